What follows belongs to an exercise in optimizing a design on an open flow for small area and a short achievable clock period; a production flow would make more cautious choices. RTL that was checked went through simulation tests only; none was proved equivalent to the original. Order is by start time. A run may have started before the one above it ended, and the first run may already hold edits. Not every run is shown, and edits may drop behaviour that the tests do not exercise. Function not checked in runs 1 to 9, 20, 21, 23 and 26: the RTL went through the layout flow alone.

==> flow/design.v <==
`timescale 1 ns / 1 ns
module filter_mlab
               (
                i_clk,
                i_clk_enable,
                i_reset_n,
                filter_in,
                filter_out
                );
  input   i_clk; 
  input   i_clk_enable; 
  input   i_reset_n; 
  input   signed [17:0] filter_in;  
  output  signed [17:0] filter_out;  
  parameter signed [5:0] coeff1 = 6'b111101;  
  parameter signed [5:0] coeff2 = 6'b111000;  
  parameter signed [5:0] coeff3 = 6'b111000;  
  parameter signed [5:0] coeff4 = 6'b000000;  
  parameter signed [5:0] coeff5 = 6'b001011;  
  parameter signed [5:0] coeff6 = 6'b010000;  
  parameter signed [5:0] coeff7 = 6'b001011;  
  parameter signed [5:0] coeff8 = 6'b000000;  
  parameter signed [5:0] coeff9 = 6'b111000;  
  parameter signed [5:0] coeff10 = 6'b111000;  
  parameter signed [5:0] coeff11 = 6'b111101;  
  reg  [3:0] cur_count;  
  wire phase_8;  
  wire phase_0;  
  reg  signed [17:0] delay_pipeline [0:10] ;  
  wire signed [17:0] inputmux_1;  
  reg  signed [25:0] acc_final;  
  reg  signed [25:0] acc_out_1;  
  wire signed [25:0] product_1;  
  wire signed [5:0] product_1_mux;  
  wire signed [23:0] mul_temp;  
  wire signed [25:0] prod_typeconvert_1;  
  wire signed [25:0] acc_sum_1;  
  wire signed [25:0] acc_in_1;  
  wire signed [25:0] add_signext;  
  wire signed [25:0] add_signext_1;  
  wire signed [26:0] add_temp;  
  wire signed [17:0] output_typeconvert;  
  reg  signed [17:0] output_register;  
  always @ (posedge i_clk or negedge i_reset_n)
    begin: Counter_process
      if (i_reset_n == 1'b0) begin
        cur_count <= 4'b1000;
      end
      else begin
        if (i_clk_enable == 1'b1) begin
          if (cur_count == 4'b1000) begin
            cur_count <= 4'b0000;
          end
          else begin
            cur_count <= cur_count + 1;
          end
        end
      end
    end  
  assign  phase_8 = (cur_count == 4'b1000 && i_clk_enable == 1'b1)? 1 : 0;
  assign  phase_0 = (cur_count == 4'b0000 && i_clk_enable == 1'b1)? 1 : 0;
  always @( posedge i_clk or negedge i_reset_n)
    begin: Delay_Pipeline_process
      if (i_reset_n == 1'b0) begin
        delay_pipeline[0] <= 0;
        delay_pipeline[1] <= 0;
        delay_pipeline[2] <= 0;
        delay_pipeline[3] <= 0;
        delay_pipeline[4] <= 0;
        delay_pipeline[5] <= 0;
        delay_pipeline[6] <= 0;
        delay_pipeline[7] <= 0;
        delay_pipeline[8] <= 0;
        delay_pipeline[9] <= 0;
        delay_pipeline[10] <= 0;
      end
      else begin
        if (phase_8 == 1'b1) begin
          delay_pipeline[0] <= filter_in;
          delay_pipeline[1] <= delay_pipeline[0];
          delay_pipeline[2] <= delay_pipeline[1];
          delay_pipeline[3] <= delay_pipeline[2];
          delay_pipeline[4] <= delay_pipeline[3];
          delay_pipeline[5] <= delay_pipeline[4];
          delay_pipeline[6] <= delay_pipeline[5];
          delay_pipeline[7] <= delay_pipeline[6];
          delay_pipeline[8] <= delay_pipeline[7];
          delay_pipeline[9] <= delay_pipeline[8];
          delay_pipeline[10] <= delay_pipeline[9];
        end
      end
    end  
  assign inputmux_1 = (cur_count == 4'b0000) ? delay_pipeline[0] :
                     (cur_count == 4'b0001) ? delay_pipeline[1] :
                     (cur_count == 4'b0010) ? delay_pipeline[2] :
                     (cur_count == 4'b0011) ? delay_pipeline[4] :
                     (cur_count == 4'b0100) ? delay_pipeline[5] :
                     (cur_count == 4'b0101) ? delay_pipeline[6] :
                     (cur_count == 4'b0110) ? delay_pipeline[8] :
                     (cur_count == 4'b0111) ? delay_pipeline[9] :
                     delay_pipeline[10];
  assign product_1_mux = (cur_count == 4'b0000) ? coeff1 :
                        (cur_count == 4'b0001) ? coeff2 :
                        (cur_count == 4'b0010) ? coeff3 :
                        (cur_count == 4'b0011) ? coeff5 :
                        (cur_count == 4'b0100) ? coeff6 :
                        (cur_count == 4'b0101) ? coeff7 :
                        (cur_count == 4'b0110) ? coeff9 :
                        (cur_count == 4'b0111) ? coeff10 :
                        coeff11;
  assign mul_temp = inputmux_1 * product_1_mux;
  assign product_1 = $signed({mul_temp, 2'b00});
  assign prod_typeconvert_1 = product_1;
  assign add_signext = prod_typeconvert_1;
  assign add_signext_1 = acc_out_1;
  assign add_temp = add_signext + add_signext_1;
  assign acc_sum_1 = ((add_temp[26] == 1'b0 & add_temp[25] != 1'b0) || (add_temp[26] == 1'b0 && add_temp[25:0] == 26'b01111111111111111111111111)  
) ? 26'b01111111111111111111111111 : 
      (add_temp[26] == 1'b1 && add_temp[25] != 1'b1) ? 26'b10000000000000000000000000 : add_temp[25:0];
  assign acc_in_1 = (phase_0 == 1'b1) ? prod_typeconvert_1 :
                   acc_sum_1;
  always @ (posedge i_clk or negedge i_reset_n)
    begin: Acc_reg_1_process
      if (i_reset_n == 1'b0) begin
        acc_out_1 <= 0;
      end
      else begin
        if (i_clk_enable == 1'b1) begin
          acc_out_1 <= acc_in_1;
        end
      end
    end  
  always @ (posedge i_clk or negedge i_reset_n)
    begin: Finalsum_reg_process
      if (i_reset_n == 1'b0) begin
        acc_final <= 0;
      end
      else begin
        if (phase_0 == 1'b1) begin
          acc_final <= acc_out_1;
        end
      end
    end  
  assign output_typeconvert = ((acc_final[25] == 1'b0 & acc_final[24] != 1'b0) || (acc_final[25] == 1'b0 && acc_final[24:7] == 18'b011111111111111111)  
) ? 18'b011111111111111111 : 
      (acc_final[25] == 1'b1 && acc_final[24] != 1'b1) ? 18'b100000000000000000 : (acc_final[24:0] + {acc_final[7], {6{~acc_final[7]}}})>>>7;
  always @ (posedge i_clk or negedge i_reset_n)
    begin: Output_Register_process
      if (i_reset_n == 1'b0) begin
        output_register <= 0;
      end
      else begin
        if (phase_8 == 1'b1) begin
          output_register <= output_typeconvert;
        end
      end
    end  
  assign filter_out = output_register;
endmodule   
==> flow/run.sh <==
#!/bin/bash
# synth_recipe.tcl (not shown) runs the flow's synth.tcl, then flattens the netlist and writes it again
# the make line also repeats each setting of config.mk as NAME=value (left out here)
make -C /OpenROAD-flow-scripts/flow DESIGN_CONFIG=/design/flow/config.mk WORK_HOME=/design/flow/orfs CLKGATE_MAP_FILE= SYNTH_SCRIPT=/design/flow/synth_recipe.tcl finish
==> flow/config.mk <==
export PLATFORM = sky130hd
export DESIGN_NAME = filter_mlab
export DESIGN_NICKNAME = filter_mlab
export VERILOG_FILES = /design/flow/design.v
export SDC_FILE = /design/flow/constraint.sdc
export NUM_CORES = 4
export LEC_CHECK = 0
export CAP_MARGIN = 20
export CORE_MARGIN = 2
export CORE_UTILIZATION = 40
export SLEW_MARGIN = 20
==> flow/constraint.sdc <==
create_clock -name core_clock -period 10.0 [get_ports {i_clk}]
set_input_delay 2.0000 -clock core_clock [delete_from_list [all_inputs] [get_ports {i_clk}]]
set_output_delay 2.0000 -clock core_clock [all_outputs]
set_load 0.01 [all_outputs]
==> notes.md, run 1 <==
- The flow ran to the end and the layout has no timing, DRC or antenna violations.
- The post-synthesis cell count is 1960.
- In this run, CTS created clock tree buffers numbering 30.
- The starting density of the core is 40.5%.
- A synthesized cell averages 8.65 um2.
- Yosys attributes the largest share of cell area to sky130_fd_sc_hd__dfrtp_1 (40%), sky130_fd_sc_hd__nand2_1 (15%), sky130_fd_sc_hd__fa_1 (8.9%).
- The largest net degree at the start of global routing is 106.
- The startpoint class of the critical path is a flip-flop.
- The area growth from synthesis to layout is 12.1%.
- Setup repair after global routing left no endpoint under its margin.
- Input and output buffers added on the ports amount to 38.
- The most critical setup path has its endpoint at acc_out_1[8]$_DFFE_PN0P_.
- The worst pin sits at a relative slew slack of 28.8%.
- The synthesis warning total is 2.
- Of the post-synthesis cell area, the dominant cell type holds 39.7%.
- The worst path needs 9.35 ns of the cycle, external delays included.
- The initial antenna violation count is 0.
- In this run the standard cell core region covers 0.0419 mm2.
- The floorplan step set the die width to 210 um.
- Synthesis inferred 270 register bits.
- The clock input transition at the sequential cells of the worst setup and hold paths is 0.06 ns.
- The multiplexer share of the synthesized area is 1.65%.
- The number of vias per cell is 5.40.
- The maximum level of the CTS H-tree is 1.
- The total overflow reported by the global router is 0.
- In the final timing run, aggregate negative setup slack is 0 ns.
- In the final routed layout, each cell accounts on average for 16.6 um.
- The layout net count is 2148.
- The worst reg-to-reg path cell count is 31.
- 0 antenna diodes ended up in the layout.
- Across every metal layer, demand over resource in global routing totals 19.5%.
- Broken down by cell family, the worst path's largest delay share belongs to adder cells.
- Summing every instance area after synthesis gives 0.0169 mm2.
- After synthesis, the share of flip-flops with an asynchronous set or reset is 100%.
- The leading register cell type out of synthesis is sky130_fd_sc_hd__dfrtp_1.
- The final setup violation count is 0.
- The buffer depth of the longest clock path is 3.
- The aggregate routed wire length is 42100 um.
- The root buffer cell chosen for the clock tree is sky130_fd_sc_hd__clkbuf_16.
- For this design the top-level I/O count stands at 39.
- The path category of the worst min-delay check is reg -> reg.
- Counting both buffers and inverters, the worst setup path holds a total of 4.
- The floorplan step set the die height to 210 um.
- The DRC marker count from the first detailed-route iteration is 933.
- The arrival time at the worst endpoint is 9.83 ns.
- Across the run, the number of max-cap violations was 0.
- TritonCTS built the clock tree.
- In this run the worst setup path begins at cur_count[0]$_DFFE_PN0P_.
- The die covers 0.0440 mm2.
- The endpoint identified for the worst register-to-register timing path is acc_out_1[8]$_DFFE_PN0P_.
- After synthesis, the largest family of logic cells by area is simple AND/OR/NAND/NOR gates.
- The number of endpoints with negative hold slack in the final report is 0.
- For this run, the detailed router's first-pass iteration total came to 5.
- The worst-skew pair later-pin latency is 0.61 ns.
- The via count of the first global-routing pass was 13684.
- The first-pass GRT wire length is 70500 um.
- The via count is 13667.
- Ranked by instance count, the synthesized netlist is headed by sky130_fd_sc_hd__nand2_1 (678), sky130_fd_sc_hd__dfrtp_1 (269), sky130_fd_sc_hd__nor2_1 (136).
- The number of hold buffers added after CTS was 0.
- The weighted congestion reported at the end of routability-driven placement is 0.864.
- The data required time at the worst endpoint is 10.47 ns.
- The slew at the pin closest to its max-slew limit is 1.07 ns.
- The max-slew violation count is 0.
- The detailed-placement wirelength estimate is 29500 um.
- For this run, the top clock speed supported by timing is 0.107 GHz.
- Counting every net in the synthesized netlist gives 2139.
- sky130_fd_sc_hd__dfrtp_1 takes more of the synthesized area than any other cell.
- The maximum net fanout on the critical path is 28.
- After floorplanning, the core was divided into 75 placement rows.
- The period utilization is 93.5%.
- For this design, the slowest cell found on the critical path is sky130_fd_sc_hd__and2_2.
- The tree built by TritonCTS fans out to 270 sinks.
- After detailed routing, the number of remaining DRC violations is 0.
- The reg2reg setup slack is 0.65 ns.
- STA classifies the critical path endpoint as a flip-flop.
- The post-route netlist has 7.79% of its cells at a drive strength greater than 1.
- The sequential cell area fraction in the yosys report is 39.9%.
- The adder-cell share of the synthesized area is 15.0%.
- After synthesis, the netlist uses 72 different library cells.
- The most numerous cell in the Yosys netlist is sky130_fd_sc_hd__nand2_1.
- The cell count along the critical path is 31.
- The number of enable-type register cells in the synthesized netlist is 0.
- The maximum single-stage delay on the critical path is 0.65 ns.
- Summing the areas of all xor and xnor instances in the mapped netlist gives 2.89% of the synthesized area.
- The synthesized netlist devotes 14.0% of its cell area to compound gates.
- The remaining antenna violation count after routing is 0.
- Of the total synthesized cell area, the portion taken by AND, OR, NAND and NOR gates is 22.9%.
- The start-to-end type of the worst setup path is reg -> reg.
- The cell occurring most often along the worst timing path is sky130_fd_sc_hd__ha_1.
- The start of the worst register-to-register path is cur_count[0]$_DFFE_PN0P_.
- For the final database, setup skew stands at 0.0549 ns.
==> cell families (layout without fill, tap and decap cells) <==
family | count (synthesis) | in the layout
compound gates | 347 | 347
xor+xnor | 56 | 56
fa+ha+maj | 158 | 158
buf+inv | 160 | 191
flops | 270 | 270
mux | 25 | 25
simple gates | 944 | 944
==> flip-flops by register name (all words and copies together) (netlist names) <==
| name | cells |
|---|---|
| acc_final | 25 |
| delay_pipeline | 198 |
| output_register | 18 |
| cur_count | 4 |
| acc_out_1 | 25 |
==> what timing repair did <==
| item | 4_1_cts | 5_1_grt |
|---|---|---|
| resized for setup | 0 | 3 |
| setup buffers | 0 | 6 |
| setup endpoints to repair | 0 | 24 |
==> worst register-to-register path, delay by kind of cell (launching register included) <==
kind / cells / cell delay, ns
and+or+nand+nor: 9 / 2.31
xor gates and xnor gates: 1 / 0.15
adders and majority gates: 7 / 3.05
DFF: 1 / 0.44
AOI/OAI and AO/OA: 10 / 2.41
buffers and inverters: 4 / 0.86
==> placed cells by master (no fill, tap or decap), types with 10 or more instances in the layout <==
master	synthesis	routed
sky130_fd_sc_hd__a22oi_1	18	18
sky130_fd_sc_hd__inv_1	56	56
sky130_fd_sc_hd__a21oi_2	12	14
sky130_fd_sc_hd__a31oi_1	28	28
sky130_fd_sc_hd__clkdlybuf4s50_1	0	37
sky130_fd_sc_hd__clkbuf_16	0	30
sky130_fd_sc_hd__mux2_2	23	23
sky130_fd_sc_hd__o21ai_0	38	37
sky130_fd_sc_hd__nor2_1	136	136
sky130_fd_sc_hd__o21bai_1	10	10
sky130_fd_sc_hd__nand2b_1	10	10
sky130_fd_sc_hd__nand2_1	678	678
sky130_fd_sc_hd__dfrtp_1	269	269
sky130_fd_sc_hd__a21o_1	19	19
sky130_fd_sc_hd__ha_1	83	83
sky130_fd_sc_hd__nand3_1	12	12
sky130_fd_sc_hd__o22a_1	17	17
sky130_fd_sc_hd__buf_4	0	40
sky130_fd_sc_hd__a211oi_1	23	22
sky130_fd_sc_hd__o22ai_1	35	35
sky130_fd_sc_hd__nand4_1	10	10
sky130_fd_sc_hd__xor2_1	21	21
sky130_fd_sc_hd__o221ai_1	19	19
sky130_fd_sc_hd__xnor2_1	35	35
sky130_fd_sc_hd__nor3_1	25	25
sky130_fd_sc_hd__a21oi_1	83	81
sky130_fd_sc_hd__fa_1	75	75
sky130_fd_sc_hd__and2_1	22	21
==> area by class of cell <==
| class | count | area [um2] |
|---|---|---|
| Timing Repair Buffer | 81 | 728 |
| Clock inverter | 12 | 166 |
| Fill cell | 4101 | 22900 |
| Sequential cell | 270 | 6760 |
| Clock buffer | 42 | 866 |
| Multi-Input combinational cell | 1530 | 9590 |
| Inverter | 56 | 210 |
| Tap cell | 539 | 674 |
==> stage by stage <==
| step | hold slack, ns | utilization (%) | instance area [um2] | worst slack (ns) | std cells |
|---|---|---|---|---|---|
| 2_1_floorplan | 0.439 | - | 16900 | 1.63 | 1960 |
| 4_1_cts | 0.466 | 45.2 | 18900 | 0.366 | 2524 |
| 3_5_place_dp | 0.449 | 42.7 | 17900 | 0.407 | 2470 |
| 6_report | 0.462 | 45.4 | 19000 | 0.646 | 2530 |
| 5_1_grt | 0.487 | 45.4 | 19000 | 0.0464 | 2530 |
| 3_3_place_gp | 0.444 | 42.7 | 17900 | 0.702 | 2470 |
==> how the worst min path moves through the flow <==
stage	to	start	slack (ns)	cells after the start
global placement	delay_pipeline[8][4]$_DFFE_PN0P_	delay_pipeline[7][4]$_DFFE_PN0P_	0.44	2
global route	delay_pipeline[4][3]$_DFFE_PN0P_	delay_pipeline[3][3]$_DFFE_PN0P_	0.49	2
detailed placement	delay_pipeline[8][3]$_DFFE_PN0P_	delay_pipeline[7][3]$_DFFE_PN0P_	0.45	2
finish	delay_pipeline[8][11]$_DFFE_PN0P_	delay_pipeline[7][11]$_DFFE_PN0P_	0.46	2
CTS	delay_pipeline[8][3]$_DFFE_PN0P_	delay_pipeline[7][3]$_DFFE_PN0P_	0.47	2
floorplan	delay_pipeline[4][0]$_DFFE_PN0P_	delay_pipeline[3][0]$_DFFE_PN0P_	0.44	2
==> layer usage <==
metal  vias to the layer above  share of wire (%)  global-route usage [%]
li1                       6572                  -                       -
met1                      6712                 44                    25.7
met2                       307                 49                    33.4
met3                        76                4.1                    2.51
met4                         0                3.2                    6.63
met5                         -                  0                       0
Power of run 1 is left out: the tool's default activity adds up to more than one toggle a clock period on the data nets, which glitch-free logic cannot reach.
==> run 2: changes to the inputs <==
==> flow/design.v (replaced) <==
`timescale 1 ns / 1 ns
module filter_mlab
               (
                i_clk,
                i_clk_enable,
                i_reset_n,
                filter_in,
                filter_out
                );
  input   i_clk;
  input   i_clk_enable;
  input   i_reset_n;
  input   signed [17:0] filter_in;
  output  signed [17:0] filter_out;
  reg  [3:0] cur_count;
  reg  [3:0] vcnt;                   
  reg  signed [17:0] d [0:10];       
  reg  signed [24:0] acc;
  reg  signed [17:0] output_register;
  wire phase_8 = (cur_count == 4'd8) & i_clk_enable;
  always @(posedge i_clk or negedge i_reset_n)
    if (!i_reset_n)
      cur_count <= 4'd8;
    else if (i_clk_enable)
      cur_count <= (cur_count == 4'd8) ? 4'd0 : cur_count + 4'd1;
  always @(posedge i_clk or negedge i_reset_n)
    if (!i_reset_n)
      vcnt <= 4'd0;
    else if (phase_8 && vcnt != 4'd11)
      vcnt <= vcnt + 4'd1;
  integer i;
  always @(posedge i_clk)
    if (phase_8) begin
      d[0] <= filter_in;
      for (i = 1; i < 11; i = i + 1)
        d[i] <= d[i-1];
    end
  reg  signed [17:0] xsel;
  reg  [3:0] age;
  always @* begin
    case (cur_count)
      4'd0: begin xsel = d[1];  age = 4'd1;  end
      4'd1: begin xsel = d[2];  age = 4'd2;  end
      4'd2: begin xsel = d[3];  age = 4'd3;  end
      4'd3: begin xsel = d[5];  age = 4'd5;  end
      4'd4: begin xsel = d[6];  age = 4'd6;  end
      4'd5: begin xsel = d[7];  age = 4'd7;  end
      4'd6: begin xsel = d[9];  age = 4'd9;  end
      4'd7: begin xsel = d[10]; age = 4'd10; end
      default: begin xsel = d[10]; age = 4'd10; end
    endcase
  end
  wire valid = (age < vcnt);
  wire signed [24:0] x1  = valid ? {{7{xsel[17]}}, xsel} : 25'sd0;
  wire signed [24:0] x3  = x1 + (x1 <<< 1);
  wire signed [24:0] x8  = x1 <<< 3;
  wire signed [24:0] x11 = x8 + x3;
  wire signed [24:0] x16 = x1 <<< 4;
  reg  signed [24:0] term;
  always @* begin
    case (cur_count)
      4'd0, 4'd8:             term = -x3;
      4'd1, 4'd2, 4'd6, 4'd7: term = -x8;
      4'd3, 4'd5:             term = x11;
      default:                term = x16;
    endcase
  end
  wire signed [19:0] q    = acc[24:5];
  wire               up   = acc[4] & ((|acc[3:0]) | acc[5]);
  wire signed [19:0] qr   = q + {19'd0, up};
  wire               pos_ovf = ~qr[19] & (qr[18] | qr[17]);
  wire               neg_ovf =  qr[19] & ~(qr[18] & qr[17]);
  wire signed [17:0] y    = pos_ovf ? 18'sh1ffff : neg_ovf ? 18'sh20000 : qr[17:0];
  always @(posedge i_clk or negedge i_reset_n)
    if (!i_reset_n)
      acc <= 25'sd0;
    else if (i_clk_enable)
      acc <= (cur_count == 4'd8) ? term : acc + term;
  always @(posedge i_clk or negedge i_reset_n)
    if (!i_reset_n)
      output_register <= 18'sd0;
    else if (phase_8)
      output_register <= y;
  assign filter_out = output_register;
endmodule
==> run 2 against run 1 <==
Die area is 18% lower. Hold slack worse by 0.057 ns. Register-to-register slack improved by 0.14 ns. Cell area decreased by 17%. Routed wire length decreased by 24%. Synthesized cell count decreased by 37%. Critical endpoint is now acc[24]$_DFFE_PN0P_. Largest cell class is now registers.
==> notes.md, run 2 <==
- The endpoint of the most critical register-to-register path is acc[24]$_DFFE_PN0P_ (was acc_out_1[8]$_DFFE_PN0P_).
- The number of design rule violations left after detail routing is 0 (unchanged).
- The worst reg-to-reg path cell count is 42 (was 31).
- The most flop-heavy register is d (was delay_pipeline).
- The number of fill cells in the layout is 3207 (was 4101).
- The CTS tree is done (unchanged).
- The timing startpoint of the critical path is cur_count[0]$_DFFE_PN0P_ (unchanged).
- The slew at the pin closest to its max-slew limit is 1.15 ns (was 1.07 ns).
- The die outline area is 0.0362 mm2 (was 0.0440 mm2).
- The setup total negative slack came to 0 ns (unchanged).
- The source of the worst hold timing path is d[8][5]$_DFFE_PP_ (was delay_pipeline[7][11]$_DFFE_PN0P_).
- The count of TritonRoute iterations in the first routing pass is 5 (unchanged).
- The fraction of layout cells with a size suffix above 1 is 8.72% (was 7.79%).
- The largest net degree at the start of global routing came to 93 (was 106).
- The number of diodes added for antenna fixing is 0 (unchanged).
- The met3 usage in global routing is 2.13% (was 2.51%).
- The period utilization came to 92.2% (was 93.5%).
- The number of hold buffers added after CTS was 0 (unchanged).
- The post-synthesis cell type with the largest combined area is sky130_fd_sc_hd__edfxtp_1 (was sky130_fd_sc_hd__dfrtp_1).
- The clock tree root buffer cell is sky130_fd_sc_hd__clkbuf_16 (unchanged).
- The via count of the first global-routing pass came to 9638 (was 13684).
- The total overflow reported by the global router was 0 (unchanged).
- Biggest regs: d x198, acc x25, output_register x18 (was delay_pipeline x198, acc_final x25, acc_out_1 x25).
- The post-synthesis instance area is 0.0139 mm2 (was 0.0169 mm2).
- The busiest metal layer after global routing is met2 (unchanged).
- The height of the chip is 190 um (was 210 um).
- The overall die width came to 190 um (was 210 um).
- The number of clock sinks was 249 (was 270).
- The top cell type's share of synthesized area is 42.9% (was 39.7%).
- The number of maximum-capacitance violations is 0 (unchanged).
- The arrival time at the worst endpoint is 9.68 ns (was 9.83 ns).
- The critical path capture point type is a flip-flop (unchanged).
- The unique cell type count in the Yosys netlist is 84 (was 72).
- The number of flip-flops under the largest register name is 198 (unchanged).
- The initial antenna violation count came to 0 (unchanged).
- The worst clock skew on the final layout is 0.0134 ns (was 0.0549 ns).
- The final cell utilization of the core is 45.6% (was 45.4%).
- The remaining antenna violation count after routing is 0 (unchanged).
- The total number of placement rows is 68 (was 75).
- The maximum single-stage delay on the critical path is 0.41 ns (was 0.65 ns).
- Run status: complete, no violations (unchanged).
- The start-to-end type of the worst setup path is reg -> reg (unchanged).
- The number of buffers created by CTS is 27 (was 30).
- The synthesis-stage register bit count is 249 (was 270).
- The weighted congestion reported at the end of routability-driven placement is 0.917 (was 0.864).
- The first-pass GRT wire length is 51900 um (was 70500 um).
- The path category of the worst min-delay check is reg -> reg (unchanged).
- The final setup violation count is 0 (unchanged).
- The total core area is 0.0344 mm2 (was 0.0419 mm2).
- The average instance area after synthesis is 11.2 um2 (was 8.65 um2).
- The maximum net fanout on the critical path is 17 (was 28).
- The aggregate routed wire length is 32100 um (was 42100 um).
- The most numerous cell in the Yosys netlist is sky130_fd_sc_hd__edfxtp_1 (was sky130_fd_sc_hd__nand2_1).
- The start of the worst register-to-register path is cur_count[0]$_DFFE_PN0P_ (unchanged).
- The number of endpoints with negative hold slack in the final report is 0 (unchanged).
- The detailed-placement wirelength estimate is 22000 um (was 29500 um).
- The starting density of the core is 40.4% (was 40.5%).
- The terminating pin of the worst hold path is d[9][5]$_DFFE_PP_ (was delay_pipeline[8][11]$_DFFE_PN0P_).
- The cell count of the worst hold path is 0 (was 2).
- The startpoint class of the critical path is a flip-flop (unchanged).
- The peak clock frequency supported by timing is 0.108 GHz (was 0.107 GHz).
- The number of vias per cell came to 5.67 (was 5.40).
- Setup repair after global routing missed its margin: no (unchanged).
- The critical path's slowest cell is sky130_fd_sc_hd__dfrtp_1 (was sky130_fd_sc_hd__and2_2).
- The detailed-route wire length per cell is 18.3 um (was 16.6 um).
- Top library cells by usage in the layout, fill and taps aside: sky130_fd_sc_hd__edfxtp_1 (198), sky130_fd_sc_hd__nor2_1 (93), sky130_fd_sc_hd__a21oi_1 (89) (was sky130_fd_sc_hd__nand2_1 (678), sky130_fd_sc_hd__dfrtp_1 (269), sky130_fd_sc_hd__nor2_1 (136)).
- The number of I/O pins is 39 (unchanged).
- The async set or reset register ratio after synthesis is 20.5% (was 100%).
- The DRC marker count from the first detailed-route iteration is 793 (was 933).
- The maximum level of the CTS H-tree is 1 (unchanged).
- The buffer depth of the longest clock path is 3 (unchanged).
- The met2 routing resource usage after global routing is 28.9% (was 33.4%).
- Top cells by count, synth: sky130_fd_sc_hd__edfxtp_1 (198), sky130_fd_sc_hd__nor2_1 (93), sky130_fd_sc_hd__a21oi_1 (90) (was sky130_fd_sc_hd__nand2_1 (678), sky130_fd_sc_hd__dfrtp_1 (269), sky130_fd_sc_hd__nor2_1 (136)).
- The via count is 9925 (was 13667).
- The port buffer count is 38 (unchanged).
- The leading register cell type out of synthesis is sky130_fd_sc_hd__edfxtp_1 (was sky130_fd_sc_hd__dfrtp_1).
- The sequential cell area fraction in the yosys report is 52.1% (was 39.9%).
- The post-synthesis net count is 1340 (was 2139).
- The clock input transition at the sequential cells of the worst setup and hold paths is 0.06 ns (about the same).
- The worst-skew pair later-pin latency is 0.56 ns (was 0.61 ns).
- The post-synthesis cell count came to 1234 (was 1960).
- The most frequent standard cell in the layout excluding fill and tap cells is sky130_fd_sc_hd__edfxtp_1 (was sky130_fd_sc_hd__nand2_1).
- The reg2reg setup slack is 0.78 ns (was 0.65 ns).
- Top post-synthesis cells by area: sky130_fd_sc_hd__edfxtp_1 (43%), sky130_fd_sc_hd__dfrtp_1 (9.0%), sky130_fd_sc_hd__ha_1 (7.5%) (was sky130_fd_sc_hd__dfrtp_1 (40%), sky130_fd_sc_hd__nand2_1 (15%), sky130_fd_sc_hd__fa_1 (8.9%)).
- The synthesis warning total came to 2 (unchanged).
- The headroom to the max-slew limit is 23.0% (was 28.8%).
- The all-layer global routing usage came to 17.9% (was 19.5%).
- The data required time at the worst endpoint is 10.47 ns (about the same).
- The layout net count is 1382 (was 2148).
- The max-slew violation count is 0 (unchanged).
- The shortest clock period the worst path allows after layout is 9.22 ns (was 9.35 ns).
- The area overhead of the layout relative to synthesis is 13.0% (was 12.1%).
- The routing usage on met1 is 25.5% (was 25.7%).
- The number of enable-type register cells in the synthesized netlist is 198 (was 0).
[run 2: layout make-up]
class                   count  area, um2  area share, %
clock inverters            14        126          0.806
repair buffers             68        599           3.82
well taps                 455        569           3.63
multi-input cells         877       6240           39.8
flip-flops and latches    249       7220           46.1
inverters                  53        209           1.33
clock buffers              35        706           4.50
[run 2: worst max-delay path: cells and delay by family (launching register included)]
family	cells	cell delay [ns]
AO/OA/AOI/OAI	25	4.99
adder cells (fa/ha/maj)	5	1.79
AND/OR/NAND/NOR	7	1.13
XOR/XNOR	2	0.41
flip-flops	1	0.41
buffers and inverters	3	0.38
[run 2: worst max path at each step]
stage,slack [ns],endpoint,cells past startpoint
global placement,0.56,acc[24]$_DFFE_PN0P_,38
detailed placement,0.39,acc[24]$_DFFE_PN0P_,39
finish,0.78,acc[24]$_DFFE_PN0P_,42
floorplan,0.60,acc[24]$_DFFE_PN0P_,45
global route,0.07,acc[24]$_DFFE_PN0P_,43
CTS,0.34,acc[24]$_DFFE_PN0P_,39
[run 2: through the flow]
stage	hold WS (ns)	setup WS [ns]	cells	cell area [um2]
finish	0.405	0.782	1751	15700
CTS	0.413	0.337	1748	15600
global placement	0.400	0.563	1699	14800
global route	0.421	0.0657	1751	15700
detailed placement	0.405	0.387	1699	14800
floorplan	0.400	0.603	1234	13900
[run 2: timing repair]
| action | CTS | global route |
|---|---|---|
| endpoints found under the setup margin | 0 | 2 |
| resized for setup | 0 | 6 |
| setup buffers | 0 | 3 |
[run 2: cell families after synthesis]
family          synth area share [%]
compound gates                  19.2
mux                             1.13
buf+inv                         3.16
xor+xnor                        5.80
flops                           52.1
fa+ha+maj                       7.77
simple gates                    10.9
[run 2: layer usage]
metal	wire length, um	vias to the layer above	part of all wire (%)
met5	0	-	0
met4	626	0	2.0
met3	1620	51	5.0
met2	14800	255	46
met1	15100	4834	47
li1	-	4785	-
Power of run 2 is left out for the same reason.
==> run 3: changes to the inputs <==
--- a/flow/design.v
+++ b/flow/design.v
@@ -14,7 +14,7 @@
   output  signed [17:0] filter_out;
   reg  [3:0] cur_count;
   reg  [3:0] vcnt;                   
-  reg  signed [17:0] d [0:10];       
+  reg  signed [17:0] r [0:10];
   reg  signed [24:0] acc;
   reg  signed [17:0] output_register;
   wire phase_8 = (cur_count == 4'd8) & i_clk_enable;
@@ -30,24 +30,25 @@
       vcnt <= vcnt + 4'd1;
   integer i;
   always @(posedge i_clk)
-    if (phase_8) begin
-      d[0] <= filter_in;
+    if (i_clk_enable) begin
+      r[0] <= (cur_count == 4'd8) ? filter_in : r[10];
       for (i = 1; i < 11; i = i + 1)
-        d[i] <= d[i-1];
+        r[i] <= r[i-1];
     end
-  reg  signed [17:0] xsel;
+  wire               use8 = (cur_count == 4'd4) | (cur_count == 4'd6) | (cur_count == 4'd7);
+  wire signed [17:0] xsel = use8 ? r[8] : r[10];
   reg  [3:0] age;
   always @* begin
     case (cur_count)
-      4'd0: begin xsel = d[1];  age = 4'd1;  end
-      4'd1: begin xsel = d[2];  age = 4'd2;  end
-      4'd2: begin xsel = d[3];  age = 4'd3;  end
-      4'd3: begin xsel = d[5];  age = 4'd5;  end
-      4'd4: begin xsel = d[6];  age = 4'd6;  end
-      4'd5: begin xsel = d[7];  age = 4'd7;  end
-      4'd6: begin xsel = d[9];  age = 4'd9;  end
-      4'd7: begin xsel = d[10]; age = 4'd10; end
-      default: begin xsel = d[10]; age = 4'd10; end
+      4'd0: age = 4'd6;
+      4'd1: age = 4'd1;
+      4'd2: age = 4'd7;
+      4'd3: age = 4'd2;
+      4'd4: age = 4'd9;
+      4'd5: age = 4'd3;
+      4'd6: age = 4'd10;
+      4'd7: age = 4'd5;
+      default: age = 4'd10;
     endcase
   end
   wire valid = (age < vcnt);
@@ -59,9 +60,9 @@
   reg  signed [24:0] term;
   always @* begin
     case (cur_count)
-      4'd0, 4'd8:             term = -x3;
-      4'd1, 4'd2, 4'd6, 4'd7: term = -x8;
-      4'd3, 4'd5:             term = x11;
+      4'd1, 4'd8:             term = -x3;
+      4'd3, 4'd4, 4'd5, 4'd6: term = -x8;
+      4'd2, 4'd7:             term = x11;
       default:                term = x16;
     endcase
   end
==> run 3 against run 2 <==
Hold slack gained 0.010 ns. Global-route usage decreased by 2.2 points. Count of clock-buffer cells in the layout rose by 6. Critical path depth shrank 5. Via count decreased by 8.1%. Maximum frequency grew 0.86%. Utilization rose by 0.052 points. Cell area decreased by 2.6%. Critical path type unchanged.
==> notes.md, run 3 <==
- The starting density of the core was 40.6% (was 40.4%).
- The total core area is 0.0334 mm2 (was 0.0344 mm2).
- The DRC marker count from the first detailed-route iteration was 820 (was 793).
- The worst clock skew on the final layout came to 0.0235 ns (was 0.0134 ns).
- The number of flip-flops under the largest register name is 198 (unchanged).
- The first-pass GRT wire length is 45300 um (was 51900 um).
- The average instance area after synthesis came to 11.3 um2 (was 11.2 um2).
- The total overflow reported by the global router is 0 (unchanged).
- The clock tree root buffer cell is sky130_fd_sc_hd__clkbuf_16 (unchanged).
- The aggregate routed wire length is 27900 um (was 32100 um).
- The buffer depth of the longest clock path is 3 (unchanged).
- The unique cell type count in the Yosys netlist is 98 (was 84).
- The number of maximum-capacitance violations is 0 (unchanged).
- The start of the worst register-to-register path is cur_count[0]$_DFFE_PN0P_ (unchanged).
- The slew at the pin closest to its max-slew limit was 0.926 ns (was 1.15 ns).
- The worst reg-to-reg path cell count is 37 (was 42).
- Top library cells by usage in the layout, fill and taps aside: sky130_fd_sc_hd__edfxtp_1 (198), sky130_fd_sc_hd__nand2_1 (136), sky130_fd_sc_hd__a21oi_1 (86) (was sky130_fd_sc_hd__edfxtp_1 (198), sky130_fd_sc_hd__nor2_1 (93), sky130_fd_sc_hd__a21oi_1 (89)).
- The async set or reset register ratio after synthesis came to 20.5% (unchanged).
- The data required time at the worst endpoint is 10.43 ns (was 10.47 ns).
- The number of clock sinks is 249 (unchanged).
- The area overhead of the layout relative to synthesis is 12.5% (was 13.0%).
- Biggest regs: r x198, acc x25, output_register x18 (was d x198, acc x25, output_register x18).
- The critical path capture point type is a flip-flop (unchanged).
- The post-synthesis cell count is 1200 (was 1234).
- The shortest clock period the worst path allows after layout is 9.14 ns (was 9.22 ns).
- The reg2reg setup slack was 0.86 ns (was 0.78 ns).
- The number of buffers created by CTS was 27 (unchanged).
- The most numerous cell type found on the critical path is sky130_fd_sc_hd__ha_1.
- The all-layer global routing usage is 15.7% (was 17.9%).
- The die outline area is 0.0354 mm2 (was 0.0362 mm2).
- The headroom to the max-slew limit was 38.1% (was 23.0%).
- The most frequent standard cell in the layout excluding fill and tap cells is sky130_fd_sc_hd__edfxtp_1 (unchanged).
- The hold slack came to 0.416 ns (was 0.405 ns).
- The number of vias per cell is 5.31 (was 5.67).
- The number of fill cells in the layout is 3104 (was 3207).
- The layout net count is 1355 (was 1382).
- The number of diodes added for antenna fixing is 0 (unchanged).
- The most numerous cell in the Yosys netlist is sky130_fd_sc_hd__edfxtp_1 (unchanged).
- The max-slew violation count is 0 (unchanged).
- The leading register cell type out of synthesis is sky130_fd_sc_hd__edfxtp_1 (unchanged).
- The startpoint class of the critical path is a flip-flop (unchanged).
- The start-to-end type of the worst setup path is reg -> reg (unchanged).
- The CTS tree is done (unchanged).
- The kind of cell adding the most delay to the critical path is compound AO/OA/AOI/OAI gates (unchanged).
- The post-synthesis cell type with the largest combined area is sky130_fd_sc_hd__edfxtp_1 (unchanged).
- Top cells by count, synth: sky130_fd_sc_hd__edfxtp_1 (198), sky130_fd_sc_hd__nand2_1 (136), sky130_fd_sc_hd__a21oi_1 (86) (was sky130_fd_sc_hd__edfxtp_1 (198), sky130_fd_sc_hd__nor2_1 (93), sky130_fd_sc_hd__a21oi_1 (90)).
- The critical path's slowest cell is sky130_fd_sc_hd__a2111oi_1 (was sky130_fd_sc_hd__dfrtp_1).
- The peak clock frequency supported by timing came to 0.109 GHz (was 0.108 GHz).
- The height of the chip came to 188 um (was 190 um).
- The largest net degree at the start of global routing was 101 (was 93).
- The detailed-route wire length per cell is 16.3 um (was 18.3 um).
- The endpoint of the most critical register-to-register path is acc[24]$_DFFE_PN0P_ (unchanged).
- Top post-synthesis cells by area: sky130_fd_sc_hd__edfxtp_1 (44%), sky130_fd_sc_hd__dfrtp_1 (9.2%), sky130_fd_sc_hd__ha_1 (7.7%) (was sky130_fd_sc_hd__edfxtp_1 (43%), sky130_fd_sc_hd__dfrtp_1 (9.0%), sky130_fd_sc_hd__ha_1 (7.5%)).
- The post-synthesis net count is 1307 (was 1340).
- The number of I/O pins is 39 (unchanged).
- The post-synthesis instance area is 0.0136 mm2 (was 0.0139 mm2).
- The via count of the first global-routing pass is 8729 (was 9638).
- The total number of placement rows is 67 (was 68).
- The worst path buffer plus inverter count is 2 (was 3).
- The maximum level of the CTS H-tree is 1 (unchanged).
- Setup repair after global routing missed its margin: no (unchanged).
- The fraction of layout cells with a size suffix above 1 is 8.90% (was 8.72%).
- The via count was 9119 (was 9925).
- Run status: complete, no violations (unchanged).
- The end point of the critical path was acc[24]$_DFFE_PN0P_ (unchanged).
- The maximum single-stage delay on the critical path is 0.49 ns (was 0.41 ns).
- The synthesis-stage register bit count came to 249 (unchanged).
- The synthesis warning total is 2 (unchanged).
- The overall die width is 188 um (was 190 um).
- The remaining antenna violation count after routing is 0 (unchanged).
- The number of design rule violations left after detail routing is 0 (unchanged).
- The count of TritonRoute iterations in the first routing pass is 5 (unchanged).
- The arrival time at the worst endpoint came to 9.57 ns (was 9.68 ns).
- The timing startpoint of the critical path is cur_count[0]$_DFFE_PN0P_ (unchanged).
- The period utilization came to 91.4% (was 92.2%).
- The port buffer count is 38 (unchanged).
- The weighted congestion reported at the end of routability-driven placement came to 0.895 (was 0.917).
- The sequential cell area fraction in the yosys report is 53.2% (was 52.1%).
- The initial antenna violation count is 0 (unchanged).
- The detailed-placement wirelength estimate is 19600 um (was 22000 um).
- The path category of the worst min-delay check is reg -> reg (unchanged).
- The number of enable-type register cells in the synthesized netlist was 198 (unchanged).
- The number of hold buffers added after CTS is 0 (unchanged).
- The cell count along the critical path was 37 (was 42).
- The top cell type's share of synthesized area is 43.8% (was 42.9%).
- The maximum net fanout on the critical path is 17 (unchanged).
- The setup total negative slack is 0 ns (unchanged).
- The final setup violation count is 0 (unchanged).
- The most flop-heavy register is r (was d).
- The number of endpoints with negative hold slack in the final report is 0 (unchanged).
- The worst-skew pair later-pin latency is 0.54 ns (was 0.56 ns).
- The clock input transition at the sequential cells of the worst setup and hold paths is 0.06 ns (about the same).
run 3: cell families after synthesis:
kind of cell	synth area share (%)
adder cells (fa/ha/maj)	8.10
AND/OR/NAND/NOR	13.4
flip-flops	53.2
XOR/XNOR	5.09
multiplexers	2.03
buffers and inverters	3.13
AO/OA/AOI/OAI	15.0
run 3: area by class of cell:
class                           count  area (um2)  area share [%]
Clock buffer                       41         738            4.83
Clock inverter                      9        97.6           0.639
Inverter                           47         178            1.16
Multi-Input combinational cell    864        5930            38.9
Sequential cell                   249        7220            47.3
Tap cell                          448         561            3.67
Timing Repair Buffer               59         538            3.52
run 3: how the worst min path moves through the flow:
stage                                   from            endpoint  slack [ns]  depth (start not counted)
after floorplan            r[9][0]$_DFFE_PP_  r[10][0]$_DFFE_PP_        0.40                          0
final                     r[5][17]$_DFFE_PP_  r[6][17]$_DFFE_PP_        0.42                          0
after detailed placement   r[9][9]$_DFFE_PP_  r[10][9]$_DFFE_PP_        0.40                          0
after global placement     r[9][0]$_DFFE_PP_  r[10][0]$_DFFE_PP_        0.40                          0
after global routing       r[3][9]$_DFFE_PP_   r[4][9]$_DFFE_PP_        0.42                          0
after CTS                 r[5][17]$_DFFE_PP_  r[6][17]$_DFFE_PP_        0.42                          0
run 3: through the flow:
stage	util, %	setup WS (ns)	area [um2]	instances
6_report	45.6	0.860	15300	1717
5_1_grt	45.6	0.0103	15300	1717
4_1_cts	45.6	0.673	15300	1717
3_5_place_dp	43.1	0.733	14400	1667
3_3_place_gp	43.1	0.979	14400	1667
2_1_floorplan	-	1.67	13600	1200
run 3: worst register-to-register path: cells and delay by family (launching register included):
kind | cells | cell delay [ns]
and+or+nand+nor | 8 | 1.75
AOI/OAI and AO/OA | 19 | 4.45
muxes | 2 | 0.43
xor gates and xnor gates | 1 | 0.16
adders and majority gates | 5 | 1.56
DFF | 1 | 0.40
buffers and inverters | 2 | 0.28
run 3: repair_timing:
item,4_1_cts,5_1_grt
buffers inserted,0,0
hold endpoints to repair,0,0
setup endpoints to repair,0,2
gates resized for setup,0,6
run 3: routing by layer:
metal	global-route usage (%)	share of wire [%]	up-vias
li1	-	-	4552
met1	22.5	49	4338
met2	25.0	45	185
met3	2.20	4.3	44
met4	4.33	2.4	0
met5	0	0	-
Power of run 3 is left out for the same reason.
==> run 4: changes to the inputs <==
--- a/flow/design.v
+++ b/flow/design.v
@@ -52,20 +52,25 @@
     endcase
   end
   wire valid = (age < vcnt);
-  wire signed [24:0] x1  = valid ? {{7{xsel[17]}}, xsel} : 25'sd0;
-  wire signed [24:0] x3  = x1 + (x1 <<< 1);
-  wire signed [24:0] x8  = x1 <<< 3;
-  wire signed [24:0] x11 = x8 + x3;
-  wire signed [24:0] x16 = x1 <<< 4;
-  reg  signed [24:0] term;
+  wire signed [17:0] xm = valid ? xsel : 18'sd0;
+  wire signed [24:0] xs = {{7{xm[17]}}, xm};
+  reg p1, n1, m4, m8, p16;
   always @* begin
+    {p1, n1, m4, m8, p16} = 5'b00000;
     case (cur_count)
-      4'd1, 4'd8:             term = -x3;
-      4'd3, 4'd4, 4'd5, 4'd6: term = -x8;
-      4'd2, 4'd7:             term = x11;
-      default:                term = x16;
+      4'd1, 4'd8:             {p1, m4} = 2'b11;         
+      4'd3, 4'd4, 4'd5, 4'd6: m8 = 1'b1;                
+      4'd2, 4'd7:             {n1, m4, p16} = 3'b111;   
+      default:                p16 = 1'b1;               
     endcase
   end
+  wire [24:0] t1 = (p1 | n1) ? (xs ^ {25{n1}}) : 25'd0;
+  wire [24:0] t2 = m4 ? ~(xs << 2) : 25'd0;
+  wire [24:0] t3 = m8 ? ~(xs << 3) : p16 ? (xs << 4) : 25'd0;
+  wire [1:0]  kc = {1'b0, n1} + {1'b0, m4} + {1'b0, m8};
+  wire [24:0] k  = {23'd0, kc};
+  wire [24:0] base = (cur_count == 4'd8) ? 25'd0 : acc;
+  wire [24:0] sum  = base + t1 + t2 + t3 + k;
   wire signed [19:0] q    = acc[24:5];
   wire               up   = acc[4] & ((|acc[3:0]) | acc[5]);
   wire signed [19:0] qr   = q + {19'd0, up};
@@ -76,7 +81,7 @@
     if (!i_reset_n)
       acc <= 25'sd0;
     else if (i_clk_enable)
-      acc <= (cur_count == 4'd8) ? term : acc + term;
+      acc <= sum;
   always @(posedge i_clk or negedge i_reset_n)
     if (!i_reset_n)
       output_register <= 18'sd0;
==> run 4 against run 3 <==
Via count decreased by 21%. Critical endpoint unchanged. Clock skew decreased by 0.0024 ns. Sequential share of layout area increased by 3.1 points. Die area decreased by 6.2%.
==> notes.md, run 4 <==
- Run status: complete, no violations (unchanged).
- The unique cell type count in the Yosys netlist came to 82 (was 98).
- The synthesis warning total is 2 (unchanged).
- The all-layer global routing usage came to 14.2% (was 15.7%).
- The number of cells after detailed placement is 1367 (was 1667).
- The post-synthesis cell type with the largest combined area is sky130_fd_sc_hd__edfxtp_1 (unchanged).
- The clock tree root buffer cell is sky130_fd_sc_hd__clkbuf_16 (unchanged).
- The overall die width is 182 um (was 188 um).
- The number of buffers created by CTS is 27 (unchanged).
- The startpoint class of the critical path is a flip-flop (unchanged).
- The area of all placed cells without fillers came to 0.0143 mm2 (was 0.0153 mm2).
- The data required time at the worst endpoint is 10.41 ns (was 10.43 ns).
- The die outline area is 0.0332 mm2 (was 0.0354 mm2).
- The number of maximum-capacitance violations is 0 (unchanged).
- The most numerous cell in the Yosys netlist is sky130_fd_sc_hd__edfxtp_1 (unchanged).
- The via count came to 7210 (was 9119).
- The setup total negative slack was 0 ns (unchanged).
- The synthesis-stage register bit count is 249 (unchanged).
- The number of setup buffers added after CTS came to 0 (unchanged).
- The critical path capture point type is a flip-flop (unchanged).
- The final setup violation count was 0 (unchanged).
- The number of hold buffers added after CTS is 0 (unchanged).
- The total number of placement rows is 65 (was 67).
- The worst-skew pair later-pin latency is 0.54 ns (about the same).
- The headroom to the max-slew limit is 34.9% (was 38.1%).
- The slew at the pin closest to its max-slew limit came to 0.977 ns (was 0.926 ns).
- The number of fill cells in the layout came to 2877 (was 3104).
- The via count of the first global-routing pass is 7166 (was 8729).
- The maximum net fanout on the critical path is 18 (was 17).
- The post-synthesis net count is 1061 (was 1307).
- The path category of the worst min-delay check was reg -> reg (unchanged).
- The number of enable-type register cells in the synthesized netlist is 198 (unchanged).
- The number of clock sinks came to 249 (unchanged).
- The detailed-route wire length per cell is 16.6 um (was 16.3 um).
- The number of diodes added for antenna fixing is 0 (unchanged).
- The CTS tree was done (unchanged).
- The area overhead of the layout relative to synthesis is 12.9% (was 12.5%).
- The number of resized instances in the post-cts repair step is 0 (unchanged).
- The number of cells in the finished layout apart from fillers was 1416 (was 1717).
- The detailed-placement wirelength estimate is 16300 um (was 19600 um).
- The post-synthesis cell count was 957 (was 1200).
- The max-slew violation count is 0 (unchanged).
- The average instance area after synthesis came to 13.3 um2 (was 11.3 um2).
- The height of the chip came to 182 um (was 188 um).
- The top cell type's share of synthesized area is 46.8% (was 43.8%).
- Top cells by count, synth: sky130_fd_sc_hd__edfxtp_1 (198), sky130_fd_sc_hd__inv_1 (103), sky130_fd_sc_hd__nor2_1 (62) (was sky130_fd_sc_hd__edfxtp_1 (198), sky130_fd_sc_hd__nand2_1 (136), sky130_fd_sc_hd__a21oi_1 (86)).
- The number of flip-flops under the largest register name is 198 (unchanged).
- The number of vias per cell was 5.09 (was 5.31).
- Top library cells by usage in the layout, fill and taps aside: sky130_fd_sc_hd__edfxtp_1 (198), sky130_fd_sc_hd__inv_1 (103), sky130_fd_sc_hd__nor2_1 (62) (was sky130_fd_sc_hd__edfxtp_1 (198), sky130_fd_sc_hd__nand2_1 (136), sky130_fd_sc_hd__a21oi_1 (86)).
- The peak clock frequency supported by timing is 0.159 GHz (was 0.109 GHz).
- The leading register cell type out of synthesis is sky130_fd_sc_hd__edfxtp_1 (unchanged).
- The start-to-end type of the worst setup path was reg -> reg (unchanged).
- The final cell utilization of the core is 45.7% (was 45.6%).
- The remaining antenna violation count after routing is 0 (unchanged).
- Top post-synthesis cells by area: sky130_fd_sc_hd__edfxtp_1 (47%), sky130_fd_sc_hd__dfrtp_1 (9.8%), sky130_fd_sc_hd__fa_1 (7.4%) (was sky130_fd_sc_hd__edfxtp_1 (44%), sky130_fd_sc_hd__dfrtp_1 (9.2%), sky130_fd_sc_hd__ha_1 (7.7%)).
- The fraction of layout cells with a size suffix above 1 came to 13.0% (was 8.90%).
- The most flop-heavy register is r (unchanged).
- The initial antenna violation count is 0 (unchanged).
- The first-pass GRT wire length is 38000 um (was 45300 um).
- The buffer depth of the longest clock path is 3 (unchanged).
- The arrival time at the worst endpoint is 6.70 ns (was 9.57 ns).
- The async set or reset register ratio after synthesis came to 20.5% (unchanged).
- The worst clock skew on the final layout came to 0.0211 ns (was 0.0235 ns).
- The number of I/O pins came to 39 (unchanged).
- The shortest clock period the worst path allows after layout came to 6.29 ns (was 9.14 ns).
- The DRC marker count from the first detailed-route iteration is 319 (was 820).
- The most frequent standard cell in the layout excluding fill and tap cells is sky130_fd_sc_hd__edfxtp_1 (unchanged).
- The sequential cell area fraction in the yosys report was 56.8% (was 53.2%).
- The post-synthesis instance area is 0.0127 mm2 (was 0.0136 mm2).
- The aggregate routed wire length is 23500 um (was 27900 um).
- The layout net count is 1099 (was 1355).
- Setup repair after global routing missed its margin: no (unchanged).
- Biggest regs: r x198, acc x25, output_register x18 (unchanged).
- The clock input transition at the sequential cells of the worst setup and hold paths was 0.06 ns (about the same).
- The total core area is 0.0314 mm2 (was 0.0334 mm2).
- The starting density of the core was 40.5% (was 40.6%).
- The area of placed instances is 0.0135 mm2 (was 0.0144 mm2).
- The maximum level of the CTS H-tree is 1 (unchanged).
- The largest net degree at the start of global routing was 89 (was 101).
- The weighted congestion reported at the end of routability-driven placement is 0.844 (was 0.895).
- The port buffer count was 38 (unchanged).
- The total overflow reported by the global router was 0 (unchanged).
- The period utilization is 62.9% (was 91.4%).
- The count of TritonRoute iterations in the first routing pass was 4 (was 5).
- The number of design rule violations left after detail routing is 0 (unchanged).
- The number of endpoints with negative hold slack in the final report was 0 (unchanged).
## run 4: cell count changes in the layout (fill, tap and decap cells not counted), sizes merged, moves of 17 or more
cell / before / now
ha: 83 / 36
inv: 47 / 105
o21ai: 76 / 20
a21oi: 90 / 29
mux2: 2 / 31
fa: 3 / 47
o22a: 1 / 19
o2bb2ai: 0 / 17
nand2: 137 / 58
xnor2: 52 / 24
## run 4: kinds of logic after synthesis
group / share of synthesized area, %
multiplexers: 5.77
flip-flops: 56.8
AND/OR/NAND/NOR: 9.94
AO/OA/AOI/OAI: 9.28
buffers and inverters: 4.81
adder cells (fa/ha/maj): 11.0
XOR/XNOR: 2.41
## run 4: per-layer routing
metal | global-route usage (%) | wire, um | up-vias
met5 | 0 | 0 | -
met4 | 3.23 | 433 | 0
met3 | 2.18 | 889 | 41
met2 | 22.6 | 10600 | 116
met1 | 20.7 | 11500 | 3548
li1 | - | - | 3505
## run 4: cell type report
| class | count | area, um2 | area share [%] |
|---|---|---|---|
| clock buffer | 34 | 702 | 4.89 |
| sequential | 249 | 7220 | 50.4 |
| timing repair buffer | 48 | 468 | 3.26 |
| clock inverter | 14 | 168 | 1.17 |
| inverter | 105 | 394 | 2.75 |
| tap | 402 | 503 | 3.51 |
| multi-input combinational | 564 | 4880 | 34.0 |
## run 4: stage by stage
stage               hold WS, ns  setup slack, ns
finish                    0.407             3.71
global route              0.421             3.29
CTS                       0.410             3.74
detailed placement        0.405             3.79
global placement          0.400             3.89
floorplan                 0.400             4.42
## run 4: worst max-delay path, stage by stage, from the launching register on
cell and delay, ns:
sky130_fd_sc_hd__dfrtp_1 0.46, sky130_fd_sc_hd__inv_1 0.16, sky130_fd_sc_hd__ha_1 0.36, sky130_fd_sc_hd__mux2i_1 0.14, sky130_fd_sc_hd__nand2_1 0.07, sky130_fd_sc_hd__ha_1 0.26
sky130_fd_sc_hd__a21boi_1 0.12, sky130_fd_sc_hd__o21a_1 0.17, sky130_fd_sc_hd__o21a_1 0.16, sky130_fd_sc_hd__buf_4 0.25, sky130_fd_sc_hd__nor3_2 0.34, sky130_fd_sc_hd__mux2_2 0.39
sky130_fd_sc_hd__fa_1 0.53, sky130_fd_sc_hd__inv_1 0.05, sky130_fd_sc_hd__ha_1 0.37, sky130_fd_sc_hd__a211oi_2 0.32, sky130_fd_sc_hd__a21o_1 0.15, sky130_fd_sc_hd__fa_1 0.21
sky130_fd_sc_hd__a21oi_1 0.11, sky130_fd_sc_hd__nor2_1 0.27, sky130_fd_sc_hd__o21ai_2 0.15, sky130_fd_sc_hd__and3_1 0.22, sky130_fd_sc_hd__o311ai_0 0.57, sky130_fd_sc_hd__a31o_1 0.23
sky130_fd_sc_hd__nand3_1 0.06
## run 4: final timing paths
| kind | start | endpoint | slack, ns | cells past startpoint |
|---|---|---|---|---|
| worst max-delay path | cur_count[0]$_DFFE_PN0P_ | acc[24]$_DFFE_PN0P_ | 3.71 | 24 |
| worst min-delay path | r[2][0]$_DFFE_PP_ | r[3][0]$_DFFE_PP_ | 0.41 | 0 |
| worst max register to register | cur_count[0]$_DFFE_PN0P_ | acc[24]$_DFFE_PN0P_ | 3.71 | 24 |
| worst min register to register | r[2][0]$_DFFE_PP_ | r[3][0]$_DFFE_PP_ | 0.41 | 0 |
| max in group asynchronous | i_reset_n | acc[0]$_DFFE_PN0P_ | 7.93 | 2 |
| min in group asynchronous | i_reset_n | output_register[15]$_DFFE_PN0P_ | 1.59 | 2 |
Power of run 4 is left out for the same reason.
==> run 5: changes to the inputs <==
==> flow/design.v (replaced) <==
`timescale 1 ns / 1 ns
module filter_mlab
               (
                i_clk,
                i_clk_enable,
                i_reset_n,
                filter_in,
                filter_out
                );
  input   i_clk;
  input   i_clk_enable;
  input   i_reset_n;
  input   signed [17:0] filter_in;
  output  signed [17:0] filter_out;
  reg  [3:0] cur_count;             
  reg  [3:0] vcnt;                  
  reg  signed [17:0] r [0:10];
  reg  signed [24:0] acc;
  reg  signed [17:0] output_register;
  reg        is_s;                  
  reg  [3:0] sel1;                  
  reg  [3:0] sel2;                  
  wire [3:0] cnt_n  = is_s ? 4'd0 : cur_count + 4'd1;
  wire [3:0] vcnt_n = (is_s && vcnt != 4'd11) ? vcnt + 4'd1 : vcnt;
  function v;
    input [3:0] vc;
    input [3:0] a;
    v = (a < vc);
  endfunction
  reg [3:0] s1_n, s2_n;
  always @* begin
    s1_n = 4'd0;
    s2_n = 4'd0;
    case (cnt_n)
      4'd0: begin s1_n[0] = v(vcnt_n, 4'd7);  s2_n[0] = v(vcnt_n, 4'd6); end
      4'd1: begin s1_n[1] = v(vcnt_n, 4'd1);  s2_n[1] = v(vcnt_n, 4'd1); end
      4'd2: begin s1_n[1] = v(vcnt_n, 4'd7);  s2_n[0] = v(vcnt_n, 4'd7); end
      4'd3: begin s1_n[2] = v(vcnt_n, 4'd2);                             end
      4'd4: begin s1_n[3] = v(vcnt_n, 4'd9);  s2_n[2] = v(vcnt_n, 4'd5); end
      4'd5: begin s1_n[2] = v(vcnt_n, 4'd3);                             end
      4'd6: begin s1_n[3] = v(vcnt_n, 4'd10);                            end
      4'd7: begin s1_n[0] = v(vcnt_n, 4'd5);  s2_n[3] = v(vcnt_n, 4'd5); end
      default: begin s1_n[1] = v(vcnt_n, 4'd10); s2_n[1] = v(vcnt_n, 4'd10); end
    endcase
  end
  always @(posedge i_clk or negedge i_reset_n)
    if (!i_reset_n) begin
      cur_count <= 4'd8;
      vcnt      <= 4'd0;
      is_s      <= 1'b1;
      sel1      <= 4'd0;
      sel2      <= 4'd0;
    end
    else if (i_clk_enable) begin
      cur_count <= cnt_n;
      vcnt      <= vcnt_n;
      is_s      <= (cnt_n == 4'd8);
      sel1      <= s1_n;
      sel2      <= s2_n;
    end
  integer i;
  always @(posedge i_clk)
    if (i_clk_enable) begin
      r[0] <= is_s ? filter_in : r[10];
      for (i = 1; i < 11; i = i + 1)
        r[i] <= r[i-1];
    end
  wire [24:0] x5  = {{7{r[5][17]}},  r[5]};
  wire [24:0] x8  = {{7{r[8][17]}},  r[8]};
  wire [24:0] x10 = {{7{r[10][17]}}, r[10]};
  wire [24:0] v1 = ({25{sel1[0]}} & x8)
                 | ({25{sel1[1]}} & (x10 << 2))
                 | ({25{sel1[2]}} & (x10 << 3))
                 | ({25{sel1[3]}} & (x8 << 3));
  wire [24:0] v2 = ({25{sel2[0]}} & (x10 << 4))
                 | ({25{sel2[1]}} & x10)
                 | ({25{sel2[2]}} & (x5 << 3))
                 | ({25{sel2[3]}} & (x8 << 2));
  wire [24:0] base = is_s ? 25'd0 : acc;
  wire [24:0] hs   = base ^ ~v1 ^ v2;
  wire [24:0] hc   = (base & ~v1) | (base & v2) | (~v1 & v2);
  wire [24:0] sum  = hs + {hc[23:0], 1'b1};
  wire signed [19:0] q    = acc[24:5];
  wire               up   = acc[4] & ((|acc[3:0]) | acc[5]);
  wire signed [19:0] qr   = q + {19'd0, up};
  wire               pos_ovf = ~qr[19] & (qr[18] | qr[17]);
  wire               neg_ovf =  qr[19] & ~(qr[18] & qr[17]);
  wire signed [17:0] y    = pos_ovf ? 18'sh1ffff : neg_ovf ? 18'sh20000 : qr[17:0];
  always @(posedge i_clk or negedge i_reset_n)
    if (!i_reset_n)
      acc <= 25'sd0;
    else if (i_clk_enable)
      acc <= sum;
  always @(posedge i_clk or negedge i_reset_n)
    if (!i_reset_n)
      output_register <= 18'sd0;
    else if (i_clk_enable && is_s)
      output_register <= y;
  assign filter_out = output_register;
endmodule
==> run 5 against run 4 <==
Cell area is 4.8% lower. Setup slack better by 2.1 ns. Critical path depth is 13 lower. Count of clock-buffer cells in the layout rose by 5.
==> notes.md, run 5 <==
- The clock tree root buffer cell is sky130_fd_sc_hd__clkbuf_16 (unchanged).
- Top cells by count, synth: sky130_fd_sc_hd__edfxtp_1 (198), sky130_fd_sc_hd__nand2_1 (66), sky130_fd_sc_hd__a21oi_1 (63) (was sky130_fd_sc_hd__edfxtp_1 (198), sky130_fd_sc_hd__inv_1 (103), sky130_fd_sc_hd__nor2_1 (62)).
- The worst-skew pair later-pin latency is 0.54 ns (about the same).
- The largest net degree at the start of global routing is 103 (was 89).
- The number of cells after detailed placement is 1295 (was 1367).
- The area overhead of the layout relative to synthesis is 14.0% (was 12.9%).
- Top library cells by usage in the layout, fill and taps aside: sky130_fd_sc_hd__edfxtp_1 (198), sky130_fd_sc_hd__nand2_1 (66), sky130_fd_sc_hd__a21oi_1 (62) (was sky130_fd_sc_hd__edfxtp_1 (198), sky130_fd_sc_hd__inv_1 (103), sky130_fd_sc_hd__nor2_1 (62)).
- The average instance area after synthesis is 13.3 um2 (about the same).
- The slew at the pin closest to its max-slew limit was 0.947 ns (was 0.977 ns).
- The synthesis warning total came to 2 (unchanged).
- The post-synthesis net count is 974 (was 1061).
- The all-layer global routing usage is 15.9% (was 14.2%).
- The buffer depth of the longest clock path is 3 (unchanged).
- The data required time at the worst endpoint is 10.43 ns (was 10.41 ns).
- The detailed-placement wirelength estimate is 15600 um (was 16300 um).
- The remaining antenna violation count after routing is 0 (unchanged).
- The headroom to the max-slew limit is 36.9% (was 34.9%).
- The layout net count is 1007 (was 1099).
- The maximum net fanout on the critical path is 19 (was 18).
- The count of TritonRoute iterations in the first routing pass is 5 (was 4).
- The detailed-route wire length per cell was 18.2 um (was 16.6 um).
- The weighted congestion reported at the end of routability-driven placement is 0.854 (was 0.844).
- The hold slack was 0.411 ns (was 0.407 ns).
- The top cell type's share of synthesized area is 49.7% (was 46.8%).
- The number of enable-type register cells in the synthesized netlist is 198 (unchanged).
- The area occupied by registers is 0.00745 mm2 (was 0.00722 mm2).
- The number of design rule violations left after detail routing is 0 (unchanged).
- The peak clock frequency supported by timing is 0.240 GHz (was 0.159 GHz).
- Biggest regs: r x198, acc x25, output_register x18 (unchanged).
- The number of diodes added for antenna fixing is 0 (unchanged).
- The synthesis-stage register bit count came to 258 (was 249).
- The arrival time at the worst endpoint is 4.60 ns (was 6.70 ns).
- The number of setup buffers added after CTS is 0 (unchanged).
- The final setup violation count was 0 (unchanged).
- The most flop-heavy register is r (unchanged).
- The total number of placement rows was 63 (was 65).
- The number of fill cells in the layout came to 2688 (was 2877).
- The sequential cell area fraction in the yosys report was 62.2% (was 56.8%).
- The setup total negative slack came to 0 ns (unchanged).
- The number of flip-flops under the largest register name is 198 (unchanged).
- The startpoint class of the critical path is a flip-flop (unchanged).
- The number of buffers created by CTS came to 28 (was 27).
- The maximum level of the CTS H-tree is 1 (unchanged).
- Run status: complete, no violations (unchanged).
- The max-slew violation count is 0 (unchanged).
- The initial antenna violation count came to 0 (unchanged).
- The leading register cell type out of synthesis is sky130_fd_sc_hd__edfxtp_1 (unchanged).
- The starting density of the core came to 40.5% (about the same).
- The area of the multi-input gates is 0.00424 mm2 (was 0.00488 mm2).
- The most numerous cell in the Yosys netlist is sky130_fd_sc_hd__edfxtp_1 (unchanged).
- The via count of the first global-routing pass is 7235 (was 7166).
- The die outline area came to 0.0313 mm2 (was 0.0332 mm2).
- The DRC marker count from the first detailed-route iteration is 516 (was 319).
- The total overflow reported by the global router was 0 (unchanged).
- The CTS tree is done (unchanged).
- The critical path capture point type is a flip-flop (unchanged).
- The number of maximum-capacitance violations is 0 (unchanged).
- The number of clock sinks is 258 (was 249).
- The shortest clock period the worst path allows after layout is 4.17 ns (was 6.29 ns).
- The overall die width came to 177 um (was 182 um).
- The port buffer count is 38 (unchanged).
- The first-pass GRT wire length came to 39400 um (was 38000 um).
- The total core area is 0.0296 mm2 (was 0.0314 mm2).
- The worst clock skew on the final layout came to 0.0105 ns (was 0.0211 ns).
- The height of the chip is 177 um (was 182 um).
- The number of endpoints with negative hold slack in the final report is 0 (unchanged).
- The number of cells in the finished layout apart from fillers came to 1347 (was 1416).
- The unique cell type count in the Yosys netlist was 67 (was 82).
- Top post-synthesis cells by area: sky130_fd_sc_hd__edfxtp_1 (50%), sky130_fd_sc_hd__dfrtp_1 (12%), sky130_fd_sc_hd__fa_1 (4.2%) (was sky130_fd_sc_hd__edfxtp_1 (47%), sky130_fd_sc_hd__dfrtp_1 (9.8%), sky130_fd_sc_hd__fa_1 (7.4%)).
- The period utilization was 41.7% (was 62.9%).
- The post-synthesis cell type with the largest combined area is sky130_fd_sc_hd__edfxtp_1 (unchanged).
- The post-synthesis instance area is 0.0120 mm2 (was 0.0127 mm2).
- The start-to-end type of the worst setup path is reg -> reg (unchanged).
- The clock input transition at the sequential cells of the worst setup and hold paths is 0.06 ns (about the same).
- The number of resized instances in the post-cts repair step is 0 (unchanged).
- The via count is 7254 (was 7210).
- The most frequent standard cell in the layout excluding fill and tap cells is sky130_fd_sc_hd__edfxtp_1 (unchanged).
- Setup repair after global routing missed its margin: no (unchanged).
- The number of I/O pins came to 39 (unchanged).
- The aggregate routed wire length came to 24500 um (was 23500 um).
- The fraction of layout cells with a size suffix above 1 is 11.4% (was 13.0%).
- The post-synthesis cell count is 902 (was 957).
- The number of hold buffers added after CTS is 0 (unchanged).
- The path category of the worst min-delay check is reg -> reg (unchanged).
- The number of vias per cell is 5.39 (was 5.09).
- The async set or reset register ratio after synthesis is 23.3% (was 20.5%).
## run 5: cell types whose count changed after synthesis, sizes merged, moves of 11 or more
cell     change
o2bb2ai     -14
a21oi       +36
fa          -22
a22oi       +29
mux2i       -34
a221oi      +16
nor2        -18
a22o        +13
nor2b       +11
inv         -72
nor3        -21
o22a        -19
o21ai       +23
## run 5: layout make-up
cell class                 count  share of cell area (%)
clock buffer                  39                    5.74
clock inverter                13                    1.06
inverter                      33                   0.908
multi-input combinational    571                    31.1
sequential                   258                    54.6
tap                          390                    3.58
timing repair buffer          43                    3.06
## run 5: layer usage
metal | track usage [%] | share of wire [%] | vias to the layer above | wire length (um)
li1 | - | - | 3448 | -
met1 | 23.5 | 49 | 3589 | 12000
met2 | 24.9 | 45 | 183 | 10900
met3 | 2.28 | 4.3 | 34 | 1060
met4 | 3.82 | 1.8 | 0 | 435
met5 | 0 | 0 | - | 0
## run 5: metrics by stage
step                      setup WS, ns  util (%)  cell area (um2)
final                             5.83      46.2            13600
after floorplan                   5.95         -            12000
after global routing              5.59      46.2            13600
after detailed placement          5.14      43.0            12700
after CTS                         5.71      46.2            13600
after global placement            5.29      43.0            12700
## run 5: cells by family after synthesis
logic type | Yosys count | synth area share (%)
flops | 258 | 62.2
compound gates | 228 | 12.8
simple gates | 208 | 8.70
buf+inv | 73 | 2.37
fa+ha+maj | 51 | 6.90
xor+xnor | 42 | 3.07
mux | 42 | 3.91
## run 5: final timing paths
kind / slack (ns) / end / cells after the start / from
max: 5.83 / acc[18]$_DFFE_PN0P_ / 11 / sel2[1]$_DFFE_PN0P_
min: 0.41 / r[5][5]$_DFFE_PP_ / 0 / r[4][5]$_DFFE_PP_
max reg2reg: 5.83 / acc[18]$_DFFE_PN0P_ / 11 / sel2[1]$_DFFE_PN0P_
min reg2reg: 0.41 / r[5][5]$_DFFE_PP_ / 0 / r[4][5]$_DFFE_PP_
max in group asynchronous: 7.85 / cur_count[2]$_DFFE_PN0P_ / 2 / i_reset_n
min in group asynchronous: 1.63 / output_register[0]$_DFFE_PN0P_ / 2 / i_reset_n
## run 5: worst max-delay path, cell delays in order, from the launching register on
cell	delay, ns
sky130_fd_sc_hd__dfrtp_1	0.92
sky130_fd_sc_hd__nand2_1	0.15
sky130_fd_sc_hd__fa_1	0.57
sky130_fd_sc_hd__inv_1	0.08
sky130_fd_sc_hd__fa_1	0.48
sky130_fd_sc_hd__a211oi_1	0.37
sky130_fd_sc_hd__o211ai_1	0.20
sky130_fd_sc_hd__a31oi_2	0.31
sky130_fd_sc_hd__o21ai_1	0.29
sky130_fd_sc_hd__a221oi_2	0.33
sky130_fd_sc_hd__xnor2_1	0.09
sky130_fd_sc_hd__mux2_2	0.26
Power of run 5 is left out for the same reason.
==> run 6: changes to the inputs <==
==> flow/flow/run.sh (new file) <==
#!/bin/bash
# Standard ORFS layout (standard.sh, unchanged synthesis) with a
# tighter setup-repair target so that timing repair works towards a short
# achieved period. The clock period and constraints are not changed.
set -o pipefail
bash standard.sh SETUP_SLACK_MARGIN=6.5 finish 2>&1 | tee standard.log
==> flow/standard.sh (new file) <==
#!/bin/bash
# synth_recipe.tcl (not shown) runs the flow's synth.tcl, then flattens the netlist and writes it again
# the make line also repeats each setting of config.mk as NAME=value (left out here)
make -C /OpenROAD-flow-scripts/flow DESIGN_CONFIG=/design/flow/config.mk WORK_HOME=/design/flow/orfs CLKGATE_MAP_FILE= SYNTH_SCRIPT=/design/flow/synth_recipe.tcl "${@:-finish}"
removed: flow/run.sh
==> run 6 against run 5 <==
Final cell count is 0.89% higher. Utilization is 1.6 points higher. Cell area is 3.4% higher. Register-to-register slack better by 0.65 ns. Global-route usage hardly changed.
==> notes.md, run 6 <==
- The unique cell type count in the Yosys netlist is 67 (unchanged).
- The number of clock sinks is 258 (unchanged).
- Biggest regs: r x198, acc x25, output_register x18 (unchanged).
- The maximum net fanout on the critical path is 7 (was 19).
- The most flop-heavy register is r (unchanged).
- The fraction of layout cells with a size suffix above 1 came to 17.3% (was 11.4%).
- The number of vias per cell is 5.42 (was 5.39).
- The sequential cell area fraction in the yosys report is 62.2% (unchanged).
- The top cell type's share of synthesized area is 49.7% (unchanged).
- The layout net count is 1020 (was 1007).
- The overall die width is 177 um (unchanged).
- The async set or reset register ratio after synthesis is 23.3% (unchanged).
- The most frequent standard cell in the layout excluding fill and tap cells is sky130_fd_sc_hd__edfxtp_1 (unchanged).
- The start of the worst register-to-register path is sel1[0]$_DFFE_PN0P_ (was sel2[1]$_DFFE_PN0P_).
- The largest net degree at the start of global routing came to 175 (was 103).
- CP cell instances: buf_12 -> and2_4 -> fa_1 -> inv_2 -> fa_2 -> a211oi_4 -> o211ai_1 -> a31oi_4 -> o21ai_4 -> a221oi_2 -> xnor2_1 -> mux2_2 (was nand2_1 -> fa_1 -> inv_1 -> fa_1 -> a211oi_1 -> o211ai_1 -> a31oi_2 -> o21ai_1 -> a221oi_2 -> xnor2_1 -> mux2_2).
- The clock tree root buffer cell is sky130_fd_sc_hd__clkbuf_16 (unchanged).
- The number of flip-flops under the largest register name came to 198 (unchanged).
- The shortest clock period the worst path allows after layout is 3.52 ns (was 4.17 ns).
- The final setup violation count came to 0 (unchanged).
- The number of cells in the finished layout apart from fillers is 1359 (was 1347).
- The maximum level of the CTS H-tree came to 1 (unchanged).
- The post-synthesis net count came to 974 (unchanged).
- The average instance area after synthesis is 13.3 um2 (unchanged).
- The number of design rule violations left after detail routing is 0 (unchanged).
- The terminating pin of the worst hold path was r[4][9]$_DFFE_PP_ (was r[5][5]$_DFFE_PP_).
- The DRC marker count from the first detailed-route iteration is 565 (was 516).
- The post-synthesis instance area came to 0.0120 mm2 (unchanged).
- The remaining antenna violation count after routing is 0 (unchanged).
- The CTS tree was done (unchanged).
- The source of the worst hold timing path was r[3][9]$_DFFE_PP_ (was r[4][5]$_DFFE_PP_).
- The die outline area came to 0.0313 mm2 (unchanged).
- The number of enable-type register cells in the synthesized netlist is 198 (unchanged).
- The height of the chip is 177 um (unchanged).
- The detailed-placement wirelength estimate was 15000 um (was 15600 um).
- The endpoint of the most critical register-to-register path was acc[18]$_DFFE_PN0P_ (unchanged).
- The synthesis-stage register bit count is 258 (unchanged).
- The arrival time at the worst endpoint came to 3.94 ns (was 4.60 ns).
- Top post-synthesis cells by area: sky130_fd_sc_hd__edfxtp_1 (50%), sky130_fd_sc_hd__dfrtp_1 (12%), sky130_fd_sc_hd__fa_1 (4.2%) (unchanged).
- The weighted congestion reported at the end of routability-driven placement was 0.857 (was 0.854).
- The via count of the first global-routing pass is 7146 (was 7235).
- The post-synthesis cell count is 902 (unchanged).
- The setup total negative slack was 0 ns (unchanged).
- The critical path's slowest cell was sky130_fd_sc_hd__dfrtp_4 (was sky130_fd_sc_hd__dfrtp_1).
- The routing usage on met1 is 24.2% (was 23.5%).
- The number of hold buffers added after CTS is 0 (unchanged).
- Setup repair after global routing missed its margin: yes (was no).
- The kind of cell adding the most delay to the critical path is compound AO/OA/AOI/OAI gates (unchanged).
- The number of I/O pins is 39 (unchanged).
- The number of cells after detailed placement is 1294 (was 1295).
- The number of endpoints with negative hold slack in the final report was 0 (unchanged).
- The total core area was 0.0296 mm2 (unchanged).
- Run status: complete, no violations (unchanged).
- The critical path capture point type is a flip-flop (unchanged).
- The reg2reg setup slack is 6.48 ns (was 5.83 ns).
- The count of TritonRoute iterations in the first routing pass is 5 (unchanged).
- The buffer depth of the longest clock path is 3 (unchanged).
- The total number of placement rows came to 63 (unchanged).
- The worst-skew pair later-pin latency is 0.54 ns (about the same).
- Top library cells by usage in the layout, fill and taps aside: sky130_fd_sc_hd__edfxtp_1 (198), sky130_fd_sc_hd__nand2_1 (65), sky130_fd_sc_hd__a21oi_1 (57) (was sky130_fd_sc_hd__edfxtp_1 (198), sky130_fd_sc_hd__nand2_1 (66), sky130_fd_sc_hd__a21oi_1 (62)).
- The clock input transition at the sequential cells of the worst setup and hold paths came to 0.06 ns (about the same).
- The max-slew violation count is 0 (unchanged).
- The aggregate routed wire length came to 24800 um (was 24500 um).
- The met3 usage in global routing is 2.34% (was 2.28%).
- The number of diodes added for antenna fixing is 0 (unchanged).
- The startpoint class of the critical path is a flip-flop (unchanged).
- The busiest metal layer after global routing is met1 (was met2).
- The path category of the worst min-delay check is reg -> reg (unchanged).
- The peak clock frequency supported by timing is 0.284 GHz (was 0.240 GHz).
- The headroom to the max-slew limit is 38.2% (was 36.9%).
- The slew at the pin closest to its max-slew limit is 0.928 ns (was 0.947 ns).
- The number of maximum-capacitance violations is 0 (unchanged).
- The period utilization is 35.2% (was 41.7%).
- The area overhead of the layout relative to synthesis is 17.9% (was 14.0%).
- The worst path buffer plus inverter count is 2 (was 1).
- The via count came to 7370 (was 7254).
- The initial antenna violation count is 0 (unchanged).
- The starting density of the core was 40.5% (unchanged).
- The maximum single-stage delay on the critical path came to 0.56 ns (was 0.92 ns).
- The post-synthesis cell type with the largest combined area is sky130_fd_sc_hd__edfxtp_1 (unchanged).
- The worst reg-to-reg path cell count is 12 (was 11).
- The synthesis warning total is 2 (unchanged).
- The port buffer count is 38 (unchanged).
- The start-to-end type of the worst setup path is reg -> reg (unchanged).
- Top cells by count, synth: sky130_fd_sc_hd__edfxtp_1 (198), sky130_fd_sc_hd__nand2_1 (66), sky130_fd_sc_hd__a21oi_1 (63) (unchanged).
- The number of buffers created by CTS is 28 (unchanged).
- The most numerous cell in the Yosys netlist is sky130_fd_sc_hd__edfxtp_1 (unchanged).
- The detailed-route wire length per cell came to 18.2 um (about the same).
- The first-pass GRT wire length is 39300 um (was 39400 um).
- The total overflow reported by the global router is 0 (unchanged).
- The all-layer global routing usage came to 16.0% (was 15.9%).
- The leading register cell type out of synthesis is sky130_fd_sc_hd__edfxtp_1 (unchanged).
- The data required time at the worst endpoint came to 10.43 ns (about the same).
- The number of fill cells in the layout was 2628 (was 2688).
- The met2 routing resource usage after global routing was 23.8% (was 24.9%).
- The worst clock skew on the final layout is 0.0144 ns (was 0.0105 ns).
- The cell count of the worst hold path is 0 (unchanged).
-- run 6: cell counts after synthesis --
Identical to the previous run, type by type.
-- run 6: what timing repair did --
item                       in CTS  in global routing
setup buffers                   7                  5
cloned                          1                  1
resized for setup              40                 33
pin swaps                       4                  8
setup endpoints to repair      34                 31
-- run 6: layout make-up --
class / count / area [um2] / share of cell area, %
Tap cell: 390 / 488 / 3.46
Sequential cell: 258 / 7470 / 52.9
Inverter: 33 / 124 / 0.878
Clock buffer: 34 / 723 / 5.12
Multi-Input combinational cell: 571 / 4510 / 31.9
Clock inverter: 17 / 184 / 1.30
Timing Repair Buffer: 56 / 619 / 4.39
-- run 6: worst max path at each step --
stage	to	depth (start not counted)	start
floorplan	acc[21]$_DFFE_PN0P_	14	is_s$_DFFE_PN1P_
global placement	output_register[3]$_DFFE_PN0P_	5	i_clk_enable
detailed placement	output_register[5]$_DFFE_PN0P_	5	i_clk_enable
CTS	acc[24]$_DFFE_PN0P_	12	sel1[1]$_DFFE_PN0P_
global route	acc[24]$_DFFE_PN0P_	15	sel2[1]$_DFFE_PN0P_
finish	acc[18]$_DFFE_PN0P_	12	sel1[0]$_DFFE_PN0P_
-- run 6: cell families after synthesis --
logic type	synth area share, %
simple gates	8.70
mux	3.91
compound gates	12.8
fa+ha+maj	6.90
flops	62.2
xor+xnor	3.07
buf+inv	2.37
-- run 6: metrics by stage --
stage	worst slack (ns)	hold WS, ns	util [%]	instance area, um2
after floorplan	6.51	0.400	-	12000
after global placement	5.40	0.400	43.1	12700
after detailed placement	5.32	0.405	43.1	12700
after CTS	6.42	0.416	47.0	13900
after global routing	6.35	0.423	47.8	14100
final	6.48	0.414	47.8	14100
-- run 6: layer usage --
layer  vias to the layer above  share of wire [%]
met5                         -                  0
met4                         0                2.1
met3                        36                5.3
met2                       191                 44
met1                      3664                 48
li1                       3479                  -
Power of run 6 is left out for the same reason.
==> run 7: changes to the inputs <==
==> flow/flow/run.sh (replaced) <==
#!/bin/bash
# Standard ORFS layout (standard.sh, unchanged synthesis) with a
# tighter setup-repair target so that timing repair works towards a short
# achieved period. The clock period and constraints are not changed.
set -o pipefail
bash standard.sh SETUP_SLACK_MARGIN=7.0 finish 2>&1 | tee standard.log
==> run 7 against run 6 <==
Still clean. Cell area is 5.0% higher. Maximum frequency up 3.1%. First-iteration DRC count increased by 4.1%. Routed wire length increased by 6.9%. Setup slack better by 0.11 ns. Register-to-register slack gained 0.11 ns. Count of clock-buffer cells in the layout down 3. Highest routed layer unchanged.
==> notes.md, run 7 <==
- The height of the chip is 177 um (unchanged).
- The slew at the pin closest to its max-slew limit is 0.791 ns (was 0.928 ns).
- The most flop-heavy register is r (unchanged).
- The number of flip-flops under the largest register name is 198 (unchanged).
- The port buffer count came to 38 (unchanged).
- The synthesis-stage register bit count is 258 (unchanged).
- Biggest regs: r x198, acc x25, output_register x18 (unchanged).
- The unique cell type count in the Yosys netlist is 67 (unchanged).
- Setup repair after global routing missed its margin: yes (unchanged).
- The fraction of layout cells with a size suffix above 1 came to 26.5% (was 17.3%).
- The detailed-route wire length per cell is 18.7 um (was 18.2 um).
- The area of the multi-input gates is 0.00479 mm2 (was 0.00451 mm2).
- The hold slack is 0.412 ns (was 0.414 ns).
- The number of vias per cell is 5.39 (was 5.42).
- The via count of the first global-routing pass came to 7486 (was 7146).
- The shortest clock period the worst path allows after layout is 3.41 ns (was 3.52 ns).
- The buffer depth of the longest clock path is 3 (unchanged).
- The maximum net fanout on the critical path is 5 (was 7).
- The headroom to the max-slew limit was 47.3% (was 38.2%).
- Top library cells by usage in the layout, fill and taps aside: sky130_fd_sc_hd__edfxtp_1 (198), sky130_fd_sc_hd__nand2_1 (62), sky130_fd_sc_hd__buf_4 (57) (was sky130_fd_sc_hd__edfxtp_1 (198), sky130_fd_sc_hd__nand2_1 (65), sky130_fd_sc_hd__a21oi_1 (57)).
- The remaining antenna violation count after routing is 0 (unchanged).
- Top post-synthesis cells by area: sky130_fd_sc_hd__edfxtp_1 (50%), sky130_fd_sc_hd__dfrtp_1 (12%), sky130_fd_sc_hd__fa_1 (4.2%) (unchanged).
- The number of enable-type register cells in the synthesized netlist was 198 (unchanged).
- The fraction of synthesized cell area in xor and xnor cells is 3.07% (unchanged).
- The max-slew violation count came to 0 (unchanged).
- The simple-gate share of the synthesized area was 8.70% (unchanged).
- The total core area is 0.0296 mm2 (unchanged).
- The overall die width was 177 um (unchanged).
- The first-pass GRT wire length came to 41600 um (was 39300 um).
- The multiplexer share of the synthesized area is 3.91% (unchanged).
- The number of diodes added for antenna fixing was 0 (unchanged).
- The top cell type's share of synthesized area is 49.7% (unchanged).
- The number of maximum-capacitance violations is 0 (unchanged).
- The number of I/O pins is 39 (unchanged).
- The clock tree root buffer cell is sky130_fd_sc_hd__clkbuf_16 (unchanged).
- The sequential cell area fraction in the yosys report was 62.2% (unchanged).
- The average instance area after synthesis is 13.3 um2 (unchanged).
- The largest net degree at the start of global routing is 82 (was 175).
- The critical path capture point type is a flip-flop (unchanged).
- The number of fill cells in the layout was 2573 (was 2628).
- The leading register cell type out of synthesis is sky130_fd_sc_hd__edfxtp_1 (unchanged).
- The final setup violation count was 0 (unchanged).
- The path category of the worst min-delay check is reg -> reg (unchanged).
- The final cell utilization of the core came to 50.1% (was 47.8%).
- The all-layer global routing usage is 17.1% (was 16.0%).
- The layout net count is 1076 (was 1020).
- The share of the synthesized area in compound gates (AO/OA/AOI/OAI) is 12.8% (unchanged).
- The number of hold buffers added after CTS is 0 (unchanged).
- The main combinational cell family by area after synthesis is compound AO/OA/AOI/OAI gates (unchanged).
- The synthesis warning total was 2 (unchanged).
- The total number of placement rows is 63 (unchanged).
- The number of design rule violations left after detail routing was 0 (unchanged).
- The startpoint class of the critical path is a flip-flop (unchanged).
- The worst clock skew on the final layout is 0.0160 ns (was 0.0144 ns).
- The post-synthesis instance area is 0.0120 mm2 (unchanged).
- Top cells by count, synth: sky130_fd_sc_hd__edfxtp_1 (198), sky130_fd_sc_hd__nand2_1 (66), sky130_fd_sc_hd__a21oi_1 (63) (unchanged).
- The worst-skew pair later-pin latency came to 0.55 ns (was 0.54 ns).
- The period utilization is 34.1% (was 35.2%).
- The CTS tree is done (unchanged).
- The via count is 7626 (was 7370).
- The DRC marker count from the first detailed-route iteration was 588 (was 565).
- The aggregate routed wire length was 26500 um (was 24800 um).
- The weighted congestion reported at the end of routability-driven placement was 0.878 (was 0.857).
- The clock input transition at the sequential cells of the worst setup and hold paths came to 0.06 ns (about the same).
- The number of endpoints with negative hold slack in the final report was 0 (unchanged).
- The post-synthesis cell count came to 902 (unchanged).
- The area overhead of the layout relative to synthesis was 23.8% (was 17.9%).
- The initial antenna violation count is 0 (unchanged).
- The peak clock frequency supported by timing is 0.293 GHz (was 0.284 GHz).
- The area of all placed cells without fillers is 0.0148 mm2 (was 0.0141 mm2).
- The post-synthesis cell type with the largest combined area is sky130_fd_sc_hd__edfxtp_1 (unchanged).
- The arrival time at the worst endpoint came to 3.85 ns (was 3.94 ns).
- The setup total negative slack was 0 ns (unchanged).
- The total overflow reported by the global router came to 0 (unchanged).
- The area occupied by registers is 0.00747 mm2 (about the same).
- Run status: complete, no violations (unchanged).
- The starting density of the core is 40.5% (unchanged).
- The start-to-end type of the worst setup path is reg -> reg (unchanged).
- The post-synthesis net count is 974 (unchanged).
- The area of placed instances is 0.0129 mm2 (was 0.0127 mm2).
- The maximum level of the CTS H-tree is 1 (unchanged).
- The most numerous cell in the Yosys netlist is sky130_fd_sc_hd__edfxtp_1 (unchanged).
- The number of clock sinks was 258 (unchanged).
- The data required time at the worst endpoint came to 10.44 ns (was 10.43 ns).
- The most frequent standard cell in the layout excluding fill and tap cells is sky130_fd_sc_hd__edfxtp_1 (unchanged).
- The number of buffers created by CTS came to 28 (unchanged).
- The count of TritonRoute iterations in the first routing pass was 5 (unchanged).
- The die outline area came to 0.0313 mm2 (unchanged).
- The adder-cell share of the synthesized area is 6.90% (unchanged).
- The detailed-placement wirelength estimate came to 15500 um (was 15000 um).
- The async set or reset register ratio after synthesis is 23.3% (unchanged).
## run 7: worst paths after layout
path                            depth (start not counted)                 from                         endpoint  slack [ns]
worst min-delay path                                    0    r[3][7]$_DFFE_PP_                r[4][7]$_DFFE_PP_        0.41
min in group asynchronous                               2            i_reset_n  output_register[10]$_DFFE_PN0P_        1.63
worst max-delay path                                   13  sel1[0]$_DFFE_PN0P_              acc[18]$_DFFE_PN0P_        6.59
worst max register to register                         13  sel1[0]$_DFFE_PN0P_              acc[18]$_DFFE_PN0P_        6.59
worst min register to register                          0    r[3][7]$_DFFE_PP_                r[4][7]$_DFFE_PP_        0.41
max in group asynchronous                               2            i_reset_n              sel2[0]$_DFFE_PN0P_        7.77
## run 7: logic make-up after synthesis
family / after synthesis
AND/OR/NAND/NOR: 208
XOR/XNOR: 42
flip-flops: 258
adder cells (fa/ha/maj): 51
buffers and inverters: 73
AO/OA/AOI/OAI: 228
multiplexers: 42
## run 7: cell type report
| class | instances | area share [%] |
|---|---|---|
| sequential | 258 | 50.4 |
| timing repair buffer | 112 | 7.03 |
| tap | 390 | 3.29 |
| multi-input combinational | 571 | 32.3 |
| clock buffer | 31 | 4.80 |
| inverter | 33 | 0.836 |
| clock inverter | 20 | 1.25 |
## run 7: worst max-delay path, cell delays in order, from the launching register on
cell                       delay [ns]
sky130_fd_sc_hd__dfrtp_4         0.52
sky130_fd_sc_hd__buf_4           0.16
sky130_fd_sc_hd__and2_1          0.14
sky130_fd_sc_hd__fa_1            0.50
sky130_fd_sc_hd__inv_2           0.05
sky130_fd_sc_hd__fa_2            0.43
sky130_fd_sc_hd__a211oi_4        0.25
sky130_fd_sc_hd__o211ai_1        0.13
sky130_fd_sc_hd__buf_4           0.16
sky130_fd_sc_hd__a31oi_4         0.22
sky130_fd_sc_hd__o21ai_4         0.12
sky130_fd_sc_hd__a221oi_2        0.27
sky130_fd_sc_hd__xnor2_1         0.09
sky130_fd_sc_hd__mux2_2          0.26
## run 7: per-stage QoR
stage | setup WS, ns | std cells
global placement | 5.37 | 1295
CTS | 6.60 | 1386
floorplan | 6.75 | 902
global route | 6.40 | 1415
finish | 6.59 | 1415
detailed placement | 5.33 | 1295
## run 7: repair_timing
| action | in CTS | in global routing |
|---|---|---|
| setup buffers | 39 | 28 |
| gates cloned | 1 | 1 |
| resized for setup | 149 | 32 |
| pin swaps | 17 | 17 |
| endpoints found under the hold margin | 0 | 0 |
| endpoints found under the setup margin | 194 | 54 |
## run 7: routing by layer
| layer | share of wire, % | GRT usage, % |
|---|---|---|
| met5 | 0 | 0 |
| met4 | 3.3 | 4.99 |
| met3 | 4.5 | 2.90 |
| met2 | 44 | 26.2 |
| met1 | 48 | 25.0 |
Power of run 7 is left out for the same reason.
==> run 8: changes to the inputs <==
--- a/flow/design.v
+++ b/flow/design.v
@@ -15,7 +15,6 @@
   reg  [3:0] cur_count;             
   reg  [3:0] vcnt;                  
   reg  signed [17:0] r [0:10];
-  reg  signed [24:0] acc;
   reg  signed [17:0] output_register;
   reg        is_s;                  
   reg  [3:0] sel1;                  
@@ -76,21 +75,31 @@
                  | ({25{sel2[1]}} & x10)
                  | ({25{sel2[2]}} & (x5 << 3))
                  | ({25{sel2[3]}} & (x8 << 2));
-  wire [24:0] base = is_s ? 25'd0 : acc;
-  wire [24:0] hs   = base ^ ~v1 ^ v2;
-  wire [24:0] hc   = (base & ~v1) | (base & v2) | (~v1 & v2);
-  wire [24:0] sum  = hs + {hc[23:0], 1'b1};
-  wire signed [19:0] q    = acc[24:5];
-  wire               up   = acc[4] & ((|acc[3:0]) | acc[5]);
-  wire signed [19:0] qr   = q + {19'd0, up};
-  wire               pos_ovf = ~qr[19] & (qr[18] | qr[17]);
-  wire               neg_ovf =  qr[19] & ~(qr[18] & qr[17]);
-  wire signed [17:0] y    = pos_ovf ? 18'sh1ffff : neg_ovf ? 18'sh20000 : qr[17:0];
-  always @(posedge i_clk or negedge i_reset_n)
-    if (!i_reset_n)
-      acc <= 25'sd0;
-    else if (i_clk_enable)
-      acc <= sum;
+  reg  [24:0] acc;
+  reg         c1, c2;
+  wire [24:0] base = is_s ? 25'd16 : acc;
+  wire        ci1  = c1 & ~is_s;
+  wire        ci2  = c2 & ~is_s;
+  wire [24:0] nv1  = ~v1;
+  wire [24:0] hs   = base ^ nv1 ^ v2;
+  wire [24:0] hc   = (base & nv1) | (base & v2) | (nv1 & v2);
+  wire [8:0]  s0   = {1'b0, hs[7:0]}   + {1'b0, hc[6:0], 1'b1};
+  wire [8:0]  s1   = {1'b0, hs[15:8]}  + {1'b0, hc[14:7]} + {8'd0, ci1};
+  wire [8:0]  s2   = {hs[24:16]}       + {hc[23:15]}      + {8'd0, ci2};
+  always @(posedge i_clk)
+    if (i_clk_enable) begin
+      acc <= {s2[8:0], s1[7:0], s0[7:0]};
+      c1  <= s0[8];
+      c2  <= s1[8];
+    end
+  wire [16:0] hi   = acc[24:8] + {8'd0, c2, 7'd0, c1};
+  wire [19:0] q    = {hi, acc[7:5]};
+  wire        tie  = (acc[4:0] == 5'd0);
+  wire        pos_ovf = ~q[19] & (q[18] | q[17]);
+  wire        neg_ovf =  q[19] & ~(q[18] & q[17]);
+  wire [17:0] yr   = {q[17:1], q[0] & ~tie};
+  wire [17:0] y    = (vcnt == 4'd0) ? 18'd0 :
+                     pos_ovf ? 18'h1ffff : neg_ovf ? 18'h20000 : yr;
   always @(posedge i_clk or negedge i_reset_n)
     if (!i_reset_n)
       output_register <= 18'sd0;
==> flow/flow/run.sh (replaced) <==
#!/bin/bash
# Standard ORFS layout (standard.sh, unchanged synthesis) with a
# tighter setup-repair target so that timing repair works towards a short
# achieved period. The clock period and constraints are not changed.
set -o pipefail
bash standard.sh SETUP_SLACK_MARGIN=7.5  finish 2>&1 | tee standard.log
==> run 8 against run 7 <==
Still clean. Clock skew is essentially flat. First-iteration DRC count fell by 7.8%. Synthesized area shrank 3.5%. Cell area up 0.51%. Count of clock-buffer cells in the layout rose by 5. Final cell count fell by 5.2%. Routed wire length fell by 2.3%. Via count shrank 7.0%. Flip-flop and latch count rose by 2.
==> notes.md, run 8 <==
- The setup total negative slack is 0 ns (unchanged).
- The kind of cell adding the most delay to the critical path is compound AO/OA/AOI/OAI gates (unchanged).
- CP cell instances: a22o_1 -> a221oi_2 -> fa_1 -> fa_2 -> fa_2 -> a21o_1 -> a21oi_2 -> nor2b_1 -> o21a_1 -> o41a_1 -> xnor2_1 (was buf_4 -> and2_1 -> fa_1 -> inv_2 -> fa_2 -> a211oi_4 -> o211ai_1 -> buf_4 -> a31oi_4 -> o21ai_4 -> a221oi_2 -> xnor2_1 -> mux2_2).
- The average instance area after synthesis was 14.6 um2 (was 13.3 um2).
- The number of buffers created by CTS was 28 (unchanged).
- Top library cells by usage in the layout, fill and taps aside: sky130_fd_sc_hd__edfxtp_1 (225), sky130_fd_sc_hd__buf_4 (70), sky130_fd_sc_hd__nand2_1 (56) (was sky130_fd_sc_hd__edfxtp_1 (198), sky130_fd_sc_hd__nand2_1 (62), sky130_fd_sc_hd__buf_4 (57)).
- The post-synthesis cell type with the largest combined area is sky130_fd_sc_hd__edfxtp_1 (unchanged).
- The number of enable-type register cells in the synthesized netlist is 225 (was 198).
- The synthesis warning total was 2 (unchanged).
- The number of maximum-capacitance violations is 0 (unchanged).
- The maximum level of the CTS H-tree came to 1 (unchanged).
- The number of flip-flops under the largest register name is 198 (unchanged).
- The via count of the first global-routing pass is 7217 (was 7486).
- The critical path's slowest cell is sky130_fd_sc_hd__dfrtp_4 (unchanged).
- The die outline area is 0.0303 mm2 (was 0.0313 mm2).
- The number of endpoints with negative hold slack in the final report was 0 (unchanged).
- The critical path capture point type was a flip-flop (unchanged).
- The buffer depth of the longest clock path is 3 (unchanged).
- The detailed-route wire length per cell came to 19.3 um (was 18.7 um).
- The total number of placement rows is 62 (was 63).
- The overall die width is 174 um (was 177 um).
- The port buffer count came to 38 (unchanged).
- Run status: complete, no violations (unchanged).
- The fraction of layout cells with a size suffix above 1 was 29.6% (was 26.5%).
- The number of I/O pins was 39 (unchanged).
- The top cell type's share of synthesized area is 58.5% (was 49.7%).
- The first-pass GRT wire length is 40100 um (was 41600 um).
- The area overhead of the layout relative to synthesis is 28.9% (was 23.8%).
- The number of cells in the finished layout apart from fillers is 1341 (was 1415).
- The most numerous cell in the Yosys netlist is sky130_fd_sc_hd__edfxtp_1 (unchanged).
- The async set or reset register ratio after synthesis is 13.5% (was 23.3%).
- The period utilization is 34.6% (was 34.1%).
- The post-synthesis net count is 868 (was 974).
- The detailed-placement wirelength estimate is 14800 um (was 15500 um).
- The start-to-end type of the worst setup path is reg -> reg (unchanged).
- The leading register cell type out of synthesis is sky130_fd_sc_hd__edfxtp_1 (unchanged).
- The startpoint class of the critical path is a flip-flop (unchanged).
- The largest net degree at the start of global routing was 88 (was 82).
- The sequential cell area fraction in the yosys report was 66.1% (was 62.2%).
- Setup repair after global routing missed its margin: yes (unchanged).
- The number of hold buffers added after CTS is 0 (unchanged).
- The starting density of the core was 40.5% (about the same).
- The area of placed instances is 0.0125 mm2 (was 0.0129 mm2).
- The DRC marker count from the first detailed-route iteration is 542 (was 588).
- The maximum net fanout on the critical path is 3 (was 5).
- The total overflow reported by the global router is 0 (unchanged).
- The final setup violation count is 0 (unchanged).
- The data required time at the worst endpoint is 10.30 ns (was 10.44 ns).
- The total core area is 0.0285 mm2 (was 0.0296 mm2).
- The worst setup slack after placement is 5.89 ns (was 5.33 ns).
- The synthesis-stage register bit count is 260 (was 258).
- The weighted congestion reported at the end of routability-driven placement was 0.774 (was 0.878).
- The post-synthesis instance area came to 0.0116 mm2 (was 0.0120 mm2).
- The post-synthesis cell count came to 791 (was 902).
- The shortest clock period the worst path allows after layout came to 3.46 ns (was 3.41 ns).
- The worst clock skew on the final layout was 0.0161 ns (was 0.0160 ns).
- The layout net count is 1012 (was 1076).
- The most flop-heavy register is r (unchanged).
- The clock tree root buffer cell is sky130_fd_sc_hd__clkbuf_16 (unchanged).
- The area of all placed cells without fillers is 0.0149 mm2 (was 0.0148 mm2).
- The peak clock frequency supported by timing is 0.289 GHz (was 0.293 GHz).
- The worst-skew pair later-pin latency is 0.56 ns (was 0.55 ns).
- The number of clock sinks is 260 (was 258).
- The unique cell type count in the Yosys netlist is 61 (was 67).
- The maximum single-stage delay on the critical path is 0.51 ns (was 0.52 ns).
- The max-slew violation count is 0 (unchanged).
- The remaining antenna violation count after routing was 0 (unchanged).
- The number of design rule violations left after detail routing was 0 (unchanged).
- The initial antenna violation count came to 0 (unchanged).
- The via count is 7092 (was 7626).
- The aggregate routed wire length is 25800 um (was 26500 um).
- The headroom to the max-slew limit is 47.3% (about the same).
- The number of vias per cell is 5.29 (was 5.39).
- The setup slack after layout is 6.54 ns (was 6.59 ns).
- The path category of the worst min-delay check is reg -> reg (unchanged).
- The cell occurring most often along the worst timing path is sky130_fd_sc_hd__fa_2 (was sky130_fd_sc_hd__buf_4).
- The CTS tree is done (unchanged).
- Biggest regs: r x198, acc x25, output_register x18 (unchanged).
- The slew at the pin closest to its max-slew limit is 0.791 ns (about the same).
- The number of diodes added for antenna fixing is 0 (unchanged).
- The all-layer global routing usage is 16.9% (was 17.1%).
- The clock input transition at the sequential cells of the worst setup and hold paths is 0.06 ns (about the same).
- Top post-synthesis cells by area: sky130_fd_sc_hd__edfxtp_1 (58%), sky130_fd_sc_hd__dfrtp_1 (7.1%), sky130_fd_sc_hd__fa_1 (5.0%) (was sky130_fd_sc_hd__edfxtp_1 (50%), sky130_fd_sc_hd__dfrtp_1 (12%), sky130_fd_sc_hd__fa_1 (4.2%)).
- The most frequent standard cell in the layout excluding fill and tap cells is sky130_fd_sc_hd__edfxtp_1 (unchanged).
- Top cells by count, synth: sky130_fd_sc_hd__edfxtp_1 (225), sky130_fd_sc_hd__nand2_1 (67), sky130_fd_sc_hd__a22oi_1 (34) (was sky130_fd_sc_hd__edfxtp_1 (198), sky130_fd_sc_hd__nand2_1 (66), sky130_fd_sc_hd__a21oi_1 (63)).
- The worst path buffer plus inverter count is 0 (was 3).
- The count of TritonRoute iterations in the first routing pass is 7 (was 5).
- The height of the chip is 174 um (was 177 um).
- The number of cells after detailed placement is 1189 (was 1295).
- The arrival time at the worst endpoint is 3.76 ns (was 3.85 ns).
[run 8: cell count changes after synthesis, moves of 10 or more]
cell	change
sky130_fd_sc_hd__a21oi_1	-38
sky130_fd_sc_hd__edfxtp_1	+27
sky130_fd_sc_hd__nor2_1	-26
sky130_fd_sc_hd__dfrtp_1	-25
sky130_fd_sc_hd__mux2_2	-15
sky130_fd_sc_hd__a221o_1	+12
sky130_fd_sc_hd__nor2b_1	+10
[run 8: path summary, 6_finish.rpt]
kind,endpoint,slack [ns],depth (start not counted),startpoint
min in group asynchronous,vcnt[0]$_DFFE_PN0P_,1.52,1,i_reset_n
min reg2reg,r[1][13]$_DFFE_PP_,0.41,0,r[0][13]$_DFFE_PP_
min,r[1][13]$_DFFE_PP_,0.41,0,r[0][13]$_DFFE_PP_
max reg2reg,acc[24]$_DFFE_PP_,6.54,11,sel1[1]$_DFFE_PN0P_
max in group asynchronous,sel1[2]$_DFFE_PN0P_,7.89,1,i_reset_n
max,acc[24]$_DFFE_PP_,6.54,11,sel1[1]$_DFFE_PN0P_
[run 8: cell type report]
type | instances | area (um2)
Timing Repair Buffer | 147 | 1580
Sequential cell | 260 | 7650
Multi-Input combinational cell | 465 | 4070
Clock buffer | 36 | 731
Inverter | 33 | 128
Clock inverter | 16 | 256
Tap cell | 384 | 480
Fill cell | 2414 | 13700
[run 8: logic make-up (layout without fill, tap and decap cells)]
| logic type | after synthesis | count (layout) | share of synthesized area [%] |
|---|---|---|---|
| DFF | 260 | 260 | 66.1 |
| and+or+nand+nor | 181 | 181 | 7.74 |
| AOI/OAI and AO/OA | 165 | 165 | 10.7 |
| buffers and inverters | 66 | 232 | 2.22 |
| adders and majority gates | 56 | 56 | 7.95 |
| xor gates and xnor gates | 38 | 38 | 2.88 |
| muxes | 25 | 25 | 2.42 |
[run 8: timing repair]
item | CTS | global route
gates resized for setup | 157 | 30
gates cloned | 8 | 2
pin swaps | 31 | 27
setup buffers | 68 | 22
endpoints found under the setup margin | 200 | 59
[run 8: layer usage]
layer | vias to the layer above | part of all wire (%) | track usage, %
met4 | 0 | 2.4 | 5.11
li1 | 3280 | - | -
met2 | 217 | 47 | 26.4
met5 | - | 0 | 0
met1 | 3549 | 46 | 24.5
met3 | 46 | 5.2 | 2.71
[run 8: through the flow]
stage	utilization, %	hold slack [ns]
2_1_floorplan	-	0.400
3_3_place_gp	43.6	0.401
3_5_place_dp	43.6	0.405
4_1_cts	50.8	0.413
5_1_grt	52.2	0.424
6_report	52.2	0.414
Power of run 8 is not shown: the default activity estimate is doubtful for this run.
==> run 9: changes to the inputs <==
==> flow/flow/run.sh (replaced) <==
#!/bin/bash
# Standard ORFS layout (standard.sh, unchanged synthesis) with a
# tighter setup-repair target so that timing repair works towards a short
# achieved period. The clock period and constraints are not changed.
set -o pipefail
bash standard.sh SETUP_SLACK_MARGIN=7.0  finish 2>&1 | tee standard.log
==> run 9 against run 8 <==
Still clean. Global-route usage fell by 0.62 points. Register-to-register slack got worse by 0.10 ns. Routed wire length fell by 3.3%. Count of clock-buffer cells in the layout rose by 4. Setup slack got worse by 0.10 ns. Critical endpoint unchanged. Die area did not move. Final cell count fell by 2.8%. Utilization fell by 2.6 points. Highest routed layer is now met5. Maximum frequency fell by 2.8%. Cell area fell by 4.9%. Non-clock buffer count fell by 35.
==> notes.md, run 9 <==
- Run status: complete, no violations (unchanged).
- The total overflow reported by the global router is 0 (unchanged).
- The number of endpoints with negative hold slack in the final report was 0 (unchanged).
- The critical path's slowest cell was sky130_fd_sc_hd__fa_1 (was sky130_fd_sc_hd__dfrtp_4).
- The area overhead of the layout relative to synthesis is 22.6% (was 28.9%).
- The area occupied by registers was 0.00765 mm2 (unchanged).
- The synthesis warning total is 2 (unchanged).
- The clock tree root buffer cell was sky130_fd_sc_hd__clkbuf_16 (unchanged).
- Top cells by count, synth: sky130_fd_sc_hd__edfxtp_1 (225), sky130_fd_sc_hd__nand2_1 (67), sky130_fd_sc_hd__a22oi_1 (34) (unchanged).
- The number of flip-flops under the largest register name is 198 (unchanged).
- The path category of the worst min-delay check is reg -> reg (unchanged).
- The sequential cell area fraction in the yosys report is 66.1% (unchanged).
- The shortest clock period the worst path allows after layout is 3.56 ns (was 3.46 ns).
- The top cell type's share of synthesized area came to 58.5% (unchanged).
- The post-synthesis instance area came to 0.0116 mm2 (unchanged).
- The synthesis-stage register bit count is 260 (unchanged).
- The peak clock frequency supported by timing is 0.281 GHz (was 0.289 GHz).
- The detailed-placement wirelength estimate is 14600 um (was 14800 um).
- The most flop-heavy register is r (unchanged).
- The number of maximum-capacitance violations was 0 (unchanged).
- The DRC marker count from the first detailed-route iteration is 564 (was 542).
- The worst path buffer plus inverter count was 1 (was 0).
- The height of the chip is 174 um (unchanged).
- The all-layer global routing usage is 16.3% (was 16.9%).
- Top library cells by usage in the layout, fill and taps aside: sky130_fd_sc_hd__edfxtp_1 (225), sky130_fd_sc_hd__nand2_1 (63), sky130_fd_sc_hd__buf_4 (52) (was sky130_fd_sc_hd__edfxtp_1 (225), sky130_fd_sc_hd__buf_4 (70), sky130_fd_sc_hd__nand2_1 (56)).
- The post-synthesis cell type with the largest combined area is sky130_fd_sc_hd__edfxtp_1 (unchanged).
- The number of I/O pins is 39 (unchanged).
- The via count of the first global-routing pass is 6754 (was 7217).
- The number of design rule violations left after detail routing came to 0 (unchanged).
- The setup total negative slack was 0 ns (unchanged).
- The arrival time at the worst endpoint is 3.84 ns (was 3.76 ns).
- The headroom to the max-slew limit is 66.1% (was 47.3%).
- The most frequent standard cell in the layout excluding fill and tap cells is sky130_fd_sc_hd__edfxtp_1 (unchanged).
- The data required time at the worst endpoint is 10.28 ns (was 10.30 ns).
- The startpoint class of the critical path is a flip-flop (unchanged).
- The starting density of the core is 40.5% (unchanged).
- The leading register cell type out of synthesis is sky130_fd_sc_hd__edfxtp_1 (unchanged).
- The area of the multi-input gates was 0.00390 mm2 (was 0.00407 mm2).
- The period utilization is 35.6% (was 34.6%).
- The detailed route wirelength on metal3 is 1540 um (was 1350 um).
- The number of enable-type register cells in the synthesized netlist is 225 (unchanged).
- The aggregate routed wire length is 25000 um (was 25800 um).
- The final setup violation count is 0 (unchanged).
- The hold slack is 0.416 ns (was 0.414 ns).
- The weighted congestion reported at the end of routability-driven placement is 0.791 (was 0.774).
- The uppermost layer routed is met5 (was met4).
- The die outline area is 0.0303 mm2 (unchanged).
- The number of hold buffers added after CTS came to 0 (unchanged).
- The via count is 6956 (was 7092).
- The met2 wire length is 11300 um (was 12000 um).
- The number of vias per cell came to 5.34 (was 5.29).
- The worst clock skew on the final layout is 0.0385 ns (was 0.0161 ns).
- The clock input transition at the sequential cells of the worst setup and hold paths is 0.06 ns (about the same).
- The worst-skew pair later-pin latency is 0.57 ns (was 0.56 ns).
- The largest net degree at the start of global routing is 95 (was 88).
- The start-to-end type of the worst setup path was reg -> reg (unchanged).
- The number of fill cells in the layout was 2436 (was 2414).
- The post-synthesis cell count is 791 (unchanged).
- The critical path capture point type is a flip-flop (unchanged).
- The buffer depth of the longest clock path is 3 (unchanged).
- The slew at the pin closest to its max-slew limit is 0.507 ns (was 0.791 ns).
- The cell occurring most often along the worst timing path is sky130_fd_sc_hd__fa_2 (unchanged).
- The kind of cell adding the most delay to the critical path is compound AO/OA/AOI/OAI gates (unchanged).
- The first-pass GRT wire length is 38500 um (was 40100 um).
- The wire length the detailed router placed on met1 is 11500 um (was 11800 um).
- The maximum single-stage delay on the critical path is 0.48 ns (was 0.51 ns).
- The remaining antenna violation count after routing is 0 (unchanged).
- The maximum level of the CTS H-tree is 1 (unchanged).
- The layout net count came to 978 (was 1012).
- The port buffer count is 38 (unchanged).
- The number of clock sinks is 260 (unchanged).
- The detailed-route wire length per cell is 19.2 um (was 19.3 um).
- The final cell utilization of the core came to 49.6% (was 52.2%).
- The post-synthesis net count is 868 (unchanged).
- The total number of placement rows was 62 (unchanged).
- Biggest regs: r x198, acc x25, output_register x18 (unchanged).
- The count of TritonRoute iterations in the first routing pass is 5 (was 7).
- CP cell instances: buf_12 -> a22o_1 -> a221oi_4 -> fa_1 -> fa_2 -> fa_2 -> a21o_1 -> a21oi_2 -> nor2b_1 -> o21a_1 -> o41a_1 -> xnor2_1 (was a22o_1 -> a221oi_2 -> fa_1 -> fa_2 -> fa_2 -> a21o_1 -> a21oi_2 -> nor2b_1 -> o21a_1 -> o41a_1 -> xnor2_1).
- The total core area came to 0.0285 mm2 (unchanged).
- The CTS tree is done (unchanged).
- The overall die width was 174 um (unchanged).
- The fraction of layout cells with a size suffix above 1 is 23.7% (was 29.6%).
- The unique cell type count in the Yosys netlist was 61 (unchanged).
- The max-slew violation count was 0 (unchanged).
- The number of diodes added for antenna fixing came to 0 (unchanged).
- The async set or reset register ratio after synthesis was 13.5% (unchanged).
- The initial antenna violation count is 1 (was 0).
- Setup repair after global routing missed its margin: yes (unchanged).
- The number of buffers created by CTS was 28 (unchanged).
- Top post-synthesis cells by area: sky130_fd_sc_hd__edfxtp_1 (58%), sky130_fd_sc_hd__dfrtp_1 (7.1%), sky130_fd_sc_hd__fa_1 (5.0%) (unchanged).
- The average instance area after synthesis came to 14.6 um2 (unchanged).
- The most numerous cell in the Yosys netlist is sky130_fd_sc_hd__edfxtp_1 (unchanged).
- The maximum net fanout on the critical path is 2 (was 3).
==> run 9: kinds of logic (layout without fill, tap and decap cells) <==
| group | count (synthesis) | after routing | synth area share [%] |
|---|---|---|---|
| fa+ha+maj | 56 | 56 | 7.95 |
| compound gates | 165 | 166 | 10.7 |
| mux | 25 | 25 | 2.42 |
| xor+xnor | 38 | 38 | 2.88 |
| flops | 260 | 260 | 66.1 |
| simple gates | 181 | 181 | 7.74 |
| buf+inv | 66 | 193 | 2.22 |
==> run 9: path summary, 6_finish.rpt <==
check	to	slack (ns)	cells past startpoint	from
max	acc[24]$_DFFE_PP_	6.44	12	sel1[1]$_DFFE_PN0P_
min	r[3][8]$_DFFE_PP_	0.42	0	r[2][8]$_DFFE_PP_
max reg2reg	acc[24]$_DFFE_PP_	6.44	12	sel1[1]$_DFFE_PN0P_
min reg2reg	r[3][8]$_DFFE_PP_	0.42	0	r[2][8]$_DFFE_PP_
max in group asynchronous	sel2[0]$_DFFE_PN0P_	7.76	2	i_reset_n
min in group asynchronous	vcnt[1]$_DFFE_PN0P_	1.87	2	i_reset_n
==> run 9: layout make-up <==
class	instances	area share, %
clock buffer	40	5.56
inverter	33	0.901
multi-input combinational	466	27.5
timing repair buffer	112	7.95
sequential	260	54.0
tap	384	3.39
clock inverter	8	0.645
==> run 9: stage by stage <==
step                cell area (um2)  instances  setup slack, ns
finish                        14200       1303             6.44
global route                  14200       1303             6.36
floorplan                     11700        791             6.55
global placement              12400       1187             5.90
detailed placement            12400       1187             5.80
CTS                           13900       1286             6.46
==> run 9: timing repair <==
item                       in CTS  in global routing
pin swaps                      21                 23
gates resized for setup       127                 23
gates cloned                    4                  2
buffers inserted               47                 15
setup endpoints to repair     209                 45
==> run 9: per-layer routing <==
layer  global-route usage, %  vias up
met5                       0        -
met4                    5.04        2
met3                    3.08       59
met2                    24.8      221
met1                    23.8     3464
li1                        -     3210
Power of run 9 is not shown: the default activity estimate is doubtful for this run.
==> run 10: changes to the inputs <==
--- a/flow/design.v
+++ b/flow/design.v
@@ -84,8 +84,10 @@
   wire [24:0] hs   = base ^ nv1 ^ v2;
   wire [24:0] hc   = (base & nv1) | (base & v2) | (nv1 & v2);
   wire [8:0]  s0   = {1'b0, hs[7:0]}   + {1'b0, hc[6:0], 1'b1};
-  wire [8:0]  s1   = {1'b0, hs[15:8]}  + {1'b0, hc[14:7]} + {8'd0, ci1};
-  wire [8:0]  s2   = {hs[24:16]}       + {hc[23:15]}      + {8'd0, ci2};
+  wire [9:0]  s1w  = {1'b0, hs[15:8], 1'b1} + {1'b0, hc[14:7], ci1};
+  wire [9:0]  s2w  = {hs[24:16], 1'b1}      + {hc[23:15], ci2};
+  wire [8:0]  s1   = s1w[9:1];
+  wire [8:0]  s2   = s2w[9:1];
   always @(posedge i_clk)
     if (i_clk_enable) begin
       acc <= {s2[8:0], s1[7:0], s0[7:0]};
==> run 10 against run 9 <==
Global-route usage shrank 0.21 points. Maximum frequency up 14%. Synthesized cell count decreased by 1.8%.
==> notes.md, run 10 <==
- The maximum net fanout on the critical path is 7 (was 2).
- The headroom to the max-slew limit is 45.8% (was 66.1%).
- Run status: complete, no violations (unchanged).
- Setup repair after global routing missed its margin: yes (unchanged).
- The port buffer count is 38 (unchanged).
- The aggregate routed wire length is 24500 um (was 25000 um).
- The layout net count came to 964 (was 978).
- The number of buffers created by CTS was 28 (unchanged).
- The largest net degree at the start of global routing is 90 (was 95).
- The fraction of layout cells with a size suffix above 1 is 24.4% (was 23.7%).
- The overall die width was 174 um (about the same).
- The most flop-heavy register is r (unchanged).
- The most numerous cell in the Yosys netlist is sky130_fd_sc_hd__edfxtp_1 (unchanged).
- The data required time at the worst endpoint came to 10.29 ns (was 10.28 ns).
- The arrival time at the worst endpoint came to 3.40 ns (was 3.84 ns).
- The shortest clock period the worst path allows after layout is 3.11 ns (was 3.56 ns).
- The number of clock sinks was 260 (unchanged).
- The number of design rule violations left after detail routing is 0 (unchanged).
- The setup total negative slack is 0 ns (unchanged).
- The number of diodes added for antenna fixing came to 0 (unchanged).
- The start-to-end type of the worst setup path is reg -> reg (unchanged).
- The starting density of the core is 40.5% (about the same).
- Top post-synthesis cells by area: sky130_fd_sc_hd__edfxtp_1 (58%), sky130_fd_sc_hd__dfrtp_1 (7.1%), sky130_fd_sc_hd__fa_1 (4.7%) (was sky130_fd_sc_hd__edfxtp_1 (58%), sky130_fd_sc_hd__dfrtp_1 (7.1%), sky130_fd_sc_hd__fa_1 (5.0%)).
- The clock tree root buffer cell is sky130_fd_sc_hd__clkbuf_16 (unchanged).
- The remaining antenna violation count after routing is 0 (unchanged).
- The via count of the first global-routing pass is 6687 (was 6754).
- The total overflow reported by the global router is 0 (unchanged).
- The total number of placement rows is 62 (unchanged).
- The buffer depth of the longest clock path is 3 (unchanged).
- The post-synthesis cell type with the largest combined area is sky130_fd_sc_hd__edfxtp_1 (unchanged).
- The post-synthesis cell count is 777 (was 791).
- The worst-skew pair later-pin latency is 0.55 ns (was 0.57 ns).
- The initial antenna violation count was 0 (was 1).
- The most frequent standard cell in the layout excluding fill and tap cells is sky130_fd_sc_hd__edfxtp_1 (unchanged).
- The average instance area after synthesis is 14.9 um2 (was 14.6 um2).
- The all-layer global routing usage is 16.1% (was 16.3%).
- The multiplexer share of the synthesized area came to 2.39% (was 2.41%).
- The synthesis-stage register bit count is 260 (unchanged).
- The period utilization was 31.1% (was 35.6%).
- The number of endpoints with negative hold slack in the final report is 0 (unchanged).
- The max-slew violation count came to 0 (unchanged).
- The simple-gate share of the synthesized area was 7.76% (was 7.74%).
- The worst clock skew on the final layout was 0.0170 ns (was 0.0385 ns).
- The clock input transition at the sequential cells of the worst setup and hold paths is 0.06 ns (about the same).
- The critical path capture point type was a flip-flop (unchanged).
- The fraction of synthesized cell area in xor and xnor cells was 3.24% (was 2.88%).
- The slew at the pin closest to its max-slew limit came to 0.813 ns (was 0.507 ns).
- The final setup violation count is 0 (unchanged).
- The leading register cell type out of synthesis is sky130_fd_sc_hd__edfxtp_1 (unchanged).
- The startpoint class of the critical path is a flip-flop (unchanged).
- The detailed-placement wirelength estimate is 13900 um (was 14600 um).
- The main combinational cell family by area after synthesis is compound AO/OA/AOI/OAI gates (unchanged).
- The number of cells in the finished layout apart from fillers came to 1292 (was 1303).
- The unique cell type count in the Yosys netlist is 64 (was 61).
- The via count was 6818 (was 6956).
- The number of I/O pins is 39 (unchanged).
- The weighted congestion reported at the end of routability-driven placement is 0.763 (was 0.791).
- Top cells by count, synth: sky130_fd_sc_hd__edfxtp_1 (225), sky130_fd_sc_hd__nand2_1 (44), sky130_fd_sc_hd__dfrtp_1 (33), sky130_fd_sc_hd__inv_1 (33), sky130_fd_sc_hd__a22oi_1 (31) (was sky130_fd_sc_hd__edfxtp_1 (225), sky130_fd_sc_hd__nand2_1 (67), sky130_fd_sc_hd__a22oi_1 (34)).
- The share of the synthesized area in compound gates (AO/OA/AOI/OAI) is 10.6% (was 10.7%).
- The area overhead of the layout relative to synthesis is 23.4% (was 22.6%).
- The adder-cell share of the synthesized area is 7.82% (was 7.95%).
- The peak clock frequency supported by timing came to 0.322 GHz (was 0.281 GHz).
- Biggest regs: r x198, acc x25, output_register x18 (unchanged).
- The maximum level of the CTS H-tree is 1 (unchanged).
- The detailed-route wire length per cell is 18.9 um (was 19.2 um).
- The die outline area was 0.0303 mm2 (about the same).
- The number of cells after detailed placement is 1172 (was 1187).
- The sequential cell area fraction in the yosys report is 66.1% (about the same).
- The height of the chip is 174 um (about the same).
- The post-synthesis net count is 854 (was 868).
- The count of TritonRoute iterations in the first routing pass is 7 (was 5).
- The first-pass GRT wire length is 38000 um (was 38500 um).
- The hold slack was 0.411 ns (was 0.416 ns).
- The number of maximum-capacitance violations is 0 (unchanged).
- The path category of the worst min-delay check is reg -> reg (unchanged).
- Top library cells by usage in the layout, fill and taps aside: sky130_fd_sc_hd__edfxtp_1 (225), sky130_fd_sc_hd__buf_4 (56), sky130_fd_sc_hd__nand2_1 (42) (was sky130_fd_sc_hd__edfxtp_1 (225), sky130_fd_sc_hd__nand2_1 (63), sky130_fd_sc_hd__buf_4 (52)).
- The number of hold buffers added after CTS came to 0 (unchanged).
- The DRC marker count from the first detailed-route iteration is 559 (was 564).
- The CTS tree is done (unchanged).
- The number of vias per cell came to 5.28 (was 5.34).
- The number of flip-flops under the largest register name was 198 (unchanged).
- The top cell type's share of synthesized area is 58.5% (about the same).
- The total core area came to 0.0285 mm2 (unchanged).
- The synthesis warning total was 2 (unchanged).
- The number of enable-type register cells in the synthesized netlist is 225 (unchanged).
- The async set or reset register ratio after synthesis is 13.5% (unchanged).
- The post-synthesis instance area is 0.0116 mm2 (about the same).
[run 10: changes by cell type in the layout (fill, tap and decap cells not counted), moves of 7 or more]
cell	change
sky130_fd_sc_hd__nand2_1	-21
sky130_fd_sc_hd__a221oi_2	+7
sky130_fd_sc_hd__or3_1	+7
sky130_fd_sc_hd__buf_6	-7
sky130_fd_sc_hd__nand2b_1	+12
[run 10: cells by family (layout without fill, tap and decap cells)]
logic type,after synthesis,after routing
compound gates,161,161
buf+inv,64,195
fa+ha+maj,56,56
flops,260,260
xor+xnor,41,41
mux,25,25
simple gates,170,170
[run 10: repair_timing]
action,4_1_cts,5_1_grt
pin swaps,11,15
endpoints found under the setup margin,228,37
resized for setup,119,37
buffers inserted,43,23
gates cloned,3,0
[run 10: layout make-up]
class,count,area (um2)
Tap cell,384,480
Inverter,33,124
Clock buffer,35,727
Sequential cell,260,7660
Clock inverter,16,238
Multi-Input combinational cell,453,3960
Fill cell,2463,14300
Timing Repair Buffer,111,1060
[run 10: metal layers]
layer	vias up	GRT usage, %	share of wire (%)
met5	-	0	0
met4	0	4.48	2.5
met3	46	2.89	5.4
met2	185	25.0	45
met1	3403	23.3	47
li1	3184	-	-
[run 10: critical path, cell delays in order, from the launching register on]
cell and delay, ns:
sky130_fd_sc_hd__dfrtp_1 0.41, sky130_fd_sc_hd__buf_12 0.16, sky130_fd_sc_hd__a22o_1 0.21, sky130_fd_sc_hd__a221oi_2 0.22, sky130_fd_sc_hd__fa_1 0.51, sky130_fd_sc_hd__fa_2 0.38, sky130_fd_sc_hd__a21o_1 0.17, sky130_fd_sc_hd__a21oi_2 0.15
sky130_fd_sc_hd__nor2b_1 0.07, sky130_fd_sc_hd__o21a_1 0.20, sky130_fd_sc_hd__o221a_2 0.24, sky130_fd_sc_hd__xor2_1 0.14
[run 10: path summary, 6_finish.rpt]
check,slack [ns],start,depth (start not counted),endpoint
min reg2reg,0.41,r[4][2]$_DFFE_PP_,0,r[5][2]$_DFFE_PP_
max reg2reg,6.89,sel1[1]$_DFFE_PN0P_,11,acc[15]$_DFFE_PP_
max in group asynchronous,7.84,i_reset_n,1,sel1[0]$_DFFE_PN0P_
min in group asynchronous,1.55,i_reset_n,1,cur_count[1]$_DFFE_PN0P_
min,0.41,r[4][2]$_DFFE_PP_,0,r[5][2]$_DFFE_PP_
max,6.89,sel1[1]$_DFFE_PN0P_,11,acc[15]$_DFFE_PP_
[run 10: metrics by stage]
step                      utilization (%)  setup slack (ns)  instance area (um2)
after floorplan                         -              6.88                11700
final                                49.9              6.89                14300
after global routing                 49.9              6.79                14300
after global placement               43.4              5.22                12400
after detailed placement             43.4              5.17                12400
after CTS                            48.7              6.92                13900
Power of run 10 is not shown: the default activity estimate is doubtful for this run.
==> run 11: changes to the inputs <==
==> flow/flow/run.sh (replaced) <==
#!/bin/bash
set -o pipefail
bash standard.sh 'SETUP_SLACK_MARGIN=7.0' 'CTS_BUF_LIST=sky130_fd_sc_hd__clkbuf_8' 'BUFFER_PORTS_ARGS=-buffer_cell sky130_fd_sc_hd__buf_2' finish 2>&1 | tee standard.log
==> run 11 against run 10 <==
Die area is the same. First-iteration DRC count is 7.2% lower. Clock skew grew 0.012 ns. Synthesized area unchanged. Sequential share of layout area is 1.3 points higher. Count of clock-buffer cells in the layout grew 10. Critical path depth is the same. Non-clock buffer count is 3 lower. Critical endpoint is now acc[23]$_DFFE_PP_. Largest cell class unchanged. Highest routed layer unchanged.
==> notes.md, run 11 <==
- The number of clock sinks is 260 (unchanged).
- The number of endpoints with negative hold slack in the final report was 0 (unchanged).
- The most numerous cell in the Yosys netlist is sky130_fd_sc_hd__edfxtp_1 (unchanged).
- The post-synthesis instance area is 0.0116 mm2 (unchanged).
- Top cells by count, synth: sky130_fd_sc_hd__edfxtp_1 (225), sky130_fd_sc_hd__nand2_1 (44), sky130_fd_sc_hd__dfrtp_1 (33), sky130_fd_sc_hd__inv_1 (33), sky130_fd_sc_hd__a22oi_1 (31) (unchanged).
- The number of fill cells in the layout was 2476 (was 2463).
- The endpoint of the most critical register-to-register path is acc[23]$_DFFE_PP_ (was acc[15]$_DFFE_PP_).
- The starting density of the core is 40.5% (unchanged).
- The critical path capture point type is a flip-flop (unchanged).
- The die outline area is 0.0303 mm2 (unchanged).
- The arrival time at the worst endpoint is 3.39 ns (was 3.40 ns).
- The average instance area after synthesis came to 14.9 um2 (unchanged).
- The fraction of layout cells with a size suffix above 1 is 26.6% (was 24.4%).
- The period utilization came to 30.8% (was 31.1%).
- The layout net count is 976 (was 964).
- The height of the chip came to 174 um (unchanged).
- The end point of the critical path is acc[23]$_DFFE_PP_ (was acc[15]$_DFFE_PP_).
- The number of I/O pins was 39 (unchanged).
- The total core area is 0.0285 mm2 (unchanged).
- The most flop-heavy register is r (unchanged).
- The all-layer global routing usage came to 15.6% (was 16.1%).
- The headroom to the max-slew limit is 46.5% (was 45.8%).
- The number of maximum-capacitance violations was 0 (unchanged).
- The leading register cell type out of synthesis is sky130_fd_sc_hd__edfxtp_1 (unchanged).
- The number of enable-type register cells in the synthesized netlist was 225 (unchanged).
- The overall die width came to 174 um (unchanged).
- The port buffer count is 38 (unchanged).
- The worst clock skew on the final layout is 0.0286 ns (was 0.0170 ns).
- The count of TritonRoute iterations in the first routing pass was 5 (was 7).
- The max-slew violation count is 0 (unchanged).
- The number of flip-flops under the largest register name is 198 (unchanged).
- The start of the worst register-to-register path is sel1[1]$_DFFE_PN0P_ (unchanged).
- The worst reg-to-reg path cell count is 11 (unchanged).
- The synthesis-stage register bit count is 260 (unchanged).
- The detailed-route wire length per cell is 18.7 um (was 18.9 um).
- The via count is 6895 (was 6818).
- The area overhead of the layout relative to synthesis came to 20.3% (was 23.4%).
- The number of diodes added for antenna fixing was 0 (unchanged).
- The startpoint class of the critical path was a flip-flop (unchanged).
- The buffer depth of the longest clock path is 3 (unchanged).
- The aggregate routed wire length is 24600 um (was 24500 um).
- The detailed-placement wirelength estimate is 13700 um (was 13900 um).
- The worst-skew pair later-pin latency was 0.56 ns (was 0.55 ns).
- The hold slack is 0.412 ns (was 0.411 ns).
- The number of buffers created by CTS is 43 (was 28).
- Top library cells by usage in the layout, fill and taps aside: sky130_fd_sc_hd__edfxtp_1 (225), sky130_fd_sc_hd__buf_4 (54), sky130_fd_sc_hd__clkbuf_8 (45) (was sky130_fd_sc_hd__edfxtp_1 (225), sky130_fd_sc_hd__buf_4 (56), sky130_fd_sc_hd__nand2_1 (42)).
- The clock tree root buffer cell is sky130_fd_sc_hd__clkbuf_8 (was sky130_fd_sc_hd__clkbuf_16).
- Run status: complete, no violations (unchanged).
- The async set or reset register ratio after synthesis was 13.5% (unchanged).
- The shortest clock period the worst path allows after layout came to 3.08 ns (was 3.11 ns).
- The weighted congestion reported at the end of routability-driven placement is 0.786 (was 0.763).
- The maximum level of the CTS H-tree is 2 (was 1).
- The post-synthesis cell count was 777 (unchanged).
- The initial antenna violation count is 0 (unchanged).
- The start-to-end type of the worst setup path was reg -> reg (unchanged).
- The data required time at the worst endpoint is 10.31 ns (was 10.29 ns).
- The path category of the worst min-delay check is reg -> reg (unchanged).
- The total overflow reported by the global router is 0 (unchanged).
- Biggest regs: r x198, acc x25, output_register x18 (unchanged).
- The CTS tree is done (unchanged).
- Top post-synthesis cells by area: sky130_fd_sc_hd__edfxtp_1 (58%), sky130_fd_sc_hd__dfrtp_1 (7.1%), sky130_fd_sc_hd__fa_1 (4.7%) (unchanged).
- The most frequent standard cell in the layout excluding fill and tap cells is sky130_fd_sc_hd__edfxtp_1 (unchanged).
- The first-pass GRT wire length is 36900 um (was 38000 um).
- The maximum net fanout on the critical path came to 8 (was 7).
- Setup repair after global routing missed its margin: yes (unchanged).
- The reg2reg setup slack is 6.92 ns (was 6.89 ns).
- The setup total negative slack is 0 ns (unchanged).
- The worst setup slack after placement was 5.18 ns (was 5.17 ns).
- The setup slack after layout was 6.92 ns (was 6.89 ns).
- The timing startpoint of the critical path was sel1[1]$_DFFE_PN0P_ (unchanged).
- The clock input transition at the sequential cells of the worst setup and hold paths came to 0.06 ns (about the same).
- The peak clock frequency supported by timing was 0.325 GHz (was 0.322 GHz).
- The post-synthesis net count is 854 (unchanged).
- The post-synthesis cell type with the largest combined area is sky130_fd_sc_hd__edfxtp_1 (unchanged).
- The slew at the pin closest to its max-slew limit is 0.802 ns (was 0.813 ns).
- The total number of placement rows is 62 (unchanged).
- The remaining antenna violation count after routing is 0 (unchanged).
- The via count of the first global-routing pass is 6610 (was 6687).
- The unique cell type count in the Yosys netlist was 64 (unchanged).
- The number of design rule violations left after detail routing is 0 (unchanged).
- The sequential cell area fraction in the yosys report came to 66.1% (unchanged).
- The largest net degree at the start of global routing is 90 (unchanged).
- The final setup violation count was 0 (unchanged).
- The DRC marker count from the first detailed-route iteration is 519 (was 559).
- The top cell type's share of synthesized area is 58.5% (unchanged).
- The number of vias per cell is 5.24 (was 5.28).
- The synthesis warning total was 2 (unchanged).
run 11: how the worst min path moves through the flow:
stage          slack [ns]  cells past startpoint               start                  end
6_report             0.41                      0   r[3][8]$_DFFE_PP_    r[4][8]$_DFFE_PP_
5_1_grt              0.41                      0  r[4][14]$_DFFE_PP_   r[5][14]$_DFFE_PP_
4_1_cts              0.41                      0  r[9][16]$_DFFE_PP_  r[10][16]$_DFFE_PP_
3_5_place_dp         0.40                      0  r[9][12]$_DFFE_PP_  r[10][12]$_DFFE_PP_
3_3_place_gp         0.40                      0   r[7][8]$_DFFE_PP_    r[8][8]$_DFFE_PP_
2_1_floorplan        0.40                      0   r[9][0]$_DFFE_PP_   r[10][0]$_DFFE_PP_
run 11: critical path: stages (launching register included):
cell,delay (ns)
sky130_fd_sc_hd__dfrtp_1,0.41
sky130_fd_sc_hd__buf_12,0.15
sky130_fd_sc_hd__a22o_1,0.21
sky130_fd_sc_hd__a221oi_2,0.24
sky130_fd_sc_hd__fa_1,0.51
sky130_fd_sc_hd__fa_2,0.39
sky130_fd_sc_hd__a21o_1,0.18
sky130_fd_sc_hd__a21oi_2,0.14
sky130_fd_sc_hd__nor2b_1,0.06
sky130_fd_sc_hd__o21a_1,0.20
sky130_fd_sc_hd__o211ai_1,0.23
sky130_fd_sc_hd__xnor2_1,0.10
run 11: routing by layer:
metal / wire length [um] / vias to the layer above / track usage, %
met5: 0 / - / 0
li1: - / 3212 / -
met1: 11300 / 3418 / 22.3
met2: 11100 / 211 / 23.9
met4: 572 / 0 / 4.87
met3: 1570 / 54 / 3.32
run 11: timing repair:
item | CTS | global route
resized for setup | 37 | 23
endpoints found under the hold margin | 0 | 0
pin swaps | 9 | 8
buffers inserted | 33 | 28
hold buffers | 0 | 0
cloned | 2 | 1
endpoints found under the setup margin | 223 | 31
run 11: layout make-up:
| class | instances | area (um2) | area share (%) |
|---|---|---|---|
| flip-flops and latches | 260 | 7650 | 55.1 |
| multi-input cells | 453 | 3880 | 27.9 |
| repair buffers | 108 | 940 | 6.76 |
| clock buffers | 45 | 619 | 4.46 |
| well taps | 384 | 480 | 3.46 |
| clock inverters | 33 | 199 | 1.43 |
| inverters | 33 | 124 | 0.891 |
run 11: per-stage QoR:
stage / area (um2) / instances / util, %
6_report: 13900 / 1316 / 48.7
2_1_floorplan: 11700 / 777 / -
4_1_cts: 13500 / 1287 / 47.4
3_3_place_gp: 12200 / 1174 / 42.8
3_5_place_dp: 12200 / 1174 / 42.8
5_1_grt: 13900 / 1316 / 48.7
run 11: cell families (layout without fill, tap and decap cells):
kind of cell	count (synthesis)	count (layout)	share of synthesized area [%]
buffers and inverters	64	219	2.15
adder cells (fa/ha/maj)	56	56	7.82
XOR/XNOR	41	41	3.24
multiplexers	25	25	2.39
flip-flops	260	260	66.1
AND/OR/NAND/NOR	170	170	7.76
AO/OA/AOI/OAI	161	161	10.6
Power of run 11 is not shown: the default activity estimate is doubtful for this run.
==> run 12: changes to the inputs <==
==> flow/flow/run.sh (replaced) <==
#!/bin/bash
set -o pipefail
bash standard.sh 'SETUP_SLACK_MARGIN=7.0' 'CTS_CLUSTER_SIZE=30' 'CTS_CLUSTER_DIAMETER=60' 'BUFFER_PORTS_ARGS=-buffer_cell sky130_fd_sc_hd__buf_2' finish 2>&1 | tee standard.log
==> run 12 against run 11 <==
Maximum frequency is essentially flat. Critical path depth is the same. Sequential share of layout area rose by 1.1 points. Clock skew shrank 0.011 ns. Cell area shrank 2.1%. Register-to-register slack about the same. Final cell count is 4.2% lower. First-iteration DRC count decreased by 12%. Routed wire length fell by 6.8%. Hold slack improved by 0.0026 ns. Largest cell class unchanged. Setup slack gained 0.00054 ns. Highest routed layer unchanged.
==> notes.md, run 12 <==
- The clock input transition at the sequential cells of the worst setup and hold paths is 0.07 ns (was 0.06 ns).
- The number of clock sinks came to 260 (unchanged).
- The number of buffers created by CTS is 20 (was 43).
- The number of cells after detailed placement is 1174 (unchanged).
- The number of vias per cell is 5.26 (was 5.24).
- The period utilization came to 30.8% (about the same).
- The via count was 6635 (was 6895).
- The start-to-end type of the worst setup path is reg -> reg (unchanged).
- The post-synthesis instance area is 0.0116 mm2 (unchanged).
- The worst-skew pair later-pin latency was 0.51 ns (was 0.56 ns).
- The weighted congestion reported at the end of routability-driven placement came to 0.786 (unchanged).
- The area overhead of the layout relative to synthesis was 17.8% (was 20.3%).
- The average instance area after synthesis is 14.9 um2 (unchanged).
- The most numerous cell in the Yosys netlist was sky130_fd_sc_hd__edfxtp_1 (unchanged).
- The number of maximum-capacitance violations is 0 (unchanged).
- The height of the chip is 174 um (unchanged).
- The via count of the first global-routing pass came to 6395 (was 6610).
- The number of flip-flops under the largest register name is 198 (unchanged).
- The maximum level of the CTS H-tree is 1 (was 2).
- The critical path capture point type is a flip-flop (unchanged).
- The clock tree root buffer cell is sky130_fd_sc_hd__clkbuf_16 (was sky130_fd_sc_hd__clkbuf_8).
- The worst clock skew on the final layout is 0.0180 ns (was 0.0286 ns).
- The final setup violation count is 0 (unchanged).
- The fraction of layout cells with a size suffix above 1 came to 23.4% (was 26.6%).
- The number of hold buffers added after CTS is 0 (unchanged).
- The number of diodes added for antenna fixing came to 0 (unchanged).
- The detailed-placement wirelength estimate came to 13700 um (unchanged).
- The overall die width is 174 um (unchanged).
- Top post-synthesis cells by area: sky130_fd_sc_hd__edfxtp_1 (58%), sky130_fd_sc_hd__dfrtp_1 (7.1%), sky130_fd_sc_hd__fa_1 (4.7%) (unchanged).
- The async set or reset register ratio after synthesis is 13.5% (unchanged).
- Setup repair after global routing missed its margin: yes (unchanged).
- The detailed-route wire length per cell came to 18.2 um (was 18.7 um).
- The layout net count was 941 (was 976).
- The most flop-heavy register is r (unchanged).
- The number of endpoints with negative hold slack in the final report is 0 (unchanged).
- The CTS tree was done (unchanged).
- The worst setup slack after placement is 5.18 ns (unchanged).
- The sequential cell area fraction in the yosys report is 66.1% (unchanged).
- The DRC marker count from the first detailed-route iteration is 456 (was 519).
- The kind of cell adding the most delay to the critical path is compound AO/OA/AOI/OAI gates (unchanged).
- The arrival time at the worst endpoint is 3.33 ns (was 3.39 ns).
- The starting density of the core came to 40.5% (unchanged).
- The critical path's slowest cell is sky130_fd_sc_hd__fa_1 (unchanged).
- The number of cells in the finished layout apart from fillers is 1261 (was 1316).
- The synthesis-stage register bit count is 260 (unchanged).
- CP cell instances: buf_12 -> a22o_1 -> a221oi_2 -> fa_1 -> fa_2 -> a21o_1 -> a21oi_2 -> nor2b_1 -> o21a_1 -> o221a_2 -> xor2_1 (was buf_12 -> a22o_1 -> a221oi_2 -> fa_1 -> fa_2 -> a21o_1 -> a21oi_2 -> nor2b_1 -> o21a_1 -> o211ai_1 -> xnor2_1).
- The most frequent standard cell in the layout excluding fill and tap cells is sky130_fd_sc_hd__edfxtp_1 (unchanged).
- The synthesis warning total is 2 (unchanged).
- The maximum net fanout on the critical path is 8 (unchanged).
- The shortest clock period the worst path allows after layout is 3.08 ns (about the same).
- Biggest regs: r x198, acc x25, output_register x18 (unchanged).
- The leading register cell type out of synthesis is sky130_fd_sc_hd__edfxtp_1 (unchanged).
- The simple-gate share of the synthesized area is 7.76% (unchanged).
- The setup total negative slack came to 0 ns (unchanged).
- The post-synthesis cell type with the largest combined area is sky130_fd_sc_hd__edfxtp_1 (unchanged).
- The total overflow reported by the global router is 0 (unchanged).
- The port buffer count is 38 (unchanged).
- Top cells by count, synth: sky130_fd_sc_hd__edfxtp_1 (225), sky130_fd_sc_hd__nand2_1 (44), sky130_fd_sc_hd__dfrtp_1 (33), sky130_fd_sc_hd__inv_1 (33), sky130_fd_sc_hd__a22oi_1 (31) (unchanged).
- The slew at the pin closest to its max-slew limit is 0.790 ns (was 0.802 ns).
- The peak clock frequency supported by timing is 0.325 GHz (about the same).
- The initial antenna violation count is 0 (unchanged).
- The post-synthesis net count is 854 (unchanged).
- Top library cells by usage in the layout, fill and taps aside: sky130_fd_sc_hd__edfxtp_1 (225), sky130_fd_sc_hd__buf_4 (45), sky130_fd_sc_hd__nand2_1 (42) (was sky130_fd_sc_hd__edfxtp_1 (225), sky130_fd_sc_hd__buf_4 (54), sky130_fd_sc_hd__clkbuf_8 (45)).
- The worst path buffer plus inverter count came to 1 (unchanged).
- The number of enable-type register cells in the synthesized netlist is 225 (unchanged).
- The fraction of synthesized cell area in xor and xnor cells is 3.24% (unchanged).
- The total core area is 0.0285 mm2 (unchanged).
- The number of I/O pins is 39 (unchanged).
- The total number of placement rows is 62 (unchanged).
- The largest net degree at the start of global routing came to 90 (unchanged).
- The startpoint class of the critical path is a flip-flop (unchanged).
- The buffer depth of the longest clock path is 3 (unchanged).
- Run status: complete, no violations (unchanged).
- The headroom to the max-slew limit is 47.3% (was 46.5%).
- The number of design rule violations left after detail routing is 0 (unchanged).
- The die outline area is 0.0303 mm2 (unchanged).
- The top cell type's share of synthesized area was 58.5% (unchanged).
- The count of TritonRoute iterations in the first routing pass is 5 (unchanged).
- The post-synthesis cell count is 777 (unchanged).
- The first-pass GRT wire length is 35900 um (was 36900 um).
- The unique cell type count in the Yosys netlist is 64 (unchanged).
- The setup slack after layout came to 6.92 ns (about the same).
- The hold slack is 0.414 ns (was 0.412 ns).
- The maximum single-stage delay on the critical path was 0.51 ns (about the same).
- The remaining antenna violation count after routing is 0 (unchanged).
- The path category of the worst min-delay check is reg -> reg (unchanged).
- The all-layer global routing usage was 15.1% (was 15.6%).
- The adder-cell share of the synthesized area is 7.82% (unchanged).
- The max-slew violation count is 0 (unchanged).
- The main combinational cell family by area after synthesis is compound AO/OA/AOI/OAI gates (unchanged).
- The aggregate routed wire length is 22900 um (was 24600 um).
- The data required time at the worst endpoint came to 10.25 ns (was 10.31 ns).
- The share of the synthesized area in compound gates (AO/OA/AOI/OAI) came to 10.6% (unchanged).
- The multiplexer share of the synthesized area is 2.39% (unchanged).
[run 12: changes by cell type in the layout (fill, tap and decap cells not counted), sizes merged]
cell / delta
clkbuf: -26
clkinv: -12
buf: -11
inv: -4
bufinv: -2
bufbuf: +1
clkinvlp: -1
[run 12: cells by family (layout without fill, tap and decap cells)]
logic type,count (synthesis),after routing
AO/OA/AOI/OAI,161,161
XOR/XNOR,41,41
adder cells (fa/ha/maj),56,56
buffers and inverters,64,164
flip-flops,260,260
multiplexers,25,25
AND/OR/NAND/NOR,170,170
[run 12: layer usage]
metal / share of wire (%) / GRT usage, % / vias to the layer above
li1: - / - / 3137
met1: 47 / 22.3 / 3292
met2: 45 / 23.2 / 167
met3: 4.7 / 2.27 / 39
met4: 3.1 / 4.69 / 0
met5: 0 / 0 / -
[run 12: metrics by stage]
| step | util [%] | area (um2) |
|---|---|---|
| 2_1_floorplan | - | 11700 |
| 6_report | 47.7 | 13600 |
| 3_3_place_gp | 42.8 | 12200 |
| 4_1_cts | 47.2 | 13500 |
| 5_1_grt | 47.7 | 13600 |
| 3_5_place_dp | 42.8 | 12200 |
[run 12: worst register-to-register path, delay by kind of cell (launching register included)]
family	cells	cell delay, ns
XOR/XNOR	1	0.13
flip-flops	1	0.42
adder cells (fa/ha/maj)	2	0.90
buffers and inverters	1	0.15
AND/OR/NAND/NOR	1	0.06
AO/OA/AOI/OAI	6	1.17
[run 12: area by class of cell]
type                            instances  area (um2)
Clock buffer                           21         526
Clock inverter                         14         149
Fill cell                            2482       14900
Inverter                               33         124
Multi-Input combinational cell        453        3850
Sequential cell                       260        7650
Tap cell                              384         480
Timing Repair Buffer                   96         841
[run 12: path summary, 6_finish.rpt]
| check | startpoint | end | slack [ns] | depth (start not counted) |
|---|---|---|---|---|
| min in group asynchronous | i_reset_n | output_register[17]$_DFFE_PN0P_ | 1.58 | 1 |
| max in group asynchronous | i_reset_n | sel2[1]$_DFFE_PN0P_ | 7.84 | 1 |
| max | sel1[1]$_DFFE_PN0P_ | acc[15]$_DFFE_PP_ | 6.92 | 11 |
| min reg2reg | r[4][14]$_DFFE_PP_ | r[5][14]$_DFFE_PP_ | 0.41 | 0 |
| max reg2reg | sel1[1]$_DFFE_PN0P_ | acc[15]$_DFFE_PP_ | 6.92 | 11 |
| min | r[4][14]$_DFFE_PP_ | r[5][14]$_DFFE_PP_ | 0.41 | 0 |
[run 12: repair_timing]
action,in CTS,in global routing
setup endpoints to repair,223,36
endpoints found under the hold margin,0,0
buffers inserted,38,11
pin swaps,10,4
resized for setup,39,13
cloned,3,0
Power of run 12 is not shown: the default activity estimate is doubtful for this run.
==> run 13: changes to the inputs <==
--- a/flow/design.v
+++ b/flow/design.v
@@ -16,7 +16,7 @@
   reg  [3:0] vcnt;                  
   reg  signed [17:0] r [0:10];
   reg  signed [17:0] output_register;
-  reg        is_s;                  
+  wire       is_s = cur_count[3];   
   reg  [3:0] sel1;                  
   reg  [3:0] sel2;                  
   wire [3:0] cnt_n  = is_s ? 4'd0 : cur_count + 4'd1;
@@ -46,14 +46,12 @@
     if (!i_reset_n) begin
       cur_count <= 4'd8;
       vcnt      <= 4'd0;
-      is_s      <= 1'b1;
       sel1      <= 4'd0;
       sel2      <= 4'd0;
     end
     else if (i_clk_enable) begin
       cur_count <= cnt_n;
       vcnt      <= vcnt_n;
-      is_s      <= (cnt_n == 4'd8);
       sel1      <= s1_n;
       sel2      <= s2_n;
     end
==> flow/flow/run.sh (replaced) <==
#!/bin/bash
set -o pipefail
bash standard.sh 'SETUP_SLACK_MARGIN=6.9' 'CTS_CLUSTER_SIZE=30' 'CTS_CLUSTER_DIAMETER=60' 'BUFFER_PORTS_ARGS=-buffer_cell sky130_fd_sc_hd__buf_2' finish 2>&1 | tee standard.log
==> run 13 against run 12 <==
Still clean on timing, DRC and antenna. Cell area decreased by 2.7%. Synthesized cell count increased by 0.26%. First-iteration DRC count up 56%. Count of clock-buffer cells in the layout up 2. Synthesized area is 1.6% lower. Routed wire length rose by 3.2%. Global-route usage grew 0.56 points. Largest cell class unchanged.
==> notes.md, run 13 <==
- Setup repair after global routing missed its margin: yes (unchanged).
- The arrival time at the worst endpoint is 3.32 ns (was 3.33 ns).
- The number of I/O pins is 39 (unchanged).
- The most frequent standard cell in the layout excluding fill and tap cells is sky130_fd_sc_hd__edfxtp_1 (unchanged).
- The leading register cell type out of synthesis is sky130_fd_sc_hd__edfxtp_1 (unchanged).
- The kind of cell adding the most delay to the critical path is compound AO/OA/AOI/OAI gates (unchanged).
- The area of the multi-input gates is 0.00361 mm2 (was 0.00385 mm2).
- The buffer depth of the longest clock path is 3 (unchanged).
- The average instance area after synthesis is 14.6 um2 (was 14.9 um2).
- The post-synthesis net count is 856 (was 854).
- The clock input transition at the sequential cells of the worst setup and hold paths is 0.08 ns (was 0.07 ns).
- The hold slack is 0.406 ns (was 0.414 ns).
- The number of enable-type register cells in the synthesized netlist is 225 (unchanged).
- The number of hold buffers added after CTS is 0 (unchanged).
- Run status: complete, no violations (unchanged).
- The count of TritonRoute iterations in the first routing pass is 5 (unchanged).
- The cell occurring most often along the worst timing path is sky130_fd_sc_hd__a21oi_2.
- The total core area is 0.0279 mm2 (was 0.0285 mm2).
- The synthesis warning total is 2 (unchanged).
- The number of diodes added for antenna fixing is 0 (unchanged).
- The via count of the first global-routing pass is 6428 (was 6395).
- The sequential cell area fraction in the yosys report is 66.9% (was 66.1%).
- The maximum net fanout on the critical path is 6 (was 8).
- The first-pass GRT wire length came to 36800 um (was 35900 um).
- The number of vias per cell came to 5.30 (was 5.26).
- The height of the chip is 173 um (was 174 um).
- The area overhead of the layout relative to synthesis is 16.5% (was 17.8%).
- The initial antenna violation count was 0 (unchanged).
- The number of clock sinks came to 259 (was 260).
- The period utilization was 30.6% (was 30.8%).
- The via count is 6612 (was 6635).
- The headroom to the max-slew limit is 49.6% (was 47.3%).
- The start of the worst register-to-register path is sel1[1]$_DFFE_PN0P_ (unchanged).
- The slew at the pin closest to its max-slew limit was 0.755 ns (was 0.790 ns).
- The weighted congestion reported at the end of routability-driven placement is 0.789 (was 0.786).
- The layout net count came to 932 (was 941).
- Top library cells by usage in the layout, fill and taps aside: sky130_fd_sc_hd__edfxtp_1 (225), sky130_fd_sc_hd__nand2_1 (65), sky130_fd_sc_hd__buf_4 (39) (was sky130_fd_sc_hd__edfxtp_1 (225), sky130_fd_sc_hd__buf_4 (45), sky130_fd_sc_hd__nand2_1 (42)).
- The critical path's slowest cell was sky130_fd_sc_hd__dfrtp_4 (was sky130_fd_sc_hd__fa_1).
- The clock tree root buffer cell is sky130_fd_sc_hd__clkbuf_16 (unchanged).
- The all-layer global routing usage came to 15.7% (was 15.1%).
- The worst clock skew on the final layout is 0.0265 ns (was 0.0180 ns).
- The detailed-route wire length per cell is 19.0 um (was 18.2 um).
- The terminating pin of the worst hold path is r[10][8]$_DFFE_PP_ (was r[5][14]$_DFFE_PP_).
- The number of maximum-capacitance violations is 0 (unchanged).
- The source of the worst hold timing path was r[9][8]$_DFFE_PP_ (was r[4][14]$_DFFE_PP_).
- The overall die width is 173 um (was 174 um).
- Top cells by count, synth: sky130_fd_sc_hd__edfxtp_1 (225), sky130_fd_sc_hd__nand2_1 (67), sky130_fd_sc_hd__inv_1 (39) (was sky130_fd_sc_hd__edfxtp_1 (225), sky130_fd_sc_hd__nand2_1 (44), sky130_fd_sc_hd__dfrtp_1 (33), sky130_fd_sc_hd__inv_1 (33), sky130_fd_sc_hd__a22oi_1 (31)).
- The port buffer count is 38 (unchanged).
- The post-synthesis cell count came to 779 (was 777).
- The number of buffers created by CTS is 20 (unchanged).
- The post-synthesis instance area came to 0.0114 mm2 (was 0.0116 mm2).
- The path category of the worst min-delay check is reg -> reg (unchanged).
- The number of fill cells in the layout is 2444 (was 2482).
- The maximum level of the CTS H-tree is 1 (unchanged).
- The cell count of the worst hold path was 0 (unchanged).
- Top post-synthesis cells by area: sky130_fd_sc_hd__edfxtp_1 (59%), sky130_fd_sc_hd__dfrtp_1 (7.3%), sky130_fd_sc_hd__fa_1 (4.8%) (was sky130_fd_sc_hd__edfxtp_1 (58%), sky130_fd_sc_hd__dfrtp_1 (7.1%), sky130_fd_sc_hd__fa_1 (4.7%)).
- The fraction of layout cells with a size suffix above 1 is 20.7% (was 23.4%).
- Biggest regs: r x198, acc x25, output_register x18 (unchanged).
- The max-slew violation count came to 0 (unchanged).
- The area occupied by registers is 0.00764 mm2 (was 0.00765 mm2).
- The die outline area is 0.0298 mm2 (was 0.0303 mm2).
- The number of endpoints with negative hold slack in the final report is 0 (unchanged).
- The final setup violation count is 0 (unchanged).
- The data required time at the worst endpoint is 10.25 ns (about the same).
- The worst path buffer plus inverter count is 0 (was 1).
- The post-synthesis cell type with the largest combined area is sky130_fd_sc_hd__edfxtp_1 (unchanged).
- The DRC marker count from the first detailed-route iteration is 713 (was 456).
- CP cell instances: a22o_1 -> a221oi_2 -> fa_1 -> fa_2 -> a21o_1 -> a21oi_2 -> o21bai_1 -> a21oi_2 -> a22oi_1 -> xor2_1 (was buf_12 -> a22o_1 -> a221oi_2 -> fa_1 -> fa_2 -> a21o_1 -> a21oi_2 -> nor2b_1 -> o21a_1 -> o221a_2 -> xor2_1).
- The synthesis-stage register bit count is 259 (was 260).
- The critical path capture point type was a flip-flop (unchanged).
- The largest net degree at the start of global routing is 73 (was 90).
- The maximum single-stage delay on the critical path is 0.53 ns (was 0.51 ns).
- The top cell type's share of synthesized area was 59.4% (was 58.5%).
- The most numerous cell in the Yosys netlist is sky130_fd_sc_hd__edfxtp_1 (unchanged).
- The number of flip-flops under the largest register name is 198 (unchanged).
- The shortest clock period the worst path allows after layout came to 3.06 ns (was 3.08 ns).
- The number of design rule violations left after detail routing is 0 (unchanged).
- The remaining antenna violation count after routing is 0 (unchanged).
- The detailed-placement wirelength estimate was 14400 um (was 13700 um).
- The unique cell type count in the Yosys netlist was 56 (was 64).
- The aggregate routed wire length was 23600 um (was 22900 um).
- The worst setup slack after placement was 5.59 ns (was 5.18 ns).
- The total overflow reported by the global router is 0 (unchanged).
- The worst-skew pair later-pin latency is 0.52 ns (was 0.51 ns).
- The endpoint of the most critical register-to-register path is acc[15]$_DFFE_PP_ (unchanged).
- The setup total negative slack was 0 ns (unchanged).
- The reg2reg setup slack came to 6.94 ns (was 6.92 ns).
- The start-to-end type of the worst setup path is reg -> reg (unchanged).
- The peak clock frequency supported by timing was 0.326 GHz (was 0.325 GHz).
- The CTS tree is done (unchanged).
- The starting density of the core was 40.8% (was 40.5%).
- The startpoint class of the critical path is a flip-flop (unchanged).
- The setup slack after layout is 6.94 ns (was 6.92 ns).
- The async set or reset register ratio after synthesis was 13.1% (was 13.5%).
- The total number of placement rows was 61 (was 62).
- The worst reg-to-reg path cell count is 10 (was 11).
- The most flop-heavy register is r (unchanged).
## run 13: cell count changes after synthesis, moves of 4 or more
cell                       previous run  this run
sky130_fd_sc_hd__nand2b_1            17         2
sky130_fd_sc_hd__o22a_1               5         0
sky130_fd_sc_hd__nand2_1             44        67
sky130_fd_sc_hd__a31oi_1              0         4
sky130_fd_sc_hd__inv_1               33        39
sky130_fd_sc_hd__a22o_1              16        21
## run 13: worst max-delay path by stage
stage	slack, ns	end	start	depth (start not counted)
floorplan	6.85	acc[15]$_DFFE_PP_	cur_count[3]$_DFFE_PN1P_	11
global placement	5.63	acc[21]$_DFFE_PP_	i_clk_enable	3
detailed placement	5.59	acc[24]$_DFFE_PP_	i_clk_enable	3
CTS	6.91	acc[5]$_DFFE_PP_	cur_count[3]$_DFFE_PN1P_	13
global route	6.87	acc[23]$_DFFE_PP_	sel1[1]$_DFFE_PN0P_	10
finish	6.94	acc[15]$_DFFE_PP_	sel1[1]$_DFFE_PN0P_	10
## run 13: cells by family (layout without fill, tap and decap cells)
logic type	Yosys count	count (layout)	share of synthesized area, %
AO/OA/AOI/OAI	165	165	10.6
XOR/XNOR	38	38	2.93
adder cells (fa/ha/maj)	56	56	7.94
buffers and inverters	70	160	2.39
flip-flops	259	259	66.9
multiplexers	20	20	1.96
AND/OR/NAND/NOR	171	171	7.31
## run 13: layout make-up
type	instances	area share, %
inverters	39	1.13
repair inverters	1	0.0378
repair buffers	84	4.82
clock inverters	13	1.41
flip-flops and latches	259	57.7
multi-input cells	450	27.3
clock buffers	23	4.10
well taps	378	3.57
## run 13: metrics by stage
step	utilization (%)	instance area, um2	cells
2_1_floorplan	-	11400	779
3_5_place_dp	43.0	12000	1168
5_1_grt	47.6	13200	1247
3_3_place_gp	43.0	12000	1168
6_report	47.6	13200	1247
4_1_cts	46.8	13000	1233
## run 13: repair_timing
item                       in CTS  in global routing
setup endpoints to repair     107                 91
resized for setup              37                 22
gates cloned                    2                  1
pin swaps                       3                 14
setup buffers                  27                 13
hold endpoints to repair        0                  0
## run 13: routing by layer
metal  track usage [%]  part of all wire (%)  vias up
li1                  -                     -     3085
met1              23.8                    48     3294
met2              23.3                    44      195
met3              2.81                   5.7       38
met4              3.99                   2.3        0
met5                 0                     0        -
Power of run 13 is not shown: the default activity estimate is doubtful for this run.
==> run 14: changes to the inputs <==
==> flow/flow/run.sh (replaced) <==
#!/bin/bash
set -o pipefail
bash standard.sh 'SETUP_SLACK_MARGIN=7.0' 'CTS_CLUSTER_SIZE=40' 'CTS_CLUSTER_DIAMETER=70' 'BUFFER_PORTS_ARGS=-buffer_cell sky130_fd_sc_hd__buf_2' finish 2>&1 | tee standard.log
==> run 14 against run 13 <==
Still clean on timing, DRC and antenna. Maximum frequency fell by 0.99%. Setup slack got worse by 0.031 ns. Register-to-register slack got worse by 0.03 ns. Routed wire length rose by 2.1%. Sequential share of layout area fell by 0.98 points. Flip-flop and latch count did not move. Global-route usage barely moved. Non-clock buffer count rose by 23. Via count rose by 1.1%.
==> notes.md, run 14 <==
- The critical path capture point type is a flip-flop (unchanged).
- The largest net degree at the start of global routing is 81 (was 73).
- The average instance area after synthesis is 14.6 um2 (unchanged).
- Setup repair after global routing missed its margin: yes (unchanged).
- The area overhead of the layout relative to synthesis is 18.4% (was 16.5%).
- The start-to-end type of the worst setup path is reg -> reg (unchanged).
- The leading register cell type out of synthesis is sky130_fd_sc_hd__edfxtp_1 (unchanged).
- The clock tree root buffer cell is sky130_fd_sc_hd__clkbuf_16 (unchanged).
- The aggregate routed wire length is 24100 um (was 23600 um).
- The buffer depth of the longest clock path is 3 (unchanged).
- The final setup violation count is 0 (unchanged).
- The total number of placement rows is 61 (unchanged).
- The number of flip-flops under the largest register name is 198 (unchanged).
- The number of maximum-capacitance violations was 0 (unchanged).
- The setup total negative slack came to 0 ns (unchanged).
- The starting density of the core came to 40.8% (unchanged).
- The total core area is 0.0279 mm2 (unchanged).
- The area occupied by registers is 0.00763 mm2 (was 0.00764 mm2).
- The hold slack is 0.390 ns (was 0.406 ns).
- The area of the multi-input gates was 0.00376 mm2 (was 0.00361 mm2).
- The maximum net fanout on the critical path is 5 (was 6).
- The period utilization is 30.9% (was 30.6%).
- The detailed-placement wirelength estimate came to 13900 um (was 14400 um).
- The worst-skew pair later-pin latency is 0.53 ns (was 0.52 ns).
- The worst path buffer plus inverter count was 1 (was 0).
- The number of hold buffers added after CTS is 0 (unchanged).
- The clock input transition at the sequential cells of the worst setup and hold paths is 0.12 ns (was 0.08 ns).
- The shortest clock period the worst path allows after layout was 3.09 ns (was 3.06 ns).
- The top cell type's share of synthesized area is 59.4% (unchanged).
- The start of the worst register-to-register path was sel1[1]$_DFFE_PN0P_ (unchanged).
- The number of clock sinks was 259 (unchanged).
- The via count is 6687 (was 6612).
- The worst clock skew on the final layout is 0.0380 ns (was 0.0265 ns).
- Top library cells by usage in the layout, fill and taps aside: sky130_fd_sc_hd__edfxtp_1 (225), sky130_fd_sc_hd__nand2_1 (65), sky130_fd_sc_hd__buf_4 (58) (was sky130_fd_sc_hd__edfxtp_1 (225), sky130_fd_sc_hd__nand2_1 (65), sky130_fd_sc_hd__buf_4 (39)).
- The total overflow reported by the global router is 0 (unchanged).
- The area of placed instances is 0.0120 mm2 (about the same).
- The layout net count is 951 (was 932).
- The slew at the pin closest to its max-slew limit came to 0.732 ns (was 0.755 ns).
- The source of the worst hold timing path is r[4][3]$_DFFE_PP_ (was r[9][8]$_DFFE_PP_).
- The kind of cell adding the most delay to the critical path is compound AO/OA/AOI/OAI gates (unchanged).
- The port buffer count is 38 (unchanged).
- The max-slew violation count came to 0 (unchanged).
- The all-layer global routing usage is 15.7% (about the same).
- The post-synthesis cell type with the largest combined area is sky130_fd_sc_hd__edfxtp_1 (unchanged).
- The maximum level of the CTS H-tree is 1 (unchanged).
- The sequential cell area fraction in the yosys report was 66.9% (unchanged).
- The initial antenna violation count is 1 (was 0).
- The number of design rule violations left after detail routing is 0 (unchanged).
- The via count of the first global-routing pass came to 6358 (was 6428).
- The path category of the worst min-delay check is reg -> reg (unchanged).
- The count of TritonRoute iterations in the first routing pass came to 6 (was 5).
- The overall die width is 173 um (unchanged).
- The die outline area is 0.0298 mm2 (unchanged).
- CP cell instances: buf_12 -> a22o_1 -> a221oi_2 -> fa_1 -> fa_2 -> a21o_1 -> a21oi_2 -> nor2b_1 -> o21a_1 -> o211ai_1 -> xnor2_1 (was a22o_1 -> a221oi_2 -> fa_1 -> fa_2 -> a21o_1 -> a21oi_2 -> o21bai_1 -> a21oi_2 -> a22oi_1 -> xor2_1).
- The timing startpoint of the critical path is sel1[1]$_DFFE_PN0P_ (unchanged).
- The number of I/O pins came to 39 (unchanged).
- The number of vias per cell is 5.29 (was 5.30).
- The critical path's slowest cell is sky130_fd_sc_hd__dfrtp_4 (unchanged).
- Run status: complete, no violations (unchanged).
- The startpoint class of the critical path is a flip-flop (unchanged).
- Biggest regs: r x198, acc x25, output_register x18 (unchanged).
- The arrival time at the worst endpoint is 3.35 ns (was 3.32 ns).
- The remaining antenna violation count after routing is 0 (unchanged).
- The number of enable-type register cells in the synthesized netlist came to 225 (unchanged).
- The number of fill cells in the layout was 2406 (was 2444).
- The unique cell type count in the Yosys netlist is 56 (unchanged).
- The synthesis warning total is 2 (unchanged).
- The DRC marker count from the first detailed-route iteration is 534 (was 713).
- The headroom to the max-slew limit came to 51.2% (was 49.6%).
- The reg2reg setup slack came to 6.91 ns (was 6.94 ns).
- The CTS tree is done (unchanged).
- The async set or reset register ratio after synthesis is 13.1% (unchanged).
- The most frequent standard cell in the layout excluding fill and tap cells is sky130_fd_sc_hd__edfxtp_1 (unchanged).
- The most numerous cell in the Yosys netlist is sky130_fd_sc_hd__edfxtp_1 (unchanged).
- The data required time at the worst endpoint is 10.26 ns (was 10.25 ns).
- The height of the chip is 173 um (unchanged).
- The first-pass GRT wire length is 36700 um (was 36800 um).
- The peak clock frequency supported by timing came to 0.323 GHz (was 0.326 GHz).
- The detailed-route wire length per cell is 19.1 um (was 19.0 um).
- The weighted congestion reported at the end of routability-driven placement came to 0.779 (was 0.789).
- The setup slack after layout is 6.91 ns (was 6.94 ns).
- The number of buffers created by CTS is 16 (was 20).
- The area of all placed cells without fillers is 0.0135 mm2 (was 0.0132 mm2).
- The worst setup slack after placement came to 5.66 ns (was 5.59 ns).
- The maximum single-stage delay on the critical path is 0.54 ns (was 0.53 ns).
- The most flop-heavy register is r (unchanged).
- The synthesis-stage register bit count came to 259 (unchanged).
- Top cells by count, synth: sky130_fd_sc_hd__edfxtp_1 (225), sky130_fd_sc_hd__nand2_1 (67), sky130_fd_sc_hd__inv_1 (39) (unchanged).
- Top post-synthesis cells by area: sky130_fd_sc_hd__edfxtp_1 (59%), sky130_fd_sc_hd__dfrtp_1 (7.3%), sky130_fd_sc_hd__fa_1 (4.8%) (unchanged).
- The number of endpoints with negative hold slack in the final report is 0 (unchanged).
- The post-synthesis net count is 856 (unchanged).
- The fraction of layout cells with a size suffix above 1 is 24.3% (was 20.7%).
- The post-synthesis cell count is 779 (unchanged).
- The post-synthesis instance area is 0.0114 mm2 (unchanged).
[run 14: cell counts after synthesis]
Identical to the previous run, type by type.
[run 14: stage by stage]
stage | std cells | util (%)
after CTS | 1237 | 46.8
final | 1263 | 48.3
after global routing | 1262 | 48.3
after global placement | 1167 | 43.0
after floorplan | 779 | -
after detailed placement | 1167 | 43.0
[run 14: cells by family (layout without fill, tap and decap cells)]
kind of cell / Yosys count / count (layout) / share of synthesized area (%)
AO/OA/AOI/OAI: 165 / 165 / 10.6
XOR/XNOR: 38 / 38 / 2.93
adder cells (fa/ha/maj): 56 / 56 / 7.94
buffers and inverters: 70 / 175 / 2.39
flip-flops: 259 / 259 / 66.9
multiplexers: 20 / 20 / 1.96
other: 0 / 1 / 0
AND/OR/NAND/NOR: 171 / 171 / 7.31
[run 14: worst reg2reg max path: cells and delay by family, from the launching register on]
kind / cells / cell delay (ns)
adders and majority gates: 2 / 0.88
xor gates and xnor gates: 1 / 0.10
DFF: 1 / 0.54
AOI/OAI and AO/OA: 6 / 1.12
and+or+nand+nor: 1 / 0.07
buffers and inverters: 1 / 0.15
[run 14: final timing paths]
check	to	cells past startpoint
worst max-delay path	acc[23]$_DFFE_PP_	11
worst min register to register	r[5][3]$_DFFE_PP_	0
min in group asynchronous	sel2[0]$_DFFE_PN0P_	1
worst max register to register	acc[23]$_DFFE_PP_	11
max in group asynchronous	sel2[2]$_DFFE_PN0P_	1
worst min-delay path	r[5][3]$_DFFE_PP_	0
[run 14: cell type report]
type | instances | share of cell area, %
diodes | 1 | 0.0186
clock buffers | 17 | 3.16
clock inverters | 11 | 1.25
inverters | 39 | 1.11
multi-input cells | 450 | 27.9
flip-flops and latches | 259 | 56.7
well taps | 378 | 3.51
repair buffers | 107 | 6.30
repair inverters | 1 | 0.0372
[run 14: per-layer routing]
metal / global-route usage, % / up-vias / part of all wire (%)
met5: 0 / - / 0
met2: 22.9 / 194 / 44
met4: 4.24 / 0 / 2.2
met3: 2.70 / 34 / 6.0
met1: 24.1 / 3339 / 48
li1: - / 3120 / -
[run 14: what timing repair did]
item | in CTS | in global routing
pin swaps | 15 | 20
gates cloned | 3 | 1
resized for setup | 35 | 39
setup buffers | 39 | 24
setup endpoints to repair | 217 | 111
Power of run 14 is not shown: the default activity estimate is doubtful for this run.
==> run 15: changes to the inputs <==
==> flow/flow/run.sh (replaced) <==
#!/bin/bash
set -o pipefail
bash standard.sh 'SETUP_SLACK_MARGIN=6.6' 'CTS_CLUSTER_SIZE=30' 'CTS_CLUSTER_DIAMETER=60' 'BUFFER_PORTS_ARGS=-buffer_cell sky130_fd_sc_hd__buf_2' finish 2>&1 | tee standard.log
==> run 15 against run 14 <==
Still clean. Die area unchanged. Final cell count is 4.7% lower. Sequential share of layout area increased by 2.6 points. Non-clock buffer count fell by 62. Register-to-register slack worse by 0.27 ns. Maximum frequency fell by 7.9%. Critical path depth fell by 1. Cell area is 4.6% lower. Hold slack improved by 0.021 ns. Synthesized cell count did not move. Synthesized area stayed put. Critical path type unchanged.
==> notes.md, run 15 <==
- Run status: complete, no violations (unchanged).
- The maximum level of the CTS H-tree is 1 (unchanged).
- The most frequent standard cell in the layout excluding fill and tap cells is sky130_fd_sc_hd__edfxtp_1 (unchanged).
- The clock tree root buffer cell is sky130_fd_sc_hd__clkbuf_16 (unchanged).
- The period utilization is 33.6% (was 30.9%).
- The main combinational cell family by area after synthesis is compound AO/OA/AOI/OAI gates (unchanged).
- The share of the synthesized area in compound gates (AO/OA/AOI/OAI) is 10.6% (unchanged).
- The async set or reset register ratio after synthesis is 13.1% (unchanged).
- The post-synthesis net count is 856 (unchanged).
- The start-to-end type of the worst setup path was reg -> reg (unchanged).
- The detailed-route wire length per cell is 18.6 um (was 19.1 um).
- The worst clock skew on the final layout is 0.0172 ns (was 0.0380 ns).
- The starting density of the core is 40.8% (unchanged).
- The number of endpoints with negative hold slack in the final report came to 0 (unchanged).
- The top cell type's share of synthesized area came to 59.4% (unchanged).
- The sequential cell area fraction in the yosys report was 66.9% (unchanged).
- The number of clock sinks is 259 (unchanged).
- Top library cells by usage in the layout, fill and taps aside: sky130_fd_sc_hd__edfxtp_1 (225), sky130_fd_sc_hd__nand2_1 (66), sky130_fd_sc_hd__inv_1 (38) (was sky130_fd_sc_hd__edfxtp_1 (225), sky130_fd_sc_hd__nand2_1 (65), sky130_fd_sc_hd__buf_4 (58)).
- The first-pass GRT wire length is 34900 um (was 36700 um).
- The data required time at the worst endpoint came to 10.25 ns (was 10.26 ns).
- The average instance area after synthesis is 14.6 um2 (unchanged).
- The total overflow reported by the global router is 0 (unchanged).
- The arrival time at the worst endpoint was 3.61 ns (was 3.35 ns).
- The shortest clock period the worst path allows after layout is 3.36 ns (was 3.09 ns).
- The via count is 6390 (was 6687).
- The number of diodes added for antenna fixing was 0 (was 1).
- The clock input transition at the sequential cells of the worst setup and hold paths was 0.10 ns (was 0.12 ns).
- The die outline area is 0.0298 mm2 (unchanged).
- The final cell utilization of the core was 46.1% (was 48.3%).
- The total number of placement rows was 61 (unchanged).
- The aggregate routed wire length is 22400 um (was 24100 um).
- The peak clock frequency supported by timing was 0.298 GHz (was 0.323 GHz).
- The area overhead of the layout relative to synthesis is 13.0% (was 18.4%).
- The overall die width came to 173 um (unchanged).
- The slew at the pin closest to its max-slew limit is 0.738 ns (was 0.732 ns).
- The synthesis-stage register bit count is 259 (unchanged).
- The number of buffers created by CTS is 18 (was 16).
- The synthesis warning total is 2 (unchanged).
- The setup total negative slack is 0 ns (unchanged).
- The DRC marker count from the first detailed-route iteration is 579 (was 534).
- The weighted congestion reported at the end of routability-driven placement is 0.789 (was 0.779).
- The startpoint class of the critical path is a flip-flop (unchanged).
- The layout net count is 891 (was 951).
- Top post-synthesis cells by area: sky130_fd_sc_hd__edfxtp_1 (59%), sky130_fd_sc_hd__dfrtp_1 (7.3%), sky130_fd_sc_hd__fa_1 (4.8%) (unchanged).
- The number of enable-type register cells in the synthesized netlist is 225 (unchanged).
- The simple-gate share of the synthesized area is 7.31% (unchanged).
- The post-synthesis cell type with the largest combined area is sky130_fd_sc_hd__edfxtp_1 (unchanged).
- The initial antenna violation count is 0 (was 1).
- The headroom to the max-slew limit is 50.8% (was 51.2%).
- The unique cell type count in the Yosys netlist is 56 (unchanged).
- The CTS tree was done (unchanged).
- The maximum net fanout on the critical path is 11 (was 5).
- The adder-cell share of the synthesized area is 7.94% (unchanged).
- The detailed-placement wirelength estimate is 13800 um (was 13900 um).
- The multiplexer share of the synthesized area is 1.96% (unchanged).
- The path category of the worst min-delay check is reg -> reg (unchanged).
- The post-synthesis cell count is 779 (unchanged).
- Top cells by count, synth: sky130_fd_sc_hd__edfxtp_1 (225), sky130_fd_sc_hd__nand2_1 (67), sky130_fd_sc_hd__inv_1 (39) (unchanged).
- Biggest regs: r x198, acc x25, output_register x18 (unchanged).
- The leading register cell type out of synthesis is sky130_fd_sc_hd__edfxtp_1 (unchanged).
- The number of vias per cell came to 5.31 (was 5.29).
- The max-slew violation count is 0 (unchanged).
- The via count of the first global-routing pass was 5993 (was 6358).
- The most numerous cell in the Yosys netlist is sky130_fd_sc_hd__edfxtp_1 (unchanged).
- The number of design rule violations left after detail routing is 0 (unchanged).
- The fraction of layout cells with a size suffix above 1 came to 14.9% (was 24.3%).
- The critical path capture point type was a flip-flop (unchanged).
- The most flop-heavy register is r (unchanged).
- The worst-skew pair later-pin latency is 0.51 ns (was 0.53 ns).
- The height of the chip came to 173 um (unchanged).
- The number of hold buffers added after CTS is 0 (unchanged).
- The total core area was 0.0279 mm2 (unchanged).
- The number of I/O pins is 39 (unchanged).
- The largest net degree at the start of global routing is 105 (was 81).
- Setup repair after global routing missed its margin: yes (unchanged).
- The final setup violation count came to 0 (unchanged).
- The number of flip-flops under the largest register name is 198 (unchanged).
- The buffer depth of the longest clock path is 3 (unchanged).
- The post-synthesis instance area is 0.0114 mm2 (unchanged).
- The fraction of synthesized cell area in xor and xnor cells is 2.93% (unchanged).
- The hold slack came to 0.412 ns (was 0.390 ns).
- The number of fill cells in the layout is 2445 (was 2406).
- The remaining antenna violation count after routing is 0 (unchanged).
- The port buffer count is 38 (unchanged).
- The all-layer global routing usage is 14.7% (was 15.7%).
- The count of TritonRoute iterations in the first routing pass is 5 (was 6).
- The number of maximum-capacitance violations is 0 (unchanged).
run 15: cell counts after synthesis:
Identical to the previous run, type by type.
run 15: layout make-up:
class / instances / area (um2) / share of cell area, %
clock buffer: 19 / 475 / 3.70
clock inverter: 13 / 243 / 1.89
inverter: 39 / 150 / 1.17
multi-input combinational: 450 / 3540 / 27.5
sequential: 259 / 7630 / 59.3
tap: 378 / 473 / 3.68
timing repair buffer: 45 / 347 / 2.70
timing repair inverter: 1 / 5.00 / 0.0389
run 15: what timing repair did:
action / 4_1_cts / 5_1_grt
gates resized for setup: 16 / 12
setup buffers: 1 / 2
cloned: 1 / 2
endpoints found under the setup margin: 29 / 22
run 15: kinds of logic (layout without fill, tap and decap cells):
family,count (synthesis),in the layout
DFF,259,259
adders and majority gates,56,56
muxes,20,20
and+or+nand+nor,171,171
AOI/OAI and AO/OA,165,165
buffers and inverters,70,117
xor gates and xnor gates,38,38
run 15: worst paths after layout:
path                                              endpoint  depth (start not counted)                 from  slack (ns)
setup / recovery                         acc[15]$_DFFE_PP_                         10  sel1[1]$_DFFE_PN0P_        6.64
hold / removal                          r[3][12]$_DFFE_PP_                          0   r[2][12]$_DFFE_PP_        0.41
setup reg to reg                         acc[15]$_DFFE_PP_                         10  sel1[1]$_DFFE_PN0P_        6.64
hold reg to reg                         r[3][12]$_DFFE_PP_                          0   r[2][12]$_DFFE_PP_        0.41
max in group asynchronous              sel2[0]$_DFFE_PN0P_                          1            i_reset_n        7.90
min in group asynchronous  output_register[16]$_DFFE_PN0P_                          1            i_reset_n        1.55
run 15: routing by layer:
layer  up-vias  wire (um)  GRT usage, %  part of all wire, %
met4         0        402          3.49                  1.8
met5         -          0             0                    0
met1      3170      11100          23.2                   49
li1       3011          -             -                    -
met2       181       9900          21.3                   44
met3        28       1040          2.20                  4.7
run 15: through the flow:
stage / instance area [um2] / setup slack (ns) / std cells
3_5_place_dp: 12000 / 5.56 / 1166
2_1_floorplan: 11400 / 6.64 / 779
3_3_place_gp: 12000 / 5.65 / 1166
4_1_cts: 12800 / 6.60 / 1200
5_1_grt: 12900 / 6.48 / 1204
6_report: 12900 / 6.64 / 1204
run 15: worst max-delay path: stages, from the launching register on:
cell and delay, ns:
sky130_fd_sc_hd__dfrtp_4 0.58, sky130_fd_sc_hd__a22o_1 0.24, sky130_fd_sc_hd__a221oi_2 0.23, sky130_fd_sc_hd__fa_1 0.51, sky130_fd_sc_hd__fa_1 0.47, sky130_fd_sc_hd__a21o_1 0.19
sky130_fd_sc_hd__a21oi_1 0.23, sky130_fd_sc_hd__o21bai_1 0.10, sky130_fd_sc_hd__a21oi_1 0.27, sky130_fd_sc_hd__a22oi_1 0.14, sky130_fd_sc_hd__xor2_1 0.16
Power of run 15 is not shown: the default activity estimate is doubtful for this run.
==> run 16: changes to the inputs <==
==> flow/flow/run.sh (replaced) <==
#!/bin/bash
set -o pipefail
bash standard.sh 'SETUP_SLACK_MARGIN=6.8' 'CTS_CLUSTER_SIZE=30' 'CTS_CLUSTER_DIAMETER=60' 'BUFFER_PORTS_ARGS=-buffer_cell sky130_fd_sc_hd__buf_2' finish 2>&1 | tee standard.log
==> run 16 against run 15 <==
Still clean. Utilization grew 0.79 points. Setup slack improved by 0.18 ns. Cell area rose by 1.7%. Clock skew is 0.0075 ns higher. Synthesized cell count is the same. Critical path depth rose by 1. Register-to-register slack improved by 0.18 ns. Largest cell class unchanged.
==> notes.md, run 16 <==
- Run status: complete, no violations (unchanged).
- The maximum level of the CTS H-tree is 1 (unchanged).
- The maximum net fanout on the critical path is 6 (was 11).
- The max-slew violation count was 0 (unchanged).
- The number of diodes added for antenna fixing is 0 (unchanged).
- The fraction of layout cells with a size suffix above 1 is 17.9% (was 14.9%).
- The worst reg-to-reg path cell count is 11 (was 10).
- The average instance area after synthesis is 14.6 um2 (unchanged).
- The clock tree root buffer cell is sky130_fd_sc_hd__clkbuf_16 (unchanged).
- The total number of placement rows was 61 (unchanged).
- The largest net degree at the start of global routing is 86 (was 105).
- The clock input transition at the sequential cells of the worst setup and hold paths is 0.09 ns (was 0.10 ns).
- The post-synthesis instance area came to 0.0114 mm2 (unchanged).
- The synthesis warning total is 2 (unchanged).
- The number of clock sinks is 259 (unchanged).
- The die outline area is 0.0298 mm2 (unchanged).
- The initial antenna violation count is 0 (unchanged).
- The layout net count is 913 (was 891).
- The number of maximum-capacitance violations is 0 (unchanged).
- The count of TritonRoute iterations in the first routing pass is 5 (unchanged).
- Top library cells by usage in the layout, fill and taps aside: sky130_fd_sc_hd__edfxtp_1 (225), sky130_fd_sc_hd__nand2_1 (65), sky130_fd_sc_hd__inv_1 (38) (was sky130_fd_sc_hd__edfxtp_1 (225), sky130_fd_sc_hd__nand2_1 (66), sky130_fd_sc_hd__inv_1 (38)).
- The height of the chip came to 173 um (unchanged).
- The cell count of the worst hold path is 0 (unchanged).
- The DRC marker count from the first detailed-route iteration is 634 (was 579).
- The data required time at the worst endpoint is 10.26 ns (was 10.25 ns).
- The number of flip-flops under the largest register name came to 198 (unchanged).
- The startpoint class of the critical path is a flip-flop (unchanged).
- The via count is 6528 (was 6390).
- The total overflow reported by the global router is 0 (unchanged).
- The post-synthesis cell type with the largest combined area was sky130_fd_sc_hd__edfxtp_1 (unchanged).
- The reg2reg setup slack was 6.82 ns (was 6.64 ns).
- The post-synthesis cell count is 779 (unchanged).
- The worst clock skew on the final layout is 0.0247 ns (was 0.0172 ns).
- The top cell type's share of synthesized area is 59.4% (unchanged).
- The remaining antenna violation count after routing is 0 (unchanged).
- The first-pass GRT wire length is 35400 um (was 34900 um).
- The critical path capture point type was a flip-flop (unchanged).
- The source of the worst hold timing path is r[9][15]$_DFFE_PP_ (was r[2][12]$_DFFE_PP_).
- The detailed-placement wirelength estimate was 14300 um (was 13800 um).
- The all-layer global routing usage is 15.0% (was 14.7%).
- The arrival time at the worst endpoint is 3.44 ns (was 3.61 ns).
- Top cells by count, synth: sky130_fd_sc_hd__edfxtp_1 (225), sky130_fd_sc_hd__nand2_1 (67), sky130_fd_sc_hd__inv_1 (39) (unchanged).
- The buffer depth of the longest clock path is 3 (unchanged).
- The path category of the worst min-delay check is reg -> reg (unchanged).
- The number of buffers created by CTS is 21 (was 18).
- The most frequent standard cell in the layout excluding fill and tap cells is sky130_fd_sc_hd__edfxtp_1 (unchanged).
- The aggregate routed wire length is 23000 um (was 22400 um).
- The detailed-route wire length per cell is 18.7 um (was 18.6 um).
- The leading register cell type out of synthesis is sky130_fd_sc_hd__edfxtp_1 (unchanged).
- The unique cell type count in the Yosys netlist is 56 (unchanged).
- The headroom to the max-slew limit is 50.7% (was 50.8%).
- The final cell utilization of the core is 46.9% (was 46.1%).
- The worst-skew pair later-pin latency is 0.52 ns (was 0.51 ns).
- The endpoint of the most critical register-to-register path is acc[15]$_DFFE_PP_ (unchanged).
- Top post-synthesis cells by area: sky130_fd_sc_hd__edfxtp_1 (59%), sky130_fd_sc_hd__dfrtp_1 (7.3%), sky130_fd_sc_hd__fa_1 (4.8%) (unchanged).
- The number of vias per cell was 5.32 (was 5.31).
- The start-to-end type of the worst setup path is reg -> reg (unchanged).
- The async set or reset register ratio after synthesis is 13.1% (unchanged).
- The start of the worst register-to-register path is sel1[1]$_DFFE_PN0P_ (unchanged).
- The starting density of the core is 40.8% (unchanged).
- The number of enable-type register cells in the synthesized netlist is 225 (unchanged).
- The slew at the pin closest to its max-slew limit is 0.740 ns (was 0.738 ns).
- The terminating pin of the worst hold path is r[10][15]$_DFFE_PP_ (was r[3][12]$_DFFE_PP_).
- The most numerous cell in the Yosys netlist is sky130_fd_sc_hd__edfxtp_1 (unchanged).
- The port buffer count is 38 (unchanged).
- The final setup violation count is 0 (unchanged).
- The number of design rule violations left after detail routing was 0 (unchanged).
- The sequential cell area fraction in the yosys report is 66.9% (unchanged).
- The post-synthesis net count is 856 (unchanged).
- Setup repair after global routing missed its margin: yes (unchanged).
- The total core area is 0.0279 mm2 (unchanged).
- The shortest clock period the worst path allows after layout came to 3.18 ns (was 3.36 ns).
- The area overhead of the layout relative to synthesis is 15.0% (was 13.0%).
- The number of hold buffers added after CTS is 0 (unchanged).
- The synthesis-stage register bit count is 259 (unchanged).
- Biggest regs: r x198, acc x25, output_register x18 (unchanged).
- The period utilization was 31.8% (was 33.6%).
- The CTS tree is done (unchanged).
- The number of I/O pins was 39 (unchanged).
- The peak clock frequency supported by timing came to 0.315 GHz (was 0.298 GHz).
- The setup total negative slack was 0 ns (unchanged).
- The most flop-heavy register is r (unchanged).
- The number of endpoints with negative hold slack in the final report is 0 (unchanged).
- The via count of the first global-routing pass is 6256 (was 5993).
- The weighted congestion reported at the end of routability-driven placement is 0.796 (was 0.789).
- The overall die width is 173 um (unchanged).
[run 16: cell families (layout without fill, tap and decap cells)]
logic type                 after synthesis  in the layout  share of synthesized area (%)
and+or+nand+nor                        171            171                           7.31
xor gates and xnor gates                38             38                           2.93
buffers and inverters                   70            141                           2.39
adders and majority gates               56             56                           7.94
DFF                                    259            259                           66.9
muxes                                   20             20                           1.96
AOI/OAI and AO/OA                      165            165                           10.6
[run 16: metal layers]
metal  vias to the layer above  global-route usage [%]  routed length, um
met5                         -                       0                  0
met2                       193                    23.3              10400
li1                       3057                       -                  -
met3                        27                    2.66               1290
met1                      3251                    22.3              10900
met4                         0                    3.31                408
[run 16: how the worst max path moves through the flow]
stage	from	to	slack, ns	depth (start not counted)
floorplan	sel1[3]$_DFFE_PN0P_	acc[15]$_DFFE_PP_	6.80	11
global placement	i_clk_enable	r[10][17]$_DFFE_PP_	5.58	3
detailed placement	i_clk_enable	r[10][17]$_DFFE_PP_	5.52	3
CTS	sel1[1]$_DFFE_PN0P_	acc[14]$_DFFE_PP_	6.82	10
global route	sel1[1]$_DFFE_PN0P_	acc[15]$_DFFE_PP_	6.69	11
finish	sel1[1]$_DFFE_PN0P_	acc[15]$_DFFE_PP_	6.82	11
[run 16: cell type report]
cell class	instances	area, um2
fillers	2404	14800
flip-flops and latches	259	7630
multi-input cells	450	3560
clock buffers	22	529
repair buffers	64	487
well taps	378	473
clock inverters	15	245
inverters	39	150
repair inverters	1	5.00
[run 16: metrics by stage]
step                instances  worst slack (ns)  cell area [um2]  hold slack [ns]
detailed placement       1168              5.52            12000            0.405
CTS                      1216              6.82            12900            0.422
floorplan                 779              6.80            11400            0.400
finish                   1228              6.82            13100            0.420
global route             1228              6.69            13100            0.426
global placement         1168              5.58            12000            0.400
[run 16: critical path: stages, from the launching register on]
cell and delay, ns:
sky130_fd_sc_hd__dfrtp_4 0.54, sky130_fd_sc_hd__buf_12 0.15, sky130_fd_sc_hd__a22o_1 0.21, sky130_fd_sc_hd__a221oi_2 0.23, sky130_fd_sc_hd__fa_1 0.51, sky130_fd_sc_hd__fa_2 0.42, sky130_fd_sc_hd__a21o_1 0.19, sky130_fd_sc_hd__a21oi_2 0.16
sky130_fd_sc_hd__o21bai_1 0.11, sky130_fd_sc_hd__a21oi_2 0.16, sky130_fd_sc_hd__a22oi_1 0.09, sky130_fd_sc_hd__xor2_1 0.15
[run 16: timing repair]
action | 4_1_cts | 5_1_grt
pin swaps | 2 | 8
endpoints found under the setup margin | 103 | 13
gates cloned | 1 | 1
buffers inserted | 10 | 11
resized for setup | 28 | 13
Power of run 16 is not shown: the default activity estimate is doubtful for this run.
==> run 17: changes to the inputs <==
==> flow/flow/run.sh (replaced) <==
#!/bin/bash
set -o pipefail
bash standard.sh 'SETUP_SLACK_MARGIN=6.9' 'CTS_CLUSTER_SIZE=30' 'CTS_CLUSTER_DIAMETER=60' 'BUFFER_PORTS_ARGS=-buffer_cell sky130_fd_sc_hd__buf_1' finish 2>&1 | tee standard.log
==> run 17 against run 16 <==
Via count rose by 1.8%. Critical endpoint is now acc[23]$_DFFE_PP_. Maximum frequency rose by 4.6%. Global-route usage rose by 0.72 points. Synthesized cell count did not move. Hold slack got worse by 0.0069 ns. Die area did not move.
==> notes.md, run 17 <==
- Run status: complete, no violations (unchanged).
- The peak clock frequency supported by timing was 0.329 GHz (was 0.315 GHz).
- The post-synthesis cell count was 779 (unchanged).
- The most numerous cell in the Yosys netlist is sky130_fd_sc_hd__edfxtp_1 (unchanged).
- The first-pass GRT wire length is 37200 um (was 35400 um).
- The die outline area is 0.0298 mm2 (unchanged).
- The buffer depth of the longest clock path is 3 (unchanged).
- The synthesis warning total is 2 (unchanged).
- The path category of the worst min-delay check is reg -> reg (unchanged).
- The most flop-heavy register is r (unchanged).
- The setup total negative slack is 0 ns (unchanged).
- The number of buffers created by CTS came to 21 (unchanged).
- The synthesis-stage register bit count was 259 (unchanged).
- The area of all placed cells without fillers is 0.0133 mm2 (was 0.0131 mm2).
- The simple-gate share of the synthesized area was 7.31% (unchanged).
- The multiplexer share of the synthesized area is 1.96% (unchanged).
- The aggregate routed wire length is 23600 um (was 23000 um).
- The number of enable-type register cells in the synthesized netlist is 225 (unchanged).
- The arrival time at the worst endpoint came to 3.30 ns (was 3.44 ns).
- Biggest regs: r x198, acc x25, output_register x18 (unchanged).
- The starting density of the core was 40.8% (unchanged).
- The average instance area after synthesis is 14.6 um2 (unchanged).
- The number of vias per cell is 5.34 (was 5.32).
- The largest net degree at the start of global routing is 81 (was 86).
- The reg2reg setup slack came to 6.96 ns (was 6.82 ns).
- The via count came to 6648 (was 6528).
- The weighted congestion reported at the end of routability-driven placement came to 0.762 (was 0.796).
- The total number of placement rows came to 61 (unchanged).
- Top cells by count, synth: sky130_fd_sc_hd__edfxtp_1 (225), sky130_fd_sc_hd__nand2_1 (67), sky130_fd_sc_hd__inv_1 (39) (unchanged).
- The port buffer count is 38 (unchanged).
- The number of diodes added for antenna fixing is 0 (unchanged).
- The worst-skew pair later-pin latency is 0.52 ns (about the same).
- The critical path capture point type is a flip-flop (unchanged).
- The period utilization is 30.4% (was 31.8%).
- CP cell instances: a22o_1 -> a221oi_2 -> fa_1 -> fa_2 -> a21o_1 -> a21oi_4 -> nor2b_1 -> o21a_1 -> o211ai_1 -> xnor2_1 (was buf_12 -> a22o_1 -> a221oi_2 -> fa_1 -> fa_2 -> a21o_1 -> a21oi_2 -> o21bai_1 -> a21oi_2 -> a22oi_1 -> xor2_1).
- The async set or reset register ratio after synthesis is 13.1% (unchanged).
- The top cell type's share of synthesized area is 59.4% (unchanged).
- The unique cell type count in the Yosys netlist is 56 (unchanged).
- The overall die width was 173 um (unchanged).
- The shortest clock period the worst path allows after layout is 3.04 ns (was 3.18 ns).
- The maximum level of the CTS H-tree was 1 (unchanged).
- The leading register cell type out of synthesis is sky130_fd_sc_hd__edfxtp_1 (unchanged).
- The detailed-placement wirelength estimate is 14200 um (was 14300 um).
- The area overhead of the layout relative to synthesis is 16.7% (was 15.0%).
- The worst clock skew on the final layout is 0.0153 ns (was 0.0247 ns).
- The total overflow reported by the global router was 0 (unchanged).
- The adder-cell share of the synthesized area is 7.94% (unchanged).
- The startpoint class of the critical path is a flip-flop (unchanged).
- Top post-synthesis cells by area: sky130_fd_sc_hd__edfxtp_1 (59%), sky130_fd_sc_hd__dfrtp_1 (7.3%), sky130_fd_sc_hd__fa_1 (4.8%) (unchanged).
- The fraction of synthesized cell area in xor and xnor cells came to 2.93% (unchanged).
- The detailed-route wire length per cell was 19.0 um (was 18.7 um).
- The post-synthesis net count is 856 (unchanged).
- The initial antenna violation count was 0 (unchanged).
- The all-layer global routing usage is 15.8% (was 15.0%).
- The data required time at the worst endpoint is 10.26 ns (about the same).
- The post-synthesis cell type with the largest combined area was sky130_fd_sc_hd__edfxtp_1 (unchanged).
- The start-to-end type of the worst setup path is reg -> reg (unchanged).
- The most frequent standard cell in the layout excluding fill and tap cells is sky130_fd_sc_hd__edfxtp_1 (unchanged).
- The number of endpoints with negative hold slack in the final report is 0 (unchanged).
- The count of TritonRoute iterations in the first routing pass is 5 (unchanged).
- The number of clock sinks is 259 (unchanged).
- The CTS tree was done (unchanged).
- The height of the chip is 173 um (unchanged).
- The DRC marker count from the first detailed-route iteration is 652 (was 634).
- The maximum single-stage delay on the critical path is 0.54 ns (about the same).
- The share of the synthesized area in compound gates (AO/OA/AOI/OAI) was 10.6% (unchanged).
- The via count of the first global-routing pass is 6481 (was 6256).
- The max-slew violation count is 0 (unchanged).
- The critical path's slowest cell is sky130_fd_sc_hd__dfrtp_4 (unchanged).
- Setup repair after global routing missed its margin: yes (unchanged).
- The main combinational cell family by area after synthesis is compound AO/OA/AOI/OAI gates (unchanged).
- The maximum net fanout on the critical path is 7 (was 6).
- The number of I/O pins is 39 (unchanged).
- The clock input transition at the sequential cells of the worst setup and hold paths is 0.10 ns (was 0.09 ns).
- The remaining antenna violation count after routing is 0 (unchanged).
- The number of flip-flops under the largest register name came to 198 (unchanged).
- The total core area is 0.0279 mm2 (unchanged).
- The slew at the pin closest to its max-slew limit came to 0.849 ns (was 0.740 ns).
- Top library cells by usage in the layout, fill and taps aside: sky130_fd_sc_hd__edfxtp_1 (225), sky130_fd_sc_hd__nand2_1 (65), sky130_fd_sc_hd__inv_1 (38) (unchanged).
- The post-synthesis instance area is 0.0114 mm2 (unchanged).
- The sequential cell area fraction in the yosys report is 66.9% (unchanged).
- The final setup violation count is 0 (unchanged).
- The area of placed instances was 0.0119 mm2 (was 0.0120 mm2).
- The fraction of layout cells with a size suffix above 1 came to 16.4% (was 17.9%).
- The headroom to the max-slew limit is 43.4% (was 50.7%).
- The layout net count is 930 (was 913).
- The clock tree root buffer cell is sky130_fd_sc_hd__clkbuf_16 (unchanged).
- The number of maximum-capacitance violations is 0 (unchanged).
- The number of design rule violations left after detail routing is 0 (unchanged).
-- run 17: cell types whose count changed in the layout (fill, tap and decap cells not counted), moves of 4 or more --
| cell | change |
|---|---|
| sky130_fd_sc_hd__buf_4 | +19 |
| sky130_fd_sc_hd__buf_12 | -4 |
| sky130_fd_sc_hd__buf_1 | +36 |
| sky130_fd_sc_hd__buf_2 | -37 |
-- run 17: final timing paths --
kind                       depth (start not counted)                start                         endpoint
min in group asynchronous                          1            i_reset_n  output_register[16]$_DFFE_PN0P_
max in group asynchronous                          1            i_reset_n              sel1[3]$_DFFE_PN0P_
max                                               10  sel1[0]$_DFFE_PN0P_                acc[23]$_DFFE_PP_
min                                                0   r[4][15]$_DFFE_PP_               r[5][15]$_DFFE_PP_
min reg2reg                                        0   r[4][15]$_DFFE_PP_               r[5][15]$_DFFE_PP_
max reg2reg                                       10  sel1[0]$_DFFE_PN0P_                acc[23]$_DFFE_PP_
-- run 17: per-stage QoR --
stage,std cells,setup slack (ns),util [%],hold WS [ns]
floorplan,779,6.85,-,0.400
global placement,1169,5.76,42.8,0.400
detailed placement,1169,5.72,42.8,0.405
CTS,1232,6.84,47.0,0.415
global route,1245,6.86,47.6,0.426
finish,1245,6.96,47.6,0.413
-- run 17: worst max-delay path: cells and delay by family, from the launching register on --
family          cells  cell delay, ns
xor+xnor            1            0.10
flops               1            0.54
compound gates      6            1.20
fa+ha+maj           2            0.90
simple gates        1            0.06
-- run 17: metal layers --
layer  GRT usage (%)  part of all wire [%]  vias up
met5               0                     0        -
met4            3.63                   2.2        0
met3            2.42                   5.2       32
met2            24.5                    45      200
met1            23.4                    47     3328
li1                -                     -     3088
-- run 17: logic make-up after synthesis --
kind of cell,after synthesis
flip-flops,259
XOR/XNOR,38
adder cells (fa/ha/maj),56
AO/OA/AOI/OAI,165
AND/OR/NAND/NOR,171
buffers and inverters,70
multiplexers,20
-- run 17: repair_timing --
action	in CTS	in global routing
endpoints found under the setup margin	122	64
buffers inserted	22	13
resized for setup	32	20
hold buffers	0	0
pin swaps	5	10
cloned	4	0
-- run 17: cell type report --
cell class | count | area (um2)
Timing Repair inverter | 1 | 5.00
Timing Repair Buffer | 81 | 599
Multi-Input combinational cell | 450 | 3630
Fill cell | 2410 | 14600
Tap cell | 378 | 473
Sequential cell | 259 | 7630
Clock buffer | 21 | 526
Inverter | 39 | 150
Clock inverter | 16 | 256
Power of run 17 is not shown: the default activity estimate is doubtful for this run.
==> run 18: changes to the inputs <==
==> flow/flow/run.sh (replaced) <==
#!/bin/bash
set -o pipefail
bash standard.sh 'SETUP_SLACK_MARGIN=6.9' 'CTS_CLUSTER_SIZE=30' 'CTS_CLUSTER_DIAMETER=60' 'BUFFER_PORTS_ARGS=-buffer_cell sky130_fd_sc_hd__buf_1' 'CORE_UTILIZATION=60' 'PLACE_DENSITY=0.75' finish 2>&1 | tee standard.log
==> run 18 against run 17 <==
First-iteration DRC count down 7.1%. Maximum frequency down 3.4%. Hold slack better by 0.0038 ns. Die area down 33%. Critical path depth unchanged.
==> notes.md, run 18 <==
- The clock tree root buffer cell was sky130_fd_sc_hd__clkbuf_16 (unchanged).
- The fraction of synthesized cell area in xor and xnor cells is 2.93% (unchanged).
- The startpoint class of the critical path was a flip-flop (unchanged).
- The met2 routing resource usage after global routing was 35.1% (was 24.5%).
- The main combinational cell family by area after synthesis is compound AO/OA/AOI/OAI gates (unchanged).
- The number of buffers created by CTS is 17 (was 21).
- The final setup violation count is 0 (unchanged).
- The number of vias per cell was 6.20 (was 5.34).
- The starting density of the core came to 61.0% (was 40.8%).
- The busiest metal layer after global routing was met2 (unchanged).
- The number of clock sinks is 259 (unchanged).
- The fraction of layout cells with a size suffix above 1 is 13.6% (was 16.4%).
- The post-synthesis instance area was 0.0114 mm2 (unchanged).
- The buffer depth of the longest clock path came to 3 (unchanged).
- The worst-skew pair later-pin latency is 0.51 ns (was 0.52 ns).
- The adder-cell share of the synthesized area came to 7.94% (unchanged).
- The number of maximum-capacitance violations is 0 (unchanged).
- The average instance area after synthesis is 14.6 um2 (unchanged).
- The total number of placement rows is 50 (was 61).
- The overall die width is 142 um (was 173 um).
- The number of hold buffers added after CTS is 0 (unchanged).
- The headroom to the max-slew limit came to 44.0% (was 43.4%).
- The number of design rule violations left after detail routing came to 0 (unchanged).
- The maximum net fanout on the critical path is 7 (unchanged).
- The leading register cell type out of synthesis is sky130_fd_sc_hd__edfxtp_1 (unchanged).
- The setup total negative slack is 0 ns (unchanged).
- The async set or reset register ratio after synthesis came to 13.1% (unchanged).
- Run status: complete, no violations (unchanged).
- The number of flip-flops under the largest register name came to 198 (unchanged).
- The most flop-heavy register was r (unchanged).
- The via count is 6681 (was 6648).
- The synthesis warning total is 2 (unchanged).
- The data required time at the worst endpoint is 10.25 ns (was 10.26 ns).
- The port buffer count is 38 (unchanged).
- The share of the synthesized area in compound gates (AO/OA/AOI/OAI) is 10.6% (unchanged).
- The number of I/O pins is 39 (unchanged).
- The post-synthesis cell type with the largest combined area is sky130_fd_sc_hd__edfxtp_1 (unchanged).
- The met3 usage in global routing is 3.21% (was 2.42%).
- The layout net count is 911 (was 930).
- The initial antenna violation count is 0 (unchanged).
- The routing usage on met1 is 34.0% (was 23.4%).
- The DRC marker count from the first detailed-route iteration is 606 (was 652).
- Biggest regs: r x198, acc x25, output_register x18 (unchanged).
- The area of the multi-input gates was 0.00357 mm2 (was 0.00363 mm2).
- The post-synthesis net count is 856 (unchanged).
- The shortest clock period the worst path allows after layout is 3.14 ns (was 3.04 ns).
- The area overhead of the layout relative to synthesis came to 11.7% (was 16.7%).
- The via count of the first global-routing pass is 6379 (was 6481).
- The simple-gate share of the synthesized area came to 7.31% (unchanged).
- The largest net degree at the start of global routing is 204 (was 81).
- The total overflow reported by the global router is 0 (unchanged).
- Top library cells by usage in the layout, fill and taps aside: sky130_fd_sc_hd__edfxtp_1 (225), sky130_fd_sc_hd__nand2_1 (65), sky130_fd_sc_hd__inv_1 (38) (unchanged).
- The number of fill cells in the layout is 1219 (was 2410).
- The start-to-end type of the worst setup path was reg -> reg (unchanged).
- The worst clock skew on the final layout was 0.0192 ns (was 0.0153 ns).
- The most frequent standard cell in the layout excluding fill and tap cells is sky130_fd_sc_hd__edfxtp_1 (unchanged).
- Top post-synthesis cells by area: sky130_fd_sc_hd__edfxtp_1 (59%), sky130_fd_sc_hd__dfrtp_1 (7.3%), sky130_fd_sc_hd__fa_1 (4.8%) (unchanged).
- The unique cell type count in the Yosys netlist is 56 (unchanged).
- The weighted congestion reported at the end of routability-driven placement is 0.850 (was 0.762).
- The clock input transition at the sequential cells of the worst setup and hold paths is 0.10 ns (about the same).
- Top cells by count, synth: sky130_fd_sc_hd__edfxtp_1 (225), sky130_fd_sc_hd__nand2_1 (67), sky130_fd_sc_hd__inv_1 (39) (unchanged).
- The max-slew violation count came to 0 (unchanged).
- The all-layer global routing usage is 22.5% (was 15.8%).
- The path category of the worst min-delay check is reg -> reg (unchanged).
- The multiplexer share of the synthesized area is 1.96% (unchanged).
- The critical path capture point type is a flip-flop (unchanged).
- The detailed-route wire length per cell came to 20.8 um (was 19.0 um).
- The detailed-placement wirelength estimate is 13500 um (was 14200 um).
- The area occupied by registers came to 0.00763 mm2 (about the same).
- The height of the chip came to 142 um (was 173 um).
- The arrival time at the worst endpoint was 3.39 ns (was 3.30 ns).
- The most numerous cell in the Yosys netlist is sky130_fd_sc_hd__edfxtp_1 (unchanged).
- The first-pass GRT wire length was 35100 um (was 37200 um).
- The post-synthesis cell count is 779 (unchanged).
- The die outline area is 0.0201 mm2 (was 0.0298 mm2).
- The number of endpoints with negative hold slack in the final report was 0 (unchanged).
- The CTS tree was done (unchanged).
- The aggregate routed wire length is 22500 um (was 23600 um).
- The total core area is 0.0186 mm2 (was 0.0279 mm2).
- The synthesis-stage register bit count was 259 (unchanged).
- The number of diodes added for antenna fixing is 0 (unchanged).
- The count of TritonRoute iterations in the first routing pass was 7 (was 5).
- The slew at the pin closest to its max-slew limit came to 0.839 ns (was 0.849 ns).
- The maximum level of the CTS H-tree was 1 (unchanged).
- The period utilization is 31.4% (was 30.4%).
- The remaining antenna violation count after routing came to 0 (unchanged).
- The sequential cell area fraction in the yosys report was 66.9% (unchanged).
- The top cell type's share of synthesized area was 59.4% (unchanged).
- Setup repair after global routing missed its margin: yes (unchanged).
- The peak clock frequency supported by timing is 0.318 GHz (was 0.329 GHz).
- The number of enable-type register cells in the synthesized netlist is 225 (unchanged).
run 18: layout make-up:
cell class / instances / share of cell area, %
flip-flops and latches: 259 / 60.1
multi-input cells: 450 / 28.1
repair buffers: 66 / 3.60
clock buffers: 17 / 3.35
well taps: 234 / 2.30
clock inverters: 12 / 1.32
inverters: 39 / 1.18
repair inverters: 1 / 0.0394
run 18: path summary, 6_finish.rpt:
| check | from | to | slack, ns | cells past startpoint |
|---|---|---|---|---|
| max | sel1[1]$_DFFE_PN0P_ | acc[23]$_DFFE_PP_ | 6.86 | 10 |
| min | r[4][14]$_DFFE_PP_ | r[5][14]$_DFFE_PP_ | 0.42 | 0 |
| max reg2reg | sel1[1]$_DFFE_PN0P_ | acc[23]$_DFFE_PP_ | 6.86 | 10 |
| min reg2reg | r[4][14]$_DFFE_PP_ | r[5][14]$_DFFE_PP_ | 0.42 | 0 |
| max in group asynchronous | i_reset_n | sel2[1]$_DFFE_PN0P_ | 7.79 | 1 |
| min in group asynchronous | i_reset_n | output_register[11]$_DFFE_PN0P_ | 1.60 | 1 |
run 18: critical path, stage by stage (launching register included):
cell and delay, ns:
sky130_fd_sc_hd__dfrtp_4 0.55, sky130_fd_sc_hd__a22o_1 0.24, sky130_fd_sc_hd__a221oi_2 0.23, sky130_fd_sc_hd__fa_1 0.51, sky130_fd_sc_hd__fa_2 0.42, sky130_fd_sc_hd__a21o_1 0.19
sky130_fd_sc_hd__a21oi_2 0.15, sky130_fd_sc_hd__nor2b_1 0.06, sky130_fd_sc_hd__o21a_1 0.19, sky130_fd_sc_hd__o211ai_1 0.24, sky130_fd_sc_hd__xnor2_1 0.11
run 18: metal layers:
metal | share of wire, % | vias up | wire length (um)
li1 | - | 3045 | -
met2 | 45 | 274 | 10100
met1 | 46 | 3316 | 10200
met3 | 6.9 | 46 | 1550
met5 | 0 | - | 0
met4 | 2.6 | 0 | 586
run 18: logic make-up after synthesis:
family | Yosys count
compound gates | 165
xor+xnor | 38
buf+inv | 70
simple gates | 171
flops | 259
mux | 20
fa+ha+maj | 56
run 18: through the flow:
stage / cell area (um2) / hold WS (ns) / util (%) / setup slack, ns / cells
floorplan: 11400 / 0.400 / - / 6.85 / 779
global placement: 11700 / 0.401 / 62.9 / 5.92 / 1022
detailed placement: 11700 / 0.405 / 62.9 / 5.79 / 1022
CTS: 12500 / 0.417 / 67.1 / 6.90 / 1063
global route: 12700 / 0.419 / 68.1 / 6.77 / 1078
finish: 12700 / 0.417 / 68.1 / 6.86 / 1078
run 18: timing repair:
action,in CTS,in global routing
setup buffers,10,13
pin swaps,4,13
endpoints found under the setup margin,241,229
resized for setup,30,14
gates cloned,2,2
Power of run 18 is not shown: the default activity estimate is doubtful for this run.
==> run 19: changes to the inputs <==
==> flow/flow/run.sh (replaced) <==
#!/bin/bash
set -o pipefail
bash standard.sh 'SETUP_SLACK_MARGIN=6.9' 'CTS_CLUSTER_SIZE=30' 'CTS_CLUSTER_DIAMETER=60' 'BUFFER_PORTS_ARGS=-buffer_cell sky130_fd_sc_hd__buf_1' 'CORE_UTILIZATION=70' 'PLACE_DENSITY=0.85' finish 2>&1 | tee standard.log
==> run 19 against run 18 <==
Global-route usage up 4.7 points. Synthesized cell count unchanged. First-iteration DRC count up 48%.
==> notes.md, run 19 <==
- The detailed-placement wirelength estimate came to 14200 um (was 13500 um).
- The count of TritonRoute iterations in the first routing pass is 6 (was 7).
- Run status: complete, no violations (unchanged).
- The most frequent standard cell in the layout excluding fill and tap cells is sky130_fd_sc_hd__edfxtp_1 (unchanged).
- The maximum single-stage delay on the critical path is 0.59 ns (was 0.55 ns).
- The post-synthesis cell type with the largest combined area was sky130_fd_sc_hd__edfxtp_1 (unchanged).
- The clock tree root buffer cell is sky130_fd_sc_hd__clkbuf_16 (unchanged).
- The headroom to the max-slew limit is 46.2% (was 44.0%).
- The simple-gate share of the synthesized area is 7.31% (unchanged).
- The port buffer count is 38 (unchanged).
- The max-slew violation count is 0 (unchanged).
- The arrival time at the worst endpoint is 3.39 ns (about the same).
- The shortest clock period the worst path allows after layout was 3.14 ns (about the same).
- The slew at the pin closest to its max-slew limit is 0.807 ns (was 0.839 ns).
- The number of vias per cell came to 6.57 (was 6.20).
- The unique cell type count in the Yosys netlist is 56 (unchanged).
- The buffer depth of the longest clock path is 3 (unchanged).
- The CTS tree is done (unchanged).
- The path category of the worst min-delay check is reg -> reg (unchanged).
- The critical path's slowest cell is sky130_fd_sc_hd__dfrtp_4 (unchanged).
- The maximum level of the CTS H-tree came to 1 (unchanged).
- The area overhead of the layout relative to synthesis came to 10.7% (was 11.7%).
- The critical path capture point type is a flip-flop (unchanged).
- The post-synthesis instance area is 0.0114 mm2 (unchanged).
- Top cells by count, synth: sky130_fd_sc_hd__edfxtp_1 (225), sky130_fd_sc_hd__nand2_1 (67), sky130_fd_sc_hd__inv_1 (39) (unchanged).
- The number of enable-type register cells in the synthesized netlist came to 225 (unchanged).
- The leading register cell type out of synthesis is sky130_fd_sc_hd__edfxtp_1 (unchanged).
- The area of placed instances is 0.0117 mm2 (about the same).
- The maximum net fanout on the critical path was 14 (was 7).
- The top cell type's share of synthesized area is 59.4% (unchanged).
- The detailed-route wire length per cell came to 22.4 um (was 20.8 um).
- The number of diodes added for antenna fixing was 0 (unchanged).
- The clock input transition at the sequential cells of the worst setup and hold paths is 0.11 ns (was 0.10 ns).
- The worst clock skew on the final layout is 0.0303 ns (was 0.0192 ns).
- The post-synthesis net count is 856 (unchanged).
- The number of hold buffers added after CTS is 0 (unchanged).
- The sequential cell area fraction in the yosys report came to 66.9% (unchanged).
- Setup repair after global routing missed its margin: yes (unchanged).
- The async set or reset register ratio after synthesis is 13.1% (unchanged).
- The weighted congestion reported at the end of routability-driven placement was 0.873 (was 0.850).
- The layout net count is 912 (was 911).
- The total overflow reported by the global router came to 0 (unchanged).
- The first-pass GRT wire length was 36700 um (was 35100 um).
- The number of endpoints with negative hold slack in the final report is 0 (unchanged).
- The peak clock frequency supported by timing is 0.319 GHz (was 0.318 GHz).
- The adder-cell share of the synthesized area is 7.94% (unchanged).
- The final setup violation count is 0 (unchanged).
- The aggregate routed wire length was 23700 um (was 22500 um).
- The total number of placement rows is 46 (was 50).
- The setup total negative slack is 0 ns (unchanged).
- Top library cells by usage in the layout, fill and taps aside: sky130_fd_sc_hd__edfxtp_1 (225), sky130_fd_sc_hd__nand2_1 (66), sky130_fd_sc_hd__inv_1 (38) (was sky130_fd_sc_hd__edfxtp_1 (225), sky130_fd_sc_hd__nand2_1 (65), sky130_fd_sc_hd__inv_1 (38)).
- Top post-synthesis cells by area: sky130_fd_sc_hd__edfxtp_1 (59%), sky130_fd_sc_hd__dfrtp_1 (7.3%), sky130_fd_sc_hd__fa_1 (4.8%) (unchanged).
- The average instance area after synthesis is 14.6 um2 (unchanged).
- The total core area is 0.0159 mm2 (was 0.0186 mm2).
- The startpoint class of the critical path was a flip-flop (unchanged).
- The number of I/O pins came to 39 (unchanged).
- CP cell instances: buf_4 -> a22o_1 -> a221oi_1 -> fa_1 -> ha_1 -> inv_1 -> o21bai_1 -> a21oi_2 -> xnor2_1 (was a22o_1 -> a221oi_2 -> fa_1 -> fa_2 -> a21o_1 -> a21oi_2 -> nor2b_1 -> o21a_1 -> o211ai_1 -> xnor2_1).
- The all-layer global routing usage is 27.2% (was 22.5%).
- The area of all placed cells without fillers is 0.0126 mm2 (was 0.0127 mm2).
- The most numerous cell in the Yosys netlist is sky130_fd_sc_hd__edfxtp_1 (unchanged).
- The most flop-heavy register is r (unchanged).
- The post-synthesis cell count is 779 (unchanged).
- The period utilization was 31.4% (about the same).
- The overall die width is 131 um (was 142 um).
- The number of buffers created by CTS is 14 (was 17).
- The synthesis warning total is 2 (unchanged).
- The share of the synthesized area in compound gates (AO/OA/AOI/OAI) was 10.6% (unchanged).
- Biggest regs: r x198, acc x25, output_register x18 (unchanged).
- The initial antenna violation count was 0 (unchanged).
- The DRC marker count from the first detailed-route iteration is 896 (was 606).
- The main combinational cell family by area after synthesis is compound AO/OA/AOI/OAI gates (unchanged).
- The data required time at the worst endpoint came to 10.25 ns (about the same).
- The start-to-end type of the worst setup path is reg -> reg (unchanged).
- The worst setup slack after placement is 5.72 ns (was 5.79 ns).
- The via count is 6946 (was 6681).
- The height of the chip is 131 um (was 142 um).
- The number of flip-flops under the largest register name is 198 (unchanged).
- The number of clock sinks is 259 (unchanged).
- The fraction of synthesized cell area in xor and xnor cells is 2.93% (unchanged).
- The multiplexer share of the synthesized area is 1.96% (unchanged).
- The number of maximum-capacitance violations came to 0 (unchanged).
- The fraction of layout cells with a size suffix above 1 came to 14.3% (was 13.6%).
- The die outline area came to 0.0173 mm2 (was 0.0201 mm2).
- The synthesis-stage register bit count is 259 (unchanged).
- The largest net degree at the start of global routing is 93 (was 204).
- The setup slack after layout is 6.86 ns (about the same).
- The number of design rule violations left after detail routing is 0 (unchanged).
- The starting density of the core is 71.6% (was 61.0%).
- The via count of the first global-routing pass is 6905 (was 6379).
- The remaining antenna violation count after routing came to 0 (unchanged).
- The worst-skew pair later-pin latency is 0.50 ns (was 0.51 ns).
run 19: worst paths after layout:
check	slack (ns)	start	cells past startpoint	endpoint
min in group asynchronous	1.57	i_reset_n	1	cur_count[1]$_DFFE_PN0P_
worst max register to register	6.86	sel1[3]$_DFFE_PN0P_	9	acc[6]$_DFFE_PP_
max in group asynchronous	7.85	i_reset_n	1	sel2[2]$_DFFE_PN0P_
worst max-delay path	6.86	sel1[3]$_DFFE_PN0P_	9	acc[6]$_DFFE_PP_
worst min register to register	0.41	r[9][5]$_DFFE_PP_	0	r[10][5]$_DFFE_PP_
worst min-delay path	0.41	r[9][5]$_DFFE_PP_	0	r[10][5]$_DFFE_PP_
run 19: what timing repair did:
| item | in CTS | in global routing |
|---|---|---|
| gates cloned | 2 | 0 |
| buffers inserted | 12 | 14 |
| pin swaps | 4 | 18 |
| resized for setup | 39 | 21 |
| setup endpoints to repair | 188 | 86 |
run 19: per-layer routing:
| layer | up-vias | GRT usage (%) | part of all wire (%) |
|---|---|---|---|
| met5 | - | 0 | 0 |
| met4 | 0 | 10.4 | 4.0 |
| met3 | 90 | 6.02 | 9.8 |
| met2 | 425 | 43.0 | 48 |
| met1 | 3389 | 37.9 | 38 |
| li1 | 3042 | - | - |
run 19: per-stage QoR:
step / instances / util, % / hold WS, ns
floorplan: 779 / - / 0.400
global placement: 1007 / 73.8 / 0.401
detailed placement: 1007 / 73.8 / 0.405
CTS: 1044 / 78.1 / 0.415
global route: 1058 / 79.3 / 0.416
finish: 1058 / 79.3 / 0.407
run 19: cells by family after synthesis:
logic type / Yosys count
buf+inv: 70
flops: 259
simple gates: 171
mux: 20
xor+xnor: 38
compound gates: 165
fa+ha+maj: 56
run 19: critical path: cells and delay by family (launching register included):
family,cells,cell delay [ns]
buffers and inverters,2,0.27
XOR/XNOR,1,0.12
AO/OA/AOI/OAI,4,0.98
adder cells (fa/ha/maj),2,0.90
flip-flops,1,0.59
run 19: final cells by class:
| cell class | instances | area (um2) |
|---|---|---|
| Fill cell | 853 | 3290 |
| Timing Repair inverter | 1 | 5.00 |
| Multi-Input combinational cell | 450 | 3620 |
| Sequential cell | 259 | 7630 |
| Inverter | 39 | 150 |
| Timing Repair Buffer | 70 | 470 |
| Tap cell | 216 | 270 |
| Clock buffer | 16 | 379 |
| Clock inverter | 7 | 68.8 |
Power of run 19 is not shown: the default activity estimate is doubtful for this run.
==> run 20: changes to the inputs <==
--- a/flow/design.v
+++ b/flow/design.v
@@ -74,26 +74,27 @@
                  | ({25{sel2[2]}} & (x5 << 3))
                  | ({25{sel2[3]}} & (x8 << 2));
   reg  [24:0] acc;
-  reg         c1, c2;
+  reg         c1, c2, c3;
   wire [24:0] base = is_s ? 25'd16 : acc;
   wire        ci1  = c1 & ~is_s;
   wire        ci2  = c2 & ~is_s;
+  wire        ci3  = c3 & ~is_s;
   wire [24:0] nv1  = ~v1;
   wire [24:0] hs   = base ^ nv1 ^ v2;
   wire [24:0] hc   = (base & nv1) | (base & v2) | (nv1 & v2);
-  wire [8:0]  s0   = {1'b0, hs[7:0]}   + {1'b0, hc[6:0], 1'b1};
-  wire [9:0]  s1w  = {1'b0, hs[15:8], 1'b1} + {1'b0, hc[14:7], ci1};
-  wire [9:0]  s2w  = {hs[24:16], 1'b1}      + {hc[23:15], ci2};
-  wire [8:0]  s1   = s1w[9:1];
-  wire [8:0]  s2   = s2w[9:1];
+  wire [6:0]  s0   = {1'b0, hs[5:0]}         + {1'b0, hc[4:0], 1'b1};
+  wire [7:0]  s1w  = {1'b0, hs[11:6], 1'b1}  + {1'b0, hc[10:5], ci1};
+  wire [7:0]  s2w  = {1'b0, hs[17:12], 1'b1} + {1'b0, hc[16:11], ci2};
+  wire [7:0]  s3w  = {hs[24:18], 1'b1}       + {hc[23:17], ci3};
   always @(posedge i_clk)
     if (i_clk_enable) begin
-      acc <= {s2[8:0], s1[7:0], s0[7:0]};
-      c1  <= s0[8];
-      c2  <= s1[8];
+      acc <= {s3w[7:1], s2w[6:1], s1w[6:1], s0[5:0]};
+      c1  <= s0[6];
+      c2  <= s1w[7];
+      c3  <= s2w[7];
     end
-  wire [16:0] hi   = acc[24:8] + {8'd0, c2, 7'd0, c1};
-  wire [19:0] q    = {hi, acc[7:5]};
+  wire [18:0] hi   = acc[24:6] + {c3, 5'd0, c2, 5'd0, c1};
+  wire [19:0] q    = {hi, acc[5]};
   wire        tie  = (acc[4:0] == 5'd0);
   wire        pos_ovf = ~q[19] & (q[18] | q[17]);
   wire        neg_ovf =  q[19] & ~(q[18] & q[17]);
==> flow/flow/run.sh (replaced) <==
#!/bin/bash
set -o pipefail
bash standard.sh 'SETUP_SLACK_MARGIN=6.9' 'CTS_CLUSTER_SIZE=30' 'CTS_CLUSTER_DIAMETER=60' 'BUFFER_PORTS_ARGS=-buffer_cell sky130_fd_sc_hd__buf_2' 'CORE_UTILIZATION=60' 'PLACE_DENSITY=0.75' finish 2>&1 | tee standard.log
==> run 20 against run 19 <==
Setup slack gained 0.066 ns. Register-to-register slack improved by 0.08 ns. Clock skew increased by 0.0044 ns. Count of clock-buffer cells in the layout increased by 1. First-iteration DRC count down 21%. Final cell count is 10% higher. Die area is 21% higher. Still clean. Hold slack worse by 0.0049 ns. Largest cell class unchanged. Sequential share of layout area down 3.3 points. Maximum frequency is 2.1% higher. Critical endpoint is now filter_out[8]. Synthesized cell count is 8.3% higher.
==> notes.md, run 20 <==
- The startpoint class of the critical path is a flip-flop (unchanged).
- The sequential cell area fraction in the yosys report is 64.2% (was 66.9%).
- The clock tree root buffer cell is sky130_fd_sc_hd__clkbuf_16 (unchanged).
- The start-to-end type of the worst setup path is reg -> out (was reg -> reg).
- The number of hold buffers added after CTS is 0 (unchanged).
- The number of flip-flops under the largest register name is 198 (unchanged).
- The adder-cell share of the synthesized area is 7.72% (was 7.94%).
- The area overhead of the layout relative to synthesis is 12.5% (was 10.7%).
- The number of diodes added for antenna fixing is 0 (unchanged).
- The final setup violation count is 0 (unchanged).
- The critical path capture point type is an output pin (was flip-flop).
- The worst path buffer plus inverter count is 1 (was 2).
- The top cell type's share of synthesized area is 57.1% (was 59.4%).
- The post-synthesis cell count is 844 (was 779).
- The number of endpoints with negative hold slack in the final report is 0 (unchanged).
- The clock input transition at the sequential cells of the worst setup and hold paths is 0.10 ns (was 0.11 ns).
- The maximum net fanout on the critical path is 3 (was 14).
- The post-synthesis cell type with the largest combined area was sky130_fd_sc_hd__edfxtp_1 (unchanged).
- The main combinational cell family by area after synthesis is compound AO/OA/AOI/OAI gates (unchanged).
- The worst-skew pair later-pin latency is 0.51 ns (was 0.50 ns).
- The most numerous cell in the Yosys netlist is sky130_fd_sc_hd__edfxtp_1 (unchanged).
- CP cell instances: buf_2 (was buf_4 -> a22o_1 -> a221oi_1 -> fa_1 -> ha_1 -> inv_1 -> o21bai_1 -> a21oi_2 -> xnor2_1).
- Top library cells by usage in the layout, fill and taps aside: sky130_fd_sc_hd__edfxtp_1 (226), sky130_fd_sc_hd__nand2_1 (75), sky130_fd_sc_hd__a21oi_1 (42) (was sky130_fd_sc_hd__edfxtp_1 (225), sky130_fd_sc_hd__nand2_1 (66), sky130_fd_sc_hd__inv_1 (38)).
- The total overflow reported by the global router came to 0 (unchanged).
- Setup repair after global routing missed its margin: yes (unchanged).
- Run status: complete, no violations (unchanged).
- The share of the synthesized area in compound gates (AO/OA/AOI/OAI) is 13.0% (was 10.6%).
- The number of I/O pins is 39 (unchanged).
- The via count came to 7173 (was 6946).
- The headroom to the max-slew limit is 49.1% (was 46.2%).
- The largest net degree at the start of global routing is 66 (was 93).
- The number of buffers created by CTS came to 17 (was 14).
- The peak clock frequency supported by timing is 0.326 GHz (was 0.319 GHz).
- The DRC marker count from the first detailed-route iteration is 711 (was 896).
- The fraction of synthesized cell area in xor and xnor cells is 3.17% (was 2.93%).
- The simple-gate share of the synthesized area is 7.08% (was 7.31%).
- The buffer depth of the longest clock path is 3 (unchanged).
- The area of the multi-input gates was 0.00405 mm2 (was 0.00362 mm2).
- The async set or reset register ratio after synthesis is 13.1% (about the same).
- The shortest clock period the worst path allows after layout came to 3.07 ns (was 3.14 ns).
- The via count of the first global-routing pass came to 7031 (was 6905).
- The weighted congestion reported at the end of routability-driven placement was 0.837 (was 0.873).
- The setup total negative slack came to 0 ns (unchanged).
- The maximum level of the CTS H-tree is 1 (unchanged).
- The post-synthesis net count is 922 (was 856).
- The count of TritonRoute iterations in the first routing pass is 7 (was 6).
- The aggregate routed wire length was 23600 um (was 23700 um).
- The port buffer count is 38 (unchanged).
- The number of design rule violations left after detail routing is 0 (unchanged).
- The number of vias per cell came to 6.14 (was 6.57).
- The maximum single-stage delay on the critical path is 0.41 ns (was 0.59 ns).
- The unique cell type count in the Yosys netlist is 66 (was 56).
- The arrival time at the worst endpoint came to 1.07 ns (was 3.39 ns).
- The number of clock sinks is 260 (was 259).
- The overall die width is 145 um (was 131 um).
- The period utilization came to 30.7% (was 31.4%).
- The starting density of the core is 61.1% (was 71.6%).
- The max-slew violation count was 0 (unchanged).
- The synthesis-stage register bit count is 260 (was 259).
- The multiplexer share of the synthesized area is 2.05% (was 1.96%).
- The total core area came to 0.0195 mm2 (was 0.0159 mm2).
- The detailed-route wire length per cell came to 20.2 um (was 22.4 um).
- The data required time at the worst endpoint was 8.00 ns (was 10.25 ns).
- The average instance area after synthesis came to 14.1 um2 (was 14.6 um2).
- The CTS tree is done (unchanged).
- The most flop-heavy register is r (unchanged).
- The first-pass GRT wire length was 36700 um (about the same).
- The all-layer global routing usage came to 22.6% (was 27.2%).
- The path category of the worst min-delay check is reg -> reg (unchanged).
- The initial antenna violation count is 0 (unchanged).
- The remaining antenna violation count after routing was 0 (unchanged).
- Biggest regs: r x198, acc x25, output_register x18 (unchanged).
- The die outline area was 0.0210 mm2 (was 0.0173 mm2).
- The layout net count is 971 (was 912).
- The number of fill cells in the layout is 1290 (was 853).
- The synthesis warning total is 2 (unchanged).
- The post-synthesis instance area is 0.0119 mm2 (was 0.0114 mm2).
- The number of maximum-capacitance violations is 0 (unchanged).
- The critical path's slowest cell is sky130_fd_sc_hd__dfrtp_1 (was sky130_fd_sc_hd__dfrtp_4).
- The detailed-placement wirelength estimate was 14500 um (was 14200 um).
- The number of enable-type register cells in the synthesized netlist was 226 (was 225).
- The worst clock skew on the final layout is 0.0347 ns (was 0.0303 ns).
- The fraction of layout cells with a size suffix above 1 is 18.4% (was 14.3%).
- The area occupied by registers was 0.00766 mm2 (was 0.00763 mm2).
- Top post-synthesis cells by area: sky130_fd_sc_hd__edfxtp_1 (57%), sky130_fd_sc_hd__dfrtp_1 (6.9%), sky130_fd_sc_hd__fa_1 (4.4%) (was sky130_fd_sc_hd__edfxtp_1 (59%), sky130_fd_sc_hd__dfrtp_1 (7.3%), sky130_fd_sc_hd__fa_1 (4.8%)).
- The leading register cell type out of synthesis was sky130_fd_sc_hd__edfxtp_1 (unchanged).
- The kind of cell adding the most delay to the critical path is flip-flops (was compound AO/OA/AOI/OAI gates).
- The total number of placement rows is 51 (was 46).
- The slew at the pin closest to its max-slew limit was 0.764 ns (was 0.807 ns).
- The height of the chip is 145 um (was 131 um).
- The most frequent standard cell in the layout excluding fill and tap cells is sky130_fd_sc_hd__edfxtp_1 (unchanged).
- Top cells by count, synth: sky130_fd_sc_hd__edfxtp_1 (226), sky130_fd_sc_hd__nand2_1 (78), sky130_fd_sc_hd__a21oi_1 (46) (was sky130_fd_sc_hd__edfxtp_1 (225), sky130_fd_sc_hd__nand2_1 (67), sky130_fd_sc_hd__inv_1 (39)).
-- run 20: cell count changes in the layout (fill, tap and decap cells not counted), moves of 9 or more --
cell	change
sky130_fd_sc_hd__buf_2	+37
sky130_fd_sc_hd__a31o_2	+10
sky130_fd_sc_hd__a21oi_1	+24
sky130_fd_sc_hd__a221o_1	-11
sky130_fd_sc_hd__nand2_1	+9
sky130_fd_sc_hd__buf_1	-36
-- run 20: worst register-to-register path: stages (launching register included) --
cell                       delay [ns]
sky130_fd_sc_hd__edfxtp_1        0.54
sky130_fd_sc_hd__a222oi_1        0.53
sky130_fd_sc_hd__a21boi_4        0.28
sky130_fd_sc_hd__fa_1            0.44
sky130_fd_sc_hd__inv_1           0.07
sky130_fd_sc_hd__ha_2            0.31
sky130_fd_sc_hd__a21o_1          0.22
sky130_fd_sc_hd__a31oi_4         0.16
sky130_fd_sc_hd__o21ai_1         0.11
sky130_fd_sc_hd__xor2_1          0.15
-- run 20: kinds of logic (layout without fill, tap and decap cells) --
| group | Yosys count | after routing |
|---|---|---|
| mux | 22 | 22 |
| flops | 260 | 260 |
| simple gates | 175 | 175 |
| fa+ha+maj | 58 | 58 |
| buf+inv | 75 | 134 |
| compound gates | 211 | 211 |
| xor+xnor | 43 | 43 |
-- run 20: repair_timing --
action,in CTS,in global routing
setup endpoints to repair,166,96
pin swaps,1,4
resized for setup,29,20
gates cloned,2,1
buffers inserted,11,14
hold endpoints to repair,0,0
-- run 20: final cells by class --
cell class / instances / share of cell area, %
clock buffers: 17 / 3.18
multi-input cells: 509 / 30.3
inverters: 34 / 0.982
clock inverters: 12 / 1.69
flip-flops and latches: 260 / 57.2
repair inverters: 1 / 0.0374
well taps: 265 / 2.48
repair buffers: 70 / 4.10
-- run 20: worst paths after layout --
kind                                                 from                        endpoint  slack, ns  cells after the start
max in group asynchronous                       i_reset_n             sel1[1]$_DFFE_PN0P_       7.90                      1
max                        output_register[8]$_DFFE_PN0P_                   filter_out[8]       6.93                      1
max reg2reg                           r[10][17]$_DFFE_PP_               acc[24]$_DFFE_PP_       6.94                      9
min in group asynchronous                       i_reset_n  output_register[8]$_DFFE_PN0P_       1.55                      1
min                                    r[7][12]$_DFFE_PP_              r[8][12]$_DFFE_PP_       0.40                      0
min reg2reg                            r[7][12]$_DFFE_PP_              r[8][12]$_DFFE_PP_       0.40                      0
-- run 20: routing by layer --
metal | share of wire, % | vias up | global-route usage, %
met5 | 0 | - | 0
met4 | 1.6 | 0 | 5.06
met3 | 6.3 | 38 | 3.16
met2 | 48 | 291 | 36.9
met1 | 44 | 3551 | 32.9
li1 | - | 3293 | -
-- run 20: through the flow --
step	cells	worst slack, ns	util, %	hold slack, ns	instance area, um2
global placement	1111	5.52	63.0	0.401	12300
floorplan	844	6.90	-	0.400	11900
global route	1168	6.85	68.7	0.416	13400
detailed placement	1111	5.32	63.0	0.405	12300
finish	1168	6.93	68.7	0.403	13400
CTS	1153	6.90	67.6	0.409	13200
Power of run 20 is not shown: the default activity estimate is doubtful for this run.
==> run 21: changes to the inputs <==
==> flow/flow/run.sh (replaced) <==
#!/bin/bash
set -o pipefail
bash standard.sh 'SETUP_SLACK_MARGIN=7.0' 'CTS_CLUSTER_SIZE=30' 'CTS_CLUSTER_DIAMETER=60' 'BUFFER_PORTS_ARGS=-buffer_cell sky130_fd_sc_hd__buf_2' 'CORE_UTILIZATION=60' 'PLACE_DENSITY=0.75' finish 2>&1 | tee standard.log
==> run 21 against run 20 <==
Still clean on timing, DRC and antenna. Register-to-register slack better by 0.07 ns. Utilization is 1.4 points higher. Global-route usage rose by 0.14 points. Synthesized cell count stayed put. Setup slack improved by 0.027 ns. Final cell count is 2.5% higher. Hold slack gained 0.017 ns. Sequential share of layout area decreased by 1.2 points. Die area unchanged. Maximum frequency is 0.88% higher. Critical path depth stayed put. Critical path type unchanged.
==> notes.md, run 21 <==
- Run status: complete, no violations (unchanged).
- The start of the worst register-to-register path is sel1[1]$_DFFE_PN0P_ (was r[10][17]$_DFFE_PP_).
- The CTS tree was done (unchanged).
- The data required time at the worst endpoint came to 8.00 ns (about the same).
- The total core area is 0.0195 mm2 (unchanged).
- The shortest clock period the worst path allows after layout is 3.04 ns (was 3.07 ns).
- The total overflow reported by the global router came to 0 (unchanged).
- The endpoint of the most critical register-to-register path was acc[11]$_DFFE_PP_ (was acc[24]$_DFFE_PP_).
- The remaining antenna violation count after routing is 0 (unchanged).
- The unique cell type count in the Yosys netlist is 66 (unchanged).
- The height of the chip was 145 um (unchanged).
- The starting density of the core came to 61.1% (unchanged).
- The area overhead of the layout relative to synthesis is 14.9% (was 12.5%).
- The headroom to the max-slew limit is 47.0% (was 49.1%).
- The aggregate routed wire length came to 24400 um (was 23600 um).
- The post-synthesis cell count is 844 (unchanged).
- CP cell instances: buf_2 (unchanged).
- The number of hold buffers added after CTS is 0 (unchanged).
- The terminating pin of the worst hold path was r[2][5]$_DFFE_PP_ (was r[8][12]$_DFFE_PP_).
- The leading register cell type out of synthesis is sky130_fd_sc_hd__edfxtp_1 (unchanged).
- The maximum single-stage delay on the critical path is 0.41 ns (about the same).
- The most numerous cell in the Yosys netlist is sky130_fd_sc_hd__edfxtp_1 (unchanged).
- The arrival time at the worst endpoint is 1.04 ns (was 1.07 ns).
- The number of flip-flops under the largest register name is 198 (unchanged).
- The fraction of layout cells with a size suffix above 1 is 21.0% (was 18.4%).
- The worst-skew pair later-pin latency was 0.50 ns (was 0.51 ns).
- The period utilization came to 30.4% (was 30.7%).
- The all-layer global routing usage is 22.8% (was 22.6%).
- The number of diodes added for antenna fixing is 0 (unchanged).
- The worst clock skew on the final layout is 0.0166 ns (was 0.0347 ns).
- The most flop-heavy register is r (unchanged).
- The post-synthesis instance area was 0.0119 mm2 (unchanged).
- The maximum net fanout on the critical path is 3 (unchanged).
- The weighted congestion reported at the end of routability-driven placement is 0.867 (was 0.837).
- The worst path buffer plus inverter count is 1 (unchanged).
- The die outline area came to 0.0210 mm2 (unchanged).
- The total number of placement rows was 51 (unchanged).
- The synthesis-stage register bit count is 260 (unchanged).
- Top cells by count, synth: sky130_fd_sc_hd__edfxtp_1 (226), sky130_fd_sc_hd__nand2_1 (78), sky130_fd_sc_hd__a21oi_1 (46) (unchanged).
- The cell count of the worst hold path came to 0 (unchanged).
- Top post-synthesis cells by area: sky130_fd_sc_hd__edfxtp_1 (57%), sky130_fd_sc_hd__dfrtp_1 (6.9%), sky130_fd_sc_hd__fa_1 (4.4%) (unchanged).
- The setup slack after layout is 6.96 ns (was 6.93 ns).
- The most frequent standard cell in the layout excluding fill and tap cells is sky130_fd_sc_hd__edfxtp_1 (unchanged).
- The number of vias per cell is 6.16 (was 6.14).
- The number of buffers created by CTS is 17 (unchanged).
- The top cell type's share of synthesized area is 57.1% (unchanged).
- The setup total negative slack is 0 ns (unchanged).
- The critical path capture point type is an output pin (unchanged).
- The number of maximum-capacitance violations is 0 (unchanged).
- The via count of the first global-routing pass is 6966 (was 7031).
- The number of endpoints with negative hold slack in the final report is 0 (unchanged).
- The average instance area after synthesis is 14.1 um2 (unchanged).
- Top library cells by usage in the layout, fill and taps aside: sky130_fd_sc_hd__edfxtp_1 (226), sky130_fd_sc_hd__nand2_1 (75), sky130_fd_sc_hd__buf_4 (50) (was sky130_fd_sc_hd__edfxtp_1 (226), sky130_fd_sc_hd__nand2_1 (75), sky130_fd_sc_hd__a21oi_1 (42)).
- The sequential cell area fraction in the yosys report came to 64.2% (unchanged).
- The number of clock sinks was 260 (unchanged).
- The post-synthesis net count is 922 (unchanged).
- The final setup violation count is 0 (unchanged).
- The number of design rule violations left after detail routing is 0 (unchanged).
- The clock input transition at the sequential cells of the worst setup and hold paths is 0.10 ns (about the same).
- The port buffer count came to 38 (unchanged).
- The max-slew violation count was 0 (unchanged).
- The DRC marker count from the first detailed-route iteration is 567 (was 711).
- The number of I/O pins is 39 (unchanged).
- The count of TritonRoute iterations in the first routing pass is 5 (was 7).
- The source of the worst hold timing path is r[1][5]$_DFFE_PP_ (was r[7][12]$_DFFE_PP_).
- The start-to-end type of the worst setup path is reg -> out (unchanged).
- The worst reg-to-reg path cell count is 9 (unchanged).
- The reg2reg setup slack is 7.01 ns (was 6.94 ns).
- The post-synthesis cell type with the largest combined area is sky130_fd_sc_hd__edfxtp_1 (unchanged).
- The final cell utilization of the core was 70.2% (was 68.7%).
- The path category of the worst min-delay check is reg -> reg (unchanged).
- The detailed-route wire length per cell came to 20.4 um (was 20.2 um).
- Biggest regs: r x198, acc x25, output_register x18 (unchanged).
- The buffer depth of the longest clock path is 3 (unchanged).
- Setup repair after global routing missed its margin: yes (unchanged).
- The via count was 7371 (was 7173).
- The slew at the pin closest to its max-slew limit is 0.796 ns (was 0.764 ns).
- The async set or reset register ratio after synthesis is 13.1% (unchanged).
- The worst setup slack after placement is 5.26 ns (was 5.32 ns).
- The clock tree root buffer cell was sky130_fd_sc_hd__clkbuf_16 (unchanged).
- The synthesis warning total is 2 (unchanged).
- The initial antenna violation count is 0 (unchanged).
- The startpoint class of the critical path is a flip-flop (unchanged).
- The first-pass GRT wire length is 36600 um (was 36700 um).
- The kind of cell adding the most delay to the critical path is flip-flops (unchanged).
- The overall die width is 145 um (unchanged).
- The layout net count is 1000 (was 971).
- The largest net degree at the start of global routing is 83 (was 66).
- The number of enable-type register cells in the synthesized netlist is 226 (unchanged).
- The maximum level of the CTS H-tree is 1 (unchanged).
- The critical path's slowest cell is sky130_fd_sc_hd__dfrtp_1 (unchanged).
- The peak clock frequency supported by timing was 0.328 GHz (was 0.326 GHz).
- The detailed-placement wirelength estimate is 14300 um (was 14500 um).
[run 21: cell counts after synthesis]
Identical to the previous run, type by type.
[run 21: what timing repair did]
action / 4_1_cts / 5_1_grt
gates resized for setup: 30 / 29
hold endpoints to repair: 0 / 0
endpoints found under the setup margin: 231 / 34
gates cloned: 4 / 1
setup buffers: 27 / 25
pin swaps: 1 / 15
[run 21: worst register-to-register path, cell delays in order (launching register included)]
cell and delay, ns:
sky130_fd_sc_hd__dfrtp_4 0.56, sky130_fd_sc_hd__buf_4 0.21, sky130_fd_sc_hd__a22o_1 0.22, sky130_fd_sc_hd__a221oi_1 0.35, sky130_fd_sc_hd__fa_1 0.49, sky130_fd_sc_hd__ha_1 0.36
sky130_fd_sc_hd__a21oi_2 0.20, sky130_fd_sc_hd__o21bai_1 0.09, sky130_fd_sc_hd__a21oi_1 0.18, sky130_fd_sc_hd__xnor2_1 0.08
[run 21: per-stage QoR]
step,area (um2),std cells,hold WS (ns)
after global placement,12300,1111,0.401
after floorplan,12000,844,0.400
after CTS,13300,1171,0.421
after detailed placement,12300,1111,0.405
after global routing,13700,1197,0.421
final,13700,1197,0.419
[run 21: worst max-delay path by stage]
| stage | from | endpoint | slack (ns) | cells after the start |
|---|---|---|---|---|
| detailed placement | i_clk_enable | r[5][17]$_DFFE_PP_ | 5.26 | 3 |
| global route | output_register[4]$_DFFE_PN0P_ | filter_out[4] | 6.93 | 1 |
| floorplan | i_clk_enable | output_register[10]$_DFFE_PN0P_ | 6.98 | 7 |
| global placement | i_clk_enable | r[5][17]$_DFFE_PP_ | 5.35 | 3 |
| finish | output_register[4]$_DFFE_PN0P_ | filter_out[4] | 6.96 | 1 |
| CTS | output_register[4]$_DFFE_PN0P_ | filter_out[4] | 6.94 | 1 |
[run 21: cell type report]
class,instances,area [um2]
inverters,34,131
fillers,1250,5810
clock inverters,12,191
repair buffers,98,848
well taps,265,332
flip-flops and latches,260,7660
repair inverters,1,5.00
clock buffers,17,425
multi-input cells,510,4060
[run 21: metal layers]
metal,global-route usage [%],part of all wire (%),vias to the layer above
li1,-,-,3361
met1,32.6,43,3636
met2,36.4,47,317
met3,3.92,6.8,57
met4,6.64,3.0,0
met5,0,0,-
[run 21: kinds of logic after synthesis]
| kind of cell | after synthesis | share of synthesized area, % |
|---|---|---|
| compound gates | 211 | 13.0 |
| xor+xnor | 43 | 3.17 |
| fa+ha+maj | 58 | 7.72 |
| buf+inv | 75 | 2.77 |
| flops | 260 | 64.2 |
| mux | 22 | 2.05 |
| simple gates | 175 | 7.08 |
Power of run 21 is not shown: the default activity estimate is doubtful for this run.
==> run 22: changes to the inputs <==
--- a/flow/design.v
+++ b/flow/design.v
@@ -74,27 +74,26 @@
                  | ({25{sel2[2]}} & (x5 << 3))
                  | ({25{sel2[3]}} & (x8 << 2));
   reg  [24:0] acc;
-  reg         c1, c2, c3;
+  reg         c1, c2;
   wire [24:0] base = is_s ? 25'd16 : acc;
   wire        ci1  = c1 & ~is_s;
   wire        ci2  = c2 & ~is_s;
-  wire        ci3  = c3 & ~is_s;
   wire [24:0] nv1  = ~v1;
   wire [24:0] hs   = base ^ nv1 ^ v2;
   wire [24:0] hc   = (base & nv1) | (base & v2) | (nv1 & v2);
-  wire [6:0]  s0   = {1'b0, hs[5:0]}         + {1'b0, hc[4:0], 1'b1};
-  wire [7:0]  s1w  = {1'b0, hs[11:6], 1'b1}  + {1'b0, hc[10:5], ci1};
-  wire [7:0]  s2w  = {1'b0, hs[17:12], 1'b1} + {1'b0, hc[16:11], ci2};
-  wire [7:0]  s3w  = {hs[24:18], 1'b1}       + {hc[23:17], ci3};
+  wire [8:0]  s0   = {1'b0, hs[7:0]}   + {1'b0, hc[6:0], 1'b1};
+  wire [9:0]  s1w  = {1'b0, hs[15:8], 1'b1} + {1'b0, hc[14:7], ci1};
+  wire [9:0]  s2w  = {hs[24:16], 1'b1}      + {hc[23:15], ci2};
+  wire [8:0]  s1   = s1w[9:1];
+  wire [8:0]  s2   = s2w[9:1];
   always @(posedge i_clk)
     if (i_clk_enable) begin
-      acc <= {s3w[7:1], s2w[6:1], s1w[6:1], s0[5:0]};
-      c1  <= s0[6];
-      c2  <= s1w[7];
-      c3  <= s2w[7];
+      acc <= {s2[8:0], s1[7:0], s0[7:0]};
+      c1  <= s0[8];
+      c2  <= s1[8];
     end
-  wire [18:0] hi   = acc[24:6] + {c3, 5'd0, c2, 5'd0, c1};
-  wire [19:0] q    = {hi, acc[5]};
+  wire [16:0] hi   = acc[24:8] + {8'd0, c2, 7'd0, c1};
+  wire [19:0] q    = {hi, acc[7:5]};
   wire        tie  = (acc[4:0] == 5'd0);
   wire        pos_ovf = ~q[19] & (q[18] | q[17]);
   wire        neg_ovf =  q[19] & ~(q[18] & q[17]);
==> flow/flow/run.sh (replaced) <==
#!/bin/bash
set -o pipefail
bash standard.sh 'SETUP_SLACK_MARGIN=6.9' 'CTS_CLUSTER_SIZE=30' 'CTS_CLUSTER_DIAMETER=60' 'BUFFER_PORTS_ARGS=-buffer_cell sky130_fd_sc_hd__buf_2' 'CORE_UTILIZATION=60' 'PLACE_DENSITY=0.75' finish 2>&1 | tee standard.log
==> run 22 against run 21 <==
Synthesized area fell by 4.3%. First-iteration DRC count fell by 4.1%. Clock skew rose by 0.0034 ns. Global-route usage fell by 1.2 points. Via count fell by 8.8%. Highest routed layer unchanged.
==> notes.md, run 22 <==
- Top post-synthesis cells by area: sky130_fd_sc_hd__edfxtp_1 (59%), sky130_fd_sc_hd__dfrtp_1 (7.3%), sky130_fd_sc_hd__fa_1 (4.8%) (was sky130_fd_sc_hd__edfxtp_1 (57%), sky130_fd_sc_hd__dfrtp_1 (6.9%), sky130_fd_sc_hd__fa_1 (4.4%)).
- The post-synthesis cell count was 779 (was 844).
- The count of TritonRoute iterations in the first routing pass was 6 (was 5).
- The via count of the first global-routing pass is 6374 (was 6966).
- Top cells by count, synth: sky130_fd_sc_hd__edfxtp_1 (225), sky130_fd_sc_hd__nand2_1 (67), sky130_fd_sc_hd__inv_1 (39) (was sky130_fd_sc_hd__edfxtp_1 (226), sky130_fd_sc_hd__nand2_1 (78), sky130_fd_sc_hd__a21oi_1 (46)).
- The all-layer global routing usage is 21.5% (was 22.8%).
- The shortest clock period the worst path allows after layout is 3.05 ns (was 3.04 ns).
- The number of vias per cell came to 6.18 (was 6.16).
- The largest net degree at the start of global routing was 85 (was 83).
- Setup repair after global routing missed its margin: yes (unchanged).
- The max-slew violation count is 0 (unchanged).
- The total core area is 0.0186 mm2 (was 0.0195 mm2).
- The async set or reset register ratio after synthesis is 13.1% (about the same).
- The CTS tree is done (unchanged).
- The worst clock skew on the final layout is 0.0200 ns (was 0.0166 ns).
- The height of the chip is 142 um (was 145 um).
- The worst-skew pair later-pin latency is 0.50 ns (about the same).
- The area overhead of the layout relative to synthesis was 13.2% (was 14.9%).
- The critical path capture point type is a flip-flop (was output pin).
- The number of I/O pins is 39 (unchanged).
- The fraction of layout cells with a size suffix above 1 is 19.2% (was 21.0%).
- The number of flip-flops under the largest register name came to 198 (unchanged).
- The synthesis warning total is 2 (unchanged).
- The via count is 6725 (was 7371).
- The synthesis-stage register bit count is 259 (was 260).
- The setup total negative slack is 0 ns (unchanged).
- The maximum net fanout on the critical path is 19 (was 3).
- The headroom to the max-slew limit came to 52.5% (was 47.0%).
- The weighted congestion reported at the end of routability-driven placement is 0.911 (was 0.867).
- The buffer depth of the longest clock path came to 3 (unchanged).
- The remaining antenna violation count after routing was 0 (unchanged).
- The most numerous cell in the Yosys netlist is sky130_fd_sc_hd__edfxtp_1 (unchanged).
- Top library cells by usage in the layout, fill and taps aside: sky130_fd_sc_hd__edfxtp_1 (225), sky130_fd_sc_hd__nand2_1 (65), sky130_fd_sc_hd__inv_1 (38) (was sky130_fd_sc_hd__edfxtp_1 (226), sky130_fd_sc_hd__nand2_1 (75), sky130_fd_sc_hd__buf_4 (50)).
- The aggregate routed wire length came to 22200 um (was 24400 um).
- The starting density of the core is 61.0% (was 61.1%).
- The slew at the pin closest to its max-slew limit came to 0.712 ns (was 0.796 ns).
- The total overflow reported by the global router was 0 (unchanged).
- The DRC marker count from the first detailed-route iteration was 544 (was 567).
- The number of clock sinks is 259 (was 260).
- The data required time at the worst endpoint was 10.25 ns (was 8.00 ns).
- The post-synthesis cell type with the largest combined area is sky130_fd_sc_hd__edfxtp_1 (unchanged).
- The path category of the worst min-delay check is reg -> reg (unchanged).
- The setup slack after layout is 6.95 ns (was 6.96 ns).
- The overall die width came to 142 um (was 145 um).
- The start-to-end type of the worst setup path is reg -> reg (was reg -> out).
- The first-pass GRT wire length is 33500 um (was 36600 um).
- The maximum single-stage delay on the critical path was 0.66 ns (was 0.41 ns).
- The period utilization is 30.5% (was 30.4%).
- The most flop-heavy register is r (unchanged).
- The clock tree root buffer cell is sky130_fd_sc_hd__clkbuf_16 (unchanged).
- The kind of cell adding the most delay to the critical path was adder cells (was flip-flops).
- The total number of placement rows was 50 (was 51).
- The number of buffers created by CTS is 17 (unchanged).
- The number of enable-type register cells in the synthesized netlist is 225 (was 226).
- The most frequent standard cell in the layout excluding fill and tap cells is sky130_fd_sc_hd__edfxtp_1 (unchanged).
- The average instance area after synthesis was 14.6 um2 (was 14.1 um2).
- The worst setup slack after placement is 5.63 ns (was 5.26 ns).
- The peak clock frequency supported by timing is 0.328 GHz (about the same).
- CP cell instances: nand2_1 -> nand2_1 -> a21o_1 -> a21oi_4 -> buf_4 -> fa_1 -> inv_1 -> ha_1 -> or2_2 -> a21oi_1 -> a21oi_1 -> xnor2_1 (was buf_2).
- The layout net count was 922 (was 1000).
- The initial antenna violation count is 0 (unchanged).
- The leading register cell type out of synthesis is sky130_fd_sc_hd__edfxtp_1 (unchanged).
- The unique cell type count in the Yosys netlist was 56 (was 66).
- Run status: complete, no violations (unchanged).
- The top cell type's share of synthesized area is 59.4% (was 57.1%).
- The number of cells in the finished layout apart from fillers was 1089 (was 1197).
- The detailed-route wire length per cell is 20.4 um (about the same).
- The critical path's slowest cell is sky130_fd_sc_hd__dfrtp_2 (was sky130_fd_sc_hd__dfrtp_1).
- The number of maximum-capacitance violations was 0 (unchanged).
- The die outline area came to 0.0201 mm2 (was 0.0210 mm2).
- The port buffer count is 38 (unchanged).
- The number of diodes added for antenna fixing is 0 (unchanged).
- The number of cells after detailed placement is 1023 (was 1111).
- The detailed-placement wirelength estimate is 13400 um (was 14300 um).
- The worst path buffer plus inverter count is 2 (was 1).
- The clock input transition at the sequential cells of the worst setup and hold paths is 0.09 ns (was 0.10 ns).
- Biggest regs: r x198, acc x25, output_register x18 (unchanged).
- The post-synthesis instance area is 0.0114 mm2 (was 0.0119 mm2).
- The startpoint class of the critical path is a flip-flop (unchanged).
- The number of endpoints with negative hold slack in the final report is 0 (unchanged).
- The maximum level of the CTS H-tree is 1 (unchanged).
- The arrival time at the worst endpoint is 3.30 ns (was 1.04 ns).
- The number of hold buffers added after CTS is 0 (unchanged).
- The sequential cell area fraction in the yosys report came to 66.9% (was 64.2%).
- The post-synthesis net count is 856 (was 922).
- The final cell utilization of the core is 69.1% (was 70.2%).
- The number of design rule violations left after detail routing was 0 (unchanged).
- The final setup violation count was 0 (unchanged).
run 22: cell types whose count changed after synthesis, sizes merged, moves of 6 or more:
cell   change
a21oi     -22
a21o       -9
buf        -6
nor2       +8
nand2     -11
a31oi     -10
a221o     +11
a31o      -17
run 22: layout make-up:
cell class / instances / area, um2
Timing Repair inverter: 1 / 5.00
Fill cell: 1202 / 5770
Clock buffer: 19 / 433
Inverter: 39 / 150
Multi-Input combinational cell: 450 / 3610
Timing Repair Buffer: 77 / 622
Tap cell: 234 / 293
Sequential cell: 259 / 7630
Clock inverter: 10 / 133
run 22: worst reg2reg max path: stages, from the launching register on:
cell and delay, ns:
sky130_fd_sc_hd__dfrtp_2 0.66, sky130_fd_sc_hd__nand2_1 0.10, sky130_fd_sc_hd__nand2_1 0.11, sky130_fd_sc_hd__a21o_1 0.16, sky130_fd_sc_hd__a21oi_4 0.06, sky130_fd_sc_hd__buf_4 0.16, sky130_fd_sc_hd__fa_1 0.50, sky130_fd_sc_hd__inv_1 0.05
sky130_fd_sc_hd__ha_1 0.32, sky130_fd_sc_hd__or2_2 0.32, sky130_fd_sc_hd__a21oi_1 0.17, sky130_fd_sc_hd__a21oi_1 0.07, sky130_fd_sc_hd__xnor2_1 0.13
run 22: cells by family (layout without fill, tap and decap cells):
group                    Yosys count  in the layout  share of synthesized area [%]
flip-flops                       259            259                           66.9
AND/OR/NAND/NOR                  171            171                           7.31
AO/OA/AOI/OAI                    165            165                           10.6
buffers and inverters             70            146                           2.39
adder cells (fa/ha/maj)           56             56                           7.94
XOR/XNOR                          38             38                           2.93
multiplexers                      20             20                           1.96
run 22: stage by stage:
stage / cell area [um2] / hold WS (ns)
6_report: 12900 / 0.418
3_5_place_dp: 11800 / 0.405
5_1_grt: 12900 / 0.427
2_1_floorplan: 11400 / 0.400
3_3_place_gp: 11800 / 0.401
4_1_cts: 12600 / 0.422
run 22: per-layer routing:
metal | wire [um] | up-vias | GRT usage, %
met5 | 0 | - | 0
met4 | 571 | 0 | 6.32
met3 | 1570 | 49 | 4.02
met2 | 10300 | 271 | 34.2
met1 | 9770 | 3338 | 31.1
li1 | - | 3067 | -
run 22: repair_timing:
item | in CTS | in global routing
resized for setup | 31 | 22
pin swaps | 2 | 12
setup endpoints to repair | 167 | 25
setup buffers | 11 | 22
gates cloned | 3 | 1
run 22: path summary, 6_finish.rpt:
check                                     from             endpoint  slack, ns  depth (start not counted)
min reg2reg                  r[7][4]$_DFFE_PP_    r[8][4]$_DFFE_PP_       0.42                          0
max reg2reg                sel2[3]$_DFFE_PN0P_    acc[24]$_DFFE_PP_       6.95                         12
min in group asynchronous            i_reset_n  sel2[0]$_DFFE_PN0P_       1.55                          1
max                        sel2[3]$_DFFE_PN0P_    acc[24]$_DFFE_PP_       6.95                         12
max in group asynchronous            i_reset_n  sel1[0]$_DFFE_PN0P_       7.92                          1
min                          r[7][4]$_DFFE_PP_    r[8][4]$_DFFE_PP_       0.42                          0
Power of run 22 is not shown: the default activity estimate is doubtful for this run.
==> run 23: changes to the inputs <==
--- a/flow/design.v
+++ b/flow/design.v
@@ -46,12 +46,13 @@
     if (!i_reset_n) begin
       cur_count <= 4'd8;
       vcnt      <= 4'd0;
-      sel1      <= 4'd0;
-      sel2      <= 4'd0;
     end
     else if (i_clk_enable) begin
       cur_count <= cnt_n;
       vcnt      <= vcnt_n;
+    end
+  always @(posedge i_clk)
+    if (i_clk_enable) begin
       sel1      <= s1_n;
       sel2      <= s2_n;
     end
@@ -98,7 +99,7 @@
   wire        pos_ovf = ~q[19] & (q[18] | q[17]);
   wire        neg_ovf =  q[19] & ~(q[18] & q[17]);
   wire [17:0] yr   = {q[17:1], q[0] & ~tie};
-  wire [17:0] y    = (vcnt == 4'd0) ? 18'd0 :
+  wire [17:0] y    = (vcnt[3:1] == 3'd0) ? 18'd0 :
                      pos_ovf ? 18'h1ffff : neg_ovf ? 18'h20000 : yr;
   always @(posedge i_clk or negedge i_reset_n)
     if (!i_reset_n)
==> run 23 against run 22 <==
Still clean. Hold slack better by 0.0012 ns. Count of clock-buffer cells in the layout down 3. Sequential share of layout area up 0.31 points. Cell area down 0.26%. First-iteration DRC count up 8.8%. Final cell count down 2.9%. Die area down 0.96%. Flip-flop and latch count unchanged. Clock skew down 0.0040 ns. Highest routed layer unchanged.
==> notes.md, run 23 <==
- The detailed route wirelength on metal3 was 1580 um (was 1570 um).
- The most flop-heavy register is r (unchanged).
- The async set or reset register ratio after synthesis is 10.0% (was 13.1%).
- The synthesis warning total is 2 (unchanged).
- The initial antenna violation count is 0 (unchanged).
- The total number of placement rows is 50 (unchanged).
- The weighted congestion reported at the end of routability-driven placement is 0.847 (was 0.911).
- The source of the worst hold timing path is r[3][4]$_DFFE_PP_ (was r[7][4]$_DFFE_PP_).
- The number of flip-flops under the largest register name is 198 (unchanged).
- The setup total negative slack is 0 ns (unchanged).
- Top library cells by usage in the layout, fill and taps aside: sky130_fd_sc_hd__edfxtp_1 (233), sky130_fd_sc_hd__nand2_1 (50), sky130_fd_sc_hd__buf_4 (43) (was sky130_fd_sc_hd__edfxtp_1 (225), sky130_fd_sc_hd__nand2_1 (65), sky130_fd_sc_hd__inv_1 (38)).
- The post-synthesis cell type with the largest combined area is sky130_fd_sc_hd__edfxtp_1 (unchanged).
- The area overhead of the layout relative to synthesis is 14.0% (was 13.2%).
- The path category of the worst min-delay check is reg -> reg (unchanged).
- The unique cell type count in the Yosys netlist is 56 (unchanged).
- The remaining antenna violation count after routing is 0 (unchanged).
- The slew at the pin closest to its max-slew limit came to 0.711 ns (was 0.712 ns).
- The overall die width came to 141 um (was 142 um).
- The data required time at the worst endpoint is 10.23 ns (was 10.25 ns).
- The total overflow reported by the global router was 0 (unchanged).
- The synthesis-stage register bit count was 259 (unchanged).
- The DRC marker count from the first detailed-route iteration came to 592 (was 544).
- The wire length the detailed router placed on met1 is 9420 um (was 9770 um).
- The number of cells in the finished layout apart from fillers came to 1057 (was 1089).
- The height of the chip is 141 um (was 142 um).
- The uppermost layer routed is met4 (unchanged).
- The starting density of the core is 60.6% (was 61.0%).
- The first-pass GRT wire length came to 33300 um (was 33500 um).
- The number of clock sinks is 259 (unchanged).
- The all-layer global routing usage was 21.5% (about the same).
- Top cells by count, synth: sky130_fd_sc_hd__edfxtp_1 (233), sky130_fd_sc_hd__nand2_1 (53), sky130_fd_sc_hd__a22oi_1 (31), sky130_fd_sc_hd__inv_1 (31), sky130_fd_sc_hd__ha_1 (28) (was sky130_fd_sc_hd__edfxtp_1 (225), sky130_fd_sc_hd__nand2_1 (67), sky130_fd_sc_hd__inv_1 (39)).
- The maximum level of the CTS H-tree came to 1 (unchanged).
- The start-to-end type of the worst setup path is reg -> reg (unchanged).
- The largest net degree at the start of global routing is 85 (unchanged).
- The worst clock skew on the final layout is 0.0161 ns (was 0.0200 ns).
- The top cell type's share of synthesized area is 62.1% (was 59.4%).
- The arrival time at the worst endpoint is 3.66 ns (was 3.30 ns).
- The worst setup slack after placement is 5.79 ns (was 5.63 ns).
- The via count of the first global-routing pass came to 6244 (was 6374).
- The detailed-placement wirelength estimate is 13400 um (about the same).
- The number of diodes added for antenna fixing came to 0 (unchanged).
- The post-synthesis net count is 812 (was 856).
- The fraction of layout cells with a size suffix above 1 is 21.9% (was 19.2%).
- The number of hold buffers added after CTS was 0 (unchanged).
- The share of the synthesized area in compound gates (AO/OA/AOI/OAI) was 10.0% (was 10.6%).
- The most frequent standard cell in the layout excluding fill and tap cells is sky130_fd_sc_hd__edfxtp_1 (unchanged).
- The count of TritonRoute iterations in the first routing pass came to 5 (was 6).
- Biggest regs: r x198, acc x25, output_register x18 (unchanged).
- The number of cells after detailed placement was 983 (was 1023).
- The average instance area after synthesis is 15.3 um2 (was 14.6 um2).
- Top post-synthesis cells by area: sky130_fd_sc_hd__edfxtp_1 (62%), sky130_fd_sc_hd__dfrtp_1 (5.6%), sky130_fd_sc_hd__fa_1 (4.8%) (was sky130_fd_sc_hd__edfxtp_1 (59%), sky130_fd_sc_hd__dfrtp_1 (7.3%), sky130_fd_sc_hd__fa_1 (4.8%)).
- The multiplexer share of the synthesized area is 2.38% (was 1.96%).
- The period utilization came to 34.2% (was 30.5%).
- The shortest clock period the worst path allows after layout is 3.42 ns (was 3.05 ns).
- The number of design rule violations left after detail routing is 0 (unchanged).
- The layout net count is 891 (was 922).
- The leading register cell type out of synthesis is sky130_fd_sc_hd__edfxtp_1 (unchanged).
- The via count came to 6571 (was 6725).
- The number of buffers created by CTS came to 15 (was 17).
- Setup repair after global routing missed its margin: yes (unchanged).
- The simple-gate share of the synthesized area came to 6.69% (was 7.31%).
- The number of I/O pins was 39 (unchanged).
- The adder-cell share of the synthesized area is 7.91% (was 7.94%).
- The buffer depth of the longest clock path is 3 (unchanged).
- The critical path capture point type was a flip-flop (unchanged).
- The number of endpoints with negative hold slack in the final report is 0 (unchanged).
- The post-synthesis cell count is 736 (was 779).
- The number of vias per cell is 6.22 (was 6.18).
- The startpoint class of the critical path is a flip-flop (unchanged).
- The max-slew violation count is 0 (unchanged).
- The headroom to the max-slew limit came to 52.6% (was 52.5%).
- The clock tree root buffer cell is sky130_fd_sc_hd__clkbuf_16 (unchanged).
- The peak clock frequency supported by timing is 0.292 GHz (was 0.328 GHz).
- The most numerous cell in the Yosys netlist is sky130_fd_sc_hd__edfxtp_1 (unchanged).
- The total core area is 0.0186 mm2 (about the same).
- The met2 wire length is 10000 um (was 10300 um).
- The final setup violation count is 0 (unchanged).
- The clock input transition at the sequential cells of the worst setup and hold paths is 0.10 ns (was 0.09 ns).
- The number of maximum-capacitance violations is 0 (unchanged).
- The timing startpoint of the critical path is sel1[1]$_DFFE_PP_ (was sel2[3]$_DFFE_PN0P_).
- The aggregate routed wire length is 21800 um (was 22200 um).
- The fraction of synthesized cell area in xor and xnor cells is 3.03% (was 2.93%).
- The CTS tree is done (unchanged).
- The sequential cell area fraction in the yosys report is 67.9% (was 66.9%).
- The detailed-route wire length per cell was 20.6 um (was 20.4 um).
- The worst-skew pair later-pin latency is 0.49 ns (was 0.50 ns).
- The number of enable-type register cells in the synthesized netlist was 233 (was 225).
- The main combinational cell family by area after synthesis is compound AO/OA/AOI/OAI gates (unchanged).
- The start of the worst register-to-register path is sel1[1]$_DFFE_PP_ (was sel2[3]$_DFFE_PN0P_).
- The maximum net fanout on the critical path came to 5 (was 19).
- The die outline area is 0.0199 mm2 (was 0.0201 mm2).
- Run status: complete, no violations (unchanged).
- The port buffer count is 38 (unchanged).
- The post-synthesis instance area is 0.0113 mm2 (was 0.0114 mm2).
- The setup slack after layout came to 6.58 ns (was 6.95 ns).
-- run 23: critical path, stage by stage (launching register included) --
cell                        delay, ns
sky130_fd_sc_hd__edfxtp_1        0.57
sky130_fd_sc_hd__a22o_1          0.31
sky130_fd_sc_hd__a221oi_2        0.27
sky130_fd_sc_hd__fa_1            0.52
sky130_fd_sc_hd__fa_2            0.39
sky130_fd_sc_hd__a21o_1          0.20
sky130_fd_sc_hd__a21oi_2         0.18
sky130_fd_sc_hd__o21bai_2        0.10
sky130_fd_sc_hd__a2111oi_2       0.39
sky130_fd_sc_hd__nor3_1          0.10
sky130_fd_sc_hd__xor2_1          0.15
-- run 23: metrics by stage --
stage	hold slack [ns]	util, %	cell area, um2
2_1_floorplan	0.400	-	11300
3_3_place_gp	0.401	62.9	11700
3_5_place_dp	0.405	62.9	11700
4_1_cts	0.422	67.9	12600
5_1_grt	0.424	69.1	12800
6_report	0.419	69.1	12800
-- run 23: kinds of logic after synthesis --
kind of cell	after synthesis
flops	259
compound gates	148
simple gates	152
mux	24
buf+inv	59
xor+xnor	39
fa+ha+maj	55
-- run 23: final timing paths --
kind,cells past startpoint,slack [ns],endpoint
max,10,6.58,acc[15]$_DFFE_PP_
min,0,0.42,r[4][4]$_DFFE_PP_
max reg2reg,10,6.58,acc[15]$_DFFE_PP_
min reg2reg,0,0.42,r[4][4]$_DFFE_PP_
max in group asynchronous,1,8.13,output_register[15]$_DFFE_PN0P_
min in group asynchronous,1,1.49,cur_count[0]$_DFFE_PN0P_
-- run 23: cell type report --
type	count	area [um2]
clock buffers	16	379
clock inverters	9	151
fillers	1189	5740
inverters	31	120
multi-input cells	418	3560
flip-flops and latches	259	7650
well taps	234	293
repair buffers	90	686
-- run 23: layer usage --
metal	vias to the layer above	GRT usage, %
li1	2969	-
met1	3250	31.4
met2	303	33.4
met3	49	3.70
met4	0	7.05
met5	-	0
-- run 23: repair_timing --
| item | 4_1_cts | 5_1_grt |
|---|---|---|
| resized for setup | 27 | 26 |
| hold endpoints to repair | 0 | 0 |
| setup endpoints to repair | 199 | 33 |
| pin swaps | 6 | 25 |
| gates cloned | 1 | 1 |
| buffers inserted | 36 | 11 |
Power of run 23 is not shown: the default activity estimate is doubtful for this run.
==> run 24: changes to the inputs <==
--- a/flow/design.v
+++ b/flow/design.v
@@ -46,13 +46,12 @@
     if (!i_reset_n) begin
       cur_count <= 4'd8;
       vcnt      <= 4'd0;
+      sel1      <= 4'd0;
+      sel2      <= 4'd0;
     end
     else if (i_clk_enable) begin
       cur_count <= cnt_n;
       vcnt      <= vcnt_n;
-    end
-  always @(posedge i_clk)
-    if (i_clk_enable) begin
       sel1      <= s1_n;
       sel2      <= s2_n;
     end
@@ -99,7 +98,7 @@
   wire        pos_ovf = ~q[19] & (q[18] | q[17]);
   wire        neg_ovf =  q[19] & ~(q[18] & q[17]);
   wire [17:0] yr   = {q[17:1], q[0] & ~tie};
-  wire [17:0] y    = (vcnt[3:1] == 3'd0) ? 18'd0 :
+  wire [17:0] y    = (vcnt == 4'd0) ? 18'd0 :
                      pos_ovf ? 18'h1ffff : neg_ovf ? 18'h20000 : yr;
   always @(posedge i_clk or negedge i_reset_n)
     if (!i_reset_n)
==> flow/flow/run.sh (replaced) <==
#!/bin/bash
set -o pipefail
bash standard.sh 'SETUP_SLACK_MARGIN=7.0' 'CTS_CLUSTER_SIZE=30' 'CTS_CLUSTER_DIAMETER=60' 'BUFFER_PORTS_ARGS=-buffer_cell sky130_fd_sc_hd__buf_2' 'CORE_UTILIZATION=60' 'PLACE_DENSITY=0.75' finish 2>&1 | tee standard.log
==> run 24 against run 23 <==
Flip-flop and latch count stayed put. Register-to-register slack gained 0.28 ns. Clock skew grew 0.0021 ns. Maximum frequency is 8.8% higher. Count of clock-buffer cells in the layout is 2 higher. Final cell count up 5.3%. Non-clock buffer count rose by 8. Die area is 0.97% higher. Global-route usage up 1.7 points. Largest cell class unchanged.
==> notes.md, run 24 <==
- The synthesis warning total is 2 (unchanged).
- The timing startpoint of the critical path is sel1[1]$_DFFE_PN0P_ (was sel1[1]$_DFFE_PP_).
- The most flop-heavy register is r (unchanged).
- The worst clock skew on the final layout is 0.0182 ns (was 0.0161 ns).
- Top library cells by usage in the layout, fill and taps aside: sky130_fd_sc_hd__edfxtp_1 (225), sky130_fd_sc_hd__nand2_1 (64), sky130_fd_sc_hd__buf_4 (50) (was sky130_fd_sc_hd__edfxtp_1 (233), sky130_fd_sc_hd__nand2_1 (50), sky130_fd_sc_hd__buf_4 (43)).
- The remaining antenna violation count after routing is 0 (unchanged).
- The data required time at the worst endpoint is 10.28 ns (was 10.23 ns).
- The via count was 6848 (was 6571).
- The routing usage on met1 is 35.2% (was 31.4%).
- The start of the worst register-to-register path is sel1[1]$_DFFE_PN0P_ (was sel1[1]$_DFFE_PP_).
- The leading register cell type out of synthesis is sky130_fd_sc_hd__edfxtp_1 (unchanged).
- The final setup violation count is 0 (unchanged).
- The number of design rule violations left after detail routing is 0 (unchanged).
- Top cells by count, synth: sky130_fd_sc_hd__edfxtp_1 (225), sky130_fd_sc_hd__nand2_1 (67), sky130_fd_sc_hd__inv_1 (39) (was sky130_fd_sc_hd__edfxtp_1 (233), sky130_fd_sc_hd__nand2_1 (53), sky130_fd_sc_hd__a22oi_1 (31), sky130_fd_sc_hd__inv_1 (31), sky130_fd_sc_hd__ha_1 (28)).
- The port buffer count is 38 (unchanged).
- The detailed-placement wirelength estimate was 13600 um (was 13400 um).
- The number of diodes added for antenna fixing was 0 (unchanged).
- The end point of the critical path is acc[23]$_DFFE_PP_ (was acc[15]$_DFFE_PP_).
- Run status: complete, no violations (unchanged).
- The clock tree root buffer cell is sky130_fd_sc_hd__clkbuf_16 (unchanged).
- The top cell type's share of synthesized area was 59.4% (was 62.1%).
- The path category of the worst min-delay check was reg -> reg (unchanged).
- The number of I/O pins is 39 (unchanged).
- The initial antenna violation count is 0 (unchanged).
- CP cell instances: buf_12 -> a22o_1 -> a221oi_2 -> fa_1 -> fa_2 -> a21o_1 -> a21oi_2 -> nor2b_1 -> o21a_1 -> o211ai_1 -> xnor2_1 (was a22o_1 -> a221oi_2 -> fa_1 -> fa_2 -> a21o_1 -> a21oi_2 -> o21bai_2 -> a2111oi_2 -> nor3_1 -> xor2_1).
- The critical path capture point type is a flip-flop (unchanged).
- The worst-skew pair later-pin latency is 0.52 ns (was 0.49 ns).
- The total number of placement rows is 50 (unchanged).
- The DRC marker count from the first detailed-route iteration is 714 (was 592).
- The maximum level of the CTS H-tree is 1 (unchanged).
- The count of TritonRoute iterations in the first routing pass is 6 (was 5).
- The arrival time at the worst endpoint is 3.42 ns (was 3.66 ns).
- The weighted congestion reported at the end of routability-driven placement was 0.869 (was 0.847).
- The die outline area came to 0.0201 mm2 (was 0.0199 mm2).
- The most numerous cell in the Yosys netlist is sky130_fd_sc_hd__edfxtp_1 (unchanged).
- The area overhead of the layout relative to synthesis came to 16.2% (was 14.0%).
- The synthesis-stage register bit count is 259 (unchanged).
- The post-synthesis cell count is 779 (was 736).
- The number of maximum-capacitance violations was 0 (unchanged).
- The unique cell type count in the Yosys netlist is 56 (unchanged).
- The slew at the pin closest to its max-slew limit is 0.773 ns (was 0.711 ns).
- The cell count of the worst hold path is 0 (unchanged).
- The fraction of layout cells with a size suffix above 1 is 22.6% (was 21.9%).
- The starting density of the core was 61.0% (was 60.6%).
- Setup repair after global routing missed its margin: yes (unchanged).
- The largest net degree at the start of global routing was 90 (was 85).
- The most frequent standard cell in the layout excluding fill and tap cells is sky130_fd_sc_hd__edfxtp_1 (unchanged).
- The sequential cell area fraction in the yosys report is 66.9% (was 67.9%).
- The post-synthesis instance area is 0.0114 mm2 (was 0.0113 mm2).
- The peak clock frequency supported by timing came to 0.318 GHz (was 0.292 GHz).
- The detailed-route wire length per cell is 20.9 um (was 20.6 um).
- The met3 usage in global routing came to 3.07% (was 3.70%).
- The worst reg-to-reg path cell count is 11 (was 10).
- The shortest clock period the worst path allows after layout is 3.14 ns (was 3.42 ns).
- The number of clock sinks came to 259 (unchanged).
- The reg2reg setup slack is 6.86 ns (was 6.58 ns).
- The busiest metal layer after global routing is met2 (unchanged).
- The number of flip-flops under the largest register name is 198 (unchanged).
- The start-to-end type of the worst setup path is reg -> reg (unchanged).
- The average instance area after synthesis was 14.6 um2 (was 15.3 um2).
- The number of endpoints with negative hold slack in the final report is 0 (unchanged).
- Biggest regs: r x198, acc x25, output_register x18 (unchanged).
- The total core area was 0.0186 mm2 (about the same).
- The startpoint class of the critical path is a flip-flop (unchanged).
- The maximum net fanout on the critical path is 5 (unchanged).
- Top post-synthesis cells by area: sky130_fd_sc_hd__edfxtp_1 (59%), sky130_fd_sc_hd__dfrtp_1 (7.3%), sky130_fd_sc_hd__fa_1 (4.8%) (was sky130_fd_sc_hd__edfxtp_1 (62%), sky130_fd_sc_hd__dfrtp_1 (5.6%), sky130_fd_sc_hd__fa_1 (4.8%)).
- The buffer depth of the longest clock path was 3 (unchanged).
- The met2 routing resource usage after global routing came to 35.8% (was 33.4%).
- The clock input transition at the sequential cells of the worst setup and hold paths is 0.10 ns (about the same).
- The all-layer global routing usage was 23.1% (was 21.5%).
- The height of the chip is 142 um (was 141 um).
- The number of vias per cell is 6.15 (was 6.22).
- The post-synthesis net count is 856 (was 812).
- The first-pass GRT wire length was 35900 um (was 33300 um).
- The post-synthesis cell type with the largest combined area is sky130_fd_sc_hd__edfxtp_1 (unchanged).
- The CTS tree is done (unchanged).
- The setup total negative slack is 0 ns (unchanged).
- The max-slew violation count is 0 (unchanged).
- The critical path's slowest cell was sky130_fd_sc_hd__dfrtp_4 (was sky130_fd_sc_hd__edfxtp_1).
- The number of enable-type register cells in the synthesized netlist is 225 (was 233).
- The number of buffers created by CTS was 18 (was 15).
- The layout net count is 944 (was 891).
- The period utilization is 31.4% (was 34.2%).
- The total overflow reported by the global router was 0 (unchanged).
- The headroom to the max-slew limit is 48.5% (was 52.6%).
- The maximum single-stage delay on the critical path is 0.54 ns (was 0.57 ns).
- The endpoint of the most critical register-to-register path is acc[23]$_DFFE_PP_ (was acc[15]$_DFFE_PP_).
- The via count of the first global-routing pass is 6649 (was 6244).
- The aggregate routed wire length is 23300 um (was 21800 um).
- The overall die width is 142 um (was 141 um).
- The async set or reset register ratio after synthesis is 13.1% (was 10.0%).
-- run 24: cell types whose count changed after synthesis, sizes merged, moves of 3 or more --
cell,delta
mux2,-4
a221o,-7
inv,+8
o211ai,+3
a22o,+6
dfrtp,+8
a2111oi,-3
o21ai,+13
edfxtp,-8
nand2,+14
and3,-3
buf,+4
nand3,+8
-- run 24: final cells by class --
class / count / area, um2
inverter: 39 / 150
clock buffer: 18 / 450
tap: 234 / 293
timing repair inverter: 1 / 5.00
sequential: 259 / 7630
clock inverter: 14 / 210
fill: 1235 / 5430
timing repair buffer: 98 / 827
multi-input combinational: 450 / 3650
-- run 24: cells by family (layout without fill, tap and decap cells) --
| group | count (synthesis) | after routing | synth area share (%) |
|---|---|---|---|
| DFF | 259 | 259 | 66.9 |
| and+or+nand+nor | 171 | 171 | 7.31 |
| AOI/OAI and AO/OA | 165 | 165 | 10.6 |
| buffers and inverters | 70 | 170 | 2.39 |
| adders and majority gates | 56 | 56 | 7.94 |
| xor gates and xnor gates | 38 | 38 | 2.93 |
| muxes | 20 | 20 | 1.96 |
-- run 24: worst min-delay path by stage --
stage                               end               start  slack, ns
global placement    r[10][13]$_DFFE_PP_  r[9][13]$_DFFE_PP_       0.40
finish               r[5][15]$_DFFE_PP_  r[4][15]$_DFFE_PP_       0.42
floorplan            r[10][0]$_DFFE_PP_   r[9][0]$_DFFE_PP_       0.40
CTS                  r[10][4]$_DFFE_PP_   r[9][4]$_DFFE_PP_       0.42
detailed placement  r[10][11]$_DFFE_PP_  r[9][11]$_DFFE_PP_       0.40
global route         r[7][11]$_DFFE_PP_  r[6][11]$_DFFE_PP_       0.42
-- run 24: stage by stage --
stage          worst slack [ns]  instances  util (%)  hold slack [ns]  area [um2]
2_1_floorplan              6.95        779         -            0.400       11400
3_3_place_gp               5.66       1023      63.2            0.401       11800
3_5_place_dp               5.57       1023      63.2            0.405       11800
4_1_cts                    6.90       1091      69.3            0.421       12900
5_1_grt                    6.77       1113      70.9            0.424       13200
6_report                   6.86       1113      70.9            0.421       13200
-- run 24: routing by layer --
metal	vias up	share of wire, %
li1	3107	-
met1	3406	44
met2	285	46
met3	50	7.1
met4	0	2.6
met5	-	0
-- run 24: what timing repair did --
action,CTS,global route
hold buffers,0,0
endpoints found under the setup margin,215,49
buffers inserted,32,21
pin swaps,11,15
cloned,4,1
gates resized for setup,36,26
-- run 24: worst max-delay path: cells and delay by family (launching register included) --
kind | cells | cell delay, ns
XOR/XNOR | 1 | 0.08
AO/OA/AOI/OAI | 6 | 1.18
flip-flops | 1 | 0.54
buffers and inverters | 1 | 0.15
adder cells (fa/ha/maj) | 2 | 0.88
AND/OR/NAND/NOR | 1 | 0.07
Power of run 24 is not shown: the default activity estimate is doubtful for this run.
==> run 25: changes to the inputs <==
==> flow/flow/run.sh (replaced) <==
#!/bin/bash
set -o pipefail
bash standard.sh 'SETUP_SLACK_MARGIN=6.9' 'CTS_CLUSTER_SIZE=30' 'CTS_CLUSTER_DIAMETER=60' 'BUFFER_PORTS_ARGS=-buffer_cell sky130_fd_sc_hd__buf_2' 'CORE_UTILIZATION=60' 'PLACE_DENSITY=0.75' 'ABC_AREA=1' finish 2>&1 | tee standard.log
==> run 25 against run 24 <==
Register-to-register slack improved by 0.15 ns. Via count rose by 5.0%. Cell area fell by 0.23%. Maximum frequency rose by 2.7%. Sequential share of layout area barely moved. Non-clock buffer count fell by 32. Count of clock-buffer cells in the layout fell by 1. Hold slack improved by 0.0015 ns. Final cell count rose by 15%. Critical path depth fell by 5. Critical endpoint is now sel1[2]$_DFFE_PN0P_. Highest routed layer unchanged.
==> notes.md, run 25 <==
- The number of maximum-capacitance violations is 0 (unchanged).
- The slew at the pin closest to its max-slew limit is 0.751 ns (was 0.773 ns).
- The sequential cell area fraction in the yosys report is 64.7% (was 66.9%).
- The leading register cell type out of synthesis is sky130_fd_sc_hd__edfxtp_1 (unchanged).
- The detailed-placement wirelength estimate came to 14200 um (was 13600 um).
- The number of endpoints with negative hold slack in the final report is 0 (unchanged).
- The most flop-heavy register is r (unchanged).
- Setup repair after global routing missed its margin: yes (unchanged).
- The start of the worst register-to-register path is sel1[1]$_DFFE_PN0P_ (unchanged).
- The number of I/O pins came to 39 (unchanged).
- The port buffer count is 38 (unchanged).
- The largest net degree at the start of global routing is 97 (was 90).
- The worst reg-to-reg path cell count came to 12 (was 11).
- The worst clock skew on the final layout is 0.0210 ns (was 0.0182 ns).
- Top library cells by usage in the layout, fill and taps aside: sky130_fd_sc_hd__edfxtp_1 (225), sky130_fd_sc_hd__nand2_1 (172), sky130_fd_sc_hd__inv_1 (100) (was sky130_fd_sc_hd__edfxtp_1 (225), sky130_fd_sc_hd__nand2_1 (64), sky130_fd_sc_hd__buf_4 (50)).
- The headroom to the max-slew limit is 49.9% (was 48.5%).
- The worst-skew pair later-pin latency was 0.50 ns (was 0.52 ns).
- The post-synthesis net count is 1021 (was 856).
- The detailed-route wire length per cell is 17.1 um (was 20.9 um).
- The number of vias per cell came to 5.61 (was 6.15).
- The critical path capture point type is a flip-flop (unchanged).
- The first-pass GRT wire length came to 34400 um (was 35900 um).
- The maximum level of the CTS H-tree is 1 (unchanged).
- The period utilization is 30.6% (was 31.4%).
- The via count of the first global-routing pass is 6759 (was 6649).
- The initial antenna violation count was 0 (unchanged).
- The height of the chip is 144 um (was 142 um).
- The arrival time at the worst endpoint is 3.47 ns (was 3.42 ns).
- The unique cell type count in the Yosys netlist is 47 (was 56).
- The aggregate routed wire length is 21900 um (was 23300 um).
- The most frequent standard cell in the layout excluding fill and tap cells is sky130_fd_sc_hd__edfxtp_1 (unchanged).
- Biggest regs: r x198, acc x25, output_register x18 (unchanged).
- The DRC marker count from the first detailed-route iteration was 628 (was 714).
- The synthesis warning total came to 2 (unchanged).
- The die outline area is 0.0207 mm2 (was 0.0201 mm2).
- The total core area is 0.0193 mm2 (was 0.0186 mm2).
- The setup total negative slack is 0 ns (unchanged).
- The weighted congestion reported at the end of routability-driven placement came to 0.848 (was 0.869).
- The timing startpoint of the critical path is i_clk_enable (was sel1[1]$_DFFE_PN0P_).
- The reg2reg setup slack came to 7.01 ns (was 6.86 ns).
- The final setup violation count came to 0 (unchanged).
- The number of clock sinks came to 259 (unchanged).
- The fraction of layout cells with a size suffix above 1 came to 17.2% (was 22.6%).
- The count of TritonRoute iterations in the first routing pass is 5 (was 6).
- The buffer depth of the longest clock path is 3 (unchanged).
- The start-to-end type of the worst setup path is in -> reg (was reg -> reg).
- The max-slew violation count came to 0 (unchanged).
- The number of enable-type register cells in the synthesized netlist came to 225 (unchanged).
- The end point of the critical path is sel1[2]$_DFFE_PN0P_ (was acc[23]$_DFFE_PP_).
- The post-synthesis cell type with the largest combined area is sky130_fd_sc_hd__edfxtp_1 (unchanged).
- Run status: complete, no violations (unchanged).
- The number of design rule violations left after detail routing is 0 (unchanged).
- The clock tree root buffer cell is sky130_fd_sc_hd__clkbuf_16 (unchanged).
- The all-layer global routing usage was 21.5% (was 23.1%).
- The number of flip-flops under the largest register name is 198 (unchanged).
- The clock input transition at the sequential cells of the worst setup and hold paths is 0.10 ns (about the same).
- The total overflow reported by the global router is 0 (unchanged).
- The area overhead of the layout relative to synthesis is 12.2% (was 16.2%).
- The number of diodes added for antenna fixing was 0 (unchanged).
- The most numerous cell in the Yosys netlist is sky130_fd_sc_hd__edfxtp_1 (unchanged).
- The peak clock frequency supported by timing is 0.327 GHz (was 0.318 GHz).
- The maximum net fanout on the critical path is 96 (was 5).
- The via count is 7189 (was 6848).
- The endpoint of the most critical register-to-register path is acc[24]$_DFFE_PP_ (was acc[23]$_DFFE_PP_).
- The startpoint class of the critical path is a primary input (was flip-flop).
- The overall die width was 144 um (was 142 um).
- The post-synthesis instance area is 0.0118 mm2 (was 0.0114 mm2).
- The synthesis-stage register bit count came to 259 (unchanged).
- The shortest clock period the worst path allows after layout is 3.06 ns (was 3.14 ns).
- The CTS tree was done (unchanged).
- Top cells by count, synth: sky130_fd_sc_hd__edfxtp_1 (225), sky130_fd_sc_hd__nand2_1 (172), sky130_fd_sc_hd__inv_1 (108) (was sky130_fd_sc_hd__edfxtp_1 (225), sky130_fd_sc_hd__nand2_1 (67), sky130_fd_sc_hd__inv_1 (39)).
- The average instance area after synthesis is 12.5 um2 (was 14.6 um2).
- The total number of placement rows is 51 (was 50).
- The post-synthesis cell count is 944 (was 779).
- The async set or reset register ratio after synthesis was 13.1% (unchanged).
- The data required time at the worst endpoint is 10.41 ns (was 10.28 ns).
- The starting density of the core came to 60.8% (was 61.0%).
- The top cell type's share of synthesized area is 57.5% (was 59.4%).
- The number of fill cells in the layout came to 1399 (was 1235).
- The remaining antenna violation count after routing came to 0 (unchanged).
- Top post-synthesis cells by area: sky130_fd_sc_hd__edfxtp_1 (57%), sky130_fd_sc_hd__dfrtp_1 (7.0%), sky130_fd_sc_hd__nand2_1 (5.5%) (was sky130_fd_sc_hd__edfxtp_1 (59%), sky130_fd_sc_hd__dfrtp_1 (7.3%), sky130_fd_sc_hd__fa_1 (4.8%)).
- The layout net count was 1083 (was 944).
- The path category of the worst min-delay check is reg -> reg (unchanged).
- The number of buffers created by CTS is 17 (was 18).
run 25: routing by layer:
| metal | global-route usage, % | wire length (um) |
|---|---|---|
| met1 | 31.6 | 10100 |
| met2 | 34.3 | 10100 |
| met3 | 3.18 | 1250 |
| met4 | 5.37 | 429 |
| met5 | 0 | 0 |
run 25: area by class of cell:
type,instances,area (um2),share of cell area (%)
clock buffers,17,425,3.23
repair buffers,66,495,3.76
repair inverters,1,7.51,0.0569
well taps,265,332,2.51
flip-flops and latches,259,7620,57.8
clock inverters,12,183,1.39
inverters,110,435,3.30
multi-input cells,551,3690,28.0
run 25: timing repair:
| item | 4_1_cts | 5_1_grt |
|---|---|---|
| cloned | 2 | 1 |
| endpoints found under the hold margin | 0 | 0 |
| setup endpoints to repair | 37 | 29 |
| gates resized for setup | 20 | 19 |
| setup buffers | 10 | 14 |
| hold buffers | 0 | 0 |
| pin swaps | 1 | 1 |
run 25: cell families after synthesis:
logic type	count (synthesis)	synth area share, %
DFF	259	64.7
and+or+nand+nor	306	12.3
xor gates and xnor gates	36	2.68
AOI/OAI and AO/OA	153	8.01
buffers and inverters	134	4.58
adders and majority gates	56	7.68
run 25: through the flow:
step / instances / instance area, um2 / util, % / hold slack [ns] / setup WS (ns)
after floorplan: 944 / 11800 / - / 0.400 / 6.98
after global placement: 1225 / 12200 / 63.1 / 0.400 / 6.00
after detailed placement: 1225 / 12200 / 63.1 / 0.405 / 5.95
after CTS: 1266 / 13000 / 67.1 / 0.424 / 6.92
after global routing: 1281 / 13200 / 68.2 / 0.430 / 6.77
final: 1281 / 13200 / 68.2 / 0.423 / 6.94
run 25: critical path, cell delays in order:
cell and delay [ns]:
sky130_fd_sc_hd__buf_8 0.34, sky130_fd_sc_hd__buf_16 0.41, sky130_fd_sc_hd__inv_1 0.31, sky130_fd_sc_hd__a21oi_1 0.19, sky130_fd_sc_hd__nand2_1 0.07, sky130_fd_sc_hd__o21ai_0 0.07
run 25: worst min-delay path by stage:
stage               slack [ns]                   to  cells past startpoint          startpoint
finish                    0.42   r[7][12]$_DFFE_PP_                      0  r[6][12]$_DFFE_PP_
global route              0.43   r[7][12]$_DFFE_PP_                      0  r[6][12]$_DFFE_PP_
CTS                       0.42  r[10][15]$_DFFE_PP_                      0  r[9][15]$_DFFE_PP_
detailed placement        0.40    r[2][0]$_DFFE_PP_                      0   r[1][0]$_DFFE_PP_
global placement          0.40   r[5][15]$_DFFE_PP_                      0  r[4][15]$_DFFE_PP_
floorplan                 0.40   r[10][0]$_DFFE_PP_                      0   r[9][0]$_DFFE_PP_
Power of run 25 is not shown: the default activity estimate is doubtful for this run.
==> run 26: changes to the inputs <==
--- a/flow/design.v
+++ b/flow/design.v
@@ -62,25 +62,26 @@
       for (i = 1; i < 11; i = i + 1)
         r[i] <= r[i-1];
     end
-  wire [24:0] x5  = {{7{r[5][17]}},  r[5]};
-  wire [24:0] x8  = {{7{r[8][17]}},  r[8]};
-  wire [24:0] x10 = {{7{r[10][17]}}, r[10]};
-  wire [24:0] v1 = ({25{sel1[0]}} & x8)
-                 | ({25{sel1[1]}} & (x10 << 2))
-                 | ({25{sel1[2]}} & (x10 << 3))
-                 | ({25{sel1[3]}} & (x8 << 3));
-  wire [24:0] v2 = ({25{sel2[0]}} & (x10 << 4))
-                 | ({25{sel2[1]}} & x10)
-                 | ({25{sel2[2]}} & (x5 << 3))
-                 | ({25{sel2[3]}} & (x8 << 2));
+  wire [21:0] x5  = {{4{r[5][17]}},  r[5]};
+  wire [21:0] x8  = {{4{r[8][17]}},  r[8]};
+  wire [21:0] x10 = {{4{r[10][17]}}, r[10]};
+  wire [21:0] v1 = ({22{sel1[0]}} & x8)
+                 | ({22{sel1[1]}} & (x10 << 2))
+                 | ({22{sel1[2]}} & (x10 << 3))
+                 | ({22{sel1[3]}} & (x8 << 3));
+  wire [21:0] v2 = ({22{sel2[0]}} & (x10 << 4))
+                 | ({22{sel2[1]}} & x10)
+                 | ({22{sel2[2]}} & (x5 << 3))
+                 | ({22{sel2[3]}} & (x8 << 2));
+  wire [21:0] u1 = {v1[21], ~v1[20:0]};
+  wire [21:0] u2 = {~v2[21], v2[20:0]};
   reg  [24:0] acc;
   reg         c1, c2;
-  wire [24:0] base = is_s ? 25'd16 : acc;
+  wire [24:0] base = is_s ? 25'h1c00010 : acc;
   wire        ci1  = c1 & ~is_s;
   wire        ci2  = c2 & ~is_s;
-  wire [24:0] nv1  = ~v1;
-  wire [24:0] hs   = base ^ nv1 ^ v2;
-  wire [24:0] hc   = (base & nv1) | (base & v2) | (nv1 & v2);
+  wire [24:0] hs   = {base[24:22], base[21:0] ^ u1 ^ u2};
+  wire [24:0] hc   = {3'b000, (base[21:0] & u1) | (base[21:0] & u2) | (u1 & u2)};
   wire [8:0]  s0   = {1'b0, hs[7:0]}   + {1'b0, hc[6:0], 1'b1};
   wire [9:0]  s1w  = {1'b0, hs[15:8], 1'b1} + {1'b0, hc[14:7], ci1};
   wire [9:0]  s2w  = {hs[24:16], 1'b1}      + {hc[23:15], ci2};
==> flow/flow/run.sh (replaced) <==
#!/bin/bash
set -o pipefail
bash standard.sh 'SETUP_SLACK_MARGIN=6.9' 'CTS_CLUSTER_SIZE=30' 'CTS_CLUSTER_DIAMETER=60' 'BUFFER_PORTS_ARGS=-buffer_cell sky130_fd_sc_hd__buf_2' 'CORE_UTILIZATION=60' 'PLACE_DENSITY=0.75' finish 2>&1 | tee standard.log
==> run 26 against run 25 <==
Hold slack got worse by 0.0055 ns. Non-clock buffer count rose by 4. Register-to-register slack got worse by 0.12 ns. Synthesized area fell by 1.8%. Cell area fell by 0.35%. Global-route usage rose by 1.1 points. Flip-flop and latch count did not move. Synthesized cell count fell by 15%. Maximum frequency fell by 1.6%. Via count fell by 2.6%. Highest routed layer unchanged. Clock skew rose by 0.0034 ns.
==> notes.md, run 26 <==
- The adder-cell share of the synthesized area came to 7.37% (was 7.68%).
- The layout net count was 935 (was 1083).
- Top cells by count, synth: sky130_fd_sc_hd__edfxtp_1 (225), sky130_fd_sc_hd__nand2_1 (75), sky130_fd_sc_hd__inv_1 (38) (was sky130_fd_sc_hd__edfxtp_1 (225), sky130_fd_sc_hd__nand2_1 (172), sky130_fd_sc_hd__inv_1 (108)).
- The start-to-end type of the worst setup path was reg -> reg (was in -> reg).
- The die outline area came to 0.0204 mm2 (was 0.0207 mm2).
- The number of fill cells in the layout is 1201 (was 1399).
- The fraction of layout cells with a size suffix above 1 was 19.7% (was 17.2%).
- The starting density of the core is 61.5% (was 60.8%).
- The worst path buffer plus inverter count is 1 (was 3).
- The setup total negative slack is 0 ns (unchanged).
- The total overflow reported by the global router came to 0 (unchanged).
- The count of TritonRoute iterations in the first routing pass came to 5 (unchanged).
- The area overhead of the layout relative to synthesis was 13.8% (was 12.2%).
- The clock input transition at the sequential cells of the worst setup and hold paths is 0.10 ns (about the same).
- The post-synthesis instance area came to 0.0115 mm2 (was 0.0118 mm2).
- The data required time at the worst endpoint came to 10.27 ns (was 10.41 ns).
- The worst clock skew on the final layout is 0.0245 ns (was 0.0210 ns).
- The kind of cell adding the most delay to the critical path is compound AO/OA/AOI/OAI gates (was buffers and inverters).
- The weighted congestion reported at the end of routability-driven placement was 0.854 (was 0.848).
- The area occupied by registers is 0.00762 mm2 (unchanged).
- The number of I/O pins is 39 (unchanged).
- The total core area came to 0.0188 mm2 (was 0.0193 mm2).
- The headroom to the max-slew limit is 50.6% (was 49.9%).
- The number of flip-flops under the largest register name is 198 (unchanged).
- The async set or reset register ratio after synthesis is 13.1% (unchanged).
- The most numerous cell in the Yosys netlist is sky130_fd_sc_hd__edfxtp_1 (unchanged).
- The number of vias per cell was 6.33 (was 5.61).
- Run status: complete, no violations (unchanged).
- The post-synthesis cell count came to 805 (was 944).
- The peak clock frequency supported by timing is 0.321 GHz (was 0.327 GHz).
- The remaining antenna violation count after routing was 0 (unchanged).
- The via count was 7004 (was 7189).
- The fraction of synthesized cell area in xor and xnor cells is 2.50% (was 2.68%).
- The post-synthesis net count was 879 (was 1021).
- The synthesis-stage register bit count is 259 (unchanged).
- The path category of the worst min-delay check was reg -> reg (unchanged).
- The buffer depth of the longest clock path is 3 (unchanged).
- The total number of placement rows is 50 (was 51).
- The average instance area after synthesis is 14.3 um2 (was 12.5 um2).
- The slew at the pin closest to its max-slew limit is 0.741 ns (was 0.751 ns).
- The detailed-placement wirelength estimate is 14200 um (about the same).
- Top post-synthesis cells by area: sky130_fd_sc_hd__edfxtp_1 (59%), sky130_fd_sc_hd__dfrtp_1 (7.2%), sky130_fd_sc_hd__fa_1 (4.3%) (was sky130_fd_sc_hd__edfxtp_1 (57%), sky130_fd_sc_hd__dfrtp_1 (7.0%), sky130_fd_sc_hd__nand2_1 (5.5%)).
- The maximum level of the CTS H-tree is 1 (unchanged).
- The number of design rule violations left after detail routing came to 0 (unchanged).
- The area of the multi-input gates is 0.00379 mm2 (was 0.00369 mm2).
- The overall die width is 143 um (was 144 um).
- The post-synthesis cell type with the largest combined area is sky130_fd_sc_hd__edfxtp_1 (unchanged).
- CP cell instances: buf_12 -> a22o_1 -> a221oi_2 -> fa_1 -> fa_2 -> a21o_1 -> a21oi_2 -> o21ai_2 -> o41ai_4 -> xor2_1 (was buf_8 -> buf_16 -> inv_1 -> a21oi_1 -> nand2_1 -> o21ai_0).
- The top cell type's share of synthesized area was 58.5% (was 57.5%).
- The number of endpoints with negative hold slack in the final report is 0 (unchanged).
- The critical path's slowest cell is sky130_fd_sc_hd__fa_1 (was sky130_fd_sc_hd__buf_16).
- The final cell utilization of the core is 70.0% (was 68.2%).
- The synthesis warning total is 2 (unchanged).
- The DRC marker count from the first detailed-route iteration came to 715 (was 628).
- The maximum net fanout on the critical path is 8 (was 96).
- The hold slack is 0.417 ns (was 0.423 ns).
- The via count of the first global-routing pass was 6898 (was 6759).
- Top library cells by usage in the layout, fill and taps aside: sky130_fd_sc_hd__edfxtp_1 (225), sky130_fd_sc_hd__nand2_1 (74), sky130_fd_sc_hd__buf_2 (37) (was sky130_fd_sc_hd__edfxtp_1 (225), sky130_fd_sc_hd__nand2_1 (172), sky130_fd_sc_hd__inv_1 (100)).
- The first-pass GRT wire length came to 35800 um (was 34400 um).
- The most flop-heavy register is r (unchanged).
- The sequential cell area fraction in the yosys report is 65.9% (was 64.7%).
- The height of the chip is 143 um (was 144 um).
- Setup repair after global routing missed its margin: yes (unchanged).
- The max-slew violation count is 0 (unchanged).
- The clock tree root buffer cell is sky130_fd_sc_hd__clkbuf_16 (unchanged).
- The critical path capture point type is a flip-flop (unchanged).
- The number of diodes added for antenna fixing is 0 (unchanged).
- The unique cell type count in the Yosys netlist is 65 (was 47).
- The number of clock sinks is 259 (unchanged).
- The number of buffers created by CTS is 18 (was 17).
- The final setup violation count is 0 (unchanged).
- The worst-skew pair later-pin latency was 0.52 ns (was 0.50 ns).
- The maximum single-stage delay on the critical path is 0.50 ns (was 0.41 ns).
- The main combinational cell family by area after synthesis is compound AO/OA/AOI/OAI gates (was simple AND/OR/NAND/NOR gates).
- The CTS tree was done (unchanged).
- The detailed-route wire length per cell came to 21.1 um (was 17.1 um).
- The aggregate routed wire length is 23300 um (was 21900 um).
- The number of hold buffers added after CTS is 0 (unchanged).
- The leading register cell type out of synthesis is sky130_fd_sc_hd__edfxtp_1 (unchanged).
- The startpoint class of the critical path is a flip-flop (was primary input).
- The multiplexer share of the synthesized area came to 2.03% (was 0%).
- The share of the synthesized area in compound gates (AO/OA/AOI/OAI) is 11.7% (was 8.01%).
- The reg2reg setup slack is 6.89 ns (was 7.01 ns).
- The all-layer global routing usage is 22.6% (was 21.5%).
- The largest net degree at the start of global routing is 90 (was 97).
- The arrival time at the worst endpoint is 3.39 ns (was 3.47 ns).
- The simple-gate share of the synthesized area is 8.03% (was 12.3%).
- The most frequent standard cell in the layout excluding fill and tap cells is sky130_fd_sc_hd__edfxtp_1 (unchanged).
- The period utilization came to 31.1% (was 30.6%).
- Biggest regs: r x198, acc x25, output_register x18 (unchanged).
- The initial antenna violation count is 0 (unchanged).
- The number of enable-type register cells in the synthesized netlist was 225 (unchanged).
- The port buffer count came to 38 (unchanged).
- The number of maximum-capacitance violations is 0 (unchanged).
- The shortest clock period the worst path allows after layout is 3.11 ns (was 3.06 ns).
## run 26: cell types whose count changed in the layout (fill, tap and decap cells not counted), sizes merged, moves of 19 or more
cell	before	now
nand3	57	16
o21ai	60	17
inv	108	45
mux2	0	19
nor2	49	24
nor2b	0	20
nand2	185	75
a22oi	1	35
## run 26: path summary, 6_finish.rpt
kind / from / end / cells after the start
setup / recovery: sel1[0]$_DFFE_PN0P_ / acc[23]$_DFFE_PP_ / 10
hold / removal: r[3][13]$_DFFE_PP_ / r[4][13]$_DFFE_PP_ / 0
setup reg to reg: sel1[0]$_DFFE_PN0P_ / acc[23]$_DFFE_PP_ / 10
hold reg to reg: r[3][13]$_DFFE_PP_ / r[4][13]$_DFFE_PP_ / 0
max in group asynchronous: i_reset_n / sel1[1]$_DFFE_PN0P_ / 1
min in group asynchronous: i_reset_n / output_register[12]$_DFFE_PN0P_ / 1
## run 26: through the flow
step,instances,worst slack [ns],area (um2)
after floorplan,805,6.90,11600
after global placement,1048,5.37,11900
after detailed placement,1048,5.25,11900
after CTS,1093,6.89,12900
after global routing,1107,6.79,13100
final,1107,6.89,13100
## run 26: area by class of cell
| type | instances | area share [%] |
|---|---|---|
| flip-flops and latches | 259 | 58.0 |
| multi-input cells | 474 | 28.9 |
| repair buffers | 70 | 4.56 |
| clock buffers | 19 | 3.46 |
| well taps | 234 | 2.23 |
| clock inverters | 13 | 1.79 |
| inverters | 38 | 1.11 |
## run 26: what timing repair did
action / in CTS / in global routing
pin swaps: 9 / 20
endpoints found under the hold margin: 0 / 0
gates resized for setup: 32 / 25
buffers inserted: 11 / 12
setup endpoints to repair: 210 / 117
gates cloned: 2 / 2
## run 26: kinds of logic after synthesis
logic type | Yosys count
buffers and inverters | 72
AO/OA/AOI/OAI | 181
flip-flops | 259
AND/OR/NAND/NOR | 186
multiplexers | 21
adder cells (fa/ha/maj) | 53
XOR/XNOR | 33
## run 26: worst reg2reg max path: stages, from the launching register on
cell and delay [ns]:
sky130_fd_sc_hd__dfrtp_2 0.44, sky130_fd_sc_hd__buf_12 0.15, sky130_fd_sc_hd__a22o_1 0.22, sky130_fd_sc_hd__a221oi_2 0.21, sky130_fd_sc_hd__fa_1 0.50, sky130_fd_sc_hd__fa_2 0.38, sky130_fd_sc_hd__a21o_1 0.20, sky130_fd_sc_hd__a21oi_2 0.19
sky130_fd_sc_hd__o21ai_2 0.12, sky130_fd_sc_hd__o41ai_4 0.36, sky130_fd_sc_hd__xor2_1 0.11
## run 26: layer usage
layer  routed length (um)  track usage [%]
met2                10900             35.4
met4                  539             7.50
met5                    0                0
met1                10200             32.8
met3                 1740             3.45
Power of run 26 is not shown: the default activity estimate is doubtful for this run.
==> run 27: changes to the inputs <==
--- a/flow/design.v
+++ b/flow/design.v
@@ -62,26 +62,25 @@
       for (i = 1; i < 11; i = i + 1)
         r[i] <= r[i-1];
     end
-  wire [21:0] x5  = {{4{r[5][17]}},  r[5]};
-  wire [21:0] x8  = {{4{r[8][17]}},  r[8]};
-  wire [21:0] x10 = {{4{r[10][17]}}, r[10]};
-  wire [21:0] v1 = ({22{sel1[0]}} & x8)
-                 | ({22{sel1[1]}} & (x10 << 2))
-                 | ({22{sel1[2]}} & (x10 << 3))
-                 | ({22{sel1[3]}} & (x8 << 3));
-  wire [21:0] v2 = ({22{sel2[0]}} & (x10 << 4))
-                 | ({22{sel2[1]}} & x10)
-                 | ({22{sel2[2]}} & (x5 << 3))
-                 | ({22{sel2[3]}} & (x8 << 2));
-  wire [21:0] u1 = {v1[21], ~v1[20:0]};
-  wire [21:0] u2 = {~v2[21], v2[20:0]};
+  wire [24:0] x5  = {{7{r[5][17]}},  r[5]};
+  wire [24:0] x8  = {{7{r[8][17]}},  r[8]};
+  wire [24:0] x10 = {{7{r[10][17]}}, r[10]};
+  wire [24:0] v1 = ({25{sel1[0]}} & x8)
+                 | ({25{sel1[1]}} & (x10 << 2))
+                 | ({25{sel1[2]}} & (x10 << 3))
+                 | ({25{sel1[3]}} & (x8 << 3));
+  wire [24:0] v2 = ({25{sel2[0]}} & (x10 << 4))
+                 | ({25{sel2[1]}} & x10)
+                 | ({25{sel2[2]}} & (x5 << 3))
+                 | ({25{sel2[3]}} & (x8 << 2));
   reg  [24:0] acc;
   reg         c1, c2;
-  wire [24:0] base = is_s ? 25'h1c00010 : acc;
+  wire [24:0] base = is_s ? 25'd16 : acc;
   wire        ci1  = c1 & ~is_s;
   wire        ci2  = c2 & ~is_s;
-  wire [24:0] hs   = {base[24:22], base[21:0] ^ u1 ^ u2};
-  wire [24:0] hc   = {3'b000, (base[21:0] & u1) | (base[21:0] & u2) | (u1 & u2)};
+  wire [24:0] nv1  = ~v1;
+  wire [24:0] hs   = base ^ nv1 ^ v2;
+  wire [24:0] hc   = (base & nv1) | (base & v2) | (nv1 & v2);
   wire [8:0]  s0   = {1'b0, hs[7:0]}   + {1'b0, hc[6:0], 1'b1};
   wire [9:0]  s1w  = {1'b0, hs[15:8], 1'b1} + {1'b0, hc[14:7], ci1};
   wire [9:0]  s2w  = {hs[24:16], 1'b1}      + {hc[23:15], ci2};
==> flow/flow/run.sh (replaced) <==
#!/bin/bash
set -o pipefail
bash standard.sh 'SETUP_SLACK_MARGIN=6.9' 'CTS_CLUSTER_SIZE=24' 'CTS_CLUSTER_DIAMETER=50' 'CTS_BUF_LIST=sky130_fd_sc_hd__clkbuf_8' 'BUFFER_PORTS_ARGS=-buffer_cell sky130_fd_sc_hd__buf_2' 'CORE_UTILIZATION=60' 'PLACE_DENSITY=0.75' finish 2>&1 | tee standard.log
==> run 27 against run 26 <==
Flip-flop and latch count did not move. Die area is 1.4% lower. Non-clock buffer count rose by 22. Hold slack got worse by 0.0049 ns. First-iteration DRC count shrank 14%. Synthesized area shrank 1.5%. Global-route usage is 0.38 points lower. Cell area is 1.6% lower. Utilization is 0.64 points lower. Critical endpoint is now filter_out[17].
==> notes.md, run 27 <==
- The first-pass GRT wire length came to 34700 um (was 35800 um).
- Run status: complete, no violations (unchanged).
- The starting density of the core was 61.0% (was 61.5%).
- The synthesis-stage register bit count came to 259 (unchanged).
- The post-synthesis cell count is 779 (was 805).
- The post-synthesis net count is 856 (was 879).
- The maximum single-stage delay on the critical path is 0.41 ns (was 0.50 ns).
- The number of vias per cell was 6.03 (was 6.33).
- The CTS tree was done (unchanged).
- Biggest regs: r x198, acc x25, output_register x18 (unchanged).
- The start-to-end type of the worst setup path is reg -> out (was reg -> reg).
- The clock input transition at the sequential cells of the worst setup and hold paths is 0.12 ns (was 0.10 ns).
- The number of enable-type register cells in the synthesized netlist is 225 (unchanged).
- The worst clock skew on the final layout is 0.0297 ns (was 0.0245 ns).
- The critical path capture point type is an output pin (was flip-flop).
- The unique cell type count in the Yosys netlist came to 56 (was 65).
- The average instance area after synthesis is 14.6 um2 (was 14.3 um2).
- The fraction of layout cells with a size suffix above 1 was 21.9% (was 19.7%).
- The number of hold buffers added after CTS is 0 (unchanged).
- The post-synthesis cell type with the largest combined area is sky130_fd_sc_hd__edfxtp_1 (unchanged).
- The arrival time at the worst endpoint was 1.10 ns (was 3.39 ns).
- The startpoint class of the critical path is a flip-flop (unchanged).
- The total number of placement rows is 50 (unchanged).
- The all-layer global routing usage is 22.2% (was 22.6%).
- The largest net degree at the start of global routing is 85 (was 90).
- The most flop-heavy register is r (unchanged).
- The area of placed instances came to 0.0118 mm2 (was 0.0119 mm2).
- The top cell type's share of synthesized area is 59.4% (was 58.5%).
- The remaining antenna violation count after routing is 0 (unchanged).
- The DRC marker count from the first detailed-route iteration is 614 (was 715).
- Top post-synthesis cells by area: sky130_fd_sc_hd__edfxtp_1 (59%), sky130_fd_sc_hd__dfrtp_1 (7.3%), sky130_fd_sc_hd__fa_1 (4.8%) (was sky130_fd_sc_hd__edfxtp_1 (59%), sky130_fd_sc_hd__dfrtp_1 (7.2%), sky130_fd_sc_hd__fa_1 (4.3%)).
- The setup slack after layout is 6.90 ns (was 6.89 ns).
- Setup repair after global routing missed its margin: yes (unchanged).
- Top library cells by usage in the layout, fill and taps aside: sky130_fd_sc_hd__edfxtp_1 (225), sky130_fd_sc_hd__nand2_1 (65), sky130_fd_sc_hd__buf_4 (49) (was sky130_fd_sc_hd__edfxtp_1 (225), sky130_fd_sc_hd__nand2_1 (74), sky130_fd_sc_hd__buf_2 (37)).
- The number of design rule violations left after detail routing came to 0 (unchanged).
- The total core area is 0.0186 mm2 (was 0.0188 mm2).
- The port buffer count is 38 (unchanged).
- The synthesis warning total is 2 (unchanged).
- The via count of the first global-routing pass is 6645 (was 6898).
- The overall die width is 142 um (was 143 um).
- The path category of the worst min-delay check is reg -> reg (unchanged).
- The number of buffers created by CTS was 23 (was 18).
- The detailed-route wire length per cell is 20.1 um (was 21.1 um).
- The number of endpoints with negative hold slack in the final report is 0 (unchanged).
- The maximum level of the CTS H-tree is 1 (unchanged).
- The layout net count is 943 (was 935).
- The detailed-placement wirelength estimate is 13400 um (was 14200 um).
- The most numerous cell in the Yosys netlist is sky130_fd_sc_hd__edfxtp_1 (unchanged).
- The critical path's slowest cell is sky130_fd_sc_hd__dfrtp_1 (was sky130_fd_sc_hd__fa_1).
- The final setup violation count is 0 (unchanged).
- The slew at the pin closest to its max-slew limit came to 0.957 ns (was 0.741 ns).
- The area of all placed cells without fillers is 0.0129 mm2 (was 0.0131 mm2).
- CP cell instances: buf_2 (was buf_12 -> a22o_1 -> a221oi_2 -> fa_1 -> fa_2 -> a21o_1 -> a21oi_2 -> o21ai_2 -> o41ai_4 -> xor2_1).
- The peak clock frequency supported by timing is 0.322 GHz (was 0.321 GHz).
- The final cell utilization of the core came to 69.4% (was 70.0%).
- Top cells by count, synth: sky130_fd_sc_hd__edfxtp_1 (225), sky130_fd_sc_hd__nand2_1 (67), sky130_fd_sc_hd__inv_1 (39) (was sky130_fd_sc_hd__edfxtp_1 (225), sky130_fd_sc_hd__nand2_1 (75), sky130_fd_sc_hd__inv_1 (38)).
- The total overflow reported by the global router came to 0 (unchanged).
- The post-synthesis instance area came to 0.0114 mm2 (was 0.0115 mm2).
- The die outline area is 0.0201 mm2 (was 0.0204 mm2).
- The leading register cell type out of synthesis is sky130_fd_sc_hd__edfxtp_1 (unchanged).
- The clock tree root buffer cell is sky130_fd_sc_hd__clkbuf_8 (was sky130_fd_sc_hd__clkbuf_16).
- The async set or reset register ratio after synthesis was 13.1% (unchanged).
- The initial antenna violation count was 0 (unchanged).
- The area overhead of the layout relative to synthesis came to 13.7% (was 13.8%).
- The setup total negative slack was 0 ns (unchanged).
- The number of I/O pins is 39 (unchanged).
- The headroom to the max-slew limit was 36.2% (was 50.6%).
- The aggregate routed wire length is 22500 um (was 23300 um).
- The number of flip-flops under the largest register name is 198 (unchanged).
- The sequential cell area fraction in the yosys report is 66.9% (was 65.9%).
- The number of maximum-capacitance violations is 0 (unchanged).
- The kind of cell adding the most delay to the critical path is flip-flops (was compound AO/OA/AOI/OAI gates).
- The worst setup slack after placement is 5.63 ns (was 5.25 ns).
- The worst-skew pair later-pin latency is 0.56 ns (was 0.52 ns).
- The number of clock sinks is 259 (unchanged).
- The buffer depth of the longest clock path was 3 (unchanged).
- The weighted congestion reported at the end of routability-driven placement is 0.911 (was 0.854).
- The period utilization was 31.0% (was 31.1%).
- The most frequent standard cell in the layout excluding fill and tap cells is sky130_fd_sc_hd__edfxtp_1 (unchanged).
- The count of TritonRoute iterations in the first routing pass came to 5 (unchanged).
- The maximum net fanout on the critical path is 2 (was 8).
- The shortest clock period the worst path allows after layout came to 3.10 ns (was 3.11 ns).
- The worst path buffer plus inverter count is 1 (unchanged).
- The data required time at the worst endpoint came to 8.00 ns (was 10.27 ns).
- The height of the chip was 142 um (was 143 um).
- The max-slew violation count is 0 (unchanged).
- The via count is 6732 (was 7004).
- The number of diodes added for antenna fixing is 0 (unchanged).
[run 27: cell count changes in the layout (fill, tap and decap cells not counted), sizes merged, moves of 4 or more]
| cell | previous run | this run |
|---|---|---|
| nand2 | 75 | 67 |
| or3 | 2 | 6 |
| buf | 66 | 89 |
| a221o | 0 | 11 |
| xor2 | 15 | 11 |
| o211ai | 19 | 4 |
| xnor2 | 18 | 27 |
| o22ai | 7 | 2 |
| inv | 45 | 53 |
| o21ai | 17 | 24 |
[run 27: final cells by class]
type	instances	area (um2)
clock buffer	23	317
clock inverter	18	240
fill	1195	5710
inverter	39	150
multi-input combinational	450	3600
sequential	259	7630
tap	234	293
timing repair buffer	92	701
timing repair inverter	1	5.00
[run 27: kinds of logic after synthesis]
| family | Yosys count | share of synthesized area (%) |
|---|---|---|
| flops | 259 | 66.9 |
| simple gates | 171 | 7.31 |
| compound gates | 165 | 10.6 |
| buf+inv | 70 | 2.39 |
| fa+ha+maj | 56 | 7.94 |
| xor+xnor | 38 | 2.93 |
| mux | 20 | 1.96 |
[run 27: per-layer routing]
layer  vias to the layer above  track usage, %  wire, um  part of all wire, %
li1                       3112               -         -                    -
met1                      3283            31.6      9750                   43
met2                       285            35.1     10300                   46
met3                        52            3.78      1770                  7.9
met4                         0            7.84       665                  3.0
met5                         -               0         0                    0
[run 27: what timing repair did]
item | CTS | global route
buffers inserted | 22 | 27
setup endpoints to repair | 141 | 30
gates cloned | 3 | 0
gates resized for setup | 32 | 19
pin swaps | 3 | 13
[run 27: metrics by stage]
stage / hold WS (ns) / cells
final: 0.412 / 1116
after global routing: 0.416 / 1116
after detailed placement: 0.405 / 1023
after global placement: 0.401 / 1023
after floorplan: 0.400 / 779
after CTS: 0.420 / 1089
[run 27: path summary, 6_finish.rpt]
kind	startpoint	cells after the start	slack (ns)	to
max in group asynchronous	i_reset_n	1	7.96	sel2[0]$_DFFE_PN0P_
worst max-delay path	output_register[17]$_DFFE_PN0P_	1	6.90	filter_out[17]
worst min-delay path	r[3][12]$_DFFE_PP_	0	0.41	r[4][12]$_DFFE_PP_
min in group asynchronous	i_reset_n	1	1.50	sel2[1]$_DFFE_PN0P_
worst min register to register	r[3][12]$_DFFE_PP_	0	0.41	r[4][12]$_DFFE_PP_
worst max register to register	sel1[1]$_DFFE_PN0P_	9	6.94	acc[24]$_DFFE_PP_
Power of run 27 is not shown: the default activity estimate is doubtful for this run.
==> run 28: changes to the inputs <==
==> flow/flow/run.sh (replaced) <==
#!/bin/bash
set -o pipefail
bash standard.sh 'SETUP_SLACK_MARGIN=6.9' 'CTS_CLUSTER_SIZE=20' 'CTS_CLUSTER_DIAMETER=45' 'CTS_BUF_LIST=sky130_fd_sc_hd__clkbuf_8' 'BUFFER_PORTS_ARGS=-buffer_cell sky130_fd_sc_hd__buf_2' 'CORE_UTILIZATION=60' 'PLACE_DENSITY=0.75' finish 2>&1 | tee standard.log
==> run 28 against run 27 <==
Synthesized area unchanged. Flip-flop and latch count unchanged. Setup slack improved by 0.011 ns. Critical endpoint is now filter_out[10]. Still clean on timing, DRC and antenna. Maximum frequency rose by 0.34%. First-iteration DRC count increased by 17%. Clock skew decreased by 0.0028 ns. Utilization up 0.89 points. Critical path depth stayed put. Synthesized cell count unchanged. Via count is 2.1% higher.
==> notes.md, run 28 <==
- The number of vias per cell is 6.06 (was 6.03).
- The post-synthesis cell type with the largest combined area is sky130_fd_sc_hd__edfxtp_1 (unchanged).
- The number of clock sinks is 259 (unchanged).
- Top cells by count, synth: sky130_fd_sc_hd__edfxtp_1 (225), sky130_fd_sc_hd__nand2_1 (67), sky130_fd_sc_hd__inv_1 (39) (unchanged).
- The number of fill cells in the layout is 1181 (was 1195).
- The unique cell type count in the Yosys netlist is 56 (unchanged).
- The final setup violation count is 0 (unchanged).
- The number of maximum-capacitance violations is 0 (unchanged).
- The data required time at the worst endpoint is 8.00 ns (about the same).
- The average instance area after synthesis was 14.6 um2 (unchanged).
- The post-synthesis instance area is 0.0114 mm2 (unchanged).
- The kind of cell adding the most delay to the critical path was flip-flops (unchanged).
- The post-synthesis cell count came to 779 (unchanged).
- The number of diodes added for antenna fixing is 0 (unchanged).
- The post-synthesis net count came to 856 (unchanged).
- The starting density of the core is 61.0% (unchanged).
- The total core area is 0.0186 mm2 (unchanged).
- The slew at the pin closest to its max-slew limit came to 0.965 ns (was 0.957 ns).
- The DRC marker count from the first detailed-route iteration is 716 (was 614).
- The area occupied by registers was 0.00763 mm2 (unchanged).
- The top cell type's share of synthesized area is 59.4% (unchanged).
- The headroom to the max-slew limit is 35.6% (was 36.2%).
- The number of cells in the finished layout apart from fillers is 1134 (was 1116).
- The number of endpoints with negative hold slack in the final report came to 0 (unchanged).
- The final cell utilization of the core is 70.3% (was 69.4%).
- Setup repair after global routing missed its margin: yes (unchanged).
- The number of buffers created by CTS is 27 (was 23).
- The number of enable-type register cells in the synthesized netlist is 225 (unchanged).
- The overall die width came to 142 um (unchanged).
- The number of hold buffers added after CTS came to 0 (unchanged).
- The via count of the first global-routing pass is 6678 (was 6645).
- The largest net degree at the start of global routing was 85 (unchanged).
- The leading register cell type out of synthesis is sky130_fd_sc_hd__edfxtp_1 (unchanged).
- Biggest regs: r x198, acc x25, output_register x18 (unchanged).
- The die outline area is 0.0201 mm2 (unchanged).
- The number of I/O pins came to 39 (unchanged).
- The critical path capture point type was an output pin (unchanged).
- The most flop-heavy register was r (unchanged).
- The max-slew violation count is 0 (unchanged).
- The all-layer global routing usage is 22.4% (was 22.2%).
- The number of design rule violations left after detail routing is 0 (unchanged).
- The fraction of synthesized cell area in xor and xnor cells is 2.93% (unchanged).
- The shortest clock period the worst path allows after layout came to 3.09 ns (was 3.10 ns).
- The most numerous cell in the Yosys netlist is sky130_fd_sc_hd__edfxtp_1 (unchanged).
- The share of the synthesized area in compound gates (AO/OA/AOI/OAI) is 10.6% (unchanged).
- The simple-gate share of the synthesized area is 7.31% (unchanged).
- The area overhead of the layout relative to synthesis is 15.2% (was 13.7%).
- Run status: complete, no violations (unchanged).
- The synthesis-stage register bit count is 259 (unchanged).
- The port buffer count is 38 (unchanged).
- The sequential cell area fraction in the yosys report was 66.9% (unchanged).
- Top post-synthesis cells by area: sky130_fd_sc_hd__edfxtp_1 (59%), sky130_fd_sc_hd__dfrtp_1 (7.3%), sky130_fd_sc_hd__fa_1 (4.8%) (unchanged).
- The detailed-route wire length per cell is 20.2 um (was 20.1 um).
- The total overflow reported by the global router was 0 (unchanged).
- The maximum single-stage delay on the critical path was 0.39 ns (was 0.41 ns).
- The height of the chip is 142 um (unchanged).
- The path category of the worst min-delay check is reg -> reg (unchanged).
- The most frequent standard cell in the layout excluding fill and tap cells is sky130_fd_sc_hd__edfxtp_1 (unchanged).
- The total number of placement rows is 50 (unchanged).
- The number of cells after detailed placement was 1023 (unchanged).
- The async set or reset register ratio after synthesis is 13.1% (unchanged).
- The clock tree root buffer cell is sky130_fd_sc_hd__clkbuf_8 (unchanged).
- The area of the multi-input gates came to 0.00362 mm2 (was 0.00360 mm2).
- The layout net count is 957 (was 943).
- The multiplexer share of the synthesized area is 1.96% (unchanged).
- The peak clock frequency supported by timing is 0.323 GHz (was 0.322 GHz).
- The buffer depth of the longest clock path is 3 (unchanged).
- The maximum net fanout on the critical path was 2 (unchanged).
- The main combinational cell family by area after synthesis is compound AO/OA/AOI/OAI gates (unchanged).
- The CTS tree is done (unchanged).
- The clock input transition at the sequential cells of the worst setup and hold paths is 0.10 ns (was 0.12 ns).
- The worst clock skew on the final layout is 0.0269 ns (was 0.0297 ns).
- The startpoint class of the critical path is a flip-flop (unchanged).
- The critical path's slowest cell was sky130_fd_sc_hd__dfrtp_1 (unchanged).
- The worst-skew pair later-pin latency came to 0.56 ns (about the same).
- The aggregate routed wire length is 22900 um (was 22500 um).
- Top library cells by usage in the layout, fill and taps aside: sky130_fd_sc_hd__edfxtp_1 (225), sky130_fd_sc_hd__nand2_1 (65), sky130_fd_sc_hd__buf_4 (57) (was sky130_fd_sc_hd__edfxtp_1 (225), sky130_fd_sc_hd__nand2_1 (65), sky130_fd_sc_hd__buf_4 (49)).
- The remaining antenna violation count after routing is 0 (unchanged).
- The maximum level of the CTS H-tree is 1 (unchanged).
- The first-pass GRT wire length came to 34800 um (was 34700 um).
- The detailed-placement wirelength estimate is 13400 um (unchanged).
- The start-to-end type of the worst setup path is reg -> out (unchanged).
- The arrival time at the worst endpoint is 1.09 ns (was 1.10 ns).
- The worst setup slack after placement is 5.63 ns (unchanged).
- CP cell instances: buf_2 (unchanged).
- The number of flip-flops under the largest register name is 198 (unchanged).
- The period utilization is 30.9% (was 31.0%).
- The fraction of layout cells with a size suffix above 1 came to 23.6% (was 21.9%).
- The adder-cell share of the synthesized area was 7.94% (unchanged).
- The count of TritonRoute iterations in the first routing pass was 8 (was 5).
- The via count is 6872 (was 6732).
- The initial antenna violation count is 0 (unchanged).
- The worst path buffer plus inverter count is 1 (unchanged).
- The weighted congestion reported at the end of routability-driven placement is 0.911 (unchanged).
- The setup slack after layout was 6.91 ns (was 6.90 ns).
- The setup total negative slack was 0 ns (unchanged).
- The synthesis warning total is 2 (unchanged).
run 28: kinds of logic after synthesis:
logic type	count (synthesis)
AND/OR/NAND/NOR	171
AO/OA/AOI/OAI	165
adder cells (fa/ha/maj)	56
flip-flops	259
buffers and inverters	70
multiplexers	20
XOR/XNOR	38
run 28: final cells by class:
cell class                      count  area share [%]
Sequential cell                   259            58.2
Clock inverter                     22            1.96
Inverter                           39            1.15
Tap cell                          234            2.23
Multi-Input combinational cell    450            27.6
Timing Repair Buffer              102            5.92
Clock buffer                       27            2.84
Timing Repair inverter              1          0.0382
run 28: timing repair:
| item | CTS | global route |
|---|---|---|
| cloned | 3 | 0 |
| pin swaps | 2 | 19 |
| gates resized for setup | 34 | 23 |
| buffers inserted | 29 | 30 |
| setup endpoints to repair | 147 | 28 |
run 28: path summary, 6_finish.rpt:
path,depth (start not counted),slack [ns],from,end
max,1,6.91,output_register[10]$_DFFE_PN0P_,filter_out[10]
min,0,0.42,r[4][11]$_DFFE_PP_,r[5][11]$_DFFE_PP_
max reg2reg,10,6.92,sel1[0]$_DFFE_PN0P_,acc[24]$_DFFE_PP_
min reg2reg,0,0.42,r[4][11]$_DFFE_PP_,r[5][11]$_DFFE_PP_
max in group asynchronous,1,7.97,i_reset_n,sel1[3]$_DFFE_PN0P_
min in group asynchronous,1,1.49,i_reset_n,sel2[1]$_DFFE_PN0P_
run 28: layer usage:
metal / vias to the layer above / track usage, % / wire (um)
li1: 3138 / - / -
met2: 311 / 35.1 / 10600
met1: 3376 / 31.5 / 9830
met4: 0 / 8.89 / 568
met5: - / 0 / 0
met3: 47 / 4.32 / 1840
run 28: stage by stage:
stage | area, um2 | hold slack [ns]
6_report | 13100 | 0.416
3_5_place_dp | 11800 | 0.405
3_3_place_gp | 11800 | 0.401
5_1_grt | 13100 | 0.419
2_1_floorplan | 11400 | 0.400
4_1_cts | 12800 | 0.419
Power of run 28 is not shown: the default activity estimate is doubtful for this run.
==> run 29: changes to the inputs <==
==> flow/flow/run.sh (replaced) <==
#!/bin/bash
set -o pipefail
bash standard.sh 'SETUP_SLACK_MARGIN=6.9' 'CTS_CLUSTER_SIZE=30' 'CTS_CLUSTER_DIAMETER=60' 'BUFFER_PORTS_ARGS=-buffer_cell sky130_fd_sc_hd__buf_2' 'CORE_UTILIZATION=60' 'PLACE_DENSITY=0.75' 'TNS_END_PERCENT=20' finish 2>&1 | tee standard.log
==> run 29 against run 28 <==
Still clean on timing, DRC and antenna. Flip-flop and latch count stayed put. Synthesized area stayed put. Cell area is 1.8% lower.
==> notes.md, run 29 <==
- The overall die width is 142 um (unchanged).
- The post-synthesis instance area was 0.0114 mm2 (unchanged).
- The total number of placement rows came to 50 (unchanged).
- The number of design rule violations left after detail routing is 0 (unchanged).
- The initial antenna violation count is 0 (unchanged).
- The average instance area after synthesis was 14.6 um2 (unchanged).
- The most frequent standard cell in the layout excluding fill and tap cells is sky130_fd_sc_hd__edfxtp_1 (unchanged).
- The sequential cell area fraction in the yosys report is 66.9% (unchanged).
- Top post-synthesis cells by area: sky130_fd_sc_hd__edfxtp_1 (59%), sky130_fd_sc_hd__dfrtp_1 (7.3%), sky130_fd_sc_hd__fa_1 (4.8%) (unchanged).
- The critical path's slowest cell is sky130_fd_sc_hd__or4b_2 (was sky130_fd_sc_hd__dfrtp_1).
- The count of TritonRoute iterations in the first routing pass came to 5 (was 8).
- The detailed-route wire length per cell is 20.4 um (was 20.2 um).
- The detailed-placement wirelength estimate came to 13500 um (was 13400 um).
- The max-slew violation count is 0 (unchanged).
- The die outline area was 0.0201 mm2 (unchanged).
- The maximum level of the CTS H-tree is 1 (unchanged).
- The unique cell type count in the Yosys netlist is 56 (unchanged).
- The setup total negative slack is 0 ns (unchanged).
- The worst reg-to-reg path cell count is 10 (unchanged).
- The number of maximum-capacitance violations was 0 (unchanged).
- The clock tree root buffer cell is sky130_fd_sc_hd__clkbuf_16 (was sky130_fd_sc_hd__clkbuf_8).
- The number of diodes added for antenna fixing is 0 (unchanged).
- The via count of the first global-routing pass is 6396 (was 6678).
- The number of flip-flops under the largest register name is 198 (unchanged).
- The height of the chip is 142 um (unchanged).
- The area overhead of the layout relative to synthesis came to 13.1% (was 15.2%).
- The start of the worst register-to-register path is sel1[0]$_DFFE_PN0P_ (unchanged).
- The data required time at the worst endpoint is 10.41 ns (was 8.00 ns).
- The arrival time at the worst endpoint is 3.47 ns (was 1.09 ns).
- Biggest regs: r x198, acc x25, output_register x18 (unchanged).
- The number of enable-type register cells in the synthesized netlist is 225 (unchanged).
- The critical path capture point type was a flip-flop (was output pin).
- The number of I/O pins is 39 (unchanged).
- The first-pass GRT wire length was 34300 um (was 34800 um).
- The total core area was 0.0186 mm2 (unchanged).
- The source of the worst hold timing path is r[2][11]$_DFFE_PP_ (was r[4][11]$_DFFE_PP_).
- The worst-skew pair later-pin latency is 0.51 ns (was 0.56 ns).
- The remaining antenna violation count after routing is 0 (unchanged).
- The buffer depth of the longest clock path is 3 (unchanged).
- The starting density of the core is 61.0% (unchanged).
- The all-layer global routing usage is 22.1% (was 22.4%).
- The headroom to the max-slew limit came to 50.6% (was 35.6%).
- CP cell instances: buf_16 -> buf_12 -> nand3_1 -> or4b_2 -> o21ai_0 (was buf_2).
- The fraction of layout cells with a size suffix above 1 is 19.6% (was 23.6%).
- The DRC marker count from the first detailed-route iteration came to 743 (was 716).
- The aggregate routed wire length was 22200 um (was 22900 um).
- The maximum net fanout on the critical path is 56 (was 2).
- The via count is 6744 (was 6872).
- Setup repair after global routing missed its margin: yes (unchanged).
- The start-to-end type of the worst setup path is in -> reg (was reg -> out).
- The top cell type's share of synthesized area came to 59.4% (unchanged).
- The layout net count is 922 (was 957).
- The most numerous cell in the Yosys netlist is sky130_fd_sc_hd__edfxtp_1 (unchanged).
- The total overflow reported by the global router came to 0 (unchanged).
- The synthesis-stage register bit count is 259 (unchanged).
- Top library cells by usage in the layout, fill and taps aside: sky130_fd_sc_hd__edfxtp_1 (225), sky130_fd_sc_hd__nand2_1 (64), sky130_fd_sc_hd__inv_1 (38), sky130_fd_sc_hd__buf_2 (38), sky130_fd_sc_hd__buf_4 (33) (was sky130_fd_sc_hd__edfxtp_1 (225), sky130_fd_sc_hd__nand2_1 (65), sky130_fd_sc_hd__buf_4 (57)).
- The async set or reset register ratio after synthesis was 13.1% (unchanged).
- The weighted congestion reported at the end of routability-driven placement was 0.865 (was 0.911).
- The cell count of the worst hold path was 0 (unchanged).
- Top cells by count, synth: sky130_fd_sc_hd__edfxtp_1 (225), sky130_fd_sc_hd__nand2_1 (67), sky130_fd_sc_hd__inv_1 (39) (unchanged).
- The shortest clock period the worst path allows after layout is 3.06 ns (was 3.09 ns).
- The reg2reg setup slack is 6.94 ns (was 6.92 ns).
- The worst clock skew on the final layout was 0.0247 ns (was 0.0269 ns).
- The number of endpoints with negative hold slack in the final report was 0 (unchanged).
- The leading register cell type out of synthesis is sky130_fd_sc_hd__edfxtp_1 (unchanged).
- The path category of the worst min-delay check was reg -> reg (unchanged).
- The final setup violation count came to 0 (unchanged).
- The most flop-heavy register is r (unchanged).
- The number of hold buffers added after CTS came to 0 (unchanged).
- The maximum single-stage delay on the critical path is 0.64 ns (was 0.39 ns).
- The synthesis warning total is 2 (unchanged).
- The peak clock frequency supported by timing was 0.327 GHz (was 0.323 GHz).
- The number of buffers created by CTS is 17 (was 27).
- The post-synthesis cell count is 779 (unchanged).
- The endpoint of the most critical register-to-register path is acc[23]$_DFFE_PP_ (was acc[24]$_DFFE_PP_).
- The number of vias per cell is 6.19 (was 6.06).
- The post-synthesis cell type with the largest combined area is sky130_fd_sc_hd__edfxtp_1 (unchanged).
- The slew at the pin closest to its max-slew limit is 0.741 ns (was 0.965 ns).
- The port buffer count is 38 (unchanged).
- The period utilization is 30.6% (was 30.9%).
- The largest net degree at the start of global routing is 93 (was 85).
- Run status: complete, no violations (unchanged).
- The terminating pin of the worst hold path is r[3][11]$_DFFE_PP_ (was r[5][11]$_DFFE_PP_).
- The number of clock sinks is 259 (unchanged).
- The CTS tree is done (unchanged).
- The post-synthesis net count is 856 (unchanged).
- The clock input transition at the sequential cells of the worst setup and hold paths was 0.10 ns (about the same).
- The startpoint class of the critical path is a primary input (was flip-flop).
[run 29: cell counts after synthesis]
Identical to the previous run, type by type.
[run 29: routing by layer]
metal	up-vias	share of wire (%)	global-route usage, %
li1	3069	-	-
met1	3322	44	32.7
met2	289	45	33.8
met3	64	7.0	3.27
met4	0	3.7	8.26
met5	-	0	0
[run 29: how the worst max path moves through the flow]
stage / cells past startpoint / to / start
global route: 10 / acc[23]$_DFFE_PP_ / sel2[2]$_DFFE_PN0P_
finish: 5 / sel2[3]$_DFFE_PN0P_ / i_clk_enable
floorplan: 5 / output_register[7]$_DFFE_PN0P_ / i_clk_enable
detailed placement: 5 / output_register[3]$_DFFE_PN0P_ / i_clk_enable
CTS: 10 / acc[23]$_DFFE_PP_ / r[10][14]$_DFFE_PP_
global placement: 5 / output_register[1]$_DFFE_PN0P_ / i_clk_enable
[run 29: logic make-up after synthesis]
logic type	synth area share [%]
compound gates	10.6
xor+xnor	2.93
fa+ha+maj	7.94
buf+inv	2.39
flops	66.9
mux	1.96
simple gates	7.31
[run 29: area by class of cell]
type                            count  area (um2)
Fill cell                        1238        5770
Timing Repair inverter              1        5.00
Inverter                           39         150
Tap cell                          234         293
Sequential cell                   259        7640
Clock buffer                       18         429
Multi-Input combinational cell    450        3600
Clock inverter                     12         154
Timing Repair Buffer               77         598
[run 29: worst max-delay path, delay by kind of cell]
| family | cells | cell delay [ns] |
|---|---|---|
| buffers and inverters | 2 | 0.50 |
| AO/OA/AOI/OAI | 1 | 0.10 |
| AND/OR/NAND/NOR | 2 | 0.78 |
[run 29: what timing repair did]
action / in CTS / in global routing
endpoints found under the setup margin: 137 / 27
gates cloned: 3 / 0
buffers inserted: 11 / 22
gates resized for setup: 30 / 23
pin swaps: 3 / 16
[run 29: stage by stage]
stage	setup slack, ns	hold WS, ns	area (um2)	utilization, %	instances
4_1_cts	6.74	0.418	12600	67.6	1067
5_1_grt	6.84	0.421	12900	69.0	1090
3_5_place_dp	5.63	0.405	11800	63.2	1023
2_1_floorplan	6.83	0.400	11400	-	779
3_3_place_gp	5.80	0.400	11800	63.2	1023
6_report	6.94	0.418	12900	69.0	1090
Power of run 29 is not shown: the default activity estimate is doubtful for this run.
==> run 30: changes to the inputs <==
==> flow/flow/run.sh (replaced) <==
#!/bin/bash
set -o pipefail
bash standard.sh 'SETUP_SLACK_MARGIN=7.0' 'CTS_CLUSTER_SIZE=30' 'CTS_CLUSTER_DIAMETER=60' 'BUFFER_PORTS_ARGS=-buffer_cell sky130_fd_sc_hd__buf_2' 'CORE_UTILIZATION=60' 'PLACE_DENSITY=0.75' 'TNS_END_PERCENT=20' finish 2>&1 | tee standard.log
==> run 30 against run 29 <==
Clock skew increased by 0.0051 ns. Sequential share of layout area decreased by 0.52 points. Non-clock buffer count up 1. Still clean on timing, DRC and antenna. Cell area rose by 0.86%. Register-to-register slack got worse by 0.12 ns. Maximum frequency fell by 3.9%. Synthesized cell count stayed put. Setup slack worse by 0.12 ns. Synthesized area unchanged. First-iteration DRC count up 19%. Critical path depth increased by 6.
==> notes.md, run 30 <==
- Run status: complete, no violations (unchanged).
- The number of enable-type register cells in the synthesized netlist came to 225 (unchanged).
- The weighted congestion reported at the end of routability-driven placement was 0.824 (was 0.865).
- The peak clock frequency supported by timing came to 0.314 GHz (was 0.327 GHz).
- The overall die width is 142 um (unchanged).
- Top library cells by usage in the layout, fill and taps aside: sky130_fd_sc_hd__edfxtp_1 (225), sky130_fd_sc_hd__nand2_1 (65), sky130_fd_sc_hd__inv_1 (38) (was sky130_fd_sc_hd__edfxtp_1 (225), sky130_fd_sc_hd__nand2_1 (64), sky130_fd_sc_hd__inv_1 (38), sky130_fd_sc_hd__buf_2 (38), sky130_fd_sc_hd__buf_4 (33)).
- The port buffer count is 38 (unchanged).
- The slew at the pin closest to its max-slew limit is 0.748 ns (was 0.741 ns).
- The sequential cell area fraction in the yosys report came to 66.9% (unchanged).
- The detailed-placement wirelength estimate is 13800 um (was 13500 um).
- The maximum level of the CTS H-tree is 1 (unchanged).
- The number of buffers created by CTS is 17 (unchanged).
- The aggregate routed wire length was 23400 um (was 22200 um).
- The critical path's slowest cell is sky130_fd_sc_hd__fa_2 (was sky130_fd_sc_hd__or4b_2).
- The worst clock skew on the final layout came to 0.0297 ns (was 0.0247 ns).
- The number of flip-flops under the largest register name is 198 (unchanged).
- The initial antenna violation count is 0 (unchanged).
- Top post-synthesis cells by area: sky130_fd_sc_hd__edfxtp_1 (59%), sky130_fd_sc_hd__dfrtp_1 (7.3%), sky130_fd_sc_hd__fa_1 (4.8%) (unchanged).
- The post-synthesis cell type with the largest combined area is sky130_fd_sc_hd__edfxtp_1 (unchanged).
- The number of vias per cell is 6.26 (was 6.19).
- The final setup violation count came to 0 (unchanged).
- The path category of the worst min-delay check is reg -> reg (unchanged).
- The setup total negative slack is 0 ns (unchanged).
- The cell occurring most often along the worst timing path is sky130_fd_sc_hd__fa_2.
- Top cells by count, synth: sky130_fd_sc_hd__edfxtp_1 (225), sky130_fd_sc_hd__nand2_1 (67), sky130_fd_sc_hd__inv_1 (39) (unchanged).
- The average instance area after synthesis came to 14.6 um2 (unchanged).
- The shortest clock period the worst path allows after layout was 3.18 ns (was 3.06 ns).
- The maximum single-stage delay on the critical path is 0.52 ns (was 0.64 ns).
- Setup repair after global routing missed its margin: yes (unchanged).
- The main combinational cell family by area after synthesis was compound AO/OA/AOI/OAI gates (unchanged).
- The post-synthesis net count is 856 (unchanged).
- The buffer depth of the longest clock path came to 3 (unchanged).
- The total number of placement rows was 50 (unchanged).
- The DRC marker count from the first detailed-route iteration was 884 (was 743).
- The first-pass GRT wire length came to 36200 um (was 34300 um).
- The start-to-end type of the worst setup path is reg -> reg (was in -> reg).
- The largest net degree at the start of global routing is 91 (was 93).
- The number of endpoints with negative hold slack in the final report is 0 (unchanged).
- The via count came to 6822 (was 6744).
- The clock tree root buffer cell is sky130_fd_sc_hd__clkbuf_16 (unchanged).
- The number of fill cells in the layout came to 1234 (was 1238).
- The most frequent standard cell in the layout excluding fill and tap cells is sky130_fd_sc_hd__edfxtp_1 (unchanged).
- The all-layer global routing usage is 23.4% (was 22.1%).
- The kind of cell adding the most delay to the critical path is compound AO/OA/AOI/OAI gates (was simple AND/OR/NAND/NOR gates).
- The clock input transition at the sequential cells of the worst setup and hold paths was 0.10 ns (about the same).
- The startpoint class of the critical path is a flip-flop (was primary input).
- The remaining antenna violation count after routing is 0 (unchanged).
- The synthesis-stage register bit count is 259 (unchanged).
- The number of I/O pins is 39 (unchanged).
- The layout net count was 923 (was 922).
- The headroom to the max-slew limit is 50.1% (was 50.6%).
- The number of maximum-capacitance violations is 0 (unchanged).
- The starting density of the core is 61.0% (unchanged).
- The area overhead of the layout relative to synthesis is 14.1% (was 13.1%).
- The top cell type's share of synthesized area came to 59.4% (unchanged).
- The worst-skew pair later-pin latency came to 0.50 ns (was 0.51 ns).
- The fraction of layout cells with a size suffix above 1 came to 20.3% (was 19.6%).
- The number of design rule violations left after detail routing is 0 (unchanged).
- The adder-cell share of the synthesized area is 7.94% (unchanged).
- The unique cell type count in the Yosys netlist was 56 (unchanged).
- The detailed-route wire length per cell is 21.5 um (was 20.4 um).
- Biggest regs: r x198, acc x25, output_register x18 (unchanged).
- The most numerous cell in the Yosys netlist is sky130_fd_sc_hd__edfxtp_1 (unchanged).
- The via count of the first global-routing pass is 6594 (was 6396).
- The height of the chip is 142 um (unchanged).
- The post-synthesis cell count is 779 (unchanged).
- The critical path capture point type is a flip-flop (unchanged).
- The fraction of synthesized cell area in xor and xnor cells is 2.93% (unchanged).
- The count of TritonRoute iterations in the first routing pass is 6 (was 5).
- The number of hold buffers added after CTS is 0 (unchanged).
- The simple-gate share of the synthesized area came to 7.31% (unchanged).
- The maximum net fanout on the critical path is 3 (was 56).
- The total overflow reported by the global router is 0 (unchanged).
- The number of clock sinks was 259 (unchanged).
- The async set or reset register ratio after synthesis is 13.1% (unchanged).
- The worst path buffer plus inverter count was 1 (was 2).
- The CTS tree was done (unchanged).
- The arrival time at the worst endpoint is 3.41 ns (was 3.47 ns).
- The die outline area was 0.0201 mm2 (unchanged).
- The post-synthesis instance area came to 0.0114 mm2 (unchanged).
- The synthesis warning total is 2 (unchanged).
- The period utilization is 31.8% (was 30.6%).
- CP cell instances: buf_6 -> a22o_1 -> a221oi_2 -> fa_2 -> fa_2 -> a21o_1 -> a21oi_2 -> nor2b_1 -> o21a_1 -> o211ai_1 -> xnor2_1 (was buf_16 -> buf_12 -> nand3_1 -> or4b_2 -> o21ai_0).
- The number of diodes added for antenna fixing was 0 (unchanged).
- The multiplexer share of the synthesized area came to 1.96% (unchanged).
- The share of the synthesized area in compound gates (AO/OA/AOI/OAI) is 10.6% (unchanged).
- The data required time at the worst endpoint came to 10.23 ns (was 10.41 ns).
- The most flop-heavy register is r (unchanged).
- The total core area is 0.0186 mm2 (unchanged).
- The leading register cell type out of synthesis is sky130_fd_sc_hd__edfxtp_1 (unchanged).
- The max-slew violation count is 0 (unchanged).
run 30: routing by layer:
layer	vias up	global-route usage [%]	share of wire, %
met1	3403	34.9	43
li1	3063	-	-
met2	307	36.2	46
met3	49	3.44	7.8
met4	0	7.53	2.4
met5	-	0	0
run 30: path summary, 6_finish.rpt:
kind                                     start                        endpoint  slack, ns  depth (start not counted)
max                        sel1[1]$_DFFE_PN0P_               acc[23]$_DFFE_PP_       6.82                         11
min reg2reg                 r[1][12]$_DFFE_PP_              r[2][12]$_DFFE_PP_       0.42                          0
min                         r[1][12]$_DFFE_PP_              r[2][12]$_DFFE_PP_       0.42                          0
max in group asynchronous            i_reset_n             sel2[1]$_DFFE_PN0P_       7.86                          1
min in group asynchronous            i_reset_n  output_register[3]$_DFFE_PN0P_       1.57                          1
max reg2reg                sel1[1]$_DFFE_PN0P_               acc[23]$_DFFE_PP_       6.82                         11
run 30: area by class of cell:
cell class	count	area (um2)	area share [%]
clock buffer	17	425	3.28
clock inverter	12	144	1.11
inverter	39	150	1.16
multi-input combinational	450	3660	28.2
sequential	259	7630	58.8
tap	234	293	2.26
timing repair buffer	78	666	5.13
timing repair inverter	1	5.00	0.0386
run 30: logic make-up after synthesis:
family	Yosys count
flip-flops	259
AND/OR/NAND/NOR	171
AO/OA/AOI/OAI	165
buffers and inverters	70
adder cells (fa/ha/maj)	56
XOR/XNOR	38
multiplexers	20
run 30: what timing repair did:
item,CTS,global route
cloned,5,0
pin swaps,11,16
buffers inserted,19,15
resized for setup,37,20
setup endpoints to repair,218,49
run 30: metrics by stage:
step           instance area [um2]  util [%]  setup WS (ns)  cells  hold WS (ns)
3_3_place_gp                 11800      63.3           5.79   1022         0.400
4_1_cts                      12800      68.4           6.89   1075         0.421
3_5_place_dp                 11800      63.3           5.71   1022         0.405
5_1_grt                      13000      69.6           6.71   1090         0.423
6_report                     13000      69.6           6.82   1090         0.416
2_1_floorplan                11400         -           6.95    779         0.400
Power of run 30 is not shown: the default activity estimate is doubtful for this run.

[re-timing with driven ports]
How much do the figures lean on ideal ports? The routed layouts below were timed once more, with nothing changed but the port constraints. Step 1, drivers: a clkbuf_16 drives i_clk and a buf_2 each remaining input, both assumed. Step 2 moves the port delays by t, midway between the first and last clock arrival at a register: inputs arrive t later, outputs are due t later. That takes back most of the time a late clock gives input paths. Three values: no drivers, after step 1, after step 2; two values: the first two.
run	t, ns	setup slack, ns	hold slack, ns	worst setup path at the end
run 1	0.640	0.646 / 0.646 / 0.646	0.462 / 0.462 / 0.462	register to register
run 2	0.601	0.782 / 0.782 / 0.782	0.405 / 0.405 / 0.405	register to register
run 3	0.582	0.860 / 0.860 / 0.860	0.416 / 0.416 / 0.416	register to register
run 4	0.580	3.712 / 3.712 / 3.712	0.407 / 0.407 / 0.407	register to register
run 5	0.587	5.834 / 5.834 / 5.424	0.411 / 0.411 / 0.411	input to register
run 6	0.589	6.485 / 6.485 / 6.060	0.414 / 0.414 / 0.414	input to register
run 7	0.592	6.590 / 6.590 / 6.453	0.412 / 0.412 / 0.412	input to register
run 8	0.599	6.540 / 6.540 / 6.540	0.414 / 0.414 / 0.414	register to register
run 9	0.593	6.440 / 6.440 / 6.440	0.416 / 0.416 / 0.416	register to register
run 10	0.592	6.890 / 6.886 / 6.406	0.411 / 0.411 / 0.411	input to register
run 11	0.591	6.921 / 6.882 / 6.293	0.412 / 0.412 / 0.412	input to register
run 12	0.552	6.921 / 6.921 / 6.397	0.414 / 0.414 / 0.414	input to register
run 13	0.552	6.937 / 6.922 / 6.484	0.406 / 0.406 / 0.406	input to register
run 14	0.555	6.906 / 6.900 / 6.482	0.390 / 0.390 / 0.390	input to register
run 15	0.550	6.640 / 6.640 / 6.198	0.412 / 0.412 / 0.412	input to register
run 16	0.559	6.823 / 6.823 / 6.341	0.420 / 0.420 / 0.420	input to register
run 17	0.556	6.963 / 6.924 / 6.432	0.413 / 0.413 / 0.413	input to register
run 18	0.538	6.857 / 6.857 / 6.462	0.417 / 0.417 / 0.417	input to register
run 19	0.530	6.863 / 6.863 / 6.499	0.407 / 0.407 / 0.407	input to register
run 20	0.544	6.929 / 6.882 / 6.351	0.403 / 0.403 / 0.403	input to register
run 21	0.538	6.956 / 6.911 / 6.457	0.419 / 0.419 / 0.419	input to register
run 22	0.533	6.947 / 6.923 / 6.412	0.418 / 0.418 / 0.418	input to register
run 23	0.526	6.580 / 6.580 / 6.495	0.419 / 0.419 / 0.419	input to register
run 24	0.558	6.857 / 6.857 / 6.425	0.421 / 0.421 / 0.421	input to register
run 25	0.536	6.939 / 6.934 / 6.401	0.423 / 0.423 / 0.423	input to register
run 26	0.559	6.889 / 6.884 / 6.409	0.417 / 0.417 / 0.417	input to register
run 27	0.582	6.898 / 6.857 / 6.334	0.412 / 0.412 / 0.412	input to register
run 28	0.590	6.908 / 6.866 / 6.304	0.416 / 0.416 / 0.416	input to register
run 29	0.545	6.939 / 6.858 / 6.313	0.418 / 0.418 / 0.418	input to register
run 30	0.530	6.815 / 6.815 / 6.335	0.416 / 0.416 / 0.416	input to register
After both steps setup and hold are still met in every run listed. For run 11, which loses most, drivers alone change the setup slack by -0.039 ns; drivers and shift together by -0.628 ns.
